Context: an optimization exercise on an open-source flow, tuned for small area and a short achievable clock period. The choices shown serve that exercise and are no tape-out recipe. Where RTL was checked, it was by simulation tests only, not by an equivalence proof against the original. Runs are listed by start time; runs that overlapped did not see each other's results, and the first one shown may already differ from the original design. The series may have gaps, and a smaller design here may also do less where the tests do not look. Only the layout flow was run in runs 2, 3, 5, 7, 8 and 10; the RTL was not checked for function there.

==> design.v <==
module MatMul4x4_FP16 (
    input clk,
    input rst,
    input [255:0] A,
    input [255:0] B,
    output [511:0] C
);
    reg signed [31:0] Cr [0:3][0:3];
    integer i, j, k;
    always @(posedge clk or posedge rst) begin
        if (rst) begin
            for (i = 0; i < 4; i = i + 1)
                for (j = 0; j < 4; j = j + 1)
                    Cr[i][j] <= 0;
        end else begin
            for (i = 0; i < 4; i = i + 1)
                for (j = 0; j < 4; j = j + 1)
                    for (k = 0; k < 4; k = k + 1)
                        Cr[i][j] <= Cr[i][j] + $signed(A[(i*4+k)*16 +: 16]) * $signed(B[(k*4+j)*16 +: 16]);
        end
    end
    genvar gi, gj;
    generate
        for (gi = 0; gi < 4; gi = gi + 1) begin : g_row
            for (gj = 0; gj < 4; gj = gj + 1) begin : g_col
                assign C[(gi*4+gj)*32 +: 32] = Cr[gi][gj];
            end
        end
    endgenerate
endmodule
==> run.sh <==
#!/bin/bash
# synth_recipe.tcl (not shown) runs the flow's synth.tcl, then flattens the netlist and writes it again
# the make line also repeats each setting of config.mk as NAME=value (left out here)
make -C /OpenROAD-flow-scripts/flow DESIGN_CONFIG=/design/flow/config.mk WORK_HOME=/design/flow/orfs CLKGATE_MAP_FILE= SYNTH_SCRIPT=/design/flow/synth_recipe.tcl finish
==> config.mk <==
export PLATFORM = sky130hd
export DESIGN_NAME = MatMul4x4_FP16
export DESIGN_NICKNAME = MatMul4x4_FP16
export VERILOG_FILES = /design/flow/design.v
export SDC_FILE = /design/flow/constraint.sdc
export NUM_CORES = 4
export LEC_CHECK = 0
export CAP_MARGIN = 20
export CORE_MARGIN = 2
export CORE_UTILIZATION = 40
export SLEW_MARGIN = 20
==> constraint.sdc <==
create_clock -name core_clock -period 8.0 [get_ports {clk}]
set_input_delay 1.6000 -clock core_clock [delete_from_list [all_inputs] [get_ports {clk}]]
set_output_delay 1.6000 -clock core_clock [all_outputs]
set_load 0.01 [all_outputs]
==> results of run 1 <==
## Yosys cell counts (76+ instances only)
cell type	count
o21ai_1	88
nor3_1	76
o21ai_0	103
a21oi_1	330
xnor2_1	493
ha_1	1568
clkbuf_1	894
and2_1	1950
xor2_1	126
nand2b_1	120
nor2_1	411
fa_1	4672
nand2_1	2077
inv_1	5360
a21o_1	199
dfrtp_1	512
## cell type report
cell class / count / share of cell area, %
multi-input combinational: 12900 / 71.6
inverter: 5362 / 9.59
timing repair buffer: 1661 / 7.58
sequential: 512 / 6.10
tap: 6174 / 3.68
clock buffer: 124 / 1.23
clock inverter: 36 / 0.251
antenna: 16 / 0.0191
## stage by stage
step	utilization (%)	setup slack, ns
after global routing	45.2	0.459
final	45.2	0.636
after CTS	45.2	0.739
after global placement	44.5	-0.171
after floorplan	-	-0.552
after detailed placement	44.5	-0.229
## cells by family (layout without fill, tap and decap cells)
kind of cell / Yosys count / after routing / synth area share, %
and+or+nand+nor: 4897 / 4897 / 13.0
DFF: 512 / 512 / 6.87
muxes: 11 / 11 / 0.0597
other: 0 / 16 / 0
adders and majority gates: 6240 / 6240 / 60.6
AOI/OAI and AO/OA: 1106 / 1106 / 3.87
xor gates and xnor gates: 619 / 619 / 2.91
buffers and inverters: 6274 / 7183 / 12.6
## worst max path at each step
stage           start    endpoint  slack (ns)  cells after the start
6_report       B[226]  Cr[14][31]        0.64                     25
3_3_place_gp   B[226]  Cr[14][31]       -0.17                     25
5_1_grt        B[209]  Cr[13][31]        0.46                     25
3_5_place_dp   B[226]  Cr[14][31]       -0.23                     25
4_1_cts        B[226]  Cr[14][31]        0.74                     25
2_1_floorplan     rst    Cr[0][0]       -0.55                      1
## worst reg2reg max path: stages (launching register included)
cell and delay [ns]:
dfrtp_1 0.61, inv_1 0.12, fa_1 0.54, inv_1 0.06, fa_1 0.53, fa_1 0.45, fa_1 0.54, inv_1 0.05
fa_1 0.48, inv_1 0.05, ha_1 0.29, a21o_1 0.16, a21o_1 0.16, a21oi_1 0.20, o21ai_1 0.20, o2111ai_1 0.49
a31oi_1 0.18, buf_4 0.18, nand4_1 0.08, nand4b_1 0.11, a21oi_1 0.19, xnor2_1 0.14
## routing by layer
metal	up-vias	routed length [um]
li1	58200	-
met1	68000	224000
met2	2949	247000
met3	576	33700
met4	18	14500
met5	-	104
==> summary.md, run 1 <==
| Metric | Value |
|---|---|
| Status | timing/DRC/antenna clean |
| Final worst path period share | 92.1% |
| GRT overflow | 0 |
| Worst-case reg-to-reg path depth | 21 |
| Avg Inst Size Synth | 9.49 um2 |
| Vias in the first global route | 143000 |
| Delay of the slowest critical-path stage | 0.53 ns |
| Hold_buf cts | 0 |
| Largest reg by FF count | Cr |
| Setup CP Type | in2reg |
| Num ports | 1026 |
| Cts repair resizes | 0 |
| Hold path startpoint | Cr[1][0] |
| 1st-iter DRT viols | 6453 |
| Number of post-CTS setup repair buffers | 0 |
| Max-slew violation count | 0 |
| Max reg flops | 512 |
| Cells on Worst Hold Path | 1 |
| CTS tree | done |
| Post-route cell area | 210000 um2 |
| Worst hold slack | 0.507 ns |
| Unrepaired setup endpoints after global routing | no |
| Die width | 687 um |
| Top Registers | Cr (512) |
| GRT met3 Usage | 4.12% |
| Die outline area | 472000 um2 |
| Final #Nets | 27300 |
| YS warnings | 2 |
| # rows | 250 |
| Synth area leader | fa_1 |
| Pin count of the biggest net entering global routing | 95 |
| Area grow syn2layout | 12.5% |
| GR Util met1 | 31.3% |
| Critical-path top delay cell | fa_1 |
| Fillers | 44700 |
| Max Fclk | 0.136 GHz |
| Netlist Area Pre-Place | 187000 um2 |
| Critical Path Most Common Cell | fa_1 |
| Critical path required time | 8.72 ns |
| Starting density of the core | 40.2% |
| Hold Path Class | reg2reg |
| Sequential element share of the synthesized area | 6.87% |
| Slew headroom | 38.1% |
| Drt pass-1 iters | 6 |
| Vias per cell | 4.85 |
| Core Footprint | 464000 um2 |
| Worst slew pin tran | 0.917 ns |
| CP bufs+invs | 7 |
| Max Root-Sink Buffers | 4 |
| Most common cell after layout, fill and taps aside | inv_1 |
| Layout cell share with drive strength beyond 1 | 6.41% |
| Netlist cell types | 84 |
| Most frequent cells in the layout | 5356 x inv_1, 4672 x fa_1, 2077 x nand2_1 |
| Final ANT Viol Nets | 0 |
| Final GP Congestion | 0.866 |
| FF-to-FF Start | Cr[4][15] |
| Post-DP Area | 207000 um2 |
| FF-to-FF End | Cr[4][30] |
| Post-DP HPWL | 445000 um |
| CP Capture Type | flop |
| Met2 usage | 38.0% |
| Most used routing layer | met2 |
| Post-synthesis sequential element count | 512 |
| Hold path endpoint | Cr[1][0] |
| Clock latency (worst-skew pair) | 0.89 ns |
| Minimum clock period | 7.36 ns |
| CP top delay family | adder cells |
| Clock sink count | 512 |
| Maxcap violations | 0 |
| Post-synth top flop | dfrtp_1 |
| R2r setup slk | 2.08 ns |
| Drc violations | 0 |
| Initial antenna violation count | 64 |
| CTS clk-pin slew, worst paths | 0.05 ns |
| CTS H-Tree Depth | 3 |
| Root buf cell | clkbuf_16 |
| Async SR Flop Fraction | 100% |
| Register area | 12800 um2 |
| Global-route wire length before repair | 834000 um |
| Mapped Cells | 19700 |
| Yosys top cell area share | 50.1% |
| Via count | 130000 |
| Area contributors post-synth | fa_1 50%, inv_1 11%, ha_1 11% |
| Gr usage total | 22.9% |
| Fin Clk Skew | 0.0747 ns |
| Post-detailed-route wirelength per cell | 19.4 um |
| Crit-path max FO | 29 |
| WL final | 520000 um |
| EDFF count, synth | 0 |
| Worst Setup Start Kind | primary input |
| IO buf count | 641 |
| Final std cells w/o fill | 26800 |
| Final Hold Viols | 0 |
| Die height | 687 um |
| Finish-stage setup viols | 0 |
| Critical Path AT | 8.09 ns |
| Footprint of the multi-input gates | 150000 um2 |
| CTS buffer count | 91 |
| Setup tns final | 0 ns |
| Placed cell count | 26600 |
Power of run 1 is left out: the tool's default activity adds up to more than one toggle a clock period on the data nets, which glitch-free logic cannot reach.
==> run 2: changes to the inputs <==
==> design.v (replaced) <==
module fa (input a, input b, input ci, output s, output co);
  assign s = a ^ b ^ ci;
  assign co = (a & b) | (a & ci) | (b & ci);
endmodule
module ha (input a, input b, output s, output co);
  assign s = a ^ b;
  assign co = a & b;
endmodule
module mac (
  input  [16:0] a,      
  input  [7:0] one, input [7:0] two, input [7:0] neg,
  input  [31:0] acc,
  output [31:0] sum
);
  wire [16:0] pp0;
  assign pp0 = (({17{one[0]}} & a) | ({17{two[0]}} & {a[15:0], 1'b0})) ^ {17{neg[0]}};
  wire [16:0] pp1;
  assign pp1 = (({17{one[1]}} & a) | ({17{two[1]}} & {a[15:0], 1'b0})) ^ {17{neg[1]}};
  wire [16:0] pp2;
  assign pp2 = (({17{one[2]}} & a) | ({17{two[2]}} & {a[15:0], 1'b0})) ^ {17{neg[2]}};
  wire [16:0] pp3;
  assign pp3 = (({17{one[3]}} & a) | ({17{two[3]}} & {a[15:0], 1'b0})) ^ {17{neg[3]}};
  wire [16:0] pp4;
  assign pp4 = (({17{one[4]}} & a) | ({17{two[4]}} & {a[15:0], 1'b0})) ^ {17{neg[4]}};
  wire [16:0] pp5;
  assign pp5 = (({17{one[5]}} & a) | ({17{two[5]}} & {a[15:0], 1'b0})) ^ {17{neg[5]}};
  wire [16:0] pp6;
  assign pp6 = (({17{one[6]}} & a) | ({17{two[6]}} & {a[15:0], 1'b0})) ^ {17{neg[6]}};
  wire [16:0] pp7;
  assign pp7 = (({17{one[7]}} & a) | ({17{two[7]}} & {a[15:0], 1'b0})) ^ {17{neg[7]}};
  wire s1;
  wire c2;
  wire s3;
  wire c4;
  wire s5;
  wire c6;
  wire s7;
  wire s8;
  wire c9;
  wire s10;
  wire c11;
  wire s12;
  wire c13;
  wire s14;
  wire c15;
  wire s16;
  wire c17;
  wire s18;
  wire c19;
  wire s20;
  wire c21;
  wire s22;
  wire c23;
  wire s24;
  wire c25;
  wire s26;
  wire c27;
  wire s28;
  wire c29;
  wire s30;
  wire c31;
  wire s32;
  wire c33;
  wire s34;
  wire c35;
  wire s36;
  wire c37;
  wire s38;
  wire c39;
  wire s40;
  wire c41;
  wire s42;
  wire c43;
  wire s44;
  wire c45;
  wire s46;
  wire c47;
  wire s48;
  wire c49;
  wire s50;
  wire c51;
  wire s52;
  wire c53;
  wire s54;
  wire c55;
  wire s56;
  wire c57;
  wire s58;
  wire c59;
  wire s60;
  wire c61;
  wire s62;
  wire c63;
  wire s64;
  wire c65;
  wire s66;
  wire c67;
  wire s68;
  wire c69;
  wire s70;
  wire c71;
  wire s72;
  wire c73;
  wire s74;
  wire c75;
  wire s76;
  wire c77;
  wire s78;
  wire s79;
  wire c80;
  wire s81;
  wire c82;
  wire s83;
  wire c84;
  wire s85;
  wire c86;
  wire s87;
  wire c88;
  wire s89;
  wire c90;
  wire s91;
  wire c92;
  wire s93;
  wire c94;
  wire s95;
  wire c96;
  wire s97;
  wire c98;
  wire s99;
  wire c100;
  wire s101;
  wire c102;
  wire s103;
  wire c104;
  wire s105;
  wire c106;
  wire s107;
  wire c108;
  wire s109;
  wire c110;
  wire s111;
  wire c112;
  wire s113;
  wire c114;
  wire s115;
  wire c116;
  wire s117;
  wire c118;
  wire s119;
  wire c120;
  wire s121;
  wire c122;
  wire s123;
  wire c124;
  wire s125;
  wire c126;
  wire s127;
  wire c128;
  wire s129;
  wire c130;
  wire s131;
  wire c132;
  wire s133;
  wire c134;
  wire s135;
  wire c136;
  wire s137;
  wire c138;
  wire s139;
  wire c140;
  wire s141;
  wire c142;
  wire s143;
  wire c144;
  wire s145;
  wire c146;
  wire s147;
  wire c148;
  wire s149;
  wire c150;
  wire s151;
  wire c152;
  wire s153;
  wire c154;
  wire s155;
  wire c156;
  wire s157;
  wire c158;
  wire s159;
  wire c160;
  wire s161;
  wire c162;
  wire s163;
  wire c164;
  wire s165;
  wire s166;
  wire c167;
  wire s168;
  wire c169;
  wire s170;
  wire c171;
  wire s172;
  wire c173;
  wire s174;
  wire c175;
  wire s176;
  wire c177;
  wire s178;
  wire c179;
  wire s180;
  wire c181;
  wire s182;
  wire c183;
  wire s184;
  wire c185;
  wire s186;
  wire c187;
  wire s188;
  wire c189;
  wire s190;
  wire c191;
  wire s192;
  wire c193;
  wire s194;
  wire c195;
  wire s196;
  wire c197;
  wire s198;
  wire c199;
  wire s200;
  wire c201;
  wire s202;
  wire c203;
  wire s204;
  wire c205;
  wire s206;
  wire c207;
  wire s208;
  wire c209;
  wire s210;
  wire c211;
  wire s212;
  wire c213;
  wire s214;
  wire c215;
  wire s216;
  wire c217;
  wire s218;
  wire c219;
  wire s220;
  wire s221;
  wire c222;
  wire s223;
  wire c224;
  wire s225;
  wire c226;
  wire s227;
  wire c228;
  wire s229;
  wire c230;
  wire s231;
  wire c232;
  wire s233;
  wire c234;
  wire s235;
  wire c236;
  wire s237;
  wire c238;
  wire s239;
  wire c240;
  wire s241;
  wire c242;
  wire s243;
  wire c244;
  wire s245;
  wire c246;
  wire s247;
  wire c248;
  wire s249;
  wire c250;
  wire s251;
  wire c252;
  wire s253;
  wire c254;
  wire s255;
  wire c256;
  wire s257;
  wire c258;
  wire s259;
  wire c260;
  wire s261;
  wire c262;
  wire s263;
  wire c264;
  wire s265;
  wire c266;
  wire s267;
  wire c268;
  wire s269;
  wire c270;
  wire s271;
  wire c272;
  wire s273;
  wire c274;
  wire s275;
  wire c276;
  wire s277;
  wire c278;
  wire s279;
  wire c280;
  wire s281;
  wire c282;
  wire s283;
  ha u_s1 (.a(acc[14]), .b(neg[7]), .s(s1), .co(c2));
  ha u_s3 (.a(acc[15]), .b(pp0[15]), .s(s3), .co(c4));
  assign s5 = ~(acc[16] ^ pp1[14]);
  assign c6 = acc[16] | pp1[14];
  assign s7 = ~acc[17];
  ha u_s8 (.a(acc[8]), .b(neg[4]), .s(s8), .co(c9));
  ha u_s10 (.a(acc[9]), .b(pp0[9]), .s(s10), .co(c11));
  fa u_s12 (.a(acc[10]), .b(neg[5]), .ci(pp0[10]), .s(s12), .co(c13));
  ha u_s14 (.a(pp1[8]), .b(pp2[6]), .s(s14), .co(c15));
  fa u_s16 (.a(acc[11]), .b(pp0[11]), .ci(pp1[9]), .s(s16), .co(c17));
  ha u_s18 (.a(pp2[7]), .b(pp3[5]), .s(s18), .co(c19));
  fa u_s20 (.a(acc[12]), .b(neg[6]), .ci(pp0[12]), .s(s20), .co(c21));
  fa u_s22 (.a(pp1[10]), .b(pp2[8]), .ci(pp3[6]), .s(s22), .co(c23));
  ha u_s24 (.a(pp4[4]), .b(pp5[2]), .s(s24), .co(c25));
  fa u_s26 (.a(acc[13]), .b(pp0[13]), .ci(pp1[11]), .s(s26), .co(c27));
  fa u_s28 (.a(pp2[9]), .b(pp3[7]), .ci(pp4[5]), .s(s28), .co(c29));
  ha u_s30 (.a(pp5[3]), .b(pp6[1]), .s(s30), .co(c31));
  fa u_s32 (.a(pp0[14]), .b(pp1[12]), .ci(pp2[10]), .s(s32), .co(c33));
  fa u_s34 (.a(pp3[8]), .b(pp4[6]), .ci(pp5[4]), .s(s34), .co(c35));
  fa u_s36 (.a(pp6[2]), .b(pp7[0]), .ci(s1), .s(s36), .co(c37));
  fa u_s38 (.a(c2), .b(pp1[13]), .ci(pp2[11]), .s(s38), .co(c39));
  fa u_s40 (.a(pp3[9]), .b(pp4[7]), .ci(pp5[5]), .s(s40), .co(c41));
  fa u_s42 (.a(pp6[3]), .b(pp7[1]), .ci(s3), .s(s42), .co(c43));
  fa u_s44 (.a(pp2[12]), .b(pp3[10]), .ci(pp4[8]), .s(s44), .co(c45));
  fa u_s46 (.a(pp5[6]), .b(pp6[4]), .ci(pp7[2]), .s(s46), .co(c47));
  fa u_s48 (.a(~pp0[16]), .b(c4), .ci(s5), .s(s48), .co(c49));
  fa u_s50 (.a(s7), .b(pp1[15]), .ci(pp2[13]), .s(s50), .co(c51));
  fa u_s52 (.a(pp3[11]), .b(pp4[9]), .ci(pp5[7]), .s(s52), .co(c53));
  fa u_s54 (.a(pp6[5]), .b(pp7[3]), .ci(c6), .s(s54), .co(c55));
  fa u_s56 (.a(acc[17]), .b(acc[18]), .ci(pp2[14]), .s(s56), .co(c57));
  fa u_s58 (.a(pp3[12]), .b(pp4[10]), .ci(pp5[8]), .s(s58), .co(c59));
  fa u_s60 (.a(pp6[6]), .b(pp7[4]), .ci(~pp1[16]), .s(s60), .co(c61));
  assign s62 = ~(acc[19] ^ pp2[15]);
  assign c63 = acc[19] | pp2[15];
  fa u_s64 (.a(pp3[13]), .b(pp4[11]), .ci(pp5[9]), .s(s64), .co(c65));
  ha u_s66 (.a(pp6[7]), .b(pp7[5]), .s(s66), .co(c67));
  fa u_s68 (.a(acc[20]), .b(pp3[14]), .ci(pp4[12]), .s(s68), .co(c69));
  fa u_s70 (.a(pp5[10]), .b(pp6[8]), .ci(pp7[6]), .s(s70), .co(c71));
  assign s72 = ~(acc[21] ^ pp3[15]);
  assign c73 = acc[21] | pp3[15];
  ha u_s74 (.a(pp4[13]), .b(pp5[11]), .s(s74), .co(c75));
  fa u_s76 (.a(acc[22]), .b(pp4[14]), .ci(pp5[12]), .s(s76), .co(c77));
  assign s78 = ~acc[23];
  ha u_s79 (.a(acc[4]), .b(neg[2]), .s(s79), .co(c80));
  ha u_s81 (.a(acc[5]), .b(pp0[5]), .s(s81), .co(c82));
  fa u_s83 (.a(acc[6]), .b(neg[3]), .ci(pp0[6]), .s(s83), .co(c84));
  ha u_s85 (.a(pp1[4]), .b(pp2[2]), .s(s85), .co(c86));
  fa u_s87 (.a(acc[7]), .b(pp0[7]), .ci(pp1[5]), .s(s87), .co(c88));
  ha u_s89 (.a(pp2[3]), .b(pp3[1]), .s(s89), .co(c90));
  fa u_s91 (.a(pp0[8]), .b(pp1[6]), .ci(pp2[4]), .s(s91), .co(c92));
  fa u_s93 (.a(pp3[2]), .b(pp4[0]), .ci(s8), .s(s93), .co(c94));
  fa u_s95 (.a(c9), .b(pp1[7]), .ci(pp2[5]), .s(s95), .co(c96));
  fa u_s97 (.a(pp3[3]), .b(pp4[1]), .ci(s10), .s(s97), .co(c98));
  fa u_s99 (.a(pp3[4]), .b(pp4[2]), .ci(pp5[0]), .s(s99), .co(c100));
  fa u_s101 (.a(c11), .b(s14), .ci(s12), .s(s101), .co(c102));
  fa u_s103 (.a(pp4[3]), .b(pp5[1]), .ci(c15), .s(s103), .co(c104));
  fa u_s105 (.a(s18), .b(c13), .ci(s16), .s(s105), .co(c106));
  fa u_s107 (.a(pp6[0]), .b(c19), .ci(s24), .s(s107), .co(c108));
  fa u_s109 (.a(c17), .b(s20), .ci(s22), .s(s109), .co(c110));
  fa u_s111 (.a(c25), .b(s30), .ci(c21), .s(s111), .co(c112));
  fa u_s113 (.a(c23), .b(s26), .ci(s28), .s(s113), .co(c114));
  fa u_s115 (.a(c31), .b(c27), .ci(c29), .s(s115), .co(c116));
  fa u_s117 (.a(s32), .b(s34), .ci(s36), .s(s117), .co(c118));
  fa u_s119 (.a(c33), .b(c35), .ci(c37), .s(s119), .co(c120));
  fa u_s121 (.a(s38), .b(s40), .ci(s42), .s(s121), .co(c122));
  fa u_s123 (.a(c39), .b(c41), .ci(s44), .s(s123), .co(c124));
  fa u_s125 (.a(s46), .b(c43), .ci(s48), .s(s125), .co(c126));
  fa u_s127 (.a(c45), .b(c47), .ci(s50), .s(s127), .co(c128));
  fa u_s129 (.a(s52), .b(s54), .ci(c49), .s(s129), .co(c130));
  fa u_s131 (.a(c51), .b(c53), .ci(s56), .s(s131), .co(c132));
  fa u_s133 (.a(s58), .b(s60), .ci(c55), .s(s133), .co(c134));
  fa u_s135 (.a(s62), .b(s66), .ci(c57), .s(s135), .co(c136));
  fa u_s137 (.a(c59), .b(c61), .ci(s64), .s(s137), .co(c138));
  fa u_s139 (.a(~pp2[16]), .b(c63), .ci(c67), .s(s139), .co(c140));
  fa u_s141 (.a(c65), .b(s68), .ci(s70), .s(s141), .co(c142));
  fa u_s143 (.a(pp6[9]), .b(pp7[7]), .ci(s72), .s(s143), .co(c144));
  fa u_s145 (.a(s74), .b(c69), .ci(c71), .s(s145), .co(c146));
  fa u_s147 (.a(pp6[10]), .b(pp7[8]), .ci(~pp3[16]), .s(s147), .co(c148));
  fa u_s149 (.a(c73), .b(c75), .ci(s76), .s(s149), .co(c150));
  fa u_s151 (.a(s78), .b(pp4[15]), .ci(pp5[13]), .s(s151), .co(c152));
  fa u_s153 (.a(pp6[11]), .b(pp7[9]), .ci(c77), .s(s153), .co(c154));
  fa u_s155 (.a(acc[23]), .b(acc[24]), .ci(pp5[14]), .s(s155), .co(c156));
  fa u_s157 (.a(pp6[12]), .b(pp7[10]), .ci(~pp4[16]), .s(s157), .co(c158));
  assign s159 = ~(acc[25] ^ pp5[15]);
  assign c160 = acc[25] | pp5[15];
  ha u_s161 (.a(pp6[13]), .b(pp7[11]), .s(s161), .co(c162));
  fa u_s163 (.a(acc[26]), .b(pp6[14]), .ci(pp7[12]), .s(s163), .co(c164));
  assign s165 = ~acc[27];
  ha u_s166 (.a(acc[2]), .b(neg[1]), .s(s166), .co(c167));
  ha u_s168 (.a(acc[3]), .b(pp0[3]), .s(s168), .co(c169));
  fa u_s170 (.a(pp0[4]), .b(pp1[2]), .ci(pp2[0]), .s(s170), .co(c171));
  fa u_s172 (.a(c80), .b(pp1[3]), .ci(pp2[1]), .s(s172), .co(c173));
  fa u_s174 (.a(pp3[0]), .b(c82), .ci(s85), .s(s174), .co(c175));
  fa u_s176 (.a(c86), .b(s89), .ci(c84), .s(s176), .co(c177));
  fa u_s178 (.a(c90), .b(c88), .ci(s91), .s(s178), .co(c179));
  fa u_s180 (.a(c92), .b(c94), .ci(s95), .s(s180), .co(c181));
  fa u_s182 (.a(c96), .b(s99), .ci(c98), .s(s182), .co(c183));
  fa u_s184 (.a(c100), .b(s103), .ci(c102), .s(s184), .co(c185));
  fa u_s186 (.a(c104), .b(s107), .ci(c106), .s(s186), .co(c187));
  fa u_s188 (.a(c108), .b(s111), .ci(c110), .s(s188), .co(c189));
  fa u_s190 (.a(c112), .b(s115), .ci(c114), .s(s190), .co(c191));
  fa u_s192 (.a(c116), .b(s119), .ci(c118), .s(s192), .co(c193));
  fa u_s194 (.a(c120), .b(s123), .ci(c122), .s(s194), .co(c195));
  fa u_s196 (.a(c124), .b(s127), .ci(c126), .s(s196), .co(c197));
  fa u_s198 (.a(c128), .b(s131), .ci(c130), .s(s198), .co(c199));
  fa u_s200 (.a(s135), .b(c132), .ci(s137), .s(s200), .co(c201));
  fa u_s202 (.a(s139), .b(c136), .ci(c138), .s(s202), .co(c203));
  fa u_s204 (.a(c140), .b(s143), .ci(s145), .s(s204), .co(c205));
  fa u_s206 (.a(s147), .b(c144), .ci(c146), .s(s206), .co(c207));
  fa u_s208 (.a(c148), .b(s151), .ci(s153), .s(s208), .co(c209));
  fa u_s210 (.a(c152), .b(s155), .ci(s157), .s(s210), .co(c211));
  fa u_s212 (.a(s159), .b(s161), .ci(c156), .s(s212), .co(c213));
  fa u_s214 (.a(~pp5[16]), .b(c160), .ci(c162), .s(s214), .co(c215));
  fa u_s216 (.a(s165), .b(pp6[15]), .ci(pp7[13]), .s(s216), .co(c217));
  fa u_s218 (.a(acc[27]), .b(acc[28]), .ci(pp7[14]), .s(s218), .co(c219));
  assign s220 = ~acc[29];
  ha u_s221 (.a(acc[0]), .b(neg[0]), .s(s221), .co(c222));
  ha u_s223 (.a(acc[1]), .b(pp0[1]), .s(s223), .co(c224));
  fa u_s225 (.a(pp0[2]), .b(pp1[0]), .ci(s166), .s(s225), .co(c226));
  fa u_s227 (.a(c167), .b(pp1[1]), .ci(s168), .s(s227), .co(c228));
  fa u_s229 (.a(s79), .b(c169), .ci(s170), .s(s229), .co(c230));
  fa u_s231 (.a(s81), .b(c171), .ci(s172), .s(s231), .co(c232));
  fa u_s233 (.a(c173), .b(s83), .ci(s174), .s(s233), .co(c234));
  fa u_s235 (.a(s87), .b(c175), .ci(s176), .s(s235), .co(c236));
  fa u_s237 (.a(s93), .b(c177), .ci(s178), .s(s237), .co(c238));
  fa u_s239 (.a(s97), .b(c179), .ci(s180), .s(s239), .co(c240));
  fa u_s241 (.a(c181), .b(s101), .ci(s182), .s(s241), .co(c242));
  fa u_s243 (.a(s105), .b(c183), .ci(s184), .s(s243), .co(c244));
  fa u_s245 (.a(s109), .b(c185), .ci(s186), .s(s245), .co(c246));
  fa u_s247 (.a(s113), .b(c187), .ci(s188), .s(s247), .co(c248));
  fa u_s249 (.a(s117), .b(c189), .ci(s190), .s(s249), .co(c250));
  fa u_s251 (.a(s121), .b(c191), .ci(s192), .s(s251), .co(c252));
  fa u_s253 (.a(s125), .b(c193), .ci(s194), .s(s253), .co(c254));
  fa u_s255 (.a(s129), .b(c195), .ci(s196), .s(s255), .co(c256));
  fa u_s257 (.a(s133), .b(c197), .ci(s198), .s(s257), .co(c258));
  fa u_s259 (.a(c134), .b(s200), .ci(c199), .s(s259), .co(c260));
  fa u_s261 (.a(s141), .b(c201), .ci(s202), .s(s261), .co(c262));
  fa u_s263 (.a(c142), .b(c203), .ci(s204), .s(s263), .co(c264));
  fa u_s265 (.a(s149), .b(c205), .ci(s206), .s(s265), .co(c266));
  fa u_s267 (.a(c150), .b(c207), .ci(s208), .s(s267), .co(c268));
  fa u_s269 (.a(c154), .b(s210), .ci(c209), .s(s269), .co(c270));
  fa u_s271 (.a(c158), .b(s212), .ci(c211), .s(s271), .co(c272));
  fa u_s273 (.a(s163), .b(s214), .ci(c213), .s(s273), .co(c274));
  fa u_s275 (.a(c164), .b(s216), .ci(c215), .s(s275), .co(c276));
  fa u_s277 (.a(~pp6[16]), .b(c217), .ci(s218), .s(s277), .co(c278));
  fa u_s279 (.a(s220), .b(pp7[15]), .ci(c219), .s(s279), .co(c280));
  fa u_s281 (.a(acc[29]), .b(acc[30]), .ci(~pp7[16]), .s(s281), .co(c282));
  assign s283 = ~acc[31];
  wire [31:0] x = {c282, c280, c278, c276, c274, c272, c270, c268, c266, c264, c262, c260, c258, c256, c254, c252, c250, c248, c246, c244, c242, c240, c238, c236, c234, c232, c230, c228, c226, c224, c222, s221};
  wire [31:0] y = {s283, s281, s279, s277, s275, s273, s271, s269, s267, s265, s263, s261, s259, s257, s255, s253, s251, s249, s247, s245, s243, s241, s239, s237, s235, s233, s231, s229, s227, s225, s223, pp0[0]};
  assign sum = x + y;
endmodule
module booth_enc (
  input  [15:0] b,
  output [7:0] one, output [7:0] two, output [7:0] neg
);
  wire [16:0] bb = {b, 1'b0};
  genvar k;
  generate for (k = 0; k < 8; k = k + 1) begin : g_d
    wire b0 = bb[2*k];
    wire b1 = bb[2*k+1];
    wire b2 = bb[2*k+2];
    assign one[k] = b1 ^ b0;
    assign two[k] = (b2 & ~b1 & ~b0) | (~b2 & b1 & b0);
    assign neg[k] = b2 & ~(b1 & b0);
  end endgenerate
endmodule
module MatMul4x4_FP16 (
    input clk,
    input rst,
    input [255:0] A,
    input [255:0] B,
    output [511:0] C
);
    wire [7:0] one [0:3];
    wire [7:0] two [0:3];
    wire [7:0] neg [0:3];
    reg  [31:0] Cr [0:3][0:3];
    wire [31:0] Cn [0:3][0:3];
    genvar gi, gj;
    generate
        for (gj = 0; gj < 4; gj = gj + 1) begin : g_enc
            booth_enc u_enc (.b(B[(12+gj)*16 +: 16]), .one(one[gj]), .two(two[gj]), .neg(neg[gj]));
        end
        for (gi = 0; gi < 4; gi = gi + 1) begin : g_row
            for (gj = 0; gj < 4; gj = gj + 1) begin : g_col
                wire [15:0] a = A[(gi*4+3)*16 +: 16];
                mac u_mac (.a({a[15], a}), .one(one[gj]), .two(two[gj]), .neg(neg[gj]),
                           .acc(Cr[gi][gj]), .sum(Cn[gi][gj]));
                always @(posedge clk or posedge rst) begin
                    if (rst) Cr[gi][gj] <= 32'd0;
                    else     Cr[gi][gj] <= Cn[gi][gj];
                end
                assign C[(gi*4+gj)*32 +: 32] = Cr[gi][gj];
            end
        end
    endgenerate
endmodule
--- a/config.mk
+++ b/config.mk
@@ -9,3 +9,5 @@
 export CORE_MARGIN = 2
 export CORE_UTILIZATION = 40
 export SLEW_MARGIN = 20
+export SYNTH_HIERARCHICAL = 1
+export SYNTH_MINIMUM_KEEP_SIZE = 0
==> run 2 against run 1 <==
  * Still clean
  * Clock skew fell by 0.029 ns
  * Die area shrank 31%
  * Sequential share of layout area rose by 2.8 points
  * First-iteration DRC count up 82%
  * Global-route usage is 6.8 points higher
  * Maximum frequency is 3.9% higher
==> summary.md, run 2 <==
| Metric | Value |
|---|---|
| Status | timing/DRC/antenna clean |
| Worst-path cell chain | clkdlybuf4s50_1, nand2b_1, o21ai_4, a22oi_1, xnor2_1, fa_1, fa_1, fa_1, fa_1, ha_1, a21oi_1, o21ai_0, a21oi_1, a211oi_2, o21a_1, a311oi_1 |
| Global-route wire length before repair | 738000 um |
| CP top delay family | compound AO/OA/AOI/OAI gates |
| Final ANT Viol Nets | 0 |
| Avg Inst Size Synth | 9.52 um2 |
| Mapped Cells | 13500 |
| Largest reg by FF count | Cr |
| Netlist Area Pre-Place | 129000 um2 |
| EDFF count, synth | 0 |
| Initial antenna violation count | 30 |
| GR Util met1 | 39.9% |
| # rows | 208 |
| 1st-iter DRT viols | 11700 |
| Post-DP HPWL | 363000 um |
| Area contributors post-synth | fa_1 29%, xnor2_1 15%, a22oi_1 12% |
| Drt pass-1 iters | 7 |
| Max Fclk | 0.141 GHz |
| Synth cell count leaders | 2272 x xnor2_1, 2048 x a22oi_1, 1872 x fa_1, 1296 x clkbuf_1, 892 x ha_1 |
| Layout cell share with drive strength beyond 1 | 8.05% |
| Max-slew violation count | 0 |
| Delay of the slowest critical-path stage | 0.75 ns |
| Drc violations | 0 |
| Area grow syn2layout | 12.1% |
| Most common cell after layout, fill and taps aside | xnor2_1 |
| Post-detailed-route wirelength per cell | 27.8 um |
| Gr usage total | 29.8% |
| GRT met3 Usage | 8.86% |
| Minimum clock period | 7.09 ns |
| Critical-path top delay cell | o21ai_4 |
| CTS tree | done |
| Final #Nets | 16600 |
| Number of post-CTS setup repair buffers | 0 |
| Worst Setup Start Kind | primary input |
| Clock latency (worst-skew pair) | 0.81 ns |
| CP bufs+invs | 1 |
| Met2 usage | 45.0% |
| Unrepaired setup endpoints after global routing | no |
| Final Hold Viols | 0 |
| Worst slew pin tran | 1.01 ns |
| WL final | 492000 um |
| CTS clk-pin slew, worst paths | 0.06 ns |
| Netlist cell types | 62 |
| Die outline area | 327000 um2 |
| Hold_buf cts | 0 |
| Num ports | 1026 |
| Slew headroom | 32.4% |
| Max reg flops | 512 |
| Final GP Congestion | 0.932 |
| CTS buffer count | 86 |
| Die width | 572 um |
| Final worst path period share | 88.6% |
| Synth area leader | fa_1 |
| Post-synth top flop | dfrtp_1 |
| Die height | 572 um |
| Most used routing layer | met2 |
| Fin Clk Skew | 0.0461 ns |
| R2r setup slk | 2.95 ns |
| CTS H-Tree Depth | 3 |
| Vias in the first global route | 112000 |
| Placed cell count | 17600 |
| Maxcap violations | 0 |
| IO buf count | 641 |
| Via count | 110000 |
| Pin count of the biggest net entering global routing | 112 |
| Async SR Flop Fraction | 100% |
| Fillers | 30700 |
| GRT overflow | 0 |
| YS warnings | 9 |
| Cts repair resizes | 0 |
| Most frequent cells in the layout | 2272 x xnor2_1, 2048 x a22oi_1, 1872 x fa_1 |
| Post-synthesis sequential element count | 512 |
| Vias per cell | 6.20 |
| Top Registers | Cr (512) |
| Hold Path Class | reg2reg |
| Final std cells w/o fill | 17700 |
| Root buf cell | clkbuf_16 |
| Setup CP Type | in2reg |
| Max Root-Sink Buffers | 4 |
| Yosys top cell area share | 29.1% |
| Sequential element share of the synthesized area | 9.94% |
| Top-count cell post-synth | xnor2_1 |
| Critical Path AT | 7.75 ns |
| Crit-path max FO | 20 |
| Critical path required time | 8.66 ns |
| Finish-stage setup viols | 0 |
| Clock sink count | 512 |
| Critical Path Most Common Cell | fa_1 |
| CP Capture Type | flop |
| Starting density of the core | 40.2% |
| Core Footprint | 321000 um2 |
## run 2: cell count changes in the layout (fill, tap and decap cells not counted), sizes merged, moves of 198 or more
cell and delta:
inv -4913, fa -2800, a22oi +2046, and2 -1934, xnor2 +1779, nand2 -1585, ha -676, buf -467
a21oi +198
## run 2: final cells by class
class	instances	area, um2	share of cell area [%]
Timing Repair Buffer	1249	12700	8.81
Multi-Input combinational cell	11000	109000	75.4
Sequential cell	512	12800	8.87
Clock inverter	31	417	0.288
Tap cell	4305	5390	3.73
Inverter	449	1690	1.17
Antenna cell	8	20.0	0.0139
Clock buffer	115	2440	1.69
## run 2: metal layers
metal / up-vias / part of all wire, % / routed length, um
li1: 47400 / - / -
met1: 55700 / 41 / 201000
met2: 5824 / 43 / 213000
met3: 906 / 11 / 55700
met4: 16 / 4.5 / 22300
met5: - / 0.022 / 107
## run 2: logic make-up after synthesis
| group | Yosys count | synth area share, % |
|---|---|---|
| adder cells (fa/ha/maj) | 2764 | 37.7 |
| buffers and inverters | 1977 | 5.97 |
| XOR/XNOR | 2560 | 17.4 |
| AND/OR/NAND/NOR | 1688 | 6.20 |
| multiplexers | 48 | 0.388 |
| flip-flops | 512 | 9.94 |
| AO/OA/AOI/OAI | 3980 | 22.4 |
## run 2: per-module statistics from Yosys, one instance, submodules excluded
module,flip-flops and latches,cells inside
MatMul4x4_FP16,512,513
booth_enc,0,38
fa,0,1
ha,0,1
mac,0,669
## run 2: stage by stage
| stage | hold WS [ns] | setup slack [ns] | TNS, ns | area [um2] | utilization, % |
|---|---|---|---|---|---|
| 4_1_cts | 0.646 | 1.16 | 0 | 144000 | 45.0 |
| 3_5_place_dp | 0.633 | 0.306 | 0 | 142000 | 44.1 |
| 6_report | 0.641 | 0.914 | 0 | 144000 | 45.0 |
| 3_3_place_gp | 0.614 | 0.0935 | 0 | 142000 | 44.1 |
| 5_1_grt | 0.666 | 0.741 | 0 | 144000 | 45.0 |
| 2_1_floorplan | 0.668 | -0.552 | -282.79 | 129000 | - |
## run 2: worst min-delay path, stage by stage (launching register included)
cell,delay [ns]
dfrtp_1,0.35
ha_1,0.14
ha_1,0.12
## run 2: final timing paths
check,from,endpoint,depth (start not counted)
max reg2reg,Cr[11][14],Cr[11][26],12
max in group asynchronous,rst,Cr[6][1],4
max,B[197],Cr[12][26],16
min in group asynchronous,rst,Cr[12][6],2
min,Cr[5][0],Cr[5][0],2
min reg2reg,Cr[5][0],Cr[5][0],2
Power of run 2 is left out for the same reason.
==> run 3: changes to the inputs <==
--- a/config.mk
+++ b/config.mk
@@ -8,6 +8,7 @@
 export CAP_MARGIN = 20
 export CORE_MARGIN = 2
 export CORE_UTILIZATION = 40
+export SETUP_SLACK_MARGIN = 1.5
 export SLEW_MARGIN = 20
 export SYNTH_HIERARCHICAL = 1
 export SYNTH_MINIMUM_KEEP_SIZE = 0
==> run 3 against run 2 <==
  * Register-to-register slack improved by 0.32 ns
  * Sequential cell count unchanged
  * Critical path depth increased by 1
  * Critical endpoint is now Cr[7][29]
  * Still clean on timing, DRC and antenna
  * Synthesized cell count unchanged
==> summary.md, run 3 <==
| Metric | Value |
|---|---|
| Status | timing/DRC/antenna clean |
| Avg Inst Size Synth | 9.52 um2 |
| Final Hold Viols | 0 |
| Vias in the first global route | 112000 |
| Top-count cell post-synth | xnor2_1 |
| Die width | 572 um |
| Clock latency (worst-skew pair) | 0.87 ns |
| Post-synthesis sequential element count | 512 |
| Die outline area | 327000 um2 |
| Final worst path period share | 80.5% |
| Max-slew violation count | 0 |
| Layout cell share with drive strength beyond 1 | 8.82% |
| R2r setup slk | 3.27 ns |
| Final #Nets | 16600 |
| Setup CP Type | in2reg |
| Max reg flops | 512 |
| Top Registers | Cr (512) |
| Post-detailed-route wirelength per cell | 28.5 um |
| Minimum clock period | 6.44 ns |
| Synth cell count leaders | 2272 x xnor2_1, 2048 x a22oi_1, 1872 x fa_1, 1296 x clkbuf_1, 892 x ha_1 |
| Critical Path AT | 7.14 ns |
| Die height | 572 um |
| CP startpoint | B[248] |
| CTS clk-pin slew, worst paths | 0.06 ns |
| CP Capture Type | flop |
| Mapped Cells | 13500 |
| Via count | 111000 |
| Drt pass-1 iters | 7 |
| Initial antenna violation count | 21 |
| GRT overflow | 0 |
| Drc violations | 0 |
| Hold path endpoint | Cr[6][0] |
| Slew headroom | 29.5% |
| Setup tns final | 0 ns |
| Most common cell after layout, fill and taps aside | xnor2_1 |
| Max Root-Sink Buffers | 4 |
| CTS buffer count | 87 |
| Netlist cell types | 62 |
| Worst-case reg-to-reg path depth | 12 |
| Post-DP HPWL | 361000 um |
| FF-to-FF End | Cr[13][25] |
| Core Footprint | 321000 um2 |
| Fin Clk Skew | 0.0522 ns |
| Unrepaired setup endpoints after global routing | yes |
| Fillers | 30500 |
| WL final | 505000 um |
| Worst hold slack | 0.639 ns |
| Post-synth top flop | dfrtp_1 |
| Most frequent cells in the layout | 2272 x xnor2_1, 2048 x a22oi_1, 1872 x fa_1 |
| Worst Setup Start Kind | primary input |
| Cells on Worst Hold Path | 2 |
| CTS tree | done |
| Pin count of the biggest net entering global routing | 115 |
| Global-route wire length before repair | 739000 um |
| Largest reg by FF count | Cr |
| Finished Core Util | 45.5% |
| Hold Path Class | reg2reg |
| Clock sink count | 512 |
| Num ports | 1026 |
| IO buf count | 641 |
| Worst slew pin tran | 1.06 ns |
| Critical path required time | 8.70 ns |
| 1st-iter DRT viols | 12500 |
| CTS H-Tree Depth | 3 |
| Netlist Area Pre-Place | 129000 um2 |
| Area contributors post-synth | fa_1 29%, xnor2_1 15%, a22oi_1 12% |
| Finish-stage setup viols | 0 |
| Yosys top cell area share | 29.1% |
| Final GP Congestion | 0.925 |
| Starting density of the core | 40.2% |
| # rows | 208 |
| Vias per cell | 6.26 |
| Synth area leader | fa_1 |
| Max Fclk | 0.155 GHz |
| Final ANT Viol Nets | 0 |
| Hold_buf cts | 0 |
| EDFF count, synth | 0 |
| Async SR Flop Fraction | 100% |
| Sequential element share of the synthesized area | 9.94% |
| YS warnings | 9 |
| Area grow syn2layout | 13.3% |
| Maxcap violations | 0 |
| FF-to-FF Start | Cr[13][15] |
| Root buf cell | clkbuf_16 |
| Gr usage total | 29.9% |
| Crit-path max FO | 60 |
| Hold path startpoint | Cr[6][0] |
==> run 3: cell counts after synthesis <==
No cell type changed its count.
==> run 3: worst max-delay path by stage <==
| stage | to | slack, ns | cells after the start |
|---|---|---|---|
| after floorplan | Cr[0][0] | -0.55 | 1 |
| after global placement | Cr[4][25] | 0.41 | 16 |
| after detailed placement | Cr[1][28] | 0.38 | 16 |
| after CTS | Cr[11][26] | 1.46 | 15 |
| after global routing | Cr[10][25] | 1.40 | 16 |
| final | Cr[7][29] | 1.56 | 17 |
==> run 3: logic make-up (layout without fill, tap and decap cells) <==
| group | Yosys count | count (layout) | share of synthesized area [%] |
|---|---|---|---|
| xor+xnor | 2560 | 2560 | 17.4 |
| other cells | 0 | 17 | 0 |
| flops | 512 | 512 | 9.94 |
| compound gates | 3980 | 3980 | 22.4 |
| mux | 48 | 48 | 0.388 |
| fa+ha+maj | 2764 | 2764 | 37.7 |
| simple gates | 1688 | 1688 | 6.20 |
| buf+inv | 1977 | 1867 | 5.97 |
==> run 3: per-module statistics from Yosys, one instance, submodules excluded <==
| module | area, um2 | flops+latches | cells | times used |
|---|---|---|---|---|
| ha | 12.5 | 0 | 1 | 304 |
| booth_enc | 283 | 0 | 38 | 4 |
| fa | 20.0 | 0 | 1 | 1856 |
| mac | 4620 | 0 | 669 | 16 |
| MatMul4x4_FP16 | 12800 | 512 | 513 | 1 |
==> run 3: routing by layer <==
layer / vias up / track usage (%) / share of wire (%)
met5: - / 0.456 / 0.050
met1: 56100 / 39.8 / 40
met2: 6489 / 44.2 / 43
li1: 47400 / - / -
met4: 8 / 14.3 / 5.5
met3: 1121 / 8.71 / 12
==> run 3: critical path, stage by stage <==
cell             delay (ns)
clkdlybuf4s50_1        0.49
ha_2                   0.40
buf_12                 0.35
buf_4                  0.26
a22oi_1                0.11
xnor2_1                0.20
fa_1                   0.50
fa_1                   0.54
fa_1                   0.43
ha_1                   0.39
a2111oi_0              0.82
nor3_1                 0.15
a21oi_1                0.21
o21ai_2                0.10
buf_4                  0.18
o311ai_1               0.26
nor3_1                 0.09
==> run 3: stage by stage <==
stage,setup slack [ns],instances,instance area [um2]
floorplan,-0.552,13500,129000
global placement,0.411,17500,141000
detailed placement,0.381,17500,141000
CTS,1.46,17700,145000
global route,1.40,17700,146000
finish,1.56,17700,146000
==> run 3: area by class of cell <==
type	count	area [um2]	share of cell area, %
flip-flops and latches	512	12800	8.77
diodes	17	42.5	0.0291
well taps	4305	5390	3.69
clock buffers	114	2450	1.68
inverters	449	1690	1.16
repair buffers	1265	13500	9.24
clock inverters	39	571	0.391
multi-input cells	11000	110000	75.0
==> run 3: repair_timing <==
action | in CTS | in global routing
gates resized for setup | 10 | 180
setup endpoints to repair | 48 | 206
buffers inserted | 24 | 36
pin swaps | 7 | 38
gates cloned | 1 | 18
Power of run 3 is left out for the same reason.
==> run 4: changes to the inputs <==
==> design.v (replaced) <==
module mac (
  input  [15:0] a,
  input  [7:0] one, input [7:0] two, input [7:0] neg,
  input  [31:0] acc,
  output [31:0] sum
);
  wire pp1;
  wire pp2;
  wire pp3;
  wire pp4;
  wire pp5;
  wire pp6;
  wire pp7;
  wire pp8;
  wire pp9;
  wire pp10;
  wire pp11;
  wire pp12;
  wire pp13;
  wire pp14;
  wire pp15;
  wire pp16;
  wire pp17;
  wire pp18;
  wire pp19;
  wire pp20;
  wire pp21;
  wire pp22;
  wire pp23;
  wire pp24;
  wire pp25;
  wire pp26;
  wire pp27;
  wire pp28;
  wire pp29;
  wire pp30;
  wire pp31;
  wire pp32;
  wire pp33;
  wire pp34;
  wire pp35;
  wire pp36;
  wire pp37;
  wire pp38;
  wire pp39;
  wire pp40;
  wire pp41;
  wire pp42;
  wire pp43;
  wire pp44;
  wire pp45;
  wire pp46;
  wire pp47;
  wire pp48;
  wire pp49;
  wire pp50;
  wire pp51;
  wire pp52;
  wire pp53;
  wire pp54;
  wire pp55;
  wire pp56;
  wire pp57;
  wire pp58;
  wire pp59;
  wire pp60;
  wire pp61;
  wire pp62;
  wire pp63;
  wire pp64;
  wire pp65;
  wire pp66;
  wire pp67;
  wire pp68;
  wire pp69;
  wire pp70;
  wire pp71;
  wire pp72;
  wire pp73;
  wire pp74;
  wire pp75;
  wire pp76;
  wire pp77;
  wire pp78;
  wire pp79;
  wire pp80;
  wire pp81;
  wire pp82;
  wire pp83;
  wire pp84;
  wire pp85;
  wire pp86;
  wire pp87;
  wire pp88;
  wire pp89;
  wire pp90;
  wire pp91;
  wire pp92;
  wire pp93;
  wire pp94;
  wire pp95;
  wire pp96;
  wire pp97;
  wire pp98;
  wire pp99;
  wire pp100;
  wire pp101;
  wire pp102;
  wire pp103;
  wire pp104;
  wire pp105;
  wire pp106;
  wire pp107;
  wire pp108;
  wire pp109;
  wire pp110;
  wire pp111;
  wire pp112;
  wire pp113;
  wire pp114;
  wire pp115;
  wire pp116;
  wire pp117;
  wire pp118;
  wire pp119;
  wire pp120;
  wire pp121;
  wire pp122;
  wire pp123;
  wire pp124;
  wire pp125;
  wire pp126;
  wire pp127;
  wire pp128;
  wire pp129;
  wire pp130;
  wire pp131;
  wire pp132;
  wire pp133;
  wire pp134;
  wire pp135;
  wire pp136;
  wire s137;
  wire c138;
  wire s139;
  wire c140;
  wire s141;
  wire c142;
  wire s143;
  wire s144;
  wire c145;
  wire s146;
  wire c147;
  wire s148;
  wire c149;
  wire s150;
  wire c151;
  wire s152;
  wire c153;
  wire s154;
  wire c155;
  wire s156;
  wire c157;
  wire s158;
  wire c159;
  wire s160;
  wire c161;
  wire s162;
  wire c163;
  wire s164;
  wire c165;
  wire s166;
  wire c167;
  wire s168;
  wire c169;
  wire s170;
  wire c171;
  wire s172;
  wire c173;
  wire s174;
  wire c175;
  wire s176;
  wire c177;
  wire s178;
  wire c179;
  wire s180;
  wire c181;
  wire s182;
  wire c183;
  wire s184;
  wire c185;
  wire s186;
  wire c187;
  wire s188;
  wire c189;
  wire s190;
  wire c191;
  wire s192;
  wire c193;
  wire s194;
  wire c195;
  wire s196;
  wire c197;
  wire s198;
  wire c199;
  wire s200;
  wire c201;
  wire s202;
  wire c203;
  wire s204;
  wire c205;
  wire s206;
  wire c207;
  wire s208;
  wire c209;
  wire s210;
  wire c211;
  wire s212;
  wire c213;
  wire s214;
  wire s215;
  wire c216;
  wire s217;
  wire c218;
  wire s219;
  wire c220;
  wire s221;
  wire c222;
  wire s223;
  wire c224;
  wire s225;
  wire c226;
  wire s227;
  wire c228;
  wire s229;
  wire c230;
  wire s231;
  wire c232;
  wire s233;
  wire c234;
  wire s235;
  wire c236;
  wire s237;
  wire c238;
  wire s239;
  wire c240;
  wire s241;
  wire c242;
  wire s243;
  wire c244;
  wire s245;
  wire c246;
  wire s247;
  wire c248;
  wire s249;
  wire c250;
  wire s251;
  wire c252;
  wire s253;
  wire c254;
  wire s255;
  wire c256;
  wire s257;
  wire c258;
  wire s259;
  wire c260;
  wire s261;
  wire c262;
  wire s263;
  wire c264;
  wire s265;
  wire c266;
  wire s267;
  wire c268;
  wire s269;
  wire c270;
  wire s271;
  wire c272;
  wire s273;
  wire c274;
  wire s275;
  wire c276;
  wire s277;
  wire c278;
  wire s279;
  wire c280;
  wire s281;
  wire c282;
  wire s283;
  wire c284;
  wire s285;
  wire c286;
  wire s287;
  wire c288;
  wire s289;
  wire c290;
  wire s291;
  wire c292;
  wire s293;
  wire c294;
  wire s295;
  wire c296;
  wire s297;
  wire c298;
  wire s299;
  wire c300;
  wire s301;
  wire s302;
  wire c303;
  wire s304;
  wire c305;
  wire s306;
  wire c307;
  wire s308;
  wire c309;
  wire s310;
  wire c311;
  wire s312;
  wire c313;
  wire s314;
  wire c315;
  wire s316;
  wire c317;
  wire s318;
  wire c319;
  wire s320;
  wire c321;
  wire s322;
  wire c323;
  wire s324;
  wire c325;
  wire s326;
  wire c327;
  wire s328;
  wire c329;
  wire s330;
  wire c331;
  wire s332;
  wire c333;
  wire s334;
  wire c335;
  wire s336;
  wire c337;
  wire s338;
  wire c339;
  wire s340;
  wire c341;
  wire s342;
  wire c343;
  wire s344;
  wire c345;
  wire s346;
  wire c347;
  wire s348;
  wire c349;
  wire s350;
  wire c351;
  wire s352;
  wire c353;
  wire s354;
  wire c355;
  wire s356;
  wire s357;
  wire c358;
  wire s359;
  wire c360;
  wire s361;
  wire c362;
  wire s363;
  wire c364;
  wire s365;
  wire c366;
  wire s367;
  wire c368;
  wire s369;
  wire c370;
  wire s371;
  wire c372;
  wire s373;
  wire c374;
  wire s375;
  wire c376;
  wire s377;
  wire c378;
  wire s379;
  wire c380;
  wire s381;
  wire c382;
  wire s383;
  wire c384;
  wire s385;
  wire c386;
  wire s387;
  wire c388;
  wire s389;
  wire c390;
  wire s391;
  wire c392;
  wire s393;
  wire c394;
  wire s395;
  wire c396;
  wire s397;
  wire c398;
  wire s399;
  wire c400;
  wire s401;
  wire c402;
  wire s403;
  wire c404;
  wire s405;
  wire c406;
  wire s407;
  wire c408;
  wire s409;
  wire c410;
  wire s411;
  wire c412;
  wire s413;
  wire c414;
  wire s415;
  wire c416;
  wire s417;
  wire c418;
  wire s419;
  assign pp1 = (one[0] & a[0]) ^ neg[0];
  assign pp2 = (((one[0] & a[1]) | (two[0] & a[0])) ^ neg[0]);
  assign pp3 = (((one[0] & a[2]) | (two[0] & a[1])) ^ neg[0]);
  assign pp4 = (((one[0] & a[3]) | (two[0] & a[2])) ^ neg[0]);
  assign pp5 = (((one[0] & a[4]) | (two[0] & a[3])) ^ neg[0]);
  assign pp6 = (((one[0] & a[5]) | (two[0] & a[4])) ^ neg[0]);
  assign pp7 = (((one[0] & a[6]) | (two[0] & a[5])) ^ neg[0]);
  assign pp8 = (((one[0] & a[7]) | (two[0] & a[6])) ^ neg[0]);
  assign pp9 = (((one[0] & a[8]) | (two[0] & a[7])) ^ neg[0]);
  assign pp10 = (((one[0] & a[9]) | (two[0] & a[8])) ^ neg[0]);
  assign pp11 = (((one[0] & a[10]) | (two[0] & a[9])) ^ neg[0]);
  assign pp12 = (((one[0] & a[11]) | (two[0] & a[10])) ^ neg[0]);
  assign pp13 = (((one[0] & a[12]) | (two[0] & a[11])) ^ neg[0]);
  assign pp14 = (((one[0] & a[13]) | (two[0] & a[12])) ^ neg[0]);
  assign pp15 = (((one[0] & a[14]) | (two[0] & a[13])) ^ neg[0]);
  assign pp16 = (((one[0] & a[15]) | (two[0] & a[14])) ^ neg[0]);
  assign pp17 = ~(((one[0] & a[15]) | (two[0] & a[15])) ^ neg[0]);
  assign pp18 = (one[1] & a[0]) ^ neg[1];
  assign pp19 = (((one[1] & a[1]) | (two[1] & a[0])) ^ neg[1]);
  assign pp20 = (((one[1] & a[2]) | (two[1] & a[1])) ^ neg[1]);
  assign pp21 = (((one[1] & a[3]) | (two[1] & a[2])) ^ neg[1]);
  assign pp22 = (((one[1] & a[4]) | (two[1] & a[3])) ^ neg[1]);
  assign pp23 = (((one[1] & a[5]) | (two[1] & a[4])) ^ neg[1]);
  assign pp24 = (((one[1] & a[6]) | (two[1] & a[5])) ^ neg[1]);
  assign pp25 = (((one[1] & a[7]) | (two[1] & a[6])) ^ neg[1]);
  assign pp26 = (((one[1] & a[8]) | (two[1] & a[7])) ^ neg[1]);
  assign pp27 = (((one[1] & a[9]) | (two[1] & a[8])) ^ neg[1]);
  assign pp28 = (((one[1] & a[10]) | (two[1] & a[9])) ^ neg[1]);
  assign pp29 = (((one[1] & a[11]) | (two[1] & a[10])) ^ neg[1]);
  assign pp30 = (((one[1] & a[12]) | (two[1] & a[11])) ^ neg[1]);
  assign pp31 = (((one[1] & a[13]) | (two[1] & a[12])) ^ neg[1]);
  assign pp32 = (((one[1] & a[14]) | (two[1] & a[13])) ^ neg[1]);
  assign pp33 = (((one[1] & a[15]) | (two[1] & a[14])) ^ neg[1]);
  assign pp34 = ~(((one[1] & a[15]) | (two[1] & a[15])) ^ neg[1]);
  assign pp35 = (one[2] & a[0]) ^ neg[2];
  assign pp36 = (((one[2] & a[1]) | (two[2] & a[0])) ^ neg[2]);
  assign pp37 = (((one[2] & a[2]) | (two[2] & a[1])) ^ neg[2]);
  assign pp38 = (((one[2] & a[3]) | (two[2] & a[2])) ^ neg[2]);
  assign pp39 = (((one[2] & a[4]) | (two[2] & a[3])) ^ neg[2]);
  assign pp40 = (((one[2] & a[5]) | (two[2] & a[4])) ^ neg[2]);
  assign pp41 = (((one[2] & a[6]) | (two[2] & a[5])) ^ neg[2]);
  assign pp42 = (((one[2] & a[7]) | (two[2] & a[6])) ^ neg[2]);
  assign pp43 = (((one[2] & a[8]) | (two[2] & a[7])) ^ neg[2]);
  assign pp44 = (((one[2] & a[9]) | (two[2] & a[8])) ^ neg[2]);
  assign pp45 = (((one[2] & a[10]) | (two[2] & a[9])) ^ neg[2]);
  assign pp46 = (((one[2] & a[11]) | (two[2] & a[10])) ^ neg[2]);
  assign pp47 = (((one[2] & a[12]) | (two[2] & a[11])) ^ neg[2]);
  assign pp48 = (((one[2] & a[13]) | (two[2] & a[12])) ^ neg[2]);
  assign pp49 = (((one[2] & a[14]) | (two[2] & a[13])) ^ neg[2]);
  assign pp50 = (((one[2] & a[15]) | (two[2] & a[14])) ^ neg[2]);
  assign pp51 = ~(((one[2] & a[15]) | (two[2] & a[15])) ^ neg[2]);
  assign pp52 = (one[3] & a[0]) ^ neg[3];
  assign pp53 = (((one[3] & a[1]) | (two[3] & a[0])) ^ neg[3]);
  assign pp54 = (((one[3] & a[2]) | (two[3] & a[1])) ^ neg[3]);
  assign pp55 = (((one[3] & a[3]) | (two[3] & a[2])) ^ neg[3]);
  assign pp56 = (((one[3] & a[4]) | (two[3] & a[3])) ^ neg[3]);
  assign pp57 = (((one[3] & a[5]) | (two[3] & a[4])) ^ neg[3]);
  assign pp58 = (((one[3] & a[6]) | (two[3] & a[5])) ^ neg[3]);
  assign pp59 = (((one[3] & a[7]) | (two[3] & a[6])) ^ neg[3]);
  assign pp60 = (((one[3] & a[8]) | (two[3] & a[7])) ^ neg[3]);
  assign pp61 = (((one[3] & a[9]) | (two[3] & a[8])) ^ neg[3]);
  assign pp62 = (((one[3] & a[10]) | (two[3] & a[9])) ^ neg[3]);
  assign pp63 = (((one[3] & a[11]) | (two[3] & a[10])) ^ neg[3]);
  assign pp64 = (((one[3] & a[12]) | (two[3] & a[11])) ^ neg[3]);
  assign pp65 = (((one[3] & a[13]) | (two[3] & a[12])) ^ neg[3]);
  assign pp66 = (((one[3] & a[14]) | (two[3] & a[13])) ^ neg[3]);
  assign pp67 = (((one[3] & a[15]) | (two[3] & a[14])) ^ neg[3]);
  assign pp68 = ~(((one[3] & a[15]) | (two[3] & a[15])) ^ neg[3]);
  assign pp69 = (one[4] & a[0]) ^ neg[4];
  assign pp70 = (((one[4] & a[1]) | (two[4] & a[0])) ^ neg[4]);
  assign pp71 = (((one[4] & a[2]) | (two[4] & a[1])) ^ neg[4]);
  assign pp72 = (((one[4] & a[3]) | (two[4] & a[2])) ^ neg[4]);
  assign pp73 = (((one[4] & a[4]) | (two[4] & a[3])) ^ neg[4]);
  assign pp74 = (((one[4] & a[5]) | (two[4] & a[4])) ^ neg[4]);
  assign pp75 = (((one[4] & a[6]) | (two[4] & a[5])) ^ neg[4]);
  assign pp76 = (((one[4] & a[7]) | (two[4] & a[6])) ^ neg[4]);
  assign pp77 = (((one[4] & a[8]) | (two[4] & a[7])) ^ neg[4]);
  assign pp78 = (((one[4] & a[9]) | (two[4] & a[8])) ^ neg[4]);
  assign pp79 = (((one[4] & a[10]) | (two[4] & a[9])) ^ neg[4]);
  assign pp80 = (((one[4] & a[11]) | (two[4] & a[10])) ^ neg[4]);
  assign pp81 = (((one[4] & a[12]) | (two[4] & a[11])) ^ neg[4]);
  assign pp82 = (((one[4] & a[13]) | (two[4] & a[12])) ^ neg[4]);
  assign pp83 = (((one[4] & a[14]) | (two[4] & a[13])) ^ neg[4]);
  assign pp84 = (((one[4] & a[15]) | (two[4] & a[14])) ^ neg[4]);
  assign pp85 = ~(((one[4] & a[15]) | (two[4] & a[15])) ^ neg[4]);
  assign pp86 = (one[5] & a[0]) ^ neg[5];
  assign pp87 = (((one[5] & a[1]) | (two[5] & a[0])) ^ neg[5]);
  assign pp88 = (((one[5] & a[2]) | (two[5] & a[1])) ^ neg[5]);
  assign pp89 = (((one[5] & a[3]) | (two[5] & a[2])) ^ neg[5]);
  assign pp90 = (((one[5] & a[4]) | (two[5] & a[3])) ^ neg[5]);
  assign pp91 = (((one[5] & a[5]) | (two[5] & a[4])) ^ neg[5]);
  assign pp92 = (((one[5] & a[6]) | (two[5] & a[5])) ^ neg[5]);
  assign pp93 = (((one[5] & a[7]) | (two[5] & a[6])) ^ neg[5]);
  assign pp94 = (((one[5] & a[8]) | (two[5] & a[7])) ^ neg[5]);
  assign pp95 = (((one[5] & a[9]) | (two[5] & a[8])) ^ neg[5]);
  assign pp96 = (((one[5] & a[10]) | (two[5] & a[9])) ^ neg[5]);
  assign pp97 = (((one[5] & a[11]) | (two[5] & a[10])) ^ neg[5]);
  assign pp98 = (((one[5] & a[12]) | (two[5] & a[11])) ^ neg[5]);
  assign pp99 = (((one[5] & a[13]) | (two[5] & a[12])) ^ neg[5]);
  assign pp100 = (((one[5] & a[14]) | (two[5] & a[13])) ^ neg[5]);
  assign pp101 = (((one[5] & a[15]) | (two[5] & a[14])) ^ neg[5]);
  assign pp102 = ~(((one[5] & a[15]) | (two[5] & a[15])) ^ neg[5]);
  assign pp103 = (one[6] & a[0]) ^ neg[6];
  assign pp104 = (((one[6] & a[1]) | (two[6] & a[0])) ^ neg[6]);
  assign pp105 = (((one[6] & a[2]) | (two[6] & a[1])) ^ neg[6]);
  assign pp106 = (((one[6] & a[3]) | (two[6] & a[2])) ^ neg[6]);
  assign pp107 = (((one[6] & a[4]) | (two[6] & a[3])) ^ neg[6]);
  assign pp108 = (((one[6] & a[5]) | (two[6] & a[4])) ^ neg[6]);
  assign pp109 = (((one[6] & a[6]) | (two[6] & a[5])) ^ neg[6]);
  assign pp110 = (((one[6] & a[7]) | (two[6] & a[6])) ^ neg[6]);
  assign pp111 = (((one[6] & a[8]) | (two[6] & a[7])) ^ neg[6]);
  assign pp112 = (((one[6] & a[9]) | (two[6] & a[8])) ^ neg[6]);
  assign pp113 = (((one[6] & a[10]) | (two[6] & a[9])) ^ neg[6]);
  assign pp114 = (((one[6] & a[11]) | (two[6] & a[10])) ^ neg[6]);
  assign pp115 = (((one[6] & a[12]) | (two[6] & a[11])) ^ neg[6]);
  assign pp116 = (((one[6] & a[13]) | (two[6] & a[12])) ^ neg[6]);
  assign pp117 = (((one[6] & a[14]) | (two[6] & a[13])) ^ neg[6]);
  assign pp118 = (((one[6] & a[15]) | (two[6] & a[14])) ^ neg[6]);
  assign pp119 = ~(((one[6] & a[15]) | (two[6] & a[15])) ^ neg[6]);
  assign pp120 = (one[7] & a[0]) ^ neg[7];
  assign pp121 = (((one[7] & a[1]) | (two[7] & a[0])) ^ neg[7]);
  assign pp122 = (((one[7] & a[2]) | (two[7] & a[1])) ^ neg[7]);
  assign pp123 = (((one[7] & a[3]) | (two[7] & a[2])) ^ neg[7]);
  assign pp124 = (((one[7] & a[4]) | (two[7] & a[3])) ^ neg[7]);
  assign pp125 = (((one[7] & a[5]) | (two[7] & a[4])) ^ neg[7]);
  assign pp126 = (((one[7] & a[6]) | (two[7] & a[5])) ^ neg[7]);
  assign pp127 = (((one[7] & a[7]) | (two[7] & a[6])) ^ neg[7]);
  assign pp128 = (((one[7] & a[8]) | (two[7] & a[7])) ^ neg[7]);
  assign pp129 = (((one[7] & a[9]) | (two[7] & a[8])) ^ neg[7]);
  assign pp130 = (((one[7] & a[10]) | (two[7] & a[9])) ^ neg[7]);
  assign pp131 = (((one[7] & a[11]) | (two[7] & a[10])) ^ neg[7]);
  assign pp132 = (((one[7] & a[12]) | (two[7] & a[11])) ^ neg[7]);
  assign pp133 = (((one[7] & a[13]) | (two[7] & a[12])) ^ neg[7]);
  assign pp134 = (((one[7] & a[14]) | (two[7] & a[13])) ^ neg[7]);
  assign pp135 = (((one[7] & a[15]) | (two[7] & a[14])) ^ neg[7]);
  assign pp136 = ~(((one[7] & a[15]) | (two[7] & a[15])) ^ neg[7]);
  ha u_s137 (.a(acc[14]), .b(neg[7]), .s(s137), .co(c138));
  ha u_s139 (.a(acc[15]), .b(pp106), .s(s139), .co(c140));
  fa u_s141 (.a(acc[16]), .b(pp107), .ci(1'b1), .s(s141), .co(c142));
  assign s143 = ~acc[17];
  ha u_s144 (.a(acc[8]), .b(neg[4]), .s(s144), .co(c145));
  ha u_s146 (.a(acc[9]), .b(pp10), .s(s146), .co(c147));
  fa u_s148 (.a(acc[10]), .b(neg[5]), .ci(pp11), .s(s148), .co(c149));
  ha u_s150 (.a(pp26), .b(pp41), .s(s150), .co(c151));
  fa u_s152 (.a(acc[11]), .b(pp12), .ci(pp27), .s(s152), .co(c153));
  ha u_s154 (.a(pp42), .b(pp57), .s(s154), .co(c155));
  fa u_s156 (.a(acc[12]), .b(neg[6]), .ci(pp103), .s(s156), .co(c157));
  fa u_s158 (.a(pp13), .b(pp28), .ci(pp43), .s(s158), .co(c159));
  ha u_s160 (.a(pp58), .b(pp73), .s(s160), .co(c161));
  fa u_s162 (.a(acc[13]), .b(pp104), .ci(pp14), .s(s162), .co(c163));
  fa u_s164 (.a(pp29), .b(pp44), .ci(pp59), .s(s164), .co(c165));
  ha u_s166 (.a(pp74), .b(pp89), .s(s166), .co(c167));
  fa u_s168 (.a(pp105), .b(pp120), .ci(pp15), .s(s168), .co(c169));
  fa u_s170 (.a(pp30), .b(pp45), .ci(pp60), .s(s170), .co(c171));
  fa u_s172 (.a(pp75), .b(pp90), .ci(s137), .s(s172), .co(c173));
  fa u_s174 (.a(c138), .b(pp121), .ci(pp16), .s(s174), .co(c175));
  fa u_s176 (.a(pp31), .b(pp46), .ci(pp61), .s(s176), .co(c177));
  fa u_s178 (.a(pp76), .b(pp91), .ci(s139), .s(s178), .co(c179));
  fa u_s180 (.a(pp122), .b(pp17), .ci(pp32), .s(s180), .co(c181));
  fa u_s182 (.a(pp47), .b(pp62), .ci(pp77), .s(s182), .co(c183));
  fa u_s184 (.a(pp92), .b(c140), .ci(s141), .s(s184), .co(c185));
  fa u_s186 (.a(s143), .b(pp108), .ci(pp123), .s(s186), .co(c187));
  fa u_s188 (.a(pp33), .b(pp48), .ci(pp63), .s(s188), .co(c189));
  fa u_s190 (.a(pp78), .b(pp93), .ci(c142), .s(s190), .co(c191));
  fa u_s192 (.a(acc[17]), .b(acc[18]), .ci(pp109), .s(s192), .co(c193));
  fa u_s194 (.a(pp124), .b(pp34), .ci(pp49), .s(s194), .co(c195));
  fa u_s196 (.a(pp64), .b(pp79), .ci(pp94), .s(s196), .co(c197));
  fa u_s198 (.a(acc[19]), .b(pp110), .ci(1'b1), .s(s198), .co(c199));
  fa u_s200 (.a(pp125), .b(pp50), .ci(pp65), .s(s200), .co(c201));
  ha u_s202 (.a(pp80), .b(pp95), .s(s202), .co(c203));
  fa u_s204 (.a(acc[20]), .b(pp111), .ci(pp126), .s(s204), .co(c205));
  fa u_s206 (.a(pp51), .b(pp66), .ci(pp81), .s(s206), .co(c207));
  fa u_s208 (.a(acc[21]), .b(pp112), .ci(1'b1), .s(s208), .co(c209));
  ha u_s210 (.a(pp127), .b(pp67), .s(s210), .co(c211));
  fa u_s212 (.a(acc[22]), .b(pp113), .ci(pp128), .s(s212), .co(c213));
  assign s214 = ~acc[23];
  ha u_s215 (.a(acc[4]), .b(neg[2]), .s(s215), .co(c216));
  ha u_s217 (.a(acc[5]), .b(pp21), .s(s217), .co(c218));
  fa u_s219 (.a(acc[6]), .b(neg[3]), .ci(pp22), .s(s219), .co(c220));
  ha u_s221 (.a(pp37), .b(pp52), .s(s221), .co(c222));
  fa u_s223 (.a(acc[7]), .b(pp23), .ci(pp38), .s(s223), .co(c224));
  ha u_s225 (.a(pp53), .b(pp8), .s(s225), .co(c226));
  fa u_s227 (.a(pp24), .b(pp39), .ci(pp54), .s(s227), .co(c228));
  fa u_s229 (.a(pp69), .b(pp9), .ci(s144), .s(s229), .co(c230));
  fa u_s231 (.a(c145), .b(pp25), .ci(pp40), .s(s231), .co(c232));
  fa u_s233 (.a(pp55), .b(pp70), .ci(s146), .s(s233), .co(c234));
  fa u_s235 (.a(pp56), .b(pp71), .ci(pp86), .s(s235), .co(c236));
  fa u_s237 (.a(c147), .b(s150), .ci(s148), .s(s237), .co(c238));
  fa u_s239 (.a(pp72), .b(pp87), .ci(c151), .s(s239), .co(c240));
  fa u_s241 (.a(s154), .b(c149), .ci(s152), .s(s241), .co(c242));
  fa u_s243 (.a(pp88), .b(c155), .ci(s160), .s(s243), .co(c244));
  fa u_s245 (.a(c153), .b(s156), .ci(s158), .s(s245), .co(c246));
  fa u_s247 (.a(c161), .b(s166), .ci(c157), .s(s247), .co(c248));
  fa u_s249 (.a(c159), .b(s162), .ci(s164), .s(s249), .co(c250));
  fa u_s251 (.a(c167), .b(c163), .ci(c165), .s(s251), .co(c252));
  fa u_s253 (.a(s168), .b(s170), .ci(s172), .s(s253), .co(c254));
  fa u_s255 (.a(c169), .b(c171), .ci(c173), .s(s255), .co(c256));
  fa u_s257 (.a(s174), .b(s176), .ci(s178), .s(s257), .co(c258));
  fa u_s259 (.a(c175), .b(c177), .ci(s180), .s(s259), .co(c260));
  fa u_s261 (.a(s182), .b(c179), .ci(s184), .s(s261), .co(c262));
  fa u_s263 (.a(c181), .b(c183), .ci(s186), .s(s263), .co(c264));
  fa u_s265 (.a(s188), .b(s190), .ci(c185), .s(s265), .co(c266));
  fa u_s267 (.a(c187), .b(c189), .ci(s192), .s(s267), .co(c268));
  fa u_s269 (.a(s194), .b(s196), .ci(c191), .s(s269), .co(c270));
  fa u_s271 (.a(s202), .b(c193), .ci(c195), .s(s271), .co(c272));
  fa u_s273 (.a(c197), .b(s198), .ci(s200), .s(s273), .co(c274));
  fa u_s275 (.a(pp96), .b(c203), .ci(c199), .s(s275), .co(c276));
  fa u_s277 (.a(c201), .b(s204), .ci(s206), .s(s277), .co(c278));
  fa u_s279 (.a(pp82), .b(pp97), .ci(s210), .s(s279), .co(c280));
  fa u_s281 (.a(c205), .b(c207), .ci(s208), .s(s281), .co(c282));
  fa u_s283 (.a(pp68), .b(pp83), .ci(pp98), .s(s283), .co(c284));
  fa u_s285 (.a(c211), .b(c209), .ci(s212), .s(s285), .co(c286));
  fa u_s287 (.a(s214), .b(pp114), .ci(pp129), .s(s287), .co(c288));
  fa u_s289 (.a(pp84), .b(pp99), .ci(c213), .s(s289), .co(c290));
  fa u_s291 (.a(acc[23]), .b(acc[24]), .ci(pp100), .s(s291), .co(c292));
  fa u_s293 (.a(pp115), .b(pp130), .ci(pp85), .s(s293), .co(c294));
  fa u_s295 (.a(acc[25]), .b(pp101), .ci(1'b1), .s(s295), .co(c296));
  ha u_s297 (.a(pp116), .b(pp131), .s(s297), .co(c298));
  fa u_s299 (.a(acc[26]), .b(pp102), .ci(pp117), .s(s299), .co(c300));
  assign s301 = ~acc[27];
  ha u_s302 (.a(acc[2]), .b(neg[1]), .s(s302), .co(c303));
  ha u_s304 (.a(acc[3]), .b(pp19), .s(s304), .co(c305));
  fa u_s306 (.a(pp20), .b(pp35), .ci(pp5), .s(s306), .co(c307));
  fa u_s308 (.a(c216), .b(pp36), .ci(pp6), .s(s308), .co(c309));
  fa u_s310 (.a(pp7), .b(c218), .ci(s221), .s(s310), .co(c311));
  fa u_s312 (.a(c222), .b(s225), .ci(c220), .s(s312), .co(c313));
  fa u_s314 (.a(c226), .b(c224), .ci(s227), .s(s314), .co(c315));
  fa u_s316 (.a(c228), .b(c230), .ci(s231), .s(s316), .co(c317));
  fa u_s318 (.a(c232), .b(s235), .ci(c234), .s(s318), .co(c319));
  fa u_s320 (.a(c236), .b(s239), .ci(c238), .s(s320), .co(c321));
  fa u_s322 (.a(c240), .b(s243), .ci(c242), .s(s322), .co(c323));
  fa u_s324 (.a(c244), .b(s247), .ci(c246), .s(s324), .co(c325));
  fa u_s326 (.a(c248), .b(s251), .ci(c250), .s(s326), .co(c327));
  fa u_s328 (.a(c252), .b(s255), .ci(c254), .s(s328), .co(c329));
  fa u_s330 (.a(c256), .b(s259), .ci(c258), .s(s330), .co(c331));
  fa u_s332 (.a(c260), .b(s263), .ci(c262), .s(s332), .co(c333));
  fa u_s334 (.a(c264), .b(s267), .ci(c266), .s(s334), .co(c335));
  fa u_s336 (.a(s271), .b(c268), .ci(s273), .s(s336), .co(c337));
  fa u_s338 (.a(c272), .b(s275), .ci(c274), .s(s338), .co(c339));
  fa u_s340 (.a(s279), .b(c276), .ci(c278), .s(s340), .co(c341));
  fa u_s342 (.a(s283), .b(c280), .ci(c282), .s(s342), .co(c343));
  fa u_s344 (.a(c284), .b(s287), .ci(s289), .s(s344), .co(c345));
  fa u_s346 (.a(c288), .b(s291), .ci(s293), .s(s346), .co(c347));
  fa u_s348 (.a(s297), .b(c292), .ci(c294), .s(s348), .co(c349));
  fa u_s350 (.a(pp132), .b(c298), .ci(c296), .s(s350), .co(c351));
  fa u_s352 (.a(s301), .b(pp118), .ci(pp133), .s(s352), .co(c353));
  fa u_s354 (.a(acc[27]), .b(acc[28]), .ci(pp119), .s(s354), .co(c355));
  assign s356 = ~acc[29];
  ha u_s357 (.a(acc[0]), .b(neg[0]), .s(s357), .co(c358));
  ha u_s359 (.a(acc[1]), .b(pp2), .s(s359), .co(c360));
  fa u_s361 (.a(pp18), .b(pp3), .ci(s302), .s(s361), .co(c362));
  fa u_s363 (.a(c303), .b(pp4), .ci(s304), .s(s363), .co(c364));
  fa u_s365 (.a(s215), .b(c305), .ci(s306), .s(s365), .co(c366));
  fa u_s367 (.a(s217), .b(c307), .ci(s308), .s(s367), .co(c368));
  fa u_s369 (.a(c309), .b(s219), .ci(s310), .s(s369), .co(c370));
  fa u_s371 (.a(s223), .b(c311), .ci(s312), .s(s371), .co(c372));
  fa u_s373 (.a(s229), .b(c313), .ci(s314), .s(s373), .co(c374));
  fa u_s375 (.a(s233), .b(c315), .ci(s316), .s(s375), .co(c376));
  fa u_s377 (.a(c317), .b(s237), .ci(s318), .s(s377), .co(c378));
  fa u_s379 (.a(s241), .b(c319), .ci(s320), .s(s379), .co(c380));
  fa u_s381 (.a(s245), .b(c321), .ci(s322), .s(s381), .co(c382));
  fa u_s383 (.a(s249), .b(c323), .ci(s324), .s(s383), .co(c384));
  fa u_s385 (.a(s253), .b(c325), .ci(s326), .s(s385), .co(c386));
  fa u_s387 (.a(s257), .b(c327), .ci(s328), .s(s387), .co(c388));
  fa u_s389 (.a(c329), .b(s261), .ci(s330), .s(s389), .co(c390));
  fa u_s391 (.a(s265), .b(c331), .ci(s332), .s(s391), .co(c392));
  fa u_s393 (.a(s269), .b(c333), .ci(s334), .s(s393), .co(c394));
  fa u_s395 (.a(c270), .b(s336), .ci(c335), .s(s395), .co(c396));
  fa u_s397 (.a(s277), .b(c337), .ci(s338), .s(s397), .co(c398));
  fa u_s399 (.a(s281), .b(c339), .ci(s340), .s(s399), .co(c400));
  fa u_s401 (.a(s285), .b(c341), .ci(s342), .s(s401), .co(c402));
  fa u_s403 (.a(c286), .b(c343), .ci(s344), .s(s403), .co(c404));
  fa u_s405 (.a(c290), .b(s346), .ci(c345), .s(s405), .co(c406));
  fa u_s407 (.a(s295), .b(s348), .ci(c347), .s(s407), .co(c408));
  fa u_s409 (.a(s299), .b(c349), .ci(s350), .s(s409), .co(c410));
  fa u_s411 (.a(c300), .b(s352), .ci(c351), .s(s411), .co(c412));
  fa u_s413 (.a(pp134), .b(c353), .ci(s354), .s(s413), .co(c414));
  fa u_s415 (.a(s356), .b(pp135), .ci(c355), .s(s415), .co(c416));
  fa u_s417 (.a(acc[29]), .b(acc[30]), .ci(pp136), .s(s417), .co(c418));
  assign s419 = ~acc[31];
  wire [31:0] x = {c418, c416, c414, c412, c410, c408, c406, c404, c402, c400, c398, c396, c394, c392, c390, c388, c386, c384, c382, c380, c378, c376, c374, c372, c370, c368, c366, c364, c362, c360, c358, s357};
  wire [31:0] y = {s419, s417, s415, s413, s411, s409, s407, s405, s403, s401, s399, s397, s395, s393, s391, s389, s387, s385, s383, s381, s379, s377, s375, s373, s371, s369, s367, s365, s363, s361, s359, pp1};
  wire [31:0] p = x ^ y;
  wire [31:0] g = x & y;
  wire G1 = g[1] | (p[1] & g[0]);
  wire G2 = g[3] | (p[3] & g[2]);
  wire P2 = p[3] & p[2];
  wire G3 = g[5] | (p[5] & g[4]);
  wire P3 = p[5] & p[4];
  wire G4 = g[7] | (p[7] & g[6]);
  wire P4 = p[7] & p[6];
  wire G5 = g[9] | (p[9] & g[8]);
  wire P5 = p[9] & p[8];
  wire G6 = g[11] | (p[11] & g[10]);
  wire P6 = p[11] & p[10];
  wire G7 = g[13] | (p[13] & g[12]);
  wire P7 = p[13] & p[12];
  wire G8 = g[15] | (p[15] & g[14]);
  wire P8 = p[15] & p[14];
  wire G9 = g[17] | (p[17] & g[16]);
  wire P9 = p[17] & p[16];
  wire G10 = g[19] | (p[19] & g[18]);
  wire P10 = p[19] & p[18];
  wire G11 = g[21] | (p[21] & g[20]);
  wire P11 = p[21] & p[20];
  wire G12 = g[23] | (p[23] & g[22]);
  wire P12 = p[23] & p[22];
  wire G13 = g[25] | (p[25] & g[24]);
  wire P13 = p[25] & p[24];
  wire G14 = g[27] | (p[27] & g[26]);
  wire P14 = p[27] & p[26];
  wire G15 = g[29] | (p[29] & g[28]);
  wire P15 = p[29] & p[28];
  wire G16 = g[31] | (p[31] & g[30]);
  wire P16 = p[31] & p[30];
  wire G17 = G2 | (P2 & G1);
  wire G18 = G4 | (P4 & G3);
  wire P18 = P4 & P3;
  wire G19 = G6 | (P6 & G5);
  wire P19 = P6 & P5;
  wire G20 = G8 | (P8 & G7);
  wire P20 = P8 & P7;
  wire G21 = G10 | (P10 & G9);
  wire P21 = P10 & P9;
  wire G22 = G12 | (P12 & G11);
  wire P22 = P12 & P11;
  wire G23 = G14 | (P14 & G13);
  wire P23 = P14 & P13;
  wire G24 = G16 | (P16 & G15);
  wire P24 = P16 & P15;
  wire G25 = G18 | (P18 & G17);
  wire G26 = G20 | (P20 & G19);
  wire P26 = P20 & P19;
  wire G27 = G22 | (P22 & G21);
  wire P27 = P22 & P21;
  wire G28 = G24 | (P24 & G23);
  wire P28 = P24 & P23;
  wire G29 = G26 | (P26 & G25);
  wire G30 = G28 | (P28 & G27);
  wire P30 = P28 & P27;
  wire G31 = G30 | (P30 & G29);
  wire G32 = G27 | (P27 & G29);
  wire G33 = G19 | (P19 & G25);
  wire G34 = G21 | (P21 & G29);
  wire G35 = G23 | (P23 & G32);
  wire G36 = G3 | (P3 & G17);
  wire G37 = G5 | (P5 & G25);
  wire G38 = G7 | (P7 & G33);
  wire G39 = G9 | (P9 & G29);
  wire G40 = G11 | (P11 & G34);
  wire G41 = G13 | (P13 & G32);
  wire G42 = G15 | (P15 & G35);
  wire G43 = g[2] | (p[2] & G1);
  wire G44 = g[4] | (p[4] & G17);
  wire G45 = g[6] | (p[6] & G36);
  wire G46 = g[8] | (p[8] & G25);
  wire G47 = g[10] | (p[10] & G37);
  wire G48 = g[12] | (p[12] & G33);
  wire G49 = g[14] | (p[14] & G38);
  wire G50 = g[16] | (p[16] & G29);
  wire G51 = g[18] | (p[18] & G39);
  wire G52 = g[20] | (p[20] & G34);
  wire G53 = g[22] | (p[22] & G40);
  wire G54 = g[24] | (p[24] & G32);
  wire G55 = g[26] | (p[26] & G41);
  wire G56 = g[28] | (p[28] & G35);
  wire G57 = g[30] | (p[30] & G42);
  assign sum[0] = p[0];
  assign sum[1] = p[1] ^ g[0];
  assign sum[2] = p[2] ^ G1;
  assign sum[3] = p[3] ^ G43;
  assign sum[4] = p[4] ^ G17;
  assign sum[5] = p[5] ^ G44;
  assign sum[6] = p[6] ^ G36;
  assign sum[7] = p[7] ^ G45;
  assign sum[8] = p[8] ^ G25;
  assign sum[9] = p[9] ^ G46;
  assign sum[10] = p[10] ^ G37;
  assign sum[11] = p[11] ^ G47;
  assign sum[12] = p[12] ^ G33;
  assign sum[13] = p[13] ^ G48;
  assign sum[14] = p[14] ^ G38;
  assign sum[15] = p[15] ^ G49;
  assign sum[16] = p[16] ^ G29;
  assign sum[17] = p[17] ^ G50;
  assign sum[18] = p[18] ^ G39;
  assign sum[19] = p[19] ^ G51;
  assign sum[20] = p[20] ^ G34;
  assign sum[21] = p[21] ^ G52;
  assign sum[22] = p[22] ^ G40;
  assign sum[23] = p[23] ^ G53;
  assign sum[24] = p[24] ^ G32;
  assign sum[25] = p[25] ^ G54;
  assign sum[26] = p[26] ^ G41;
  assign sum[27] = p[27] ^ G55;
  assign sum[28] = p[28] ^ G35;
  assign sum[29] = p[29] ^ G56;
  assign sum[30] = p[30] ^ G42;
  assign sum[31] = p[31] ^ G57;
endmodule
module fa (input a, input b, input ci, output s, output co);
  assign s = a ^ b ^ ci;
  assign co = (a & b) | (a & ci) | (b & ci);
endmodule
module ha (input a, input b, output s, output co);
  assign s = a ^ b;
  assign co = a & b;
endmodule
module ha1 (input a, input b, output s, output co);
  assign s = ~(a ^ b);
  assign co = a | b;
endmodule
module bsel (input one, input two, input neg, input a0, input a1, output p);
  assign p = ((one & a0) | (two & a1)) ^ neg;
endmodule
module bseln (input one, input two, input neg, input a0, input a1, output pn);
  assign pn = ~(((one & a0) | (two & a1)) ^ neg);
endmodule
module booth_enc (
  input  [15:0] b,
  output [7:0] one, output [7:0] two, output [7:0] neg
);
  wire [16:0] bb = {b, 1'b0};
  genvar k;
  generate for (k = 0; k < 8; k = k + 1) begin : g_d
    wire b0 = bb[2*k];
    wire b1 = bb[2*k+1];
    wire b2 = bb[2*k+2];
    assign one[k] = b1 ^ b0;
    assign two[k] = (b2 & ~b1 & ~b0) | (~b2 & b1 & b0);
    assign neg[k] = b2 & ~(b1 & b0);
  end endgenerate
endmodule
module MatMul4x4_FP16 (
    input clk,
    input rst,
    input [255:0] A,
    input [255:0] B,
    output [511:0] C
);
    wire [7:0] one [0:3];
    wire [7:0] two [0:3];
    wire [7:0] neg [0:3];
    reg  [31:0] Cr [0:3][0:3];
    wire [31:0] Cn [0:3][0:3];
    genvar gi, gj;
    generate
        for (gj = 0; gj < 4; gj = gj + 1) begin : g_enc
            booth_enc u_enc (.b(B[(12+gj)*16 +: 16]), .one(one[gj]), .two(two[gj]), .neg(neg[gj]));
        end
        for (gi = 0; gi < 4; gi = gi + 1) begin : g_row
            for (gj = 0; gj < 4; gj = gj + 1) begin : g_col
                mac u_mac (.a(A[(gi*4+3)*16 +: 16]), .one(one[gj]), .two(two[gj]), .neg(neg[gj]),
                           .acc(Cr[gi][gj]), .sum(Cn[gi][gj]));
                always @(posedge clk or posedge rst) begin
                    if (rst) Cr[gi][gj] <= 32'd0;
                    else     Cr[gi][gj] <= Cn[gi][gj];
                end
                assign C[(gi*4+gj)*32 +: 32] = Cr[gi][gj];
            end
        end
    endgenerate
endmodule
==> run 4 against run 3 <==
  * Register-to-register slack lost 0.30 ns
  * Largest cell class unchanged
  * Global-route usage grew 0.46 points
  * Die area fell by 9.2%
  * Maximum frequency rose by 0.33%
  * Synthesized area shrank 9.3%
  * Non-clock buffer count up 165
  * Still clean
  * Sequential share of layout area grew 0.47 points
  * First-iteration DRC count fell by 12%
==> summary.md, run 4 <==
| Metric | Value |
|---|---|
| Status | timing/DRC/antenna clean |
| Worst-case reg-to-reg path depth | 15 |
| Post-synthesis mux area share | 0% |
| Unrepaired setup endpoints after global routing | yes |
| Vias per cell | 6.16 |
| Layout cell share with drive strength beyond 1 | 13.1% |
| Final GP Congestion | 0.918 |
| Critical Path AT | 7.13 ns |
| Xor/xnor share of the synthesized area | 18.2% |
| Post-synthesis compound-gate area fraction | 17.4% |
| Placed cell count | 14800 |
| Max reg flops | 512 |
| Via count | 93600 |
| Hold Path Class | reg2reg |
| Gr usage total | 30.4% |
| FF-to-FF Start | Cr[5][14] |
| Worst slew pin tran | 1.05 ns |
| Final #Nets | 14700 |
| Clock latency (worst-skew pair) | 0.86 ns |
| Hold_buf cts | 0 |
| R2r setup slk | 2.97 ns |
| CP Capture Type | flop |
| Final Hold Viols | 0 |
| Crit-path max FO | 11 |
| Finish-stage setup viols | 0 |
| Core Footprint | 291000 um2 |
| Cells on Worst Hold Path | 2 |
| YS warnings | 9 |
| Sequential element share of the synthesized area | 11.0% |
| Max Root-Sink Buffers | 4 |
| Fin Clk Skew | 0.0386 ns |
| Starting density of the core | 40.2% |
| Yosys top cell area share | 37.3% |
| Minimum clock period | 6.42 ns |
| Synth area leader | fa_1 |
| Num ports | 1026 |
| Hold path startpoint | Cr[4][31] |
| GRT overflow | 0 |
| Drc violations | 0 |
| IO buf count | 641 |
| Post-detailed-route wirelength per cell | 30.4 um |
| Worst Setup Start Kind | primary input |
| Final std cells w/o fill | 15200 |
| Async SR Flop Fraction | 100% |
| Mapped Cells | 10800 |
| Pin count of the biggest net entering global routing | 110 |
| Root buf cell | clkbuf_16 |
| Avg Inst Size Synth | 10.8 um2 |
| Post-synthesis sequential element count | 512 |
| Vias in the first global route | 100000 |
| Drt pass-1 iters | 9 |
| Die width | 545 um |
| Maxcap violations | 0 |
| Critical path required time | 8.71 ns |
| Max-slew violation count | 0 |
| Post-synth top flop | dfrtp_1 |
| Netlist Area Pre-Place | 117000 um2 |
| Final worst path period share | 80.2% |
| Largest reg by FF count | Cr |
| Post-DP HPWL | 319000 um |
| EDFF count, synth | 0 |
| FF-to-FF End | Cr[5][27] |
| Top-count cell post-synth | fa_1 |
| Area contributors post-synth | fa_1 37%, xnor2_1 16%, a22oi_1 12% |
| CTS buffer count | 88 |
| Clock sink count | 512 |
| Synth cell count leaders | 2176 x fa_1, 2144 x xnor2_1, 1920 x a22oi_1, 1008 x clkbuf_1, 796 x ha_1 |
| CTS H-Tree Depth | 3 |
| Most frequent cells in the layout | 2136 x xnor2_1, 2129 x fa_1, 1914 x a22oi_1 |
| Main combinational cell family by area after synthesis | adder cells |
| 1st-iter DRT viols | 11000 |
| # rows | 198 |
| Setup CP Type | in2reg |
| Final ANT Viol Nets | 0 |
| WL final | 462000 um |
| Synth Area in Adders | 45.8% |
| Area grow syn2layout | 18.5% |
| Slew headroom | 29.7% |
| CTS tree | done |
| Netlist cell types | 36 |
| Most common cell after layout, fill and taps aside | xnor2_1 |
| Global-route wire length before repair | 669000 um |
| Hold path endpoint | Cr[4][31] |
| Die height | 545 um |
| Die outline area | 297000 um2 |
| Max Fclk | 0.156 GHz |
| Post-Synth Simple-Gate Area | 2.35% |
| Initial antenna violation count | 33 |
| Top Registers | Cr (512) |
| CTS clk-pin slew, worst paths | 0.05 ns |
run 4: cell count changes after synthesis, sizes merged, moves of 112 or more:
| cell | delta |
|---|---|
| nor2 | -368 |
| a21oi | -320 |
| fa | +304 |
| clkbuf | -288 |
| nand2 | -256 |
| nand3 | -176 |
| nor3 | -160 |
| a22oi | -128 |
| xnor2 | -128 |
| a211oi | -112 |
run 4: critical path, cell delays in order:
cell and delay, ns:
clkdlybuf4s50_1 0.49, nand2b_1 0.21, o21ai_4 0.22, buf_4 0.22, clkbuf_16 0.21, a22oi_1 0.11
xnor2_1 0.22, fa_1 0.46, fa_1 0.41, fa_1 0.57, fa_1 0.46, ha_1 0.34
nand4_1 0.10, o22ai_2 0.14, nor2_1 0.09, a22o_1 0.19, a21o_4 0.22, o21ai_4 0.20
a31o_1 0.21, fa_2 0.43
run 4: Yosys stat by module (local to each module, per instance):
module,cells,copies in the design,flip-flops and latches,cell area (um2)
MatMul4x4_FP16,513,1,512,12800
ha,1,304,0,12.5
booth_enc,38,4,0,283
fa,1,1920,0,20.0
mac,494,16,0,3790
run 4: cell type report:
type / instances / area (um2)
Antenna cell: 15 / 37.5
Clock buffer: 118 / 2530
Clock inverter: 35 / 454
Fill cell: 26300 / 152000
Inverter: 449 / 1690
Multi-Input combinational cell: 8739 / 100000
Sequential cell: 512 / 12800
Tap cell: 3900 / 4880
Timing Repair Buffer: 1430 / 15800
run 4: cells by family after synthesis:
logic type | Yosys count
fa+ha+maj | 2972
compound gates | 2732
xor+xnor | 2432
buf+inv | 1593
simple gates | 536
flops | 512
other cells | 16
run 4: how the worst max path moves through the flow:
stage	startpoint	end	slack, ns	depth (start not counted)
2_1_floorplan	rst	Cr[0][0]	-0.55	1
3_3_place_gp	B[220]	Cr[5][27]	0.12	21
3_5_place_dp	B[220]	Cr[5][27]	0.06	21
4_1_cts	B[204]	Cr[0][30]	1.50	20
5_1_grt	B[199]	Cr[0][31]	1.41	21
6_report	B[254]	Cr[11][30]	1.58	20
run 4: stage by stage:
step	area, um2	worst slack, ns	utilization [%]	hold WS, ns	TNS, ns
5_1_grt	139000	1.41	47.6	0.618	0
3_5_place_dp	131000	0.0637	45.1	0.579	0
4_1_cts	136000	1.50	46.7	0.600	0
6_report	139000	1.58	47.6	0.602	0
3_3_place_gp	131000	0.116	45.1	0.579	0
2_1_floorplan	119000	-0.552	-	0.620	-282.79
run 4: repair_timing:
action                     4_1_cts  5_1_grt
gates resized for setup         85      241
gates cloned                    19       31
setup buffers                   67       91
pin swaps                       59      145
setup endpoints to repair      163      151
run 4: metal layers:
metal	track usage (%)	up-vias	share of wire, %	routed length (um)
met1	40.1	48500	38	177000
met3	9.29	1176	13	59800
met5	0	-	0.028	130
met4	14.1	16	5.6	25900
met2	45.5	6267	43	198000
li1	-	37600	-	-
Power of run 4 is left out for the same reason.
==> run 5: changes to the inputs <==
==> design.v (replaced) <==
module mac (
  input  [15:0] a,
  input  [7:0] one, input [7:0] two, input [7:0] neg,
  input  [31:0] accs,
  input  [31:0] acck,
  input  kc,
  output [31:0] sn,
  output [31:0] kn,
  output kcn
);
  wire pp1;
  wire pp2;
  wire pp3;
  wire pp4;
  wire pp5;
  wire pp6;
  wire pp7;
  wire pp8;
  wire pp9;
  wire pp10;
  wire pp11;
  wire pp12;
  wire pp13;
  wire pp14;
  wire pp15;
  wire pp16;
  wire pp17;
  wire pp18;
  wire pp19;
  wire pp20;
  wire pp21;
  wire pp22;
  wire pp23;
  wire pp24;
  wire pp25;
  wire pp26;
  wire pp27;
  wire pp28;
  wire pp29;
  wire pp30;
  wire pp31;
  wire pp32;
  wire pp33;
  wire pp34;
  wire pp35;
  wire pp36;
  wire pp37;
  wire pp38;
  wire pp39;
  wire pp40;
  wire pp41;
  wire pp42;
  wire pp43;
  wire pp44;
  wire pp45;
  wire pp46;
  wire pp47;
  wire pp48;
  wire pp49;
  wire pp50;
  wire pp51;
  wire pp52;
  wire pp53;
  wire pp54;
  wire pp55;
  wire pp56;
  wire pp57;
  wire pp58;
  wire pp59;
  wire pp60;
  wire pp61;
  wire pp62;
  wire pp63;
  wire pp64;
  wire pp65;
  wire pp66;
  wire pp67;
  wire pp68;
  wire pp69;
  wire pp70;
  wire pp71;
  wire pp72;
  wire pp73;
  wire pp74;
  wire pp75;
  wire pp76;
  wire pp77;
  wire pp78;
  wire pp79;
  wire pp80;
  wire pp81;
  wire pp82;
  wire pp83;
  wire pp84;
  wire pp85;
  wire pp86;
  wire pp87;
  wire pp88;
  wire pp89;
  wire pp90;
  wire pp91;
  wire pp92;
  wire pp93;
  wire pp94;
  wire pp95;
  wire pp96;
  wire pp97;
  wire pp98;
  wire pp99;
  wire pp100;
  wire pp101;
  wire pp102;
  wire pp103;
  wire pp104;
  wire pp105;
  wire pp106;
  wire pp107;
  wire pp108;
  wire pp109;
  wire pp110;
  wire pp111;
  wire pp112;
  wire pp113;
  wire pp114;
  wire pp115;
  wire pp116;
  wire pp117;
  wire pp118;
  wire pp119;
  wire pp120;
  wire pp121;
  wire pp122;
  wire pp123;
  wire pp124;
  wire pp125;
  wire pp126;
  wire pp127;
  wire pp128;
  wire pp129;
  wire pp130;
  wire pp131;
  wire pp132;
  wire pp133;
  wire pp134;
  wire pp135;
  wire pp136;
  wire s137;
  wire c138;
  wire s139;
  wire c140;
  wire s141;
  wire c142;
  wire s143;
  wire c144;
  wire s145;
  wire c146;
  wire s147;
  wire c148;
  wire s149;
  wire c150;
  wire s151;
  wire c152;
  wire s153;
  wire c154;
  wire s155;
  wire c156;
  wire s157;
  wire c158;
  wire s159;
  wire s160;
  wire c161;
  wire s162;
  wire c163;
  wire s164;
  wire c165;
  wire s166;
  wire c167;
  wire s168;
  wire c169;
  wire s170;
  wire c171;
  wire s172;
  wire c173;
  wire s174;
  wire c175;
  wire s176;
  wire c177;
  wire s178;
  wire c179;
  wire s180;
  wire c181;
  wire s182;
  wire c183;
  wire s184;
  wire c185;
  wire s186;
  wire c187;
  wire s188;
  wire c189;
  wire s190;
  wire c191;
  wire s192;
  wire c193;
  wire s194;
  wire c195;
  wire s196;
  wire c197;
  wire s198;
  wire c199;
  wire s200;
  wire c201;
  wire s202;
  wire c203;
  wire s204;
  wire c205;
  wire s206;
  wire c207;
  wire s208;
  wire c209;
  wire s210;
  wire c211;
  wire s212;
  wire c213;
  wire s214;
  wire c215;
  wire s216;
  wire c217;
  wire s218;
  wire c219;
  wire s220;
  wire c221;
  wire s222;
  wire c223;
  wire s224;
  wire c225;
  wire s226;
  wire c227;
  wire s228;
  wire c229;
  wire s230;
  wire c231;
  wire s232;
  wire c233;
  wire s234;
  wire c235;
  wire s236;
  wire c237;
  wire s238;
  wire c239;
  wire s240;
  wire c241;
  wire s242;
  wire c243;
  wire s244;
  wire c245;
  wire s246;
  wire c247;
  wire s248;
  wire c249;
  wire s250;
  wire s251;
  wire c252;
  wire s253;
  wire c254;
  wire s255;
  wire c256;
  wire s257;
  wire c258;
  wire s259;
  wire c260;
  wire s261;
  wire c262;
  wire s263;
  wire c264;
  wire s265;
  wire c266;
  wire s267;
  wire c268;
  wire s269;
  wire c270;
  wire s271;
  wire c272;
  wire s273;
  wire c274;
  wire s275;
  wire c276;
  wire s277;
  wire c278;
  wire s279;
  wire c280;
  wire s281;
  wire c282;
  wire s283;
  wire c284;
  wire s285;
  wire c286;
  wire s287;
  wire c288;
  wire s289;
  wire c290;
  wire s291;
  wire c292;
  wire s293;
  wire c294;
  wire s295;
  wire c296;
  wire s297;
  wire c298;
  wire s299;
  wire c300;
  wire s301;
  wire c302;
  wire s303;
  wire c304;
  wire s305;
  wire c306;
  wire s307;
  wire c308;
  wire s309;
  wire c310;
  wire s311;
  wire c312;
  wire s313;
  wire c314;
  wire s315;
  wire c316;
  wire s317;
  wire c318;
  wire s319;
  wire c320;
  wire s321;
  wire c322;
  wire s323;
  wire c324;
  wire s325;
  wire c326;
  wire s327;
  wire c328;
  wire s329;
  wire c330;
  wire s331;
  wire c332;
  wire s333;
  wire c334;
  wire s335;
  wire c336;
  wire s337;
  wire c338;
  wire s339;
  wire c340;
  wire s341;
  wire c342;
  wire s343;
  wire c344;
  wire s345;
  wire s346;
  wire c347;
  wire s348;
  wire c349;
  wire s350;
  wire c351;
  wire s352;
  wire c353;
  wire s354;
  wire c355;
  wire s356;
  wire c357;
  wire s358;
  wire c359;
  wire s360;
  wire c361;
  wire s362;
  wire c363;
  wire s364;
  wire c365;
  wire s366;
  wire c367;
  wire s368;
  wire c369;
  wire s370;
  wire c371;
  wire s372;
  wire c373;
  wire s374;
  wire c375;
  wire s376;
  wire c377;
  wire s378;
  wire c379;
  wire s380;
  wire c381;
  wire s382;
  wire c383;
  wire s384;
  wire c385;
  wire s386;
  wire c387;
  wire s388;
  wire c389;
  wire s390;
  wire c391;
  wire s392;
  wire c393;
  wire s394;
  wire c395;
  wire s396;
  wire c397;
  wire s398;
  wire c399;
  wire s400;
  wire c401;
  wire s402;
  wire c403;
  wire s404;
  wire s405;
  wire c406;
  wire s407;
  wire c408;
  wire s409;
  wire c410;
  wire s411;
  wire c412;
  wire s413;
  wire c414;
  wire s415;
  wire c416;
  wire s417;
  wire c418;
  wire s419;
  wire c420;
  wire s421;
  wire c422;
  wire s423;
  wire c424;
  wire s425;
  wire c426;
  wire s427;
  wire c428;
  wire s429;
  wire c430;
  wire s431;
  wire c432;
  wire s433;
  wire c434;
  wire s435;
  wire c436;
  wire s437;
  wire c438;
  wire s439;
  wire c440;
  wire s441;
  wire c442;
  wire s443;
  wire c444;
  wire s445;
  wire c446;
  wire s447;
  wire c448;
  wire s449;
  wire c450;
  wire s451;
  wire c452;
  wire s453;
  wire c454;
  wire s455;
  wire c456;
  wire s457;
  wire c458;
  wire s459;
  wire c460;
  wire s461;
  wire c462;
  wire s463;
  wire c464;
  wire s465;
  wire c466;
  wire s467;
  assign pp1 = (one[0] & a[0]) ^ neg[0];
  assign pp2 = (((one[0] & a[1]) | (two[0] & a[0])) ^ neg[0]);
  assign pp3 = (((one[0] & a[2]) | (two[0] & a[1])) ^ neg[0]);
  assign pp4 = (((one[0] & a[3]) | (two[0] & a[2])) ^ neg[0]);
  assign pp5 = (((one[0] & a[4]) | (two[0] & a[3])) ^ neg[0]);
  assign pp6 = (((one[0] & a[5]) | (two[0] & a[4])) ^ neg[0]);
  assign pp7 = (((one[0] & a[6]) | (two[0] & a[5])) ^ neg[0]);
  assign pp8 = (((one[0] & a[7]) | (two[0] & a[6])) ^ neg[0]);
  assign pp9 = (((one[0] & a[8]) | (two[0] & a[7])) ^ neg[0]);
  assign pp10 = (((one[0] & a[9]) | (two[0] & a[8])) ^ neg[0]);
  assign pp11 = (((one[0] & a[10]) | (two[0] & a[9])) ^ neg[0]);
  assign pp12 = (((one[0] & a[11]) | (two[0] & a[10])) ^ neg[0]);
  assign pp13 = (((one[0] & a[12]) | (two[0] & a[11])) ^ neg[0]);
  assign pp14 = (((one[0] & a[13]) | (two[0] & a[12])) ^ neg[0]);
  assign pp15 = (((one[0] & a[14]) | (two[0] & a[13])) ^ neg[0]);
  assign pp16 = (((one[0] & a[15]) | (two[0] & a[14])) ^ neg[0]);
  assign pp17 = ~(((one[0] & a[15]) | (two[0] & a[15])) ^ neg[0]);
  assign pp18 = (one[1] & a[0]) ^ neg[1];
  assign pp19 = (((one[1] & a[1]) | (two[1] & a[0])) ^ neg[1]);
  assign pp20 = (((one[1] & a[2]) | (two[1] & a[1])) ^ neg[1]);
  assign pp21 = (((one[1] & a[3]) | (two[1] & a[2])) ^ neg[1]);
  assign pp22 = (((one[1] & a[4]) | (two[1] & a[3])) ^ neg[1]);
  assign pp23 = (((one[1] & a[5]) | (two[1] & a[4])) ^ neg[1]);
  assign pp24 = (((one[1] & a[6]) | (two[1] & a[5])) ^ neg[1]);
  assign pp25 = (((one[1] & a[7]) | (two[1] & a[6])) ^ neg[1]);
  assign pp26 = (((one[1] & a[8]) | (two[1] & a[7])) ^ neg[1]);
  assign pp27 = (((one[1] & a[9]) | (two[1] & a[8])) ^ neg[1]);
  assign pp28 = (((one[1] & a[10]) | (two[1] & a[9])) ^ neg[1]);
  assign pp29 = (((one[1] & a[11]) | (two[1] & a[10])) ^ neg[1]);
  assign pp30 = (((one[1] & a[12]) | (two[1] & a[11])) ^ neg[1]);
  assign pp31 = (((one[1] & a[13]) | (two[1] & a[12])) ^ neg[1]);
  assign pp32 = (((one[1] & a[14]) | (two[1] & a[13])) ^ neg[1]);
  assign pp33 = (((one[1] & a[15]) | (two[1] & a[14])) ^ neg[1]);
  assign pp34 = ~(((one[1] & a[15]) | (two[1] & a[15])) ^ neg[1]);
  assign pp35 = (one[2] & a[0]) ^ neg[2];
  assign pp36 = (((one[2] & a[1]) | (two[2] & a[0])) ^ neg[2]);
  assign pp37 = (((one[2] & a[2]) | (two[2] & a[1])) ^ neg[2]);
  assign pp38 = (((one[2] & a[3]) | (two[2] & a[2])) ^ neg[2]);
  assign pp39 = (((one[2] & a[4]) | (two[2] & a[3])) ^ neg[2]);
  assign pp40 = (((one[2] & a[5]) | (two[2] & a[4])) ^ neg[2]);
  assign pp41 = (((one[2] & a[6]) | (two[2] & a[5])) ^ neg[2]);
  assign pp42 = (((one[2] & a[7]) | (two[2] & a[6])) ^ neg[2]);
  assign pp43 = (((one[2] & a[8]) | (two[2] & a[7])) ^ neg[2]);
  assign pp44 = (((one[2] & a[9]) | (two[2] & a[8])) ^ neg[2]);
  assign pp45 = (((one[2] & a[10]) | (two[2] & a[9])) ^ neg[2]);
  assign pp46 = (((one[2] & a[11]) | (two[2] & a[10])) ^ neg[2]);
  assign pp47 = (((one[2] & a[12]) | (two[2] & a[11])) ^ neg[2]);
  assign pp48 = (((one[2] & a[13]) | (two[2] & a[12])) ^ neg[2]);
  assign pp49 = (((one[2] & a[14]) | (two[2] & a[13])) ^ neg[2]);
  assign pp50 = (((one[2] & a[15]) | (two[2] & a[14])) ^ neg[2]);
  assign pp51 = ~(((one[2] & a[15]) | (two[2] & a[15])) ^ neg[2]);
  assign pp52 = (one[3] & a[0]) ^ neg[3];
  assign pp53 = (((one[3] & a[1]) | (two[3] & a[0])) ^ neg[3]);
  assign pp54 = (((one[3] & a[2]) | (two[3] & a[1])) ^ neg[3]);
  assign pp55 = (((one[3] & a[3]) | (two[3] & a[2])) ^ neg[3]);
  assign pp56 = (((one[3] & a[4]) | (two[3] & a[3])) ^ neg[3]);
  assign pp57 = (((one[3] & a[5]) | (two[3] & a[4])) ^ neg[3]);
  assign pp58 = (((one[3] & a[6]) | (two[3] & a[5])) ^ neg[3]);
  assign pp59 = (((one[3] & a[7]) | (two[3] & a[6])) ^ neg[3]);
  assign pp60 = (((one[3] & a[8]) | (two[3] & a[7])) ^ neg[3]);
  assign pp61 = (((one[3] & a[9]) | (two[3] & a[8])) ^ neg[3]);
  assign pp62 = (((one[3] & a[10]) | (two[3] & a[9])) ^ neg[3]);
  assign pp63 = (((one[3] & a[11]) | (two[3] & a[10])) ^ neg[3]);
  assign pp64 = (((one[3] & a[12]) | (two[3] & a[11])) ^ neg[3]);
  assign pp65 = (((one[3] & a[13]) | (two[3] & a[12])) ^ neg[3]);
  assign pp66 = (((one[3] & a[14]) | (two[3] & a[13])) ^ neg[3]);
  assign pp67 = (((one[3] & a[15]) | (two[3] & a[14])) ^ neg[3]);
  assign pp68 = ~(((one[3] & a[15]) | (two[3] & a[15])) ^ neg[3]);
  assign pp69 = (one[4] & a[0]) ^ neg[4];
  assign pp70 = (((one[4] & a[1]) | (two[4] & a[0])) ^ neg[4]);
  assign pp71 = (((one[4] & a[2]) | (two[4] & a[1])) ^ neg[4]);
  assign pp72 = (((one[4] & a[3]) | (two[4] & a[2])) ^ neg[4]);
  assign pp73 = (((one[4] & a[4]) | (two[4] & a[3])) ^ neg[4]);
  assign pp74 = (((one[4] & a[5]) | (two[4] & a[4])) ^ neg[4]);
  assign pp75 = (((one[4] & a[6]) | (two[4] & a[5])) ^ neg[4]);
  assign pp76 = (((one[4] & a[7]) | (two[4] & a[6])) ^ neg[4]);
  assign pp77 = (((one[4] & a[8]) | (two[4] & a[7])) ^ neg[4]);
  assign pp78 = (((one[4] & a[9]) | (two[4] & a[8])) ^ neg[4]);
  assign pp79 = (((one[4] & a[10]) | (two[4] & a[9])) ^ neg[4]);
  assign pp80 = (((one[4] & a[11]) | (two[4] & a[10])) ^ neg[4]);
  assign pp81 = (((one[4] & a[12]) | (two[4] & a[11])) ^ neg[4]);
  assign pp82 = (((one[4] & a[13]) | (two[4] & a[12])) ^ neg[4]);
  assign pp83 = (((one[4] & a[14]) | (two[4] & a[13])) ^ neg[4]);
  assign pp84 = (((one[4] & a[15]) | (two[4] & a[14])) ^ neg[4]);
  assign pp85 = ~(((one[4] & a[15]) | (two[4] & a[15])) ^ neg[4]);
  assign pp86 = (one[5] & a[0]) ^ neg[5];
  assign pp87 = (((one[5] & a[1]) | (two[5] & a[0])) ^ neg[5]);
  assign pp88 = (((one[5] & a[2]) | (two[5] & a[1])) ^ neg[5]);
  assign pp89 = (((one[5] & a[3]) | (two[5] & a[2])) ^ neg[5]);
  assign pp90 = (((one[5] & a[4]) | (two[5] & a[3])) ^ neg[5]);
  assign pp91 = (((one[5] & a[5]) | (two[5] & a[4])) ^ neg[5]);
  assign pp92 = (((one[5] & a[6]) | (two[5] & a[5])) ^ neg[5]);
  assign pp93 = (((one[5] & a[7]) | (two[5] & a[6])) ^ neg[5]);
  assign pp94 = (((one[5] & a[8]) | (two[5] & a[7])) ^ neg[5]);
  assign pp95 = (((one[5] & a[9]) | (two[5] & a[8])) ^ neg[5]);
  assign pp96 = (((one[5] & a[10]) | (two[5] & a[9])) ^ neg[5]);
  assign pp97 = (((one[5] & a[11]) | (two[5] & a[10])) ^ neg[5]);
  assign pp98 = (((one[5] & a[12]) | (two[5] & a[11])) ^ neg[5]);
  assign pp99 = (((one[5] & a[13]) | (two[5] & a[12])) ^ neg[5]);
  assign pp100 = (((one[5] & a[14]) | (two[5] & a[13])) ^ neg[5]);
  assign pp101 = (((one[5] & a[15]) | (two[5] & a[14])) ^ neg[5]);
  assign pp102 = ~(((one[5] & a[15]) | (two[5] & a[15])) ^ neg[5]);
  assign pp103 = (one[6] & a[0]) ^ neg[6];
  assign pp104 = (((one[6] & a[1]) | (two[6] & a[0])) ^ neg[6]);
  assign pp105 = (((one[6] & a[2]) | (two[6] & a[1])) ^ neg[6]);
  assign pp106 = (((one[6] & a[3]) | (two[6] & a[2])) ^ neg[6]);
  assign pp107 = (((one[6] & a[4]) | (two[6] & a[3])) ^ neg[6]);
  assign pp108 = (((one[6] & a[5]) | (two[6] & a[4])) ^ neg[6]);
  assign pp109 = (((one[6] & a[6]) | (two[6] & a[5])) ^ neg[6]);
  assign pp110 = (((one[6] & a[7]) | (two[6] & a[6])) ^ neg[6]);
  assign pp111 = (((one[6] & a[8]) | (two[6] & a[7])) ^ neg[6]);
  assign pp112 = (((one[6] & a[9]) | (two[6] & a[8])) ^ neg[6]);
  assign pp113 = (((one[6] & a[10]) | (two[6] & a[9])) ^ neg[6]);
  assign pp114 = (((one[6] & a[11]) | (two[6] & a[10])) ^ neg[6]);
  assign pp115 = (((one[6] & a[12]) | (two[6] & a[11])) ^ neg[6]);
  assign pp116 = (((one[6] & a[13]) | (two[6] & a[12])) ^ neg[6]);
  assign pp117 = (((one[6] & a[14]) | (two[6] & a[13])) ^ neg[6]);
  assign pp118 = (((one[6] & a[15]) | (two[6] & a[14])) ^ neg[6]);
  assign pp119 = ~(((one[6] & a[15]) | (two[6] & a[15])) ^ neg[6]);
  assign pp120 = (one[7] & a[0]) ^ neg[7];
  assign pp121 = (((one[7] & a[1]) | (two[7] & a[0])) ^ neg[7]);
  assign pp122 = (((one[7] & a[2]) | (two[7] & a[1])) ^ neg[7]);
  assign pp123 = (((one[7] & a[3]) | (two[7] & a[2])) ^ neg[7]);
  assign pp124 = (((one[7] & a[4]) | (two[7] & a[3])) ^ neg[7]);
  assign pp125 = (((one[7] & a[5]) | (two[7] & a[4])) ^ neg[7]);
  assign pp126 = (((one[7] & a[6]) | (two[7] & a[5])) ^ neg[7]);
  assign pp127 = (((one[7] & a[7]) | (two[7] & a[6])) ^ neg[7]);
  assign pp128 = (((one[7] & a[8]) | (two[7] & a[7])) ^ neg[7]);
  assign pp129 = (((one[7] & a[9]) | (two[7] & a[8])) ^ neg[7]);
  assign pp130 = (((one[7] & a[10]) | (two[7] & a[9])) ^ neg[7]);
  assign pp131 = (((one[7] & a[11]) | (two[7] & a[10])) ^ neg[7]);
  assign pp132 = (((one[7] & a[12]) | (two[7] & a[11])) ^ neg[7]);
  assign pp133 = (((one[7] & a[13]) | (two[7] & a[12])) ^ neg[7]);
  assign pp134 = (((one[7] & a[14]) | (two[7] & a[13])) ^ neg[7]);
  assign pp135 = (((one[7] & a[15]) | (two[7] & a[14])) ^ neg[7]);
  assign pp136 = ~(((one[7] & a[15]) | (two[7] & a[15])) ^ neg[7]);
  ha u_s137 (.a(acck[12]), .b(accs[12]), .s(s137), .co(c138));
  ha u_s139 (.a(acck[13]), .b(accs[13]), .s(s139), .co(c140));
  fa u_s141 (.a(acck[14]), .b(accs[14]), .ci(neg[7]), .s(s141), .co(c142));
  ha u_s143 (.a(pp105), .b(pp120), .s(s143), .co(c144));
  fa u_s145 (.a(acck[15]), .b(accs[15]), .ci(pp106), .s(s145), .co(c146));
  ha u_s147 (.a(pp121), .b(pp16), .s(s147), .co(c148));
  fa u_s149 (.a(acck[16]), .b(accs[16]), .ci(1'b1), .s(s149), .co(c150));
  fa u_s151 (.a(pp107), .b(pp122), .ci(pp17), .s(s151), .co(c152));
  fa u_s153 (.a(acck[17]), .b(accs[17]), .ci(1'b1), .s(s153), .co(c154));
  ha u_s155 (.a(pp108), .b(pp123), .s(s155), .co(c156));
  fa u_s157 (.a(acck[18]), .b(accs[18]), .ci(pp109), .s(s157), .co(c158));
  assign s159 = ~acck[19];
  fa u_s160 (.a(acck[8]), .b(accs[8]), .ci(kc), .s(s160), .co(c161));
  ha u_s162 (.a(neg[4]), .b(pp24), .s(s162), .co(c163));
  fa u_s164 (.a(acck[9]), .b(accs[9]), .ci(pp10), .s(s164), .co(c165));
  ha u_s166 (.a(pp25), .b(pp40), .s(s166), .co(c167));
  fa u_s168 (.a(acck[10]), .b(accs[10]), .ci(neg[5]), .s(s168), .co(c169));
  fa u_s170 (.a(pp11), .b(pp26), .ci(pp41), .s(s170), .co(c171));
  ha u_s172 (.a(pp56), .b(pp71), .s(s172), .co(c173));
  fa u_s174 (.a(acck[11]), .b(accs[11]), .ci(pp12), .s(s174), .co(c175));
  fa u_s176 (.a(pp27), .b(pp42), .ci(pp57), .s(s176), .co(c177));
  ha u_s178 (.a(pp72), .b(pp87), .s(s178), .co(c179));
  fa u_s180 (.a(s137), .b(neg[6]), .ci(pp103), .s(s180), .co(c181));
  fa u_s182 (.a(pp13), .b(pp28), .ci(pp43), .s(s182), .co(c183));
  fa u_s184 (.a(pp58), .b(pp73), .ci(pp88), .s(s184), .co(c185));
  fa u_s186 (.a(c138), .b(s139), .ci(pp104), .s(s186), .co(c187));
  fa u_s188 (.a(pp14), .b(pp29), .ci(pp44), .s(s188), .co(c189));
  fa u_s190 (.a(pp59), .b(pp74), .ci(pp89), .s(s190), .co(c191));
  fa u_s192 (.a(c140), .b(pp15), .ci(pp30), .s(s192), .co(c193));
  fa u_s194 (.a(pp45), .b(pp60), .ci(pp75), .s(s194), .co(c195));
  fa u_s196 (.a(pp90), .b(s141), .ci(s143), .s(s196), .co(c197));
  fa u_s198 (.a(pp31), .b(pp46), .ci(pp61), .s(s198), .co(c199));
  fa u_s200 (.a(pp76), .b(pp91), .ci(c142), .s(s200), .co(c201));
  fa u_s202 (.a(c144), .b(s147), .ci(s145), .s(s202), .co(c203));
  fa u_s204 (.a(s149), .b(pp32), .ci(pp47), .s(s204), .co(c205));
  fa u_s206 (.a(pp62), .b(pp77), .ci(pp92), .s(s206), .co(c207));
  fa u_s208 (.a(c148), .b(c146), .ci(s151), .s(s208), .co(c209));
  fa u_s210 (.a(c150), .b(s153), .ci(pp33), .s(s210), .co(c211));
  fa u_s212 (.a(pp48), .b(pp63), .ci(pp78), .s(s212), .co(c213));
  fa u_s214 (.a(pp93), .b(s155), .ci(c152), .s(s214), .co(c215));
  fa u_s216 (.a(c154), .b(pp124), .ci(pp34), .s(s216), .co(c217));
  fa u_s218 (.a(pp49), .b(pp64), .ci(pp79), .s(s218), .co(c219));
  fa u_s220 (.a(pp94), .b(c156), .ci(s157), .s(s220), .co(c221));
  fa u_s222 (.a(accs[19]), .b(s159), .ci(pp110), .s(s222), .co(c223));
  fa u_s224 (.a(pp125), .b(pp50), .ci(pp65), .s(s224), .co(c225));
  fa u_s226 (.a(pp80), .b(pp95), .ci(c158), .s(s226), .co(c227));
  fa u_s228 (.a(acck[19]), .b(acck[20]), .ci(accs[20]), .s(s228), .co(c229));
  fa u_s230 (.a(pp111), .b(pp126), .ci(pp51), .s(s230), .co(c231));
  fa u_s232 (.a(pp66), .b(pp81), .ci(pp96), .s(s232), .co(c233));
  fa u_s234 (.a(acck[21]), .b(accs[21]), .ci(1'b1), .s(s234), .co(c235));
  fa u_s236 (.a(pp112), .b(pp127), .ci(pp67), .s(s236), .co(c237));
  ha u_s238 (.a(pp82), .b(pp97), .s(s238), .co(c239));
  fa u_s240 (.a(acck[22]), .b(accs[22]), .ci(pp113), .s(s240), .co(c241));
  fa u_s242 (.a(pp128), .b(pp68), .ci(pp83), .s(s242), .co(c243));
  fa u_s244 (.a(acck[23]), .b(accs[23]), .ci(1'b1), .s(s244), .co(c245));
  ha u_s246 (.a(pp114), .b(pp129), .s(s246), .co(c247));
  fa u_s248 (.a(acck[24]), .b(accs[24]), .ci(pp100), .s(s248), .co(c249));
  assign s250 = ~acck[25];
  ha u_s251 (.a(accs[4]), .b(neg[2]), .s(s251), .co(c252));
  ha u_s253 (.a(accs[5]), .b(pp21), .s(s253), .co(c254));
  fa u_s255 (.a(accs[6]), .b(neg[3]), .ci(pp22), .s(s255), .co(c256));
  ha u_s257 (.a(pp37), .b(pp52), .s(s257), .co(c258));
  fa u_s259 (.a(accs[7]), .b(pp23), .ci(pp38), .s(s259), .co(c260));
  ha u_s261 (.a(pp53), .b(pp8), .s(s261), .co(c262));
  fa u_s263 (.a(s160), .b(pp39), .ci(pp54), .s(s263), .co(c264));
  fa u_s265 (.a(pp69), .b(pp9), .ci(s162), .s(s265), .co(c266));
  fa u_s267 (.a(c161), .b(pp55), .ci(pp70), .s(s267), .co(c268));
  fa u_s269 (.a(c163), .b(s166), .ci(s164), .s(s269), .co(c270));
  fa u_s271 (.a(pp86), .b(s168), .ci(c167), .s(s271), .co(c272));
  fa u_s273 (.a(s172), .b(c165), .ci(s170), .s(s273), .co(c274));
  fa u_s275 (.a(c169), .b(c173), .ci(s178), .s(s275), .co(c276));
  fa u_s277 (.a(c171), .b(s174), .ci(s176), .s(s277), .co(c278));
  fa u_s279 (.a(c179), .b(c175), .ci(c177), .s(s279), .co(c280));
  fa u_s281 (.a(s180), .b(s182), .ci(s184), .s(s281), .co(c282));
  fa u_s283 (.a(c181), .b(c183), .ci(c185), .s(s283), .co(c284));
  fa u_s285 (.a(s186), .b(s188), .ci(s190), .s(s285), .co(c286));
  fa u_s287 (.a(c187), .b(c189), .ci(c191), .s(s287), .co(c288));
  fa u_s289 (.a(s192), .b(s194), .ci(s196), .s(s289), .co(c290));
  fa u_s291 (.a(c193), .b(c195), .ci(s198), .s(s291), .co(c292));
  fa u_s293 (.a(s200), .b(c197), .ci(s202), .s(s293), .co(c294));
  fa u_s295 (.a(c199), .b(s204), .ci(s206), .s(s295), .co(c296));
  fa u_s297 (.a(c201), .b(c203), .ci(s208), .s(s297), .co(c298));
  fa u_s299 (.a(c205), .b(c207), .ci(s210), .s(s299), .co(c300));
  fa u_s301 (.a(s212), .b(s214), .ci(c209), .s(s301), .co(c302));
  fa u_s303 (.a(c211), .b(c213), .ci(s216), .s(s303), .co(c304));
  fa u_s305 (.a(s218), .b(c215), .ci(s220), .s(s305), .co(c306));
  fa u_s307 (.a(c217), .b(c219), .ci(s222), .s(s307), .co(c308));
  fa u_s309 (.a(s224), .b(s226), .ci(c221), .s(s309), .co(c310));
  fa u_s311 (.a(s228), .b(c223), .ci(c225), .s(s311), .co(c312));
  fa u_s313 (.a(s230), .b(s232), .ci(c227), .s(s313), .co(c314));
  fa u_s315 (.a(c229), .b(s234), .ci(s238), .s(s315), .co(c316));
  fa u_s317 (.a(c231), .b(c233), .ci(s236), .s(s317), .co(c318));
  fa u_s319 (.a(c235), .b(pp98), .ci(c239), .s(s319), .co(c320));
  fa u_s321 (.a(c237), .b(s240), .ci(s242), .s(s321), .co(c322));
  fa u_s323 (.a(s244), .b(pp84), .ci(pp99), .s(s323), .co(c324));
  fa u_s325 (.a(s246), .b(c241), .ci(c243), .s(s325), .co(c326));
  fa u_s327 (.a(c245), .b(pp115), .ci(pp130), .s(s327), .co(c328));
  fa u_s329 (.a(pp85), .b(c247), .ci(s248), .s(s329), .co(c330));
  fa u_s331 (.a(accs[25]), .b(s250), .ci(pp101), .s(s331), .co(c332));
  fa u_s333 (.a(pp116), .b(pp131), .ci(c249), .s(s333), .co(c334));
  fa u_s335 (.a(acck[25]), .b(acck[26]), .ci(accs[26]), .s(s335), .co(c336));
  fa u_s337 (.a(pp102), .b(pp117), .ci(pp132), .s(s337), .co(c338));
  fa u_s339 (.a(acck[27]), .b(accs[27]), .ci(1'b1), .s(s339), .co(c340));
  ha u_s341 (.a(pp118), .b(pp133), .s(s341), .co(c342));
  fa u_s343 (.a(acck[28]), .b(accs[28]), .ci(pp119), .s(s343), .co(c344));
  assign s345 = ~acck[29];
  ha u_s346 (.a(accs[2]), .b(neg[1]), .s(s346), .co(c347));
  ha u_s348 (.a(accs[3]), .b(pp19), .s(s348), .co(c349));
  fa u_s350 (.a(pp20), .b(pp35), .ci(pp5), .s(s350), .co(c351));
  fa u_s352 (.a(c252), .b(pp36), .ci(pp6), .s(s352), .co(c353));
  fa u_s354 (.a(pp7), .b(c254), .ci(s257), .s(s354), .co(c355));
  fa u_s356 (.a(c258), .b(s261), .ci(c256), .s(s356), .co(c357));
  fa u_s358 (.a(c262), .b(c260), .ci(s263), .s(s358), .co(c359));
  fa u_s360 (.a(c264), .b(s267), .ci(c266), .s(s360), .co(c361));
  fa u_s362 (.a(c268), .b(s271), .ci(c270), .s(s362), .co(c363));
  fa u_s364 (.a(c272), .b(s275), .ci(c274), .s(s364), .co(c365));
  fa u_s366 (.a(c276), .b(s279), .ci(c278), .s(s366), .co(c367));
  fa u_s368 (.a(c280), .b(s283), .ci(c282), .s(s368), .co(c369));
  fa u_s370 (.a(c284), .b(s287), .ci(c286), .s(s370), .co(c371));
  fa u_s372 (.a(c288), .b(s291), .ci(c290), .s(s372), .co(c373));
  fa u_s374 (.a(c292), .b(s295), .ci(c294), .s(s374), .co(c375));
  fa u_s376 (.a(c296), .b(s299), .ci(c298), .s(s376), .co(c377));
  fa u_s378 (.a(c300), .b(s303), .ci(c302), .s(s378), .co(c379));
  fa u_s380 (.a(c304), .b(s307), .ci(c306), .s(s380), .co(c381));
  fa u_s382 (.a(s311), .b(c308), .ci(c310), .s(s382), .co(c383));
  fa u_s384 (.a(s315), .b(c312), .ci(s317), .s(s384), .co(c385));
  fa u_s386 (.a(s319), .b(c316), .ci(c318), .s(s386), .co(c387));
  fa u_s388 (.a(s323), .b(c320), .ci(s325), .s(s388), .co(c389));
  fa u_s390 (.a(c324), .b(s327), .ci(c326), .s(s390), .co(c391));
  fa u_s392 (.a(c328), .b(s331), .ci(s333), .s(s392), .co(c393));
  fa u_s394 (.a(s335), .b(c332), .ci(s337), .s(s394), .co(c395));
  fa u_s396 (.a(c336), .b(s339), .ci(s341), .s(s396), .co(c397));
  fa u_s398 (.a(c340), .b(pp134), .ci(c342), .s(s398), .co(c399));
  fa u_s400 (.a(accs[29]), .b(s345), .ci(pp135), .s(s400), .co(c401));
  fa u_s402 (.a(acck[29]), .b(acck[30]), .ci(accs[30]), .s(s402), .co(c403));
  assign s404 = ~acck[31];
  ha u_s405 (.a(accs[0]), .b(neg[0]), .s(s405), .co(c406));
  ha u_s407 (.a(accs[1]), .b(pp2), .s(s407), .co(c408));
  fa u_s409 (.a(pp18), .b(pp3), .ci(s346), .s(s409), .co(c410));
  fa u_s411 (.a(c347), .b(pp4), .ci(s348), .s(s411), .co(c412));
  fa u_s413 (.a(s251), .b(c349), .ci(s350), .s(s413), .co(c414));
  fa u_s415 (.a(s253), .b(c351), .ci(s352), .s(s415), .co(c416));
  fa u_s417 (.a(c353), .b(s255), .ci(s354), .s(s417), .co(c418));
  fa u_s419 (.a(s259), .b(c355), .ci(s356), .s(s419), .co(c420));
  fa u_s421 (.a(s265), .b(c357), .ci(s358), .s(s421), .co(c422));
  fa u_s423 (.a(c359), .b(s269), .ci(s360), .s(s423), .co(c424));
  fa u_s425 (.a(s273), .b(c361), .ci(s362), .s(s425), .co(c426));
  fa u_s427 (.a(s277), .b(c363), .ci(s364), .s(s427), .co(c428));
  fa u_s429 (.a(s281), .b(c365), .ci(s366), .s(s429), .co(c430));
  fa u_s431 (.a(s285), .b(c367), .ci(s368), .s(s431), .co(c432));
  fa u_s433 (.a(s289), .b(c369), .ci(s370), .s(s433), .co(c434));
  fa u_s435 (.a(c371), .b(s293), .ci(s372), .s(s435), .co(c436));
  fa u_s437 (.a(s297), .b(c373), .ci(s374), .s(s437), .co(c438));
  fa u_s439 (.a(s301), .b(c375), .ci(s376), .s(s439), .co(c440));
  fa u_s441 (.a(s305), .b(c377), .ci(s378), .s(s441), .co(c442));
  fa u_s443 (.a(s309), .b(c379), .ci(s380), .s(s443), .co(c444));
  fa u_s445 (.a(s313), .b(c381), .ci(s382), .s(s445), .co(c446));
  fa u_s447 (.a(c314), .b(s384), .ci(c383), .s(s447), .co(c448));
  fa u_s449 (.a(s321), .b(c385), .ci(s386), .s(s449), .co(c450));
  fa u_s451 (.a(c322), .b(c387), .ci(s388), .s(s451), .co(c452));
  fa u_s453 (.a(s329), .b(c389), .ci(s390), .s(s453), .co(c454));
  fa u_s455 (.a(c330), .b(c391), .ci(s392), .s(s455), .co(c456));
  fa u_s457 (.a(c334), .b(s394), .ci(c393), .s(s457), .co(c458));
  fa u_s459 (.a(c338), .b(s396), .ci(c395), .s(s459), .co(c460));
  fa u_s461 (.a(s343), .b(s398), .ci(c397), .s(s461), .co(c462));
  fa u_s463 (.a(c344), .b(s400), .ci(c399), .s(s463), .co(c464));
  fa u_s465 (.a(s402), .b(pp136), .ci(c401), .s(s465), .co(c466));
  assign s467 = accs[31] ^ s404 ^ c403;
  wire [31:0] x = {c466, c464, c462, c460, c458, c456, c454, c452, c450, c448, c446, c444, c442, c440, c438, c436, c434, c432, c430, c428, c426, c424, c422, c420, c418, c416, c414, c412, c410, c408, c406, s405};
  wire [31:0] y = {s467, s465, s463, s461, s459, s457, s455, s453, s451, s449, s447, s445, s443, s441, s439, s437, s435, s433, s431, s429, s427, s425, s423, s421, s419, s417, s415, s413, s411, s409, s407, pp1};
  wire [7:0] lx = x[7:0];
  wire [7:0] ly = y[7:0];
  wire [7:0] ls;
  wire [7:0] lp = lx ^ ly;
  wire [7:0] lg = lx & ly;
  wire lG1 = lg[1] | (lp[1] & lg[0]);
  wire lG2 = lg[3] | (lp[3] & lg[2]);
  wire lP2 = lp[3] & lp[2];
  wire lG3 = lg[5] | (lp[5] & lg[4]);
  wire lP3 = lp[5] & lp[4];
  wire lG4 = lg[7] | (lp[7] & lg[6]);
  wire lP4 = lp[7] & lp[6];
  wire lG5 = lg[2] | (lp[2] & lG1);
  wire lG6 = lG2 | (lP2 & lG1);
  wire lG7 = lg[6] | (lp[6] & lG3);
  wire lP7 = lp[6] & lP3;
  wire lG8 = lG4 | (lP4 & lG3);
  wire lP8 = lP4 & lP3;
  wire lG9 = lg[4] | (lp[4] & lG6);
  wire lG10 = lG3 | (lP3 & lG6);
  wire lG11 = lG7 | (lP7 & lG6);
  wire lG12 = lG8 | (lP8 & lG6);
  assign ls[0] = lp[0];
  assign ls[1] = lp[1] ^ lg[0];
  assign ls[2] = lp[2] ^ lG1;
  assign ls[3] = lp[3] ^ lG5;
  assign ls[4] = lp[4] ^ lG6;
  assign ls[5] = lp[5] ^ lG9;
  assign ls[6] = lp[6] ^ lG10;
  assign ls[7] = lp[7] ^ lG11;
  assign kcn = lG12;
  assign sn = {x[31:8], ls};
  assign kn = {y[31:8], 8'd0};
endmodule
module fa (input a, input b, input ci, output s, output co);
  assign s = a ^ b ^ ci;
  assign co = (a & b) | (a & ci) | (b & ci);
endmodule
module ha (input a, input b, output s, output co);
  assign s = a ^ b;
  assign co = a & b;
endmodule
module ha1 (input a, input b, output s, output co);
  assign s = ~(a ^ b);
  assign co = a | b;
endmodule
module bsel (input one, input two, input neg, input a0, input a1, output p);
  assign p = ((one & a0) | (two & a1)) ^ neg;
endmodule
module bseln (input one, input two, input neg, input a0, input a1, output pn);
  assign pn = ~(((one & a0) | (two & a1)) ^ neg);
endmodule
module booth_enc (
  input  [15:0] b,
  output [7:0] one, output [7:0] two, output [7:0] neg
);
  wire [16:0] bb = {b, 1'b0};
  genvar k;
  generate for (k = 0; k < 8; k = k + 1) begin : g_d
    wire b0 = bb[2*k];
    wire b1 = bb[2*k+1];
    wire b2 = bb[2*k+2];
    assign one[k] = b1 ^ b0;
    assign two[k] = (b2 & ~b1 & ~b0) | (~b2 & b1 & b0);
    assign neg[k] = b2 & ~(b1 & b0);
  end endgenerate
endmodule
module outadd (input [23:0] x, input [23:0] y, input ci, output [23:0] s);
  wire [23:0] p = x ^ y;
  wire [23:0] g = x & y;
  wire g0c = g[0] | (p[0] & ci);
  wire G1 = g[1] | (p[1] & g0c);
  wire G2 = g[3] | (p[3] & g[2]);
  wire P2 = p[3] & p[2];
  wire G3 = g[5] | (p[5] & g[4]);
  wire P3 = p[5] & p[4];
  wire G4 = g[7] | (p[7] & g[6]);
  wire P4 = p[7] & p[6];
  wire G5 = g[9] | (p[9] & g[8]);
  wire P5 = p[9] & p[8];
  wire G6 = g[11] | (p[11] & g[10]);
  wire P6 = p[11] & p[10];
  wire G7 = g[13] | (p[13] & g[12]);
  wire P7 = p[13] & p[12];
  wire G8 = g[15] | (p[15] & g[14]);
  wire P8 = p[15] & p[14];
  wire G9 = g[17] | (p[17] & g[16]);
  wire P9 = p[17] & p[16];
  wire G10 = g[19] | (p[19] & g[18]);
  wire P10 = p[19] & p[18];
  wire G11 = g[21] | (p[21] & g[20]);
  wire P11 = p[21] & p[20];
  wire G12 = g[23] | (p[23] & g[22]);
  wire P12 = p[23] & p[22];
  wire G13 = g[2] | (p[2] & G1);
  wire G14 = G2 | (P2 & G1);
  wire G15 = g[6] | (p[6] & G3);
  wire P15 = p[6] & P3;
  wire G16 = G4 | (P4 & G3);
  wire P16 = P4 & P3;
  wire G17 = g[10] | (p[10] & G5);
  wire P17 = p[10] & P5;
  wire G18 = G6 | (P6 & G5);
  wire P18 = P6 & P5;
  wire G19 = g[14] | (p[14] & G7);
  wire P19 = p[14] & P7;
  wire G20 = G8 | (P8 & G7);
  wire P20 = P8 & P7;
  wire G21 = g[18] | (p[18] & G9);
  wire P21 = p[18] & P9;
  wire G22 = G10 | (P10 & G9);
  wire P22 = P10 & P9;
  wire G23 = g[22] | (p[22] & G11);
  wire P23 = p[22] & P11;
  wire G24 = G12 | (P12 & G11);
  wire P24 = P12 & P11;
  wire G25 = g[4] | (p[4] & G14);
  wire G26 = G3 | (P3 & G14);
  wire G27 = G15 | (P15 & G14);
  wire G28 = G16 | (P16 & G14);
  wire G29 = g[12] | (p[12] & G18);
  wire P29 = p[12] & P18;
  wire G30 = G7 | (P7 & G18);
  wire P30 = P7 & P18;
  wire G31 = G19 | (P19 & G18);
  wire P31 = P19 & P18;
  wire G32 = G20 | (P20 & G18);
  wire P32 = P20 & P18;
  wire G33 = g[20] | (p[20] & G22);
  wire P33 = p[20] & P22;
  wire G34 = G11 | (P11 & G22);
  wire P34 = P11 & P22;
  wire G35 = G23 | (P23 & G22);
  wire P35 = P23 & P22;
  wire G36 = G24 | (P24 & G22);
  wire P36 = P24 & P22;
  wire G37 = g[8] | (p[8] & G28);
  wire G38 = G5 | (P5 & G28);
  wire G39 = G17 | (P17 & G28);
  wire G40 = G18 | (P18 & G28);
  wire G41 = G29 | (P29 & G28);
  wire G42 = G30 | (P30 & G28);
  wire G43 = G31 | (P31 & G28);
  wire G44 = G32 | (P32 & G28);
  wire G45 = g[16] | (p[16] & G44);
  wire G46 = G9 | (P9 & G44);
  wire G47 = G21 | (P21 & G44);
  wire G48 = G22 | (P22 & G44);
  wire G49 = G33 | (P33 & G44);
  wire G50 = G34 | (P34 & G44);
  wire G51 = G35 | (P35 & G44);
  wire G52 = G36 | (P36 & G44);
  assign s[0] = p[0] ^ ci;
  assign s[1] = p[1] ^ g0c;
  assign s[2] = p[2] ^ G1;
  assign s[3] = p[3] ^ G13;
  assign s[4] = p[4] ^ G14;
  assign s[5] = p[5] ^ G25;
  assign s[6] = p[6] ^ G26;
  assign s[7] = p[7] ^ G27;
  assign s[8] = p[8] ^ G28;
  assign s[9] = p[9] ^ G37;
  assign s[10] = p[10] ^ G38;
  assign s[11] = p[11] ^ G39;
  assign s[12] = p[12] ^ G40;
  assign s[13] = p[13] ^ G41;
  assign s[14] = p[14] ^ G42;
  assign s[15] = p[15] ^ G43;
  assign s[16] = p[16] ^ G44;
  assign s[17] = p[17] ^ G45;
  assign s[18] = p[18] ^ G46;
  assign s[19] = p[19] ^ G47;
  assign s[20] = p[20] ^ G48;
  assign s[21] = p[21] ^ G49;
  assign s[22] = p[22] ^ G50;
  assign s[23] = p[23] ^ G51;
endmodule
module MatMul4x4_FP16 (
    input clk,
    input rst,
    input [255:0] A,
    input [255:0] B,
    output [511:0] C
);
    localparam [31:0] KMASK = 32'b11111111111111111111111100000000;
    wire [7:0] one [0:3];
    wire [7:0] two [0:3];
    wire [7:0] neg [0:3];
    reg  [31:0] Sr [0:3][0:3];
    reg  [31:0] Kr [0:3][0:3];
    reg         Kc [0:3][0:3];
    wire        Kcn [0:3][0:3];
    wire [31:0] Sn [0:3][0:3];
    wire [31:0] Kn [0:3][0:3];
    genvar gi, gj;
    generate
        for (gj = 0; gj < 4; gj = gj + 1) begin : g_enc
            booth_enc u_enc (.b(B[(12+gj)*16 +: 16]), .one(one[gj]), .two(two[gj]), .neg(neg[gj]));
        end
        for (gi = 0; gi < 4; gi = gi + 1) begin : g_row
            for (gj = 0; gj < 4; gj = gj + 1) begin : g_col
                mac u_mac (.a(A[(gi*4+3)*16 +: 16]), .one(one[gj]), .two(two[gj]), .neg(neg[gj]),
                           .accs(Sr[gi][gj]), .acck(Kr[gi][gj] & KMASK), .kc(Kc[gi][gj]),
                           .sn(Sn[gi][gj]), .kn(Kn[gi][gj]), .kcn(Kcn[gi][gj]));
                always @(posedge clk or posedge rst) begin
                    if (rst) begin
                        Sr[gi][gj] <= 32'd0;
                        Kr[gi][gj] <= 32'd0;
                        Kc[gi][gj] <= 1'b0;
                    end else begin
                        Sr[gi][gj] <= Sn[gi][gj];
                        Kr[gi][gj] <= Kn[gi][gj] & KMASK;
                        Kc[gi][gj] <= Kcn[gi][gj];
                    end
                end
                wire [31:0] kk = Kr[gi][gj] & KMASK;
                assign C[(gi*4+gj)*32 +: 8] = Sr[gi][gj][7:0];
                outadd u_out (.x(Sr[gi][gj][31:8]), .y(kk[31:8]), .ci(Kc[gi][gj]),
                              .s(C[(gi*4+gj)*32+8 +: 24]));
            end
        end
    endgenerate
endmodule
==> flow/run.sh (new file) <==
#!/bin/bash
# Own layout flow: the standard ORFS flow (standard.sh), with the port
# buffers that buffer_ports inserts made plain sky130 buffers (buf_1, which
# repair_design/repair_timing may then upsize) instead of the default
# clkdlybuf4s50_1 delay cells. Everything else is the standard flow.
set -euo pipefail
cd "$(dirname "$0")/.."
export BUFFER_PORTS_ARGS="-buffer_cell sky130_fd_sc_hd__buf_1"
if [[ -f flow/extra.env ]]; then
  set -a; source flow/extra.env; set +a
fi
bash standard.sh finish > flow_standard.log 2>&1
==> standard.sh (new file) <==
#!/bin/bash
# synth_recipe.tcl (not shown) runs the flow's synth.tcl, then flattens the netlist and writes it again
# the make line also repeats each setting of config.mk as NAME=value (left out here)
make -C /OpenROAD-flow-scripts/flow DESIGN_CONFIG=/design/flow/config.mk WORK_HOME=/design/flow/orfs CLKGATE_MAP_FILE= SYNTH_SCRIPT=/design/flow/synth_recipe.tcl "${@:-finish}"
--- a/config.mk
+++ b/config.mk
@@ -7,8 +7,8 @@
 export LEC_CHECK = 0
 export CAP_MARGIN = 20
 export CORE_MARGIN = 2
-export CORE_UTILIZATION = 40
-export SETUP_SLACK_MARGIN = 1.5
+export CORE_UTILIZATION = 50
+export SETUP_SLACK_MARGIN = 2.5
 export SLEW_MARGIN = 20
 export SYNTH_HIERARCHICAL = 1
 export SYNTH_MINIMUM_KEEP_SIZE = 0
removed: run.sh
==> run 5 against run 4 <==
  * Critical path depth fell by 9
  * Clock skew barely moved
  * Cell count increased by 3.7%
  * Die area fell by 3.0%
  * Critical path type is now reg2out
  * Largest cell class unchanged
  * Maximum frequency increased by 15%
  * First-iteration DRC count shrank 12%
  * Routed wire length rose by 1.4%
  * Still clean on timing, DRC and antenna
==> summary.md, run 5 <==
| Metric | Value |
|---|---|
| R2r setup slk | 4.81 ns |
| Top Registers | Sr (512), Kr (384), Kc (16) |
| Critical-path top delay cell | fa_2 |
| 1st-iter DRT viols | 9688 |
| Final std cells w/o fill | 15800 |
| Final Hold Viols | 0 |
| Worst Setup Start Kind | flop |
| Vias per cell | 6.25 |
| Post-detailed-route wirelength per cell | 29.7 um |
| # rows | 195 |
| Hold_buf cts | 0 |
| Die outline area | 288000 um2 |
| CP top delay family | adder cells |
| Via count | 98500 |
| Unrepaired setup endpoints after global routing | yes |
| Gr usage total | 32.7% |
| Maxcap violations | 0 |
| Global-route wire length before repair | 707000 um |
| Mapped Cells | 12700 |
| Core Footprint | 282000 um2 |
| Avg Inst Size Synth | 11.2 um2 |
| Minimum clock period | 5.57 ns |
| Starting density of the core | 50.2% |
| Delay of the slowest critical-path stage | 0.56 ns |
| Netlist Area Pre-Place | 142000 um2 |
| Post-DP HPWL | 329000 um |
| CTS buffer count | 134 |
| Post-DP Area | 141000 um2 |
| CTS tree | done |
| Fin Clk Skew | 0.0388 ns |
| IO buf count | 641 |
| Largest reg by FF count | Sr |
| Clock sink count | 912 |
| Most common cell after layout, fill and taps aside | fa_1 |
| Slack of the critical path | 2.43 ns |
| Die width | 536 um |
| Initial antenna violation count | 25 |
| Placed cell count | 15400 |
| Max reg flops | 512 |
| Final #Nets | 15700 |
| Critical Path Most Common Cell | fa_2 |
| Max Root-Sink Buffers | 4 |
| Post-route cell area | 148000 um2 |
| Finish-stage setup viols | 0 |
| Hold Path Class | reg2reg |
| CTS clk-pin slew, worst paths | 0.06 ns |
| Drt pass-1 iters | 6 |
| Die height | 536 um |
| CTS H-Tree Depth | 4 |
| Num ports | 1026 |
| WL final | 468000 um |
| YS warnings | 13 |
| Max Fclk | 0.179 GHz |
| GRT overflow | 0 |
| Layout cell share with drive strength beyond 1 | 10.2% |
| Max-slew violation count | 0 |
| Worst slew pin tran | 1.25 ns |
| Status | timing/DRC/antenna clean |
| Critical Path AT | 3.97 ns |
| Critical path required time | 6.40 ns |
| Setup CP Type | reg2out |
| Most frequent cells in the layout | 2399 x fa_1, 2268 x xnor2_1, 1920 x a22oi_1 |
| Worst hold slack | 0.484 ns |
| CP bufs+invs | 4 |
| Clock latency (worst-skew pair) | 0.86 ns |
| Drc violations | 0 |
| Final ANT Viol Nets | 0 |
| Final GP Congestion | 0.929 |
| Pre-CTS WS | 1.66 ns |
| Vias in the first global route | 109000 |
| Final worst path period share | 69.7% |
| Slew headroom | 16.4% |
| Area grow syn2layout | 4.78% |
| Root buf cell | clkbuf_16 |
| CP Capture Type | output pin |
| Worst-path cell chain | inv_2, fa_2, fa_2, nand2b_4, a211oi_4, buf_12, o2111ai_4, and3_4, fa_2, clkinvlp_4, buf_6 |
| Pin count of the biggest net entering global routing | 135 |
| Crit-path max FO | 3 |
run 5: cell types whose count changed in the layout (fill, tap and decap cells not counted), sizes merged, moves of 64 or more:
cell           before   now
a21o              144    64
buf               818  1022
clkbuf            167   253
clkdlybuf4s50     518     0
dfrtp             512   912
fa               2176  2432
nand2             236   300
xnor2            2144  2320
run 5: through the flow:
stage	utilization (%)	TNS (ns)
floorplan	-	-5606.37
global placement	50.1	0
detailed placement	50.1	0
CTS	52.4	0
global route	52.6	0
finish	52.6	0
run 5: final timing paths:
check                      startpoint    endpoint  depth (start not counted)
setup / recovery             Kr[3][8]      C[120]                         11
hold / removal             Sr[11][31]  Kr[11][31]                          1
setup reg to reg            Kr[5][16]   Kr[5][16]                          5
hold reg to reg            Sr[11][31]  Kr[11][31]                          1
max in group asynchronous         rst       Kc[4]                          4
min in group asynchronous         rst    Sr[3][1]                          2
run 5: final cells by class:
| type | instances | area [um2] |
|---|---|---|
| Tap cell | 3743 | 4680 |
| Clock buffer | 194 | 3930 |
| Antenna cell | 8 | 20.0 |
| Sequential cell | 912 | 22800 |
| Timing Repair Buffer | 1081 | 7080 |
| Inverter | 433 | 1630 |
| Clock inverter | 37 | 488 |
| Multi-Input combinational cell | 9346 | 108000 |
| Fill cell | 24500 | 134000 |
run 5: repair_timing:
| action | in CTS | in global routing |
|---|---|---|
| endpoints found under the setup margin | 162 | 123 |
| buffers inserted | 66 | 35 |
| endpoints found under the hold margin | 0 | 0 |
| resized for setup | 278 | 69 |
| cloned | 0 | 2 |
| pin swaps | 100 | 82 |
run 5: layer usage:
layer  track usage, %  vias to the layer above  wire (um)
met3             9.37                      872      53300
met4             14.7                       16      23400
met1             44.6                    51800     186000
met2             48.5                     5615     205000
li1                 -                    40300          -
met5                0                        -        111
Power of run 5 is not shown: the default activity estimate is doubtful for this run.
==> run 6: changes to the inputs <==
==> design.v: back to that of run 4 <==
--- a/config.mk
+++ b/config.mk
@@ -7,8 +7,8 @@
 export LEC_CHECK = 0
 export CAP_MARGIN = 20
 export CORE_MARGIN = 2
-export CORE_UTILIZATION = 50
-export SETUP_SLACK_MARGIN = 2.5
+export CORE_UTILIZATION = 40
+export SETUP_SLACK_MARGIN = 1.5
 export SLEW_MARGIN = 20
 export SYNTH_HIERARCHICAL = 1
 export SYNTH_MINIMUM_KEEP_SIZE = 0
==> run 6 against run 5 <==
  * Critical path depth up 7
  * Maximum frequency fell by 13%
  * Clock skew decreased by 0.0022 ns
  * Cell count fell by 5.0%
  * Die area is 3.1% higher
  * Non-clock buffer count is 117 higher
  * Via count fell by 7.4%
  * Global-route usage fell by 3.2 points
  * Synthesized area shrank 17%
  * Count of clock-buffer cells in the layout decreased by 68
  * Largest cell class unchanged
  * Worst hold slack better by 0.11 ns
  * Critical endpoint is now Cr[9][31]
  * Sequential cell count decreased by 400
==> summary.md, run 6 <==
| Metric | Value |
|---|---|
| Fin Clk Skew | 0.0366 ns |
| Fillers | 27000 |
| Post-synthesis mux area share | 0% |
| Critical path required time | 8.71 ns |
| Initial antenna violation count | 37 |
| Post-DP HPWL | 316000 um |
| Worst-path cell chain | clkbuf_4, a22oi_1, xnor2_2, fa_1, fa_1, fa_1, fa_1, fa_1, ha_1, a21oi_2, o22ai_2, nor2_2, a22o_1, a21o_4, o21ai_2, a31o_1, fa_1, xnor2_1 |
| CTS H-Tree Depth | 3 |
| Die width | 545 um |
| Worst path depth | 18 |
| Xor/xnor share of the synthesized area | 18.2% |
| Layout cell share with drive strength beyond 1 | 10.7% |
| Post-synthesis compound-gate area fraction | 17.4% |
| Delay of the slowest critical-path stage | 0.51 ns |
| Sequential element share of the synthesized area | 11.0% |
| Final #Nets | 14500 |
| Final GP Congestion | 0.911 |
| 1st-iter DRT viols | 9911 |
| Post-synthesis sequential element count | 512 |
| Hold Path Class | reg2reg |
| Top-count cell post-synth | fa_1 |
| Num ports | 1026 |
| YS warnings | 9 |
| Final ANT Viol Nets | 0 |
| Clock sink count | 512 |
| Pin count of the biggest net entering global routing | 118 |
| Clock latency (worst-skew pair) | 0.84 ns |
| Synth Area in Adders | 45.8% |
| Most common cell after layout, fill and taps aside | fa_1 |
| Final worst path period share | 80.0% |
| Gr usage total | 29.5% |
| Crit-path max FO | 9 |
| Via count | 91300 |
| Netlist Area Pre-Place | 117000 um2 |
| Worst hold slack | 0.599 ns |
| Netlist cell types | 36 |
| Finish-stage setup viols | 0 |
| Maxcap violations | 0 |
| Vias per cell | 6.10 |
| Max Fclk | 0.156 GHz |
| Cells on Worst Hold Path | 2 |
| Post-synth top flop | dfrtp_1 |
| Area grow syn2layout | 12.2% |
| Post-Synth Simple-Gate Area | 2.35% |
| Drt pass-1 iters | 7 |
| Minimum clock period | 6.40 ns |
| Worst slew pin tran | 1.04 ns |
| Starting density of the core | 40.2% |
| CP Capture Type | flop |
| Status | timing/DRC/antenna clean |
| GRT overflow | 0 |
| Yosys top cell area share | 37.3% |
| Die outline area | 297000 um2 |
| Footprint of the multi-input gates | 99700 um2 |
| # rows | 198 |
| Mapped Cells | 10800 |
| Setup CP Type | in2reg |
| Critical-path top delay cell | fa_1 |
| Unrepaired setup endpoints after global routing | yes |
| Synth cell count leaders | 2176 x fa_1, 2144 x xnor2_1, 1920 x a22oi_1, 1008 x clkbuf_1, 796 x ha_1 |
| Drc violations | 0 |
| Post-detailed-route wirelength per cell | 29.7 um |
| Critical Path AT | 7.11 ns |
| Vias in the first global route | 99600 |
| Final Hold Viols | 0 |
| Core Footprint | 291000 um2 |
| Async SR Flop Fraction | 100% |
| Avg Inst Size Synth | 10.8 um2 |
| CP bufs+invs | 1 |
| Synth area leader | fa_1 |
| CTS clk-pin slew, worst paths | 0.05 ns |
| CTS tree | done |
| Main combinational cell family by area after synthesis | adder cells |
| Worst Setup Start Kind | primary input |
| Register area | 12800 um2 |
| Slew headroom | 30.4% |
| Max reg flops | 512 |
| Top Registers | Cr (512) |
| WL final | 444000 um |
| Max-slew violation count | 0 |
| Largest reg by FF count | Cr |
| EDFF count, synth | 0 |
| Critical Path Most Common Cell | fa_1 |
| CTS buffer count | 88 |
| Root buf cell | clkbuf_16 |
| Max Root-Sink Buffers | 4 |
| Hold_buf cts | 0 |
| R2r setup slk | 2.94 ns |
| Die height | 545 um |
| IO buf count | 641 |
| Global-route wire length before repair | 657000 um |
| Most frequent cells in the layout | 2143 x fa_1, 2140 x xnor2_1, 1914 x a22oi_1 |
| Worst-case reg-to-reg path depth | 15 |
| CP top delay family | adder cells |
| Area contributors post-synth | fa_1 37%, xnor2_1 16%, a22oi_1 12% |
==> run 6: cell types whose count changed in the layout (fill, tap and decap cells not counted), moves of 36 or more <==
cell       change
dfrtp_1      -400
fa_1         -256
xnor2_1      -128
buf_12        +82
a21o_1        +64
nand2_1       -64
xor2_1        +63
a21oi_1       -55
ha_4          +48
o21bai_1      +48
a31oi_1       -46
nor2_1        -37
clkbuf_16     -36
==> run 6: logic make-up (layout without fill, tap and decap cells) <==
family	Yosys count	after routing
AOI/OAI and AO/OA	2732	2733
xor gates and xnor gates	2432	2432
adders and majority gates	2972	2972
buffers and inverters	1593	1802
DFF	512	512
other	16	82
and+or+nand+nor	536	537
==> run 6: cell type report <==
| type | instances | area share (%) |
|---|---|---|
| Multi-Input combinational cell | 8738 | 76.0 |
| Sequential cell | 512 | 9.77 |
| Timing Repair Buffer | 1198 | 6.97 |
| Tap cell | 3900 | 3.72 |
| Clock buffer | 126 | 1.97 |
| Inverter | 449 | 1.29 |
| Clock inverter | 29 | 0.293 |
| Antenna cell | 18 | 0.0343 |
==> run 6: path summary, 6_finish.rpt <==
check                      startpoint        end
setup reg to reg            Cr[6][16]  Cr[6][31]
setup / recovery               A[179]  Cr[9][31]
max in group asynchronous         rst  Cr[7][11]
min in group asynchronous         rst  Cr[9][17]
hold reg to reg             Cr[9][31]  Cr[9][31]
hold / removal              Cr[9][31]  Cr[9][31]
==> run 6: worst reg2reg max path, cell delays in order, from the launching register on <==
cell	delay, ns
dfrtp_1	0.49
fa_1	0.59
fa_1	0.45
fa_1	0.41
fa_1	0.51
fa_1	0.43
ha_1	0.36
a21oi_1	0.21
o22ai_1	0.14
nor2_1	0.15
a22o_1	0.16
a21o_4	0.12
o21ai_2	0.09
a31o_1	0.25
fa_1	0.44
xnor2_1	0.14
==> run 6: per-module statistics from Yosys, one instance, submodules excluded <==
| module | flip-flops and latches | area [um2] |
|---|---|---|
| MatMul4x4_FP16 | 512 | 12800 |
| mac | 0 | 3790 |
| booth_enc | 0 | 283 |
| fa | 0 | 20.0 |
| ha | 0 | 12.5 |
==> run 6: routing by layer <==
layer  up-vias  wire length [um]  global-route usage [%]
met5         -                95                       0
met4        16             23000                    14.2
met3      1020             58400                    10.0
met2      5480            194000                    44.7
met1     47700            168000                    37.8
li1      37100                 -                       -
==> run 6: stage by stage <==
step	util (%)	area (um2)	setup TNS [ns]	setup slack, ns	cells
2_1_floorplan	-	119000	-282.79	-0.552	10800
3_3_place_gp	43.5	127000	0	0.313	14700
3_5_place_dp	43.5	127000	0	0.224	14700
4_1_cts	44.7	130000	0	1.49	14900
5_1_grt	45.1	131000	0	1.45	15000
6_report	45.1	131000	0	1.60	15000
==> run 6: what timing repair did <==
item                                    4_1_cts  5_1_grt
cloned                                        1       15
setup buffers                                32       42
resized for setup                            14       94
pin swaps                                    14       37
endpoints found under the setup margin       64      105
Power of run 6 is left out: the tool's default activity adds up to more than one toggle a clock period on the data nets, which glitch-free logic cannot reach.
## Run 7: large edit since run 6, in outline
design.v: 888 -> 1036 lines; modules unchanged: 6
  mac: edited, 825 -> 824 lines, shown in part
  pg: new, 4 lines
  outadd: new, 133 lines
  MatMul4x4_FP16: edited, 30 -> 42 lines
==> module mac, changes in run 7, first 121 of 864 lines <==
@@ -1,8 +1,12 @@
 module mac (
   input  [15:0] a,
   input  [7:0] one, input [7:0] two, input [7:0] neg,
-  input  [31:0] acc,
-  output [31:0] sum
+  input  [31:0] accs,
+  input  [31:0] acck,
+  input  kc,
+  output [31:0] sn,
+  output [31:0] kn,
+  output kcn
 );
   wire pp1;
   wire pp2;
@@ -147,22 +151,22 @@
   wire s141;
   wire c142;
   wire s143;
-  wire s144;
-  wire c145;
-  wire s146;
-  wire c147;
-  wire s148;
-  wire c149;
-  wire s150;
-  wire c151;
-  wire s152;
-  wire c153;
-  wire s154;
-  wire c155;
-  wire s156;
-  wire c157;
-  wire s158;
-  wire c159;
+  wire c144;
+  wire s145;
+  wire c146;
+  wire s147;
+  wire c148;
+  wire s149;
+  wire c150;
+  wire s151;
+  wire c152;
+  wire s153;
+  wire c154;
+  wire s155;
+  wire c156;
+  wire s157;
+  wire c158;
+  wire s159;
   wire s160;
   wire c161;
   wire s162;
@@ -218,42 +222,42 @@
   wire s212;
   wire c213;
   wire s214;
-  wire s215;
-  wire c216;
-  wire s217;
-  wire c218;
-  wire s219;
-  wire c220;
-  wire s221;
-  wire c222;
-  wire s223;
-  wire c224;
-  wire s225;
-  wire c226;
-  wire s227;
-  wire c228;
-  wire s229;
-  wire c230;
-  wire s231;
-  wire c232;
-  wire s233;
-  wire c234;
-  wire s235;
-  wire c236;
-  wire s237;
-  wire c238;
-  wire s239;
-  wire c240;
-  wire s241;
-  wire c242;
-  wire s243;
-  wire c244;
-  wire s245;
-  wire c246;
-  wire s247;
-  wire c248;
-  wire s249;
-  wire c250;
+  wire c215;
+  wire s216;
+  wire c217;
+  wire s218;
+  wire c219;
+  wire s220;
+  wire c221;
+  wire s222;
+  wire c223;
+  wire s224;
+  wire c225;
+  wire s226;
+  wire c227;
+  wire s228;
+  wire c229;
+  wire s230;
+  wire c231;
+  wire s232;
+  wire c233;
+  wire s234;
+  wire c235;
+  wire s236;
+  wire c237;
+  wire s238;
+  wire c239;
+  wire s240;
+  wire c241;
==> module pg as of run 7 <==
module pg (input x, input y, output p, output g);
  assign p = x ^ y;
  assign g = x & y;
endmodule
==> module outadd as of run 7 <==
module outadd (input [23:0] x, input [23:0] y, input ci, output [23:0] s);
  wire [23:0] p, g;
  pg u_pg0 (.x(x[0]), .y(y[0]), .p(p[0]), .g(g[0]));
  pg u_pg1 (.x(x[1]), .y(y[1]), .p(p[1]), .g(g[1]));
  pg u_pg2 (.x(x[2]), .y(y[2]), .p(p[2]), .g(g[2]));
  pg u_pg3 (.x(x[3]), .y(y[3]), .p(p[3]), .g(g[3]));
  pg u_pg4 (.x(x[4]), .y(y[4]), .p(p[4]), .g(g[4]));
  pg u_pg5 (.x(x[5]), .y(y[5]), .p(p[5]), .g(g[5]));
  pg u_pg6 (.x(x[6]), .y(y[6]), .p(p[6]), .g(g[6]));
  pg u_pg7 (.x(x[7]), .y(y[7]), .p(p[7]), .g(g[7]));
  pg u_pg8 (.x(x[8]), .y(y[8]), .p(p[8]), .g(g[8]));
  pg u_pg9 (.x(x[9]), .y(y[9]), .p(p[9]), .g(g[9]));
  pg u_pg10 (.x(x[10]), .y(y[10]), .p(p[10]), .g(g[10]));
  pg u_pg11 (.x(x[11]), .y(y[11]), .p(p[11]), .g(g[11]));
  pg u_pg12 (.x(x[12]), .y(y[12]), .p(p[12]), .g(g[12]));
  pg u_pg13 (.x(x[13]), .y(y[13]), .p(p[13]), .g(g[13]));
  pg u_pg14 (.x(x[14]), .y(y[14]), .p(p[14]), .g(g[14]));
  pg u_pg15 (.x(x[15]), .y(y[15]), .p(p[15]), .g(g[15]));
  pg u_pg16 (.x(x[16]), .y(y[16]), .p(p[16]), .g(g[16]));
  pg u_pg17 (.x(x[17]), .y(y[17]), .p(p[17]), .g(g[17]));
  pg u_pg18 (.x(x[18]), .y(y[18]), .p(p[18]), .g(g[18]));
  pg u_pg19 (.x(x[19]), .y(y[19]), .p(p[19]), .g(g[19]));
  pg u_pg20 (.x(x[20]), .y(y[20]), .p(p[20]), .g(g[20]));
  pg u_pg21 (.x(x[21]), .y(y[21]), .p(p[21]), .g(g[21]));
  pg u_pg22 (.x(x[22]), .y(y[22]), .p(p[22]), .g(g[22]));
  pg u_pg23 (.x(x[23]), .y(y[23]), .p(p[23]), .g(g[23]));
  wire g0c = g[0] | (p[0] & ci);
  wire G1 = g[1] | (p[1] & g0c);
  wire G2 = g[3] | (p[3] & g[2]);
  wire P2 = p[3] & p[2];
  wire G3 = g[5] | (p[5] & g[4]);
  wire P3 = p[5] & p[4];
  wire G4 = g[7] | (p[7] & g[6]);
  wire P4 = p[7] & p[6];
  wire G5 = g[9] | (p[9] & g[8]);
  wire P5 = p[9] & p[8];
  wire G6 = g[11] | (p[11] & g[10]);
  wire P6 = p[11] & p[10];
  wire G7 = g[13] | (p[13] & g[12]);
  wire P7 = p[13] & p[12];
  wire G8 = g[15] | (p[15] & g[14]);
  wire P8 = p[15] & p[14];
  wire G9 = g[17] | (p[17] & g[16]);
  wire P9 = p[17] & p[16];
  wire G10 = g[19] | (p[19] & g[18]);
  wire P10 = p[19] & p[18];
  wire G11 = g[21] | (p[21] & g[20]);
  wire P11 = p[21] & p[20];
  wire G12 = g[23] | (p[23] & g[22]);
  wire P12 = p[23] & p[22];
  wire G13 = g[2] | (p[2] & G1);
  wire G14 = G2 | (P2 & G1);
  wire G15 = g[6] | (p[6] & G3);
  wire P15 = p[6] & P3;
  wire G16 = G4 | (P4 & G3);
  wire P16 = P4 & P3;
  wire G17 = g[10] | (p[10] & G5);
  wire P17 = p[10] & P5;
  wire G18 = G6 | (P6 & G5);
  wire P18 = P6 & P5;
  wire G19 = g[14] | (p[14] & G7);
  wire P19 = p[14] & P7;
  wire G20 = G8 | (P8 & G7);
  wire P20 = P8 & P7;
  wire G21 = g[18] | (p[18] & G9);
  wire P21 = p[18] & P9;
  wire G22 = G10 | (P10 & G9);
  wire P22 = P10 & P9;
  wire G23 = g[22] | (p[22] & G11);
  wire P23 = p[22] & P11;
  wire G24 = G12 | (P12 & G11);
  wire P24 = P12 & P11;
  wire G25 = g[4] | (p[4] & G14);
  wire G26 = G3 | (P3 & G14);
  wire G27 = G15 | (P15 & G14);
  wire G28 = G16 | (P16 & G14);
  wire G29 = g[12] | (p[12] & G18);
  wire P29 = p[12] & P18;
  wire G30 = G7 | (P7 & G18);
  wire P30 = P7 & P18;
  wire G31 = G19 | (P19 & G18);
  wire P31 = P19 & P18;
  wire G32 = G20 | (P20 & G18);
  wire P32 = P20 & P18;
  wire G33 = g[20] | (p[20] & G22);
  wire P33 = p[20] & P22;
  wire G34 = G11 | (P11 & G22);
  wire P34 = P11 & P22;
  wire G35 = G23 | (P23 & G22);
  wire P35 = P23 & P22;
  wire G36 = G24 | (P24 & G22);
  wire P36 = P24 & P22;
  wire G37 = g[8] | (p[8] & G28);
  wire G38 = G5 | (P5 & G28);
  wire G39 = G17 | (P17 & G28);
  wire G40 = G18 | (P18 & G28);
  wire G41 = G29 | (P29 & G28);
  wire G42 = G30 | (P30 & G28);
  wire G43 = G31 | (P31 & G28);
  wire G44 = G32 | (P32 & G28);
  wire G45 = g[16] | (p[16] & G44);
  wire G46 = G9 | (P9 & G44);
  wire G47 = G21 | (P21 & G44);
  wire G48 = G22 | (P22 & G44);
  wire G49 = G33 | (P33 & G44);
  wire G50 = G34 | (P34 & G44);
  wire G51 = G35 | (P35 & G44);
  wire G52 = G36 | (P36 & G44);
  assign s[0] = p[0] ^ ci;
  assign s[1] = p[1] ^ g0c;
  assign s[2] = p[2] ^ G1;
  assign s[3] = p[3] ^ G13;
  assign s[4] = p[4] ^ G14;
  assign s[5] = p[5] ^ G25;
  assign s[6] = p[6] ^ G26;
  assign s[7] = p[7] ^ G27;
  assign s[8] = p[8] ^ G28;
  assign s[9] = p[9] ^ G37;
  assign s[10] = p[10] ^ G38;
  assign s[11] = p[11] ^ G39;
  assign s[12] = p[12] ^ G40;
  assign s[13] = p[13] ^ G41;
  assign s[14] = p[14] ^ G42;
  assign s[15] = p[15] ^ G43;
  assign s[16] = p[16] ^ G44;
  assign s[17] = p[17] ^ G45;
  assign s[18] = p[18] ^ G46;
  assign s[19] = p[19] ^ G47;
  assign s[20] = p[20] ^ G48;
  assign s[21] = p[21] ^ G49;
  assign s[22] = p[22] ^ G50;
  assign s[23] = p[23] ^ G51;
endmodule
==> module MatMul4x4_FP16 as of run 7 <==
module MatMul4x4_FP16 (
    input clk,
    input rst,
    input [255:0] A,
    input [255:0] B,
    output [511:0] C
);
    localparam [31:0] KMASK = 32'b11111111111111111111111100000000;
    reg  [31:0] Sr [0:3][0:3];
    reg  [31:0] Kr [0:3][0:3];
    reg         Kc [0:3][0:3];
    wire        Kcn [0:3][0:3];
    wire [31:0] Sn [0:3][0:3];
    wire [31:0] Kn [0:3][0:3];
    genvar gi, gj;
    generate
        for (gi = 0; gi < 4; gi = gi + 1) begin : g_row
            for (gj = 0; gj < 4; gj = gj + 1) begin : g_col
                wire [7:0] one, two, neg;
                booth_enc u_enc (.b(B[(12+gj)*16 +: 16]), .one(one), .two(two), .neg(neg));
                mac u_mac (.a(A[(gi*4+3)*16 +: 16]), .one(one), .two(two), .neg(neg),
                           .accs(Sr[gi][gj]), .acck(Kr[gi][gj] & KMASK), .kc(Kc[gi][gj]),
                           .sn(Sn[gi][gj]), .kn(Kn[gi][gj]), .kcn(Kcn[gi][gj]));
                always @(posedge clk or posedge rst) begin
                    if (rst) begin
                        Sr[gi][gj] <= 32'd0;
                        Kr[gi][gj] <= 32'd0;
                        Kc[gi][gj] <= 1'b0;
                    end else begin
                        Sr[gi][gj] <= Sn[gi][gj];
                        Kr[gi][gj] <= Kn[gi][gj] & KMASK;
                        Kc[gi][gj] <= Kcn[gi][gj];
                    end
                end
                wire [31:0] kk = Kr[gi][gj] & KMASK;
                assign C[(gi*4+gj)*32 +: 8] = Sr[gi][gj][7:0];
                outadd u_out (.x(Sr[gi][gj][31:8]), .y(kk[31:8]), .ci(Kc[gi][gj]),
                              .s(C[(gi*4+gj)*32+8 +: 24]));
            end
        end
    endgenerate
endmodule
--- a/config.mk
+++ b/config.mk
@@ -7,8 +7,8 @@
 export LEC_CHECK = 0
 export CAP_MARGIN = 20
 export CORE_MARGIN = 2
-export CORE_UTILIZATION = 40
-export SETUP_SLACK_MARGIN = 1.5
+export CORE_UTILIZATION = 50
+export SETUP_SLACK_MARGIN = 2.5
 export SLEW_MARGIN = 20
 export SYNTH_HIERARCHICAL = 1
 export SYNTH_MINIMUM_KEEP_SIZE = 0
==> run 7 against run 6 <==
  * Via count rose by 10%
  * Count of clock-buffer cells in the layout rose by 66
  * Maximum frequency rose by 16%
  * Register-to-register slack improved by 1.9 ns
  * Routed wire length rose by 2.9%
  * Global-route usage rose by 1.8 points
  * Synthesized area rose by 23%
  * Cell count rose by 8.7%
  * Sequential share of layout area rose by 5.4 points
  * Core utilization rose by 7.1 points
  * First-iteration DRC count fell by 12%
  * Non-clock buffer count fell by 67
  * Critical path type is now reg2out
  * Highest routed layer unchanged
==> summary.md, run 7 <==
| Metric | Value |
|---|---|
| Worst hold slack | 0.472 ns |
| Critical Path AT | 3.93 ns |
| Fillers | 25100 |
| Clock sink count | 912 |
| Gr usage total | 31.3% |
| Crit-path max FO | 4 |
| Max-slew violation count | 0 |
| Drt pass-1 iters | 6 |
| GR Util met1 | 42.3% |
| Most common cell after layout, fill and taps aside | fa_1 |
| Core Footprint | 288000 um2 |
| Max Fclk | 0.181 GHz |
| Status | timing/DRC/antenna clean |
| Final ANT Viol Nets | 0 |
| Post-DP HPWL | 337000 um |
| Vias per cell | 6.18 |
| Final #Nets | 16300 |
| GRT met3 Usage | 9.45% |
| Layout cell share with drive strength beyond 1 | 10.4% |
| Most used routing layer | met2 |
| Pre-CTS WS | 1.76 ns |
| Num ports | 1026 |
| Avg Inst Size Synth | 11.0 um2 |
| Vias in the first global route | 109000 |
| Mapped Cells | 13100 |
| Post-detailed-route wirelength per cell | 28.1 um |
| Global-route wire length before repair | 698000 um |
| CTS clk-pin slew, worst paths | 0.06 ns |
| Critical-path top delay cell | dfrtp_1 |
| Pin count of the biggest net entering global routing | 133 |
| Delay of the slowest critical-path stage | 0.38 ns |
| Final worst path period share | 69.2% |
| Initial antenna violation count | 20 |
| Max reg flops | 512 |
| Final Hold Viols | 0 |
| Netlist Area Pre-Place | 144000 um2 |
| Max Root-Sink Buffers | 4 |
| Hold Path Class | reg2reg |
| Critical path required time | 6.40 ns |
| # rows | 197 |
| Minimum clock period | 5.53 ns |
| Met2 usage | 46.6% |
| Final GP Congestion | 0.936 |
| IO buf count | 641 |
| Unrepaired setup endpoints after global routing | yes |
| Hold_buf cts | 0 |
| Slack of the critical path | 2.47 ns |
| CP Capture Type | output pin |
| YS warnings | 13 |
| WL final | 457000 um |
| CTS H-Tree Depth | 4 |
| Die height | 541 um |
| GRT overflow | 0 |
| Worst slew pin tran | 1.22 ns |
| CTS buffer count | 138 |
| Most frequent cells in the layout | 2288 x fa_1, 2259 x xnor2_1, 1920 x a22oi_1 |
| Root buf cell | clkbuf_16 |
| Placed cell count | 15900 |
| Area grow syn2layout | 4.02% |
| Worst Setup Start Kind | flop |
| Drc violations | 0 |
| R2r setup slk | 4.87 ns |
| Slew headroom | 18.2% |
| Worst-path cell chain | ha_1, ha_2, or2_4, ha_4, o211ai_1, a21o_1, and2_4, o31ai_4, a221oi_4, buf_4, o21a_4, xnor2_4, buf_2 |
| Die outline area | 293000 um2 |
| Via count | 101000 |
| Largest reg by FF count | Sr |
| CTS tree | done |
| Setup CP Type | reg2out |
| Finish-stage setup viols | 0 |
| Final std cells w/o fill | 16300 |
| 1st-iter DRT viols | 8768 |
| Die width | 541 um |
| Maxcap violations | 0 |
| Fin Clk Skew | 0.0317 ns |
| Starting density of the core | 50.2% |
| Top Registers | Sr (512), Kr (384), Kc (16) |
| Clock latency (worst-skew pair) | 0.86 ns |
| Finished Core Util | 52.2% |
-- run 7: changes by cell type in the layout (fill, tap and decap cells not counted), sizes merged, moves of 63 or more --
| cell | before | now |
|---|---|---|
| xnor2 | 2144 | 2288 |
| inv | 448 | 119 |
| nor3 | 0 | 80 |
| xor2 | 288 | 192 |
| ha | 796 | 1088 |
| nor2 | 80 | 192 |
| nor2b | 65 | 192 |
| o21ai | 225 | 288 |
| dfrtp | 512 | 912 |
| fa | 2176 | 2288 |
| nand2b | 76 | 160 |
| nand2 | 236 | 384 |
-- run 7: per-stage QoR --
step / area, um2 / setup TNS, ns
final: 150000 / 0
after global routing: 150000 / 0
after CTS: 149000 / 0
after detailed placement: 144000 / 0
after global placement: 144000 / 0
after floorplan: 145000 / -5606.37
-- run 7: worst paths after layout --
check	start	depth (start not counted)	end
min	Sr[0][31]	1	Kr[0][31]
min reg2reg	Sr[0][31]	1	Kr[0][31]
max in group asynchronous	rst	4	Kr[6][10]
max reg2reg	Kr[9][16]	5	Kr[9][16]
min in group asynchronous	rst	2	Sr[15][1]
max	Kr[2][8]	13	C[94]
-- run 7: final cells by class --
cell class                      count  area [um2]  share of cell area, %
Multi-Input combinational cell  10100      111000                   73.7
Sequential cell                   912       22800                   15.2
Timing Repair Buffer             1131        6740                   4.49
Tap cell                         3781        4730                   3.15
Clock buffer                      192        4020                   2.68
Clock inverter                     53         649                  0.432
Inverter                          113         428                  0.285
Antenna cell                       12        30.0                 0.0200
-- run 7: repair_timing --
action,CTS,global route
endpoints found under the hold margin,0,0
cloned,0,0
pin swaps,79,113
resized for setup,86,147
setup endpoints to repair,97,112
buffers inserted,45,46
-- run 7: metal layers --
metal / part of all wire, % / vias up
li1: - / 42500
met1: 41 / 52300
met2: 44 / 4949
met3: 11 / 881
met4: 4.5 / 14
met5: 0.018 / -
-- run 7: critical path, delay by kind of cell (launching register included) --
family	cells	cell delay, ns
flip-flops	1	0.38
AND/OR/NAND/NOR	2	0.42
buffers and inverters	2	0.36
XOR/XNOR	1	0.15
adder cells (fa/ha/maj)	3	0.62
AO/OA/AOI/OAI	5	1.13
Power of run 7 is not shown: the default activity estimate is doubtful for this run.
==> run 8: changes to the inputs <==
--- a/design.v
+++ b/design.v
@@ -258,10 +258,10 @@
   wire s248;
   wire c249;
   wire s250;
-  wire s251;
-  wire c252;
-  wire s253;
-  wire c254;
+  wire c251;
+  wire s252;
+  wire c253;
+  wire s254;
   wire s255;
   wire c256;
   wire s257;
@@ -353,12 +353,12 @@
   wire s343;
   wire c344;
   wire s345;
-  wire s346;
-  wire c347;
-  wire s348;
-  wire c349;
-  wire s350;
-  wire c351;
+  wire c346;
+  wire s347;
+  wire c348;
+  wire s349;
+  wire c350;
+  wire s351;
   wire s352;
   wire c353;
   wire s354;
@@ -412,12 +412,12 @@
   wire s402;
   wire c403;
   wire s404;
-  wire s405;
-  wire c406;
-  wire s407;
-  wire c408;
-  wire s409;
-  wire c410;
+  wire c405;
+  wire s406;
+  wire c407;
+  wire s408;
+  wire c409;
+  wire s410;
   wire s411;
   wire c412;
   wire s413;
@@ -475,6 +475,12 @@
   wire s465;
   wire c466;
   wire s467;
+  wire c468;
+  wire s469;
+  wire c470;
+  wire s471;
+  wire c472;
+  wire s473;
   assign pp1 = (one[0] & a[0]) ^ neg[0];
   assign pp2 = (((one[0] & a[1]) | (two[0] & a[0])) ^ neg[0]);
   assign pp3 = (((one[0] & a[2]) | (two[0] & a[1])) ^ neg[0]);
@@ -623,204 +629,190 @@
   ha u_s155 (.a(pp108), .b(pp123), .s(s155), .co(c156));
   fa u_s157 (.a(acck[18]), .b(accs[18]), .ci(pp109), .s(s157), .co(c158));
   assign s159 = ~acck[19];
-  fa u_s160 (.a(acck[8]), .b(accs[8]), .ci(kc), .s(s160), .co(c161));
-  ha u_s162 (.a(neg[4]), .b(pp24), .s(s162), .co(c163));
-  fa u_s164 (.a(acck[9]), .b(accs[9]), .ci(pp10), .s(s164), .co(c165));
-  ha u_s166 (.a(pp25), .b(pp40), .s(s166), .co(c167));
-  fa u_s168 (.a(acck[10]), .b(accs[10]), .ci(neg[5]), .s(s168), .co(c169));
-  fa u_s170 (.a(pp11), .b(pp26), .ci(pp41), .s(s170), .co(c171));
-  ha u_s172 (.a(pp56), .b(pp71), .s(s172), .co(c173));
-  fa u_s174 (.a(acck[11]), .b(accs[11]), .ci(pp12), .s(s174), .co(c175));
-  fa u_s176 (.a(pp27), .b(pp42), .ci(pp57), .s(s176), .co(c177));
-  ha u_s178 (.a(pp72), .b(pp87), .s(s178), .co(c179));
-  fa u_s180 (.a(s137), .b(neg[6]), .ci(pp103), .s(s180), .co(c181));
-  fa u_s182 (.a(pp13), .b(pp28), .ci(pp43), .s(s182), .co(c183));
-  fa u_s184 (.a(pp58), .b(pp73), .ci(pp88), .s(s184), .co(c185));
-  fa u_s186 (.a(c138), .b(s139), .ci(pp104), .s(s186), .co(c187));
-  fa u_s188 (.a(pp14), .b(pp29), .ci(pp44), .s(s188), .co(c189));
-  fa u_s190 (.a(pp59), .b(pp74), .ci(pp89), .s(s190), .co(c191));
-  fa u_s192 (.a(c140), .b(pp15), .ci(pp30), .s(s192), .co(c193));
-  fa u_s194 (.a(pp45), .b(pp60), .ci(pp75), .s(s194), .co(c195));
-  fa u_s196 (.a(pp90), .b(s141), .ci(s143), .s(s196), .co(c197));
-  fa u_s198 (.a(pp31), .b(pp46), .ci(pp61), .s(s198), .co(c199));
-  fa u_s200 (.a(pp76), .b(pp91), .ci(c142), .s(s200), .co(c201));
-  fa u_s202 (.a(c144), .b(s147), .ci(s145), .s(s202), .co(c203));
-  fa u_s204 (.a(s149), .b(pp32), .ci(pp47), .s(s204), .co(c205));
-  fa u_s206 (.a(pp62), .b(pp77), .ci(pp92), .s(s206), .co(c207));
-  fa u_s208 (.a(c148), .b(c146), .ci(s151), .s(s208), .co(c209));
-  fa u_s210 (.a(c150), .b(s153), .ci(pp33), .s(s210), .co(c211));
-  fa u_s212 (.a(pp48), .b(pp63), .ci(pp78), .s(s212), .co(c213));
-  fa u_s214 (.a(pp93), .b(s155), .ci(c152), .s(s214), .co(c215));
-  fa u_s216 (.a(c154), .b(pp124), .ci(pp34), .s(s216), .co(c217));
-  fa u_s218 (.a(pp49), .b(pp64), .ci(pp79), .s(s218), .co(c219));
-  fa u_s220 (.a(pp94), .b(c156), .ci(s157), .s(s220), .co(c221));
-  fa u_s222 (.a(accs[19]), .b(s159), .ci(pp110), .s(s222), .co(c223));
-  fa u_s224 (.a(pp125), .b(pp50), .ci(pp65), .s(s224), .co(c225));
-  fa u_s226 (.a(pp80), .b(pp95), .ci(c158), .s(s226), .co(c227));
-  fa u_s228 (.a(acck[19]), .b(acck[20]), .ci(accs[20]), .s(s228), .co(c229));
-  fa u_s230 (.a(pp111), .b(pp126), .ci(pp51), .s(s230), .co(c231));
-  fa u_s232 (.a(pp66), .b(pp81), .ci(pp96), .s(s232), .co(c233));
-  fa u_s234 (.a(acck[21]), .b(accs[21]), .ci(1'b1), .s(s234), .co(c235));
-  fa u_s236 (.a(pp112), .b(pp127), .ci(pp67), .s(s236), .co(c237));
-  ha u_s238 (.a(pp82), .b(pp97), .s(s238), .co(c239));
-  fa u_s240 (.a(acck[22]), .b(accs[22]), .ci(pp113), .s(s240), .co(c241));
-  fa u_s242 (.a(pp128), .b(pp68), .ci(pp83), .s(s242), .co(c243));
-  fa u_s244 (.a(acck[23]), .b(accs[23]), .ci(1'b1), .s(s244), .co(c245));
-  ha u_s246 (.a(pp114), .b(pp129), .s(s246), .co(c247));
-  fa u_s248 (.a(acck[24]), .b(accs[24]), .ci(pp100), .s(s248), .co(c249));
-  assign s250 = ~acck[25];
-  ha u_s251 (.a(accs[4]), .b(neg[2]), .s(s251), .co(c252));
-  ha u_s253 (.a(accs[5]), .b(pp21), .s(s253), .co(c254));
-  fa u_s255 (.a(accs[6]), .b(neg[3]), .ci(pp22), .s(s255), .co(c256));
-  ha u_s257 (.a(pp37), .b(pp52), .s(s257), .co(c258));
-  fa u_s259 (.a(accs[7]), .b(pp23), .ci(pp38), .s(s259), .co(c260));
-  ha u_s261 (.a(pp53), .b(pp8), .s(s261), .co(c262));
-  fa u_s263 (.a(s160), .b(pp39), .ci(pp54), .s(s263), .co(c264));
-  fa u_s265 (.a(pp69), .b(pp9), .ci(s162), .s(s265), .co(c266));
-  fa u_s267 (.a(c161), .b(pp55), .ci(pp70), .s(s267), .co(c268));
-  fa u_s269 (.a(c163), .b(s166), .ci(s164), .s(s269), .co(c270));
-  fa u_s271 (.a(pp86), .b(s168), .ci(c167), .s(s271), .co(c272));
-  fa u_s273 (.a(s172), .b(c165), .ci(s170), .s(s273), .co(c274));
-  fa u_s275 (.a(c169), .b(c173), .ci(s178), .s(s275), .co(c276));
-  fa u_s277 (.a(c171), .b(s174), .ci(s176), .s(s277), .co(c278));
-  fa u_s279 (.a(c179), .b(c175), .ci(c177), .s(s279), .co(c280));
-  fa u_s281 (.a(s180), .b(s182), .ci(s184), .s(s281), .co(c282));
-  fa u_s283 (.a(c181), .b(c183), .ci(c185), .s(s283), .co(c284));
-  fa u_s285 (.a(s186), .b(s188), .ci(s190), .s(s285), .co(c286));
-  fa u_s287 (.a(c187), .b(c189), .ci(c191), .s(s287), .co(c288));
-  fa u_s289 (.a(s192), .b(s194), .ci(s196), .s(s289), .co(c290));
-  fa u_s291 (.a(c193), .b(c195), .ci(s198), .s(s291), .co(c292));
-  fa u_s293 (.a(s200), .b(c197), .ci(s202), .s(s293), .co(c294));
-  fa u_s295 (.a(c199), .b(s204), .ci(s206), .s(s295), .co(c296));
-  fa u_s297 (.a(c201), .b(c203), .ci(s208), .s(s297), .co(c298));
-  fa u_s299 (.a(c205), .b(c207), .ci(s210), .s(s299), .co(c300));
-  fa u_s301 (.a(s212), .b(s214), .ci(c209), .s(s301), .co(c302));
-  fa u_s303 (.a(c211), .b(c213), .ci(s216), .s(s303), .co(c304));
-  fa u_s305 (.a(s218), .b(c215), .ci(s220), .s(s305), .co(c306));
-  fa u_s307 (.a(c217), .b(c219), .ci(s222), .s(s307), .co(c308));
-  fa u_s309 (.a(s224), .b(s226), .ci(c221), .s(s309), .co(c310));
-  fa u_s311 (.a(s228), .b(c223), .ci(c225), .s(s311), .co(c312));
-  fa u_s313 (.a(s230), .b(s232), .ci(c227), .s(s313), .co(c314));
-  fa u_s315 (.a(c229), .b(s234), .ci(s238), .s(s315), .co(c316));
-  fa u_s317 (.a(c231), .b(c233), .ci(s236), .s(s317), .co(c318));
-  fa u_s319 (.a(c235), .b(pp98), .ci(c239), .s(s319), .co(c320));
-  fa u_s321 (.a(c237), .b(s240), .ci(s242), .s(s321), .co(c322));
-  fa u_s323 (.a(s244), .b(pp84), .ci(pp99), .s(s323), .co(c324));
-  fa u_s325 (.a(s246), .b(c241), .ci(c243), .s(s325), .co(c326));
-  fa u_s327 (.a(c245), .b(pp115), .ci(pp130), .s(s327), .co(c328));
-  fa u_s329 (.a(pp85), .b(c247), .ci(s248), .s(s329), .co(c330));
-  fa u_s331 (.a(accs[25]), .b(s250), .ci(pp101), .s(s331), .co(c332));
-  fa u_s333 (.a(pp116), .b(pp131), .ci(c249), .s(s333), .co(c334));
-  fa u_s335 (.a(acck[25]), .b(acck[26]), .ci(accs[26]), .s(s335), .co(c336));
-  fa u_s337 (.a(pp102), .b(pp117), .ci(pp132), .s(s337), .co(c338));
-  fa u_s339 (.a(acck[27]), .b(accs[27]), .ci(1'b1), .s(s339), .co(c340));
-  ha u_s341 (.a(pp118), .b(pp133), .s(s341), .co(c342));
-  fa u_s343 (.a(acck[28]), .b(accs[28]), .ci(pp119), .s(s343), .co(c344));
-  assign s345 = ~acck[29];
-  ha u_s346 (.a(accs[2]), .b(neg[1]), .s(s346), .co(c347));
-  ha u_s348 (.a(accs[3]), .b(pp19), .s(s348), .co(c349));
-  fa u_s350 (.a(pp20), .b(pp35), .ci(pp5), .s(s350), .co(c351));
-  fa u_s352 (.a(c252), .b(pp36), .ci(pp6), .s(s352), .co(c353));
-  fa u_s354 (.a(pp7), .b(c254), .ci(s257), .s(s354), .co(c355));
-  fa u_s356 (.a(c258), .b(s261), .ci(c256), .s(s356), .co(c357));
-  fa u_s358 (.a(c262), .b(c260), .ci(s263), .s(s358), .co(c359));
-  fa u_s360 (.a(c264), .b(s267), .ci(c266), .s(s360), .co(c361));
-  fa u_s362 (.a(c268), .b(s271), .ci(c270), .s(s362), .co(c363));
-  fa u_s364 (.a(c272), .b(s275), .ci(c274), .s(s364), .co(c365));
-  fa u_s366 (.a(c276), .b(s279), .ci(c278), .s(s366), .co(c367));
-  fa u_s368 (.a(c280), .b(s283), .ci(c282), .s(s368), .co(c369));
-  fa u_s370 (.a(c284), .b(s287), .ci(c286), .s(s370), .co(c371));
-  fa u_s372 (.a(c288), .b(s291), .ci(c290), .s(s372), .co(c373));
-  fa u_s374 (.a(c292), .b(s295), .ci(c294), .s(s374), .co(c375));
-  fa u_s376 (.a(c296), .b(s299), .ci(c298), .s(s376), .co(c377));
-  fa u_s378 (.a(c300), .b(s303), .ci(c302), .s(s378), .co(c379));
-  fa u_s380 (.a(c304), .b(s307), .ci(c306), .s(s380), .co(c381));
-  fa u_s382 (.a(s311), .b(c308), .ci(c310), .s(s382), .co(c383));
-  fa u_s384 (.a(s315), .b(c312), .ci(s317), .s(s384), .co(c385));
-  fa u_s386 (.a(s319), .b(c316), .ci(c318), .s(s386), .co(c387));
-  fa u_s388 (.a(s323), .b(c320), .ci(s325), .s(s388), .co(c389));
-  fa u_s390 (.a(c324), .b(s327), .ci(c326), .s(s390), .co(c391));
-  fa u_s392 (.a(c328), .b(s331), .ci(s333), .s(s392), .co(c393));
-  fa u_s394 (.a(s335), .b(c332), .ci(s337), .s(s394), .co(c395));
-  fa u_s396 (.a(c336), .b(s339), .ci(s341), .s(s396), .co(c397));
-  fa u_s398 (.a(c340), .b(pp134), .ci(c342), .s(s398), .co(c399));
-  fa u_s400 (.a(accs[29]), .b(s345), .ci(pp135), .s(s400), .co(c401));
-  fa u_s402 (.a(acck[29]), .b(acck[30]), .ci(accs[30]), .s(s402), .co(c403));
-  assign s404 = ~acck[31];
-  ha u_s405 (.a(accs[0]), .b(neg[0]), .s(s405), .co(c406));
-  ha u_s407 (.a(accs[1]), .b(pp2), .s(s407), .co(c408));
-  fa u_s409 (.a(pp18), .b(pp3), .ci(s346), .s(s409), .co(c410));
-  fa u_s411 (.a(c347), .b(pp4), .ci(s348), .s(s411), .co(c412));
-  fa u_s413 (.a(s251), .b(c349), .ci(s350), .s(s413), .co(c414));
-  fa u_s415 (.a(s253), .b(c351), .ci(s352), .s(s415), .co(c416));
-  fa u_s417 (.a(c353), .b(s255), .ci(s354), .s(s417), .co(c418));
-  fa u_s419 (.a(s259), .b(c355), .ci(s356), .s(s419), .co(c420));
-  fa u_s421 (.a(s265), .b(c357), .ci(s358), .s(s421), .co(c422));
-  fa u_s423 (.a(c359), .b(s269), .ci(s360), .s(s423), .co(c424));
-  fa u_s425 (.a(s273), .b(c361), .ci(s362), .s(s425), .co(c426));
-  fa u_s427 (.a(s277), .b(c363), .ci(s364), .s(s427), .co(c428));
-  fa u_s429 (.a(s281), .b(c365), .ci(s366), .s(s429), .co(c430));
-  fa u_s431 (.a(s285), .b(c367), .ci(s368), .s(s431), .co(c432));
-  fa u_s433 (.a(s289), .b(c369), .ci(s370), .s(s433), .co(c434));
-  fa u_s435 (.a(c371), .b(s293), .ci(s372), .s(s435), .co(c436));
-  fa u_s437 (.a(s297), .b(c373), .ci(s374), .s(s437), .co(c438));
-  fa u_s439 (.a(s301), .b(c375), .ci(s376), .s(s439), .co(c440));
-  fa u_s441 (.a(s305), .b(c377), .ci(s378), .s(s441), .co(c442));
-  fa u_s443 (.a(s309), .b(c379), .ci(s380), .s(s443), .co(c444));
-  fa u_s445 (.a(s313), .b(c381), .ci(s382), .s(s445), .co(c446));
-  fa u_s447 (.a(c314), .b(s384), .ci(c383), .s(s447), .co(c448));
-  fa u_s449 (.a(s321), .b(c385), .ci(s386), .s(s449), .co(c450));
-  fa u_s451 (.a(c322), .b(c387), .ci(s388), .s(s451), .co(c452));
-  fa u_s453 (.a(s329), .b(c389), .ci(s390), .s(s453), .co(c454));
-  fa u_s455 (.a(c330), .b(c391), .ci(s392), .s(s455), .co(c456));
-  fa u_s457 (.a(c334), .b(s394), .ci(c393), .s(s457), .co(c458));
-  fa u_s459 (.a(c338), .b(s396), .ci(c395), .s(s459), .co(c460));
-  fa u_s461 (.a(s343), .b(s398), .ci(c397), .s(s461), .co(c462));
-  fa u_s463 (.a(c344), .b(s400), .ci(c399), .s(s463), .co(c464));
-  fa u_s465 (.a(s402), .b(pp136), .ci(c401), .s(s465), .co(c466));
-  assign s467 = accs[31] ^ s404 ^ c403;
-  wire [31:0] x = {c466, c464, c462, c460, c458, c456, c454, c452, c450, c448, c446, c444, c442, c440, c438, c436, c434, c432, c430, c428, c426, c424, c422, c420, c418, c416, c414, c412, c410, c408, c406, s405};
-  wire [31:0] y = {s467, s465, s463, s461, s459, s457, s455, s453, s451, s449, s447, s445, s443, s441, s439, s437, s435, s433, s431, s429, s427, s425, s423, s421, s419, s417, s415, s413, s411, s409, s407, pp1};
-  wire [7:0] lx = x[7:0];
-  wire [7:0] ly = y[7:0];
-  wire [7:0] ls;
-  wire [7:0] lp, lg;
+  ha u_s160 (.a(acck[6]), .b(accs[6]), .s(s160), .co(c161));
+  ha u_s162 (.a(acck[7]), .b(accs[7]), .s(s162), .co(c163));
+  fa u_s164 (.a(acck[8]), .b(accs[8]), .ci(neg[4]), .s(s164), .co(c165));
+  ha u_s166 (.a(pp24), .b(pp39), .s(s166), .co(c167));
+  fa u_s168 (.a(acck[9]), .b(accs[9]), .ci(pp10), .s(s168), .co(c169));
+  ha u_s170 (.a(pp25), .b(pp40), .s(s170), .co(c171));
+  fa u_s172 (.a(acck[10]), .b(accs[10]), .ci(neg[5]), .s(s172), .co(c173));
+  fa u_s174 (.a(pp11), .b(pp26), .ci(pp41), .s(s174), .co(c175));
+  ha u_s176 (.a(pp56), .b(pp71), .s(s176), .co(c177));
+  fa u_s178 (.a(acck[11]), .b(accs[11]), .ci(pp12), .s(s178), .co(c179));
+  fa u_s180 (.a(pp27), .b(pp42), .ci(pp57), .s(s180), .co(c181));
+  ha u_s182 (.a(pp72), .b(pp87), .s(s182), .co(c183));
+  fa u_s184 (.a(s137), .b(neg[6]), .ci(pp103), .s(s184), .co(c185));
+  fa u_s186 (.a(pp13), .b(pp28), .ci(pp43), .s(s186), .co(c187));
+  fa u_s188 (.a(pp58), .b(pp73), .ci(pp88), .s(s188), .co(c189));
+  fa u_s190 (.a(c138), .b(s139), .ci(pp104), .s(s190), .co(c191));
+  fa u_s192 (.a(pp14), .b(pp29), .ci(pp44), .s(s192), .co(c193));
+  fa u_s194 (.a(pp59), .b(pp74), .ci(pp89), .s(s194), .co(c195));
+  fa u_s196 (.a(c140), .b(pp15), .ci(pp30), .s(s196), .co(c197));
+  fa u_s198 (.a(pp45), .b(pp60), .ci(pp75), .s(s198), .co(c199));
+  fa u_s200 (.a(pp90), .b(s141), .ci(s143), .s(s200), .co(c201));
+  fa u_s202 (.a(pp31), .b(pp46), .ci(pp61), .s(s202), .co(c203));
+  fa u_s204 (.a(pp76), .b(pp91), .ci(c142), .s(s204), .co(c205));
+  fa u_s206 (.a(c144), .b(s147), .ci(s145), .s(s206), .co(c207));
+  fa u_s208 (.a(s149), .b(pp32), .ci(pp47), .s(s208), .co(c209));
+  fa u_s210 (.a(pp62), .b(pp77), .ci(pp92), .s(s210), .co(c211));
+  fa u_s212 (.a(c148), .b(c146), .ci(s151), .s(s212), .co(c213));
+  fa u_s214 (.a(c150), .b(s153), .ci(pp33), .s(s214), .co(c215));
+  fa u_s216 (.a(pp48), .b(pp63), .ci(pp78), .s(s216), .co(c217));
+  fa u_s218 (.a(pp93), .b(s155), .ci(c152), .s(s218), .co(c219));
+  fa u_s220 (.a(c154), .b(pp124), .ci(pp34), .s(s220), .co(c221));
+  fa u_s222 (.a(pp49), .b(pp64), .ci(pp79), .s(s222), .co(c223));
+  fa u_s224 (.a(pp94), .b(c156), .ci(s157), .s(s224), .co(c225));
+  fa u_s226 (.a(accs[19]), .b(s159), .ci(pp110), .s(s226), .co(c227));
+  fa u_s228 (.a(pp125), .b(pp50), .ci(pp65), .s(s228), .co(c229));
+  fa u_s230 (.a(pp80), .b(pp95), .ci(c158), .s(s230), .co(c231));
+  fa u_s232 (.a(acck[19]), .b(acck[20]), .ci(accs[20]), .s(s232), .co(c233));
+  fa u_s234 (.a(pp111), .b(pp126), .ci(pp51), .s(s234), .co(c235));
+  fa u_s236 (.a(pp66), .b(pp81), .ci(pp96), .s(s236), .co(c237));
+  fa u_s238 (.a(acck[21]), .b(accs[21]), .ci(1'b1), .s(s238), .co(c239));
+  fa u_s240 (.a(pp112), .b(pp127), .ci(pp67), .s(s240), .co(c241));
+  ha u_s242 (.a(pp82), .b(pp97), .s(s242), .co(c243));
+  fa u_s244 (.a(acck[22]), .b(accs[22]), .ci(pp113), .s(s244), .co(c245));
+  fa u_s246 (.a(pp128), .b(pp68), .ci(pp83), .s(s246), .co(c247));
+  fa u_s248 (.a(acck[23]), .b(accs[23]), .ci(1'b1), .s(s248), .co(c249));
+  ha u_s250 (.a(pp114), .b(pp129), .s(s250), .co(c251));
+  fa u_s252 (.a(acck[24]), .b(accs[24]), .ci(pp100), .s(s252), .co(c253));
+  assign s254 = ~acck[25];
+  ha u_s255 (.a(accs[4]), .b(neg[2]), .s(s255), .co(c256));
+  fa u_s257 (.a(acck[5]), .b(accs[5]), .ci(kc), .s(s257), .co(c258));
+  ha u_s259 (.a(pp21), .b(pp36), .s(s259), .co(c260));
+  fa u_s261 (.a(s160), .b(neg[3]), .ci(pp22), .s(s261), .co(c262));
+  fa u_s263 (.a(pp37), .b(pp52), .ci(pp7), .s(s263), .co(c264));
+  fa u_s265 (.a(c161), .b(s162), .ci(pp23), .s(s265), .co(c266));
+  fa u_s267 (.a(pp38), .b(pp53), .ci(pp8), .s(s267), .co(c268));
+  fa u_s269 (.a(c163), .b(pp54), .ci(pp69), .s(s269), .co(c270));
+  fa u_s271 (.a(pp9), .b(s164), .ci(s166), .s(s271), .co(c272));
+  fa u_s273 (.a(pp55), .b(pp70), .ci(c165), .s(s273), .co(c274));
+  fa u_s275 (.a(c167), .b(s170), .ci(s168), .s(s275), .co(c276));
+  fa u_s277 (.a(pp86), .b(s172), .ci(c171), .s(s277), .co(c278));
+  fa u_s279 (.a(s176), .b(c169), .ci(s174), .s(s279), .co(c280));
+  fa u_s281 (.a(c173), .b(c177), .ci(s182), .s(s281), .co(c282));
+  fa u_s283 (.a(c175), .b(s178), .ci(s180), .s(s283), .co(c284));
+  fa u_s285 (.a(c183), .b(c179), .ci(c181), .s(s285), .co(c286));
+  fa u_s287 (.a(s184), .b(s186), .ci(s188), .s(s287), .co(c288));
+  fa u_s289 (.a(c185), .b(c187), .ci(c189), .s(s289), .co(c290));
+  fa u_s291 (.a(s190), .b(s192), .ci(s194), .s(s291), .co(c292));
+  fa u_s293 (.a(c191), .b(c193), .ci(c195), .s(s293), .co(c294));
+  fa u_s295 (.a(s196), .b(s198), .ci(s200), .s(s295), .co(c296));
+  fa u_s297 (.a(c197), .b(c199), .ci(s202), .s(s297), .co(c298));
+  fa u_s299 (.a(s204), .b(c201), .ci(s206), .s(s299), .co(c300));
+  fa u_s301 (.a(c203), .b(s208), .ci(s210), .s(s301), .co(c302));
+  fa u_s303 (.a(c205), .b(c207), .ci(s212), .s(s303), .co(c304));
+  fa u_s305 (.a(c209), .b(c211), .ci(s214), .s(s305), .co(c306));
+  fa u_s307 (.a(s216), .b(s218), .ci(c213), .s(s307), .co(c308));
+  fa u_s309 (.a(c215), .b(c217), .ci(s220), .s(s309), .co(c310));
+  fa u_s311 (.a(s222), .b(c219), .ci(s224), .s(s311), .co(c312));
+  fa u_s313 (.a(c221), .b(c223), .ci(s226), .s(s313), .co(c314));
+  fa u_s315 (.a(s228), .b(s230), .ci(c225), .s(s315), .co(c316));
+  fa u_s317 (.a(s232), .b(c227), .ci(c229), .s(s317), .co(c318));
+  fa u_s319 (.a(s234), .b(s236), .ci(c231), .s(s319), .co(c320));
+  fa u_s321 (.a(c233), .b(s238), .ci(s242), .s(s321), .co(c322));
+  fa u_s323 (.a(c235), .b(c237), .ci(s240), .s(s323), .co(c324));
+  fa u_s325 (.a(c239), .b(pp98), .ci(c243), .s(s325), .co(c326));
+  fa u_s327 (.a(c241), .b(s244), .ci(s246), .s(s327), .co(c328));
+  fa u_s329 (.a(s248), .b(pp84), .ci(pp99), .s(s329), .co(c330));
+  fa u_s331 (.a(s250), .b(c245), .ci(c247), .s(s331), .co(c332));
+  fa u_s333 (.a(c249), .b(pp115), .ci(pp130), .s(s333), .co(c334));
+  fa u_s335 (.a(pp85), .b(c251), .ci(s252), .s(s335), .co(c336));
+  fa u_s337 (.a(accs[25]), .b(s254), .ci(pp101), .s(s337), .co(c338));
+  fa u_s339 (.a(pp116), .b(pp131), .ci(c253), .s(s339), .co(c340));
+  fa u_s341 (.a(acck[25]), .b(acck[26]), .ci(accs[26]), .s(s341), .co(c342));
+  fa u_s343 (.a(pp102), .b(pp117), .ci(pp132), .s(s343), .co(c344));
+  fa u_s345 (.a(acck[27]), .b(accs[27]), .ci(1'b1), .s(s345), .co(c346));
+  ha u_s347 (.a(pp118), .b(pp133), .s(s347), .co(c348));
+  fa u_s349 (.a(acck[28]), .b(accs[28]), .ci(pp119), .s(s349), .co(c350));
+  assign s351 = ~acck[29];
+  ha u_s352 (.a(accs[2]), .b(neg[1]), .s(s352), .co(c353));
+  ha u_s354 (.a(accs[3]), .b(pp19), .s(s354), .co(c355));
+  fa u_s356 (.a(pp20), .b(pp35), .ci(pp5), .s(s356), .co(c357));
+  fa u_s358 (.a(s257), .b(c256), .ci(pp6), .s(s358), .co(c359));
+  fa u_s360 (.a(c258), .b(c260), .ci(s261), .s(s360), .co(c361));
+  fa u_s362 (.a(c262), .b(c264), .ci(s265), .s(s362), .co(c363));
+  fa u_s364 (.a(c266), .b(c268), .ci(s269), .s(s364), .co(c365));
+  fa u_s366 (.a(c270), .b(s273), .ci(c272), .s(s366), .co(c367));
+  fa u_s368 (.a(c274), .b(s277), .ci(c276), .s(s368), .co(c369));
+  fa u_s370 (.a(c278), .b(s281), .ci(c280), .s(s370), .co(c371));
+  fa u_s372 (.a(c282), .b(s285), .ci(c284), .s(s372), .co(c373));
+  fa u_s374 (.a(c286), .b(s289), .ci(c288), .s(s374), .co(c375));
+  fa u_s376 (.a(c290), .b(s293), .ci(c292), .s(s376), .co(c377));
+  fa u_s378 (.a(c294), .b(s297), .ci(c296), .s(s378), .co(c379));
+  fa u_s380 (.a(c298), .b(s301), .ci(c300), .s(s380), .co(c381));
+  fa u_s382 (.a(c302), .b(s305), .ci(c304), .s(s382), .co(c383));
+  fa u_s384 (.a(c306), .b(s309), .ci(c308), .s(s384), .co(c385));
+  fa u_s386 (.a(c310), .b(s313), .ci(c312), .s(s386), .co(c387));
+  fa u_s388 (.a(s317), .b(c314), .ci(c316), .s(s388), .co(c389));
+  fa u_s390 (.a(s321), .b(c318), .ci(s323), .s(s390), .co(c391));
+  fa u_s392 (.a(s325), .b(c322), .ci(c324), .s(s392), .co(c393));
+  fa u_s394 (.a(s329), .b(c326), .ci(s331), .s(s394), .co(c395));
+  fa u_s396 (.a(c330), .b(s333), .ci(c332), .s(s396), .co(c397));
+  fa u_s398 (.a(c334), .b(s337), .ci(s339), .s(s398), .co(c399));
+  fa u_s400 (.a(s341), .b(c338), .ci(s343), .s(s400), .co(c401));
+  fa u_s402 (.a(c342), .b(s345), .ci(s347), .s(s402), .co(c403));
+  fa u_s404 (.a(c346), .b(pp134), .ci(c348), .s(s404), .co(c405));
+  fa u_s406 (.a(accs[29]), .b(s351), .ci(pp135), .s(s406), .co(c407));
+  fa u_s408 (.a(acck[29]), .b(acck[30]), .ci(accs[30]), .s(s408), .co(c409));
+  assign s410 = ~acck[31];
+  ha u_s411 (.a(accs[0]), .b(neg[0]), .s(s411), .co(c412));
+  ha u_s413 (.a(accs[1]), .b(pp2), .s(s413), .co(c414));
+  fa u_s415 (.a(pp18), .b(pp3), .ci(s352), .s(s415), .co(c416));
+  fa u_s417 (.a(c353), .b(pp4), .ci(s354), .s(s417), .co(c418));
+  fa u_s419 (.a(s255), .b(c355), .ci(s356), .s(s419), .co(c420));
+  fa u_s421 (.a(s259), .b(c357), .ci(s358), .s(s421), .co(c422));
+  fa u_s423 (.a(c359), .b(s263), .ci(s360), .s(s423), .co(c424));
+  fa u_s425 (.a(s267), .b(c361), .ci(s362), .s(s425), .co(c426));
+  fa u_s427 (.a(s271), .b(c363), .ci(s364), .s(s427), .co(c428));
+  fa u_s429 (.a(c365), .b(s275), .ci(s366), .s(s429), .co(c430));
+  fa u_s431 (.a(s279), .b(c367), .ci(s368), .s(s431), .co(c432));
+  fa u_s433 (.a(s283), .b(c369), .ci(s370), .s(s433), .co(c434));
+  fa u_s435 (.a(s287), .b(c371), .ci(s372), .s(s435), .co(c436));
+  fa u_s437 (.a(s291), .b(c373), .ci(s374), .s(s437), .co(c438));
+  fa u_s439 (.a(s295), .b(c375), .ci(s376), .s(s439), .co(c440));
+  fa u_s441 (.a(c377), .b(s299), .ci(s378), .s(s441), .co(c442));
+  fa u_s443 (.a(s303), .b(c379), .ci(s380), .s(s443), .co(c444));
+  fa u_s445 (.a(s307), .b(c381), .ci(s382), .s(s445), .co(c446));
+  fa u_s447 (.a(s311), .b(c383), .ci(s384), .s(s447), .co(c448));
+  fa u_s449 (.a(s315), .b(c385), .ci(s386), .s(s449), .co(c450));
+  fa u_s451 (.a(s319), .b(c387), .ci(s388), .s(s451), .co(c452));
+  fa u_s453 (.a(c320), .b(s390), .ci(c389), .s(s453), .co(c454));
+  fa u_s455 (.a(s327), .b(c391), .ci(s392), .s(s455), .co(c456));
+  fa u_s457 (.a(c328), .b(c393), .ci(s394), .s(s457), .co(c458));
+  fa u_s459 (.a(s335), .b(c395), .ci(s396), .s(s459), .co(c460));
+  fa u_s461 (.a(c336), .b(c397), .ci(s398), .s(s461), .co(c462));
+  fa u_s463 (.a(c340), .b(s400), .ci(c399), .s(s463), .co(c464));
+  fa u_s465 (.a(c344), .b(s402), .ci(c401), .s(s465), .co(c466));
+  fa u_s467 (.a(s349), .b(s404), .ci(c403), .s(s467), .co(c468));
+  fa u_s469 (.a(c350), .b(s406), .ci(c405), .s(s469), .co(c470));
+  fa u_s471 (.a(s408), .b(pp136), .ci(c407), .s(s471), .co(c472));
+  assign s473 = accs[31] ^ s410 ^ c409;
+  wire [31:0] x = {c472, c470, c468, c466, c464, c462, c460, c458, c456, c454, c452, c450, c448, c446, c444, c442, c440, c438, c436, c434, c432, c430, c428, c426, c424, c422, c420, c418, c416, c414, c412, s411};
+  wire [31:0] y = {s473, s471, s469, s467, s465, s463, s461, s459, s457, s455, s453, s451, s449, s447, s445, s443, s441, s439, s437, s435, s433, s431, s429, s427, s425, s423, s421, s419, s417, s415, s413, pp1};
+  wire [4:0] lx = x[4:0];
+  wire [4:0] ly = y[4:0];
+  wire [4:0] ls;
+  wire [4:0] lp, lg;
   pg u_lpg0 (.x(lx[0]), .y(ly[0]), .p(lp[0]), .g(lg[0]));
   pg u_lpg1 (.x(lx[1]), .y(ly[1]), .p(lp[1]), .g(lg[1]));
   pg u_lpg2 (.x(lx[2]), .y(ly[2]), .p(lp[2]), .g(lg[2]));
   pg u_lpg3 (.x(lx[3]), .y(ly[3]), .p(lp[3]), .g(lg[3]));
   pg u_lpg4 (.x(lx[4]), .y(ly[4]), .p(lp[4]), .g(lg[4]));
-  pg u_lpg5 (.x(lx[5]), .y(ly[5]), .p(lp[5]), .g(lg[5]));
-  pg u_lpg6 (.x(lx[6]), .y(ly[6]), .p(lp[6]), .g(lg[6]));
-  pg u_lpg7 (.x(lx[7]), .y(ly[7]), .p(lp[7]), .g(lg[7]));
   wire lG1 = lg[1] | (lp[1] & lg[0]);
   wire lG2 = lg[3] | (lp[3] & lg[2]);
   wire lP2 = lp[3] & lp[2];
-  wire lG3 = lg[5] | (lp[5] & lg[4]);
-  wire lP3 = lp[5] & lp[4];
-  wire lG4 = lg[7] | (lp[7] & lg[6]);
-  wire lP4 = lp[7] & lp[6];
-  wire lG5 = lg[2] | (lp[2] & lG1);
-  wire lG6 = lG2 | (lP2 & lG1);
-  wire lG7 = lg[6] | (lp[6] & lG3);
-  wire lP7 = lp[6] & lP3;
-  wire lG8 = lG4 | (lP4 & lG3);
-  wire lP8 = lP4 & lP3;
-  wire lG9 = lg[4] | (lp[4] & lG6);
-  wire lG10 = lG3 | (lP3 & lG6);
-  wire lG11 = lG7 | (lP7 & lG6);
-  wire lG12 = lG8 | (lP8 & lG6);
+  wire lG3 = lg[2] | (lp[2] & lG1);
+  wire lG4 = lG2 | (lP2 & lG1);
+  wire lG5 = lg[4] | (lp[4] & lG4);
   assign ls[0] = lp[0];
   assign ls[1] = lp[1] ^ lg[0];
   assign ls[2] = lp[2] ^ lG1;
-  assign ls[3] = lp[3] ^ lG5;
-  assign ls[4] = lp[4] ^ lG6;
-  assign ls[5] = lp[5] ^ lG9;
-  assign ls[6] = lp[6] ^ lG10;
-  assign ls[7] = lp[7] ^ lG11;
-  assign kcn = lG12;
-  assign sn = {x[31:8], ls};
-  assign kn = {y[31:8], 8'd0};
+  assign ls[3] = lp[3] ^ lG3;
+  assign ls[4] = lp[4] ^ lG4;
+  assign kcn = lG5;
+  assign sn = {x[31:5], ls};
+  assign kn = {y[31:5], 5'd0};
 endmodule
 module fa (input a, input b, input ci, output s, output co);
   assign s = a ^ b ^ ci;
@@ -859,8 +851,8 @@
     assign neg[k] = b2 & ~(b1 & b0);
   end endgenerate
 endmodule
-module outadd (input [23:0] x, input [23:0] y, input ci, output [23:0] s);
-  wire [23:0] p, g;
+module outadd (input [26:0] x, input [26:0] y, input ci, output [26:0] s);
+  wire [26:0] p, g;
   pg u_pg0 (.x(x[0]), .y(y[0]), .p(p[0]), .g(g[0]));
   pg u_pg1 (.x(x[1]), .y(y[1]), .p(p[1]), .g(g[1]));
   pg u_pg2 (.x(x[2]), .y(y[2]), .p(p[2]), .g(g[2]));
@@ -885,6 +877,9 @@
   pg u_pg21 (.x(x[21]), .y(y[21]), .p(p[21]), .g(g[21]));
   pg u_pg22 (.x(x[22]), .y(y[22]), .p(p[22]), .g(g[22]));
   pg u_pg23 (.x(x[23]), .y(y[23]), .p(p[23]), .g(g[23]));
+  pg u_pg24 (.x(x[24]), .y(y[24]), .p(p[24]), .g(g[24]));
+  pg u_pg25 (.x(x[25]), .y(y[25]), .p(p[25]), .g(g[25]));
+  pg u_pg26 (.x(x[26]), .y(y[26]), .p(p[26]), .g(g[26]));
   wire g0c = g[0] | (p[0] & ci);
   wire G1 = g[1] | (p[1] & g0c);
   wire G2 = g[3] | (p[3] & g[2]);
@@ -909,88 +904,104 @@
   wire P11 = p[21] & p[20];
   wire G12 = g[23] | (p[23] & g[22]);
   wire P12 = p[23] & p[22];
-  wire G13 = g[2] | (p[2] & G1);
-  wire G14 = G2 | (P2 & G1);
-  wire G15 = g[6] | (p[6] & G3);
-  wire P15 = p[6] & P3;
-  wire G16 = G4 | (P4 & G3);
-  wire P16 = P4 & P3;
-  wire G17 = g[10] | (p[10] & G5);
-  wire P17 = p[10] & P5;
-  wire G18 = G6 | (P6 & G5);
-  wire P18 = P6 & P5;
-  wire G19 = g[14] | (p[14] & G7);
-  wire P19 = p[14] & P7;
-  wire G20 = G8 | (P8 & G7);
-  wire P20 = P8 & P7;
-  wire G21 = g[18] | (p[18] & G9);
-  wire P21 = p[18] & P9;
-  wire G22 = G10 | (P10 & G9);
-  wire P22 = P10 & P9;
-  wire G23 = g[22] | (p[22] & G11);
-  wire P23 = p[22] & P11;
-  wire G24 = G12 | (P12 & G11);
-  wire P24 = P12 & P11;
-  wire G25 = g[4] | (p[4] & G14);
-  wire G26 = G3 | (P3 & G14);
-  wire G27 = G15 | (P15 & G14);
-  wire G28 = G16 | (P16 & G14);
-  wire G29 = g[12] | (p[12] & G18);
-  wire P29 = p[12] & P18;
-  wire G30 = G7 | (P7 & G18);
-  wire P30 = P7 & P18;
-  wire G31 = G19 | (P19 & G18);
-  wire P31 = P19 & P18;
-  wire G32 = G20 | (P20 & G18);
-  wire P32 = P20 & P18;
-  wire G33 = g[20] | (p[20] & G22);
-  wire P33 = p[20] & P22;
-  wire G34 = G11 | (P11 & G22);
-  wire P34 = P11 & P22;
-  wire G35 = G23 | (P23 & G22);
-  wire P35 = P23 & P22;
-  wire G36 = G24 | (P24 & G22);
-  wire P36 = P24 & P22;
-  wire G37 = g[8] | (p[8] & G28);
-  wire G38 = G5 | (P5 & G28);
-  wire G39 = G17 | (P17 & G28);
-  wire G40 = G18 | (P18 & G28);
-  wire G41 = G29 | (P29 & G28);
-  wire G42 = G30 | (P30 & G28);
-  wire G43 = G31 | (P31 & G28);
-  wire G44 = G32 | (P32 & G28);
-  wire G45 = g[16] | (p[16] & G44);
-  wire G46 = G9 | (P9 & G44);
-  wire G47 = G21 | (P21 & G44);
-  wire G48 = G22 | (P22 & G44);
-  wire G49 = G33 | (P33 & G44);
-  wire G50 = G34 | (P34 & G44);
-  wire G51 = G35 | (P35 & G44);
-  wire G52 = G36 | (P36 & G44);
+  wire G13 = g[25] | (p[25] & g[24]);
+  wire P13 = p[25] & p[24];
+  wire G14 = g[2] | (p[2] & G1);
+  wire G15 = G2 | (P2 & G1);
+  wire G16 = g[6] | (p[6] & G3);
+  wire P16 = p[6] & P3;
+  wire G17 = G4 | (P4 & G3);
+  wire P17 = P4 & P3;
+  wire G18 = g[10] | (p[10] & G5);
+  wire P18 = p[10] & P5;
+  wire G19 = G6 | (P6 & G5);
+  wire P19 = P6 & P5;
+  wire G20 = g[14] | (p[14] & G7);
+  wire P20 = p[14] & P7;
+  wire G21 = G8 | (P8 & G7);
+  wire P21 = P8 & P7;
+  wire G22 = g[18] | (p[18] & G9);
+  wire P22 = p[18] & P9;
+  wire G23 = G10 | (P10 & G9);
+  wire P23 = P10 & P9;
+  wire G24 = g[22] | (p[22] & G11);
+  wire P24 = p[22] & P11;
+  wire G25 = G12 | (P12 & G11);
+  wire P25 = P12 & P11;
+  wire G26 = g[26] | (p[26] & G13);
+  wire P26 = p[26] & P13;
+  wire G27 = g[4] | (p[4] & G15);
+  wire G28 = G3 | (P3 & G15);
+  wire G29 = G16 | (P16 & G15);
+  wire G30 = G17 | (P17 & G15);
+  wire G31 = g[12] | (p[12] & G19);
+  wire P31 = p[12] & P19;
+  wire G32 = G7 | (P7 & G19);
+  wire P32 = P7 & P19;
+  wire G33 = G20 | (P20 & G19);
+  wire P33 = P20 & P19;
+  wire G34 = G21 | (P21 & G19);
+  wire P34 = P21 & P19;
+  wire G35 = g[20] | (p[20] & G23);
+  wire P35 = p[20] & P23;
+  wire G36 = G11 | (P11 & G23);
+  wire P36 = P11 & P23;
+  wire G37 = G24 | (P24 & G23);
+  wire P37 = P24 & P23;
+  wire G38 = G25 | (P25 & G23);
+  wire P38 = P25 & P23;
+  wire G39 = g[8] | (p[8] & G30);
+  wire G40 = G5 | (P5 & G30);
+  wire G41 = G18 | (P18 & G30);
+  wire G42 = G19 | (P19 & G30);
+  wire G43 = G31 | (P31 & G30);
+  wire G44 = G32 | (P32 & G30);
+  wire G45 = G33 | (P33 & G30);
+  wire G46 = G34 | (P34 & G30);
+  wire G47 = g[24] | (p[24] & G38);
+  wire P47 = p[24] & P38;
+  wire G48 = G13 | (P13 & G38);
+  wire P48 = P13 & P38;
+  wire G49 = G26 | (P26 & G38);
+  wire P49 = P26 & P38;
+  wire G50 = g[16] | (p[16] & G46);
+  wire G51 = G9 | (P9 & G46);
+  wire G52 = G22 | (P22 & G46);
+  wire G53 = G23 | (P23 & G46);
+  wire G54 = G35 | (P35 & G46);
+  wire G55 = G36 | (P36 & G46);
+  wire G56 = G37 | (P37 & G46);
+  wire G57 = G38 | (P38 & G46);
+  wire G58 = G47 | (P47 & G46);
+  wire G59 = G48 | (P48 & G46);
+  wire G60 = G49 | (P49 & G46);
   assign s[0] = p[0] ^ ci;
   assign s[1] = p[1] ^ g0c;
   assign s[2] = p[2] ^ G1;
-  assign s[3] = p[3] ^ G13;
-  assign s[4] = p[4] ^ G14;
-  assign s[5] = p[5] ^ G25;
-  assign s[6] = p[6] ^ G26;
-  assign s[7] = p[7] ^ G27;
-  assign s[8] = p[8] ^ G28;
-  assign s[9] = p[9] ^ G37;
-  assign s[10] = p[10] ^ G38;
-  assign s[11] = p[11] ^ G39;
-  assign s[12] = p[12] ^ G40;
-  assign s[13] = p[13] ^ G41;
-  assign s[14] = p[14] ^ G42;
-  assign s[15] = p[15] ^ G43;
-  assign s[16] = p[16] ^ G44;
-  assign s[17] = p[17] ^ G45;
-  assign s[18] = p[18] ^ G46;
-  assign s[19] = p[19] ^ G47;
-  assign s[20] = p[20] ^ G48;
-  assign s[21] = p[21] ^ G49;
-  assign s[22] = p[22] ^ G50;
-  assign s[23] = p[23] ^ G51;
+  assign s[3] = p[3] ^ G14;
+  assign s[4] = p[4] ^ G15;
+  assign s[5] = p[5] ^ G27;
+  assign s[6] = p[6] ^ G28;
+  assign s[7] = p[7] ^ G29;
+  assign s[8] = p[8] ^ G30;
+  assign s[9] = p[9] ^ G39;
+  assign s[10] = p[10] ^ G40;
+  assign s[11] = p[11] ^ G41;
+  assign s[12] = p[12] ^ G42;
+  assign s[13] = p[13] ^ G43;
+  assign s[14] = p[14] ^ G44;
+  assign s[15] = p[15] ^ G45;
+  assign s[16] = p[16] ^ G46;
+  assign s[17] = p[17] ^ G50;
+  assign s[18] = p[18] ^ G51;
+  assign s[19] = p[19] ^ G52;
+  assign s[20] = p[20] ^ G53;
+  assign s[21] = p[21] ^ G54;
+  assign s[22] = p[22] ^ G55;
+  assign s[23] = p[23] ^ G56;
+  assign s[24] = p[24] ^ G57;
+  assign s[25] = p[25] ^ G58;
+  assign s[26] = p[26] ^ G59;
 endmodule
 module MatMul4x4_FP16 (
     input clk,
@@ -999,7 +1010,7 @@
     input [255:0] B,
     output [511:0] C
 );
-    localparam [31:0] KMASK = 32'b11111111111111111111111100000000;
+    localparam [31:0] KMASK = 32'b11111111111111111111111111100000;
     reg  [31:0] Sr [0:3][0:3];
     reg  [31:0] Kr [0:3][0:3];
     reg         Kc [0:3][0:3];
@@ -1027,9 +1038,9 @@
                     end
                 end
                 wire [31:0] kk = Kr[gi][gj] & KMASK;
-                assign C[(gi*4+gj)*32 +: 8] = Sr[gi][gj][7:0];
-                outadd u_out (.x(Sr[gi][gj][31:8]), .y(kk[31:8]), .ci(Kc[gi][gj]),
-                              .s(C[(gi*4+gj)*32+8 +: 24]));
+                assign C[(gi*4+gj)*32 +: 5] = Sr[gi][gj][4:0];
+                outadd u_out (.x(Sr[gi][gj][31:5]), .y(kk[31:5]), .ci(Kc[gi][gj]),
+                              .s(C[(gi*4+gj)*32+5 +: 27]));
             end
         end
     endgenerate
--- a/config.mk
+++ b/config.mk
@@ -8,7 +8,7 @@
 export CAP_MARGIN = 20
 export CORE_MARGIN = 2
 export CORE_UTILIZATION = 50
-export SETUP_SLACK_MARGIN = 2.5
+export SETUP_SLACK_MARGIN = 2.8
 export SLEW_MARGIN = 20
 export SYNTH_HIERARCHICAL = 1
 export SYNTH_MINIMUM_KEEP_SIZE = 0
==> run 8 against run 7 <==
  * Still clean on timing, DRC and antenna
  * Cell count rose by 4.7%
  * Routed wire length rose by 4.7%
  * Critical path depth down 1
  * Worst hold slack worse by 0.0025 ns
  * Count of clock-buffer cells in the layout is 9 higher
  * Final area is 7.3% higher
  * Critical endpoint is now C[499]
  * Largest cell class unchanged
==> summary.md, run 8 <==
| Metric | Value |
|---|---|
| Status | timing/DRC/antenna clean |
| R2r setup slk | 4.86 ns |
| Initial antenna violation count | 31 |
| Netlist Area Pre-Place | 154000 um2 |
| Vias per cell | 6.12 |
| FF-to-FF End | Kr[12][16] |
| CTS buffer count | 143 |
| CTS clk-pin slew, worst paths | 0.05 ns |
| Max-slew violation count | 0 |
| Via count | 104000 |
| Post-detailed-route wirelength per cell | 28.1 um |
| Max Fclk | 0.181 GHz |
| Maxcap violations | 0 |
| GRT overflow | 0 |
| CTS tree | done |
| Die height | 559 um |
| Max Root-Sink Buffers | 4 |
| 1st-iter DRT viols | 9673 |
| Slew headroom | 17.9% |
| Pin count of the biggest net entering global routing | 160 |
| Placed cell count | 16500 |
| Critical Path Most Common Cell | o211ai_1 |
| Core Footprint | 306000 um2 |
| Most common cell after layout, fill and taps aside | fa_1 |
| CTS H-Tree Depth | 4 |
| Final Hold Viols | 0 |
| Pre-CTS WS | 1.73 ns |
| Global-route wire length before repair | 727000 um |
| Max reg flops | 512 |
| Slack of the critical path | 2.46 ns |
| Top Registers | Sr (512), Kr (432), Kc (16) |
| Vias in the first global route | 113000 |
| Unrepaired setup endpoints after global routing | yes |
| Critical-path top delay cell | or4_4 |
| CP bufs+invs | 1 |
| Die width | 559 um |
| Worst-path cell chain | ha_1, ha_2, or2_4, ha_4, o211ai_1, a21oi_2, o21a_2, o211ai_1, a21boi_2, or4_4, o2111ai_4, buf_6 |
| YS warnings | 13 |
| Final worst path period share | 69.2% |
| IO buf count | 641 |
| Minimum clock period | 5.54 ns |
| Drt pass-1 iters | 7 |
| WL final | 478000 um |
| Fin Clk Skew | 0.0395 ns |
| Mapped Cells | 13400 |
| CP Capture Type | output pin |
| Num ports | 1026 |
| Critical Path AT | 3.94 ns |
| Hold_buf cts | 0 |
| Worst-case reg-to-reg path depth | 5 |
| Hold Path Class | reg2reg |
| Hold path startpoint | Sr[8][31] |
| Largest reg by FF count | Sr |
| Gr usage total | 30.5% |
| Final ANT Viol Nets | 0 |
| Crit-path max FO | 3 |
| Clock sink count | 960 |
| Most frequent cells in the layout | 2336 x fa_1, 2160 x xnor2_1, 1568 x a22oi_1 |
| FF-to-FF Start | Kr[12][16] |
| Cells on Worst Hold Path | 1 |
| Die outline area | 313000 um2 |
| Final std cells w/o fill | 17000 |
| Finish-stage setup viols | 0 |
| Final GP Congestion | 0.919 |
| Hold path endpoint | Kr[8][31] |
| Worst Setup Start Kind | flop |
| Final #Nets | 16800 |
| Layout cell share with drive strength beyond 1 | 19.1% |
| Drc violations | 0 |
| # rows | 203 |
| Setup CP Type | reg2out |
| Critical path required time | 6.40 ns |
| Root buf cell | clkbuf_16 |
| Worst slew pin tran | 1.23 ns |
| CP top delay family | compound AO/OA/AOI/OAI gates |
| Clock latency (worst-skew pair) | 0.87 ns |
| Starting density of the core | 50.3% |
| Avg Inst Size Synth | 11.5 um2 |
| Post-DP HPWL | 350000 um |
| Delay of the slowest critical-path stage | 0.45 ns |
| Area grow syn2layout | 4.55% |
==> run 8: worst max path at each step <==
| stage | startpoint | to | slack, ns | depth (start not counted) |
|---|---|---|---|---|
| floorplan | rst | Kc[0] | -6.82 | 1 |
| global placement | B[205] | Kr[0][17] | 1.65 | 11 |
| detailed placement | B[253] | Kr[15][18] | 1.73 | 10 |
| CTS | Sr[11][5] | C[383] | 2.28 | 13 |
| global route | Sr[15][5] | C[499] | 2.28 | 12 |
| finish | Kr[15][5] | C[499] | 2.46 | 12 |
==> run 8: repair_timing <==
action,4_1_cts,5_1_grt
pin swaps,398,415
endpoints found under the setup margin,329,403
setup buffers,187,97
resized for setup,918,535
==> run 8: final cells by class <==
class,count,area [um2]
fillers,26600,145000
multi-input cells,10300,117000
flip-flops and latches,960,24000
repair buffers,1330,9460
well taps,4100,5130
clock buffers,201,4170
clock inverters,47,669
inverters,129,488
diodes,6,15.0
==> run 8: metal layers <==
metal / track usage (%) / wire, um
met3: 8.10 / 49900
met1: 40.8 / 190000
met5: 0 / 173
met4: 13.2 / 23200
met2: 46.7 / 215000
==> run 8: metrics by stage <==
| step | utilization [%] | area (um2) | hold WS [ns] | setup TNS, ns |
|---|---|---|---|---|
| after floorplan | - | 154000 | 0.566 | -6545.99 |
| after global placement | 48.5 | 148000 | 0.461 | 0 |
| after detailed placement | 48.5 | 148000 | 0.469 | 0 |
| after CTS | 51.6 | 158000 | 0.479 | 0 |
| after global routing | 52.6 | 161000 | 0.499 | 0 |
| final | 52.6 | 161000 | 0.470 | 0 |
Power of run 8 is not shown: the default activity estimate is doubtful for this run.
==> run 9: changes to the inputs <==
--- a/design.v
+++ b/design.v
@@ -806,10 +806,10 @@
   wire lG4 = lG2 | (lP2 & lG1);
   wire lG5 = lg[4] | (lp[4] & lG4);
   assign ls[0] = lp[0];
-  assign ls[1] = lp[1] ^ lg[0];
-  assign ls[2] = lp[2] ^ lG1;
-  assign ls[3] = lp[3] ^ lG3;
-  assign ls[4] = lp[4] ^ lG4;
+  sx u_lsx1 (.p(lp[1]), .c(lg[0]), .s(ls[1]));
+  sx u_lsx2 (.p(lp[2]), .c(lG1), .s(ls[2]));
+  sx u_lsx3 (.p(lp[3]), .c(lG3), .s(ls[3]));
+  sx u_lsx4 (.p(lp[4]), .c(lG4), .s(ls[4]));
   assign kcn = lG5;
   assign sn = {x[31:5], ls};
   assign kn = {y[31:5], 5'd0};
@@ -830,6 +830,9 @@
   assign p = x ^ y;
   assign g = x & y;
 endmodule
+module sx (input p, input c, output s);
+  assign s = p ^ c;
+endmodule
 module bsel (input one, input two, input neg, input a0, input a1, output p);
   assign p = ((one & a0) | (two & a1)) ^ neg;
 endmodule
@@ -975,33 +978,33 @@
   wire G58 = G47 | (P47 & G46);
   wire G59 = G48 | (P48 & G46);
   wire G60 = G49 | (P49 & G46);
-  assign s[0] = p[0] ^ ci;
-  assign s[1] = p[1] ^ g0c;
-  assign s[2] = p[2] ^ G1;
-  assign s[3] = p[3] ^ G14;
-  assign s[4] = p[4] ^ G15;
-  assign s[5] = p[5] ^ G27;
-  assign s[6] = p[6] ^ G28;
-  assign s[7] = p[7] ^ G29;
-  assign s[8] = p[8] ^ G30;
-  assign s[9] = p[9] ^ G39;
-  assign s[10] = p[10] ^ G40;
-  assign s[11] = p[11] ^ G41;
-  assign s[12] = p[12] ^ G42;
-  assign s[13] = p[13] ^ G43;
-  assign s[14] = p[14] ^ G44;
-  assign s[15] = p[15] ^ G45;
-  assign s[16] = p[16] ^ G46;
-  assign s[17] = p[17] ^ G50;
-  assign s[18] = p[18] ^ G51;
-  assign s[19] = p[19] ^ G52;
-  assign s[20] = p[20] ^ G53;
-  assign s[21] = p[21] ^ G54;
-  assign s[22] = p[22] ^ G55;
-  assign s[23] = p[23] ^ G56;
-  assign s[24] = p[24] ^ G57;
-  assign s[25] = p[25] ^ G58;
-  assign s[26] = p[26] ^ G59;
+  sx u_sx0 (.p(p[0]), .c(ci), .s(s[0]));
+  sx u_sx1 (.p(p[1]), .c(g0c), .s(s[1]));
+  sx u_sx2 (.p(p[2]), .c(G1), .s(s[2]));
+  sx u_sx3 (.p(p[3]), .c(G14), .s(s[3]));
+  sx u_sx4 (.p(p[4]), .c(G15), .s(s[4]));
+  sx u_sx5 (.p(p[5]), .c(G27), .s(s[5]));
+  sx u_sx6 (.p(p[6]), .c(G28), .s(s[6]));
+  sx u_sx7 (.p(p[7]), .c(G29), .s(s[7]));
+  sx u_sx8 (.p(p[8]), .c(G30), .s(s[8]));
+  sx u_sx9 (.p(p[9]), .c(G39), .s(s[9]));
+  sx u_sx10 (.p(p[10]), .c(G40), .s(s[10]));
+  sx u_sx11 (.p(p[11]), .c(G41), .s(s[11]));
+  sx u_sx12 (.p(p[12]), .c(G42), .s(s[12]));
+  sx u_sx13 (.p(p[13]), .c(G43), .s(s[13]));
+  sx u_sx14 (.p(p[14]), .c(G44), .s(s[14]));
+  sx u_sx15 (.p(p[15]), .c(G45), .s(s[15]));
+  sx u_sx16 (.p(p[16]), .c(G46), .s(s[16]));
+  sx u_sx17 (.p(p[17]), .c(G50), .s(s[17]));
+  sx u_sx18 (.p(p[18]), .c(G51), .s(s[18]));
+  sx u_sx19 (.p(p[19]), .c(G52), .s(s[19]));
+  sx u_sx20 (.p(p[20]), .c(G53), .s(s[20]));
+  sx u_sx21 (.p(p[21]), .c(G54), .s(s[21]));
+  sx u_sx22 (.p(p[22]), .c(G55), .s(s[22]));
+  sx u_sx23 (.p(p[23]), .c(G56), .s(s[23]));
+  sx u_sx24 (.p(p[24]), .c(G57), .s(s[24]));
+  sx u_sx25 (.p(p[25]), .c(G58), .s(s[25]));
+  sx u_sx26 (.p(p[26]), .c(G59), .s(s[26]));
 endmodule
 module MatMul4x4_FP16 (
     input clk,
==> run 9 against run 8 <==
  * Clock skew down 0.0036 ns
  * Maximum frequency grew 6.9%
  * Synthesized cell count decreased by 1.2%
  * Worst setup slack better by 0.36 ns
  * Sequential share of layout area up 0.79 points
  * Final area shrank 5.0%
  * Count of clock-buffer cells in the layout grew 11
  * Critical endpoint is now Kr[9][17]
  * Global-route usage is 0.71 points lower
  * Still clean on timing, DRC and antenna
  * Cell count fell by 3.0%
  * Register-to-register slack better by 0.02 ns
==> summary.md, run 9 <==
| Metric | Value |
|---|---|
| Status | timing/DRC/antenna clean |
| Max-slew violation count | 0 |
| Via count | 101000 |
| Post-detailed-route wirelength per cell | 27.6 um |
| Clock sink count | 960 |
| Global-route wire length before repair | 700000 um |
| Final worst path period share | 64.7% |
| IO buf count | 641 |
| Num ports | 1026 |
| Pre-CTS WS | 1.81 ns |
| Fillers | 26700 |
| Final Hold Viols | 0 |
| Max reg flops | 512 |
| Finish-stage setup viols | 0 |
| Drt pass-1 iters | 6 |
| Hold_buf cts | 0 |
| R2r setup slk | 4.88 ns |
| WL final | 456000 um |
| Core Footprint | 303000 um2 |
| Final #Nets | 16200 |
| Critical path required time | 8.70 ns |
| Max Fclk | 0.193 GHz |
| CTS buffer count | 146 |
| Setup CP Type | in2reg |
| Final ANT Viol Nets | 0 |
| YS warnings | 13 |
| Area grow syn2layout | 0.695% |
| Max Root-Sink Buffers | 4 |
| Largest reg by FF count | Sr |
| Register area | 24000 um2 |
| Hold Path Class | reg2reg |
| Drc violations | 0 |
| Pin count of the biggest net entering global routing | 156 |
| CTS tree | done |
| Starting density of the core | 50.2% |
| Unrepaired setup endpoints after global routing | yes |
| Gr usage total | 29.8% |
| Critical Path AT | 5.88 ns |
| 1st-iter DRT viols | 9702 |
| GRT overflow | 0 |
| Slack of the critical path | 2.82 ns |
| Worst Setup Start Kind | primary input |
| Die outline area | 308000 um2 |
| Worst slew pin tran | 1.17 ns |
| Final GP Congestion | 0.927 |
| Post-DP HPWL | 340000 um |
| Mapped Cells | 13300 |
| Minimum clock period | 5.18 ns |
| Vias per cell | 6.11 |
| Clock latency (worst-skew pair) | 0.85 ns |
| CTS H-Tree Depth | 4 |
| Fin Clk Skew | 0.0358 ns |
| Crit-path max FO | 12 |
| Netlist Area Pre-Place | 152000 um2 |
| Footprint of the multi-input gates | 112000 um2 |
| Avg Inst Size Synth | 11.4 um2 |
| Root buf cell | clkbuf_16 |
| Vias in the first global route | 111000 |
| Die width | 555 um |
| Slew headroom | 21.5% |
| Top Registers | Sr (512), Kr (432), Kc (16) |
| Maxcap violations | 0 |
| Layout cell share with drive strength beyond 1 | 11.8% |
| Most frequent cells in the layout | 2336 x fa_1, 2064 x xnor2_1, 1632 x a22oi_1 |
| CP Capture Type | flop |
| CTS clk-pin slew, worst paths | 0.06 ns |
| Most common cell after layout, fill and taps aside | fa_1 |
| Die height | 555 um |
| Initial antenna violation count | 25 |
| # rows | 202 |
## run 9: cell type report
type / instances / share of cell area [%]
sequential: 960 / 15.7
inverter: 161 / 0.397
clock buffer: 212 / 2.83
timing repair buffer: 1069 / 4.01
antenna: 17 / 0.0278
tap: 3978 / 3.25
clock inverter: 41 / 0.346
multi-input combinational: 10100 / 73.4
## run 9: worst max-delay path, cell delays in order
cell             delay [ns]
clkdlybuf4s15_1        0.77
nor2b_2                0.69
buf_4                  0.35
xnor2_1                0.17
fa_1                   0.46
fa_1                   0.46
fa_1                   0.42
fa_1                   0.52
fa_1                   0.43
## run 9: final timing paths
check	cells past startpoint	from	to
worst max register to register	5	Kr[12][16]	Kr[12][16]
min in group asynchronous	2	rst	Kr[14][12]
worst max-delay path	9	B[223]	Kr[9][17]
max in group asynchronous	4	rst	Sr[4][8]
worst min-delay path	1	Sr[2][31]	Kr[2][31]
worst min register to register	1	Sr[2][31]	Kr[2][31]
## run 9: repair_timing
| item | in CTS | in global routing |
|---|---|---|
| resized for setup | 125 | 144 |
| gates cloned | 0 | 0 |
| pin swaps | 45 | 48 |
| buffers inserted | 4 | 9 |
| endpoints found under the setup margin | 99 | 231 |
## run 9: through the flow
step           utilization, %   TNS, ns  std cells  area (um2)  hold slack, ns
5_1_grt                  50.6         0      16500      153000           0.485
4_1_cts                  50.3         0      16500      152000           0.480
6_report                 50.6         0      16500      153000           0.472
3_3_place_gp             48.5         0      16200      147000           0.457
2_1_floorplan               -  -6545.99      13300      152000           0.566
3_5_place_dp             48.5         0      16300      147000           0.466
## run 9: routing by layer
metal / routed length, um / up-vias / global-route usage [%]
li1: - / 42400 / -
met1: 186000 / 52500 / 40.4
met4: 20200 / 14 / 12.3
met5: 72 / - / 0
met2: 203000 / 5099 / 45.2
met3: 46700 / 934 / 7.90
Power of run 9 is not shown: the default activity estimate is doubtful for this run.
==> run 10: changes to the inputs <==
--- a/design.v
+++ b/design.v
@@ -884,127 +884,215 @@
   pg u_pg25 (.x(x[25]), .y(y[25]), .p(p[25]), .g(g[25]));
   pg u_pg26 (.x(x[26]), .y(y[26]), .p(p[26]), .g(g[26]));
   wire g0c = g[0] | (p[0] & ci);
-  wire G1 = g[1] | (p[1] & g0c);
-  wire G2 = g[3] | (p[3] & g[2]);
-  wire P2 = p[3] & p[2];
-  wire G3 = g[5] | (p[5] & g[4]);
-  wire P3 = p[5] & p[4];
-  wire G4 = g[7] | (p[7] & g[6]);
-  wire P4 = p[7] & p[6];
-  wire G5 = g[9] | (p[9] & g[8]);
-  wire P5 = p[9] & p[8];
-  wire G6 = g[11] | (p[11] & g[10]);
-  wire P6 = p[11] & p[10];
-  wire G7 = g[13] | (p[13] & g[12]);
-  wire P7 = p[13] & p[12];
-  wire G8 = g[15] | (p[15] & g[14]);
-  wire P8 = p[15] & p[14];
-  wire G9 = g[17] | (p[17] & g[16]);
-  wire P9 = p[17] & p[16];
-  wire G10 = g[19] | (p[19] & g[18]);
-  wire P10 = p[19] & p[18];
-  wire G11 = g[21] | (p[21] & g[20]);
-  wire P11 = p[21] & p[20];
-  wire G12 = g[23] | (p[23] & g[22]);
-  wire P12 = p[23] & p[22];
-  wire G13 = g[25] | (p[25] & g[24]);
-  wire P13 = p[25] & p[24];
-  wire G14 = g[2] | (p[2] & G1);
-  wire G15 = G2 | (P2 & G1);
-  wire G16 = g[6] | (p[6] & G3);
-  wire P16 = p[6] & P3;
-  wire G17 = G4 | (P4 & G3);
-  wire P17 = P4 & P3;
-  wire G18 = g[10] | (p[10] & G5);
-  wire P18 = p[10] & P5;
-  wire G19 = G6 | (P6 & G5);
-  wire P19 = P6 & P5;
-  wire G20 = g[14] | (p[14] & G7);
-  wire P20 = p[14] & P7;
-  wire G21 = G8 | (P8 & G7);
-  wire P21 = P8 & P7;
-  wire G22 = g[18] | (p[18] & G9);
-  wire P22 = p[18] & P9;
-  wire G23 = G10 | (P10 & G9);
-  wire P23 = P10 & P9;
-  wire G24 = g[22] | (p[22] & G11);
-  wire P24 = p[22] & P11;
-  wire G25 = G12 | (P12 & G11);
-  wire P25 = P12 & P11;
-  wire G26 = g[26] | (p[26] & G13);
-  wire P26 = p[26] & P13;
-  wire G27 = g[4] | (p[4] & G15);
-  wire G28 = G3 | (P3 & G15);
-  wire G29 = G16 | (P16 & G15);
-  wire G30 = G17 | (P17 & G15);
-  wire G31 = g[12] | (p[12] & G19);
-  wire P31 = p[12] & P19;
-  wire G32 = G7 | (P7 & G19);
-  wire P32 = P7 & P19;
-  wire G33 = G20 | (P20 & G19);
-  wire P33 = P20 & P19;
-  wire G34 = G21 | (P21 & G19);
-  wire P34 = P21 & P19;
-  wire G35 = g[20] | (p[20] & G23);
-  wire P35 = p[20] & P23;
-  wire G36 = G11 | (P11 & G23);
-  wire P36 = P11 & P23;
-  wire G37 = G24 | (P24 & G23);
-  wire P37 = P24 & P23;
-  wire G38 = G25 | (P25 & G23);
-  wire P38 = P25 & P23;
-  wire G39 = g[8] | (p[8] & G30);
-  wire G40 = G5 | (P5 & G30);
-  wire G41 = G18 | (P18 & G30);
-  wire G42 = G19 | (P19 & G30);
-  wire G43 = G31 | (P31 & G30);
-  wire G44 = G32 | (P32 & G30);
-  wire G45 = G33 | (P33 & G30);
-  wire G46 = G34 | (P34 & G30);
-  wire G47 = g[24] | (p[24] & G38);
-  wire P47 = p[24] & P38;
-  wire G48 = G13 | (P13 & G38);
-  wire P48 = P13 & P38;
-  wire G49 = G26 | (P26 & G38);
-  wire P49 = P26 & P38;
-  wire G50 = g[16] | (p[16] & G46);
-  wire G51 = G9 | (P9 & G46);
-  wire G52 = G22 | (P22 & G46);
-  wire G53 = G23 | (P23 & G46);
-  wire G54 = G35 | (P35 & G46);
-  wire G55 = G36 | (P36 & G46);
-  wire G56 = G37 | (P37 & G46);
-  wire G57 = G38 | (P38 & G46);
-  wire G58 = G47 | (P47 & G46);
-  wire G59 = G48 | (P48 & G46);
-  wire G60 = G49 | (P49 & G46);
+  wire G1 = g[26] | (p[26] & g[25]);
+  wire P1 = p[26] & p[25];
+  wire G2 = g[25] | (p[25] & g[24]);
+  wire P2 = p[25] & p[24];
+  wire G3 = g[24] | (p[24] & g[23]);
+  wire P3 = p[24] & p[23];
+  wire G4 = g[23] | (p[23] & g[22]);
+  wire P4 = p[23] & p[22];
+  wire G5 = g[22] | (p[22] & g[21]);
+  wire P5 = p[22] & p[21];
+  wire G6 = g[21] | (p[21] & g[20]);
+  wire P6 = p[21] & p[20];
+  wire G7 = g[20] | (p[20] & g[19]);
+  wire P7 = p[20] & p[19];
+  wire G8 = g[19] | (p[19] & g[18]);
+  wire P8 = p[19] & p[18];
+  wire G9 = g[18] | (p[18] & g[17]);
+  wire P9 = p[18] & p[17];
+  wire G10 = g[17] | (p[17] & g[16]);
+  wire P10 = p[17] & p[16];
+  wire G11 = g[16] | (p[16] & g[15]);
+  wire P11 = p[16] & p[15];
+  wire G12 = g[15] | (p[15] & g[14]);
+  wire P12 = p[15] & p[14];
+  wire G13 = g[14] | (p[14] & g[13]);
+  wire P13 = p[14] & p[13];
+  wire G14 = g[13] | (p[13] & g[12]);
+  wire P14 = p[13] & p[12];
+  wire G15 = g[12] | (p[12] & g[11]);
+  wire P15 = p[12] & p[11];
+  wire G16 = g[11] | (p[11] & g[10]);
+  wire P16 = p[11] & p[10];
+  wire G17 = g[10] | (p[10] & g[9]);
+  wire P17 = p[10] & p[9];
+  wire G18 = g[9] | (p[9] & g[8]);
+  wire P18 = p[9] & p[8];
+  wire G19 = g[8] | (p[8] & g[7]);
+  wire P19 = p[8] & p[7];
+  wire G20 = g[7] | (p[7] & g[6]);
+  wire P20 = p[7] & p[6];
+  wire G21 = g[6] | (p[6] & g[5]);
+  wire P21 = p[6] & p[5];
+  wire G22 = g[5] | (p[5] & g[4]);
+  wire P22 = p[5] & p[4];
+  wire G23 = g[4] | (p[4] & g[3]);
+  wire P23 = p[4] & p[3];
+  wire G24 = g[3] | (p[3] & g[2]);
+  wire P24 = p[3] & p[2];
+  wire G25 = g[2] | (p[2] & g[1]);
+  wire P25 = p[2] & p[1];
+  wire G26 = g[1] | (p[1] & g0c);
+  wire G27 = G1 | (P1 & G3);
+  wire P27 = P1 & P3;
+  wire G28 = G2 | (P2 & G4);
+  wire P28 = P2 & P4;
+  wire G29 = G3 | (P3 & G5);
+  wire P29 = P3 & P5;
+  wire G30 = G4 | (P4 & G6);
+  wire P30 = P4 & P6;
+  wire G31 = G5 | (P5 & G7);
+  wire P31 = P5 & P7;
+  wire G32 = G6 | (P6 & G8);
+  wire P32 = P6 & P8;
+  wire G33 = G7 | (P7 & G9);
+  wire P33 = P7 & P9;
+  wire G34 = G8 | (P8 & G10);
+  wire P34 = P8 & P10;
+  wire G35 = G9 | (P9 & G11);
+  wire P35 = P9 & P11;
+  wire G36 = G10 | (P10 & G12);
+  wire P36 = P10 & P12;
+  wire G37 = G11 | (P11 & G13);
+  wire P37 = P11 & P13;
+  wire G38 = G12 | (P12 & G14);
+  wire P38 = P12 & P14;
+  wire G39 = G13 | (P13 & G15);
+  wire P39 = P13 & P15;
+  wire G40 = G14 | (P14 & G16);
+  wire P40 = P14 & P16;
+  wire G41 = G15 | (P15 & G17);
+  wire P41 = P15 & P17;
+  wire G42 = G16 | (P16 & G18);
+  wire P42 = P16 & P18;
+  wire G43 = G17 | (P17 & G19);
+  wire P43 = P17 & P19;
+  wire G44 = G18 | (P18 & G20);
+  wire P44 = P18 & P20;
+  wire G45 = G19 | (P19 & G21);
+  wire P45 = P19 & P21;
+  wire G46 = G20 | (P20 & G22);
+  wire P46 = P20 & P22;
+  wire G47 = G21 | (P21 & G23);
+  wire P47 = P21 & P23;
+  wire G48 = G22 | (P22 & G24);
+  wire P48 = P22 & P24;
+  wire G49 = G23 | (P23 & G25);
+  wire P49 = P23 & P25;
+  wire G50 = G24 | (P24 & G26);
+  wire G51 = G25 | (P25 & g0c);
+  wire G52 = G27 | (P27 & G31);
+  wire P52 = P27 & P31;
+  wire G53 = G28 | (P28 & G32);
+  wire P53 = P28 & P32;
+  wire G54 = G29 | (P29 & G33);
+  wire P54 = P29 & P33;
+  wire G55 = G30 | (P30 & G34);
+  wire P55 = P30 & P34;
+  wire G56 = G31 | (P31 & G35);
+  wire P56 = P31 & P35;
+  wire G57 = G32 | (P32 & G36);
+  wire P57 = P32 & P36;
+  wire G58 = G33 | (P33 & G37);
+  wire P58 = P33 & P37;
+  wire G59 = G34 | (P34 & G38);
+  wire P59 = P34 & P38;
+  wire G60 = G35 | (P35 & G39);
+  wire P60 = P35 & P39;
+  wire G61 = G36 | (P36 & G40);
+  wire P61 = P36 & P40;
+  wire G62 = G37 | (P37 & G41);
+  wire P62 = P37 & P41;
+  wire G63 = G38 | (P38 & G42);
+  wire P63 = P38 & P42;
+  wire G64 = G39 | (P39 & G43);
+  wire P64 = P39 & P43;
+  wire G65 = G40 | (P40 & G44);
+  wire P65 = P40 & P44;
+  wire G66 = G41 | (P41 & G45);
+  wire P66 = P41 & P45;
+  wire G67 = G42 | (P42 & G46);
+  wire P67 = P42 & P46;
+  wire G68 = G43 | (P43 & G47);
+  wire P68 = P43 & P47;
+  wire G69 = G44 | (P44 & G48);
+  wire P69 = P44 & P48;
+  wire G70 = G45 | (P45 & G49);
+  wire P70 = P45 & P49;
+  wire G71 = G46 | (P46 & G50);
+  wire G72 = G47 | (P47 & G51);
+  wire G73 = G48 | (P48 & G26);
+  wire G74 = G49 | (P49 & g0c);
+  wire G75 = G52 | (P52 & G60);
+  wire P75 = P52 & P60;
+  wire G76 = G53 | (P53 & G61);
+  wire P76 = P53 & P61;
+  wire G77 = G54 | (P54 & G62);
+  wire P77 = P54 & P62;
+  wire G78 = G55 | (P55 & G63);
+  wire P78 = P55 & P63;
+  wire G79 = G56 | (P56 & G64);
+  wire P79 = P56 & P64;
+  wire G80 = G57 | (P57 & G65);
+  wire P80 = P57 & P65;
+  wire G81 = G58 | (P58 & G66);
+  wire P81 = P58 & P66;
+  wire G82 = G59 | (P59 & G67);
+  wire P82 = P59 & P67;
+  wire G83 = G60 | (P60 & G68);
+  wire P83 = P60 & P68;
+  wire G84 = G61 | (P61 & G69);
+  wire P84 = P61 & P69;
+  wire G85 = G62 | (P62 & G70);
+  wire P85 = P62 & P70;
+  wire G86 = G63 | (P63 & G71);
+  wire G87 = G64 | (P64 & G72);
+  wire G88 = G65 | (P65 & G73);
+  wire G89 = G66 | (P66 & G74);
+  wire G90 = G67 | (P67 & G50);
+  wire G91 = G68 | (P68 & G51);
+  wire G92 = G69 | (P69 & G26);
+  wire G93 = G70 | (P70 & g0c);
+  wire G94 = G75 | (P75 & G91);
+  wire G95 = G76 | (P76 & G92);
+  wire G96 = G77 | (P77 & G93);
+  wire G97 = G78 | (P78 & G71);
+  wire G98 = G79 | (P79 & G72);
+  wire G99 = G80 | (P80 & G73);
+  wire G100 = G81 | (P81 & G74);
+  wire G101 = G82 | (P82 & G50);
+  wire G102 = G83 | (P83 & G51);
+  wire G103 = G84 | (P84 & G26);
+  wire G104 = G85 | (P85 & g0c);
   sx u_sx0 (.p(p[0]), .c(ci), .s(s[0]));
   sx u_sx1 (.p(p[1]), .c(g0c), .s(s[1]));
-  sx u_sx2 (.p(p[2]), .c(G1), .s(s[2]));
-  sx u_sx3 (.p(p[3]), .c(G14), .s(s[3]));
-  sx u_sx4 (.p(p[4]), .c(G15), .s(s[4]));
-  sx u_sx5 (.p(p[5]), .c(G27), .s(s[5]));
-  sx u_sx6 (.p(p[6]), .c(G28), .s(s[6]));
-  sx u_sx7 (.p(p[7]), .c(G29), .s(s[7]));
-  sx u_sx8 (.p(p[8]), .c(G30), .s(s[8]));
-  sx u_sx9 (.p(p[9]), .c(G39), .s(s[9]));
-  sx u_sx10 (.p(p[10]), .c(G40), .s(s[10]));
-  sx u_sx11 (.p(p[11]), .c(G41), .s(s[11]));
-  sx u_sx12 (.p(p[12]), .c(G42), .s(s[12]));
-  sx u_sx13 (.p(p[13]), .c(G43), .s(s[13]));
-  sx u_sx14 (.p(p[14]), .c(G44), .s(s[14]));
-  sx u_sx15 (.p(p[15]), .c(G45), .s(s[15]));
-  sx u_sx16 (.p(p[16]), .c(G46), .s(s[16]));
-  sx u_sx17 (.p(p[17]), .c(G50), .s(s[17]));
-  sx u_sx18 (.p(p[18]), .c(G51), .s(s[18]));
-  sx u_sx19 (.p(p[19]), .c(G52), .s(s[19]));
-  sx u_sx20 (.p(p[20]), .c(G53), .s(s[20]));
-  sx u_sx21 (.p(p[21]), .c(G54), .s(s[21]));
-  sx u_sx22 (.p(p[22]), .c(G55), .s(s[22]));
-  sx u_sx23 (.p(p[23]), .c(G56), .s(s[23]));
-  sx u_sx24 (.p(p[24]), .c(G57), .s(s[24]));
-  sx u_sx25 (.p(p[25]), .c(G58), .s(s[25]));
-  sx u_sx26 (.p(p[26]), .c(G59), .s(s[26]));
+  sx u_sx2 (.p(p[2]), .c(G26), .s(s[2]));
+  sx u_sx3 (.p(p[3]), .c(G51), .s(s[3]));
+  sx u_sx4 (.p(p[4]), .c(G50), .s(s[4]));
+  sx u_sx5 (.p(p[5]), .c(G74), .s(s[5]));
+  sx u_sx6 (.p(p[6]), .c(G73), .s(s[6]));
+  sx u_sx7 (.p(p[7]), .c(G72), .s(s[7]));
+  sx u_sx8 (.p(p[8]), .c(G71), .s(s[8]));
+  sx u_sx9 (.p(p[9]), .c(G93), .s(s[9]));
+  sx u_sx10 (.p(p[10]), .c(G92), .s(s[10]));
+  sx u_sx11 (.p(p[11]), .c(G91), .s(s[11]));
+  sx u_sx12 (.p(p[12]), .c(G90), .s(s[12]));
+  sx u_sx13 (.p(p[13]), .c(G89), .s(s[13]));
+  sx u_sx14 (.p(p[14]), .c(G88), .s(s[14]));
+  sx u_sx15 (.p(p[15]), .c(G87), .s(s[15]));
+  sx u_sx16 (.p(p[16]), .c(G86), .s(s[16]));
+  sx u_sx17 (.p(p[17]), .c(G104), .s(s[17]));
+  sx u_sx18 (.p(p[18]), .c(G103), .s(s[18]));
+  sx u_sx19 (.p(p[19]), .c(G102), .s(s[19]));
+  sx u_sx20 (.p(p[20]), .c(G101), .s(s[20]));
+  sx u_sx21 (.p(p[21]), .c(G100), .s(s[21]));
+  sx u_sx22 (.p(p[22]), .c(G99), .s(s[22]));
+  sx u_sx23 (.p(p[23]), .c(G98), .s(s[23]));
+  sx u_sx24 (.p(p[24]), .c(G97), .s(s[24]));
+  sx u_sx25 (.p(p[25]), .c(G96), .s(s[25]));
+  sx u_sx26 (.p(p[26]), .c(G95), .s(s[26]));
 endmodule
 module MatMul4x4_FP16 (
     input clk,
==> flow/run.sh (replaced) <==
#!/bin/bash
# Own layout flow: the standard ORFS flow (standard.sh), with
#  - the port buffers that buffer_ports inserts made plain sky130 buffers
#    (buf_1, which repair_design/repair_timing may then upsize) instead of the
#    default clkdlybuf4s50_1 delay cells;
#  - the input port buffers made buf_4 before repair_design
#    (flow/upsize_inputs.tcl, run as ORFS's PRE_RESIZE_TCL hook);
#  - any extra ORFS make variables listed in flow/extra.vars (one NAME=VALUE
#    per line) passed on the make command line.
# Everything else is the standard flow. make's output goes to flow_standard.log.
set -euo pipefail
cd "$(dirname "$0")/.."
export BUFFER_PORTS_ARGS="-buffer_cell sky130_fd_sc_hd__buf_1"
export PRE_RESIZE_TCL="$PWD/flow/upsize_inputs.tcl"
extra=""
if [[ -f flow/extra.vars ]]; then
  while read -r line; do
    [[ -z "$line" || "$line" == \#* ]] && continue
    extra+=" $line"
  done < flow/extra.vars
fi
sed "s|CLKGATE_MAP_FILE= |CLKGATE_MAP_FILE= ${extra} |" standard.sh > standard_extra.sh
cmp -s standard.sh standard_extra.sh && [[ -n "$extra" ]] && { echo "extra make variables not applied" >&2; exit 1; }
bash standard_extra.sh finish > flow_standard.log 2>&1
==> flow/extra.vars (new file) <==
'DONT_USE_CELLS=sky130_fd_sc_hd__probe_p_8 sky130_fd_sc_hd__probec_p_8 sky130_fd_sc_hd__lpflow_bleeder_1 sky130_fd_sc_hd__lpflow_clkbufkapwr_1 sky130_fd_sc_hd__lpflow_clkbufkapwr_16 sky130_fd_sc_hd__lpflow_clkbufkapwr_2 sky130_fd_sc_hd__lpflow_clkbufkapwr_4 sky130_fd_sc_hd__lpflow_clkbufkapwr_8 sky130_fd_sc_hd__lpflow_clkinvkapwr_1 sky130_fd_sc_hd__lpflow_clkinvkapwr_16 sky130_fd_sc_hd__lpflow_clkinvkapwr_2 sky130_fd_sc_hd__lpflow_clkinvkapwr_4 sky130_fd_sc_hd__lpflow_clkinvkapwr_8 sky130_fd_sc_hd__lpflow_decapkapwr_12 sky130_fd_sc_hd__lpflow_decapkapwr_3 sky130_fd_sc_hd__lpflow_decapkapwr_4 sky130_fd_sc_hd__lpflow_decapkapwr_6 sky130_fd_sc_hd__lpflow_decapkapwr_8 sky130_fd_sc_hd__lpflow_inputiso0n_1 sky130_fd_sc_hd__lpflow_inputiso0p_1 sky130_fd_sc_hd__lpflow_inputiso1n_1 sky130_fd_sc_hd__lpflow_inputiso1p_1 sky130_fd_sc_hd__lpflow_inputisolatch_1 sky130_fd_sc_hd__lpflow_isobufsrc_1 sky130_fd_sc_hd__lpflow_isobufsrc_16 sky130_fd_sc_hd__lpflow_isobufsrc_2 sky130_fd_sc_hd__lpflow_isobufsrc_4 sky130_fd_sc_hd__lpflow_isobufsrc_8 sky130_fd_sc_hd__lpflow_isobufsrckapwr_16 sky130_fd_sc_hd__lpflow_lsbuf_lh_hl_isowell_tap_1 sky130_fd_sc_hd__lpflow_lsbuf_lh_hl_isowell_tap_2 sky130_fd_sc_hd__lpflow_lsbuf_lh_hl_isowell_tap_4 sky130_fd_sc_hd__lpflow_lsbuf_lh_isowell_4 sky130_fd_sc_hd__lpflow_lsbuf_lh_isowell_tap_1 sky130_fd_sc_hd__lpflow_lsbuf_lh_isowell_tap_2 sky130_fd_sc_hd__lpflow_lsbuf_lh_isowell_tap_4 sky130_fd_sc_hd__clkdlybuf4s15_1 sky130_fd_sc_hd__clkdlybuf4s15_2 sky130_fd_sc_hd__clkdlybuf4s18_1 sky130_fd_sc_hd__clkdlybuf4s18_2 sky130_fd_sc_hd__clkdlybuf4s25_1 sky130_fd_sc_hd__clkdlybuf4s25_2 sky130_fd_sc_hd__clkdlybuf4s50_1 sky130_fd_sc_hd__clkdlybuf4s50_2 sky130_fd_sc_hd__dlygate4sd1_1 sky130_fd_sc_hd__dlygate4sd2_1 sky130_fd_sc_hd__dlygate4sd3_1 sky130_fd_sc_hd__dlymetal6s2s_1 sky130_fd_sc_hd__dlymetal6s4s_1 sky130_fd_sc_hd__dlymetal6s6s_1 '
==> flow/upsize_inputs.tcl (new file) <==
# Before repair_design: make each weak input port buffer (buf_1/_2, clkbuf_1/_2
# or a delay buffer) a buf_4, since these buffers drive wide fanouts.
set n 0
foreach inst [[ord::get_db_block] getInsts] {
  set name [$inst getName]
  set m [[$inst getMaster] getName]
  if {[string match "input*" $name] && [regexp {^sky130_fd_sc_hd__(buf_[12]|clkbuf_[12]|clkdlybuf\w+)$} $m]} {
    replace_cell $name sky130_fd_sc_hd__buf_4
    incr n
  }
}
puts "upsize_inputs: $n input buffers made buf_4"
==> run 10 against run 9 <==
  * Global-route usage increased by 0.75 points
  * Core utilization shrank 0.27 points
  * Via count up 4.0%
  * Largest cell class unchanged
==> summary.md, run 10 <==
| Metric | Value |
|---|---|
| Most common cell after layout, fill and taps aside | fa_1 |
| Vias per cell | 6.15 |
| Setup CP Type | reg2out |
| Avg Inst Size Synth | 11.4 um2 |
| YS warnings | 13 |
| Finish-stage setup viols | 0 |
| FF-to-FF Start | Kr[5][16] |
| Largest reg by FF count | Sr |
| Worst-case reg-to-reg path depth | 5 |
| Gr usage total | 30.6% |
| # rows | 204 |
| Core Footprint | 309000 um2 |
| 1st-iter DRT viols | 10500 |
| Max reg flops | 512 |
| Via count | 105000 |
| Drt pass-1 iters | 8 |
| Root buf cell | clkbuf_16 |
| Clock sink count | 960 |
| Unrepaired setup endpoints after global routing | yes |
| Final ANT Viol Nets | 0 |
| Pin count of the biggest net entering global routing | 145 |
| Pre-CTS WS | 1.89 ns |
| Num ports | 1026 |
| Netlist Area Pre-Place | 155000 um2 |
| WL final | 481000 um |
| Post-DP HPWL | 362000 um |
| Max Used Layer | met5 |
| Hold path endpoint | Kr[5][31] |
| Die outline area | 315000 um2 |
| CP Capture Type | output pin |
| Worst slew pin tran | 1.24 ns |
| Global-route wire length before repair | 729000 um |
| Starting density of the core | 50.3% |
| Cells on Worst Hold Path | 1 |
| Minimum clock period | 5.22 ns |
| Fin Clk Skew | 0.0367 ns |
| Mapped Cells | 13700 |
| Clock latency (worst-skew pair) | 0.84 ns |
| Die height | 561 um |
| CTS buffer count | 145 |
| Met3 WL post-DR | 53200 um |
| Area grow syn2layout | 0.0819% |
| Hold Path Class | reg2reg |
| FF-to-FF End | Kr[5][16] |
| Final Hold Viols | 0 |
| GRT overflow | 0 |
| Critical Path AT | 3.62 ns |
| Max Fclk | 0.192 GHz |
| Finished Core Util | 50.3% |
| Crit-path max FO | 5 |
| Status | timing/DRC/antenna clean |
| R2r setup slk | 4.87 ns |
| Worst Setup Start Kind | flop |
| Maxcap violations | 0 |
| CTS clk-pin slew, worst paths | 0.06 ns |
| Post-detailed-route wirelength per cell | 28.2 um |
| CTS H-Tree Depth | 4 |
| Vias in the first global route | 113000 |
| Top Registers | Sr (512), Kr (432), Kc (16) |
| Slew headroom | 17.3% |
| IO buf count | 641 |
| Max-slew violation count | 0 |
| WL met2 | 210000 um |
| Final worst path period share | 65.3% |
| CTS tree | done |
| Critical path required time | 6.40 ns |
| WL met1 | 195000 um |
| Max Root-Sink Buffers | 4 |
| Final #Nets | 16600 |
| Layout cell share with drive strength beyond 1 | 10.7% |
| Drc violations | 0 |
| Hold path startpoint | Sr[5][31] |
| Final GP Congestion | 0.949 |
| Die width | 561 um |
| Slack of the critical path | 2.78 ns |
| CP startpoint | Sr[10][7] |
| Most frequent cells in the layout | 2336 x fa_1, 2064 x xnor2_1, 1632 x a22oi_1 |
| Initial antenna violation count | 30 |
-- run 10: worst max-delay path by stage --
stage	end	slack, ns	depth (start not counted)
floorplan	Kc[0]	-6.82	1
global placement	Kr[10][15]	1.48	10
detailed placement	Kr[11][17]	1.89	11
CTS	C[442]	2.64	10
global route	C[76]	2.71	10
finish	C[349]	2.78	9
-- run 10: critical path, stage by stage (launching register included) --
cell,delay [ns]
dfrtp_1,0.41
ha_4,0.26
a211o_1,0.29
a31oi_4,0.29
or4_4,0.22
nand2_4,0.07
a31o_4,0.30
o31a_1,0.31
xor2_4,0.45
buf_6,0.17
-- run 10: per-stage QoR --
step | cell area, um2 | std cells | hold slack [ns] | TNS, ns
after CTS | 155000 | 17000 | 0.472 | 0
after global routing | 156000 | 17100 | 0.492 | 0
after global placement | 149000 | 16800 | 0.459 | 0
after floorplan | 156000 | 13700 | 0.566 | -6545.99
final | 156000 | 17100 | 0.466 | 0
after detailed placement | 149000 | 16800 | 0.464 | 0
-- run 10: what timing repair did --
item	CTS	global route
setup endpoints to repair	71	103
pin swaps	20	39
buffers inserted	8	26
hold buffers	0	0
resized for setup	93	147
-- run 10: area by class of cell --
type                       count  area (um2)
antenna                       10        25.0
clock buffer                 199        4140
clock inverter                52         641
fill                       27600      154000
inverter                     145         548
multi-input combinational  10500      116000
sequential                   960       24000
tap                         4120        5150
timing repair buffer        1088        5080
-- run 10: metal layers --
| layer | GRT usage, % | vias to the layer above |
|---|---|---|
| li1 | - | 44300 |
| met2 | 45.3 | 5340 |
| met3 | 8.90 | 958 |
| met1 | 41.6 | 54400 |
| met4 | 13.3 | 10 |
| met5 | 0 | - |
Power of run 10 is not shown: the default activity estimate is doubtful for this run.
==> run 11: changes to the inputs <==
==> design.v: back to that of run 9 <==
==> run 11 against run 10 <==
  * Register-to-register slack improved by 0.02 ns
  * Final area fell by 2.1%
  * Global-route usage fell by 0.97 points
  * Still clean
==> summary.md, run 11 <==
| Metric | Value |
|---|---|
| Gr usage total | 29.6% |
| Most common cell after layout, fill and taps aside | fa_1 |
| Fillers | 26700 |
| WL final | 455000 um |
| Root buf cell | clkbuf_16 |
| Critical Path AT | 5.87 ns |
| Drt pass-1 iters | 9 |
| Global-route wire length before repair | 693000 um |
| Final std cells w/o fill | 16500 |
| Vias per cell | 6.09 |
| Status | timing/DRC/antenna clean |
| Num ports | 1026 |
| Critical Path Sink | Kr[3][15] |
| Drc violations | 0 |
| Layout cell share with drive strength beyond 1 | 10.2% |
| IO buf count | 641 |
| Die width | 555 um |
| Clock sink count | 960 |
| CTS clk-pin slew, worst paths | 0.06 ns |
| Largest reg by FF count | Sr |
| Unrepaired setup endpoints after global routing | yes |
| Max reg flops | 512 |
| # rows | 202 |
| 1st-iter DRT viols | 9170 |
| Initial antenna violation count | 33 |
| Minimum clock period | 5.15 ns |
| Footprint of the multi-input gates | 113000 um2 |
| Via count | 101000 |
| Clock latency (worst-skew pair) | 0.86 ns |
| Worst hold slack | 0.471 ns |
| Max Fclk | 0.194 GHz |
| Worst Setup Start Kind | primary input |
| Hold Path Class | reg2reg |
| YS warnings | 13 |
| Register area | 24000 um2 |
| FF-to-FF End | Kr[8][16] |
| GRT overflow | 0 |
| Final ANT Viol Nets | 0 |
| Setup CP Type | in2reg |
| Crit-path max FO | 42 |
| CTS tree | done |
| Fin Clk Skew | 0.0451 ns |
| Max-slew violation count | 0 |
| Avg Inst Size Synth | 11.4 um2 |
| Maxcap violations | 0 |
| Starting density of the core | 50.2% |
| CP startpoint | B[241] |
| Pin count of the biggest net entering global routing | 142 |
| Post-detailed-route wirelength per cell | 27.5 um |
| Slew headroom | 18.2% |
| Top Registers | Sr (512), Kr (432), Kc (16) |
| Worst-case reg-to-reg path depth | 5 |
| Max Root-Sink Buffers | 4 |
| Core Footprint | 303000 um2 |
| Final worst path period share | 64.4% |
| R2r setup slk | 4.89 ns |
| CTS H-Tree Depth | 4 |
| Mapped Cells | 13300 |
| Netlist Area Pre-Place | 152000 um2 |
| Die height | 555 um |
| Finish-stage setup viols | 0 |
| Vias in the first global route | 109000 |
| Post-DP HPWL | 346000 um |
| Critical path required time | 8.73 ns |
| Die outline area | 308000 um2 |
| Worst slew pin tran | 1.22 ns |
| Most frequent cells in the layout | 2336 x fa_1, 2064 x xnor2_1, 1632 x a22oi_1 |
| Final #Nets | 16200 |
| Final Hold Viols | 0 |
| Hold_buf cts | 0 |
| Area grow syn2layout | 0.163% |
| Final GP Congestion | 0.939 |
| CTS buffer count | 142 |
| CP Capture Type | flop |
| FF-to-FF Start | Kr[8][16] |
| Placed cell count | 16300 |
-- run 11: final cells by class --
class | instances | area share [%]
multi-input cells | 10100 | 74.0
flip-flops and latches | 960 | 15.8
repair buffers | 1088 | 3.47
well taps | 3978 | 3.27
clock buffers | 189 | 2.64
clock inverters | 55 | 0.442
inverters | 161 | 0.399
diodes | 14 | 0.0230
-- run 11: worst min-delay path by stage --
stage	depth (start not counted)	endpoint	startpoint
after floorplan	2	Kr[0][31]	Sr[0][31]
after global placement	1	Kr[8][31]	Sr[8][31]
after detailed placement	1	Kr[4][31]	Sr[4][31]
after CTS	1	Kr[12][31]	Sr[12][31]
after global routing	1	Kr[0][31]	Sr[0][31]
final	1	Kr[12][31]	Sr[12][31]
-- run 11: worst max-delay path, stage by stage --
cell and delay [ns]:
clkbuf_4 0.65, nand2_1 0.15, o22ai_2 0.84, a22oi_1 0.25, xnor2_1 0.21, fa_1 0.61
fa_1 0.46, fa_1 0.56, fa_1 0.41
-- run 11: repair_timing --
item,CTS,global route
resized for setup,119,154
setup endpoints to repair,97,168
setup buffers,7,5
pin swaps,34,51
-- run 11: layer usage --
layer / vias to the layer above / wire (um) / GRT usage, %
met5: - / 150 / 0.0938
met3: 883 / 48200 / 8.11
met4: 20 / 19800 / 11.5
met2: 4908 / 202000 / 44.7
li1: 42500 / - / -
met1: 52500 / 184000 / 40.4
-- run 11: through the flow --
stage / util, % / worst slack, ns / cell area, um2 / TNS [ns]
6_report: 50.3 / 2.85 / 152000 / 0
5_1_grt: 50.3 / 2.72 / 152000 / 0
4_1_cts: 50.0 / 2.64 / 151000 / 0
3_5_place_dp: 48.2 / 1.90 / 146000 / 0
3_3_place_gp: 48.1 / 1.66 / 145000 / 0
2_1_floorplan: - / -6.82 / 152000 / -6545.99
Power of run 11 is not shown: the default activity estimate is doubtful for this run.
==> run 12: changes to the inputs <==
--- a/design.v
+++ b/design.v
@@ -357,8 +357,8 @@
   wire s347;
   wire c348;
   wire s349;
-  wire c350;
-  wire s351;
+  wire s350;
+  wire c351;
   wire s352;
   wire c353;
   wire s354;
@@ -416,8 +416,8 @@
   wire s406;
   wire c407;
   wire s408;
-  wire c409;
-  wire s410;
+  wire s409;
+  wire c410;
   wire s411;
   wire c412;
   wire s413;
@@ -479,8 +479,6 @@
   wire s469;
   wire c470;
   wire s471;
-  wire c472;
-  wire s473;
   assign pp1 = (one[0] & a[0]) ^ neg[0];
   assign pp2 = (((one[0] & a[1]) | (two[0] & a[0])) ^ neg[0]);
   assign pp3 = (((one[0] & a[2]) | (two[0] & a[1])) ^ neg[0]);
@@ -678,118 +676,117 @@
   fa u_s252 (.a(acck[24]), .b(accs[24]), .ci(pp100), .s(s252), .co(c253));
   assign s254 = ~acck[25];
   ha u_s255 (.a(accs[4]), .b(neg[2]), .s(s255), .co(c256));
-  fa u_s257 (.a(acck[5]), .b(accs[5]), .ci(kc), .s(s257), .co(c258));
-  ha u_s259 (.a(pp21), .b(pp36), .s(s259), .co(c260));
-  fa u_s261 (.a(s160), .b(neg[3]), .ci(pp22), .s(s261), .co(c262));
-  fa u_s263 (.a(pp37), .b(pp52), .ci(pp7), .s(s263), .co(c264));
-  fa u_s265 (.a(c161), .b(s162), .ci(pp23), .s(s265), .co(c266));
-  fa u_s267 (.a(pp38), .b(pp53), .ci(pp8), .s(s267), .co(c268));
-  fa u_s269 (.a(c163), .b(pp54), .ci(pp69), .s(s269), .co(c270));
-  fa u_s271 (.a(pp9), .b(s164), .ci(s166), .s(s271), .co(c272));
-  fa u_s273 (.a(pp55), .b(pp70), .ci(c165), .s(s273), .co(c274));
-  fa u_s275 (.a(c167), .b(s170), .ci(s168), .s(s275), .co(c276));
-  fa u_s277 (.a(pp86), .b(s172), .ci(c171), .s(s277), .co(c278));
-  fa u_s279 (.a(s176), .b(c169), .ci(s174), .s(s279), .co(c280));
-  fa u_s281 (.a(c173), .b(c177), .ci(s182), .s(s281), .co(c282));
-  fa u_s283 (.a(c175), .b(s178), .ci(s180), .s(s283), .co(c284));
-  fa u_s285 (.a(c183), .b(c179), .ci(c181), .s(s285), .co(c286));
-  fa u_s287 (.a(s184), .b(s186), .ci(s188), .s(s287), .co(c288));
-  fa u_s289 (.a(c185), .b(c187), .ci(c189), .s(s289), .co(c290));
-  fa u_s291 (.a(s190), .b(s192), .ci(s194), .s(s291), .co(c292));
-  fa u_s293 (.a(c191), .b(c193), .ci(c195), .s(s293), .co(c294));
-  fa u_s295 (.a(s196), .b(s198), .ci(s200), .s(s295), .co(c296));
-  fa u_s297 (.a(c197), .b(c199), .ci(s202), .s(s297), .co(c298));
-  fa u_s299 (.a(s204), .b(c201), .ci(s206), .s(s299), .co(c300));
-  fa u_s301 (.a(c203), .b(s208), .ci(s210), .s(s301), .co(c302));
-  fa u_s303 (.a(c205), .b(c207), .ci(s212), .s(s303), .co(c304));
-  fa u_s305 (.a(c209), .b(c211), .ci(s214), .s(s305), .co(c306));
-  fa u_s307 (.a(s216), .b(s218), .ci(c213), .s(s307), .co(c308));
-  fa u_s309 (.a(c215), .b(c217), .ci(s220), .s(s309), .co(c310));
-  fa u_s311 (.a(s222), .b(c219), .ci(s224), .s(s311), .co(c312));
-  fa u_s313 (.a(c221), .b(c223), .ci(s226), .s(s313), .co(c314));
-  fa u_s315 (.a(s228), .b(s230), .ci(c225), .s(s315), .co(c316));
-  fa u_s317 (.a(s232), .b(c227), .ci(c229), .s(s317), .co(c318));
-  fa u_s319 (.a(s234), .b(s236), .ci(c231), .s(s319), .co(c320));
-  fa u_s321 (.a(c233), .b(s238), .ci(s242), .s(s321), .co(c322));
-  fa u_s323 (.a(c235), .b(c237), .ci(s240), .s(s323), .co(c324));
-  fa u_s325 (.a(c239), .b(pp98), .ci(c243), .s(s325), .co(c326));
-  fa u_s327 (.a(c241), .b(s244), .ci(s246), .s(s327), .co(c328));
-  fa u_s329 (.a(s248), .b(pp84), .ci(pp99), .s(s329), .co(c330));
-  fa u_s331 (.a(s250), .b(c245), .ci(c247), .s(s331), .co(c332));
-  fa u_s333 (.a(c249), .b(pp115), .ci(pp130), .s(s333), .co(c334));
-  fa u_s335 (.a(pp85), .b(c251), .ci(s252), .s(s335), .co(c336));
-  fa u_s337 (.a(accs[25]), .b(s254), .ci(pp101), .s(s337), .co(c338));
-  fa u_s339 (.a(pp116), .b(pp131), .ci(c253), .s(s339), .co(c340));
-  fa u_s341 (.a(acck[25]), .b(acck[26]), .ci(accs[26]), .s(s341), .co(c342));
-  fa u_s343 (.a(pp102), .b(pp117), .ci(pp132), .s(s343), .co(c344));
-  fa u_s345 (.a(acck[27]), .b(accs[27]), .ci(1'b1), .s(s345), .co(c346));
-  ha u_s347 (.a(pp118), .b(pp133), .s(s347), .co(c348));
-  fa u_s349 (.a(acck[28]), .b(accs[28]), .ci(pp119), .s(s349), .co(c350));
-  assign s351 = ~acck[29];
-  ha u_s352 (.a(accs[2]), .b(neg[1]), .s(s352), .co(c353));
-  ha u_s354 (.a(accs[3]), .b(pp19), .s(s354), .co(c355));
-  fa u_s356 (.a(pp20), .b(pp35), .ci(pp5), .s(s356), .co(c357));
-  fa u_s358 (.a(s257), .b(c256), .ci(pp6), .s(s358), .co(c359));
-  fa u_s360 (.a(c258), .b(c260), .ci(s261), .s(s360), .co(c361));
-  fa u_s362 (.a(c262), .b(c264), .ci(s265), .s(s362), .co(c363));
-  fa u_s364 (.a(c266), .b(c268), .ci(s269), .s(s364), .co(c365));
-  fa u_s366 (.a(c270), .b(s273), .ci(c272), .s(s366), .co(c367));
-  fa u_s368 (.a(c274), .b(s277), .ci(c276), .s(s368), .co(c369));
-  fa u_s370 (.a(c278), .b(s281), .ci(c280), .s(s370), .co(c371));
-  fa u_s372 (.a(c282), .b(s285), .ci(c284), .s(s372), .co(c373));
-  fa u_s374 (.a(c286), .b(s289), .ci(c288), .s(s374), .co(c375));
-  fa u_s376 (.a(c290), .b(s293), .ci(c292), .s(s376), .co(c377));
-  fa u_s378 (.a(c294), .b(s297), .ci(c296), .s(s378), .co(c379));
-  fa u_s380 (.a(c298), .b(s301), .ci(c300), .s(s380), .co(c381));
-  fa u_s382 (.a(c302), .b(s305), .ci(c304), .s(s382), .co(c383));
-  fa u_s384 (.a(c306), .b(s309), .ci(c308), .s(s384), .co(c385));
-  fa u_s386 (.a(c310), .b(s313), .ci(c312), .s(s386), .co(c387));
-  fa u_s388 (.a(s317), .b(c314), .ci(c316), .s(s388), .co(c389));
-  fa u_s390 (.a(s321), .b(c318), .ci(s323), .s(s390), .co(c391));
-  fa u_s392 (.a(s325), .b(c322), .ci(c324), .s(s392), .co(c393));
-  fa u_s394 (.a(s329), .b(c326), .ci(s331), .s(s394), .co(c395));
-  fa u_s396 (.a(c330), .b(s333), .ci(c332), .s(s396), .co(c397));
-  fa u_s398 (.a(c334), .b(s337), .ci(s339), .s(s398), .co(c399));
-  fa u_s400 (.a(s341), .b(c338), .ci(s343), .s(s400), .co(c401));
-  fa u_s402 (.a(c342), .b(s345), .ci(s347), .s(s402), .co(c403));
-  fa u_s404 (.a(c346), .b(pp134), .ci(c348), .s(s404), .co(c405));
-  fa u_s406 (.a(accs[29]), .b(s351), .ci(pp135), .s(s406), .co(c407));
-  fa u_s408 (.a(acck[29]), .b(acck[30]), .ci(accs[30]), .s(s408), .co(c409));
-  assign s410 = ~acck[31];
-  ha u_s411 (.a(accs[0]), .b(neg[0]), .s(s411), .co(c412));
-  ha u_s413 (.a(accs[1]), .b(pp2), .s(s413), .co(c414));
-  fa u_s415 (.a(pp18), .b(pp3), .ci(s352), .s(s415), .co(c416));
-  fa u_s417 (.a(c353), .b(pp4), .ci(s354), .s(s417), .co(c418));
-  fa u_s419 (.a(s255), .b(c355), .ci(s356), .s(s419), .co(c420));
-  fa u_s421 (.a(s259), .b(c357), .ci(s358), .s(s421), .co(c422));
-  fa u_s423 (.a(c359), .b(s263), .ci(s360), .s(s423), .co(c424));
-  fa u_s425 (.a(s267), .b(c361), .ci(s362), .s(s425), .co(c426));
-  fa u_s427 (.a(s271), .b(c363), .ci(s364), .s(s427), .co(c428));
-  fa u_s429 (.a(c365), .b(s275), .ci(s366), .s(s429), .co(c430));
-  fa u_s431 (.a(s279), .b(c367), .ci(s368), .s(s431), .co(c432));
-  fa u_s433 (.a(s283), .b(c369), .ci(s370), .s(s433), .co(c434));
-  fa u_s435 (.a(s287), .b(c371), .ci(s372), .s(s435), .co(c436));
-  fa u_s437 (.a(s291), .b(c373), .ci(s374), .s(s437), .co(c438));
-  fa u_s439 (.a(s295), .b(c375), .ci(s376), .s(s439), .co(c440));
-  fa u_s441 (.a(c377), .b(s299), .ci(s378), .s(s441), .co(c442));
-  fa u_s443 (.a(s303), .b(c379), .ci(s380), .s(s443), .co(c444));
-  fa u_s445 (.a(s307), .b(c381), .ci(s382), .s(s445), .co(c446));
-  fa u_s447 (.a(s311), .b(c383), .ci(s384), .s(s447), .co(c448));
-  fa u_s449 (.a(s315), .b(c385), .ci(s386), .s(s449), .co(c450));
-  fa u_s451 (.a(s319), .b(c387), .ci(s388), .s(s451), .co(c452));
-  fa u_s453 (.a(c320), .b(s390), .ci(c389), .s(s453), .co(c454));
-  fa u_s455 (.a(s327), .b(c391), .ci(s392), .s(s455), .co(c456));
-  fa u_s457 (.a(c328), .b(c393), .ci(s394), .s(s457), .co(c458));
-  fa u_s459 (.a(s335), .b(c395), .ci(s396), .s(s459), .co(c460));
-  fa u_s461 (.a(c336), .b(c397), .ci(s398), .s(s461), .co(c462));
-  fa u_s463 (.a(c340), .b(s400), .ci(c399), .s(s463), .co(c464));
-  fa u_s465 (.a(c344), .b(s402), .ci(c401), .s(s465), .co(c466));
-  fa u_s467 (.a(s349), .b(s404), .ci(c403), .s(s467), .co(c468));
-  fa u_s469 (.a(c350), .b(s406), .ci(c405), .s(s469), .co(c470));
-  fa u_s471 (.a(s408), .b(pp136), .ci(c407), .s(s471), .co(c472));
-  assign s473 = accs[31] ^ s410 ^ c409;
-  wire [31:0] x = {c472, c470, c468, c466, c464, c462, c460, c458, c456, c454, c452, c450, c448, c446, c444, c442, c440, c438, c436, c434, c432, c430, c428, c426, c424, c422, c420, c418, c416, c414, c412, s411};
-  wire [31:0] y = {s473, s471, s469, s467, s465, s463, s461, s459, s457, s455, s453, s451, s449, s447, s445, s443, s441, s439, s437, s435, s433, s431, s429, s427, s425, s423, s421, s419, s417, s415, s413, pp1};
+  fa u_s257 (.a(accs[5]), .b(kc), .ci(pp21), .s(s257), .co(c258));
+  fa u_s259 (.a(s160), .b(neg[3]), .ci(pp22), .s(s259), .co(c260));
+  ha u_s261 (.a(pp37), .b(pp52), .s(s261), .co(c262));
+  fa u_s263 (.a(c161), .b(s162), .ci(pp23), .s(s263), .co(c264));
+  fa u_s265 (.a(pp38), .b(pp53), .ci(pp8), .s(s265), .co(c266));
+  fa u_s267 (.a(c163), .b(pp54), .ci(pp69), .s(s267), .co(c268));
+  fa u_s269 (.a(pp9), .b(s164), .ci(s166), .s(s269), .co(c270));
+  fa u_s271 (.a(pp55), .b(pp70), .ci(c165), .s(s271), .co(c272));
+  fa u_s273 (.a(c167), .b(s170), .ci(s168), .s(s273), .co(c274));
+  fa u_s275 (.a(pp86), .b(s172), .ci(c171), .s(s275), .co(c276));
+  fa u_s277 (.a(s176), .b(c169), .ci(s174), .s(s277), .co(c278));
+  fa u_s279 (.a(c173), .b(c177), .ci(s182), .s(s279), .co(c280));
+  fa u_s281 (.a(c175), .b(s178), .ci(s180), .s(s281), .co(c282));
+  fa u_s283 (.a(c183), .b(c179), .ci(c181), .s(s283), .co(c284));
+  fa u_s285 (.a(s184), .b(s186), .ci(s188), .s(s285), .co(c286));
+  fa u_s287 (.a(c185), .b(c187), .ci(c189), .s(s287), .co(c288));
+  fa u_s289 (.a(s190), .b(s192), .ci(s194), .s(s289), .co(c290));
+  fa u_s291 (.a(c191), .b(c193), .ci(c195), .s(s291), .co(c292));
+  fa u_s293 (.a(s196), .b(s198), .ci(s200), .s(s293), .co(c294));
+  fa u_s295 (.a(c197), .b(c199), .ci(s202), .s(s295), .co(c296));
+  fa u_s297 (.a(s204), .b(c201), .ci(s206), .s(s297), .co(c298));
+  fa u_s299 (.a(c203), .b(s208), .ci(s210), .s(s299), .co(c300));
+  fa u_s301 (.a(c205), .b(c207), .ci(s212), .s(s301), .co(c302));
+  fa u_s303 (.a(c209), .b(c211), .ci(s214), .s(s303), .co(c304));
+  fa u_s305 (.a(s216), .b(s218), .ci(c213), .s(s305), .co(c306));
+  fa u_s307 (.a(c215), .b(c217), .ci(s220), .s(s307), .co(c308));
+  fa u_s309 (.a(s222), .b(c219), .ci(s224), .s(s309), .co(c310));
+  fa u_s311 (.a(c221), .b(c223), .ci(s226), .s(s311), .co(c312));
+  fa u_s313 (.a(s228), .b(s230), .ci(c225), .s(s313), .co(c314));
+  fa u_s315 (.a(s232), .b(c227), .ci(c229), .s(s315), .co(c316));
+  fa u_s317 (.a(s234), .b(s236), .ci(c231), .s(s317), .co(c318));
+  fa u_s319 (.a(c233), .b(s238), .ci(s242), .s(s319), .co(c320));
+  fa u_s321 (.a(c235), .b(c237), .ci(s240), .s(s321), .co(c322));
+  fa u_s323 (.a(c239), .b(pp98), .ci(c243), .s(s323), .co(c324));
+  fa u_s325 (.a(c241), .b(s244), .ci(s246), .s(s325), .co(c326));
+  fa u_s327 (.a(s248), .b(pp84), .ci(pp99), .s(s327), .co(c328));
+  fa u_s329 (.a(s250), .b(c245), .ci(c247), .s(s329), .co(c330));
+  fa u_s331 (.a(c249), .b(pp115), .ci(pp130), .s(s331), .co(c332));
+  fa u_s333 (.a(pp85), .b(c251), .ci(s252), .s(s333), .co(c334));
+  fa u_s335 (.a(accs[25]), .b(s254), .ci(pp101), .s(s335), .co(c336));
+  fa u_s337 (.a(pp116), .b(pp131), .ci(c253), .s(s337), .co(c338));
+  fa u_s339 (.a(acck[25]), .b(acck[26]), .ci(accs[26]), .s(s339), .co(c340));
+  fa u_s341 (.a(pp102), .b(pp117), .ci(pp132), .s(s341), .co(c342));
+  fa u_s343 (.a(acck[27]), .b(accs[27]), .ci(1'b1), .s(s343), .co(c344));
+  ha u_s345 (.a(pp118), .b(pp133), .s(s345), .co(c346));
+  fa u_s347 (.a(acck[28]), .b(accs[28]), .ci(pp119), .s(s347), .co(c348));
+  assign s349 = ~acck[29];
+  ha u_s350 (.a(accs[2]), .b(neg[1]), .s(s350), .co(c351));
+  ha u_s352 (.a(accs[3]), .b(pp19), .s(s352), .co(c353));
+  fa u_s354 (.a(pp20), .b(pp35), .ci(pp5), .s(s354), .co(c355));
+  fa u_s356 (.a(c256), .b(pp36), .ci(pp6), .s(s356), .co(c357));
+  fa u_s358 (.a(pp7), .b(s261), .ci(c258), .s(s358), .co(c359));
+  fa u_s360 (.a(c262), .b(c260), .ci(s263), .s(s360), .co(c361));
+  fa u_s362 (.a(c264), .b(c266), .ci(s267), .s(s362), .co(c363));
+  fa u_s364 (.a(c268), .b(s271), .ci(c270), .s(s364), .co(c365));
+  fa u_s366 (.a(c272), .b(s275), .ci(c274), .s(s366), .co(c367));
+  fa u_s368 (.a(c276), .b(s279), .ci(c278), .s(s368), .co(c369));
+  fa u_s370 (.a(c280), .b(s283), .ci(c282), .s(s370), .co(c371));
+  fa u_s372 (.a(c284), .b(s287), .ci(c286), .s(s372), .co(c373));
+  fa u_s374 (.a(c288), .b(s291), .ci(c290), .s(s374), .co(c375));
+  fa u_s376 (.a(c292), .b(s295), .ci(c294), .s(s376), .co(c377));
+  fa u_s378 (.a(c296), .b(s299), .ci(c298), .s(s378), .co(c379));
+  fa u_s380 (.a(c300), .b(s303), .ci(c302), .s(s380), .co(c381));
+  fa u_s382 (.a(c304), .b(s307), .ci(c306), .s(s382), .co(c383));
+  fa u_s384 (.a(c308), .b(s311), .ci(c310), .s(s384), .co(c385));
+  fa u_s386 (.a(s315), .b(c312), .ci(c314), .s(s386), .co(c387));
+  fa u_s388 (.a(s319), .b(c316), .ci(s321), .s(s388), .co(c389));
+  fa u_s390 (.a(s323), .b(c320), .ci(c322), .s(s390), .co(c391));
+  fa u_s392 (.a(s327), .b(c324), .ci(s329), .s(s392), .co(c393));
+  fa u_s394 (.a(c328), .b(s331), .ci(c330), .s(s394), .co(c395));
+  fa u_s396 (.a(c332), .b(s335), .ci(s337), .s(s396), .co(c397));
+  fa u_s398 (.a(s339), .b(c336), .ci(s341), .s(s398), .co(c399));
+  fa u_s400 (.a(c340), .b(s343), .ci(s345), .s(s400), .co(c401));
+  fa u_s402 (.a(c344), .b(pp134), .ci(c346), .s(s402), .co(c403));
+  fa u_s404 (.a(accs[29]), .b(s349), .ci(pp135), .s(s404), .co(c405));
+  fa u_s406 (.a(acck[29]), .b(acck[30]), .ci(accs[30]), .s(s406), .co(c407));
+  assign s408 = ~acck[31];
+  ha u_s409 (.a(accs[0]), .b(neg[0]), .s(s409), .co(c410));
+  ha u_s411 (.a(accs[1]), .b(pp2), .s(s411), .co(c412));
+  fa u_s413 (.a(pp18), .b(pp3), .ci(s350), .s(s413), .co(c414));
+  fa u_s415 (.a(c351), .b(pp4), .ci(s352), .s(s415), .co(c416));
+  fa u_s417 (.a(s255), .b(c353), .ci(s354), .s(s417), .co(c418));
+  fa u_s419 (.a(c355), .b(s257), .ci(s356), .s(s419), .co(c420));
+  fa u_s421 (.a(c357), .b(s259), .ci(s358), .s(s421), .co(c422));
+  fa u_s423 (.a(s265), .b(c359), .ci(s360), .s(s423), .co(c424));
+  fa u_s425 (.a(s269), .b(c361), .ci(s362), .s(s425), .co(c426));
+  fa u_s427 (.a(c363), .b(s273), .ci(s364), .s(s427), .co(c428));
+  fa u_s429 (.a(s277), .b(c365), .ci(s366), .s(s429), .co(c430));
+  fa u_s431 (.a(s281), .b(c367), .ci(s368), .s(s431), .co(c432));
+  fa u_s433 (.a(s285), .b(c369), .ci(s370), .s(s433), .co(c434));
+  fa u_s435 (.a(s289), .b(c371), .ci(s372), .s(s435), .co(c436));
+  fa u_s437 (.a(s293), .b(c373), .ci(s374), .s(s437), .co(c438));
+  fa u_s439 (.a(c375), .b(s297), .ci(s376), .s(s439), .co(c440));
+  fa u_s441 (.a(s301), .b(c377), .ci(s378), .s(s441), .co(c442));
+  fa u_s443 (.a(s305), .b(c379), .ci(s380), .s(s443), .co(c444));
+  fa u_s445 (.a(s309), .b(c381), .ci(s382), .s(s445), .co(c446));
+  fa u_s447 (.a(s313), .b(c383), .ci(s384), .s(s447), .co(c448));
+  fa u_s449 (.a(s317), .b(c385), .ci(s386), .s(s449), .co(c450));
+  fa u_s451 (.a(c318), .b(s388), .ci(c387), .s(s451), .co(c452));
+  fa u_s453 (.a(s325), .b(c389), .ci(s390), .s(s453), .co(c454));
+  fa u_s455 (.a(c326), .b(c391), .ci(s392), .s(s455), .co(c456));
+  fa u_s457 (.a(s333), .b(c393), .ci(s394), .s(s457), .co(c458));
+  fa u_s459 (.a(c334), .b(c395), .ci(s396), .s(s459), .co(c460));
+  fa u_s461 (.a(c338), .b(s398), .ci(c397), .s(s461), .co(c462));
+  fa u_s463 (.a(c342), .b(s400), .ci(c399), .s(s463), .co(c464));
+  fa u_s465 (.a(s347), .b(s402), .ci(c401), .s(s465), .co(c466));
+  fa u_s467 (.a(c348), .b(s404), .ci(c403), .s(s467), .co(c468));
+  fa u_s469 (.a(s406), .b(pp136), .ci(c405), .s(s469), .co(c470));
+  assign s471 = accs[31] ^ s408 ^ c407;
+  wire [31:0] x = {c470, c468, c466, c464, c462, c460, c458, c456, c454, c452, c450, c448, c446, c444, c442, c440, c438, c436, c434, c432, c430, c428, c426, c424, c422, c420, c418, c416, c414, c412, c410, s409};
+  wire [31:0] y = {s471, s469, s467, s465, s463, s461, s459, s457, s455, s453, s451, s449, s447, s445, s443, s441, s439, s437, s435, s433, s431, s429, s427, s425, s423, s421, s419, s417, s415, s413, s411, pp1};
   wire [4:0] lx = x[4:0];
   wire [4:0] ly = y[4:0];
   wire [4:0] ls;
@@ -811,8 +808,62 @@
   sx u_lsx3 (.p(lp[3]), .c(lG3), .s(ls[3]));
   sx u_lsx4 (.p(lp[4]), .c(lG4), .s(ls[4]));
   assign kcn = lG5;
-  assign sn = {x[31:5], ls};
-  assign kn = {y[31:5], 5'd0};
+  wire hp5, hg5;
+  pg u_hpg5 (.x(x[5]), .y(y[5]), .p(hp5), .g(hg5));
+  wire hp6, hg6;
+  pg u_hpg6 (.x(x[6]), .y(y[6]), .p(hp6), .g(hg6));
+  wire hp7, hg7;
+  pg u_hpg7 (.x(x[7]), .y(y[7]), .p(hp7), .g(hg7));
+  wire hp8, hg8;
+  pg u_hpg8 (.x(x[8]), .y(y[8]), .p(hp8), .g(hg8));
+  wire hp9, hg9;
+  pg u_hpg9 (.x(x[9]), .y(y[9]), .p(hp9), .g(hg9));
+  wire hp10, hg10;
+  pg u_hpg10 (.x(x[10]), .y(y[10]), .p(hp10), .g(hg10));
+  wire hp11, hg11;
+  pg u_hpg11 (.x(x[11]), .y(y[11]), .p(hp11), .g(hg11));
+  wire hp12, hg12;
+  pg u_hpg12 (.x(x[12]), .y(y[12]), .p(hp12), .g(hg12));
+  wire hp13, hg13;
+  pg u_hpg13 (.x(x[13]), .y(y[13]), .p(hp13), .g(hg13));
+  wire hp14, hg14;
+  pg u_hpg14 (.x(x[14]), .y(y[14]), .p(hp14), .g(hg14));
+  wire hp15, hg15;
+  pg u_hpg15 (.x(x[15]), .y(y[15]), .p(hp15), .g(hg15));
+  wire hp16, hg16;
+  pg u_hpg16 (.x(x[16]), .y(y[16]), .p(hp16), .g(hg16));
+  wire hp17, hg17;
+  pg u_hpg17 (.x(x[17]), .y(y[17]), .p(hp17), .g(hg17));
+  wire hp18, hg18;
+  pg u_hpg18 (.x(x[18]), .y(y[18]), .p(hp18), .g(hg18));
+  wire hp19, hg19;
+  pg u_hpg19 (.x(x[19]), .y(y[19]), .p(hp19), .g(hg19));
+  wire hp20, hg20;
+  pg u_hpg20 (.x(x[20]), .y(y[20]), .p(hp20), .g(hg20));
+  wire hp21, hg21;
+  pg u_hpg21 (.x(x[21]), .y(y[21]), .p(hp21), .g(hg21));
+  wire hp22, hg22;
+  pg u_hpg22 (.x(x[22]), .y(y[22]), .p(hp22), .g(hg22));
+  wire hp23, hg23;
+  pg u_hpg23 (.x(x[23]), .y(y[23]), .p(hp23), .g(hg23));
+  wire hp24, hg24;
+  pg u_hpg24 (.x(x[24]), .y(y[24]), .p(hp24), .g(hg24));
+  wire hp25, hg25;
+  pg u_hpg25 (.x(x[25]), .y(y[25]), .p(hp25), .g(hg25));
+  wire hp26, hg26;
+  pg u_hpg26 (.x(x[26]), .y(y[26]), .p(hp26), .g(hg26));
+  wire hp27, hg27;
+  pg u_hpg27 (.x(x[27]), .y(y[27]), .p(hp27), .g(hg27));
+  wire hp28, hg28;
+  pg u_hpg28 (.x(x[28]), .y(y[28]), .p(hp28), .g(hg28));
+  wire hp29, hg29;
+  pg u_hpg29 (.x(x[29]), .y(y[29]), .p(hp29), .g(hg29));
+  wire hp30, hg30;
+  pg u_hpg30 (.x(x[30]), .y(y[30]), .p(hp30), .g(hg30));
+  wire hp31, hg31;
+  pg u_hpg31 (.x(x[31]), .y(y[31]), .p(hp31), .g(hg31));
+  assign sn = {hp31, hp30, hp29, hp28, hp27, hp26, hp25, hp24, hp23, hp22, hp21, hp20, hp19, hp18, hp17, hp16, hp15, hp14, hp13, hp12, hp11, hp10, hp9, hp8, hp7, hp6, hp5, ls[4], ls[3], ls[2], ls[1], ls[0]};
+  assign kn = {hg30, hg29, hg28, hg27, hg26, hg25, hg24, hg23, hg22, hg21, hg20, hg19, hg18, hg17, hg16, hg15, hg14, hg13, hg12, hg11, hg10, hg9, hg8, hg7, hg6, hg5, 1'b0, 1'b0, 1'b0, 1'b0, 1'b0, 1'b0};
 endmodule
 module fa (input a, input b, input ci, output s, output co);
   assign s = a ^ b ^ ci;
@@ -854,35 +905,7 @@
     assign neg[k] = b2 & ~(b1 & b0);
   end endgenerate
 endmodule
-module outadd (input [26:0] x, input [26:0] y, input ci, output [26:0] s);
-  wire [26:0] p, g;
-  pg u_pg0 (.x(x[0]), .y(y[0]), .p(p[0]), .g(g[0]));
-  pg u_pg1 (.x(x[1]), .y(y[1]), .p(p[1]), .g(g[1]));
-  pg u_pg2 (.x(x[2]), .y(y[2]), .p(p[2]), .g(g[2]));
-  pg u_pg3 (.x(x[3]), .y(y[3]), .p(p[3]), .g(g[3]));
-  pg u_pg4 (.x(x[4]), .y(y[4]), .p(p[4]), .g(g[4]));
-  pg u_pg5 (.x(x[5]), .y(y[5]), .p(p[5]), .g(g[5]));
-  pg u_pg6 (.x(x[6]), .y(y[6]), .p(p[6]), .g(g[6]));
-  pg u_pg7 (.x(x[7]), .y(y[7]), .p(p[7]), .g(g[7]));
-  pg u_pg8 (.x(x[8]), .y(y[8]), .p(p[8]), .g(g[8]));
-  pg u_pg9 (.x(x[9]), .y(y[9]), .p(p[9]), .g(g[9]));
-  pg u_pg10 (.x(x[10]), .y(y[10]), .p(p[10]), .g(g[10]));
-  pg u_pg11 (.x(x[11]), .y(y[11]), .p(p[11]), .g(g[11]));
-  pg u_pg12 (.x(x[12]), .y(y[12]), .p(p[12]), .g(g[12]));
-  pg u_pg13 (.x(x[13]), .y(y[13]), .p(p[13]), .g(g[13]));
-  pg u_pg14 (.x(x[14]), .y(y[14]), .p(p[14]), .g(g[14]));
-  pg u_pg15 (.x(x[15]), .y(y[15]), .p(p[15]), .g(g[15]));
-  pg u_pg16 (.x(x[16]), .y(y[16]), .p(p[16]), .g(g[16]));
-  pg u_pg17 (.x(x[17]), .y(y[17]), .p(p[17]), .g(g[17]));
-  pg u_pg18 (.x(x[18]), .y(y[18]), .p(p[18]), .g(g[18]));
-  pg u_pg19 (.x(x[19]), .y(y[19]), .p(p[19]), .g(g[19]));
-  pg u_pg20 (.x(x[20]), .y(y[20]), .p(p[20]), .g(g[20]));
-  pg u_pg21 (.x(x[21]), .y(y[21]), .p(p[21]), .g(g[21]));
-  pg u_pg22 (.x(x[22]), .y(y[22]), .p(p[22]), .g(g[22]));
-  pg u_pg23 (.x(x[23]), .y(y[23]), .p(p[23]), .g(g[23]));
-  pg u_pg24 (.x(x[24]), .y(y[24]), .p(p[24]), .g(g[24]));
-  pg u_pg25 (.x(x[25]), .y(y[25]), .p(p[25]), .g(g[25]));
-  pg u_pg26 (.x(x[26]), .y(y[26]), .p(p[26]), .g(g[26]));
+module outadd (input [26:0] p, input [26:0] g, input ci, output [26:0] s);
   wire g0c = g[0] | (p[0] & ci);
   wire G1 = g[1] | (p[1] & g0c);
   wire G2 = g[3] | (p[3] & g[2]);
@@ -1013,7 +1036,7 @@
     input [255:0] B,
     output [511:0] C
 );
-    localparam [31:0] KMASK = 32'b11111111111111111111111111100000;
+    localparam [31:0] KMASK = 32'b11111111111111111111111111000000;
     reg  [31:0] Sr [0:3][0:3];
     reg  [31:0] Kr [0:3][0:3];
     reg         Kc [0:3][0:3];
@@ -1042,7 +1065,7 @@
                 end
                 wire [31:0] kk = Kr[gi][gj] & KMASK;
                 assign C[(gi*4+gj)*32 +: 5] = Sr[gi][gj][4:0];
-                outadd u_out (.x(Sr[gi][gj][31:5]), .y(kk[31:5]), .ci(Kc[gi][gj]),
+                outadd u_out (.p(Sr[gi][gj][31:5]), .g({1'b0, kk[31:6]}), .ci(Kc[gi][gj]),
                               .s(C[(gi*4+gj)*32+5 +: 27]));
             end
         end
==> run 12 against run 11 <==
  * Routed wire length up 0.52%
  * Sequential cell count decreased by 16
  * Clock skew is 0.00098 ns lower
  * Non-clock buffer count grew 6
  * Synthesized cell count fell by 1.7%
  * Critical path depth is 2 higher
  * Maximum frequency fell by 0.88%
  * Worst hold slack gained 0.15 ns
  * Register-to-register slack worse by 0.34 ns
  * Global-route usage up 0.36 points
  * Core utilization fell by 0.11 points
  * First-iteration DRC count rose by 6.9%
  * Largest cell class unchanged
==> summary.md, run 12 <==
| Metric | Value |
|---|---|
| # rows | 201 |
| Worst Setup Start Kind | primary input |
| CTS clk-pin slew, worst paths | 0.05 ns |
| Avg Inst Size Synth | 11.5 um2 |
| Unrepaired setup endpoints after global routing | yes |
| Fin Clk Skew | 0.0442 ns |
| WL met1 | 184000 um |
| Starting density of the core | 50.3% |
| Final worst path period share | 64.9% |
| Hold Path Class | reg2reg |
| Slew headroom | 22.0% |
| IO buf count | 641 |
| Drc violations | 0 |
| WL final | 457000 um |
| Vias in the first global route | 109000 |
| Post-DP HPWL | 343000 um |
| Status | timing/DRC/antenna clean |
| Netlist Area Pre-Place | 151000 um2 |
| Final GP Congestion | 0.923 |
| Critical-path top delay cell | ha_1 |
| Setup CP Type | in2reg |
| Num ports | 1026 |
| CTS tree | done |
| Maxcap violations | 0 |
| Final ANT Viol Nets | 0 |
| Finish-stage setup viols | 0 |
| Worst hold slack | 0.619 ns |
| Critical Path Most Common Cell | fa_1 |
| 1st-iter DRT viols | 9803 |
| Worst-path cell chain | buf_4, buf_2, ha_1, a22oi_1, xnor2_1, fa_1, fa_1, fa_1, fa_1, fa_1, ha_1 |
| Post-detailed-route wirelength per cell | 28.0 um |
| Crit-path max FO | 17 |
| Core Footprint | 300000 um2 |
| Drt pass-1 iters | 9 |
| Final Hold Viols | 0 |
| Worst slew pin tran | 1.17 ns |
| Die width | 553 um |
| Max-slew violation count | 0 |
| Clock sink count | 944 |
| Pin count of the biggest net entering global routing | 144 |
| Root buf cell | clkbuf_16 |
| CTS H-Tree Depth | 4 |
| Via count | 100000 |
| Mapped Cells | 13100 |
| Slack of the critical path | 2.81 ns |
| Pre-CTS WS | 1.58 ns |
| Fillers | 26600 |
| CTS buffer count | 138 |
| Die outline area | 306000 um2 |
| YS warnings | 13 |
| Minimum clock period | 5.19 ns |
| Top Registers | Sr (512), Kr (416), Kc (16) |
| Final #Nets | 16000 |
| Layout cell share with drive strength beyond 1 | 10.3% |
| FF-to-FF Start | Sr[15][16] |
| Placed cell count | 16000 |
| Worst-case reg-to-reg path depth | 6 |
| Max Root-Sink Buffers | 4 |
| R2r setup slk | 4.55 ns |
| Max reg flops | 512 |
| Cells on Worst Hold Path | 2 |
| Delay of the slowest critical-path stage | 0.83 ns |
| FF-to-FF End | Sr[15][16] |
| Initial antenna violation count | 40 |
| WL met2 | 199000 um |
| Met3 WL post-DR | 50800 um |
| Area grow syn2layout | -0.0997% |
| Largest reg by FF count | Sr |
| Clock latency (worst-skew pair) | 0.86 ns |
| GRT overflow | 0 |
| Gr usage total | 30.0% |
| Hold path startpoint | Sr[6][0] |
| Final std cells w/o fill | 16300 |
| Critical path required time | 8.72 ns |
| Hold path endpoint | Sr[6][0] |
| Most common cell after layout, fill and taps aside | fa_1 |
| Vias per cell | 6.15 |
| Global-route wire length before repair | 697000 um |
| Critical Path AT | 5.91 ns |
| Footprint of the multi-input gates | 111000 um2 |
| Register area | 23600 um2 |
| Setup tns final | 0 ns |
| Die height | 553 um |
| Max Fclk | 0.193 GHz |
| Most frequent cells in the layout | 2320 x fa_1, 2064 x xnor2_1, 1616 x a22oi_1 |
| Max Used Layer | met5 |
| CP Capture Type | flop |
| Hold_buf cts | 0 |
==> run 12: per-layer routing <==
layer	vias up	GRT usage [%]
met3	981	9.72
met1	52400	40.1
li1	42000	-
met4	32	13.7
met2	5066	44.1
met5	-	0
==> run 12: timing repair <==
action	in CTS	in global routing
pin swaps	8	24
resized for setup	53	87
buffers inserted	0	34
endpoints found under the setup margin	163	171
==> run 12: worst max path at each step <==
stage                    start    endpoint  slack (ns)  cells after the start
floorplan                  rst       Kc[0]       -6.59                      1
global placement        B[226]  Sr[14][15]        1.30                     11
detailed placement      B[241]  Sr[15][16]        1.58                     11
CTS                   Sr[6][8]      C[220]        2.81                      8
global route        Sr[12][10]      C[407]        2.71                      9
finish                  B[254]  Sr[15][17]        2.81                     11
==> run 12: cell type report <==
cell class / instances / share of cell area, %
timing repair buffer: 1094 / 3.53
antenna: 24 / 0.0399
inverter: 161 / 0.404
clock buffer: 190 / 2.67
sequential: 944 / 15.7
clock inverter: 51 / 0.386
multi-input combinational: 9904 / 74.0
tap: 3958 / 3.29
==> run 12: worst max-delay path, delay by kind of cell <==
family	cells	cell delay, ns
adder cells (fa/ha/maj)	7	3.42
buffers and inverters	2	0.42
XOR/XNOR	1	0.25
AO/OA/AOI/OAI	1	0.20
==> run 12: through the flow <==
stage	cell area, um2	utilization [%]
global placement	144000	48.2
detailed placement	145000	48.3
floorplan	151000	-
CTS	150000	49.9
global route	150000	50.2
finish	150000	50.2
Power of run 12 is not shown: the default activity estimate is doubtful for this run.
==> run 13: changes to the inputs <==
--- a/config.mk
+++ b/config.mk
@@ -7,7 +7,8 @@
 export LEC_CHECK = 0
 export CAP_MARGIN = 20
 export CORE_MARGIN = 2
-export CORE_UTILIZATION = 50
+export CORE_UTILIZATION = 58
+export PLACE_DENSITY = 0.68
 export SETUP_SLACK_MARGIN = 2.8
 export SLEW_MARGIN = 20
 export SYNTH_HIERARCHICAL = 1
==> run 13 against run 12 <==
  * Still clean on timing, DRC and antenna
  * Die area shrank 14%
  * Maximum frequency is 0.54% lower
  * Core utilization rose by 7.6 points
  * Count of clock-buffer cells in the layout shrank 4
  * Final area shrank 0.60%
  * Sequential cell count unchanged
==> summary.md, run 13 <==
| Metric | Value |
|---|---|
| Hold path startpoint | Sr[3][0] |
| CP startpoint | Sr[0][8] |
| Area grow syn2layout | -0.696% |
| Crit-path max FO | 4 |
| Unrepaired setup endpoints after global routing | yes |
| Top Registers | Sr (512), Kr (416), Kc (16) |
| Vias in the first global route | 110000 |
| R2r setup slk | 4.53 ns |
| CTS tree | done |
| Critical Path Sink | C[12] |
| Global-route wire length before repair | 686000 um |
| Clock sink count | 944 |
| Num ports | 1026 |
| Die outline area | 264000 um2 |
| Max Fclk | 0.191 GHz |
| Worst-path cell chain | and2_4, a221oi_2, nand2_1, a21o_1, a21o_1, a21o_1, xor2_1, buf_1 |
| Mapped Cells | 13100 |
| FF-to-FF Start | Sr[9][16] |
| Max reg flops | 512 |
| Worst hold slack | 0.629 ns |
| Root buf cell | clkbuf_16 |
| GR Util met1 | 45.0% |
| Max Root-Sink Buffers | 3 |
| Layout cell share with drive strength beyond 1 | 10.1% |
| CTS H-Tree Depth | 4 |
| Avg Inst Size Synth | 11.5 um2 |
| Setup tns final | 0 ns |
| WL final | 449000 um |
| 1st-iter DRT viols | 10900 |
| Finished Core Util | 57.8% |
| Setup CP Type | reg2out |
| Final Hold Viols | 0 |
| Most frequent cells in the layout | 2320 x fa_1, 2064 x xnor2_1, 1616 x a22oi_1 |
| Most common cell after layout, fill and taps aside | fa_1 |
| CP Capture Type | output pin |
| Slack of the critical path | 2.78 ns |
| Maxcap violations | 0 |
| Fillers | 21500 |
| IO buf count | 641 |
| Netlist Area Pre-Place | 151000 um2 |
| Clock latency (worst-skew pair) | 0.82 ns |
| Vias per cell | 6.44 |
| Worst-case reg-to-reg path depth | 6 |
| GRT met3 Usage | 12.9% |
| Pin count of the biggest net entering global routing | 125 |
| Post-DP HPWL | 336000 um |
| Critical Path AT | 3.62 ns |
| Fin Clk Skew | 0.0490 ns |
| Minimum clock period | 5.22 ns |
| Initial antenna violation count | 31 |
| YS warnings | 13 |
| Die width | 514 um |
| Post-detailed-route wirelength per cell | 28.5 um |
| Critical-path top delay cell | xor2_1 |
| Delay of the slowest critical-path stage | 0.77 ns |
| Max-slew violation count | 0 |
| Final worst path period share | 65.3% |
| Largest reg by FF count | Sr |
| Critical Path Most Common Cell | a21o_1 |
| FF-to-FF End | Sr[9][16] |
| Worst slew pin tran | 1.22 ns |
| Core Footprint | 259000 um2 |
| Final #Nets | 16000 |
| Final ANT Viol Nets | 0 |
| Status | timing/DRC/antenna clean |
| Most used routing layer | met2 |
| Final GP Congestion | 0.962 |
| Gr usage total | 34.4% |
| Met2 usage | 50.4% |
| Pre-CTS WS | 1.67 ns |
| GRT overflow | 0 |
| Die height | 514 um |
| Slew headroom | 18.6% |
| Drt pass-1 iters | 7 |
| # rows | 187 |
| Worst Setup Start Kind | flop |
| CTS clk-pin slew, worst paths | 0.06 ns |
| Via count | 102000 |
| Critical path required time | 6.40 ns |
| Hold Path Class | reg2reg |
| Starting density of the core | 58.2% |
| Drc violations | 0 |
| Finish-stage setup viols | 0 |
| CTS buffer count | 132 |
[run 13: layout make-up]
| class | count | area [um2] | share of cell area, % |
|---|---|---|---|
| antenna | 21 | 52.6 | 0.0351 |
| clock buffer | 186 | 3860 | 2.58 |
| clock inverter | 52 | 677 | 0.452 |
| inverter | 161 | 608 | 0.406 |
| multi-input combinational | 9904 | 111000 | 74.4 |
| sequential | 944 | 23600 | 15.8 |
| tap | 3402 | 4260 | 2.85 |
| timing repair buffer | 1086 | 5240 | 3.50 |
[run 13: worst min-delay path by stage]
stage          slack, ns  cells past startpoint   endpoint
2_1_floorplan       0.68                      3   Sr[0][0]
3_3_place_gp        0.60                      2  Sr[13][0]
3_5_place_dp        0.62                      2   Sr[9][0]
4_1_cts             0.63                      2   Sr[1][0]
5_1_grt             0.65                      2   Sr[9][0]
6_report            0.63                      2   Sr[3][0]
[run 13: critical path: cells and delay by family (launching register included)]
| family | cells | cell delay (ns) |
|---|---|---|
| compound gates | 4 | 1.03 |
| xor+xnor | 1 | 0.77 |
| flops | 1 | 0.45 |
| simple gates | 2 | 0.33 |
| buf+inv | 1 | 0.24 |
[run 13: stage by stage]
step	cells	instance area, um2
final	15800	150000
after global routing	15700	150000
after CTS	15700	149000
after detailed placement	15500	144000
after global placement	15500	144000
after floorplan	13100	151000
[run 13: timing repair]
action,CTS,global route
resized for setup,26,112
setup endpoints to repair,151,290
pin swaps,1,14
hold buffers,0,0
setup buffers,4,26
[run 13: layer usage]
metal	up-vias	wire, um
met3	1135	58400
met4	18	23300
li1	41900	-
met5	-	110
met2	5900	196000
met1	52600	171000
Power of run 13 is not shown: the default activity estimate is doubtful for this run.
==> run 14: changes to the inputs <==
--- a/config.mk
+++ b/config.mk
@@ -7,9 +7,8 @@
 export LEC_CHECK = 0
 export CAP_MARGIN = 20
 export CORE_MARGIN = 2
-export CORE_UTILIZATION = 58
-export PLACE_DENSITY = 0.68
-export SETUP_SLACK_MARGIN = 2.8
+export CORE_UTILIZATION = 50
+export SETUP_SLACK_MARGIN = 3.1
 export SLEW_MARGIN = 20
 export SYNTH_HIERARCHICAL = 1
 export SYNTH_MINIMUM_KEEP_SIZE = 0
==> run 14 against run 13 <==
  * First-iteration DRC count decreased by 8.2%
  * Largest cell class unchanged
  * Still clean on timing, DRC and antenna
  * Maximum frequency increased by 6.2%
  * Critical endpoint is now C[141]
  * Sequential share of layout area decreased by 0.40 points
  * Critical path type unchanged
==> summary.md, run 14 <==
| Metric | Value |
|---|---|
| Drc violations | 0 |
| CTS clk-pin slew, worst paths | 0.05 ns |
| Post-DP Area | 145000 um2 |
| Finished Core Util | 51.3% |
| Hold path startpoint | Sr[11][0] |
| Maxcap violations | 0 |
| # rows | 201 |
| Critical Path AT | 3.32 ns |
| Post-detailed-route wirelength per cell | 27.5 um |
| Most frequent cells in the layout | 2312 x fa_1, 2063 x xnor2_1, 1618 x a22oi_1 |
| Final #Nets | 16200 |
| Worst slew pin tran | 1.14 ns |
| CP Capture Type | output pin |
| Max reg flops | 512 |
| Cells on Worst Hold Path | 2 |
| Vias per cell | 6.09 |
| FF-to-FF Start | Sr[2][16] |
| Finish-stage setup viols | 0 |
| Final Hold Viols | 0 |
| Clock sink count | 944 |
| Final worst path period share | 61.4% |
| WL final | 452000 um |
| Worst hold slack | 0.622 ns |
| YS warnings | 13 |
| Root buf cell | clkbuf_16 |
| Via count | 100000 |
| Slack of the critical path | 3.08 ns |
| Pin count of the biggest net entering global routing | 130 |
| Top Registers | Sr (512), Kr (416), Kc (16) |
| Setup CP Type | reg2out |
| Netlist Area Pre-Place | 151000 um2 |
| Avg Inst Size Synth | 11.5 um2 |
| Layout cell share with drive strength beyond 1 | 12.9% |
| Drt pass-1 iters | 7 |
| Gr usage total | 29.6% |
| Max Root-Sink Buffers | 4 |
| Core Footprint | 300000 um2 |
| CTS tree | done |
| Critical-path top delay cell | xor2_1 |
| GRT overflow | 0 |
| Hold_buf cts | 0 |
| Fillers | 26500 |
| Largest reg by FF count | Sr |
| Fin Clk Skew | 0.0446 ns |
| CTS buffer count | 138 |
| Starting density of the core | 50.3% |
| Final ANT Viol Nets | 0 |
| Hold Path Class | reg2reg |
| Initial antenna violation count | 33 |
| Slew headroom | 23.9% |
| Die height | 553 um |
| 1st-iter DRT viols | 10000 |
| Footprint of the multi-input gates | 113000 um2 |
| Die outline area | 306000 um2 |
| Global-route wire length before repair | 690000 um |
| Most common cell after layout, fill and taps aside | fa_1 |
| Register area | 23700 um2 |
| Max Fclk | 0.203 GHz |
| Unrepaired setup endpoints after global routing | yes |
| Mapped Cells | 13100 |
| Clock latency (worst-skew pair) | 0.85 ns |
| Worst Setup Start Kind | flop |
| Vias in the first global route | 108000 |
| Area grow syn2layout | 2.04% |
| IO buf count | 641 |
| Post-route cell area | 154000 um2 |
| Post-DP HPWL | 347000 um |
| Die width | 553 um |
| Pre-CTS WS | 1.61 ns |
| Hold path endpoint | Sr[11][0] |
| R2r setup slk | 4.35 ns |
| Num ports | 1026 |
| Minimum clock period | 4.92 ns |
| Worst-path cell chain | and2_4, a221oi_4, buf_2, a21oi_1, or2_1, xor2_1, buf_1 |
| Status | timing/DRC/antenna clean |
| Crit-path max FO | 3 |
| CTS H-Tree Depth | 4 |
| Worst-case reg-to-reg path depth | 7 |
| Max-slew violation count | 0 |
| Critical path required time | 6.40 ns |
| Final GP Congestion | 0.941 |
| Delay of the slowest critical-path stage | 0.90 ns |
| FF-to-FF End | Sr[2][16] |
[run 14: worst max-delay path: cells and delay by family (launching register included)]
kind                      cells  cell delay (ns)
buffers and inverters         2             0.40
xor gates and xnor gates      1             0.90
and+or+nand+nor               2             0.42
DFF                           1             0.39
AOI/OAI and AO/OA             2             0.39
[run 14: cell type report]
type	count	share of cell area, %
flip-flops and latches	944	15.4
clock buffers	203	2.70
diodes	13	0.0212
inverters	161	0.396
clock inverters	41	0.286
repair buffers	1243	4.20
well taps	3958	3.22
multi-input cells	9904	73.8
[run 14: stage by stage]
step | cells | TNS [ns]
5_1_grt | 16500 | 0
2_1_floorplan | 13100 | -6225.62
6_report | 16500 | 0
3_5_place_dp | 16000 | 0
3_3_place_gp | 16000 | 0
4_1_cts | 16300 | 0
[run 14: worst max-delay path by stage]
stage	endpoint	startpoint	cells after the start
finish	C[141]	Sr[4][7]	7
global route	C[61]	Sr[1][22]	8
CTS	C[339]	Sr[10][7]	8
detailed placement	Sr[6][12]	B[225]	11
global placement	Sr[10][21]	B[230]	10
floorplan	Kc[0]	rst	1
[run 14: repair_timing]
action | 4_1_cts | 5_1_grt
gates resized for setup | 286 | 343
buffers inserted | 65 | 115
pin swaps | 71 | 82
endpoints found under the hold margin | 0 | 0
setup endpoints to repair | 621 | 499
gates cloned | 0 | 0
[run 14: metal layers]
metal  GRT usage [%]  share of wire [%]  up-vias
li1                -                  -    42200
met1            40.3                 41    52400
met2            44.4                 44     4814
met3            7.60                9.9      886
met4            13.4                5.0       16
met5               0              0.021        -
Power of run 14 is not shown: the default activity estimate is doubtful for this run.
==> run 15: changes to the inputs <==
--- a/design.v
+++ b/design.v
@@ -250,18 +250,18 @@
   wire s240;
   wire c241;
   wire s242;
-  wire c243;
-  wire s244;
-  wire c245;
-  wire s246;
-  wire c247;
-  wire s248;
-  wire c249;
-  wire s250;
-  wire c251;
-  wire s252;
-  wire c253;
-  wire s254;
+  wire s243;
+  wire c244;
+  wire s245;
+  wire c246;
+  wire s247;
+  wire c248;
+  wire s249;
+  wire c250;
+  wire s251;
+  wire c252;
+  wire s253;
+  wire c254;
   wire s255;
   wire c256;
   wire s257;
@@ -345,18 +345,18 @@
   wire s335;
   wire c336;
   wire s337;
-  wire c338;
-  wire s339;
-  wire c340;
-  wire s341;
-  wire c342;
-  wire s343;
-  wire c344;
-  wire s345;
-  wire c346;
-  wire s347;
-  wire c348;
-  wire s349;
+  wire s338;
+  wire c339;
+  wire s340;
+  wire c341;
+  wire s342;
+  wire c343;
+  wire s344;
+  wire c345;
+  wire s346;
+  wire c347;
+  wire s348;
+  wire c349;
   wire s350;
   wire c351;
   wire s352;
@@ -404,18 +404,18 @@
   wire s394;
   wire c395;
   wire s396;
-  wire c397;
-  wire s398;
-  wire c399;
-  wire s400;
-  wire c401;
-  wire s402;
-  wire c403;
-  wire s404;
-  wire c405;
-  wire s406;
-  wire c407;
-  wire s408;
+  wire s397;
+  wire c398;
+  wire s399;
+  wire c400;
+  wire s401;
+  wire c402;
+  wire s403;
+  wire c404;
+  wire s405;
+  wire c406;
+  wire s407;
+  wire c408;
   wire s409;
   wire c410;
   wire s411;
@@ -467,18 +467,6 @@
   wire s457;
   wire c458;
   wire s459;
-  wire c460;
-  wire s461;
-  wire c462;
-  wire s463;
-  wire c464;
-  wire s465;
-  wire c466;
-  wire s467;
-  wire c468;
-  wire s469;
-  wire c470;
-  wire s471;
   assign pp1 = (one[0] & a[0]) ^ neg[0];
   assign pp2 = (((one[0] & a[1]) | (two[0] & a[0])) ^ neg[0]);
   assign pp3 = (((one[0] & a[2]) | (two[0] & a[1])) ^ neg[0]);
@@ -627,191 +615,191 @@
   ha u_s155 (.a(pp108), .b(pp123), .s(s155), .co(c156));
   fa u_s157 (.a(acck[18]), .b(accs[18]), .ci(pp109), .s(s157), .co(c158));
   assign s159 = ~acck[19];
-  ha u_s160 (.a(acck[6]), .b(accs[6]), .s(s160), .co(c161));
-  ha u_s162 (.a(acck[7]), .b(accs[7]), .s(s162), .co(c163));
-  fa u_s164 (.a(acck[8]), .b(accs[8]), .ci(neg[4]), .s(s164), .co(c165));
-  ha u_s166 (.a(pp24), .b(pp39), .s(s166), .co(c167));
-  fa u_s168 (.a(acck[9]), .b(accs[9]), .ci(pp10), .s(s168), .co(c169));
-  ha u_s170 (.a(pp25), .b(pp40), .s(s170), .co(c171));
-  fa u_s172 (.a(acck[10]), .b(accs[10]), .ci(neg[5]), .s(s172), .co(c173));
-  fa u_s174 (.a(pp11), .b(pp26), .ci(pp41), .s(s174), .co(c175));
-  ha u_s176 (.a(pp56), .b(pp71), .s(s176), .co(c177));
-  fa u_s178 (.a(acck[11]), .b(accs[11]), .ci(pp12), .s(s178), .co(c179));
-  fa u_s180 (.a(pp27), .b(pp42), .ci(pp57), .s(s180), .co(c181));
-  ha u_s182 (.a(pp72), .b(pp87), .s(s182), .co(c183));
-  fa u_s184 (.a(s137), .b(neg[6]), .ci(pp103), .s(s184), .co(c185));
-  fa u_s186 (.a(pp13), .b(pp28), .ci(pp43), .s(s186), .co(c187));
-  fa u_s188 (.a(pp58), .b(pp73), .ci(pp88), .s(s188), .co(c189));
-  fa u_s190 (.a(c138), .b(s139), .ci(pp104), .s(s190), .co(c191));
-  fa u_s192 (.a(pp14), .b(pp29), .ci(pp44), .s(s192), .co(c193));
-  fa u_s194 (.a(pp59), .b(pp74), .ci(pp89), .s(s194), .co(c195));
-  fa u_s196 (.a(c140), .b(pp15), .ci(pp30), .s(s196), .co(c197));
-  fa u_s198 (.a(pp45), .b(pp60), .ci(pp75), .s(s198), .co(c199));
-  fa u_s200 (.a(pp90), .b(s141), .ci(s143), .s(s200), .co(c201));
-  fa u_s202 (.a(pp31), .b(pp46), .ci(pp61), .s(s202), .co(c203));
-  fa u_s204 (.a(pp76), .b(pp91), .ci(c142), .s(s204), .co(c205));
-  fa u_s206 (.a(c144), .b(s147), .ci(s145), .s(s206), .co(c207));
-  fa u_s208 (.a(s149), .b(pp32), .ci(pp47), .s(s208), .co(c209));
-  fa u_s210 (.a(pp62), .b(pp77), .ci(pp92), .s(s210), .co(c211));
-  fa u_s212 (.a(c148), .b(c146), .ci(s151), .s(s212), .co(c213));
-  fa u_s214 (.a(c150), .b(s153), .ci(pp33), .s(s214), .co(c215));
-  fa u_s216 (.a(pp48), .b(pp63), .ci(pp78), .s(s216), .co(c217));
-  fa u_s218 (.a(pp93), .b(s155), .ci(c152), .s(s218), .co(c219));
-  fa u_s220 (.a(c154), .b(pp124), .ci(pp34), .s(s220), .co(c221));
-  fa u_s222 (.a(pp49), .b(pp64), .ci(pp79), .s(s222), .co(c223));
-  fa u_s224 (.a(pp94), .b(c156), .ci(s157), .s(s224), .co(c225));
-  fa u_s226 (.a(accs[19]), .b(s159), .ci(pp110), .s(s226), .co(c227));
-  fa u_s228 (.a(pp125), .b(pp50), .ci(pp65), .s(s228), .co(c229));
-  fa u_s230 (.a(pp80), .b(pp95), .ci(c158), .s(s230), .co(c231));
-  fa u_s232 (.a(acck[19]), .b(acck[20]), .ci(accs[20]), .s(s232), .co(c233));
-  fa u_s234 (.a(pp111), .b(pp126), .ci(pp51), .s(s234), .co(c235));
-  fa u_s236 (.a(pp66), .b(pp81), .ci(pp96), .s(s236), .co(c237));
-  fa u_s238 (.a(acck[21]), .b(accs[21]), .ci(1'b1), .s(s238), .co(c239));
-  fa u_s240 (.a(pp112), .b(pp127), .ci(pp67), .s(s240), .co(c241));
-  ha u_s242 (.a(pp82), .b(pp97), .s(s242), .co(c243));
-  fa u_s244 (.a(acck[22]), .b(accs[22]), .ci(pp113), .s(s244), .co(c245));
-  fa u_s246 (.a(pp128), .b(pp68), .ci(pp83), .s(s246), .co(c247));
-  fa u_s248 (.a(acck[23]), .b(accs[23]), .ci(1'b1), .s(s248), .co(c249));
-  ha u_s250 (.a(pp114), .b(pp129), .s(s250), .co(c251));
-  fa u_s252 (.a(acck[24]), .b(accs[24]), .ci(pp100), .s(s252), .co(c253));
-  assign s254 = ~acck[25];
-  ha u_s255 (.a(accs[4]), .b(neg[2]), .s(s255), .co(c256));
-  fa u_s257 (.a(accs[5]), .b(kc), .ci(pp21), .s(s257), .co(c258));
-  fa u_s259 (.a(s160), .b(neg[3]), .ci(pp22), .s(s259), .co(c260));
-  ha u_s261 (.a(pp37), .b(pp52), .s(s261), .co(c262));
-  fa u_s263 (.a(c161), .b(s162), .ci(pp23), .s(s263), .co(c264));
-  fa u_s265 (.a(pp38), .b(pp53), .ci(pp8), .s(s265), .co(c266));
-  fa u_s267 (.a(c163), .b(pp54), .ci(pp69), .s(s267), .co(c268));
-  fa u_s269 (.a(pp9), .b(s164), .ci(s166), .s(s269), .co(c270));
-  fa u_s271 (.a(pp55), .b(pp70), .ci(c165), .s(s271), .co(c272));
-  fa u_s273 (.a(c167), .b(s170), .ci(s168), .s(s273), .co(c274));
-  fa u_s275 (.a(pp86), .b(s172), .ci(c171), .s(s275), .co(c276));
-  fa u_s277 (.a(s176), .b(c169), .ci(s174), .s(s277), .co(c278));
-  fa u_s279 (.a(c173), .b(c177), .ci(s182), .s(s279), .co(c280));
-  fa u_s281 (.a(c175), .b(s178), .ci(s180), .s(s281), .co(c282));
-  fa u_s283 (.a(c183), .b(c179), .ci(c181), .s(s283), .co(c284));
-  fa u_s285 (.a(s184), .b(s186), .ci(s188), .s(s285), .co(c286));
-  fa u_s287 (.a(c185), .b(c187), .ci(c189), .s(s287), .co(c288));
-  fa u_s289 (.a(s190), .b(s192), .ci(s194), .s(s289), .co(c290));
-  fa u_s291 (.a(c191), .b(c193), .ci(c195), .s(s291), .co(c292));
-  fa u_s293 (.a(s196), .b(s198), .ci(s200), .s(s293), .co(c294));
-  fa u_s295 (.a(c197), .b(c199), .ci(s202), .s(s295), .co(c296));
-  fa u_s297 (.a(s204), .b(c201), .ci(s206), .s(s297), .co(c298));
-  fa u_s299 (.a(c203), .b(s208), .ci(s210), .s(s299), .co(c300));
-  fa u_s301 (.a(c205), .b(c207), .ci(s212), .s(s301), .co(c302));
-  fa u_s303 (.a(c209), .b(c211), .ci(s214), .s(s303), .co(c304));
-  fa u_s305 (.a(s216), .b(s218), .ci(c213), .s(s305), .co(c306));
-  fa u_s307 (.a(c215), .b(c217), .ci(s220), .s(s307), .co(c308));
-  fa u_s309 (.a(s222), .b(c219), .ci(s224), .s(s309), .co(c310));
-  fa u_s311 (.a(c221), .b(c223), .ci(s226), .s(s311), .co(c312));
-  fa u_s313 (.a(s228), .b(s230), .ci(c225), .s(s313), .co(c314));
-  fa u_s315 (.a(s232), .b(c227), .ci(c229), .s(s315), .co(c316));
-  fa u_s317 (.a(s234), .b(s236), .ci(c231), .s(s317), .co(c318));
-  fa u_s319 (.a(c233), .b(s238), .ci(s242), .s(s319), .co(c320));
-  fa u_s321 (.a(c235), .b(c237), .ci(s240), .s(s321), .co(c322));
-  fa u_s323 (.a(c239), .b(pp98), .ci(c243), .s(s323), .co(c324));
-  fa u_s325 (.a(c241), .b(s244), .ci(s246), .s(s325), .co(c326));
-  fa u_s327 (.a(s248), .b(pp84), .ci(pp99), .s(s327), .co(c328));
-  fa u_s329 (.a(s250), .b(c245), .ci(c247), .s(s329), .co(c330));
-  fa u_s331 (.a(c249), .b(pp115), .ci(pp130), .s(s331), .co(c332));
-  fa u_s333 (.a(pp85), .b(c251), .ci(s252), .s(s333), .co(c334));
-  fa u_s335 (.a(accs[25]), .b(s254), .ci(pp101), .s(s335), .co(c336));
-  fa u_s337 (.a(pp116), .b(pp131), .ci(c253), .s(s337), .co(c338));
-  fa u_s339 (.a(acck[25]), .b(acck[26]), .ci(accs[26]), .s(s339), .co(c340));
-  fa u_s341 (.a(pp102), .b(pp117), .ci(pp132), .s(s341), .co(c342));
-  fa u_s343 (.a(acck[27]), .b(accs[27]), .ci(1'b1), .s(s343), .co(c344));
-  ha u_s345 (.a(pp118), .b(pp133), .s(s345), .co(c346));
-  fa u_s347 (.a(acck[28]), .b(accs[28]), .ci(pp119), .s(s347), .co(c348));
-  assign s349 = ~acck[29];
-  ha u_s350 (.a(accs[2]), .b(neg[1]), .s(s350), .co(c351));
-  ha u_s352 (.a(accs[3]), .b(pp19), .s(s352), .co(c353));
-  fa u_s354 (.a(pp20), .b(pp35), .ci(pp5), .s(s354), .co(c355));
-  fa u_s356 (.a(c256), .b(pp36), .ci(pp6), .s(s356), .co(c357));
-  fa u_s358 (.a(pp7), .b(s261), .ci(c258), .s(s358), .co(c359));
-  fa u_s360 (.a(c262), .b(c260), .ci(s263), .s(s360), .co(c361));
-  fa u_s362 (.a(c264), .b(c266), .ci(s267), .s(s362), .co(c363));
-  fa u_s364 (.a(c268), .b(s271), .ci(c270), .s(s364), .co(c365));
-  fa u_s366 (.a(c272), .b(s275), .ci(c274), .s(s366), .co(c367));
-  fa u_s368 (.a(c276), .b(s279), .ci(c278), .s(s368), .co(c369));
-  fa u_s370 (.a(c280), .b(s283), .ci(c282), .s(s370), .co(c371));
-  fa u_s372 (.a(c284), .b(s287), .ci(c286), .s(s372), .co(c373));
-  fa u_s374 (.a(c288), .b(s291), .ci(c290), .s(s374), .co(c375));
-  fa u_s376 (.a(c292), .b(s295), .ci(c294), .s(s376), .co(c377));
-  fa u_s378 (.a(c296), .b(s299), .ci(c298), .s(s378), .co(c379));
-  fa u_s380 (.a(c300), .b(s303), .ci(c302), .s(s380), .co(c381));
-  fa u_s382 (.a(c304), .b(s307), .ci(c306), .s(s382), .co(c383));
-  fa u_s384 (.a(c308), .b(s311), .ci(c310), .s(s384), .co(c385));
-  fa u_s386 (.a(s315), .b(c312), .ci(c314), .s(s386), .co(c387));
-  fa u_s388 (.a(s319), .b(c316), .ci(s321), .s(s388), .co(c389));
-  fa u_s390 (.a(s323), .b(c320), .ci(c322), .s(s390), .co(c391));
-  fa u_s392 (.a(s327), .b(c324), .ci(s329), .s(s392), .co(c393));
-  fa u_s394 (.a(c328), .b(s331), .ci(c330), .s(s394), .co(c395));
-  fa u_s396 (.a(c332), .b(s335), .ci(s337), .s(s396), .co(c397));
-  fa u_s398 (.a(s339), .b(c336), .ci(s341), .s(s398), .co(c399));
-  fa u_s400 (.a(c340), .b(s343), .ci(s345), .s(s400), .co(c401));
-  fa u_s402 (.a(c344), .b(pp134), .ci(c346), .s(s402), .co(c403));
-  fa u_s404 (.a(accs[29]), .b(s349), .ci(pp135), .s(s404), .co(c405));
-  fa u_s406 (.a(acck[29]), .b(acck[30]), .ci(accs[30]), .s(s406), .co(c407));
-  assign s408 = ~acck[31];
-  ha u_s409 (.a(accs[0]), .b(neg[0]), .s(s409), .co(c410));
-  ha u_s411 (.a(accs[1]), .b(pp2), .s(s411), .co(c412));
-  fa u_s413 (.a(pp18), .b(pp3), .ci(s350), .s(s413), .co(c414));
-  fa u_s415 (.a(c351), .b(pp4), .ci(s352), .s(s415), .co(c416));
-  fa u_s417 (.a(s255), .b(c353), .ci(s354), .s(s417), .co(c418));
-  fa u_s419 (.a(c355), .b(s257), .ci(s356), .s(s419), .co(c420));
-  fa u_s421 (.a(c357), .b(s259), .ci(s358), .s(s421), .co(c422));
-  fa u_s423 (.a(s265), .b(c359), .ci(s360), .s(s423), .co(c424));
-  fa u_s425 (.a(s269), .b(c361), .ci(s362), .s(s425), .co(c426));
-  fa u_s427 (.a(c363), .b(s273), .ci(s364), .s(s427), .co(c428));
-  fa u_s429 (.a(s277), .b(c365), .ci(s366), .s(s429), .co(c430));
-  fa u_s431 (.a(s281), .b(c367), .ci(s368), .s(s431), .co(c432));
-  fa u_s433 (.a(s285), .b(c369), .ci(s370), .s(s433), .co(c434));
-  fa u_s435 (.a(s289), .b(c371), .ci(s372), .s(s435), .co(c436));
-  fa u_s437 (.a(s293), .b(c373), .ci(s374), .s(s437), .co(c438));
-  fa u_s439 (.a(c375), .b(s297), .ci(s376), .s(s439), .co(c440));
-  fa u_s441 (.a(s301), .b(c377), .ci(s378), .s(s441), .co(c442));
-  fa u_s443 (.a(s305), .b(c379), .ci(s380), .s(s443), .co(c444));
-  fa u_s445 (.a(s309), .b(c381), .ci(s382), .s(s445), .co(c446));
-  fa u_s447 (.a(s313), .b(c383), .ci(s384), .s(s447), .co(c448));
-  fa u_s449 (.a(s317), .b(c385), .ci(s386), .s(s449), .co(c450));
-  fa u_s451 (.a(c318), .b(s388), .ci(c387), .s(s451), .co(c452));
-  fa u_s453 (.a(s325), .b(c389), .ci(s390), .s(s453), .co(c454));
-  fa u_s455 (.a(c326), .b(c391), .ci(s392), .s(s455), .co(c456));
-  fa u_s457 (.a(s333), .b(c393), .ci(s394), .s(s457), .co(c458));
-  fa u_s459 (.a(c334), .b(c395), .ci(s396), .s(s459), .co(c460));
-  fa u_s461 (.a(c338), .b(s398), .ci(c397), .s(s461), .co(c462));
-  fa u_s463 (.a(c342), .b(s400), .ci(c399), .s(s463), .co(c464));
-  fa u_s465 (.a(s347), .b(s402), .ci(c401), .s(s465), .co(c466));
-  fa u_s467 (.a(c348), .b(s404), .ci(c403), .s(s467), .co(c468));
-  fa u_s469 (.a(s406), .b(pp136), .ci(c405), .s(s469), .co(c470));
-  assign s471 = accs[31] ^ s408 ^ c407;
-  wire [31:0] x = {c470, c468, c466, c464, c462, c460, c458, c456, c454, c452, c450, c448, c446, c444, c442, c440, c438, c436, c434, c432, c430, c428, c426, c424, c422, c420, c418, c416, c414, c412, c410, s409};
-  wire [31:0] y = {s471, s469, s467, s465, s463, s461, s459, s457, s455, s453, s451, s449, s447, s445, s443, s441, s439, s437, s435, s433, s431, s429, s427, s425, s423, s421, s419, s417, s415, s413, s411, pp1};
-  wire [4:0] lx = x[4:0];
-  wire [4:0] ly = y[4:0];
-  wire [4:0] ls;
-  wire [4:0] lp, lg;
+  fa u_s160 (.a(acck[8]), .b(accs[8]), .ci(neg[4]), .s(s160), .co(c161));
+  fa u_s162 (.a(acck[9]), .b(accs[9]), .ci(pp10), .s(s162), .co(c163));
+  fa u_s164 (.a(acck[10]), .b(accs[10]), .ci(neg[5]), .s(s164), .co(c165));
+  fa u_s166 (.a(pp11), .b(pp26), .ci(pp41), .s(s166), .co(c167));
+  fa u_s168 (.a(acck[11]), .b(accs[11]), .ci(pp12), .s(s168), .co(c169));
+  fa u_s170 (.a(pp27), .b(pp42), .ci(pp57), .s(s170), .co(c171));
+  fa u_s172 (.a(s137), .b(neg[6]), .ci(pp103), .s(s172), .co(c173));
+  fa u_s174 (.a(pp13), .b(pp28), .ci(pp43), .s(s174), .co(c175));
+  ha u_s176 (.a(pp58), .b(pp73), .s(s176), .co(c177));
+  fa u_s178 (.a(c138), .b(s139), .ci(pp104), .s(s178), .co(c179));
+  fa u_s180 (.a(pp14), .b(pp29), .ci(pp44), .s(s180), .co(c181));
+  fa u_s182 (.a(pp59), .b(pp74), .ci(pp89), .s(s182), .co(c183));
+  fa u_s184 (.a(c140), .b(pp15), .ci(pp30), .s(s184), .co(c185));
+  fa u_s186 (.a(pp45), .b(pp60), .ci(pp75), .s(s186), .co(c187));
+  fa u_s188 (.a(pp90), .b(s141), .ci(s143), .s(s188), .co(c189));
+  fa u_s190 (.a(pp31), .b(pp46), .ci(pp61), .s(s190), .co(c191));
+  fa u_s192 (.a(pp76), .b(pp91), .ci(c142), .s(s192), .co(c193));
+  fa u_s194 (.a(c144), .b(s147), .ci(s145), .s(s194), .co(c195));
+  fa u_s196 (.a(s149), .b(pp32), .ci(pp47), .s(s196), .co(c197));
+  fa u_s198 (.a(pp62), .b(pp77), .ci(pp92), .s(s198), .co(c199));
+  fa u_s200 (.a(c148), .b(c146), .ci(s151), .s(s200), .co(c201));
+  fa u_s202 (.a(c150), .b(s153), .ci(pp33), .s(s202), .co(c203));
+  fa u_s204 (.a(pp48), .b(pp63), .ci(pp78), .s(s204), .co(c205));
+  fa u_s206 (.a(pp93), .b(s155), .ci(c152), .s(s206), .co(c207));
+  fa u_s208 (.a(c154), .b(pp124), .ci(pp34), .s(s208), .co(c209));
+  fa u_s210 (.a(pp49), .b(pp64), .ci(pp79), .s(s210), .co(c211));
+  fa u_s212 (.a(pp94), .b(c156), .ci(s157), .s(s212), .co(c213));
+  fa u_s214 (.a(accs[19]), .b(s159), .ci(pp110), .s(s214), .co(c215));
+  fa u_s216 (.a(pp125), .b(pp50), .ci(pp65), .s(s216), .co(c217));
+  fa u_s218 (.a(pp80), .b(pp95), .ci(c158), .s(s218), .co(c219));
+  fa u_s220 (.a(acck[19]), .b(acck[20]), .ci(accs[20]), .s(s220), .co(c221));
+  fa u_s222 (.a(pp111), .b(pp126), .ci(pp51), .s(s222), .co(c223));
+  fa u_s224 (.a(pp66), .b(pp81), .ci(pp96), .s(s224), .co(c225));
+  fa u_s226 (.a(acck[21]), .b(accs[21]), .ci(1'b1), .s(s226), .co(c227));
+  fa u_s228 (.a(pp112), .b(pp127), .ci(pp67), .s(s228), .co(c229));
+  ha u_s230 (.a(pp82), .b(pp97), .s(s230), .co(c231));
+  fa u_s232 (.a(acck[22]), .b(accs[22]), .ci(pp113), .s(s232), .co(c233));
+  fa u_s234 (.a(pp128), .b(pp68), .ci(pp83), .s(s234), .co(c235));
+  fa u_s236 (.a(acck[23]), .b(accs[23]), .ci(1'b1), .s(s236), .co(c237));
+  ha u_s238 (.a(pp114), .b(pp129), .s(s238), .co(c239));
+  fa u_s240 (.a(acck[24]), .b(accs[24]), .ci(pp100), .s(s240), .co(c241));
+  assign s242 = ~acck[25];
+  ha u_s243 (.a(accs[4]), .b(neg[2]), .s(s243), .co(c244));
+  ha u_s245 (.a(accs[5]), .b(pp21), .s(s245), .co(c246));
+  fa u_s247 (.a(accs[6]), .b(neg[3]), .ci(pp22), .s(s247), .co(c248));
+  ha u_s249 (.a(pp37), .b(pp52), .s(s249), .co(c250));
+  fa u_s251 (.a(accs[7]), .b(kc), .ci(pp23), .s(s251), .co(c252));
+  fa u_s253 (.a(pp38), .b(pp53), .ci(pp8), .s(s253), .co(c254));
+  fa u_s255 (.a(pp24), .b(pp39), .ci(pp54), .s(s255), .co(c256));
+  fa u_s257 (.a(pp69), .b(pp9), .ci(s160), .s(s257), .co(c258));
+  fa u_s259 (.a(pp25), .b(pp40), .ci(pp55), .s(s259), .co(c260));
+  fa u_s261 (.a(pp70), .b(c161), .ci(s162), .s(s261), .co(c262));
+  fa u_s263 (.a(pp56), .b(pp71), .ci(pp86), .s(s263), .co(c264));
+  fa u_s265 (.a(s164), .b(c163), .ci(s166), .s(s265), .co(c266));
+  fa u_s267 (.a(pp72), .b(pp87), .ci(c165), .s(s267), .co(c268));
+  fa u_s269 (.a(c167), .b(s168), .ci(s170), .s(s269), .co(c270));
+  fa u_s271 (.a(pp88), .b(s176), .ci(c169), .s(s271), .co(c272));
+  fa u_s273 (.a(c171), .b(s172), .ci(s174), .s(s273), .co(c274));
+  fa u_s275 (.a(c177), .b(c173), .ci(c175), .s(s275), .co(c276));
+  fa u_s277 (.a(s178), .b(s180), .ci(s182), .s(s277), .co(c278));
+  fa u_s279 (.a(c179), .b(c181), .ci(c183), .s(s279), .co(c280));
+  fa u_s281 (.a(s184), .b(s186), .ci(s188), .s(s281), .co(c282));
+  fa u_s283 (.a(c185), .b(c187), .ci(s190), .s(s283), .co(c284));
+  fa u_s285 (.a(s192), .b(c189), .ci(s194), .s(s285), .co(c286));
+  fa u_s287 (.a(c191), .b(s196), .ci(s198), .s(s287), .co(c288));
+  fa u_s289 (.a(c193), .b(c195), .ci(s200), .s(s289), .co(c290));
+  fa u_s291 (.a(c197), .b(c199), .ci(s202), .s(s291), .co(c292));
+  fa u_s293 (.a(s204), .b(s206), .ci(c201), .s(s293), .co(c294));
+  fa u_s295 (.a(c203), .b(c205), .ci(s208), .s(s295), .co(c296));
+  fa u_s297 (.a(s210), .b(c207), .ci(s212), .s(s297), .co(c298));
+  fa u_s299 (.a(c209), .b(c211), .ci(s214), .s(s299), .co(c300));
+  fa u_s301 (.a(s216), .b(s218), .ci(c213), .s(s301), .co(c302));
+  fa u_s303 (.a(s220), .b(c215), .ci(c217), .s(s303), .co(c304));
+  fa u_s305 (.a(s222), .b(s224), .ci(c219), .s(s305), .co(c306));
+  fa u_s307 (.a(c221), .b(s226), .ci(s230), .s(s307), .co(c308));
+  fa u_s309 (.a(c223), .b(c225), .ci(s228), .s(s309), .co(c310));
+  fa u_s311 (.a(c227), .b(pp98), .ci(c231), .s(s311), .co(c312));
+  fa u_s313 (.a(c229), .b(s232), .ci(s234), .s(s313), .co(c314));
+  fa u_s315 (.a(s236), .b(pp84), .ci(pp99), .s(s315), .co(c316));
+  fa u_s317 (.a(s238), .b(c233), .ci(c235), .s(s317), .co(c318));
+  fa u_s319 (.a(c237), .b(pp115), .ci(pp130), .s(s319), .co(c320));
+  fa u_s321 (.a(pp85), .b(c239), .ci(s240), .s(s321), .co(c322));
+  fa u_s323 (.a(accs[25]), .b(s242), .ci(pp101), .s(s323), .co(c324));
+  fa u_s325 (.a(pp116), .b(pp131), .ci(c241), .s(s325), .co(c326));
+  fa u_s327 (.a(acck[25]), .b(acck[26]), .ci(accs[26]), .s(s327), .co(c328));
+  fa u_s329 (.a(pp102), .b(pp117), .ci(pp132), .s(s329), .co(c330));
+  fa u_s331 (.a(acck[27]), .b(accs[27]), .ci(1'b1), .s(s331), .co(c332));
+  ha u_s333 (.a(pp118), .b(pp133), .s(s333), .co(c334));
+  fa u_s335 (.a(acck[28]), .b(accs[28]), .ci(pp119), .s(s335), .co(c336));
+  assign s337 = ~acck[29];
+  ha u_s338 (.a(accs[2]), .b(neg[1]), .s(s338), .co(c339));
+  ha u_s340 (.a(accs[3]), .b(pp19), .s(s340), .co(c341));
+  fa u_s342 (.a(pp20), .b(pp35), .ci(pp5), .s(s342), .co(c343));
+  fa u_s344 (.a(c244), .b(pp36), .ci(pp6), .s(s344), .co(c345));
+  fa u_s346 (.a(pp7), .b(c246), .ci(s249), .s(s346), .co(c347));
+  fa u_s348 (.a(c250), .b(c248), .ci(s251), .s(s348), .co(c349));
+  fa u_s350 (.a(c252), .b(c254), .ci(s255), .s(s350), .co(c351));
+  fa u_s352 (.a(c256), .b(s259), .ci(c258), .s(s352), .co(c353));
+  fa u_s354 (.a(c260), .b(s263), .ci(c262), .s(s354), .co(c355));
+  fa u_s356 (.a(c264), .b(s267), .ci(c266), .s(s356), .co(c357));
+  fa u_s358 (.a(c268), .b(s271), .ci(c270), .s(s358), .co(c359));
+  fa u_s360 (.a(c272), .b(s275), .ci(c274), .s(s360), .co(c361));
+  fa u_s362 (.a(c276), .b(s279), .ci(c278), .s(s362), .co(c363));
+  fa u_s364 (.a(c280), .b(s283), .ci(c282), .s(s364), .co(c365));
+  fa u_s366 (.a(c284), .b(s287), .ci(c286), .s(s366), .co(c367));
+  fa u_s368 (.a(c288), .b(s291), .ci(c290), .s(s368), .co(c369));
+  fa u_s370 (.a(c292), .b(s295), .ci(c294), .s(s370), .co(c371));
+  fa u_s372 (.a(c296), .b(s299), .ci(c298), .s(s372), .co(c373));
+  fa u_s374 (.a(s303), .b(c300), .ci(c302), .s(s374), .co(c375));
+  fa u_s376 (.a(s307), .b(c304), .ci(s309), .s(s376), .co(c377));
+  fa u_s378 (.a(s311), .b(c308), .ci(c310), .s(s378), .co(c379));
+  fa u_s380 (.a(s315), .b(c312), .ci(s317), .s(s380), .co(c381));
+  fa u_s382 (.a(c316), .b(s319), .ci(c318), .s(s382), .co(c383));
+  fa u_s384 (.a(c320), .b(s323), .ci(s325), .s(s384), .co(c385));
+  fa u_s386 (.a(s327), .b(c324), .ci(s329), .s(s386), .co(c387));
+  fa u_s388 (.a(c328), .b(s331), .ci(s333), .s(s388), .co(c389));
+  fa u_s390 (.a(c332), .b(pp134), .ci(c334), .s(s390), .co(c391));
+  fa u_s392 (.a(accs[29]), .b(s337), .ci(pp135), .s(s392), .co(c393));
+  fa u_s394 (.a(acck[29]), .b(acck[30]), .ci(accs[30]), .s(s394), .co(c395));
+  assign s396 = ~acck[31];
+  ha u_s397 (.a(accs[0]), .b(neg[0]), .s(s397), .co(c398));
+  ha u_s399 (.a(accs[1]), .b(pp2), .s(s399), .co(c400));
+  fa u_s401 (.a(pp18), .b(pp3), .ci(s338), .s(s401), .co(c402));
+  fa u_s403 (.a(c339), .b(pp4), .ci(s340), .s(s403), .co(c404));
+  fa u_s405 (.a(s243), .b(c341), .ci(s342), .s(s405), .co(c406));
+  fa u_s407 (.a(s245), .b(c343), .ci(s344), .s(s407), .co(c408));
+  fa u_s409 (.a(c345), .b(s247), .ci(s346), .s(s409), .co(c410));
+  fa u_s411 (.a(s253), .b(c347), .ci(s348), .s(s411), .co(c412));
+  fa u_s413 (.a(s257), .b(c349), .ci(s350), .s(s413), .co(c414));
+  fa u_s415 (.a(c351), .b(s261), .ci(s352), .s(s415), .co(c416));
+  fa u_s417 (.a(s265), .b(c353), .ci(s354), .s(s417), .co(c418));
+  fa u_s419 (.a(s269), .b(c355), .ci(s356), .s(s419), .co(c420));
+  fa u_s421 (.a(s273), .b(c357), .ci(s358), .s(s421), .co(c422));
+  fa u_s423 (.a(s277), .b(c359), .ci(s360), .s(s423), .co(c424));
+  fa u_s425 (.a(s281), .b(c361), .ci(s362), .s(s425), .co(c426));
+  fa u_s427 (.a(c363), .b(s285), .ci(s364), .s(s427), .co(c428));
+  fa u_s429 (.a(s289), .b(c365), .ci(s366), .s(s429), .co(c430));
+  fa u_s431 (.a(s293), .b(c367), .ci(s368), .s(s431), .co(c432));
+  fa u_s433 (.a(s297), .b(c369), .ci(s370), .s(s433), .co(c434));
+  fa u_s435 (.a(s301), .b(c371), .ci(s372), .s(s435), .co(c436));
+  fa u_s437 (.a(s305), .b(c373), .ci(s374), .s(s437), .co(c438));
+  fa u_s439 (.a(c306), .b(s376), .ci(c375), .s(s439), .co(c440));
+  fa u_s441 (.a(s313), .b(c377), .ci(s378), .s(s441), .co(c442));
+  fa u_s443 (.a(c314), .b(c379), .ci(s380), .s(s443), .co(c444));
+  fa u_s445 (.a(s321), .b(c381), .ci(s382), .s(s445), .co(c446));
+  fa u_s447 (.a(c322), .b(c383), .ci(s384), .s(s447), .co(c448));
+  fa u_s449 (.a(c326), .b(s386), .ci(c385), .s(s449), .co(c450));
+  fa u_s451 (.a(c330), .b(s388), .ci(c387), .s(s451), .co(c452));
+  fa u_s453 (.a(s335), .b(s390), .ci(c389), .s(s453), .co(c454));
+  fa u_s455 (.a(c336), .b(s392), .ci(c391), .s(s455), .co(c456));
+  fa u_s457 (.a(s394), .b(pp136), .ci(c393), .s(s457), .co(c458));
+  assign s459 = accs[31] ^ s396 ^ c395;
+  wire [31:0] x = {c458, c456, c454, c452, c450, c448, c446, c444, c442, c440, c438, c436, c434, c432, c430, c428, c426, c424, c422, c420, c418, c416, c414, c412, c410, c408, c406, c404, c402, c400, c398, s397};
+  wire [31:0] y = {s459, s457, s455, s453, s451, s449, s447, s445, s443, s441, s439, s437, s435, s433, s431, s429, s427, s425, s423, s421, s419, s417, s415, s413, s411, s409, s407, s405, s403, s401, s399, pp1};
+  wire [6:0] lx = x[6:0];
+  wire [6:0] ly = y[6:0];
+  wire [6:0] ls;
+  wire [6:0] lp, lg;
   pg u_lpg0 (.x(lx[0]), .y(ly[0]), .p(lp[0]), .g(lg[0]));
   pg u_lpg1 (.x(lx[1]), .y(ly[1]), .p(lp[1]), .g(lg[1]));
   pg u_lpg2 (.x(lx[2]), .y(ly[2]), .p(lp[2]), .g(lg[2]));
   pg u_lpg3 (.x(lx[3]), .y(ly[3]), .p(lp[3]), .g(lg[3]));
   pg u_lpg4 (.x(lx[4]), .y(ly[4]), .p(lp[4]), .g(lg[4]));
+  pg u_lpg5 (.x(lx[5]), .y(ly[5]), .p(lp[5]), .g(lg[5]));
+  pg u_lpg6 (.x(lx[6]), .y(ly[6]), .p(lp[6]), .g(lg[6]));
   wire lG1 = lg[1] | (lp[1] & lg[0]);
   wire lG2 = lg[3] | (lp[3] & lg[2]);
   wire lP2 = lp[3] & lp[2];
-  wire lG3 = lg[2] | (lp[2] & lG1);
-  wire lG4 = lG2 | (lP2 & lG1);
-  wire lG5 = lg[4] | (lp[4] & lG4);
+  wire lG3 = lg[5] | (lp[5] & lg[4]);
+  wire lP3 = lp[5] & lp[4];
+  wire lG4 = lg[2] | (lp[2] & lG1);
+  wire lG5 = lG2 | (lP2 & lG1);
+  wire lG6 = lg[6] | (lp[6] & lG3);
+  wire lP6 = lp[6] & lP3;
+  wire lG7 = lg[4] | (lp[4] & lG5);
+  wire lG8 = lG3 | (lP3 & lG5);
+  wire lG9 = lG6 | (lP6 & lG5);
   assign ls[0] = lp[0];
   sx u_lsx1 (.p(lp[1]), .c(lg[0]), .s(ls[1]));
   sx u_lsx2 (.p(lp[2]), .c(lG1), .s(ls[2]));
-  sx u_lsx3 (.p(lp[3]), .c(lG3), .s(ls[3]));
-  sx u_lsx4 (.p(lp[4]), .c(lG4), .s(ls[4]));
-  assign kcn = lG5;
-  wire hp5, hg5;
-  pg u_hpg5 (.x(x[5]), .y(y[5]), .p(hp5), .g(hg5));
-  wire hp6, hg6;
-  pg u_hpg6 (.x(x[6]), .y(y[6]), .p(hp6), .g(hg6));
+  sx u_lsx3 (.p(lp[3]), .c(lG4), .s(ls[3]));
+  sx u_lsx4 (.p(lp[4]), .c(lG5), .s(ls[4]));
+  sx u_lsx5 (.p(lp[5]), .c(lG7), .s(ls[5]));
+  sx u_lsx6 (.p(lp[6]), .c(lG8), .s(ls[6]));
+  assign kcn = lG9;
   wire hp7, hg7;
   pg u_hpg7 (.x(x[7]), .y(y[7]), .p(hp7), .g(hg7));
   wire hp8, hg8;
@@ -862,8 +850,8 @@
   pg u_hpg30 (.x(x[30]), .y(y[30]), .p(hp30), .g(hg30));
   wire hp31, hg31;
   pg u_hpg31 (.x(x[31]), .y(y[31]), .p(hp31), .g(hg31));
-  assign sn = {hp31, hp30, hp29, hp28, hp27, hp26, hp25, hp24, hp23, hp22, hp21, hp20, hp19, hp18, hp17, hp16, hp15, hp14, hp13, hp12, hp11, hp10, hp9, hp8, hp7, hp6, hp5, ls[4], ls[3], ls[2], ls[1], ls[0]};
-  assign kn = {hg30, hg29, hg28, hg27, hg26, hg25, hg24, hg23, hg22, hg21, hg20, hg19, hg18, hg17, hg16, hg15, hg14, hg13, hg12, hg11, hg10, hg9, hg8, hg7, hg6, hg5, 1'b0, 1'b0, 1'b0, 1'b0, 1'b0, 1'b0};
+  assign sn = {hp31, hp30, hp29, hp28, hp27, hp26, hp25, hp24, hp23, hp22, hp21, hp20, hp19, hp18, hp17, hp16, hp15, hp14, hp13, hp12, hp11, hp10, hp9, hp8, hp7, ls[6], ls[5], ls[4], ls[3], ls[2], ls[1], ls[0]};
+  assign kn = {hg30, hg29, hg28, hg27, hg26, hg25, hg24, hg23, hg22, hg21, hg20, hg19, hg18, hg17, hg16, hg15, hg14, hg13, hg12, hg11, hg10, hg9, hg8, hg7, 1'b0, 1'b0, 1'b0, 1'b0, 1'b0, 1'b0, 1'b0, 1'b0};
 endmodule
 module fa (input a, input b, input ci, output s, output co);
   assign s = a ^ b ^ ci;
@@ -905,7 +893,7 @@
     assign neg[k] = b2 & ~(b1 & b0);
   end endgenerate
 endmodule
-module outadd (input [26:0] p, input [26:0] g, input ci, output [26:0] s);
+module outadd (input [24:0] p, input [24:0] g, input ci, output [24:0] s);
   wire g0c = g[0] | (p[0] & ci);
   wire G1 = g[1] | (p[1] & g0c);
   wire G2 = g[3] | (p[3] & g[2]);
@@ -930,104 +918,92 @@
   wire P11 = p[21] & p[20];
   wire G12 = g[23] | (p[23] & g[22]);
   wire P12 = p[23] & p[22];
-  wire G13 = g[25] | (p[25] & g[24]);
-  wire P13 = p[25] & p[24];
-  wire G14 = g[2] | (p[2] & G1);
-  wire G15 = G2 | (P2 & G1);
-  wire G16 = g[6] | (p[6] & G3);
-  wire P16 = p[6] & P3;
-  wire G17 = G4 | (P4 & G3);
-  wire P17 = P4 & P3;
-  wire G18 = g[10] | (p[10] & G5);
-  wire P18 = p[10] & P5;
-  wire G19 = G6 | (P6 & G5);
-  wire P19 = P6 & P5;
-  wire G20 = g[14] | (p[14] & G7);
-  wire P20 = p[14] & P7;
-  wire G21 = G8 | (P8 & G7);
-  wire P21 = P8 & P7;
-  wire G22 = g[18] | (p[18] & G9);
-  wire P22 = p[18] & P9;
-  wire G23 = G10 | (P10 & G9);
-  wire P23 = P10 & P9;
-  wire G24 = g[22] | (p[22] & G11);
-  wire P24 = p[22] & P11;
-  wire G25 = G12 | (P12 & G11);
-  wire P25 = P12 & P11;
-  wire G26 = g[26] | (p[26] & G13);
-  wire P26 = p[26] & P13;
-  wire G27 = g[4] | (p[4] & G15);
-  wire G28 = G3 | (P3 & G15);
-  wire G29 = G16 | (P16 & G15);
-  wire G30 = G17 | (P17 & G15);
-  wire G31 = g[12] | (p[12] & G19);
-  wire P31 = p[12] & P19;
-  wire G32 = G7 | (P7 & G19);
-  wire P32 = P7 & P19;
-  wire G33 = G20 | (P20 & G19);
-  wire P33 = P20 & P19;
-  wire G34 = G21 | (P21 & G19);
-  wire P34 = P21 & P19;
-  wire G35 = g[20] | (p[20] & G23);
-  wire P35 = p[20] & P23;
-  wire G36 = G11 | (P11 & G23);
-  wire P36 = P11 & P23;
-  wire G37 = G24 | (P24 & G23);
-  wire P37 = P24 & P23;
-  wire G38 = G25 | (P25 & G23);
-  wire P38 = P25 & P23;
-  wire G39 = g[8] | (p[8] & G30);
-  wire G40 = G5 | (P5 & G30);
-  wire G41 = G18 | (P18 & G30);
-  wire G42 = G19 | (P19 & G30);
-  wire G43 = G31 | (P31 & G30);
-  wire G44 = G32 | (P32 & G30);
-  wire G45 = G33 | (P33 & G30);
-  wire G46 = G34 | (P34 & G30);
-  wire G47 = g[24] | (p[24] & G38);
-  wire P47 = p[24] & P38;
-  wire G48 = G13 | (P13 & G38);
-  wire P48 = P13 & P38;
-  wire G49 = G26 | (P26 & G38);
-  wire P49 = P26 & P38;
-  wire G50 = g[16] | (p[16] & G46);
-  wire G51 = G9 | (P9 & G46);
-  wire G52 = G22 | (P22 & G46);
-  wire G53 = G23 | (P23 & G46);
-  wire G54 = G35 | (P35 & G46);
-  wire G55 = G36 | (P36 & G46);
-  wire G56 = G37 | (P37 & G46);
-  wire G57 = G38 | (P38 & G46);
-  wire G58 = G47 | (P47 & G46);
-  wire G59 = G48 | (P48 & G46);
-  wire G60 = G49 | (P49 & G46);
+  wire G13 = g[2] | (p[2] & G1);
+  wire G14 = G2 | (P2 & G1);
+  wire G15 = g[6] | (p[6] & G3);
+  wire P15 = p[6] & P3;
+  wire G16 = G4 | (P4 & G3);
+  wire P16 = P4 & P3;
+  wire G17 = g[10] | (p[10] & G5);
+  wire P17 = p[10] & P5;
+  wire G18 = G6 | (P6 & G5);
+  wire P18 = P6 & P5;
+  wire G19 = g[14] | (p[14] & G7);
+  wire P19 = p[14] & P7;
+  wire G20 = G8 | (P8 & G7);
+  wire P20 = P8 & P7;
+  wire G21 = g[18] | (p[18] & G9);
+  wire P21 = p[18] & P9;
+  wire G22 = G10 | (P10 & G9);
+  wire P22 = P10 & P9;
+  wire G23 = g[22] | (p[22] & G11);
+  wire P23 = p[22] & P11;
+  wire G24 = G12 | (P12 & G11);
+  wire P24 = P12 & P11;
+  wire G25 = g[4] | (p[4] & G14);
+  wire G26 = G3 | (P3 & G14);
+  wire G27 = G15 | (P15 & G14);
+  wire G28 = G16 | (P16 & G14);
+  wire G29 = g[12] | (p[12] & G18);
+  wire P29 = p[12] & P18;
+  wire G30 = G7 | (P7 & G18);
+  wire P30 = P7 & P18;
+  wire G31 = G19 | (P19 & G18);
+  wire P31 = P19 & P18;
+  wire G32 = G20 | (P20 & G18);
+  wire P32 = P20 & P18;
+  wire G33 = g[20] | (p[20] & G22);
+  wire P33 = p[20] & P22;
+  wire G34 = G11 | (P11 & G22);
+  wire P34 = P11 & P22;
+  wire G35 = G23 | (P23 & G22);
+  wire P35 = P23 & P22;
+  wire G36 = G24 | (P24 & G22);
+  wire P36 = P24 & P22;
+  wire G37 = g[8] | (p[8] & G28);
+  wire G38 = G5 | (P5 & G28);
+  wire G39 = G17 | (P17 & G28);
+  wire G40 = G18 | (P18 & G28);
+  wire G41 = G29 | (P29 & G28);
+  wire G42 = G30 | (P30 & G28);
+  wire G43 = G31 | (P31 & G28);
+  wire G44 = G32 | (P32 & G28);
+  wire G45 = g[24] | (p[24] & G36);
+  wire P45 = p[24] & P36;
+  wire G46 = g[16] | (p[16] & G44);
+  wire G47 = G9 | (P9 & G44);
+  wire G48 = G21 | (P21 & G44);
+  wire G49 = G22 | (P22 & G44);
+  wire G50 = G33 | (P33 & G44);
+  wire G51 = G34 | (P34 & G44);
+  wire G52 = G35 | (P35 & G44);
+  wire G53 = G36 | (P36 & G44);
+  wire G54 = G45 | (P45 & G44);
   sx u_sx0 (.p(p[0]), .c(ci), .s(s[0]));
   sx u_sx1 (.p(p[1]), .c(g0c), .s(s[1]));
   sx u_sx2 (.p(p[2]), .c(G1), .s(s[2]));
-  sx u_sx3 (.p(p[3]), .c(G14), .s(s[3]));
-  sx u_sx4 (.p(p[4]), .c(G15), .s(s[4]));
-  sx u_sx5 (.p(p[5]), .c(G27), .s(s[5]));
-  sx u_sx6 (.p(p[6]), .c(G28), .s(s[6]));
-  sx u_sx7 (.p(p[7]), .c(G29), .s(s[7]));
-  sx u_sx8 (.p(p[8]), .c(G30), .s(s[8]));
-  sx u_sx9 (.p(p[9]), .c(G39), .s(s[9]));
-  sx u_sx10 (.p(p[10]), .c(G40), .s(s[10]));
-  sx u_sx11 (.p(p[11]), .c(G41), .s(s[11]));
-  sx u_sx12 (.p(p[12]), .c(G42), .s(s[12]));
-  sx u_sx13 (.p(p[13]), .c(G43), .s(s[13]));
-  sx u_sx14 (.p(p[14]), .c(G44), .s(s[14]));
-  sx u_sx15 (.p(p[15]), .c(G45), .s(s[15]));
-  sx u_sx16 (.p(p[16]), .c(G46), .s(s[16]));
-  sx u_sx17 (.p(p[17]), .c(G50), .s(s[17]));
-  sx u_sx18 (.p(p[18]), .c(G51), .s(s[18]));
-  sx u_sx19 (.p(p[19]), .c(G52), .s(s[19]));
-  sx u_sx20 (.p(p[20]), .c(G53), .s(s[20]));
-  sx u_sx21 (.p(p[21]), .c(G54), .s(s[21]));
-  sx u_sx22 (.p(p[22]), .c(G55), .s(s[22]));
-  sx u_sx23 (.p(p[23]), .c(G56), .s(s[23]));
-  sx u_sx24 (.p(p[24]), .c(G57), .s(s[24]));
-  sx u_sx25 (.p(p[25]), .c(G58), .s(s[25]));
-  sx u_sx26 (.p(p[26]), .c(G59), .s(s[26]));
+  sx u_sx3 (.p(p[3]), .c(G13), .s(s[3]));
+  sx u_sx4 (.p(p[4]), .c(G14), .s(s[4]));
+  sx u_sx5 (.p(p[5]), .c(G25), .s(s[5]));
+  sx u_sx6 (.p(p[6]), .c(G26), .s(s[6]));
+  sx u_sx7 (.p(p[7]), .c(G27), .s(s[7]));
+  sx u_sx8 (.p(p[8]), .c(G28), .s(s[8]));
+  sx u_sx9 (.p(p[9]), .c(G37), .s(s[9]));
+  sx u_sx10 (.p(p[10]), .c(G38), .s(s[10]));
+  sx u_sx11 (.p(p[11]), .c(G39), .s(s[11]));
+  sx u_sx12 (.p(p[12]), .c(G40), .s(s[12]));
+  sx u_sx13 (.p(p[13]), .c(G41), .s(s[13]));
+  sx u_sx14 (.p(p[14]), .c(G42), .s(s[14]));
+  sx u_sx15 (.p(p[15]), .c(G43), .s(s[15]));
+  sx u_sx16 (.p(p[16]), .c(G44), .s(s[16]));
+  sx u_sx17 (.p(p[17]), .c(G46), .s(s[17]));
+  sx u_sx18 (.p(p[18]), .c(G47), .s(s[18]));
+  sx u_sx19 (.p(p[19]), .c(G48), .s(s[19]));
+  sx u_sx20 (.p(p[20]), .c(G49), .s(s[20]));
+  sx u_sx21 (.p(p[21]), .c(G50), .s(s[21]));
+  sx u_sx22 (.p(p[22]), .c(G51), .s(s[22]));
+  sx u_sx23 (.p(p[23]), .c(G52), .s(s[23]));
+  sx u_sx24 (.p(p[24]), .c(G53), .s(s[24]));
 endmodule
 module MatMul4x4_FP16 (
     input clk,
@@ -1036,7 +1012,7 @@
     input [255:0] B,
     output [511:0] C
 );
-    localparam [31:0] KMASK = 32'b11111111111111111111111111000000;
+    localparam [31:0] KMASK = 32'b11111111111111111111111100000000;
     reg  [31:0] Sr [0:3][0:3];
     reg  [31:0] Kr [0:3][0:3];
     reg         Kc [0:3][0:3];
@@ -1064,9 +1040,9 @@
                     end
                 end
                 wire [31:0] kk = Kr[gi][gj] & KMASK;
-                assign C[(gi*4+gj)*32 +: 5] = Sr[gi][gj][4:0];
-                outadd u_out (.p(Sr[gi][gj][31:5]), .g({1'b0, kk[31:6]}), .ci(Kc[gi][gj]),
-                              .s(C[(gi*4+gj)*32+5 +: 27]));
+                assign C[(gi*4+gj)*32 +: 7] = Sr[gi][gj][6:0];
+                outadd u_out (.p(Sr[gi][gj][31:7]), .g({1'b0, kk[31:8]}), .ci(Kc[gi][gj]),
+                              .s(C[(gi*4+gj)*32+7 +: 25]));
             end
         end
     endgenerate
==> run 15 against run 14 <==
  * Count of clock-buffer cells in the layout is 30 lower
  * Worst hold slack better by 0.0020 ns
  * Sequential cell count decreased by 32
  * Critical path depth up 1
  * Maximum frequency is 2.4% lower
  * Critical endpoint is now C[255]
  * Largest cell class unchanged
  * Highest routed layer unchanged
==> summary.md, run 15 <==
| Metric | Value |
|---|---|
| Status | timing/DRC/antenna clean |
| GRT overflow | 0 |
| Clock latency (worst-skew pair) | 0.87 ns |
| Die height | 548 um |
| Final Hold Viols | 0 |
| Top Registers | Sr (512), Kr (384), Kc (16) |
| R2r setup slk | 4.44 ns |
| CTS buffer count | 134 |
| Pin count of the biggest net entering global routing | 137 |
| Hold path startpoint | Sr[9][0] |
| Root buf cell | clkbuf_16 |
| Finish-stage setup viols | 0 |
| 1st-iter DRT viols | 9334 |
| Vias in the first global route | 107000 |
| Final GP Congestion | 0.924 |
| CTS tree | done |
| WL met2 | 199000 um |
| Worst-path cell chain | and4_4, nand2_2, a211oi_4, o41ai_4, or3_4, a311oi_4, xor2_4, buf_6 |
| FF-to-FF End | Sr[10][16] |
| Max-slew violation count | 0 |
| Via count | 99300 |
| WL met1 | 183000 um |
| Max Used Layer | met5 |
| Max reg flops | 512 |
| Finished Core Util | 51.7% |
| Drt pass-1 iters | 6 |
| Hold_buf cts | 0 |
| Initial antenna violation count | 28 |
| Netlist Area Pre-Place | 148000 um2 |
| Most common cell after layout, fill and taps aside | fa_1 |
| Die outline area | 300000 um2 |
| Critical Path AT | 3.43 ns |
| CP Capture Type | output pin |
| WL final | 452000 um |
| Final ANT Viol Nets | 0 |
| CP bufs+invs | 1 |
| Core Footprint | 294000 um2 |
| Layout cell share with drive strength beyond 1 | 14.0% |
| Worst slew pin tran | 1.19 ns |
| YS warnings | 13 |
| Mapped Cells | 12800 |
| IO buf count | 641 |
| Fin Clk Skew | 0.0338 ns |
| Critical path required time | 6.40 ns |
| Gr usage total | 30.1% |
| Max Fclk | 0.199 GHz |
| Most frequent cells in the layout | 2280 x fa_1, 2063 x xnor2_1, 1618 x a22oi_1 |
| Die width | 548 um |
| Drc violations | 0 |
| Avg Inst Size Synth | 11.5 um2 |
| Worst-case reg-to-reg path depth | 6 |
| Crit-path max FO | 6 |
| Num ports | 1026 |
| Starting density of the core | 50.3% |
| Maxcap violations | 0 |
| Hold path endpoint | Sr[9][0] |
| CTS clk-pin slew, worst paths | 0.06 ns |
| CP top delay family | compound AO/OA/AOI/OAI gates |
| Pre-CTS WS | 1.58 ns |
| Global-route wire length before repair | 686000 um |
| Hold Path Class | reg2reg |
| Setup CP Type | reg2out |
| Final #Nets | 16000 |
| Cells on Worst Hold Path | 2 |
| Area grow syn2layout | 2.69% |
| Final worst path period share | 62.9% |
| FF-to-FF Start | Kr[10][16] |
| Critical-path top delay cell | or3_4 |
| Met3 WL post-DR | 49900 um |
| CTS H-Tree Depth | 4 |
| Delay of the slowest critical-path stage | 0.43 ns |
| Slack of the critical path | 2.97 ns |
| Unrepaired setup endpoints after global routing | yes |
| Post-detailed-route wirelength per cell | 27.6 um |
| Worst Setup Start Kind | flop |
| Post-DP HPWL | 345000 um |
| Largest reg by FF count | Sr |
| Minimum clock period | 5.03 ns |
| Slew headroom | 20.8% |
| Setup tns final | 0 ns |
| Max Root-Sink Buffers | 4 |
| Clock sink count | 912 |
| Vias per cell | 6.07 |
| # rows | 199 |
[run 15: changes by cell type in the layout (fill, tap and decap cells not counted), sizes merged, moves of 40 or more]
| cell | previous run | this run |
|---|---|---|
| ha | 944 | 880 |
| a31oi | 64 | 0 |
| buf | 1166 | 1317 |
| nor2 | 80 | 144 |
| nand2b | 112 | 160 |
| inv | 164 | 55 |
| nand2 | 352 | 288 |
| clkbuf | 280 | 240 |
[run 15: cell type report]
cell class / instances / area, um2
repair buffers: 1384 / 7060
well taps: 3919 / 4900
clock buffers: 173 / 3700
flip-flops and latches: 912 / 22900
diodes: 7 / 17.5
multi-input cells: 9856 / 112000
clock inverters: 62 / 993
inverters: 49 / 188
fillers: 25800 / 142000
[run 15: per-layer routing]
| metal | vias to the layer above | global-route usage (%) |
|---|---|---|
| met5 | - | 0 |
| met4 | 24 | 12.2 |
| met3 | 878 | 9.46 |
| met2 | 4663 | 45.0 |
| met1 | 51900 | 40.5 |
| li1 | 41800 | - |
[run 15: worst min-delay path, stage by stage, from the launching register on]
cell     delay [ns]
dfrtp_1        0.35
ha_1           0.14
ha_1           0.11
[run 15: stage by stage]
| stage | cells | area (um2) | hold slack [ns] |
|---|---|---|---|
| finish | 16400 | 152000 | 0.624 |
| global route | 16400 | 152000 | 0.639 |
| CTS | 16100 | 149000 | 0.625 |
| detailed placement | 15800 | 143000 | 0.617 |
| global placement | 15800 | 142000 | 0.602 |
| floorplan | 12900 | 149000 | 0.678 |
[run 15: how the worst max path moves through the flow]
stage | from | to | slack, ns | depth (start not counted)
floorplan | rst | Kc[0] | -6.15 | 1
global placement | B[244] | Sr[3][19] | 1.37 | 12
detailed placement | B[209] | Sr[13][16] | 1.58 | 11
CTS | Kc[7] | C[255] | 2.90 | 9
global route | Sr[7][15] | C[255] | 2.89 | 8
finish | Sr[7][20] | C[255] | 2.97 | 8
[run 15: timing repair]
action	4_1_cts	5_1_grt
pin swaps	71	124
buffers inserted	103	209
endpoints found under the setup margin	577	501
cloned	0	0
resized for setup	317	435
Power of run 15 is not shown: the default activity estimate is doubtful for this run.

-- afterwards: timing with drivers on the ports --
The results above use ideal ports. As a check the final layouts listed here were re-extracted and re-timed, cells and wires unchanged. Step 1 (the two cells are an assumption about what drives the block):
set clk [get_ports {clk}]
set_driving_cell -lib_cell sky130_fd_sc_hd__clkbuf_16 $clk
set_driving_cell -lib_cell sky130_fd_sc_hd__buf_2 [delete_from_list [all_inputs] $clk]
Step 2 adds t to the input delays and takes it off the output delays; t is the mean of the earliest and latest rising clock arrival at the registers after step 1. Input paths then give back, and output paths get back, about the clock's delay inside the block. a / b / c = ideal / step 1 / step 2; a / b = the first two.
| run | t, ns | setup WS [ns] | worst slew at a driven data input, ns |
|---|---|---|---|
| run 1 | 0.958 | 0.636 / 0.647 / -0.311 | 0.34 |
| run 2 | 0.894 | 0.914 / 0.980 / 0.086 | 0.11 |
| run 3 | 0.918 | 1.563 / 1.619 / 0.701 | 0.11 |
| run 4 | 0.936 | 1.584 / 1.651 / 0.715 | 0.16 |
| run 5 | 0.953 | 2.428 / 2.315 / 1.705 | 0.20 |
| run 6 | 0.926 | 1.600 / 1.660 / 0.734 | 0.17 |
| run 7 | 0.960 | 2.467 / 2.355 / 1.707 | 0.15 |
| run 8 | 0.946 | 2.463 / 2.361 / 1.943 | 0.12 |
| run 9 | 0.948 | 2.820 / 2.736 / 1.932 | 0.19 |
| run 10 | 0.929 | 2.778 / 2.676 / 1.909 | 0.13 |
| run 11 | 0.953 | 2.851 / 2.753 / 1.984 | 0.17 |
| run 12 | 0.946 | 2.805 / 2.727 / 1.903 | 0.15 |
| run 13 | 0.898 | 2.777 / 2.677 / 1.898 | 0.20 |
| run 14 | 0.933 | 3.084 / 2.979 / 2.221 | 0.16 |
| run 15 | 0.955 | 2.965 / 2.858 / 2.204 | 0.13 |
With both steps, setup timing fails in run 1, where it was met with ideal ports. The setup slack of run 1, which loses most, moves by +0.011 ns with the drivers and by -0.947 ns with both steps.
